Source: an optimization exercise on an open RTL-to-GDS flow (aim: small area, a short achievable clock period and few clock cycles). Production flows keep margins and buffers that such runs may drop.
RTL that was checked went through simulation tests only; none was proved equivalent to the original.
Runs are listed by start time; runs that overlapped did not see each other's results, and the first one shown may already differ from the original design.
Some runs may be left out. An edit can pass the tests and still lose a function that they never use.
The RTL of runs 2 to 12, 15 to 20, 22, 25, 31 and 32 was laid out without a check of its function.

$ cat design/flow/run.sh
#!/bin/bash
# synth_recipe.tcl (not shown) runs the flow's synth.tcl, then flattens the netlist and writes it again
# the make line also repeats each setting of config.mk as NAME=value (left out here)
make -C /OpenROAD-flow-scripts/flow DESIGN_CONFIG=/design/flow/config.mk WORK_HOME=/design/flow/orfs CLKGATE_MAP_FILE= SYNTH_SCRIPT=/design/flow/synth_recipe.tcl finish
$ cat design/flow/config.mk
export PLATFORM = sky130hd
export DESIGN_NAME = tqvp_CORDIC
export DESIGN_NICKNAME = tqvp_CORDIC
export VERILOG_FILES = /design/flow/design.v
export SDC_FILE = /design/flow/constraint.sdc
export NUM_CORES = 4
export LEC_CHECK = 0
export CAP_MARGIN = 20
export CORE_MARGIN = 2
export CORE_UTILIZATION = 40
export SLEW_MARGIN = 20
$ cat design/flow/constraint.sdc
create_clock -name core_clock -period 12.0 [get_ports {clk}]
set_input_delay 2.4000 -clock core_clock [delete_from_list [all_inputs] [get_ports {clk}]]
set_output_delay 2.4000 -clock core_clock [all_outputs]
set_load 0.01 [all_outputs]
$ cat design/flow/design.v
module CORDIC_angles_ROM_comb #(
    parameter FIXED_WIDTH = 16,
    parameter ITERATIONS  = 9
)(
    input  wire [$clog2(ITERATIONS):0] which_angle,                   
    output wire signed [FIXED_WIDTH-1:0] angle_out
);
    wire [$clog2(ITERATIONS):0] idx = (which_angle > (ITERATIONS-1)) ? (ITERATIONS-1) : which_angle;
    function [FIXED_WIDTH-1:0] atan_lut;
        input [$clog2(ITERATIONS):0] i;
        begin
            case (i)
                'd0:        atan_lut = 16'b0011001001000100;  
                'd1:        atan_lut = 16'b0001110110101100;  
                'd2:        atan_lut = 16'b0000111110101110;  
                'd3:        atan_lut = 16'b0000011111110101;  
                'd4:        atan_lut = 16'b0000001111111111;  
                'd5:        atan_lut = 16'b0000001000000000;  
                'd6:        atan_lut = 16'b0000000100000000;  
                'd7:        atan_lut = 16'b0000000010000000;  
                'd8:        atan_lut = 16'b0000000001000000;  
                'd9:        atan_lut = 16'b0000000000100000;  
                'd10:       atan_lut = 16'b0000000000010000;  
                default:    atan_lut = 16'b0000000000001000;  
            endcase
        end
    endfunction
    assign angle_out = $signed(atan_lut(idx));
endmodule
module CORDIC_atanh_ROM_comb #(parameter FIXED_WIDTH = 16,
                               parameter ITERATIONS = 9)
                               (
                                    input wire [$clog2(ITERATIONS):0] which_angle,
                                    output wire signed [FIXED_WIDTH-1:0] angle_out
                               );
    wire [$clog2(ITERATIONS):0] idx = (which_angle > (ITERATIONS-1)) ? (ITERATIONS-1) : which_angle;
    function [FIXED_WIDTH-1:0] atanh_lut;
        input [$clog2(ITERATIONS):0] i;
        begin 
            case(i)
                'd1: atanh_lut     = 16'b0010001100101000;      
                'd2: atanh_lut     = 16'b0001000001011001;      
                'd3: atanh_lut     = 16'b0000100000001011;      
                'd4: atanh_lut     = 16'b0000010000000001;      
                'd5: atanh_lut     = 16'b0000001000000000;      
                'd6: atanh_lut     = 16'b0000000100000000;      
                'd7: atanh_lut     = 16'b0000000010000000;      
                'd8: atanh_lut     = 16'b0000000001000000;      
                'd9: atanh_lut     = 16'b0000000000100000;      
                'd10: atanh_lut    = 16'b0000000000010000;      
                'd11: atanh_lut    = 16'b0000000000001000;      
                default: atanh_lut = 16'b0000000000000100;      
            endcase 
        end 
    endfunction
    assign angle_out = $signed(atanh_lut(idx));
endmodule
module CORDIC_iteration #(parameter FIXED_WIDTH = 16,
                          parameter ITERATIONS = 9)
                        (input signed  [FIXED_WIDTH-1:0] x,
                         input signed  [FIXED_WIDTH-1:0] y,
                         input signed  [FIXED_WIDTH-1:0] z,
                         input [$clog2(ITERATIONS):0] shift,
                         input signed [FIXED_WIDTH-1:0] delta_z,
                         input is_sigma_positive,
                         input [1:0] mode, 
                         output reg signed [FIXED_WIDTH-1:0] next_x,
                         output reg signed [FIXED_WIDTH-1:0] next_y,
                         output reg signed [FIXED_WIDTH-1:0] next_z);
        wire [4:0] sh = shift;
        wire signed [FIXED_WIDTH-1:0] x_s = x >>> sh;
        wire signed [FIXED_WIDTH-1:0] y_s = y >>> sh;
        always @(*)
        begin
            next_x = {FIXED_WIDTH{1'b0}};
            next_y = {FIXED_WIDTH{1'b0}};
            next_z = {FIXED_WIDTH{1'b0}};
            case (mode)
                2'b00:
                begin
                    if (is_sigma_positive)
                    begin
                        next_x = x - y_s;
                        next_y = y + x_s; 
                        next_z = z - delta_z;
                    end
                    else 
                    begin 
                        next_x = x + y_s;
                        next_y = y - x_s; 
                        next_z = z + delta_z;
                    end
                end
                2'b01:
                begin
                    if (is_sigma_positive)
                    begin
                        next_x = x;
                        next_y = y + x_s;
                        next_z = z - delta_z;
                    end
                    else 
                    begin
                        next_x = x;
                        next_y = y - x_s;
                        next_z = z + delta_z;
                    end
                end
                2'b10:
                begin
                    if (is_sigma_positive)
                    begin
                        next_x = x + y_s;
                        next_y = y + x_s; 
                        next_z = z - delta_z;
                    end
                    else 
                    begin
                        next_x = x - y_s;
                        next_y = y - x_s;
                        next_z = z + delta_z;
                    end
                end
                default:
                begin
                end
            endcase 
        end
endmodule
module CORDIC #(
    parameter ITERATIONS  = 9,
    parameter FIXED_WIDTH = 16
)(
    input                                   clk,
    input                                   rst_n,
    input                                   start,
    input                                   is_rotating,             
    input [1:0]                             mode,                    
    input [$clog2(FIXED_WIDTH):0]         alpha_one_left_shift,
    input [FIXED_WIDTH-1:0]                 A,
    input [FIXED_WIDTH-1:0]                 B,
    output reg [FIXED_WIDTH-1:0]            out1,
    output reg [FIXED_WIDTH-1:0]            out2,
    output reg                              done
);
    function [FIXED_WIDTH-1:0] abs_tc;
        input signed [FIXED_WIDTH-1:0] v;
        begin
            abs_tc = v[FIXED_WIDTH-1] ? (~v + {{(FIXED_WIDTH-1){1'b0}},1'b1}) : v;
        end
    endfunction
    localparam integer IDX_W = (FIXED_WIDTH <= 1) ? 1 : $clog2(FIXED_WIDTH);
    function [IDX_W:0] msb_index;
        input [FIXED_WIDTH-1:0] v;
        integer i;
        reg hit;
        begin
            msb_index = {(IDX_W+1){1'b0}};
            hit = 1'b0;
            for (i = FIXED_WIDTH-1; i >= 0; i = i - 1) begin
                if (!hit && v[i]) begin
                    msb_index = i[IDX_W:0];  
                    hit = 1'b1;                
                end
            end
        end
    endfunction
    localparam integer ITER_W = $clog2(ITERATIONS);
    reg      [ITER_W:0] iteration;
    wire     last_iter = (iteration == (ITERATIONS-1));
    reg running;
    reg [1:0] mode_latched;
    reg       rot_latched;
    reg  signed [FIXED_WIDTH-1:0] x, y, z;
    wire signed  [FIXED_WIDTH-1:0] next_x, next_y, next_z;
    wire [ITER_W:0] sh_u = iteration;
    wire [ITER_W:0] sh   = (sh_u > (FIXED_WIDTH-1)) ? (FIXED_WIDTH-1) : sh_u;
    wire is_sigma_positive = rot_latched ? ~z[FIXED_WIDTH-1] : y[FIXED_WIDTH-1];
    wire       sh_le_alpha = (sh <= alpha_one_left_shift);
    wire [$clog2(FIXED_WIDTH):0] diff = alpha_one_left_shift - sh[$clog2(FIXED_WIDTH):0];
    wire signed [FIXED_WIDTH-1:0] alpha_linear = sh_le_alpha ? ({{(FIXED_WIDTH-1){1'b0}},1'b1} <<< diff) : '0;
    wire signed [FIXED_WIDTH-1:0] delta_theta_atan;
    CORDIC_angles_ROM_comb #(
        .FIXED_WIDTH(FIXED_WIDTH),
        .ITERATIONS (ITERATIONS)
    ) angles_rom (
        .which_angle(sh),
        .angle_out  (delta_theta_atan)
    );
    wire signed [FIXED_WIDTH-1:0] delta_theta_atanh;
    CORDIC_atanh_ROM_comb #(.FIXED_WIDTH(FIXED_WIDTH),
                            .ITERATIONS(ITERATIONS)) atanh_angles_rom(.which_angle(sh),
                                                                      .angle_out(delta_theta_atanh));
    reg signed [FIXED_WIDTH-1:0] delta_z;
    always @* begin
        case (mode_latched)
            2'b00:   delta_z = delta_theta_atan;
            2'b01:     delta_z = alpha_linear;
            2'b10: delta_z = delta_theta_atanh;
            default:          delta_z = {{(FIXED_WIDTH-1){1'b0}},1'b1};  
        endcase
    end
    CORDIC_iteration #(
        .FIXED_WIDTH(FIXED_WIDTH),
        .ITERATIONS (ITERATIONS)
    ) iter_stage (
        .x(x), .y(y), .z(z),
        .shift(sh),
        .delta_z(delta_z),
        .is_sigma_positive(is_sigma_positive),
        .mode(mode_latched),
        .next_x(next_x), .next_y(next_y), .next_z(next_z)
    );
    localparam signed [FIXED_WIDTH-1:0] K_INV_Q = 16'sd9949;
    localparam signed [FIXED_WIDTH-1:0] K_HYP = 16'b0100110101001000;  
    localparam integer K_W = $clog2(FIXED_WIDTH);
    reg  [K_W:0] k_lat;   
    wire [K_W:0] msb_z = msb_index(abs_tc($signed(B)));
    wire [K_W:0] msb_y = msb_index(abs_tc($signed(B)));
    wire [K_W:0] msb_x = msb_index(abs_tc($signed(A)));
    wire [K_W:0] k_mul = (msb_z >= (alpha_one_left_shift + 1)) ? (msb_z - alpha_one_left_shift) : {(K_W+1){1'b0}};
    wire [K_W:0] k_div = (msb_y > msb_x) ? (msb_y - msb_x) : {(K_W+1){1'b0}};
    wire [K_W:0] k_comb =(mode == 2'b01) ? (is_rotating ? k_mul : k_div) : {(K_W+1){1'b0}};
    wire repeat_signal = (mode == 2'b10 && ((iteration == 4) || (iteration == 13)));
    reg skipped_already;
    always @(*)
    begin
        out1 = 0;
        out2 = 0;
        case (mode)
            2'b00:
            begin
                if (rot_latched)
                begin
                    out1 = x;  
                    out2 = y;  
                end 
                else 
                begin
                    out1 = x;  
                    out2 = z;  
                end
            end
            2'b01:
            begin
               if (rot_latched) begin
                    out1 = $signed(y) <<< k_lat;
                    out2 = z;  
                end 
                else 
                begin
                    out1 = $signed(z) <<< k_lat;
                    out2 = y;  
                end                
            end
            2'b10:
            begin
                if (rot_latched)
                begin
                    out1 = x;
                    out2 = y;
                end 
                else 
                begin
                    out1 = x;
                    out2 = z;
                end
            end
            default:
            begin
                out1 = x;
                out2 = z;
            end 
        endcase
    end
    always @(posedge clk) begin
        if (!rst_n) begin
            running          <= 1'b0;
            iteration        <= 'd0;
            mode_latched     <= 2'b00;
            rot_latched      <= 1'b0;
            x                <= '0; 
            y                <= '0; 
            z                <= '0;
            done             <= 1'b0;
            k_lat            <= {(K_W+1){1'b0}};
            skipped_already  <= 0;
        end else begin
            done             <= 1'b0;
            if (start && !running) begin
                mode_latched    <= mode;
                rot_latched     <= is_rotating;
                k_lat           <= k_comb;        
                iteration       <= 'd0;
                running         <= 1'b1;
                skipped_already <= 0;
                case (mode)
                  2'b00: begin
                      if (is_rotating) begin
                          z <= $signed(A);
                          x <= K_INV_Q; 
                          y <= '0;
                      end else begin
                          x <= $signed(A); 
                          y <= $signed(B); 
                          z <= '0;
                      end
                  end
                  2'b01: begin
                      if (is_rotating) begin
                          x <= $signed(A);
                          y <= '0;
                          z <= $signed($signed(B) >>> k_comb);
                      end else begin
                          x <= $signed(A);
                          y <= $signed($signed(B) >>> k_comb);
                          z <= '0;
                      end
                  end
                  2'b10: begin
                    iteration <= 'd1;
                    if (is_rotating)
                    begin
                        z <= $signed(A);
                        x <= K_HYP;
                        y <= 0;                        
                    end
                    else 
                    begin
                        x <= $signed(A);
                        y <= $signed(B);
                        z <= '0;
                    end
                  end
                  default: begin
                      x <= '0; y <= '0; z <= '0;
                  end
                endcase
            end else if (running) begin
                x <= next_x; 
                y <= next_y;
                z <= next_z;
                if (last_iter) 
                begin
                    running <= 1'b0;
                    done <= 1'b1;
                    skipped_already <= 0;
                end 
                else
                begin
                    if (skipped_already)
                    begin
                        skipped_already <= 0;
                        iteration <= iteration + 1'b1;
                    end
                    else if (repeat_signal)
                    begin
                        iteration <= iteration;
                        skipped_already <= 1;
                    end
                    else
                        iteration <= iteration + 1'b1;
                end
            end
        end
    end
endmodule
`default_nettype none
module tqvp_CORDIC
    #(parameter ITERATIONS=12,
      parameter FIXED_WIDTH=16)
     (
    input         clk,           
    input         rst_n,         
    input  [7:0]  ui_in,         
    output [7:0]  uo_out,        
    input [5:0]   address,       
    input [31:0]  data_in,       
    input [1:0]   data_write_n,  
    input [1:0]   data_read_n,   
    output [31:0] data_out,      
    output        data_ready,
    output        user_interrupt   
);
    reg [1:0] mode_reg;
    reg is_rotating_reg, start_reg;
    reg [FIXED_WIDTH-1:0]           A, B;
    reg [$clog2(FIXED_WIDTH):0]   shift;
    wire [FIXED_WIDTH-1:0]          out1, out2;
    wire                            done;     
    reg                             done_reg;                        
    reg [1:0] status_reg;
    generate
    always @(posedge clk) begin
        if (!rst_n) 
        begin
            mode_reg <= 0;
            is_rotating_reg <= 0;
            start_reg <= 0;
            A <= 0;
            B <= 0;
            shift <= 11;
            done_reg <= 0;
            status_reg <= 0;
        end 
        else
         begin
            done_reg <= done_reg | done;
            start_reg <= 0;
            if (done)
            begin
                status_reg <= 2;
            end
            if (address == 6'h0) 
            begin
               if (data_write_n != 2'b11)
               begin
                    mode_reg <= data_in[2:1];
                    is_rotating_reg <= data_in[3];
                    start_reg <= data_in[0];
                    if (data_in[0] && !done)
                    begin
                        status_reg <= 1;
                    end
               end
            end
            else if (address == 6'h1)
            begin
                if (data_write_n != 2'b11)              A[7:0]   <= data_in[7:0];
                if (data_write_n[1] != data_write_n[0]) A[15:8]  <= data_in[15:8];
            end
            else if (address == 6'h2)
            begin
                if (data_write_n != 2'b11)              B[7:0]   <= data_in[7:0];
                if (data_write_n[1] != data_write_n[0]) B[15:8]  <= data_in[15:8];
            end
            else if (address == 6'h3)
            begin
                if (data_write_n != 2'b11) 
                    shift <= data_in[$clog2(FIXED_WIDTH):0];
            end
        end
    end
    endgenerate
    CORDIC #(
    .ITERATIONS(ITERATIONS),
    .FIXED_WIDTH(FIXED_WIDTH)
    )cordic_module (.clk(clk),
                    .rst_n(rst_n),
                    .start(start_reg),
                    .is_rotating(is_rotating_reg), 
                    .mode(mode_reg),                 
                    .alpha_one_left_shift(shift),    
                    .A(A),                           
                    .B(B),                           
                    .out1(out1),                     
                    .out2(out2),                     
                    .done(done)                      
);
    assign data_out = (address == 6'h0) ? 32'hbadcaffe :
                      (address == 6'h4) ?  { {(32-FIXED_WIDTH){1'b0}}, out1} :
                      (address == 6'h5) ?  { {(32-FIXED_WIDTH){1'b0}}, out2} :
                      (address == 6'h6) ? {30'b0, status_reg} :
                      32'h0;
    assign data_ready = 1;
    assign user_interrupt = done;
    wire _unused = &{data_read_n, 1'b0};
    wire _unused2 = &{ui_in, 1'b0};  
    wire _unused3 = &data_in[31:16];
    assign uo_out = {6'b0, status_reg};
endmodule
==> results of run 1 <==
==> routing by layer <==
metal | part of all wire | global-route usage | vias to the layer above
met5 | 0 | 0 | -
met4 | 0.056 | 0.149 | 0
met3 | 0.086 | 0.0406 | 150
met2 | 0.43 | 0.434 | 829
met1 | 0.42 | 0.377 | 7139
li1 | - | - | 7078
==> through the flow <==
step	hold WS [ns]	cell area (sq um)	instances	util
floorplan	0.457	14400	1955	-
global placement	0.476	14900	2327	0.420
detailed placement	0.507	14900	2327	0.420
CTS	0.536	15200	2343	0.429
global route	0.547	15200	2343	0.430
finish	0.532	15200	2343	0.430
==> layout by cell type, fill, tap and decap left out, types with 13 or more instances in the layout <==
cell type	synthesis	routed
sky130_fd_sc_hd__nor2_1	194	194
sky130_fd_sc_hd__nand2_1	162	162
sky130_fd_sc_hd__o21ai_0	148	148
sky130_fd_sc_hd__a21oi_1	144	142
sky130_fd_sc_hd__mux2i_1	125	124
sky130_fd_sc_hd__dfxtp_1	107	106
sky130_fd_sc_hd__ha_1	93	93
sky130_fd_sc_hd__inv_1	69	69
sky130_fd_sc_hd__xnor2_1	55	54
sky130_fd_sc_hd__clkdlybuf4s50_1	0	54
sky130_fd_sc_hd__nor3_1	51	51
sky130_fd_sc_hd__nand3_1	46	46
sky130_fd_sc_hd__a211oi_1	37	37
sky130_fd_sc_hd__a31oi_1	34	34
sky130_fd_sc_hd__xor2_1	33	33
sky130_fd_sc_hd__a221oi_1	28	28
sky130_fd_sc_hd__nand2b_1	25	25
sky130_fd_sc_hd__nor2b_1	23	23
sky130_fd_sc_hd__a22oi_1	23	23
sky130_fd_sc_hd__a21o_1	21	21
sky130_fd_sc_hd__mux4_2	20	20
sky130_fd_sc_hd__o31ai_1	19	19
sky130_fd_sc_hd__buf_4	28	17
sky130_fd_sc_hd__o221ai_1	16	16
sky130_fd_sc_hd__o21a_1	15	15
sky130_fd_sc_hd__or3_1	14	14
sky130_fd_sc_hd__and2_1	14	14
sky130_fd_sc_hd__conb_1	2	14
sky130_fd_sc_hd__nor4_1	13	13
==> cell families (layout without fill, tap and decap cells) <==
kind of cell | count (synthesis) | in the layout | share of synthesized area
multiplexers | 156 | 156 | 0.127
other | 2 | 14 | 0.000523
flip-flops | 107 | 107 | 0.149
adder cells (fa/ha/maj) | 100 | 100 | 0.0908
buffers and inverters | 237 | 164 | 0.0725
AND/OR/NAND/NOR | 615 | 615 | 0.206
XOR/XNOR | 88 | 88 | 0.0537
AO/OA/AOI/OAI | 638 | 638 | 0.300
==> layout make-up <==
type                       instances  area [sq um]  area share
clock inverter                     6          81.3     0.00533
sequential                       107          2140       0.141
tap                              461           577      0.0378
clock buffer                      10           239      0.0157
inverter                          77           292      0.0191
timing repair buffer              71           668      0.0438
multi-input combinational       1611         11200       0.738
==> how the worst max path moves through the flow <==
stage / depth (start not counted) / end / from / slack, ns
floorplan: 34 / cordic_module.z[15] / cordic_module.iteration[2] / 5.21
global placement: 26 / cordic_module.z[14] / cordic_module.iteration[1] / 4.13
detailed placement: 25 / cordic_module.z[14] / cordic_module.iteration[1] / 4.04
CTS: 25 / cordic_module.z[14] / cordic_module.iteration[1] / 3.99
global route: 25 / cordic_module.z[14] / cordic_module.iteration[1] / 3.41
finish: 25 / cordic_module.z[14] / cordic_module.iteration[1] / 3.88
==> worst min-delay path, stage by stage, from the launching register on <==
cell	delay, ns
sky130_fd_sc_hd__dfxtp_1	0.35
sky130_fd_sc_hd__a21oi_1	0.07
sky130_fd_sc_hd__nor2_1	0.08
==> summary.txt, run 1 <==
----------------------------------------------------
[Setup path]
  Critical path's largest stage delay ... 0.83 ns
  Biggest fanout along the worst timing path ... 35
  R2R depth ... 25
  Setup slack, reg-to-reg ... 3.88 ns
  Required time reported for the critical path endpoint ... 12.23 ns
  R2r endpoint ... cordic_module.z[14]
  Endpoint arrival time on the critical path ... 8.35 ns
  Crit path buffers/inverters ... 2
  Worst-path cell with the longest stage delay ... sky130_fd_sc_hd__dfxtp_1
  Crit end category ... flip-flop
  Kind of start point of the critical path ... flip-flop
  Worst setup path category ... flip-flop to flip-flop
  FF-to-FF Start ... cordic_module.iteration[1]
  Delay-heaviest family, CP ... compound AO/OA/AOI/OAI gates
  Worst path most repeated cell ... sky130_fd_sc_hd__ha_1

[Clocking]
  Hold-fix buffer count after cts ... 0
  Number of H-tree levels ... 3
  Latest clock arrival within the worst-skew pair ... approximately 0.38 ns
  Clock sink total ... 107
  TritonCTS clock tree ... done
  Buffers from clock root to sink, at most ... 2
  Total CTS buffers ... 9
  Cts repair resizes ... 0
  CTS Root Cell ... sky130_fd_sc_hd__clkbuf_16
  Post-CTS clock slew at the launch and capture registers of the worst setup and hold paths ... about 0.090 ns
  Post-CTS setup-driven buffer insertion count ... 0

[GRT]
  Largest net degree at the start of global routing ... 70
  Global routing usage summed across all routing layers ... 0.281
  Aggregate global routing overflow ... 0
  First-pass GRT wire length ... ~83000 um
  Via count of the first global-routing pass ... 14000
  Initial antenna violation count ... 0

[Yosys]
  Commonest cells post-synth ... sky130_fd_sc_hd__nor2_1, sky130_fd_sc_hd__nand2_1, sky130_fd_sc_hd__o21ai_0, sky130_fd_sc_hd__a21oi_1, sky130_fd_sc_hd__mux2i_1
  EDFF count, synth ... 0
  Register bit count reported by yosys ... 107
  Post-synthesis cell type with the largest combined area ... sky130_fd_sc_hd__dfxtp_1
  Syn. warnings ... 5
  Ys flop type ... sky130_fd_sc_hd__dfxtp_1
  Synth cell types ... roughly 100
  Part of the Yosys area used for sequential elements ... 0.149
  Most area-consuming cells after synthesis ... sky130_fd_sc_hd__dfxtp_1, sky130_fd_sc_hd__mux2i_1, sky130_fd_sc_hd__ha_1
  Fraction of registers with async set or reset after synthesis ... 0
  Average cell area after synthesis ... 7.39 sq um
  Cell with the most instances after synthesis ... sky130_fd_sc_hd__nor2_1
  Post-Synthesis Cells ... around 1900
  Synth top area share ... 0.149
  Synthesized cell area ... 0.0144 sq mm

[Placed design]
  Detailed placer's ending HPWL ... just over 40000 um
  Final weighted congestion in routability-driven placement ... 0.994
  Number of I/O port buffers ... between 50 and 60
  Pre-CTS setup slack ... a little over 4 ns

[Status]
  Outcome ... timing/DRC/antenna clean

[Floorplanning]
  Die H ... 193 um
  Initial core utilization ... 0.405
  DIE AREA ... 0.0374 sq mm
  Standard-cell rows ... 69
  Die width ... a little under 200 um
  Area of the core region ... 0.0355 sq mm
  Count of boundary I/O pins ... 94

[Finish]
  Synth-to-Final Area Change ... 6.24%
  Count of antenna diodes in the layout ... 0
  Layout cell share with drive strength beyond 1 ... 0.0648
  Net count, final ... 2029
  Total of fill cells in the finished design ... roughly 3600

[Routing]
  Wire length per cell after detailed routing ... around 23 um
  Number of DRC violations after detailed-routing iteration 0 ... ~1900
  Number of optimization iterations in the first detailed-route pass ... 6
  Count of antenna-violating nets left after detailed routing ... 0
  Detailed-route via count ... 15200
  Number of vias per cell after detailed routing ... around 6.5
  Wire length after detailed routing ... 54700 um
  Residual DRC count ... 0

[STA]
  Number of hold-slack violations in the final timing report ... 0
  Final setup viols ... 0
  Worst-case headroom to the max-slew limit ... 0.262
  Period minus WS final ... 8.12 ns
  Count of final max-slew check failures ... 0
  Max Clock Freq ... 123 MHz
  Setup Total Neg Slack ... 0 ns
  Final setup slack of the worst path ... 3.88 ns
  Worst Max-Slew Pin Slew ... ~1.1 ns
  Unrepaired setup endpoints after global routing ... false
  Crit share post-route ... 0.676
  Worst Skew ... 0.0188 ns

[Min path]
  Hold Path End ... status_reg[1]
  Hold_sp ... status_reg[1]
  Worst hold path depth ... 2
  Hold Path Class ... flip-flop to flip-flop

[Job]
  Reported max-cap violation count ... 0

----------------------------------------------------
Testbench counts, summed over its fixed seeds: cycles 30,347.
Power of run 1 is not shown: the default activity estimate is doubtful for this run.
==> run 2, diff against run 1 <==
==> design/flow/design.v (replaced) <==
module CORDIC_angles_ROM_comb (
    input  wire [3:0]  which_angle,
    output reg  [15:0] angle_out
);
    always @* begin
        case (which_angle)
            4'd0:    angle_out = 16'b0011001001000100;  
            4'd1:    angle_out = 16'b0001110110101100;  
            4'd2:    angle_out = 16'b0000111110101110;  
            4'd3:    angle_out = 16'b0000011111110101;  
            4'd4:    angle_out = 16'b0000001111111111;  
            4'd5:    angle_out = 16'b0000001000000000;  
            4'd6:    angle_out = 16'b0000000100000000;  
            4'd7:    angle_out = 16'b0000000010000000;  
            4'd8:    angle_out = 16'b0000000001000000;  
            4'd9:    angle_out = 16'b0000000000100000;  
            4'd10:   angle_out = 16'b0000000000010000;  
            default: angle_out = 16'b0000000000001000;  
        endcase
    end
endmodule
module CORDIC_atanh_ROM_comb (
    input  wire [3:0]  which_angle,
    output reg  [15:0] angle_out
);
    always @* begin
        case (which_angle)
            4'd1:    angle_out = 16'b0010001100101000;  
            4'd2:    angle_out = 16'b0001000001011001;  
            4'd3:    angle_out = 16'b0000100000001011;  
            4'd4:    angle_out = 16'b0000010000000001;  
            4'd5:    angle_out = 16'b0000001000000000;  
            4'd6:    angle_out = 16'b0000000100000000;  
            4'd7:    angle_out = 16'b0000000010000000;  
            4'd8:    angle_out = 16'b0000000001000000;  
            4'd9:    angle_out = 16'b0000000000100000;  
            4'd10:   angle_out = 16'b0000000000010000;  
            4'd11:   angle_out = 16'b0000000000001000;  
            default: angle_out = 16'b0000000000000100;  
        endcase
    end
endmodule
module CORDIC_iteration (
    input  [15:0] x, y, z,
    input  [15:0] x_s, y_s,
    input  [15:0] delta_z,
    input         sigma,      
    input         hold_x,     
    input         hyp,
    output [15:0] next_x, next_y, next_z
);
    wire        sub_x = sigma ^ hyp;
    wire [15:0] bx    = hold_x ? 16'd0 : (y_s ^ {16{sub_x}});
    assign next_x = x + bx + {15'd0, sub_x & ~hold_x};
    assign next_y = y + (x_s ^ {16{~sigma}}) + {15'd0, ~sigma};
    assign next_z = z + (delta_z ^ {16{sigma}}) + {15'd0, sigma};
endmodule
module CORDIC (
    input             clk,
    input             rst_n,
    input             start,
    input      [1:0]  mode_in,
    input             rot_in,
    input      [4:0]  s,
    input      [15:0] A,
    input      [15:0] B,
    output     [15:0] out1,
    output     [15:0] out2,
    output     [1:0]  status,
    output reg        done
);
    localparam signed [15:0] K_INV_Q = 16'sd9949;
    localparam signed [15:0] K_HYP   = 16'b0100110101001000;
    reg  [1:0] mode;
    reg        rot;
    reg        busy, fin;
    reg  [3:0] cnt;
    reg  [3:0] k;
    reg  signed [15:0] x, y, z;
    wire lin  = (mode == 2'b01);
    wire hyp  = (mode == 2'b10);
    wire circ = (mode == 2'b00);
    wire [3:0] sh = cnt + {3'b0, hyp & (cnt < 4'd4)};
    function [3:0] msb_abs;
        input [15:0] v;
        reg [15:0] a;
        integer i;
        begin
            a = v[15] ? (~v + 16'd1) : v;
            msb_abs = 4'd0;
            for (i = 0; i < 16; i = i + 1)
                if (a[i]) msb_abs = i[3:0];
        end
    endfunction
    wire [3:0] msb_b = msb_abs(B);
    wire [3:0] msb_a = msb_abs(A);
    wire [4:0] k_mul = ({1'b0, msb_b} > s) ? ({1'b0, msb_b} - s) : 5'd0;
    wire [3:0] k_div = (msb_b > msb_a) ? (msb_b - msb_a) : 4'd0;
    wire [3:0] k_new = rot_in ? k_mul[3:0] : k_div;
    wire signed [15:0] shx_in  = busy ? x : B;
    wire        [3:0]  shx_amt = busy ? sh : k_new;
    wire signed [15:0] x_s = shx_in >>> shx_amt;
    wire signed [15:0] y_s = y >>> sh;
    wire [15:0] atan_v, atanh_v;
    CORDIC_angles_ROM_comb angles_rom (.which_angle(sh), .angle_out(atan_v));
    CORDIC_atanh_ROM_comb  atanh_rom  (.which_angle(sh), .angle_out(atanh_v));
    wire [4:0]  diff  = s - {1'b0, sh};
    wire [15:0] alpha = ({1'b0, sh} <= s) ? (16'd1 << diff) : 16'd0;
    reg  [15:0] dz;
    always @* begin
        case (mode)
            2'b00:   dz = atan_v;
            2'b01:     dz = alpha;
            2'b10: dz = atanh_v;
            default:          dz = 16'd0;
        endcase
    end
    wire sigma = rot ? ~z[15] : y[15];
    wire [15:0] nx, ny, nz;
    CORDIC_iteration iter_stage (
        .x(x), .y(y), .z(z), .x_s(x_s), .y_s(y_s), .delta_z(dz),
        .sigma(sigma), .hold_x(lin | ~(circ | hyp)), .hyp(hyp),
        .next_x(nx), .next_y(ny), .next_z(nz)
    );
    wire last = (cnt == 4'd11);
    always @(posedge clk) begin
        if (!rst_n) begin
            busy <= 1'b0;
            fin  <= 1'b0;
            done <= 1'b0;
        end else begin
            done <= busy & last;
            if (start) begin
                busy <= 1'b1;
                fin  <= 1'b0;
            end else if (busy & last) begin
                busy <= 1'b0;
                fin  <= 1'b1;
            end
        end
    end
    always @(posedge clk) begin
        if (start) begin
            mode <= mode_in;
            rot  <= rot_in;
            k    <= k_new;
            cnt  <= 4'd0;
            case (mode_in)
                2'b00: begin
                    x <= rot_in ? K_INV_Q : A;
                    y <= rot_in ? 16'd0 : B;
                    z <= rot_in ? A : 16'd0;
                end
                2'b01: begin
                    x <= A;
                    y <= rot_in ? 16'd0 : x_s;
                    z <= rot_in ? x_s : 16'd0;
                end
                2'b10: begin
                    x <= rot_in ? K_HYP : A;
                    y <= rot_in ? 16'd0 : B;
                    z <= rot_in ? A : 16'd0;
                end
                default: begin
                    x <= 16'd0;
                    y <= 16'd0;
                    z <= 16'd0;
                end
            endcase
        end else if (busy) begin
            cnt <= cnt + 4'd1;
            x <= nx;
            y <= ny;
            z <= nz;
        end
    end
    wire [15:0] lin_v = rot ? y : z;
    assign out1   = lin ? (lin_v << k) : x;
    assign out2   = (rot ^ lin) ? y : z;
    assign status = {fin, busy};
endmodule
`default_nettype none
module tqvp_CORDIC (
    input         clk,
    input         rst_n,
    input  [7:0]  ui_in,
    output [7:0]  uo_out,
    input [5:0]   address,
    input [31:0]  data_in,
    input [1:0]   data_write_n,
    input [1:0]   data_read_n,
    output [31:0] data_out,
    output        data_ready,
    output        user_interrupt
);
    reg  [15:0] A, B;
    reg  [4:0]  shift;
    wire [15:0] out1, out2;
    wire [1:0]  status;
    wire        done;
    wire wr    = (data_write_n != 2'b11);
    wire wr_hi = (data_write_n[1] != data_write_n[0]);
    wire start = wr && (address == 6'h0) && data_in[0];
    always @(posedge clk) begin
        if (!rst_n) begin
            A     <= 16'd0;
            B     <= 16'd0;
            shift <= 5'd11;
        end else begin
            if (address == 6'h1 && wr)    A[7:0]  <= data_in[7:0];
            if (address == 6'h1 && wr_hi) A[15:8] <= data_in[15:8];
            if (address == 6'h2 && wr)    B[7:0]  <= data_in[7:0];
            if (address == 6'h2 && wr_hi) B[15:8] <= data_in[15:8];
            if (address == 6'h3 && wr)    shift   <= data_in[4:0];
        end
    end
    CORDIC cordic_module (
        .clk(clk), .rst_n(rst_n),
        .start(start), .mode_in(data_in[2:1]), .rot_in(data_in[3]),
        .s(shift), .A(A), .B(B),
        .out1(out1), .out2(out2), .status(status), .done(done)
    );
    assign data_out = (address == 6'h0) ? 32'hbadcaffe :
                      (address == 6'h4) ? {16'b0, out1} :
                      (address == 6'h5) ? {16'b0, out2} :
                      (address == 6'h6) ? {30'b0, status} :
                      32'h0;
    assign data_ready     = 1'b1;
    assign user_interrupt = done;
    assign uo_out         = {6'b0, status};
    wire _unused = &{data_read_n, ui_in, data_in[31:16], 1'b0};
endmodule
==> run 2 against run 1 <==
Net effect: die area is 14% lower; sequential cell count is 8 lower; synthesized cell count is 21% lower; via count is 22% lower; clock-buffer cell count is 1 lower; first-iteration DRC count is 34% lower; cell count is 19% lower; core utilization is 0.79 points higher; register-to-register slack worse by 1.4 ns; worst setup slack worse by 1.4 ns; sequential share of layout area is 5.0 points higher; critical endpoint is now cordic_module.y[14]; largest cell class unchanged; highest routed layer unchanged.
==> summary.txt, run 2 <==
----------------------------------------------------
[Setup path]
  CP Depth ... 38 (was 25)
  Endpoint arrival time on the critical path ... 9.63 ns (was 8.35 ns)
  Worst-path cell with the longest stage delay ... sky130_fd_sc_hd__o21ai_0 (was sky130_fd_sc_hd__dfxtp_1)
  Crit end category ... flip-flop (unchanged)
  Biggest fanout along the worst timing path ... 9 (was 35)
  Setup slack, reg-to-reg ... 2.46 ns (was 3.88 ns)
  Critical path's largest stage delay ... 0.53 ns (was 0.83 ns)
  Worst setup path category ... flip-flop to flip-flop (unchanged)
  Required time reported for the critical path endpoint ... 12.09 ns (was 12.23 ns)
  Worst path most repeated cell ... sky130_fd_sc_hd__a21oi_1 (was sky130_fd_sc_hd__ha_1)
  Crit path buffers/inverters ... 2 (unchanged)
  Kind of start point of the critical path ... flip-flop (unchanged)
  Critical Path Sink ... cordic_module.y[14] (was cordic_module.z[14])
  Origin of the worst setup path ... A[1] (was cordic_module.iteration[1])
  FF-to-FF Start ... A[1] (was cordic_module.iteration[1])
  Delay-heaviest family, CP ... compound AO/OA/AOI/OAI gates (unchanged)
  R2R depth ... 38 (was 25)
  R2r endpoint ... cordic_module.y[14] (was cordic_module.z[14])

[Floorplanning]
  Initial core utilization ... 0.405 (about the same)
  DIE AREA ... 0.0322 sq mm (was 0.0374 sq mm)
  Area of the core region ... 0.0304 sq mm (was 0.0355 sq mm)
  Standard-cell rows ... 64 (was 69)
  Die H ... 179 um (was 193 um)
  Count of boundary I/O pins ... 94 (unchanged)
  Die width ... 179 um (was 193 um)

[Placed design]
  Total cell area at the placement stage ... 0.0130 sq mm (was 0.0149 sq mm)
  Number of I/O port buffers ... 54 (unchanged)
  Detailed placer's ending HPWL ... 33100 um (was 41600 um)
  Final weighted congestion in routability-driven placement ... 0.947 (was 0.994)

[Routing]
  Residual DRC count ... 0 (unchanged)
  Number of vias per cell after detailed routing ... 6.26 (was 6.49)
  Number of optimization iterations in the first detailed-route pass ... 7 (was 6)
  Wire length per cell after detailed routing ... 22.9 um (was 23.4 um)
  Met3 wire length ... 3220 um (was 4710 um)
  Number of DRC violations after detailed-routing iteration 0 ... 1250 (was 1901)
  Wire length after detailed routing ... 43700 um (was 54700 um)
  Wire length on met1 ... 19100 um (was 23200 um)
  Met2 routed WL ... 19600 um (was 23800 um)
  Count of antenna-violating nets left after detailed routing ... 0 (unchanged)
  Uppermost metal layer occupied by signal nets ... met4 (unchanged)
  Detailed-route via count ... 11900 (was 15200)

[STA]
  Worst Max-Slew Pin Slew ... 1.05 ns (was 1.11 ns)
  Worst Skew ... 0.0202 ns (was 0.0188 ns)
  Final setup viols ... 0 (unchanged)
  Max Clock Freq ... 105 MHz (was 123 MHz)
  Unrepaired setup endpoints after global routing ... false (unchanged)
  Count of final max-slew check failures ... 0 (unchanged)
  Setup Total Neg Slack ... 0 ns (unchanged)
  Number of hold-slack violations in the final timing report ... 0 (unchanged)
  Crit share post-route ... 0.795 (was 0.676)
  Period minus WS final ... 9.54 ns (was 8.12 ns)
  Worst-case headroom to the max-slew limit ... 0.300 (was 0.262)

[Clocking]
  Number of H-tree levels ... 3 (unchanged)
  CTS Root Cell ... sky130_fd_sc_hd__clkbuf_16 (unchanged)
  Clock sink total ... 99 (was 107)
  Post-CTS clock slew at the launch and capture registers of the worst setup and hold paths ... 0.08 ns (was 0.09 ns)
  Cts repair resizes ... 0 (unchanged)
  Buffers from clock root to sink, at most ... 2 (unchanged)
  Total CTS buffers ... 9 (unchanged)
  Hold-fix buffer count after cts ... 0 (unchanged)
  TritonCTS clock tree ... done (unchanged)
  Post-CTS setup-driven buffer insertion count ... 0 (unchanged)
  Latest clock arrival within the worst-skew pair ... 0.38 ns (about the same)

[Yosys]
  Register bit count reported by yosys ... 99 (was 107)
  Cell with the most instances after synthesis ... sky130_fd_sc_hd__nand2_1 (was sky130_fd_sc_hd__nor2_1)
  Part of the Yosys area used for sequential elements ... 0.206 (was 0.149)
  Synth cell types ... 86 (was 102)
  Average cell area after synthesis ... 8.05 sq um (was 7.39 sq um)
  Post-synthesis cell type with the largest combined area ... sky130_fd_sc_hd__edfxtp_1 (was sky130_fd_sc_hd__dfxtp_1)
  Commonest cells post-synth ... sky130_fd_sc_hd__nand2_1, sky130_fd_sc_hd__nor2_1, sky130_fd_sc_hd__a21oi_1, sky130_fd_sc_hd__mux2i_1, sky130_fd_sc_hd__clkbuf_1 (was sky130_fd_sc_hd__nor2_1, sky130_fd_sc_hd__nand2_1, sky130_fd_sc_hd__o21ai_0, sky130_fd_sc_hd__a21oi_1, sky130_fd_sc_hd__mux2i_1)
  Ys flop type ... sky130_fd_sc_hd__edfxtp_1 (was sky130_fd_sc_hd__dfxtp_1)
  Syn. warnings ... 4 (was 5)
  Synthesized cell area ... 0.0123 sq mm (was 0.0144 sq mm)
  Post-Synthesis Cells ... 1531 (was 1943)
  Fraction of registers with async set or reset after synthesis ... 0 (unchanged)
  Most area-consuming cells after synthesis ... sky130_fd_sc_hd__edfxtp_1, sky130_fd_sc_hd__mux2i_1, sky130_fd_sc_hd__dfxtp_1 (was sky130_fd_sc_hd__dfxtp_1, sky130_fd_sc_hd__mux2i_1, sky130_fd_sc_hd__ha_1)
  Synth top area share ... 0.134 (was 0.149)
  EDFF count, synth ... 55 (was 0)

[Finish]
  Leading cell type in the layout, fill and taps excluded ... sky130_fd_sc_hd__nand2_1 (was sky130_fd_sc_hd__nor2_1)
  Total area of multi-input combinational cells ... 0.00910 sq mm (was 0.0112 sq mm)
  Count of antenna diodes in the layout ... 0 (unchanged)
  Net count, final ... 1631 (was 2029)
  Layout cell share with drive strength beyond 1 ... 0.0743 (was 0.0648)
  Synth-to-Final Area Change ... 8.13% (was 6.24%)
  Most used cells in the layout excluding fill and tap cells ... sky130_fd_sc_hd__nand2_1, sky130_fd_sc_hd__nor2_1, sky130_fd_sc_hd__a21oi_1 (was sky130_fd_sc_hd__nor2_1, sky130_fd_sc_hd__nand2_1, sky130_fd_sc_hd__o21ai_0)
  Area used by sequential logic in the layout ... 0.00253 sq mm (was 0.00214 sq mm)
  Total of fill cells in the finished design ... 3070 (was 3635)
  Cell area after layout ... 0.0133 sq mm (was 0.0152 sq mm)

[Status]
  Outcome ... timing/DRC/antenna clean (unchanged)

[GRT]
  Aggregate global routing overflow ... 0 (unchanged)
  Via count of the first global-routing pass ... 11200 (was 14000)
  Initial antenna violation count ... 0 (unchanged)
  Global routing usage summed across all routing layers ... 0.264 (was 0.281)
  Largest net degree at the start of global routing ... 57 (was 70)
  First-pass GRT wire length ... 66800 um (was 82900 um)

[Job]
  Reported max-cap violation count ... 0 (unchanged)

[Min path]
  Hold Path Class ... flip-flop to flip-flop (unchanged)
  Hold_sp ... B[1] (was status_reg[1])

----------------------------------------------------
run 2: cell types whose count changed in the layout (fill, tap and decap cells not counted), sizes merged, moves of 26 or more:
cell    change
nor2       -68
nand2      -33
o22ai      +26
dfxtp      -63
edfxtp     +55
o21ai      -70
a21oi      -36
nor2b      +49
run 2: worst min-delay path, cell delays in order, from the launching register on:
cell and delay (ns):
sky130_fd_sc_hd__dfxtp_1 0.33, sky130_fd_sc_hd__mux2i_1 0.12, sky130_fd_sc_hd__nor2b_1 0.06
run 2: how the worst min path moves through the flow:
stage / end / cells after the start
3_3_place_gp: B[0] / 2
6_report: B[1] / 2
5_1_grt: B[0] / 2
4_1_cts: B[1] / 2
2_1_floorplan: shift[0] / 2
3_5_place_dp: B[1] / 2
run 2: kinds of logic after synthesis:
group / count (synthesis) / share of synthesized area
compound gates: 451 / 0.243
xor+xnor: 99 / 0.0704
fa+ha+maj: 76 / 0.0815
buf+inv: 179 / 0.0629
flops: 99 / 0.206
mux: 147 / 0.148
other cells: 2 / 0.000610
simple gates: 478 / 0.188
run 2: area by class of cell:
class / instances / share of cell area
flip-flops and latches: 99 / 0.190
multi-input cells: 1264 / 0.683
clock buffers: 9 / 0.0169
repair buffers: 76 / 0.0524
inverters: 53 / 0.0151
clock inverters: 7 / 0.00517
well taps: 396 / 0.0372
run 2: layer usage:
layer | global-route usage | vias up
li1 | - | 5596
met1 | 0.370 | 5682
met2 | 0.419 | 558
met3 | 0.0274 | 80
met4 | 0.105 | 0
met5 | 0 | -
run 2: stage by stage:
step / instances / hold WS, ns / util / worst slack, ns
2_1_floorplan: 1542 / 0.498 / - / 3.74
3_3_place_gp: 1887 / 0.541 / 0.428 / 2.84
3_5_place_dp: 1887 / 0.545 / 0.428 / 2.70
4_1_cts: 1903 / 0.558 / 0.438 / 2.63
5_1_grt: 1904 / 0.590 / 0.438 / 1.76
6_report: 1904 / 0.555 / 0.438 / 2.46
Power of run 2 is not shown: the default activity estimate is doubtful for this run.
==> run 3, diff against run 2 <==
--- a/design/flow/design.v
+++ b/design/flow/design.v
@@ -83,13 +83,19 @@
     wire [3:0] sh = cnt + {3'b0, hyp & (cnt < 4'd4)};
     function [3:0] msb_abs;
         input [15:0] v;
-        reg [15:0] a;
+        reg [15:0] u, c;
+        reg t;
         integer i;
         begin
-            a = v[15] ? (~v + 16'd1) : v;
+            u = v ^ {16{v[15]}};
+            t = v[15];
+            for (i = 0; i < 16; i = i + 1) begin
+                c[i] = u[i] | t;
+                t = t & u[i];
+            end
             msb_abs = 4'd0;
             for (i = 0; i < 16; i = i + 1)
-                if (a[i]) msb_abs = i[3:0];
+                if (c[i]) msb_abs = i[3:0];
         end
     endfunction
     wire [3:0] msb_b = msb_abs(B);
@@ -97,15 +103,15 @@
     wire [4:0] k_mul = ({1'b0, msb_b} > s) ? ({1'b0, msb_b} - s) : 5'd0;
     wire [3:0] k_div = (msb_b > msb_a) ? (msb_b - msb_a) : 4'd0;
     wire [3:0] k_new = rot_in ? k_mul[3:0] : k_div;
-    wire signed [15:0] shx_in  = busy ? x : B;
-    wire        [3:0]  shx_amt = busy ? sh : k_new;
-    wire signed [15:0] x_s = shx_in >>> shx_amt;
-    wire signed [15:0] y_s = y >>> sh;
+    wire pre = (cnt == 4'd15);
+    wire signed [15:0] x_s = x >>> sh;
+    wire signed [15:0] y_s = y >>> (pre ? k : sh);
     wire [15:0] atan_v, atanh_v;
     CORDIC_angles_ROM_comb angles_rom (.which_angle(sh), .angle_out(atan_v));
     CORDIC_atanh_ROM_comb  atanh_rom  (.which_angle(sh), .angle_out(atanh_v));
-    wire [4:0]  diff  = s - {1'b0, sh};
-    wire [15:0] alpha = ({1'b0, sh} <= s) ? (16'd1 << diff) : 16'd0;
+    wire [3:0] kk  = rot ? 4'd0 : k;
+    wire [5:0] e   = {1'b0, s} + {2'b0, kk} - {2'b0, sh};
+    wire [15:0] alpha = (({1'b0, sh} <= s) && (e < 6'd16)) ? (16'd1 << e[3:0]) : 16'd0;
     reg  [15:0] dz;
     always @* begin
         case (mode)
@@ -144,7 +150,7 @@
             mode <= mode_in;
             rot  <= rot_in;
             k    <= k_new;
-            cnt  <= 4'd0;
+            cnt  <= (mode_in == 2'b01) ? 4'd15 : 4'd0;
             case (mode_in)
                 2'b00: begin
                     x <= rot_in ? K_INV_Q : A;
@@ -153,8 +159,8 @@
                 end
                 2'b01: begin
                     x <= A;
-                    y <= rot_in ? 16'd0 : x_s;
-                    z <= rot_in ? x_s : 16'd0;
+                    y <= B;
+                    z <= 16'd0;
                 end
                 2'b10: begin
                     x <= rot_in ? K_HYP : A;
@@ -169,13 +175,17 @@
             endcase
         end else if (busy) begin
             cnt <= cnt + 4'd1;
-            x <= nx;
-            y <= ny;
-            z <= nz;
-        end
-    end
-    wire [15:0] lin_v = rot ? y : z;
-    assign out1   = lin ? (lin_v << k) : x;
+            if (pre) begin
+                y <= rot ? 16'd0 : y_s;
+                z <= rot ? y_s : 16'd0;
+            end else begin
+                x <= nx;
+                y <= ny;
+                z <= nz;
+            end
+        end
+    end
+    assign out1   = lin ? (rot ? (y << k) : z) : x;
     assign out2   = (rot ^ lin) ? y : z;
     assign status = {fin, busy};
 endmodule
--- a/design/flow/config.mk
+++ b/design/flow/config.mk
@@ -5,7 +5,10 @@
 export SDC_FILE = /design/flow/constraint.sdc
 export NUM_CORES = 4
 export LEC_CHECK = 0
+export ABC_CLOCK_PERIOD_IN_PS = 6000
 export CAP_MARGIN = 20
 export CORE_MARGIN = 2
 export CORE_UTILIZATION = 40
+export SETUP_SLACK_MARGIN = 5
 export SLEW_MARGIN = 20
+export TNS_END_PERCENT = 100
==> run 3 against run 2 <==
Net effect: cell count rose by 0.32%; sequential share of layout area rose by 0.094 points; clock-buffer cell count did not move; still clean on timing, DRC and antenna; critical path depth fell by 33; core utilization rose by 1.8 points; die area fell by 2.7%; critical path type is now input pin to output port; register-to-register slack improved by 2.9 ns; area after synthesis fell by 2.8%; first-iteration DRC count rose by 4.2%; via count fell by 0.63%; sequential cell count did not move.
==> summary.txt, run 3 <==
----------------------------------------------------
[Status]
  Outcome ... timing/DRC/antenna clean (unchanged)

[Floorplanning]
  Initial core utilization ... 0.405 (about the same)
  DIE AREA ... 0.0313 sq mm (was 0.0322 sq mm)
  Area of the core region ... 0.0296 sq mm (was 0.0304 sq mm)
  Count of boundary I/O pins ... 94 (unchanged)
  Die width ... 177 um (was 179 um)
  Die H ... 177 um (was 179 um)
  Standard-cell rows ... 63 (was 64)

[Min path]
  Hold Path Class ... flip-flop to flip-flop (unchanged)
  Hold Path End ... shift[2] (was B[1])
  Hold_sp ... shift[2] (was B[1])
  Worst hold path depth ... 2 (unchanged)

[Finish]
  Synth-to-Final Area Change ... 12.4% (was 8.13%)
  Layout cell share with drive strength beyond 1 ... 0.0895 (was 0.0743)
  Total area of multi-input combinational cells ... 0.00892 sq mm (was 0.00910 sq mm)
  Count of antenna diodes in the layout ... 0 (unchanged)
  Most used cells in the layout excluding fill and tap cells ... sky130_fd_sc_hd__nand2_1, sky130_fd_sc_hd__nor2_1, sky130_fd_sc_hd__mux2i_1 (was sky130_fd_sc_hd__nand2_1, sky130_fd_sc_hd__nor2_1, sky130_fd_sc_hd__a21oi_1)
  Total of fill cells in the finished design ... 2962 (was 3070)
  Area used by sequential logic in the layout ... 0.00257 sq mm (was 0.00253 sq mm)
  Number of cells in the finished layout apart from fillers ... 1910 (was 1904)
  Leading cell type in the layout, fill and taps excluded ... sky130_fd_sc_hd__nand2_1 (unchanged)
  Net count, final ... 1646 (was 1631)

[Routing]
  Residual DRC count ... 0 (unchanged)
  Detailed-route via count ... 11800 (was 11900)
  Wire length on met1 ... 18500 um (was 19100 um)
  Met2 routed WL ... 18400 um (was 19600 um)
  Met3 wire length ... 3760 um (was 3220 um)
  Count of antenna-violating nets left after detailed routing ... 0 (unchanged)
  Number of vias per cell after detailed routing ... 6.20 (was 6.26)
  Number of DRC violations after detailed-routing iteration 0 ... 1303 (was 1250)
  Number of optimization iterations in the first detailed-route pass ... 7 (unchanged)
  Wire length after detailed routing ... 42500 um (was 43700 um)
  Uppermost metal layer occupied by signal nets ... met4 (unchanged)
  Wire length per cell after detailed routing ... 22.3 um (was 22.9 um)

[Yosys]
  Average cell area after synthesis ... 7.91 sq um (was 8.05 sq um)
  Cell with the most instances after synthesis ... sky130_fd_sc_hd__nand2_1 (unchanged)
  Commonest cells post-synth ... sky130_fd_sc_hd__nand2_1, sky130_fd_sc_hd__nor2_1, sky130_fd_sc_hd__mux2i_1, sky130_fd_sc_hd__a21oi_1, sky130_fd_sc_hd__o21ai_0 (was sky130_fd_sc_hd__nand2_1, sky130_fd_sc_hd__nor2_1, sky130_fd_sc_hd__a21oi_1, sky130_fd_sc_hd__mux2i_1, sky130_fd_sc_hd__clkbuf_1)
  Fraction of registers with async set or reset after synthesis ... 0 (unchanged)
  Synthesized cell area ... 0.0120 sq mm (was 0.0123 sq mm)
  Synth top area share ... 0.148 (was 0.134)
  Post-synthesis cell type with the largest combined area ... sky130_fd_sc_hd__edfxtp_1 (unchanged)
  Synth cell types ... 80 (was 86)
  Syn. warnings ... 4 (unchanged)
  EDFF count, synth ... 59 (was 55)
  Ys flop type ... sky130_fd_sc_hd__edfxtp_1 (unchanged)
  Post-Synthesis Cells ... 1514 (was 1531)
  Part of the Yosys area used for sequential elements ... 0.215 (was 0.206)
  Most area-consuming cells after synthesis ... sky130_fd_sc_hd__edfxtp_1, sky130_fd_sc_hd__mux2i_1, sky130_fd_sc_hd__ha_1 (was sky130_fd_sc_hd__edfxtp_1, sky130_fd_sc_hd__mux2i_1, sky130_fd_sc_hd__dfxtp_1)
  Register bit count reported by yosys ... 99 (unchanged)

[Clocking]
  Clock sink total ... 99 (unchanged)
  Buffers from clock root to sink, at most ... 2 (unchanged)
  Latest clock arrival within the worst-skew pair ... 0.37 ns (was 0.38 ns)
  Hold-fix buffer count after cts ... 0 (unchanged)
  TritonCTS clock tree ... done (unchanged)
  Total CTS buffers ... 9 (unchanged)
  Number of H-tree levels ... 3 (unchanged)
  Post-CTS clock slew at the launch and capture registers of the worst setup and hold paths ... 0.08 ns (about the same)
  CTS Root Cell ... sky130_fd_sc_hd__clkbuf_16 (unchanged)

[STA]
  Worst Skew ... 0.0102 ns (was 0.0202 ns)
  Number of hold-slack violations in the final timing report ... 0 (unchanged)
  Final setup viols ... 0 (unchanged)
  Crit share post-route ... 0.581 (was 0.795)
  Unrepaired setup endpoints after global routing ... true (was false)
  Max Clock Freq ... 144 MHz (was 105 MHz)
  Count of final max-slew check failures ... 0 (unchanged)
  Worst-case headroom to the max-slew limit ... 0.299 (was 0.300)
  Period minus WS final ... 6.97 ns (was 9.54 ns)
  Setup Total Neg Slack ... 0 ns (unchanged)
  Worst Max-Slew Pin Slew ... 1.04 ns (was 1.05 ns)

[Setup path]
  Crit end category ... output port (was flip-flop)
  Worst path most repeated cell ... sky130_fd_sc_hd__clkdlybuf4s50_1 (was sky130_fd_sc_hd__a21oi_1)
  Worst setup path category ... input pin to output port (was flip-flop to flip-flop)
  R2r endpoint ... cordic_module.x[14] (was cordic_module.y[14])
  Critical path's largest stage delay ... 0.61 ns (was 0.53 ns)
  Required time reported for the critical path endpoint ... 9.60 ns (was 12.09 ns)
  Endpoint arrival time on the critical path ... 4.57 ns (was 9.63 ns)
  Ordered list of cells on the worst path ... clkdlybuf4s50_1 > nor3_4 > nand3_4 > o221ai_1 > clkdlybuf4s50_1
  FF-to-FF Start ... cordic_module.mode[0] (was A[1])
  Kind of start point of the critical path ... input pin (was flip-flop)
  Setup slack, reg-to-reg ... 5.32 ns (was 2.46 ns)
  Worst-path cell with the longest stage delay ... sky130_fd_sc_hd__clkdlybuf4s50_1 (was sky130_fd_sc_hd__o21ai_0)
  Biggest fanout along the worst timing path ... 14 (was 9)
  R2R depth ... 28 (was 38)

[Placed design]
  Final weighted congestion in routability-driven placement ... 0.982 (was 0.947)
  Cells after DPL ... 1871 (was 1887)
  Detailed placer's ending HPWL ... 31500 um (was 33100 um)
  Number of I/O port buffers ... 54 (unchanged)

[GRT]
  Largest net degree at the start of global routing ... 41 (was 57)
  Global routing usage summed across all routing layers ... 0.266 (was 0.264)
  Via count of the first global-routing pass ... 10700 (was 11200)
  First-pass GRT wire length ... 63400 um (was 66800 um)
  Initial antenna violation count ... 0 (unchanged)
  Aggregate global routing overflow ... 0 (unchanged)

[Job]
  Reported max-cap violation count ... 0 (unchanged)

----------------------------------------------------
[run 3: cell types whose count changed after synthesis, sizes merged, moves of 10 or more]
cell	before	now
a211oi	31	21
a221o	1	12
mux2i	105	122
mux4	27	12
nand2	131	144
nand3	32	43
nor2b	72	58
o21a	15	4
o21ai	82	100
o22ai	40	22
xnor2	66	56
xor2	33	48
[run 3: metrics by stage]
step / worst slack, ns / area, sq um / hold WS (ns) / util
final: 5.03 / 13500 / 0.575 / 0.455
after global routing: 4.95 / 13500 / 0.597 / 0.455
after CTS: 4.97 / 13200 / 0.572 / 0.447
after detailed placement: 3.99 / 12700 / 0.566 / 0.430
after global placement: 4.05 / 12700 / 0.544 / 0.430
after floorplan: 5.30 / 12000 / 0.500 / -
[run 3: worst max-delay path by stage]
stage | to | slack (ns) | startpoint
3_3_place_gp | cordic_module.z[14] | 4.05 | cordic_module.mode[1]
5_1_grt | cordic_module.x[14] | 4.95 | cordic_module.mode[0]
3_5_place_dp | cordic_module.z[14] | 3.99 | cordic_module.mode[1]
6_report | data_out[7] | 5.03 | address[3]
4_1_cts | cordic_module.z[14] | 4.97 | cordic_module.mode[0]
2_1_floorplan | cordic_module.z[14] | 5.30 | cordic_module.cnt[2]
[run 3: what timing repair did]
item	CTS	global route
setup endpoints to repair	40	27
cloned	1	0
setup buffers	5	17
resized for setup	29	23
pin swaps	2	6
[run 3: layout make-up]
cell class | instances | area share
inverters | 45 | 0.0135
clock buffers | 9 | 0.0167
well taps | 390 | 0.0362
clock inverters | 7 | 0.00520
repair buffers | 107 | 0.0744
flip-flops and latches | 99 | 0.191
multi-input cells | 1253 | 0.663
[run 3: logic make-up (layout without fill, tap and decap cells)]
family / Yosys count / count (layout) / share of synthesized area
simple gates: 497 / 497 / 0.197
compound gates: 419 / 419 / 0.228
buf+inv: 173 / 168 / 0.0633
mux: 141 / 141 / 0.131
xor+xnor: 104 / 104 / 0.0773
flops: 99 / 99 / 0.215
fa+ha+maj: 79 / 79 / 0.0869
other cells: 2 / 13 / 0.000627
[run 3: worst max-delay path: cells and delay by family]
kind,cells,cell delay [ns]
buf+inv,2,1.11
simple gates,2,0.69
compound gates,1,0.35
[run 3: per-layer routing]
layer  vias up  global-route usage
li1       5572                   -
met1      5626               0.363
met2       556               0.408
met3        87              0.0556
met4         0               0.110
met5         -                   0
Power of run 3 is not shown: the default activity estimate is doubtful for this run.
==> run 4, diff against run 3 <==
==> design/flow/config.mk (replaced) <==
export PLATFORM = sky130hd
export DESIGN_NAME = tqvp_CORDIC
export DESIGN_NICKNAME = tqvp_CORDIC
export VERILOG_FILES = /design/flow/design.v
export SDC_FILE = /design/flow/constraint.sdc
export NUM_CORES = 4
export LEC_CHECK = 0
export CAP_MARGIN = 20
export CORE_MARGIN = 2
export CORE_UTILIZATION = 40
export SLEW_MARGIN = 20
==> run 4 against run 3 <==
Net effect: die area unchanged; sequential share of layout area up 0.67 points; core utilization down 1.5 points; global-route usage down 0.35 points; hold slack worse by 0.0040 ns; worst setup slack worse by 1.2 ns; critical path type is now flip-flop to flip-flop; largest cell class unchanged.
==> summary.txt, run 4 <==
----------------------------------------------------
[Clocking]
  Clock sink total ... 99 (unchanged)
  TritonCTS clock tree ... done (unchanged)
  CTS Root Cell ... sky130_fd_sc_hd__clkbuf_16 (unchanged)
  Post-CTS clock slew at the launch and capture registers of the worst setup and hold paths ... 0.08 ns (about the same)
  Hold-fix buffer count after cts ... 0 (unchanged)
  Post-CTS setup-driven buffer insertion count ... 0 (was 5)
  Buffers from clock root to sink, at most ... 2 (unchanged)
  Total CTS buffers ... 9 (unchanged)
  Cts repair resizes ... 0 (was 29)
  Latest clock arrival within the worst-skew pair ... 0.37 ns (about the same)
  Number of H-tree levels ... 3 (unchanged)

[STA]
  Period minus WS final ... 8.14 ns (was 6.97 ns)
  Worst-case headroom to the max-slew limit ... 0.270 (was 0.299)
  Count of final max-slew check failures ... 0 (unchanged)
  Max Clock Freq ... 123 MHz (was 144 MHz)
  Setup Total Neg Slack ... 0 ns (unchanged)
  Worst Max-Slew Pin Slew ... 1.10 ns (was 1.04 ns)
  Unrepaired setup endpoints after global routing ... false (was true)
  Worst Skew ... 0.0137 ns (was 0.0102 ns)
  Final setup viols ... 0 (unchanged)
  Number of hold-slack violations in the final timing report ... 0 (unchanged)
  Crit share post-route ... 0.678 (was 0.581)

[Routing]
  Wire length per cell after detailed routing ... 22.1 um (was 22.3 um)
  Number of optimization iterations in the first detailed-route pass ... 5 (was 7)
  Wire length after detailed routing ... 41600 um (was 42500 um)
  Residual DRC count ... 0 (unchanged)
  Detailed-route via count ... 11700 (was 11800)
  Count of antenna-violating nets left after detailed routing ... 0 (unchanged)
  Number of vias per cell after detailed routing ... 6.18 (was 6.20)
  Number of DRC violations after detailed-routing iteration 0 ... 1304 (was 1303)

[Setup path]
  Crit end category ... flip-flop (was output port)
  Endpoint arrival time on the critical path ... 8.22 ns (was 4.57 ns)
  Worst-path cell with the longest stage delay ... sky130_fd_sc_hd__edfxtp_1 (was sky130_fd_sc_hd__clkdlybuf4s50_1)
  Biggest fanout along the worst timing path ... 26 (was 14)
  Worst path most repeated cell ... sky130_fd_sc_hd__ha_1 (was sky130_fd_sc_hd__clkdlybuf4s50_1)
  Critical path's largest stage delay ... 0.79 ns (was 0.61 ns)
  Worst setup path category ... flip-flop to flip-flop (was input pin to output port)
  Kind of start point of the critical path ... flip-flop (was input pin)
  Required time reported for the critical path endpoint ... 12.08 ns (was 9.60 ns)

[Yosys]
  Fraction of registers with async set or reset after synthesis ... 0 (unchanged)
  Average cell area after synthesis ... 7.91 sq um (unchanged)
  Synthesized cell area ... 0.0120 sq mm (unchanged)
  Post-Synthesis Cells ... 1514 (unchanged)
  Synth cell types ... 80 (unchanged)
  EDFF count, synth ... 59 (unchanged)
  Ys flop type ... sky130_fd_sc_hd__edfxtp_1 (unchanged)
  Commonest cells post-synth ... sky130_fd_sc_hd__nand2_1, sky130_fd_sc_hd__nor2_1, sky130_fd_sc_hd__mux2i_1, sky130_fd_sc_hd__a21oi_1, sky130_fd_sc_hd__o21ai_0 (unchanged)
  Most area-consuming cells after synthesis ... sky130_fd_sc_hd__edfxtp_1, sky130_fd_sc_hd__mux2i_1, sky130_fd_sc_hd__ha_1 (unchanged)
  Syn. warnings ... 4 (unchanged)
  Register bit count reported by yosys ... 99 (unchanged)
  Cell with the most instances after synthesis ... sky130_fd_sc_hd__nand2_1 (unchanged)
  Post-synthesis cell type with the largest combined area ... sky130_fd_sc_hd__edfxtp_1 (unchanged)
  Part of the Yosys area used for sequential elements ... 0.215 (unchanged)
  Synth top area share ... 0.148 (unchanged)

[GRT]
  Initial antenna violation count ... 0 (unchanged)
  Via count of the first global-routing pass ... 10600 (was 10700)
  First-pass GRT wire length ... 62600 um (was 63400 um)
  Global routing usage summed across all routing layers ... 0.263 (was 0.266)
  Largest net degree at the start of global routing ... 41 (unchanged)
  Aggregate global routing overflow ... 0 (unchanged)

[Finish]
  Leading cell type in the layout, fill and taps excluded ... sky130_fd_sc_hd__nand2_1 (unchanged)
  Net count, final ... 1623 (was 1646)
  Count of antenna diodes in the layout ... 0 (unchanged)
  Cell area after layout ... 0.0130 sq mm (was 0.0135 sq mm)
  Layout cell share with drive strength beyond 1 ... 0.0568 (was 0.0895)
  Synth-to-Final Area Change ... 8.64% (was 12.4%)
  Most used cells in the layout excluding fill and tap cells ... sky130_fd_sc_hd__nand2_1, sky130_fd_sc_hd__nor2_1, sky130_fd_sc_hd__mux2i_1 (unchanged)
  Layout Utilization ... 0.440 (was 0.455)

[Placed design]
  Final weighted congestion in routability-driven placement ... 0.982 (unchanged)
  Detailed placer's ending HPWL ... 31500 um (unchanged)
  Total cell area at the placement stage ... 0.0127 sq mm (unchanged)
  Number of I/O port buffers ... 54 (unchanged)

[Job]
  Reported max-cap violation count ... 0 (unchanged)

[Floorplanning]
  Area of the core region ... 0.0296 sq mm (unchanged)
  Die H ... 177 um (unchanged)
  Initial core utilization ... 0.405 (unchanged)
  Standard-cell rows ... 63 (unchanged)
  Count of boundary I/O pins ... 94 (unchanged)
  Die width ... 177 um (unchanged)
  DIE AREA ... 0.0313 sq mm (unchanged)

[Status]
  Outcome ... timing/DRC/antenna clean (unchanged)

[Min path]
  Hold Path Class ... flip-flop to flip-flop (unchanged)

----------------------------------------------------
## run 4: worst paths after layout
| path | from | to | slack [ns] | cells after the start |
|---|---|---|---|---|
| setup / recovery | cordic_module.mode[1] | cordic_module.z[14] | 3.86 | 30 |
| hold / removal | shift[2] | shift[2] | 0.57 | 2 |
| setup reg to reg | cordic_module.mode[1] | cordic_module.z[14] | 3.86 | 30 |
| hold reg to reg | shift[2] | shift[2] | 0.57 | 2 |
## run 4: cells by family (layout without fill, tap and decap cells)
kind of cell               after synthesis  in the layout  share of synthesized area
AOI/OAI and AO/OA                      419            419                      0.228
xor gates and xnor gates               104            104                     0.0773
adders and majority gates               79             79                     0.0869
buffers and inverters                  173            145                     0.0633
DFF                                     99             99                      0.215
muxes                                  141            141                      0.131
other                                    2             13                   0.000627
and+or+nand+nor                        497            497                      0.197
## run 4: final cells by class
type / count / area, sq um
fill: 2980 / 16600
multi-input combinational: 1253 / 8720
sequential: 99 / 2570
timing repair buffer: 84 / 761
tap: 390 / 488
clock buffer: 9 / 225
inverter: 45 / 169
clock inverter: 7 / 70.1
## run 4: through the flow
stage | hold slack, ns | std cells | worst slack [ns]
6_report | 0.571 | 1887 | 3.86
5_1_grt | 0.596 | 1887 | 3.22
4_1_cts | 0.572 | 1887 | 3.91
3_5_place_dp | 0.566 | 1871 | 3.99
3_3_place_gp | 0.544 | 1871 | 4.05
2_1_floorplan | 0.500 | 1525 | 5.30
## run 4: worst max-delay path, delay by kind of cell, from the launching register on
kind | cells | cell delay [ns]
and+or+nand+nor | 10 | 2.21
xor gates and xnor gates | 3 | 0.46
DFF | 1 | 0.79
buffers and inverters | 2 | 0.69
adders and majority gates | 5 | 1.79
AOI/OAI and AO/OA | 10 | 1.92
## run 4: routing by layer
metal	track usage	vias up	wire (um)
met2	0.398	562	18000
li1	-	5507	-
met3	0.0528	76	3640
met5	0	-	0
met1	0.364	5524	18300
met4	0.108	0	1690
Power of run 4 is not shown: the default activity estimate is doubtful for this run.
==> run 5, diff against run 4 <==
--- a/design/flow/design.v
+++ b/design/flow/design.v
@@ -104,8 +104,18 @@
     wire [3:0] k_div = (msb_b > msb_a) ? (msb_b - msb_a) : 4'd0;
     wire [3:0] k_new = rot_in ? k_mul[3:0] : k_div;
     wire pre = (cnt == 4'd15);
+    function [15:0] rev16;
+        input [15:0] v;
+        integer i;
+        begin
+            for (i = 0; i < 16; i = i + 1) rev16[i] = v[15 - i];
+        end
+    endfunction
     wire signed [15:0] x_s = x >>> sh;
-    wire signed [15:0] y_s = y >>> (pre ? k : sh);
+    wire        [15:0] ysh_in = busy ? y : rev16(y);
+    wire        [3:0]  ysh_amt = (pre | ~busy) ? k : sh;
+    wire        [31:0] ysh_ext = {{16{busy & y[15]}}, ysh_in} >> ysh_amt;
+    wire        [15:0] y_s = ysh_ext[15:0];
     wire [15:0] atan_v, atanh_v;
     CORDIC_angles_ROM_comb angles_rom (.which_angle(sh), .angle_out(atan_v));
     CORDIC_atanh_ROM_comb  atanh_rom  (.which_angle(sh), .angle_out(atanh_v));
@@ -185,7 +195,7 @@
             end
         end
     end
-    assign out1   = lin ? (rot ? (y << k) : z) : x;
+    assign out1   = lin ? (rot ? rev16(y_s) : z) : x;
     assign out2   = (rot ^ lin) ? y : z;
     assign status = {fin, busy};
 endmodule
--- a/design/flow/config.mk
+++ b/design/flow/config.mk
@@ -5,7 +5,10 @@
 export SDC_FILE = /design/flow/constraint.sdc
 export NUM_CORES = 4
 export LEC_CHECK = 0
+export ABC_CLOCK_PERIOD_IN_PS = 6000
 export CAP_MARGIN = 20
 export CORE_MARGIN = 2
 export CORE_UTILIZATION = 40
+export SETUP_SLACK_MARGIN = 5
 export SLEW_MARGIN = 20
+export TNS_END_PERCENT = 100
==> run 5 against run 4 <==
Net effect: still clean; register-to-register slack better by 1.2 ns; synthesized cell count is 5.4% lower; core utilization is 2.7 points higher; worst setup slack better by 1.2 ns; cell count is 3.3% lower; clock-buffer cell count is 1 higher; die area is 1.7% lower; maximum frequency is 17% higher; design area is 3.6% higher; critical path type unchanged.
==> summary.txt, run 5 <==
----------------------------------------------------
[STA]
  Worst Skew ... 0.0115 ns (was 0.0137 ns)
  Period minus WS final ... 6.98 ns (was 8.14 ns)
  Unrepaired setup endpoints after global routing ... true (was false)
  Crit share post-route ... 0.582 (was 0.678)
  Number of hold-slack violations in the final timing report ... 0 (unchanged)
  Max Clock Freq ... 143 MHz (was 123 MHz)
  Worst Max-Slew Pin Slew ... 1.03 ns (was 1.10 ns)
  Worst-case headroom to the max-slew limit ... 0.310 (was 0.270)
  Setup Total Neg Slack ... 0 ns (unchanged)
  Count of final max-slew check failures ... 0 (unchanged)
  Final setup viols ... 0 (unchanged)

[Setup path]
  Kind of start point of the critical path ... flip-flop (unchanged)
  Origin of the worst setup path ... cordic_module.mode[0] (was cordic_module.mode[1])
  Crit end category ... flip-flop (unchanged)
  Required time reported for the critical path endpoint ... 12.10 ns (was 12.08 ns)
  FF-to-FF Start ... cordic_module.mode[0] (was cordic_module.mode[1])
  Crit path buffers/inverters ... 3 (was 2)
  Endpoint arrival time on the critical path ... 7.08 ns (was 8.22 ns)
  Biggest fanout along the worst timing path ... 29 (was 26)
  Critical path's largest stage delay ... 0.43 ns (was 0.79 ns)
  Delay-heaviest family, CP ... compound AO/OA/AOI/OAI gates (was simple AND/OR/NAND/NOR gates)
  Worst-path cell with the longest stage delay ... sky130_fd_sc_hd__edfxtp_1 (unchanged)
  Setup slack, reg-to-reg ... 5.02 ns (was 3.86 ns)
  Worst path most repeated cell ... sky130_fd_sc_hd__a21o_1 (was sky130_fd_sc_hd__ha_1)
  Worst setup path category ... flip-flop to flip-flop (unchanged)

[Finish]
  Area used by sequential logic in the layout ... 0.00257 sq mm (unchanged)
  Synth-to-Final Area Change ... 14.6% (was 8.64%)
  Net count, final ... 1567 (was 1623)
  Layout Utilization ... 0.467 (was 0.440)
  Most used cells in the layout excluding fill and tap cells ... sky130_fd_sc_hd__nor2_1, sky130_fd_sc_hd__nand2_1, sky130_fd_sc_hd__o21ai_0 (was sky130_fd_sc_hd__nand2_1, sky130_fd_sc_hd__nor2_1, sky130_fd_sc_hd__mux2i_1)
  Cell area after layout ... 0.0135 sq mm (was 0.0130 sq mm)
  Total area of multi-input combinational cells ... 0.00886 sq mm (was 0.00872 sq mm)
  Number of cells in the finished layout apart from fillers ... 1825 (was 1887)
  Count of antenna diodes in the layout ... 0 (unchanged)
  Total of fill cells in the finished design ... 2873 (was 2980)
  Leading cell type in the layout, fill and taps excluded ... sky130_fd_sc_hd__nor2_1 (was sky130_fd_sc_hd__nand2_1)
  Layout cell share with drive strength beyond 1 ... 0.131 (was 0.0568)

[GRT]
  Via count of the first global-routing pass ... 10500 (was 10600)
  Initial antenna violation count ... 0 (unchanged)
  First-pass GRT wire length ... 64000 um (was 62600 um)
  Global routing usage summed across all routing layers ... 0.275 (was 0.263)
  Largest net degree at the start of global routing ... 46 (was 41)
  Aggregate global routing overflow ... 0 (unchanged)

[Yosys]
  Synth cell types ... 82 (was 80)
  Dominant combinational cell family by area after synthesis ... compound AO/OA/AOI/OAI gates (unchanged)
  EDFF count, synth ... 59 (unchanged)
  Synth top area share ... 0.151 (was 0.148)
  Post-synthesis cell type with the largest combined area ... sky130_fd_sc_hd__edfxtp_1 (unchanged)
  Xor/xnor cell area share of the yosys netlist ... 0.0782 (was 0.0773)
  Synthesized cell area ... 0.0118 sq mm (was 0.0120 sq mm)
  Fraction of registers with async set or reset after synthesis ... 0 (unchanged)
  Portion of netlist area occupied by mux cells ... 0.131 (about the same)
  Most area-consuming cells after synthesis ... sky130_fd_sc_hd__edfxtp_1, sky130_fd_sc_hd__ha_1, sky130_fd_sc_hd__mux2i_1 (was sky130_fd_sc_hd__edfxtp_1, sky130_fd_sc_hd__mux2i_1, sky130_fd_sc_hd__ha_1)
  Fraction of the mapped netlist area in adder cells ... 0.0885 (was 0.0869)
  Register bit count reported by yosys ... 99 (unchanged)
  Ys flop type ... sky130_fd_sc_hd__edfxtp_1 (unchanged)
  Syn. warnings ... 4 (unchanged)
  Average cell area after synthesis ... 8.21 sq um (was 7.91 sq um)
  Synth Area in Compound Gates ... 0.239 (was 0.228)
  Simple-gate portion of the synthesized area ... 0.178 (was 0.197)
  Commonest cells post-synth ... sky130_fd_sc_hd__nor2_1, sky130_fd_sc_hd__nand2_1, sky130_fd_sc_hd__o21ai_0, sky130_fd_sc_hd__a21oi_1, sky130_fd_sc_hd__mux2i_1 (was sky130_fd_sc_hd__nand2_1, sky130_fd_sc_hd__nor2_1, sky130_fd_sc_hd__mux2i_1, sky130_fd_sc_hd__a21oi_1, sky130_fd_sc_hd__o21ai_0)
  Post-Synthesis Cells ... 1432 (was 1514)
  Cell with the most instances after synthesis ... sky130_fd_sc_hd__nor2_1 (was sky130_fd_sc_hd__nand2_1)
  Part of the Yosys area used for sequential elements ... 0.219 (was 0.215)

[Routing]
  Detailed-route via count ... 11500 (was 11700)
  Count of antenna-violating nets left after detailed routing ... 0 (unchanged)
  Residual DRC count ... 0 (unchanged)
  Wire length after detailed routing ... 43100 um (was 41600 um)
  Number of DRC violations after detailed-routing iteration 0 ... 1278 (was 1304)
  Wire length per cell after detailed routing ... 23.6 um (was 22.1 um)
  Number of optimization iterations in the first detailed-route pass ... 8 (was 5)
  Number of vias per cell after detailed routing ... 6.33 (was 6.18)

[Min path]
  Hold_sp ... shift[3] (was shift[2])
  Hold Path Class ... flip-flop to flip-flop (unchanged)

[Clocking]
  Buffers from clock root to sink, at most ... 2 (unchanged)
  Number of H-tree levels ... 3 (unchanged)
  Post-CTS clock slew at the launch and capture registers of the worst setup and hold paths ... 0.08 ns (about the same)
  Latest clock arrival within the worst-skew pair ... 0.37 ns (about the same)
  Total CTS buffers ... 9 (unchanged)
  TritonCTS clock tree ... done (unchanged)
  Clock sink total ... 99 (unchanged)
  CTS Root Cell ... sky130_fd_sc_hd__clkbuf_16 (unchanged)

[Status]
  Outcome ... timing/DRC/antenna clean (unchanged)

[Placed design]
  Number of I/O port buffers ... 54 (unchanged)
  Total cell area at the placement stage ... 0.0125 sq mm (was 0.0127 sq mm)
  Detailed placer's ending HPWL ... 31500 um (about the same)
  Cells after DPL ... 1783 (was 1871)
  Final weighted congestion in routability-driven placement ... 1.07 (was 0.982)

[Floorplanning]
  DIE AREA ... 0.0308 sq mm (was 0.0313 sq mm)
  Die H ... 175 um (was 177 um)
  Count of boundary I/O pins ... 94 (unchanged)
  Initial core utilization ... 0.408 (was 0.405)
  Area of the core region ... 0.0289 sq mm (was 0.0296 sq mm)
  Standard-cell rows ... 62 (was 63)
  Die width ... 175 um (was 177 um)

[Job]
  Reported max-cap violation count ... 0 (unchanged)

----------------------------------------------------
## run 5: routing by layer
metal  share of wire  up-vias  routed length [um]  global-route usage
li1                -     5284                   -                   -
met5               0        -                   0                   0
met1            0.42     5506               18100               0.379
met2            0.43      602               18500               0.413
met4           0.060        0                2570               0.150
met3           0.092      152                3970              0.0426
## run 5: cells by family (layout without fill, tap and decap cells)
logic type	count (synthesis)	count (layout)
flip-flops	99	99
buffers and inverters	172	169
AO/OA/AOI/OAI	429	429
AND/OR/NAND/NOR	427	428
XOR/XNOR	102	102
adder cells (fa/ha/maj)	79	79
other	2	13
multiplexers	122	122
## run 5: through the flow
step | hold slack, ns | worst slack (ns)
global placement | 0.561 | 3.90
global route | 0.626 | 4.80
detailed placement | 0.562 | 3.84
CTS | 0.572 | 4.91
finish | 0.580 | 5.02
floorplan | 0.501 | 5.02
## run 5: worst paths after layout
path / end / cells after the start
min: shift[3] / 2
max reg2reg: cordic_module.z[14] / 29
min reg2reg: shift[3] / 2
max: cordic_module.z[14] / 29
## run 5: repair_timing
item | in CTS | in global routing
cloned | 2 | 1
hold buffers | 0 | 0
gates resized for setup | 58 | 43
setup buffers | 16 | 7
pin swaps | 6 | 10
endpoints found under the setup margin | 38 | 27
## run 5: final cells by class
cell class | count | share of cell area
clock buffers | 10 | 0.0186
clock inverters | 6 | 0.00390
inverters | 39 | 0.0123
multi-input cells | 1173 | 0.658
flip-flops and latches | 99 | 0.191
well taps | 384 | 0.0357
repair buffers | 113 | 0.0801
repair inverters | 1 | 0.000557
## run 5: worst min-delay path, stage by stage (launching register included)
cell and delay, ns:
sky130_fd_sc_hd__dfxtp_1 0.31, sky130_fd_sc_hd__inv_1 0.11, sky130_fd_sc_hd__o211ai_1 0.10
Power of run 5 is not shown: the default activity estimate is doubtful for this run.
==> run 6, diff against run 5 <==
--- a/design/flow/config.mk
+++ b/design/flow/config.mk
@@ -5,7 +5,7 @@
 export SDC_FILE = /design/flow/constraint.sdc
 export NUM_CORES = 4
 export LEC_CHECK = 0
-export ABC_CLOCK_PERIOD_IN_PS = 6000
+export ABC_AREA = 1
 export CAP_MARGIN = 20
 export CORE_MARGIN = 2
 export CORE_UTILIZATION = 40
==> run 6 against run 5 <==
Net effect: cell count is 19% higher; sequential share of layout area rose by 1.1 points; routed wire length is 2.3% lower; sequential cell count is the same; clock-buffer cell count shrank 1; synthesized cell count is 23% higher; first-iteration DRC count rose by 9.2%; design area shrank 5.7%; maximum frequency is 0.29% higher; area after synthesis is 3.8% lower; core utilization fell by 0.94 points; critical endpoint is now data_out[2].
==> summary.txt, run 6 <==
----------------------------------------------------
[Clocking]
  TritonCTS clock tree ... done (unchanged)
  Post-CTS clock slew at the launch and capture registers of the worst setup and hold paths ... 0.07 ns (was 0.08 ns)
  CTS Root Cell ... sky130_fd_sc_hd__clkbuf_16 (unchanged)
  Number of H-tree levels ... 3 (unchanged)
  Total CTS buffers ... 9 (unchanged)
  Buffers from clock root to sink, at most ... 2 (unchanged)
  Latest clock arrival within the worst-skew pair ... 0.36 ns (was 0.37 ns)
  Clock sink total ... 99 (unchanged)

[Setup path]
  Crit end category ... output port (was flip-flop)
  Critical path's largest stage delay ... 0.55 ns (was 0.43 ns)
  R2r endpoint ... cordic_module.z[15] (was cordic_module.z[14])
  Ordered list of cells on the worst path ... clkdlybuf4s50_1 > nor2_1 > inv_1 > nor3_4 > inv_1 > nor2_1 > buf_6 > clkinv_4 > o21ai_0 > inv_1 > nand2_1 > clkdlybuf4s50_1
  FF-to-FF Start ... cordic_module.mode[0] (unchanged)
  R2R depth ... 31 (was 29)
  Kind of start point of the critical path ... input pin (was flip-flop)
  Worst path most repeated cell ... sky130_fd_sc_hd__inv_1 (was sky130_fd_sc_hd__a21o_1)
  Worst setup path category ... input pin to output port (was flip-flop to flip-flop)
  Crit path buffers/inverters ... 7 (was 3)
  Endpoint arrival time on the critical path ... 4.56 ns (was 7.08 ns)
  Required time reported for the critical path endpoint ... 9.60 ns (was 12.10 ns)
  Biggest fanout along the worst timing path ... 9 (was 29)
  Setup slack, reg-to-reg ... 5.64 ns (was 5.02 ns)
  Delay-heaviest family, CP ... buffers and inverters (was compound AO/OA/AOI/OAI gates)
  Worst-path cell with the longest stage delay ... sky130_fd_sc_hd__clkdlybuf4s50_1 (was sky130_fd_sc_hd__edfxtp_1)

[GRT]
  Aggregate global routing overflow ... 0 (unchanged)
  Global routing met2 resource utilization ... 0.456 (was 0.413)
  Largest net degree at the start of global routing ... 37 (was 46)
  Global routing's busiest layer ... met2 (unchanged)
  First-pass GRT wire length ... 63200 um (was 64000 um)
  Routing usage on met3 ... 0.0540 (was 0.0426)
  Via count of the first global-routing pass ... 10900 (was 10500)
  Met1 Usage GRT ... 0.388 (was 0.379)
  Global routing usage summed across all routing layers ... 0.286 (was 0.275)
  Initial antenna violation count ... 0 (unchanged)

[STA]
  Unrepaired setup endpoints after global routing ... true (unchanged)
  Final setup viols ... 0 (unchanged)
  Period minus WS final ... 6.96 ns (was 6.98 ns)
  Setup Total Neg Slack ... 0 ns (unchanged)
  Crit share post-route ... 0.580 (was 0.582)
  Worst-case headroom to the max-slew limit ... 0.404 (was 0.310)
  Worst hold slack ... 0.539 ns (was 0.580 ns)
  Max Clock Freq ... 144 MHz (was 143 MHz)
  Worst Skew ... 0.0117 ns (was 0.0115 ns)
  Count of final max-slew check failures ... 0 (unchanged)
  Worst Max-Slew Pin Slew ... 0.884 ns (was 1.03 ns)
  Number of hold-slack violations in the final timing report ... 0 (unchanged)

[Floorplanning]
  Count of boundary I/O pins ... 94 (unchanged)
  Area of the core region ... 0.0278 sq mm (was 0.0289 sq mm)
  Standard-cell rows ... 61 (was 62)
  Die H ... 172 um (was 175 um)
  DIE AREA ... 0.0296 sq mm (was 0.0308 sq mm)
  Die width ... 172 um (was 175 um)
  Initial core utilization ... 0.407 (was 0.408)

[Finish]
  Number of cells in the finished layout apart from fillers ... 2175 (was 1825)
  Layout cell share with drive strength beyond 1 ... 0.0662 (was 0.131)
  Most used cells in the layout excluding fill and tap cells ... sky130_fd_sc_hd__nand2_1, sky130_fd_sc_hd__o21ai_0, sky130_fd_sc_hd__inv_1 (was sky130_fd_sc_hd__nor2_1, sky130_fd_sc_hd__nand2_1, sky130_fd_sc_hd__o21ai_0)
  Net count, final ... 1923 (was 1567)
  Synth-to-Final Area Change ... 12.3% (was 14.6%)
  Count of antenna diodes in the layout ... 0 (unchanged)
  Leading cell type in the layout, fill and taps excluded ... sky130_fd_sc_hd__nand2_1 (was sky130_fd_sc_hd__nor2_1)
  Cell area after layout ... 0.0127 sq mm (was 0.0135 sq mm)

[Min path]
  Hold_sp ... B[0] (was shift[3])
  Worst hold path depth ... 2 (unchanged)
  Hold Path End ... B[0] (was shift[3])
  Hold Path Class ... flip-flop to flip-flop (unchanged)

[Yosys]
  Synth top area share ... 0.157 (was 0.151)
  Fraction of registers with async set or reset after synthesis ... 0 (unchanged)
  Most area-consuming cells after synthesis ... sky130_fd_sc_hd__edfxtp_1, sky130_fd_sc_hd__nand2_1, sky130_fd_sc_hd__o21ai_0 (was sky130_fd_sc_hd__edfxtp_1, sky130_fd_sc_hd__ha_1, sky130_fd_sc_hd__mux2i_1)
  Commonest cells post-synth ... sky130_fd_sc_hd__nand2_1, sky130_fd_sc_hd__o21ai_0, sky130_fd_sc_hd__inv_1, sky130_fd_sc_hd__nor2_1, sky130_fd_sc_hd__a21oi_1 (was sky130_fd_sc_hd__nor2_1, sky130_fd_sc_hd__nand2_1, sky130_fd_sc_hd__o21ai_0, sky130_fd_sc_hd__a21oi_1, sky130_fd_sc_hd__mux2i_1)
  Post-Synthesis Cells ... 1761 (was 1432)
  Average cell area after synthesis ... 6.42 sq um (was 8.21 sq um)
  Cell with the most instances after synthesis ... sky130_fd_sc_hd__nand2_1 (was sky130_fd_sc_hd__nor2_1)
  Part of the Yosys area used for sequential elements ... 0.227 (was 0.219)
  Synthesized cell area ... 0.0113 sq mm (was 0.0118 sq mm)
  Syn. warnings ... 4 (unchanged)
  EDFF count, synth ... 59 (unchanged)
  Register bit count reported by yosys ... 99 (unchanged)
  Synth cell types ... 61 (was 82)
  Ys flop type ... sky130_fd_sc_hd__edfxtp_1 (unchanged)
  Post-synthesis cell type with the largest combined area ... sky130_fd_sc_hd__edfxtp_1 (unchanged)

[Status]
  Outcome ... timing/DRC/antenna clean (unchanged)

[Routing]
  Number of vias per cell after detailed routing ... 5.53 (was 6.33)
  Wire length per cell after detailed routing ... 19.3 um (was 23.6 um)
  Count of antenna-violating nets left after detailed routing ... 0 (unchanged)
  Number of optimization iterations in the first detailed-route pass ... 8 (unchanged)
  Detailed-route via count ... 12000 (was 11500)
  Wire length after detailed routing ... 42100 um (was 43100 um)
  Residual DRC count ... 0 (unchanged)
  Number of DRC violations after detailed-routing iteration 0 ... 1396 (was 1278)

[Placed design]
  Detailed placer's ending HPWL ... 32600 um (was 31500 um)
  Number of I/O port buffers ... 54 (unchanged)
  Final weighted congestion in routability-driven placement ... 0.990 (was 1.07)
  Total cell area at the placement stage ... 0.0120 sq mm (was 0.0125 sq mm)
  Cells after DPL ... 2130 (was 1783)

[Job]
  Reported max-cap violation count ... 0 (unchanged)

----------------------------------------------------
[run 6: worst max-delay path by stage]
stage / from / endpoint / slack, ns / cells after the start
floorplan: address[5] / data_out[10] / 5.70 / 8
global placement: address[5] / data_out[9] / 4.15 / 9
detailed placement: address[5] / data_out[9] / 4.01 / 9
CTS: address[5] / data_out[2] / 4.95 / 12
global route: address[5] / data_out[2] / 4.91 / 12
finish: address[5] / data_out[2] / 5.04 / 12
[run 6: repair_timing]
action	4_1_cts	5_1_grt
buffers inserted	13	12
pin swaps	7	3
setup endpoints to repair	36	18
hold buffers	0	0
resized for setup	31	22
hold endpoints to repair	0	0
gates cloned	3	1
[run 6: stage by stage]
step / setup slack, ns / util
5_1_grt: 4.91 / 0.457
3_5_place_dp: 4.01 / 0.432
6_report: 5.04 / 0.457
3_3_place_gp: 4.15 / 0.432
4_1_cts: 4.95 / 0.451
2_1_floorplan: 5.70 / -
[run 6: cell type report]
cell class	count	area (sq um)
inverters	201	778
clock inverters	7	68.8
well taps	378	473
clock buffers	9	225
repair buffers	90	837
multi-input cells	1391	7750
flip-flops and latches	99	2570
fillers	2956	15100
[run 6: kinds of logic after synthesis]
kind of cell / share of synthesized area
simple gates: 0.269
compound gates: 0.237
buf+inv: 0.108
flops: 0.227
xor+xnor: 0.0641
fa+ha+maj: 0.0920
other cells: 0.000664
mux: 0.00177
[run 6: worst min-delay path, delay by kind of cell (launching register included)]
kind / cells / cell delay [ns]
DFF: 1 / 0.34
buffers and inverters: 1 / 0.10
AOI/OAI and AO/OA: 1 / 0.06
[run 6: per-layer routing]
| layer | up-vias | part of all wire |
|---|---|---|
| li1 | 5928 | - |
| met1 | 5541 | 0.44 |
| met2 | 486 | 0.44 |
| met3 | 72 | 0.084 |
| met4 | 0 | 0.037 |
| met5 | - | 0 |
Power of run 6 is not shown: the default activity estimate is doubtful for this run.
==> run 7, diff against run 6 <==
--- a/design/flow/design.v
+++ b/design/flow/design.v
@@ -80,7 +80,8 @@
     wire lin  = (mode == 2'b01);
     wire hyp  = (mode == 2'b10);
     wire circ = (mode == 2'b00);
-    wire [3:0] sh = cnt + {3'b0, hyp & (cnt < 4'd4)};
+    reg        rep;
+    wire [3:0] sh = cnt;
     function [3:0] msb_abs;
         input [15:0] v;
         reg [15:0] u, c;
@@ -160,7 +161,9 @@
             mode <= mode_in;
             rot  <= rot_in;
             k    <= k_new;
-            cnt  <= (mode_in == 2'b01) ? 4'd15 : 4'd0;
+            cnt  <= (mode_in == 2'b01) ? 4'd15 :
+                    (mode_in == 2'b10) ? 4'd1 : 4'd0;
+            rep  <= 1'b0;
             case (mode_in)
                 2'b00: begin
                     x <= rot_in ? K_INV_Q : A;
@@ -184,7 +187,10 @@
                 end
             endcase
         end else if (busy) begin
-            cnt <= cnt + 4'd1;
+            if (hyp && cnt == 4'd4 && !rep)
+                rep <= 1'b1;
+            else
+                cnt <= cnt + 4'd1;
             if (pre) begin
                 y <= rot ? 16'd0 : y_s;
                 z <= rot ? y_s : 16'd0;
==> run 7 against run 6 <==
Net effect: still clean; hold slack lost 0.019 ns; maximum frequency grew 0.54%; worst setup slack improved by 0.037 ns; clock skew up 0.0046 ns; clock-buffer cell count rose by 11; area after synthesis is 8.3% higher; design area increased by 7.3%; routed wire length up 8.1%; critical endpoint is now data_out[14].
==> summary.txt, run 7 <==
----------------------------------------------------
[STA]
  Crit share post-route ... 0.577 (was 0.580)
  Worst hold slack ... 0.520 ns (was 0.539 ns)
  Unrepaired setup endpoints after global routing ... false (was true)
  Worst Skew ... 0.0163 ns (was 0.0117 ns)
  Period minus WS final ... 6.93 ns (was 6.96 ns)
  Setup Total Neg Slack ... 0 ns (unchanged)
  Worst Max-Slew Pin Slew ... 1.05 ns (was 0.884 ns)
  Worst-case headroom to the max-slew limit ... 0.294 (was 0.404)
  Number of hold-slack violations in the final timing report ... 0 (unchanged)
  Count of final max-slew check failures ... 0 (unchanged)
  Max Clock Freq ... 144 MHz (about the same)
  Final setup viols ... 0 (unchanged)

[Setup path]
  Kind of start point of the critical path ... input pin (unchanged)
  Crit path buffers/inverters ... 4 (was 7)
  Worst setup path category ... input pin to output port (unchanged)
  Endpoint arrival time on the critical path ... 4.53 ns (was 4.56 ns)
  Worst path most repeated cell ... sky130_fd_sc_hd__clkdlybuf4s50_1 (was sky130_fd_sc_hd__inv_1)
  Crit end category ... output port (unchanged)
  Delay-heaviest family, CP ... buffers and inverters (unchanged)
  Biggest fanout along the worst timing path ... 11 (was 9)
  Ordered list of cells on the worst path ... clkdlybuf4s50_1 > inv_1 > nor2_2 > nand2_4 > inv_2 > o211ai_1 > a21oi_2 > clkdlybuf4s50_1 (was clkdlybuf4s50_1 > nor2_1 > inv_1 > nor3_4 > inv_1 > nor2_1 > buf_6 > clkinv_4 > o21ai_0 > inv_1 > nand2_1 > clkdlybuf4s50_1)
  Critical path's largest stage delay ... 0.60 ns (was 0.55 ns)
  Worst-path cell with the longest stage delay ... sky130_fd_sc_hd__clkdlybuf4s50_1 (unchanged)
  Required time reported for the critical path endpoint ... 9.60 ns (about the same)

[Yosys]
  Commonest cells post-synth ... sky130_fd_sc_hd__nand2_1, sky130_fd_sc_hd__o21ai_0, sky130_fd_sc_hd__inv_1, sky130_fd_sc_hd__nor2_1, sky130_fd_sc_hd__a21oi_1 (unchanged)
  Post-Synthesis Cells ... 1850 (was 1761)
  Most area-consuming cells after synthesis ... sky130_fd_sc_hd__edfxtp_1, sky130_fd_sc_hd__nand2_1, sky130_fd_sc_hd__dfxtp_1 (was sky130_fd_sc_hd__edfxtp_1, sky130_fd_sc_hd__nand2_1, sky130_fd_sc_hd__o21ai_0)
  Cell with the most instances after synthesis ... sky130_fd_sc_hd__nand2_1 (unchanged)
  Syn. warnings ... 4 (unchanged)
  Ys flop type ... sky130_fd_sc_hd__dfxtp_1 (was sky130_fd_sc_hd__edfxtp_1)
  Post-synthesis cell type with the largest combined area ... sky130_fd_sc_hd__edfxtp_1 (unchanged)
  Part of the Yosys area used for sequential elements ... 0.256 (was 0.227)
  Synth top area share ... 0.145 (was 0.157)
  Average cell area after synthesis ... 6.62 sq um (was 6.42 sq um)
  Fraction of registers with async set or reset after synthesis ... 0 (unchanged)
  Synthesized cell area ... 0.0123 sq mm (was 0.0113 sq mm)
  Register bit count reported by yosys ... 127 (was 99)
  EDFF count, synth ... 59 (unchanged)
  Synth cell types ... 63 (was 61)

[Clocking]
  Clock sink total ... 127 (was 99)
  TritonCTS clock tree ... done (unchanged)
  Total CTS buffers ... 17 (was 9)
  Latest clock arrival within the worst-skew pair ... 0.44 ns (was 0.36 ns)
  CTS Root Cell ... sky130_fd_sc_hd__clkbuf_16 (unchanged)
  Buffers from clock root to sink, at most ... 2 (unchanged)
  Post-CTS clock slew at the launch and capture registers of the worst setup and hold paths ... 0.06 ns (was 0.07 ns)
  Number of H-tree levels ... 4 (was 3)
  Hold-fix buffer count after cts ... 0 (unchanged)

[Placed design]
  Number of I/O port buffers ... 54 (unchanged)
  Final weighted congestion in routability-driven placement ... 1.02 (was 0.990)
  Detailed placer's ending HPWL ... 35400 um (was 32600 um)
  Cells after DPL ... 2236 (was 2130)

[Status]
  Outcome ... timing/DRC/antenna clean (unchanged)

[Finish]
  Leading cell type in the layout, fill and taps excluded ... sky130_fd_sc_hd__nand2_1 (unchanged)
  Most used cells in the layout excluding fill and tap cells ... sky130_fd_sc_hd__nand2_1, sky130_fd_sc_hd__o21ai_0, sky130_fd_sc_hd__inv_1 (unchanged)
  Layout Utilization ... 0.449 (was 0.457)
  Number of cells in the finished layout apart from fillers ... 2270 (was 2175)
  Count of antenna diodes in the layout ... 0 (unchanged)
  Net count, final ... 2003 (was 1923)
  Synth-to-Final Area Change ... 11.3% (was 12.3%)
  Total of fill cells in the finished design ... 3150 (was 2956)
  Layout cell share with drive strength beyond 1 ... 0.0550 (was 0.0662)

[GRT]
  Initial antenna violation count ... 0 (unchanged)
  Global routing usage summed across all routing layers ... 0.284 (was 0.286)
  Via count of the first global-routing pass ... 11300 (was 10900)
  Largest net degree at the start of global routing ... 47 (was 37)
  First-pass GRT wire length ... 67200 um (was 63200 um)
  Aggregate global routing overflow ... 0 (unchanged)

[Routing]
  Count of antenna-violating nets left after detailed routing ... 0 (unchanged)
  Number of optimization iterations in the first detailed-route pass ... 5 (was 8)
  Number of vias per cell after detailed routing ... 5.55 (was 5.53)
  Detailed-route via count ... 12600 (was 12000)
  Residual DRC count ... 0 (unchanged)
  Wire length per cell after detailed routing ... 20.0 um (was 19.3 um)
  Wire length after detailed routing ... 45500 um (was 42100 um)
  Number of DRC violations after detailed-routing iteration 0 ... 1265 (was 1396)

[Floorplanning]
  Die width ... 179 um (was 172 um)
  DIE AREA ... 0.0320 sq mm (was 0.0296 sq mm)
  Initial core utilization ... 0.404 (was 0.407)
  Count of boundary I/O pins ... 94 (unchanged)
  Area of the core region ... 0.0303 sq mm (was 0.0278 sq mm)
  Die H ... 179 um (was 172 um)
  Standard-cell rows ... 64 (was 61)

[Min path]
  Hold Path Class ... flip-flop to flip-flop (unchanged)

[Job]
  Reported max-cap violation count ... 0 (unchanged)

----------------------------------------------------
-- run 7: changes by cell type after synthesis, moves of 6 or more --
cell                       change
sky130_fd_sc_hd__dfxtp_1      +28
sky130_fd_sc_hd__o21ai_0      -22
sky130_fd_sc_hd__nand2_1      +21
sky130_fd_sc_hd__nand3_1      +17
sky130_fd_sc_hd__nor2_1       +17
sky130_fd_sc_hd__a21oi_1      +12
sky130_fd_sc_hd__o221ai_1     -10
sky130_fd_sc_hd__ha_1          +8
sky130_fd_sc_hd__o21ai_1       -8
sky130_fd_sc_hd__o21bai_1      -8
sky130_fd_sc_hd__o211ai_1      +6
sky130_fd_sc_hd__o22ai_1       +6
-- run 7: cells by family after synthesis --
kind of cell | after synthesis | share of synthesized area
buffers and inverters | 295 | 0.103
AND/OR/NAND/NOR | 797 | 0.271
adder cells (fa/ha/maj) | 90 | 0.0980
flip-flops | 127 | 0.256
other | 2 | 0.000613
AO/OA/AOI/OAI | 452 | 0.209
XOR/XNOR | 83 | 0.0600
multiplexers | 4 | 0.00327
-- run 7: per-layer routing --
layer	track usage	vias up	routed length, um
li1	-	6162	-
met1	0.386	5817	19900
met2	0.455	511	20600
met3	0.0335	102	3010
met4	0.117	0	1990
met5	0	-	0
-- run 7: layout make-up --
cell class | instances | area [sq um] | share of cell area
inverter | 208 | 786 | 0.0576
clock buffer | 20 | 489 | 0.0359
timing repair buffer | 67 | 642 | 0.0471
clock inverter | 12 | 134 | 0.00982
sequential | 127 | 3130 | 0.230
multi-input combinational | 1440 | 7960 | 0.584
tap | 396 | 495 | 0.0363
-- run 7: worst paths after layout --
kind / startpoint / endpoint / slack, ns / cells after the start
max: address[0] / data_out[14] / 5.07 / 8
max reg2reg: cordic_module.rot / cordic_module.z[15] / 6.14 / 26
min reg2reg: cordic_module.rep / cordic_module.rep / 0.52 / 2
min: cordic_module.rep / cordic_module.rep / 0.52 / 2
-- run 7: stage by stage --
stage / cell area, sq um / setup slack [ns]
final: 13600 / 5.07
after global routing: 13600 / 5.01
after CTS: 13600 / 5.02
after detailed placement: 12900 / 4.55
after global placement: 12900 / 4.56
after floorplan: 12300 / 6.18
-- run 7: what timing repair did --
item	in CTS	in global routing
buffers inserted	1	0
setup endpoints to repair	16	5
pin swaps	2	1
resized for setup	11	5
cloned	0	1
hold endpoints to repair	0	0
-- run 7: worst register-to-register path: cells and delay by family (launching register included) --
kind / cells / cell delay (ns)
buffers and inverters: 5 / 1.06
and+or+nand+nor: 12 / 1.34
xor gates and xnor gates: 1 / 0.25
AOI/OAI and AO/OA: 5 / 1.39
adders and majority gates: 3 / 1.19
DFF: 1 / 0.36
Power of run 7 is not shown: the default activity estimate is doubtful for this run.
==> run 8, diff against run 7 <==
--- a/design/flow/design.v
+++ b/design/flow/design.v
@@ -80,8 +80,7 @@
     wire lin  = (mode == 2'b01);
     wire hyp  = (mode == 2'b10);
     wire circ = (mode == 2'b00);
-    reg        rep;
-    wire [3:0] sh = cnt;
+    wire [3:0] sh = cnt + {3'b0, hyp & (cnt < 4'd4)};
     function [3:0] msb_abs;
         input [15:0] v;
         reg [15:0] u, c;
@@ -161,9 +160,7 @@
             mode <= mode_in;
             rot  <= rot_in;
             k    <= k_new;
-            cnt  <= (mode_in == 2'b01) ? 4'd15 :
-                    (mode_in == 2'b10) ? 4'd1 : 4'd0;
-            rep  <= 1'b0;
+            cnt  <= (mode_in == 2'b01) ? 4'd15 : 4'd0;
             case (mode_in)
                 2'b00: begin
                     x <= rot_in ? K_INV_Q : A;
@@ -187,10 +184,7 @@
                 end
             endcase
         end else if (busy) begin
-            if (hyp && cnt == 4'd4 && !rep)
-                rep <= 1'b1;
-            else
-                cnt <= cnt + 4'd1;
+            cnt <= cnt + 4'd1;
             if (pre) begin
                 y <= rot ? 16'd0 : y_s;
                 z <= rot ? y_s : 16'd0;
==> design/flow/flow/run.sh (new file) <==
#!/bin/bash
set -euo pipefail
bash standard.sh SETUP_SLACK_MARGIN=6 finish > flow_make.log 2>&1
==> design/flow/standard.sh (new file) <==
#!/bin/bash
# synth_recipe.tcl (not shown) runs the flow's synth.tcl, then flattens the netlist and writes it again
# the make line also repeats each setting of config.mk as NAME=value (left out here)
make -C /OpenROAD-flow-scripts/flow DESIGN_CONFIG=/design/flow/config.mk WORK_HOME=/design/flow/orfs CLKGATE_MAP_FILE= SYNTH_SCRIPT=/design/flow/synth_recipe.tcl "${@:-finish}"
removed: design/flow/run.sh
==> run 8 against run 7 <==
Net effect: hold slack improved by 0.020 ns; sequential cell count decreased by 28; global-route usage about the same; worst setup slack improved by 0.66 ns; area after synthesis decreased by 7.6%; clock skew decreased by 0.00056 ns; still clean on timing, DRC and antenna; register-to-register slack improved by 0.14 ns; cell count decreased by 2.7%; critical path depth increased by 4; routed wire length decreased by 6.0%.
==> summary.txt, run 8 <==
----------------------------------------------------
[Yosys]
  Cell with the most instances after synthesis ... sky130_fd_sc_hd__nand2_1 (unchanged)
  Synth cell types ... 61 (was 63)
  Most area-consuming cells after synthesis ... sky130_fd_sc_hd__edfxtp_1, sky130_fd_sc_hd__nand2_1, sky130_fd_sc_hd__o21ai_0 (was sky130_fd_sc_hd__edfxtp_1, sky130_fd_sc_hd__nand2_1, sky130_fd_sc_hd__dfxtp_1)
  Average cell area after synthesis ... 6.42 sq um (was 6.62 sq um)
  Portion of netlist area occupied by mux cells ... 0.00177 (was 0.00327)
  Synth top area share ... 0.157 (was 0.145)
  Post-synthesis cell type with the largest combined area ... sky130_fd_sc_hd__edfxtp_1 (unchanged)
  Commonest cells post-synth ... sky130_fd_sc_hd__nand2_1, sky130_fd_sc_hd__o21ai_0, sky130_fd_sc_hd__inv_1, sky130_fd_sc_hd__nor2_1, sky130_fd_sc_hd__a21oi_1 (unchanged)
  Xor/xnor cell area share of the yosys netlist ... 0.0641 (was 0.0600)
  Dominant combinational cell family by area after synthesis ... simple AND/OR/NAND/NOR gates (unchanged)
  Fraction of the mapped netlist area in adder cells ... 0.0920 (was 0.0980)
  Post-Synthesis Cells ... 1761 (was 1850)
  Register bit count reported by yosys ... 99 (was 127)
  Syn. warnings ... 4 (unchanged)
  Simple-gate portion of the synthesized area ... 0.269 (was 0.271)
  EDFF count, synth ... 59 (unchanged)
  Ys flop type ... sky130_fd_sc_hd__edfxtp_1 (was sky130_fd_sc_hd__dfxtp_1)
  Fraction of registers with async set or reset after synthesis ... 0 (unchanged)
  Synthesized cell area ... 0.0113 sq mm (was 0.0123 sq mm)
  Synth Area in Compound Gates ... 0.237 (was 0.209)
  Part of the Yosys area used for sequential elements ... 0.227 (was 0.256)

[Min path]
  Worst hold path depth ... 2 (unchanged)
  Hold_sp ... B[0] (was cordic_module.rep)
  Hold Path Class ... flip-flop to flip-flop (unchanged)
  Hold Path End ... B[0] (was cordic_module.rep)

[Setup path]
  FF-to-FF Start ... cordic_module.mode[0] (was cordic_module.rot)
  R2r endpoint ... cordic_module.z[15] (unchanged)
  Ordered list of cells on the worst path ... buf_6 > nor2_4 > inv_2 > nor3_2 > inv_1 > nor2_4 > clkinvlp_4 > buf_4 > o21ai_1 > inv_1 > nand2_1 > clkdlybuf4s15_2 (was clkdlybuf4s50_1 > inv_1 > nor2_2 > nand2_4 > inv_2 > o211ai_1 > a21oi_2 > clkdlybuf4s50_1)
  Crit end category ... output port (unchanged)
  Worst setup path category ... input pin to output port (unchanged)
  Setup slack, reg-to-reg ... 6.28 ns (was 6.14 ns)
  Crit path buffers/inverters ... 7 (was 4)
  Kind of start point of the critical path ... input pin (unchanged)
  Endpoint arrival time on the critical path ... 3.86 ns (was 4.53 ns)
  Origin of the worst setup path ... address[4] (was address[0])
  Critical path's largest stage delay ... 0.23 ns (was 0.60 ns)
  Required time reported for the critical path endpoint ... 9.60 ns (about the same)
  Worst-path cell with the longest stage delay ... sky130_fd_sc_hd__clkdlybuf4s15_2 (was sky130_fd_sc_hd__clkdlybuf4s50_1)
  Biggest fanout along the worst timing path ... 13 (was 11)
  R2R depth ... 33 (was 26)
  CP Depth ... 12 (was 8)
  Delay-heaviest family, CP ... buffers and inverters (unchanged)

[Finish]
  Number of cells in the finished layout apart from fillers ... 2209 (was 2270)
  Leading cell type in the layout, fill and taps excluded ... sky130_fd_sc_hd__nand2_1 (unchanged)
  Net count, final ... 1957 (was 2003)
  Total of fill cells in the finished design ... 2920 (was 3150)
  Synth-to-Final Area Change ... 16.0% (was 11.3%)
  Count of antenna diodes in the layout ... 0 (unchanged)
  Layout cell share with drive strength beyond 1 ... 0.117 (was 0.0550)
  Most used cells in the layout excluding fill and tap cells ... sky130_fd_sc_hd__nand2_1, sky130_fd_sc_hd__o21ai_0, sky130_fd_sc_hd__inv_1 (unchanged)

[STA]
  Worst Skew ... 0.0158 ns (was 0.0163 ns)
  Worst Max-Slew Pin Slew ... 0.939 ns (was 1.05 ns)
  Crit share post-route ... 0.522 (was 0.577)
  Period minus WS final ... 6.26 ns (was 6.93 ns)
  Final setup slack of the worst path ... 5.74 ns (was 5.07 ns)
  Final setup viols ... 0 (unchanged)
  Worst-case headroom to the max-slew limit ... 0.368 (was 0.294)
  Number of hold-slack violations in the final timing report ... 0 (unchanged)
  Max Clock Freq ... 160 MHz (was 144 MHz)
  Unrepaired setup endpoints after global routing ... true (was false)
  Setup Total Neg Slack ... 0 ns (unchanged)
  Worst hold slack ... 0.540 ns (was 0.520 ns)
  Count of final max-slew check failures ... 0 (unchanged)

[Routing]
  Number of optimization iterations in the first detailed-route pass ... 6 (was 5)
  Number of DRC violations after detailed-routing iteration 0 ... 1536 (was 1265)
  Wire length per cell after detailed routing ... 19.4 um (was 20.0 um)
  Detailed-route via count ... 12300 (was 12600)
  Residual DRC count ... 0 (unchanged)
  Wire length after detailed routing ... 42800 um (was 45500 um)
  Number of vias per cell after detailed routing ... 5.58 (was 5.55)
  Count of antenna-violating nets left after detailed routing ... 0 (unchanged)

[GRT]
  Largest net degree at the start of global routing ... 37 (was 47)
  Initial antenna violation count ... 1 (was 0)
  Via count of the first global-routing pass ... 11100 (was 11300)
  Aggregate global routing overflow ... 0 (unchanged)
  Global routing usage summed across all routing layers ... 0.283 (was 0.284)
  First-pass GRT wire length ... 63200 um (was 67200 um)

[Floorplanning]
  Die width ... 172 um (was 179 um)
  Die H ... 172 um (was 179 um)
  Area of the core region ... 0.0278 sq mm (was 0.0303 sq mm)
  DIE AREA ... 0.0296 sq mm (was 0.0320 sq mm)
  Initial core utilization ... 0.407 (was 0.404)
  Count of boundary I/O pins ... 94 (unchanged)
  Standard-cell rows ... 61 (was 64)

[Clocking]
  TritonCTS clock tree ... done (unchanged)
  CTS Root Cell ... sky130_fd_sc_hd__clkbuf_16 (unchanged)
  Clock sink total ... 99 (was 127)
  Total CTS buffers ... 9 (was 17)
  Latest clock arrival within the worst-skew pair ... 0.38 ns (was 0.44 ns)
  Post-CTS clock slew at the launch and capture registers of the worst setup and hold paths ... 0.08 ns (was 0.06 ns)
  Number of H-tree levels ... 3 (was 4)
  Hold-fix buffer count after cts ... 0 (unchanged)
  Buffers from clock root to sink, at most ... 2 (unchanged)

[Placed design]
  Pre-CTS setup slack ... 3.94 ns (was 4.55 ns)
  Number of I/O port buffers ... 54 (unchanged)
  Final weighted congestion in routability-driven placement ... 0.997 (was 1.02)
  Cells after DPL ... 2128 (was 2236)
  Detailed placer's ending HPWL ... 31200 um (was 35400 um)

[Status]
  Outcome ... timing/DRC/antenna clean (unchanged)

[Job]
  Reported max-cap violation count ... 0 (unchanged)

----------------------------------------------------
==> run 8: how the worst max path moves through the flow <==
stage,end,slack [ns]
after floorplan,data_out[10],6.02
after global placement,data_out[9],3.93
after detailed placement,data_out[9],3.94
after CTS,data_out[12],5.69
after global routing,data_out[12],5.68
final,data_out[2],5.74
==> run 8: worst register-to-register path: cells and delay by family (launching register included) <==
kind	cells	cell delay, ns
xor gates and xnor gates	1	0.21
buffers and inverters	4	0.36
and+or+nand+nor	18	2.07
adders and majority gates	6	1.35
AOI/OAI and AO/OA	4	1.01
DFF	1	0.48
==> run 8: layer usage <==
layer | GRT usage | part of all wire | vias to the layer above
met2 | 0.448 | 0.43 | 587
met3 | 0.0522 | 0.088 | 137
li1 | - | - | 6000
met4 | 0.125 | 0.059 | 2
met1 | 0.377 | 0.42 | 5609
met5 | 0 | 0.00021 | -
==> run 8: area by class of cell <==
cell class,instances,area (sq um),share of cell area
timing repair inverter,2,13.8,0.00105
inverter,201,790,0.0602
multi-input combinational,1393,8000,0.609
sequential,99,2570,0.196
timing repair buffer,120,973,0.0742
clock buffer,10,229,0.0174
clock inverter,6,78.8,0.00601
tap,378,473,0.0360
==> run 8: cells by family (layout without fill, tap and decap cells) <==
group / Yosys count / after routing
XOR/XNOR: 82 / 83
AND/OR/NAND/NOR: 739 / 742
buffers and inverters: 286 / 339
AO/OA/AOI/OAI: 472 / 474
multiplexers: 2 / 2
flip-flops: 99 / 99
other: 2 / 13
adder cells (fa/ha/maj): 79 / 79
==> run 8: timing repair <==
item                                    4_1_cts  5_1_grt
resized for setup                           142       60
setup buffers                                29       28
hold endpoints to repair                      0        0
pin swaps                                    31       32
endpoints found under the setup margin       50       38
cloned                                        5        3
==> run 8: per-stage QoR <==
stage                util  instance area [sq um]
CTS                 0.458                  12700
floorplan               -                  11400
global placement    0.432                  12000
global route        0.472                  13100
finish              0.472                  13100
detailed placement  0.432                  12000
Power of run 8 is not shown: the default activity estimate is doubtful for this run.
==> run 9, diff against run 8 <==
--- a/design/flow/design.v
+++ b/design/flow/design.v
@@ -1,44 +1,17 @@
 module CORDIC_angles_ROM_comb (
     input  wire [3:0]  which_angle,
-    output reg  [15:0] angle_out
-);
-    always @* begin
-        case (which_angle)
-            4'd0:    angle_out = 16'b0011001001000100;  
-            4'd1:    angle_out = 16'b0001110110101100;  
-            4'd2:    angle_out = 16'b0000111110101110;  
-            4'd3:    angle_out = 16'b0000011111110101;  
-            4'd4:    angle_out = 16'b0000001111111111;  
-            4'd5:    angle_out = 16'b0000001000000000;  
-            4'd6:    angle_out = 16'b0000000100000000;  
-            4'd7:    angle_out = 16'b0000000010000000;  
-            4'd8:    angle_out = 16'b0000000001000000;  
-            4'd9:    angle_out = 16'b0000000000100000;  
-            4'd10:   angle_out = 16'b0000000000010000;  
-            default: angle_out = 16'b0000000000001000;  
-        endcase
-    end
-endmodule
-module CORDIC_atanh_ROM_comb (
-    input  wire [3:0]  which_angle,
-    output reg  [15:0] angle_out
-);
-    always @* begin
-        case (which_angle)
-            4'd1:    angle_out = 16'b0010001100101000;  
-            4'd2:    angle_out = 16'b0001000001011001;  
-            4'd3:    angle_out = 16'b0000100000001011;  
-            4'd4:    angle_out = 16'b0000010000000001;  
-            4'd5:    angle_out = 16'b0000001000000000;  
-            4'd6:    angle_out = 16'b0000000100000000;  
-            4'd7:    angle_out = 16'b0000000010000000;  
-            4'd8:    angle_out = 16'b0000000001000000;  
-            4'd9:    angle_out = 16'b0000000000100000;  
-            4'd10:   angle_out = 16'b0000000000010000;  
-            4'd11:   angle_out = 16'b0000000000001000;  
-            default: angle_out = 16'b0000000000000100;  
-        endcase
-    end
+    input  wire        hyp,
+    output wire [15:0] angle_out
+);
+    wire [3:0]  i = which_angle;
+    wire [15:0] tbl =
+        (i == 4'd0) ? 16'b0011001001000100 :                                    
+        (i == 4'd1) ? (hyp ? 16'b0010001100101000 : 16'b0001110110101100) :     
+        (i == 4'd2) ? (hyp ? 16'b0001000001011001 : 16'b0000111110101110) :     
+        (i == 4'd3) ? (hyp ? 16'b0000100000001011 : 16'b0000011111110101) :     
+                      (hyp ? 16'b0000010000000001 : 16'b0000001111111111);      
+    wire [3:0]  p = 4'd14 - i;
+    assign angle_out = (i < 4'd5) ? tbl : (16'd1 << p);
 endmodule
 module CORDIC_iteration (
     input  [15:0] x, y, z,
@@ -80,7 +53,8 @@
     wire lin  = (mode == 2'b01);
     wire hyp  = (mode == 2'b10);
     wire circ = (mode == 2'b00);
-    wire [3:0] sh = cnt + {3'b0, hyp & (cnt < 4'd4)};
+    reg        rep;
+    wire [3:0] sh = cnt;
     function [3:0] msb_abs;
         input [15:0] v;
         reg [15:0] u, c;
@@ -98,11 +72,11 @@
                 if (c[i]) msb_abs = i[3:0];
         end
     endfunction
-    wire [3:0] msb_b = msb_abs(B);
-    wire [3:0] msb_a = msb_abs(A);
-    wire [4:0] k_mul = ({1'b0, msb_b} > s) ? ({1'b0, msb_b} - s) : 5'd0;
-    wire [3:0] k_div = (msb_b > msb_a) ? (msb_b - msb_a) : 4'd0;
-    wire [3:0] k_new = rot_in ? k_mul[3:0] : k_div;
+    wire [3:0] msb_v = msb_abs(busy ? A : B);
+    wire [4:0] k_mul = ({1'b0, msb_v} > s) ? ({1'b0, msb_v} - s) : 5'd0;
+    wire [3:0] k_new = rot_in ? k_mul[3:0] : msb_v;
+    wire [3:0] k_div = (k > msb_v) ? (k - msb_v) : 4'd0;
+    wire [3:0] k_pre = rot ? k : k_div;
     wire pre = (cnt == 4'd15);
     function [15:0] rev16;
         input [15:0] v;
@@ -113,24 +87,15 @@
     endfunction
     wire signed [15:0] x_s = x >>> sh;
     wire        [15:0] ysh_in = busy ? y : rev16(y);
-    wire        [3:0]  ysh_amt = (pre | ~busy) ? k : sh;
+    wire        [3:0]  ysh_amt = ~busy ? k : pre ? k_pre : sh;
     wire        [31:0] ysh_ext = {{16{busy & y[15]}}, ysh_in} >> ysh_amt;
     wire        [15:0] y_s = ysh_ext[15:0];
-    wire [15:0] atan_v, atanh_v;
-    CORDIC_angles_ROM_comb angles_rom (.which_angle(sh), .angle_out(atan_v));
-    CORDIC_atanh_ROM_comb  atanh_rom  (.which_angle(sh), .angle_out(atanh_v));
+    wire [15:0] ang;
+    CORDIC_angles_ROM_comb angles_rom (.which_angle(sh), .hyp(hyp), .angle_out(ang));
     wire [3:0] kk  = rot ? 4'd0 : k;
     wire [5:0] e   = {1'b0, s} + {2'b0, kk} - {2'b0, sh};
     wire [15:0] alpha = (({1'b0, sh} <= s) && (e < 6'd16)) ? (16'd1 << e[3:0]) : 16'd0;
-    reg  [15:0] dz;
-    always @* begin
-        case (mode)
-            2'b00:   dz = atan_v;
-            2'b01:     dz = alpha;
-            2'b10: dz = atanh_v;
-            default:          dz = 16'd0;
-        endcase
-    end
+    wire [15:0] dz = lin ? alpha : (circ | hyp) ? ang : 16'd0;
     wire sigma = rot ? ~z[15] : y[15];
     wire [15:0] nx, ny, nz;
     CORDIC_iteration iter_stage (
@@ -160,7 +125,9 @@
             mode <= mode_in;
             rot  <= rot_in;
             k    <= k_new;
-            cnt  <= (mode_in == 2'b01) ? 4'd15 : 4'd0;
+            cnt  <= (mode_in == 2'b01) ? 4'd15 :
+                    (mode_in == 2'b10) ? 4'd1 : 4'd0;
+            rep  <= 1'b0;
             case (mode_in)
                 2'b00: begin
                     x <= rot_in ? K_INV_Q : A;
@@ -184,8 +151,12 @@
                 end
             endcase
         end else if (busy) begin
-            cnt <= cnt + 4'd1;
+            if (hyp && cnt == 4'd4 && !rep)
+                rep <= 1'b1;
+            else
+                cnt <= cnt + 4'd1;
             if (pre) begin
+                k <= k_pre;
                 y <= rot ? 16'd0 : y_s;
                 z <= rot ? y_s : 16'd0;
             end else begin
==> design/flow/run.sh (new file) <==
#!/bin/bash
# synth_recipe.tcl (not shown) runs the flow's synth.tcl, then flattens the netlist and writes it again
# the make line also repeats each setting of config.mk as NAME=value (left out here)
make -C /OpenROAD-flow-scripts/flow DESIGN_CONFIG=/design/flow/config.mk WORK_HOME=/design/flow/orfs CLKGATE_MAP_FILE= SYNTH_SCRIPT=/design/flow/synth_recipe.tcl finish
removed: design/flow/flow/run.sh
removed: design/flow/standard.sh
==> run 9 against run 8 <==
Net effect: sequential cell count is 1 higher; clock-buffer cell count is 1 lower; non-clock buffer count is 39 higher; still clean; hold slack worse by 0.070 ns; routed wire length is 15% higher; critical path depth is 22 higher; sequential share of layout area is 1.4 points lower.
==> summary.txt, run 9 <==
----------------------------------------------------
[Yosys]
  Fraction of registers with async set or reset after synthesis ... 0 (unchanged)
  Register bit count reported by yosys ... 100 (was 99)
  Part of the Yosys area used for sequential elements ... 0.220 (was 0.227)
  Synthesized cell area ... 0.0118 sq mm (was 0.0113 sq mm)
  Cell with the most instances after synthesis ... sky130_fd_sc_hd__nand2_1 (unchanged)
  Post-Synthesis Cells ... 1862 (was 1761)
  EDFF count, synth ... 59 (unchanged)
  Ys flop type ... sky130_fd_sc_hd__edfxtp_1 (unchanged)
  Commonest cells post-synth ... sky130_fd_sc_hd__nand2_1, sky130_fd_sc_hd__inv_1, sky130_fd_sc_hd__o21ai_0, sky130_fd_sc_hd__nor2_1, sky130_fd_sc_hd__a21oi_1 (was sky130_fd_sc_hd__nand2_1, sky130_fd_sc_hd__o21ai_0, sky130_fd_sc_hd__inv_1, sky130_fd_sc_hd__nor2_1, sky130_fd_sc_hd__a21oi_1)
  Synth cell types ... 63 (was 61)
  Synth top area share ... 0.154 (was 0.157)
  Average cell area after synthesis ... 6.33 sq um (was 6.42 sq um)
  Most area-consuming cells after synthesis ... sky130_fd_sc_hd__nand2_1, sky130_fd_sc_hd__edfxtp_1, sky130_fd_sc_hd__o21ai_0 (was sky130_fd_sc_hd__edfxtp_1, sky130_fd_sc_hd__nand2_1, sky130_fd_sc_hd__o21ai_0)
  Post-synthesis cell type with the largest combined area ... sky130_fd_sc_hd__nand2_1 (was sky130_fd_sc_hd__edfxtp_1)
  Syn. warnings ... 2 (was 4)

[STA]
  Worst-case headroom to the max-slew limit ... 0.360 (was 0.368)
  Final setup slack of the worst path ... 4.34 ns (was 5.74 ns)
  Count of final max-slew check failures ... 0 (unchanged)
  Number of hold-slack violations in the final timing report ... 0 (unchanged)
  Setup Total Neg Slack ... 0 ns (unchanged)
  Worst Max-Slew Pin Slew ... 0.957 ns (was 0.939 ns)
  Max Clock Freq ... 131 MHz (was 160 MHz)
  Final setup viols ... 0 (unchanged)
  Period minus WS final ... 7.66 ns (was 6.26 ns)
  Worst Skew ... 0.0161 ns (was 0.0158 ns)
  Unrepaired setup endpoints after global routing ... true (unchanged)
  Crit share post-route ... 0.638 (was 0.522)

[Setup path]
  Worst path most repeated cell ... sky130_fd_sc_hd__nand2_2
  Setup slack, reg-to-reg ... 4.68 ns (was 6.28 ns)
  Origin of the worst setup path ... cordic_module.busy (was address[4])
  CP Depth ... 34 (was 12)
  Delay-heaviest family, CP ... simple AND/OR/NAND/NOR gates (was buffers and inverters)
  Endpoint arrival time on the critical path ... 5.26 ns (was 3.86 ns)
  Kind of start point of the critical path ... flip-flop (was input pin)
  Critical path's largest stage delay ... 0.43 ns (was 0.23 ns)
  Crit end category ... output port (unchanged)
  FF-to-FF Start ... cordic_module.busy (was cordic_module.mode[0])
  Worst-path cell with the longest stage delay ... sky130_fd_sc_hd__dfxtp_4 (was sky130_fd_sc_hd__clkdlybuf4s15_2)
  Required time reported for the critical path endpoint ... 9.60 ns (about the same)
  Worst setup path category ... flip-flop to output port (was input pin to output port)
  Critical Path Sink ... data_out[1] (was data_out[2])
  R2R depth ... 49 (was 33)
  R2r endpoint ... cordic_module.x[13] (was cordic_module.z[15])
  Biggest fanout along the worst timing path ... 7 (was 13)
  Crit path buffers/inverters ... 6 (was 7)

[Routing]
  Count of antenna-violating nets left after detailed routing ... 0 (unchanged)
  Wire length after detailed routing ... 49100 um (was 42800 um)
  Number of optimization iterations in the first detailed-route pass ... 9 (was 6)
  Wire length per cell after detailed routing ... 20.9 um (was 19.4 um)
  Detailed-route via count ... 13500 (was 12300)
  Number of vias per cell after detailed routing ... 5.74 (was 5.58)
  Residual DRC count ... 0 (unchanged)
  Number of DRC violations after detailed-routing iteration 0 ... 1691 (was 1536)

[Min path]
  Hold_sp ... cordic_module.rep (was B[0])
  Hold Path Class ... flip-flop to flip-flop (unchanged)

[Finish]
  Net count, final ... 2101 (was 1957)
  Synth-to-Final Area Change ... 21.3% (was 16.0%)
  Most used cells in the layout excluding fill and tap cells ... sky130_fd_sc_hd__nand2_1, sky130_fd_sc_hd__inv_1, sky130_fd_sc_hd__o21ai_0 (was sky130_fd_sc_hd__nand2_1, sky130_fd_sc_hd__o21ai_0, sky130_fd_sc_hd__inv_1)
  Leading cell type in the layout, fill and taps excluded ... sky130_fd_sc_hd__nand2_1 (unchanged)
  Total of fill cells in the finished design ... 2943 (was 2920)
  Layout cell share with drive strength beyond 1 ... 0.157 (was 0.117)
  Cell area after layout ... 0.0143 sq mm (was 0.0131 sq mm)

[GRT]
  Largest net degree at the start of global routing ... 38 (was 37)
  Initial antenna violation count ... 0 (was 1)
  Global routing usage summed across all routing layers ... 0.306 (was 0.283)
  First-pass GRT wire length ... 71700 um (was 63200 um)
  Aggregate global routing overflow ... 0 (unchanged)
  Via count of the first global-routing pass ... 12200 (was 11100)

[Floorplanning]
  Die H ... 176 um (was 172 um)
  DIE AREA ... 0.0308 sq mm (was 0.0296 sq mm)
  Count of boundary I/O pins ... 94 (unchanged)
  Area of the core region ... 0.0289 sq mm (was 0.0278 sq mm)
  Initial core utilization ... 0.408 (was 0.407)
  Standard-cell rows ... 62 (was 61)
  Die width ... 176 um (was 172 um)

[Clocking]
  CTS Root Cell ... sky130_fd_sc_hd__clkbuf_16 (unchanged)
  Post-CTS clock slew at the launch and capture registers of the worst setup and hold paths ... 0.07 ns (was 0.08 ns)
  TritonCTS clock tree ... done (unchanged)
  Total CTS buffers ... 9 (unchanged)
  Number of H-tree levels ... 3 (unchanged)
  Clock sink total ... 100 (was 99)
  Latest clock arrival within the worst-skew pair ... 0.37 ns (was 0.38 ns)
  Buffers from clock root to sink, at most ... 2 (unchanged)
  Hold-fix buffer count after cts ... 0 (unchanged)

[Job]
  Reported max-cap violation count ... 0 (unchanged)

[Placed design]
  Detailed placer's ending HPWL ... 36200 um (was 31200 um)
  Pre-CTS setup slack ... 3.04 ns (was 3.94 ns)
  Number of I/O port buffers ... 54 (unchanged)
  Final weighted congestion in routability-driven placement ... 1.00 (was 0.997)
  Total cell area at the placement stage ... 0.0125 sq mm (was 0.0120 sq mm)

[Status]
  Outcome ... timing/DRC/antenna clean (unchanged)

----------------------------------------------------
run 9: cell count changes in the layout (fill, tap and decap cells not counted), sizes merged, moves of 7 or more:
cell	before	now
nand2	443	492
inv	199	236
buf	84	118
nand3	85	117
a21oi	108	137
xnor2	36	7
nor2	174	149
clkdlybuf4s50	22	38
o21ai	263	253
ha	72	81
or2	7	14
run 9: area by class of cell:
class,count,area (sq um),area share
clock inverter,7,71.3,0.00499
multi-input combinational,1451,8490,0.594
clock buffer,9,225,0.0158
timing repair buffer,159,1520,0.106
sequential,100,2600,0.182
tap,384,480,0.0336
antenna,1,2.50,0.000175
inverter,237,910,0.0637
run 9: worst min-delay path, cell delays in order (launching register included):
cell and delay (ns):
sky130_fd_sc_hd__dfxtp_1 0.33, sky130_fd_sc_hd__a21oi_1 0.04, sky130_fd_sc_hd__nor2_1 0.06
run 9: stage by stage:
stage          hold WS, ns  std cells   util
2_1_floorplan        0.437       1873      -
3_3_place_gp         0.452       2239  0.432
3_5_place_dp         0.456       2239  0.432
4_1_cts              0.478       2314  0.472
5_1_grt              0.553       2347  0.495
6_report             0.470       2348  0.495
run 9: logic make-up after synthesis:
kind of cell | after synthesis | share of synthesized area
XOR/XNOR | 56 | 0.0416
buffers and inverters | 324 | 0.117
adder cells (fa/ha/maj) | 91 | 0.103
flip-flops | 100 | 0.220
other | 2 | 0.000638
AND/OR/NAND/NOR | 801 | 0.283
AO/OA/AOI/OAI | 480 | 0.227
multiplexers | 8 | 0.00680
run 9: worst min path at each step:
stage / end / slack [ns] / cells after the start
2_1_floorplan: cordic_module.rep / 0.44 / 2
3_3_place_gp: cordic_module.rep / 0.45 / 2
3_5_place_dp: cordic_module.rep / 0.46 / 2
4_1_cts: cordic_module.rep / 0.48 / 2
5_1_grt: cordic_module.rep / 0.55 / 2
6_report: cordic_module.rep / 0.47 / 2
run 9: per-layer routing:
layer | vias to the layer above | global-route usage | share of wire
met4 | 0 | 0.123 | 0.050
met1 | 6219 | 0.409 | 0.41
met2 | 735 | 0.488 | 0.44
met3 | 151 | 0.0539 | 0.097
li1 | 6369 | - | -
met5 | - | 0 | 0
run 9: repair_timing:
action	4_1_cts	5_1_grt
endpoints found under the hold margin	0	0
pin swaps	36	57
gates resized for setup	143	119
endpoints found under the setup margin	31	37
gates cloned	5	1
buffers inserted	54	32
Power of run 9 is not shown: the default activity estimate is doubtful for this run.
==> run 10, diff against run 9 <==
--- a/design/flow/design.v
+++ b/design/flow/design.v
@@ -72,11 +72,11 @@
                 if (c[i]) msb_abs = i[3:0];
         end
     endfunction
-    wire [3:0] msb_v = msb_abs(busy ? A : B);
-    wire [4:0] k_mul = ({1'b0, msb_v} > s) ? ({1'b0, msb_v} - s) : 5'd0;
-    wire [3:0] k_new = rot_in ? k_mul[3:0] : msb_v;
-    wire [3:0] k_div = (k > msb_v) ? (k - msb_v) : 4'd0;
-    wire [3:0] k_pre = rot ? k : k_div;
+    wire [3:0] msb_b = msb_abs(B);
+    wire [3:0] msb_a = msb_abs(A);
+    wire [4:0] k_mul = ({1'b0, msb_b} > s) ? ({1'b0, msb_b} - s) : 5'd0;
+    wire [3:0] k_div = (msb_b > msb_a) ? (msb_b - msb_a) : 4'd0;
+    wire [3:0] k_new = rot_in ? k_mul[3:0] : k_div;
     wire pre = (cnt == 4'd15);
     function [15:0] rev16;
         input [15:0] v;
@@ -87,7 +87,7 @@
     endfunction
     wire signed [15:0] x_s = x >>> sh;
     wire        [15:0] ysh_in = busy ? y : rev16(y);
-    wire        [3:0]  ysh_amt = ~busy ? k : pre ? k_pre : sh;
+    wire        [3:0]  ysh_amt = (pre | ~busy) ? k : sh;
     wire        [31:0] ysh_ext = {{16{busy & y[15]}}, ysh_in} >> ysh_amt;
     wire        [15:0] y_s = ysh_ext[15:0];
     wire [15:0] ang;
@@ -156,7 +156,6 @@
             else
                 cnt <= cnt + 4'd1;
             if (pre) begin
-                k <= k_pre;
                 y <= rot ? 16'd0 : y_s;
                 z <= rot ? y_s : 16'd0;
             end else begin
@@ -211,11 +210,14 @@
         .s(shift), .A(A), .B(B),
         .out1(out1), .out2(out2), .status(status), .done(done)
     );
-    assign data_out = (address == 6'h0) ? 32'hbadcaffe :
-                      (address == 6'h4) ? {16'b0, out1} :
-                      (address == 6'h5) ? {16'b0, out2} :
-                      (address == 6'h6) ? {30'b0, status} :
-                      32'h0;
+    wire hi0   = (address[5:3] == 3'b000);
+    wire sel0  = hi0 & (address[2:0] == 3'b000);
+    wire sel45 = hi0 & (address[2:1] == 2'b10);
+    wire sel6  = hi0 & (address[2:0] == 3'b110);
+    wire [15:0] out12 = address[0] ? out2 : out1;
+    assign data_out = ({32{sel0}} & 32'hbadcaffe) |
+                      {16'b0, {16{sel45}} & out12} |
+                      {30'b0, {2{sel6}} & status};
     assign data_ready     = 1'b1;
     assign user_interrupt = done;
     assign uo_out         = {6'b0, status};
==> design/flow/flow/run.sh (new file) <==
#!/bin/bash
set -euo pipefail
bash standard.sh SETUP_SLACK_MARGIN=6 finish > flow_make.log 2>&1
==> design/flow/standard.sh (new file) <==
#!/bin/bash
# synth_recipe.tcl (not shown) runs the flow's synth.tcl, then flattens the netlist and writes it again
# the make line also repeats each setting of config.mk as NAME=value (left out here)
make -C /OpenROAD-flow-scripts/flow DESIGN_CONFIG=/design/flow/config.mk WORK_HOME=/design/flow/orfs CLKGATE_MAP_FILE= SYNTH_SCRIPT=/design/flow/synth_recipe.tcl "${@:-finish}"
removed: design/flow/run.sh
==> run 10 against run 9 <==
Net effect: die area up 1.1%; global-route usage fell by 2.5 points; cell count down 1.4%; non-clock buffer count is 43 lower; critical endpoint is now data_out[15]; largest cell class unchanged.
==> summary.txt, run 10 <==
----------------------------------------------------
[STA]
  Final setup viols ... 0 (unchanged)
  Worst Skew ... 0.0128 ns (was 0.0161 ns)
  Number of hold-slack violations in the final timing report ... 0 (unchanged)
  Worst Max-Slew Pin Slew ... 0.954 ns (was 0.957 ns)
  Setup Total Neg Slack ... 0 ns (unchanged)
  Max Clock Freq ... 163 MHz (was 131 MHz)
  Worst-case headroom to the max-slew limit ... 0.363 (was 0.360)
  Count of final max-slew check failures ... 0 (unchanged)
  Period minus WS final ... 6.15 ns (was 7.66 ns)
  Worst hold slack ... 0.476 ns (was 0.470 ns)
  Crit share post-route ... 0.513 (was 0.638)
  Unrepaired setup endpoints after global routing ... true (unchanged)

[Yosys]
  Most area-consuming cells after synthesis ... sky130_fd_sc_hd__nand2_1, sky130_fd_sc_hd__edfxtp_1, sky130_fd_sc_hd__ha_1 (was sky130_fd_sc_hd__nand2_1, sky130_fd_sc_hd__edfxtp_1, sky130_fd_sc_hd__o21ai_0)
  Synth top area share ... 0.161 (was 0.154)
  Synthesized cell area ... 0.0119 sq mm (was 0.0118 sq mm)
  Synth cell types ... 55 (was 63)
  Post-Synthesis Cells ... 1871 (was 1862)
  Register bit count reported by yosys ... 100 (unchanged)
  Average cell area after synthesis ... 6.36 sq um (was 6.33 sq um)
  Post-synthesis cell type with the largest combined area ... sky130_fd_sc_hd__nand2_1 (unchanged)
  Part of the Yosys area used for sequential elements ... 0.218 (was 0.220)
  Syn. warnings ... 2 (unchanged)
  Fraction of registers with async set or reset after synthesis ... 0 (unchanged)
  Commonest cells post-synth ... sky130_fd_sc_hd__nand2_1, sky130_fd_sc_hd__o21ai_0, sky130_fd_sc_hd__inv_1, sky130_fd_sc_hd__nor2_1, sky130_fd_sc_hd__a21oi_1 (was sky130_fd_sc_hd__nand2_1, sky130_fd_sc_hd__inv_1, sky130_fd_sc_hd__o21ai_0, sky130_fd_sc_hd__nor2_1, sky130_fd_sc_hd__a21oi_1)
  Cell with the most instances after synthesis ... sky130_fd_sc_hd__nand2_1 (unchanged)
  Ys flop type ... sky130_fd_sc_hd__edfxtp_1 (unchanged)
  EDFF count, synth ... 59 (unchanged)

[Routing]
  Wire length after detailed routing ... 44900 um (was 49100 um)
  Detailed-route via count ... 12900 (was 13500)
  Residual DRC count ... 0 (unchanged)
  Wire length per cell after detailed routing ... 19.4 um (was 20.9 um)
  Number of optimization iterations in the first detailed-route pass ... 9 (unchanged)
  Number of DRC violations after detailed-routing iteration 0 ... 1496 (was 1691)
  Count of antenna-violating nets left after detailed routing ... 0 (unchanged)
  Number of vias per cell after detailed routing ... 5.59 (was 5.74)

[Placed design]
  Number of I/O port buffers ... 54 (unchanged)
  Total cell area at the placement stage ... 0.0125 sq mm (about the same)
  Detailed placer's ending HPWL ... 33600 um (was 36200 um)
  Final weighted congestion in routability-driven placement ... 0.966 (was 1.00)

[GRT]
  Largest net degree at the start of global routing ... 44 (was 38)
  Initial antenna violation count ... 0 (unchanged)
  Global routing usage summed across all routing layers ... 0.281 (was 0.306)
  Aggregate global routing overflow ... 0 (unchanged)
  First-pass GRT wire length ... 66400 um (was 71700 um)
  Via count of the first global-routing pass ... 11600 (was 12200)

[Finish]
  Synth-to-Final Area Change ... 14.0% (was 21.3%)
  Most used cells in the layout excluding fill and tap cells ... sky130_fd_sc_hd__nand2_1, sky130_fd_sc_hd__inv_1, sky130_fd_sc_hd__o21ai_0 (unchanged)
  Layout cell share with drive strength beyond 1 ... 0.110 (was 0.157)
  Count of antenna diodes in the layout ... 0 (was 1)
  Leading cell type in the layout, fill and taps excluded ... sky130_fd_sc_hd__nand2_1 (unchanged)
  Layout Utilization ... 0.460 (was 0.495)
  Cell area after layout ... 0.0136 sq mm (was 0.0143 sq mm)
  Net count, final ... 2067 (was 2101)

[Floorplanning]
  Die width ... 177 um (was 176 um)
  Standard-cell rows ... 63 (was 62)
  Count of boundary I/O pins ... 94 (unchanged)
  Initial core utilization ... 0.404 (was 0.408)
  Area of the core region ... 0.0295 sq mm (was 0.0289 sq mm)
  DIE AREA ... 0.0312 sq mm (was 0.0308 sq mm)
  Die H ... 177 um (was 176 um)

[Setup path]
  Critical Path Sink ... data_out[15] (was data_out[1])
  Required time reported for the critical path endpoint ... 9.60 ns (about the same)
  Setup slack, reg-to-reg ... 6.53 ns (was 4.68 ns)
  Kind of start point of the critical path ... input pin (was flip-flop)
  Biggest fanout along the worst timing path ... 3 (was 7)
  FF-to-FF Start ... cordic_module.rot (was cordic_module.busy)
  R2R depth ... 30 (was 49)
  Worst setup path category ... input pin to output port (was flip-flop to output port)
  Endpoint arrival time on the critical path ... 3.75 ns (was 5.26 ns)
  Crit end category ... output port (unchanged)
  Origin of the worst setup path ... address[4] (was cordic_module.busy)
  R2r endpoint ... cordic_module.z[12] (was cordic_module.x[13])

[Status]
  Outcome ... timing/DRC/antenna clean (unchanged)

[Clocking]
  Clock sink total ... 100 (unchanged)
  Number of H-tree levels ... 3 (unchanged)
  CTS Root Cell ... sky130_fd_sc_hd__clkbuf_16 (unchanged)
  Hold-fix buffer count after cts ... 0 (unchanged)
  Latest clock arrival within the worst-skew pair ... 0.37 ns (about the same)
  Buffers from clock root to sink, at most ... 2 (unchanged)
  TritonCTS clock tree ... done (unchanged)
  Total CTS buffers ... 9 (unchanged)
  Post-CTS clock slew at the launch and capture registers of the worst setup and hold paths ... 0.08 ns (was 0.07 ns)

[Min path]
  Hold Path Class ... flip-flop to flip-flop (unchanged)

[Job]
  Reported max-cap violation count ... 0 (unchanged)

----------------------------------------------------
==> run 10: cell types whose count changed in the layout (fill, tap and decap cells not counted), sizes merged, moves of 16 or more <==
cell and change:
o21ai -24, buf -29, a21oi -16, xnor2 +24, inv -24, o22ai +16, clkdlybuf4s50 -17, nand2 +24
==> run 10: worst min-delay path by stage <==
stage / start / endpoint / slack (ns) / cells past startpoint
6_report: cordic_module.rep / cordic_module.rep / 0.48 / 2
5_1_grt: cordic_module.rep / cordic_module.rep / 0.52 / 2
4_1_cts: cordic_module.rep / cordic_module.rep / 0.48 / 2
3_5_place_dp: cordic_module.rep / cordic_module.rep / 0.46 / 2
3_3_place_gp: cordic_module.rep / cordic_module.rep / 0.45 / 2
2_1_floorplan: cordic_module.rep / cordic_module.rep / 0.44 / 2
==> run 10: cell families (layout without fill, tap and decap cells) <==
| logic type | after synthesis | after routing | synth area share |
|---|---|---|---|
| AOI/OAI and AO/OA | 452 | 453 | 0.212 |
| adders and majority gates | 95 | 95 | 0.106 |
| muxes | 5 | 5 | 0.00420 |
| buffers and inverters | 307 | 347 | 0.110 |
| DFF | 100 | 100 | 0.218 |
| xor gates and xnor gates | 77 | 77 | 0.0579 |
| other | 2 | 13 | 0.000631 |
| and+or+nand+nor | 833 | 835 | 0.291 |
==> run 10: metal layers <==
layer | wire length, um | track usage | vias to the layer above
met5 | 0 | 0 | -
met4 | 1570 | 0.102 | 0
met3 | 4020 | 0.0502 | 88
met2 | 20000 | 0.446 | 601
met1 | 19300 | 0.381 | 5963
li1 | - | - | 6293
==> run 10: stage by stage <==
step | instances | worst slack [ns]
floorplan | 1882 | 6.07
global placement | 2241 | 4.18
detailed placement | 2241 | 4.14
CTS | 2307 | 5.89
global route | 2315 | 5.83
finish | 2315 | 5.85
==> run 10: area by class of cell <==
class / count / area, sq um
inverter: 213 / 825
sequential: 100 / 2590
timing repair inverter: 2 / 15.0
tap: 390 / 488
timing repair buffer: 116 / 1050
fill: 3136 / 15900
multi-input combinational: 1478 / 8300
clock buffer: 9 / 225
clock inverter: 7 / 75.1
==> run 10: what timing repair did <==
action,in CTS,in global routing
endpoints found under the hold margin,0,0
setup endpoints to repair,29,50
pin swaps,14,20
setup buffers,46,5
resized for setup,165,92
gates cloned,4,3
==> run 10: worst max-delay path, cell delays in order <==
cell,delay [ns]
sky130_fd_sc_hd__buf_6,0.10
sky130_fd_sc_hd__nor2_4,0.15
sky130_fd_sc_hd__nand2_4,0.08
sky130_fd_sc_hd__nor2_4,0.10
sky130_fd_sc_hd__inv_2,0.07
sky130_fd_sc_hd__nor3_4,0.13
sky130_fd_sc_hd__buf_6,0.16
sky130_fd_sc_hd__clkinvlp_4,0.14
sky130_fd_sc_hd__buf_6,0.14
sky130_fd_sc_hd__buf_6,0.11
sky130_fd_sc_hd__nand2_2,0.07
sky130_fd_sc_hd__buf_6,0.10
Power of run 10 is not shown: the default activity estimate is doubtful for this run.
==> run 11, diff against run 10 <==
==> design/flow/flow/run.sh (replaced) <==
#!/bin/bash
set -euo pipefail
bash standard.sh SETUP_SLACK_MARGIN=7 finish > flow_make.log 2>&1
==> run 11 against run 10 <==
Net effect: die area unchanged; largest cell class unchanged; register-to-register slack gained 0.40 ns; global-route usage decreased by 0.14 points; clock-buffer cell count grew 1; sequential share of layout area shrank 0.72 points; worst setup slack improved by 0.20 ns; still clean.
==> summary.txt, run 11 <==
----------------------------------------------------
[STA]
  Worst Skew ... 0.0129 ns (was 0.0128 ns)
  Period minus WS final ... 5.95 ns (was 6.15 ns)
  Unrepaired setup endpoints after global routing ... true (unchanged)
  Max Clock Freq ... 168 MHz (was 163 MHz)
  Setup Total Neg Slack ... 0 ns (unchanged)
  Final setup viols ... 0 (unchanged)
  Count of final max-slew check failures ... 0 (unchanged)
  Worst-case headroom to the max-slew limit ... 0.355 (was 0.363)
  Number of hold-slack violations in the final timing report ... 0 (unchanged)
  Crit share post-route ... 0.496 (was 0.513)
  Worst Max-Slew Pin Slew ... 0.964 ns (was 0.954 ns)

[Routing]
  Wire length per cell after detailed routing ... 19.3 um (was 19.4 um)
  Number of DRC violations after detailed-routing iteration 0 ... 1480 (was 1496)
  Residual DRC count ... 0 (unchanged)
  Number of optimization iterations in the first detailed-route pass ... 6 (was 9)
  Detailed-route via count ... 12900 (about the same)
  Met2 routed WL ... 19700 um (was 20000 um)
  Uppermost metal layer occupied by signal nets ... met4 (unchanged)
  Count of antenna-violating nets left after detailed routing ... 0 (unchanged)
  Number of vias per cell after detailed routing ... 5.55 (was 5.59)
  Wire length after detailed routing ... 44800 um (was 44900 um)
  Met3 wire length ... 3690 um (was 4020 um)
  Wire length on met1 ... 19500 um (was 19300 um)

[Clocking]
  CTS Root Cell ... sky130_fd_sc_hd__clkbuf_16 (unchanged)
  Latest clock arrival within the worst-skew pair ... 0.37 ns (about the same)
  Clock sink total ... 100 (unchanged)
  Total CTS buffers ... 9 (unchanged)
  Buffers from clock root to sink, at most ... 2 (unchanged)
  Post-CTS clock slew at the launch and capture registers of the worst setup and hold paths ... 0.08 ns (about the same)
  Number of H-tree levels ... 3 (unchanged)
  TritonCTS clock tree ... done (unchanged)

[Yosys]
  Most area-consuming cells after synthesis ... sky130_fd_sc_hd__nand2_1, sky130_fd_sc_hd__edfxtp_1, sky130_fd_sc_hd__ha_1 (unchanged)
  Commonest cells post-synth ... sky130_fd_sc_hd__nand2_1, sky130_fd_sc_hd__o21ai_0, sky130_fd_sc_hd__inv_1, sky130_fd_sc_hd__nor2_1, sky130_fd_sc_hd__a21oi_1 (unchanged)
  Syn. warnings ... 2 (unchanged)
  Average cell area after synthesis ... 6.36 sq um (unchanged)
  EDFF count, synth ... 59 (unchanged)
  Part of the Yosys area used for sequential elements ... 0.218 (unchanged)
  Ys flop type ... sky130_fd_sc_hd__edfxtp_1 (unchanged)
  Fraction of registers with async set or reset after synthesis ... 0 (unchanged)
  Synth top area share ... 0.161 (unchanged)
  Register bit count reported by yosys ... 100 (unchanged)
  Cell with the most instances after synthesis ... sky130_fd_sc_hd__nand2_1 (unchanged)
  Synth cell types ... 55 (unchanged)
  Post-synthesis cell type with the largest combined area ... sky130_fd_sc_hd__nand2_1 (unchanged)
  Post-Synthesis Cells ... 1871 (unchanged)
  Synthesized cell area ... 0.0119 sq mm (unchanged)

[Setup path]
  Required time reported for the critical path endpoint ... 9.60 ns (about the same)
  Crit end category ... output port (unchanged)
  Biggest fanout along the worst timing path ... 9 (was 3)
  Worst setup path category ... input pin to output port (unchanged)
  R2R depth ... 33 (was 30)
  Endpoint arrival time on the critical path ... 3.55 ns (was 3.75 ns)
  Kind of start point of the critical path ... input pin (unchanged)

[GRT]
  Initial antenna violation count ... 0 (unchanged)
  Global routing usage summed across all routing layers ... 0.279 (was 0.281)
  Aggregate global routing overflow ... 0 (unchanged)
  Largest net degree at the start of global routing ... 44 (unchanged)
  First-pass GRT wire length ... 66200 um (was 66400 um)
  Via count of the first global-routing pass ... 11700 (was 11600)

[Floorplanning]
  Area of the core region ... 0.0295 sq mm (unchanged)
  DIE AREA ... 0.0312 sq mm (unchanged)
  Initial core utilization ... 0.404 (unchanged)
  Standard-cell rows ... 63 (unchanged)
  Die width ... 177 um (unchanged)
  Die H ... 177 um (unchanged)
  Count of boundary I/O pins ... 94 (unchanged)

[Status]
  Outcome ... timing/DRC/antenna clean (unchanged)

[Finish]
  Synth-to-Final Area Change ... 18.5% (was 14.0%)
  Layout cell share with drive strength beyond 1 ... 0.139 (was 0.110)
  Net count, final ... 2076 (was 2067)
  Count of antenna diodes in the layout ... 0 (unchanged)
  Most used cells in the layout excluding fill and tap cells ... sky130_fd_sc_hd__nand2_1, sky130_fd_sc_hd__inv_1, sky130_fd_sc_hd__o21ai_0 (unchanged)
  Leading cell type in the layout, fill and taps excluded ... sky130_fd_sc_hd__nand2_1 (unchanged)

[Placed design]
  Final weighted congestion in routability-driven placement ... 0.965 (was 0.966)
  Number of I/O port buffers ... 54 (unchanged)
  Detailed placer's ending HPWL ... 33700 um (was 33600 um)

[Job]
  Reported max-cap violation count ... 0 (unchanged)

[Min path]
  Hold Path Class ... flip-flop to flip-flop (unchanged)
  Worst hold path depth ... 2 (unchanged)

----------------------------------------------------
[run 11: changes by cell type in the layout (fill, tap and decap cells not counted), moves of 6 or more]
cell	before	now
sky130_fd_sc_hd__nand2_2	18	28
sky130_fd_sc_hd__buf_2	15	9
sky130_fd_sc_hd__nand2_1	490	473
sky130_fd_sc_hd__nand3_1	101	92
sky130_fd_sc_hd__buf_4	42	52
[run 11: routing by layer]
metal	vias up	global-route usage
li1	6317	-
met5	-	0
met2	512	0.436
met4	0	0.109
met1	5984	0.382
met3	92	0.0506
[run 11: layout make-up]
type                            instances  area, sq um
Multi-Input combinational cell       1478         8610
Clock buffer                           10          229
Timing Repair Buffer                  126         1250
Sequential cell                       100         2590
Timing Repair inverter                  1         8.76
Inverter                              213          858
Tap cell                              390          488
Clock inverter                          6         62.6
Fill cell                            3109        15400
[run 11: final timing paths]
kind / startpoint / slack (ns) / to
worst max-delay path: address[4] / 6.05 / data_out[15]
worst max register to register: cordic_module.rot / 6.93 / cordic_module.z[12]
worst min-delay path: cordic_module.rep / 0.47 / cordic_module.rep
worst min register to register: cordic_module.rep / 0.47 / cordic_module.rep
[run 11: kinds of logic after synthesis]
kind of cell,share of synthesized area
flip-flops,0.218
AND/OR/NAND/NOR,0.291
adder cells (fa/ha/maj),0.106
XOR/XNOR,0.0579
buffers and inverters,0.110
other,0.000631
multiplexers,0.00420
AO/OA/AOI/OAI,0.212
[run 11: per-stage QoR]
step	setup slack, ns	cells	hold slack, ns	cell area [sq um]	util
4_1_cts	6.06	2292	0.476	13400	0.456
5_1_grt	6.00	2324	0.528	14100	0.478
6_report	6.05	2324	0.474	14100	0.478
2_1_floorplan	6.11	1882	0.437	12000	-
3_3_place_gp	4.51	2243	0.450	12600	0.427
3_5_place_dp	4.64	2243	0.458	12600	0.427
[run 11: timing repair]
item                       in CTS  in global routing
pin swaps                      21                 30
hold buffers                    0                  0
setup buffers                  28                 28
gates cloned                    5                  4
setup endpoints to repair     127                 61
gates resized for setup       212                116
[run 11: critical path, stage by stage]
cell and delay (ns):
sky130_fd_sc_hd__buf_6 0.09, sky130_fd_sc_hd__nor2_4 0.13, sky130_fd_sc_hd__nand2_4 0.09, sky130_fd_sc_hd__nor2_4 0.10, sky130_fd_sc_hd__inv_2 0.05, sky130_fd_sc_hd__nor3_4 0.13
sky130_fd_sc_hd__buf_6 0.16, sky130_fd_sc_hd__inv_8 0.06, sky130_fd_sc_hd__buf_4 0.14, sky130_fd_sc_hd__nand2_1 0.06, sky130_fd_sc_hd__buf_2 0.13
Power of run 11 is not shown: the default activity estimate is doubtful for this run.
==> run 12, diff against run 11 <==
--- a/design/flow/design.v
+++ b/design/flow/design.v
@@ -18,13 +18,11 @@
     input  [15:0] x_s, y_s,
     input  [15:0] delta_z,
     input         sigma,      
-    input         hold_x,     
     input         hyp,
     output [15:0] next_x, next_y, next_z
 );
     wire        sub_x = sigma ^ hyp;
-    wire [15:0] bx    = hold_x ? 16'd0 : (y_s ^ {16{sub_x}});
-    assign next_x = x + bx + {15'd0, sub_x & ~hold_x};
+    assign next_x = x + (y_s ^ {16{sub_x}}) + {15'd0, sub_x};
     assign next_y = y + (x_s ^ {16{~sigma}}) + {15'd0, ~sigma};
     assign next_z = z + (delta_z ^ {16{sigma}}) + {15'd0, sigma};
 endmodule
@@ -95,12 +93,12 @@
     wire [3:0] kk  = rot ? 4'd0 : k;
     wire [5:0] e   = {1'b0, s} + {2'b0, kk} - {2'b0, sh};
     wire [15:0] alpha = (({1'b0, sh} <= s) && (e < 6'd16)) ? (16'd1 << e[3:0]) : 16'd0;
-    wire [15:0] dz = lin ? alpha : (circ | hyp) ? ang : 16'd0;
+    wire [15:0] dz = lin ? alpha : ang;
     wire sigma = rot ? ~z[15] : y[15];
     wire [15:0] nx, ny, nz;
     CORDIC_iteration iter_stage (
         .x(x), .y(y), .z(z), .x_s(x_s), .y_s(y_s), .delta_z(dz),
-        .sigma(sigma), .hold_x(lin | ~(circ | hyp)), .hyp(hyp),
+        .sigma(sigma), .hyp(hyp),
         .next_x(nx), .next_y(ny), .next_z(nz)
     );
     wire last = (cnt == 4'd11);
@@ -158,8 +156,8 @@
             if (pre) begin
                 y <= rot ? 16'd0 : y_s;
                 z <= rot ? y_s : 16'd0;
-            end else begin
-                x <= nx;
+            end else if (mode != 2'b11) begin
+                if (!lin) x <= nx;
                 y <= ny;
                 z <= nz;
             end
==> design/flow/flow/run.sh (replaced) <==
#!/bin/bash
set -euo pipefail
bash standard.sh SETUP_SLACK_MARGIN=6 finish > flow_make.log 2>&1
==> run 12 against run 11 <==
Net effect: still clean on timing, DRC and antenna; core utilization fell by 1.5 points; clock skew is 0.0068 ns higher; worst setup slack worse by 0.10 ns; critical path depth grew 3; non-clock buffer count is 22 lower; first-iteration DRC count did not move; area after synthesis shrank 0.64%; clock-buffer cell count down 1.
==> summary.txt, run 12 <==
----------------------------------------------------
[Yosys]
  Most area-consuming cells after synthesis ... sky130_fd_sc_hd__edfxtp_1, sky130_fd_sc_hd__nand2_1, sky130_fd_sc_hd__ha_1 (was sky130_fd_sc_hd__nand2_1, sky130_fd_sc_hd__edfxtp_1, sky130_fd_sc_hd__ha_1)
  Dominant combinational cell family by area after synthesis ... simple AND/OR/NAND/NOR gates (unchanged)
  Xor/xnor cell area share of the yosys netlist ... 0.0731 (was 0.0579)
  Simple-gate portion of the synthesized area ... 0.285 (was 0.291)
  Synth cell types ... 63 (was 55)
  Syn. warnings ... 2 (unchanged)
  Register bit count reported by yosys ... 100 (unchanged)
  Average cell area after synthesis ... 6.53 sq um (was 6.36 sq um)
  Fraction of registers with async set or reset after synthesis ... 0 (unchanged)
  Part of the Yosys area used for sequential elements ... 0.219 (was 0.218)
  Portion of netlist area occupied by mux cells ... 0.000846 (was 0.00420)
  Synth Area in Compound Gates ... 0.215 (was 0.212)
  Post-Synthesis Cells ... 1812 (was 1871)
  Synthesized cell area ... 0.0118 sq mm (was 0.0119 sq mm)
  Commonest cells post-synth ... sky130_fd_sc_hd__nand2_1, sky130_fd_sc_hd__o21ai_0, sky130_fd_sc_hd__inv_1 (was sky130_fd_sc_hd__nand2_1, sky130_fd_sc_hd__o21ai_0, sky130_fd_sc_hd__inv_1, sky130_fd_sc_hd__nor2_1, sky130_fd_sc_hd__a21oi_1)
  Post-synthesis cell type with the largest combined area ... sky130_fd_sc_hd__edfxtp_1 (was sky130_fd_sc_hd__nand2_1)
  Ys flop type ... sky130_fd_sc_hd__edfxtp_1 (unchanged)
  Fraction of the mapped netlist area in adder cells ... 0.105 (was 0.106)
  Synth top area share ... 0.150 (was 0.161)
  Cell with the most instances after synthesis ... sky130_fd_sc_hd__nand2_1 (unchanged)
  EDFF count, synth ... 59 (unchanged)

[GRT]
  Global routing usage summed across all routing layers ... 0.291 (was 0.279)
  Aggregate global routing overflow ... 0 (unchanged)
  Initial antenna violation count ... 1 (was 0)
  First-pass GRT wire length ... 68400 um (was 66200 um)
  Largest net degree at the start of global routing ... 48 (was 44)
  Via count of the first global-routing pass ... 11500 (was 11700)

[Floorplanning]
  Die H ... 176 um (was 177 um)
  Count of boundary I/O pins ... 94 (unchanged)
  Standard-cell rows ... 62 (was 63)
  Area of the core region ... 0.0289 sq mm (was 0.0295 sq mm)
  Die width ... 176 um (was 177 um)
  DIE AREA ... 0.0310 sq mm (was 0.0312 sq mm)
  Initial core utilization ... 0.409 (was 0.404)

[Finish]
  Synth-to-Final Area Change ... 13.3% (was 18.5%)
  Count of antenna diodes in the layout ... 0 (unchanged)
  Most used cells in the layout excluding fill and tap cells ... sky130_fd_sc_hd__nand2_1, sky130_fd_sc_hd__o21ai_0, sky130_fd_sc_hd__inv_1 (was sky130_fd_sc_hd__nand2_1, sky130_fd_sc_hd__inv_1, sky130_fd_sc_hd__o21ai_0)
  Leading cell type in the layout, fill and taps excluded ... sky130_fd_sc_hd__nand2_1 (unchanged)
  Layout cell share with drive strength beyond 1 ... 0.0948 (was 0.139)
  Net count, final ... 1997 (was 2076)

[STA]
  Period minus WS final ... 6.05 ns (was 5.95 ns)
  Setup Total Neg Slack ... 0 ns (unchanged)
  Count of final max-slew check failures ... 0 (unchanged)
  Worst Skew ... 0.0197 ns (was 0.0129 ns)
  Worst Max-Slew Pin Slew ... 0.981 ns (was 0.964 ns)
  Max Clock Freq ... 165 MHz (was 168 MHz)
  Crit share post-route ... 0.505 (was 0.496)
  Unrepaired setup endpoints after global routing ... true (unchanged)
  Number of hold-slack violations in the final timing report ... 0 (unchanged)
  Worst-case headroom to the max-slew limit ... 0.345 (was 0.355)
  Final setup viols ... 0 (unchanged)

[Routing]
  Wire length on met1 ... 20100 um (was 19500 um)
  Number of vias per cell after detailed routing ... 5.73 (was 5.55)
  Number of DRC violations after detailed-routing iteration 0 ... 1480 (unchanged)
  Wire length per cell after detailed routing ... 20.2 um (was 19.3 um)
  Uppermost metal layer occupied by signal nets ... met4 (unchanged)
  Number of optimization iterations in the first detailed-route pass ... 7 (was 6)
  Met3 wire length ... 3680 um (was 3690 um)
  Wire length after detailed routing ... 45300 um (was 44800 um)
  Count of antenna-violating nets left after detailed routing ... 0 (unchanged)
  Residual DRC count ... 0 (unchanged)
  Met2 routed WL ... 20100 um (was 19700 um)
  Detailed-route via count ... 12800 (was 12900)

[Setup path]
  Endpoint arrival time on the critical path ... 3.65 ns (was 3.55 ns)
  Biggest fanout along the worst timing path ... 11 (was 9)
  Worst setup path category ... flip-flop to output port (was input pin to output port)
  Required time reported for the critical path endpoint ... 9.60 ns (about the same)
  Kind of start point of the critical path ... flip-flop (was input pin)
  Crit end category ... output port (unchanged)
  Ordered list of cells on the worst path ... buf_4 > inv_1 > o21ai_4 > clkinvlp_4 > buf_4 > o21ai_0 > a21oi_1 > nor2_1 > nor2_1 > o22ai_1 > nand2_1 > nand3_1 > nand2_4 > buf_6 (was buf_6 > nor2_4 > nand2_4 > nor2_4 > inv_2 > nor3_4 > buf_6 > inv_8 > buf_4 > nand2_1 > buf_2)
  Worst-path cell with the longest stage delay ... sky130_fd_sc_hd__edfxtp_1 (was sky130_fd_sc_hd__buf_6)
  Critical path's largest stage delay ... 0.54 ns (was 0.16 ns)

[Clocking]
  Buffers from clock root to sink, at most ... 2 (unchanged)
  Clock sink total ... 100 (unchanged)
  Hold-fix buffer count after cts ... 0 (unchanged)
  TritonCTS clock tree ... done (unchanged)
  Number of H-tree levels ... 3 (unchanged)
  Total CTS buffers ... 9 (unchanged)
  Latest clock arrival within the worst-skew pair ... 0.38 ns (was 0.37 ns)
  Post-CTS clock slew at the launch and capture registers of the worst setup and hold paths ... 0.08 ns (about the same)
  CTS Root Cell ... sky130_fd_sc_hd__clkbuf_16 (unchanged)

[Placed design]
  Final weighted congestion in routability-driven placement ... 0.979 (was 0.965)
  Detailed placer's ending HPWL ... 34800 um (was 33700 um)
  Number of I/O port buffers ... 54 (unchanged)

[Min path]
  Hold Path Class ... flip-flop to flip-flop (unchanged)

[Job]
  Reported max-cap violation count ... 0 (unchanged)

[Status]
  Outcome ... timing/DRC/antenna clean (unchanged)

----------------------------------------------------
## run 12: area by class of cell
type,count,area [sq um]
clock buffers,9,225
clock inverters,7,88.8
fillers,3032,15500
inverters,188,722
multi-input cells,1446,8350
flip-flops and latches,100,2590
well taps,384,480
repair buffers,104,931
repair inverters,2,15.0
## run 12: cells by family (layout without fill, tap and decap cells)
| logic type | count (synthesis) | in the layout |
|---|---|---|
| and+or+nand+nor | 791 | 792 |
| buffers and inverters | 278 | 310 |
| xor gates and xnor gates | 97 | 97 |
| DFF | 100 | 100 |
| muxes | 1 | 1 |
| AOI/OAI and AO/OA | 449 | 449 |
| other | 2 | 13 |
| adders and majority gates | 94 | 94 |
## run 12: layer usage
layer  vias up  GRT usage
li1       6149          -
met1      6021      0.405
met2       592      0.463
met3        79     0.0459
met4         0     0.0933
met5         -          0
## run 12: critical path: cells and delay by family (launching register included)
family                 cells  cell delay [ns]
AOI/OAI and AO/OA          4             0.80
DFF                        1             0.54
buffers and inverters      5             1.07
and+or+nand+nor            5             0.87
## run 12: worst paths after layout
check | start | to | slack (ns) | cells past startpoint
max | cordic_module.cnt[3] | data_out[9] | 5.95 | 14
min | B[0] | B[0] | 0.50 | 2
max reg2reg | cordic_module.rot | cordic_module.z[14] | 6.43 | 30
min reg2reg | B[0] | B[0] | 0.50 | 2
## run 12: metrics by stage
step	setup slack [ns]	cell area [sq um]	instances	utilization	hold slack, ns
global placement	4.49	12500	2186	0.433	0.450
global route	5.90	13400	2240	0.463	0.541
detailed placement	4.47	12500	2186	0.433	0.489
floorplan	6.03	11900	1823	-	0.437
CTS	5.90	13200	2227	0.457	0.500
finish	5.95	13400	2240	0.463	0.499
## run 12: repair_timing
action / CTS / global route
cloned: 4 / 0
pin swaps: 15 / 5
gates resized for setup: 154 / 35
buffers inserted: 21 / 12
endpoints found under the setup margin: 26 / 24
Power of run 12 is not shown: the default activity estimate is doubtful for this run.
==> run 13, diff against run 12 <==
--- a/design/flow/design.v
+++ b/design/flow/design.v
@@ -21,10 +21,47 @@
     input         hyp,
     output [15:0] next_x, next_y, next_z
 );
-    wire        sub_x = sigma ^ hyp;
-    assign next_x = x + (y_s ^ {16{sub_x}}) + {15'd0, sub_x};
-    assign next_y = y + (x_s ^ {16{~sigma}}) + {15'd0, ~sigma};
-    assign next_z = z + (delta_z ^ {16{sigma}}) + {15'd0, sigma};
+    wire sub_x = sigma ^ hyp;
+    bk_add16 ax (.a(x), .b(y_s ^ {16{sub_x}}),  .ci(sub_x),  .s(next_x));
+    bk_add16 ay (.a(y), .b(x_s ^ {16{~sigma}}), .ci(~sigma), .s(next_y));
+    bk_add16 az (.a(z), .b(delta_z ^ {16{sigma}}), .ci(sigma), .s(next_z));
+endmodule
+module bk_add16 (
+    input  [15:0] a, b,
+    input         ci,
+    output [15:0] s
+);
+    wire [15:0] p = a ^ b;
+    wire [15:0] g0 = a & b;
+    wire [15:0] g = {g0[15:1], g0[0] | (p[0] & ci)};
+    wire g10 = g[1] | p[1] & g[0],     p10 = p[1] & p[0];
+    wire g32 = g[3] | p[3] & g[2],     p32 = p[3] & p[2];
+    wire g54 = g[5] | p[5] & g[4],     p54 = p[5] & p[4];
+    wire g76 = g[7] | p[7] & g[6],     p76 = p[7] & p[6];
+    wire g98 = g[9] | p[9] & g[8],     p98 = p[9] & p[8];
+    wire gba = g[11] | p[11] & g[10],  pba = p[11] & p[10];
+    wire gdc = g[13] | p[13] & g[12],  pdc = p[13] & p[12];
+    wire g30 = g32 | p32 & g10,        p30 = p32 & p10;
+    wire g74 = g76 | p76 & g54,        p74 = p76 & p54;
+    wire gb8 = gba | pba & g98,        pb8 = pba & p98;
+    wire g70 = g74 | p74 & g30;
+    wire [14:0] c;
+    assign c[0]  = g[0];
+    assign c[1]  = g10;
+    assign c[3]  = g30;
+    assign c[7]  = g70;
+    assign c[11] = gb8 | pb8 & c[7];
+    assign c[5]  = g54 | p54 & c[3];
+    assign c[9]  = g98 | p98 & c[7];
+    assign c[13] = gdc | pdc & c[11];
+    assign c[2]  = g[2] | p[2] & c[1];
+    assign c[4]  = g[4] | p[4] & c[3];
+    assign c[6]  = g[6] | p[6] & c[5];
+    assign c[8]  = g[8] | p[8] & c[7];
+    assign c[10] = g[10] | p[10] & c[9];
+    assign c[12] = g[12] | p[12] & c[11];
+    assign c[14] = g[14] | p[14] & c[13];
+    assign s = p ^ {c, ci};
 endmodule
 module CORDIC (
     input             clk,
==> run 13 against run 12 <==
Net effect: non-clock buffer count down 9; register-to-register slack worse by 0.12 ns; clock skew is 0.011 ns lower; global-route usage is 1.9 points lower; area after synthesis is 0.36% lower; die area down 0.35%; clock-buffer cell count is the same; hold slack gained 0.011 ns; critical path depth decreased by 5; worst setup slack got worse by 0.076 ns.
==> summary.txt, run 13 <==
----------------------------------------------------
[Clocking]
  TritonCTS clock tree ... done (unchanged)
  Buffers from clock root to sink, at most ... 2 (unchanged)
  CTS Root Cell ... sky130_fd_sc_hd__clkbuf_16 (unchanged)
  Number of H-tree levels ... 3 (unchanged)
  Hold-fix buffer count after cts ... 0 (unchanged)
  Latest clock arrival within the worst-skew pair ... 0.38 ns (about the same)
  Total CTS buffers ... 9 (unchanged)
  Post-CTS clock slew at the launch and capture registers of the worst setup and hold paths ... 0.08 ns (about the same)
  Clock sink total ... 100 (unchanged)

[STA]
  Period minus WS final ... 6.13 ns (was 6.05 ns)
  Setup Total Neg Slack ... 0 ns (unchanged)
  Worst Max-Slew Pin Slew ... 0.931 ns (was 0.981 ns)
  Crit share post-route ... 0.511 (was 0.505)
  Unrepaired setup endpoints after global routing ... true (unchanged)
  Max Clock Freq ... 163 MHz (was 165 MHz)
  Count of final max-slew check failures ... 0 (unchanged)
  Final setup viols ... 0 (unchanged)
  Number of hold-slack violations in the final timing report ... 0 (unchanged)
  Final setup slack of the worst path ... 5.87 ns (was 5.95 ns)
  Worst-case headroom to the max-slew limit ... 0.375 (was 0.345)
  Worst Skew ... 0.00869 ns (was 0.0197 ns)

[Floorplanning]
  Die H ... 176 um (about the same)
  Standard-cell rows ... 62 (unchanged)
  Die width ... 176 um (about the same)
  Initial core utilization ... 0.408 (was 0.409)
  Count of boundary I/O pins ... 94 (unchanged)
  Area of the core region ... 0.0289 sq mm (about the same)
  DIE AREA ... 0.0309 sq mm (was 0.0310 sq mm)

[Yosys]
  Register bit count reported by yosys ... 100 (unchanged)
  EDFF count, synth ... 59 (unchanged)
  Most area-consuming cells after synthesis ... sky130_fd_sc_hd__nand2_1, sky130_fd_sc_hd__edfxtp_1, sky130_fd_sc_hd__ha_1 (was sky130_fd_sc_hd__edfxtp_1, sky130_fd_sc_hd__nand2_1, sky130_fd_sc_hd__ha_1)
  Part of the Yosys area used for sequential elements ... 0.220 (was 0.219)
  Average cell area after synthesis ... 6.63 sq um (was 6.53 sq um)
  Fraction of registers with async set or reset after synthesis ... 0 (unchanged)
  Syn. warnings ... 2 (unchanged)
  Synth top area share ... 0.156 (was 0.150)
  Synth cell types ... 63 (unchanged)
  Post-synthesis cell type with the largest combined area ... sky130_fd_sc_hd__nand2_1 (was sky130_fd_sc_hd__edfxtp_1)
  Synthesized cell area ... 0.0118 sq mm (about the same)
  Cell with the most instances after synthesis ... sky130_fd_sc_hd__nand2_1 (unchanged)
  Commonest cells post-synth ... sky130_fd_sc_hd__nand2_1, sky130_fd_sc_hd__inv_1, sky130_fd_sc_hd__nand3_1, sky130_fd_sc_hd__o21ai_0, sky130_fd_sc_hd__nor2_1 (was sky130_fd_sc_hd__nand2_1, sky130_fd_sc_hd__o21ai_0, sky130_fd_sc_hd__inv_1)
  Ys flop type ... sky130_fd_sc_hd__edfxtp_1 (unchanged)
  Post-Synthesis Cells ... 1778 (was 1812)

[Setup path]
  Crit path buffers/inverters ... 4 (was 5)
  Crit end category ... output port (unchanged)
  Worst path most repeated cell ... sky130_fd_sc_hd__buf_6
  Delay-heaviest family, CP ... buffers and inverters (unchanged)
  Worst-path cell with the longest stage delay ... sky130_fd_sc_hd__nor3_4 (was sky130_fd_sc_hd__edfxtp_1)
  Endpoint arrival time on the critical path ... 3.73 ns (was 3.65 ns)
  Critical path's largest stage delay ... 0.24 ns (was 0.54 ns)
  Biggest fanout along the worst timing path ... 4 (was 11)
  Ordered list of cells on the worst path ... buf_6 > nor2_4 > nand2_4 > nor3_4 > buf_6 > buf_6 > o21ai_0 > a21oi_1 > buf_2 (was buf_4 > inv_1 > o21ai_4 > clkinvlp_4 > buf_4 > o21ai_0 > a21oi_1 > nor2_1 > nor2_1 > o22ai_1 > nand2_1 > nand3_1 > nand2_4 > buf_6)
  Required time reported for the critical path endpoint ... 9.60 ns (about the same)
  Worst setup path category ... input pin to output port (was flip-flop to output port)
  Kind of start point of the critical path ... input pin (was flip-flop)

[Job]
  Reported max-cap violation count ... 0 (unchanged)

[Finish]
  Net count, final ... 1960 (was 1997)
  Count of antenna diodes in the layout ... 0 (unchanged)
  Leading cell type in the layout, fill and taps excluded ... sky130_fd_sc_hd__nand2_1 (unchanged)
  Most used cells in the layout excluding fill and tap cells ... sky130_fd_sc_hd__nand2_1, sky130_fd_sc_hd__inv_1, sky130_fd_sc_hd__nand3_1 (was sky130_fd_sc_hd__nand2_1, sky130_fd_sc_hd__o21ai_0, sky130_fd_sc_hd__inv_1)
  Layout cell share with drive strength beyond 1 ... 0.0946 (was 0.0948)
  Synth-to-Final Area Change ... 10.5% (was 13.3%)
  Total of fill cells in the finished design ... 3057 (was 3032)

[GRT]
  Largest net degree at the start of global routing ... 44 (was 48)
  Via count of the first global-routing pass ... 11100 (was 11500)
  Initial antenna violation count ... 0 (was 1)
  First-pass GRT wire length ... 64200 um (was 68400 um)
  Aggregate global routing overflow ... 0 (unchanged)
  Global routing usage summed across all routing layers ... 0.272 (was 0.291)

[Routing]
  Wire length per cell after detailed routing ... 19.5 um (was 20.2 um)
  Wire length after detailed routing ... 42800 um (was 45300 um)
  Count of antenna-violating nets left after detailed routing ... 0 (unchanged)
  Met3 wire length ... 3900 um (was 3680 um)
  Number of optimization iterations in the first detailed-route pass ... 8 (was 7)
  Met2 routed WL ... 18800 um (was 20100 um)
  Wire length on met1 ... 18800 um (was 20100 um)
  Uppermost metal layer occupied by signal nets ... met4 (unchanged)
  Number of DRC violations after detailed-routing iteration 0 ... 1422 (was 1480)
  Number of vias per cell after detailed routing ... 5.55 (was 5.73)
  Residual DRC count ... 0 (unchanged)
  Detailed-route via count ... 12200 (was 12800)

[Placed design]
  Number of I/O port buffers ... 54 (unchanged)
  Detailed placer's ending HPWL ... 33100 um (was 34800 um)
  Pre-CTS setup slack ... 4.93 ns (was 4.47 ns)
  Final weighted congestion in routability-driven placement ... 0.975 (was 0.979)

[Min path]
  Hold Path Class ... flip-flop to flip-flop (unchanged)

[Status]
  Outcome ... timing/DRC/antenna clean (unchanged)

----------------------------------------------------
## run 13: cell count changes after synthesis, moves of 18 or more
cell,before,now
sky130_fd_sc_hd__o21ai_0,199,151
sky130_fd_sc_hd__a21oi_1,132,95
sky130_fd_sc_hd__nand2_1,453,489
sky130_fd_sc_hd__fa_1,9,30
sky130_fd_sc_hd__inv_1,177,196
sky130_fd_sc_hd__nand3_1,132,151
sky130_fd_sc_hd__nor2_1,132,114
## run 13: what timing repair did
item | CTS | global route
resized for setup | 143 | 47
cloned | 2 | 2
setup buffers | 20 | 9
endpoints found under the setup margin | 30 | 28
pin swaps | 11 | 11
## run 13: stage by stage
stage | utilization | std cells | cell area [sq um] | hold WS (ns)
global route | 0.451 | 2192 | 13000 | 0.544
detailed placement | 0.429 | 2143 | 12400 | 0.457
global placement | 0.429 | 2143 | 12400 | 0.449
CTS | 0.445 | 2181 | 12800 | 0.477
floorplan | - | 1789 | 11800 | 0.437
finish | 0.451 | 2192 | 13000 | 0.510
## run 13: final timing paths
check,from,endpoint,slack (ns),cells past startpoint
worst max register to register,cordic_module.cnt[1],cordic_module.x[15],6.31,23
worst min-delay path,cordic_module.rep,cordic_module.rep,0.51,2
worst max-delay path,address[4],data_out[12],5.87,9
worst min register to register,cordic_module.rep,cordic_module.rep,0.51,2
## run 13: metal layers
metal | up-vias | track usage
met1 | 5656 | 0.386
met3 | 78 | 0.0439
li1 | 5873 | -
met4 | 0 | 0.0823
met5 | - | 0
met2 | 551 | 0.424
## run 13: final cells by class
| type | count | area, sq um | share of cell area |
|---|---|---|---|
| Clock buffer | 9 | 225 | 0.0173 |
| Sequential cell | 100 | 2590 | 0.199 |
| Inverter | 219 | 841 | 0.0646 |
| Tap cell | 384 | 480 | 0.0369 |
| Clock inverter | 7 | 70.1 | 0.00538 |
| Timing Repair Buffer | 95 | 818 | 0.0629 |
| Timing Repair inverter | 1 | 5.00 | 0.000384 |
| Multi-Input combinational cell | 1377 | 7990 | 0.613 |
## run 13: cell families after synthesis
logic type | Yosys count | synth area share
compound gates | 355 | 0.171
xor+xnor | 90 | 0.0691
fa+ha+maj | 105 | 0.131
buf+inv | 313 | 0.117
flops | 100 | 0.220
mux | 2 | 0.00170
other cells | 2 | 0.000637
simple gates | 811 | 0.290
## run 13: worst register-to-register path: stages, from the launching register on
cell,delay [ns]
sky130_fd_sc_hd__edfxtp_1,0.39
sky130_fd_sc_hd__ha_1,0.34
sky130_fd_sc_hd__nand3_4,0.31
sky130_fd_sc_hd__nand2_8,0.19
sky130_fd_sc_hd__o21ai_4,0.46
sky130_fd_sc_hd__inv_2,0.27
sky130_fd_sc_hd__nand3_1,0.19
sky130_fd_sc_hd__nand3_1,0.17
sky130_fd_sc_hd__nand2_1,0.23
sky130_fd_sc_hd__xor2_1,0.24
sky130_fd_sc_hd__ha_1,0.30
sky130_fd_sc_hd__nand2_1,0.08
sky130_fd_sc_hd__nand2_1,0.05
sky130_fd_sc_hd__a31oi_1,0.27
sky130_fd_sc_hd__inv_1,0.11
sky130_fd_sc_hd__a221o_1,0.35
sky130_fd_sc_hd__nand2_1,0.07
sky130_fd_sc_hd__nand2_1,0.06
sky130_fd_sc_hd__a21boi_0,0.46
sky130_fd_sc_hd__fa_1,0.29
sky130_fd_sc_hd__xnor2_1,0.13
sky130_fd_sc_hd__xor2_1,0.19
sky130_fd_sc_hd__xor2_1,0.21
sky130_fd_sc_hd__o22ai_1,0.09
Testbench counts for the RTL of run 13, summed over its fixed seeds: cycles 29,352.
Power of run 13 is not shown: the default activity estimate is doubtful for this run.
==> run 14, diff against run 13 <==
--- a/design/flow/config.mk
+++ b/design/flow/config.mk
@@ -8,7 +8,7 @@
 export ABC_AREA = 1
 export CAP_MARGIN = 20
 export CORE_MARGIN = 2
-export CORE_UTILIZATION = 40
+export CORE_UTILIZATION = 60
 export SETUP_SLACK_MARGIN = 5
 export SLEW_MARGIN = 20
 export TNS_END_PERCENT = 100
==> run 14 against run 13 <==
Net effect: first-iteration DRC count is 6.6% lower; global-route usage is 12 points higher; largest cell class unchanged; non-clock buffer count is 3 lower; maximum frequency is 2.1% higher; synthesized cell count stayed put; clock-buffer cell count stayed put; sequential share of layout area is 0.14 points higher; critical endpoint is now data_out[1]; design area is 0.69% lower; hold slack worse by 0.038 ns; cell count is 5.6% lower; register-to-register slack better by 0.17 ns.
==> summary.txt, run 14 <==
----------------------------------------------------
[Finish]
  Most used cells in the layout excluding fill and tap cells ... sky130_fd_sc_hd__nand2_1, sky130_fd_sc_hd__inv_1, sky130_fd_sc_hd__nand3_1 (unchanged)
  Total of fill cells in the finished design ... 1819 (was 3057)
  Synth-to-Final Area Change ... 9.69% (was 10.5%)
  Leading cell type in the layout, fill and taps excluded ... sky130_fd_sc_hd__nand2_1 (unchanged)
  Layout cell share with drive strength beyond 1 ... 0.0970 (was 0.0946)
  Count of antenna diodes in the layout ... 0 (unchanged)
  Net count, final ... 1956 (was 1960)

[Yosys]
  Fraction of the mapped netlist area in adder cells ... 0.131 (unchanged)
  Cell with the most instances after synthesis ... sky130_fd_sc_hd__nand2_1 (unchanged)
  Commonest cells post-synth ... sky130_fd_sc_hd__nand2_1, sky130_fd_sc_hd__inv_1, sky130_fd_sc_hd__nand3_1, sky130_fd_sc_hd__o21ai_0, sky130_fd_sc_hd__nor2_1 (unchanged)
  Post-Synthesis Cells ... 1778 (unchanged)
  Synth cell types ... 63 (unchanged)
  Synth top area share ... 0.156 (unchanged)
  Post-synthesis cell type with the largest combined area ... sky130_fd_sc_hd__nand2_1 (unchanged)
  Syn. warnings ... 2 (unchanged)
  Most area-consuming cells after synthesis ... sky130_fd_sc_hd__nand2_1, sky130_fd_sc_hd__edfxtp_1, sky130_fd_sc_hd__ha_1 (unchanged)
  Xor/xnor cell area share of the yosys netlist ... 0.0691 (unchanged)
  Portion of netlist area occupied by mux cells ... 0.00170 (unchanged)
  Synthesized cell area ... 0.0118 sq mm (unchanged)
  EDFF count, synth ... 59 (unchanged)
  Average cell area after synthesis ... 6.63 sq um (unchanged)
  Register bit count reported by yosys ... 100 (unchanged)
  Synth Area in Compound Gates ... 0.171 (unchanged)
  Fraction of registers with async set or reset after synthesis ... 0 (unchanged)
  Dominant combinational cell family by area after synthesis ... simple AND/OR/NAND/NOR gates (unchanged)
  Ys flop type ... sky130_fd_sc_hd__edfxtp_1 (unchanged)
  Simple-gate portion of the synthesized area ... 0.290 (unchanged)
  Part of the Yosys area used for sequential elements ... 0.220 (unchanged)

[Routing]
  Number of optimization iterations in the first detailed-route pass ... 6 (was 8)
  Number of vias per cell after detailed routing ... 5.92 (was 5.55)
  Number of DRC violations after detailed-routing iteration 0 ... 1328 (was 1422)
  Wire length after detailed routing ... 40300 um (was 42800 um)
  Detailed-route via count ... 12200 (about the same)
  Count of antenna-violating nets left after detailed routing ... 0 (unchanged)
  Wire length per cell after detailed routing ... 19.5 um (about the same)
  Residual DRC count ... 0 (unchanged)

[Floorplanning]
  Count of boundary I/O pins ... 94 (unchanged)
  Standard-cell rows ... 51 (was 62)
  Area of the core region ... 0.0194 sq mm (was 0.0289 sq mm)
  Die width ... 144 um (was 176 um)
  DIE AREA ... 0.0208 sq mm (was 0.0309 sq mm)
  Initial core utilization ... 0.608 (was 0.408)
  Die H ... 144 um (was 176 um)

[GRT]
  First-pass GRT wire length ... 60600 um (was 64200 um)
  Aggregate global routing overflow ... 0 (unchanged)
  Largest net degree at the start of global routing ... 44 (unchanged)
  Initial antenna violation count ... 0 (unchanged)
  Via count of the first global-routing pass ... 11000 (was 11100)
  Global routing usage summed across all routing layers ... 0.390 (was 0.272)

[Clocking]
  Post-CTS clock slew at the launch and capture registers of the worst setup and hold paths ... 0.08 ns (about the same)
  Latest clock arrival within the worst-skew pair ... 0.37 ns (was 0.38 ns)
  Buffers from clock root to sink, at most ... 2 (unchanged)
  Hold-fix buffer count after cts ... 0 (unchanged)
  Clock sink total ... 100 (unchanged)
  TritonCTS clock tree ... done (unchanged)
  Total CTS buffers ... 9 (unchanged)
  CTS Root Cell ... sky130_fd_sc_hd__clkbuf_16 (unchanged)
  Number of H-tree levels ... 3 (unchanged)

[Setup path]
  Crit end category ... output port (unchanged)
  Kind of start point of the critical path ... input pin (unchanged)
  Ordered list of cells on the worst path ... buf_6 > nor2_4 > nand2_4 > nor3_4 > buf_6 > buf_6 > o21ai_2 > inv_1 > nand2_2 > nand2_2 > buf_6 (was buf_6 > nor2_4 > nand2_4 > nor3_4 > buf_6 > buf_6 > o21ai_0 > a21oi_1 > buf_2)
  Endpoint arrival time on the critical path ... 3.60 ns (was 3.73 ns)
  Worst setup path category ... input pin to output port (unchanged)
  Critical path's largest stage delay ... 0.24 ns (about the same)
  Worst-path cell with the longest stage delay ... sky130_fd_sc_hd__nor3_4 (unchanged)
  Worst path most repeated cell ... sky130_fd_sc_hd__buf_6 (unchanged)
  Required time reported for the critical path endpoint ... 9.60 ns (about the same)
  Crit path buffers/inverters ... 5 (was 4)
  Biggest fanout along the worst timing path ... 4 (unchanged)
  Delay-heaviest family, CP ... simple AND/OR/NAND/NOR gates (was buffers and inverters)

[STA]
  Final setup viols ... 0 (unchanged)
  Count of final max-slew check failures ... 0 (unchanged)
  Number of hold-slack violations in the final timing report ... 0 (unchanged)
  Worst Max-Slew Pin Slew ... 0.992 ns (was 0.931 ns)
  Unrepaired setup endpoints after global routing ... true (unchanged)
  Crit share post-route ... 0.500 (was 0.511)
  Setup Total Neg Slack ... 0 ns (unchanged)
  Period minus WS final ... 6.00 ns (was 6.13 ns)
  Worst Skew ... 0.0105 ns (was 0.00869 ns)
  Max Clock Freq ... 167 MHz (was 163 MHz)
  Worst-case headroom to the max-slew limit ... 0.334 (was 0.375)

[Min path]
  Hold Path Class ... flip-flop to flip-flop (unchanged)

[Status]
  Outcome ... timing/DRC/antenna clean (unchanged)

[Job]
  Reported max-cap violation count ... 0 (unchanged)

[Placed design]
  Final weighted congestion in routability-driven placement ... 1.04 (was 0.975)
  Detailed placer's ending HPWL ... 31400 um (was 33100 um)
  Number of I/O port buffers ... 54 (unchanged)

----------------------------------------------------
==> run 14: cell types whose count changed in the layout (fill, tap and decap cells not counted), moves of 2 or more <==
cell / change
sky130_fd_sc_hd__buf_12: +4
sky130_fd_sc_hd__buf_6: -4
sky130_fd_sc_hd__inv_1: -4
sky130_fd_sc_hd__buf_2: -3
sky130_fd_sc_hd__inv_2: +3
sky130_fd_sc_hd__inv_6: +3
sky130_fd_sc_hd__nand2_1: -3
sky130_fd_sc_hd__inv_8: -2
sky130_fd_sc_hd__nand2_2: +2
sky130_fd_sc_hd__o21ai_0: -2
sky130_fd_sc_hd__o21ai_1: +2
==> run 14: area by class of cell <==
type                    instances  area [sq um]  area share
multi-input cells            1376          7990       0.618
flip-flops and latches        100          2590       0.201
repair buffers                 92           855      0.0661
inverters                     219           840      0.0649
well taps                     265           332      0.0256
clock buffers                   9           225      0.0174
clock inverters                 7          92.6     0.00716
repair inverters                1          5.00    0.000387
==> run 14: kinds of logic (layout without fill, tap and decap cells) <==
logic type / Yosys count / count (layout)
compound gates: 355 / 355
xor+xnor: 90 / 90
fa+ha+maj: 105 / 105
buf+inv: 313 / 328
flops: 100 / 100
mux: 2 / 2
other cells: 2 / 13
simple gates: 811 / 811
==> run 14: routing by layer <==
metal  track usage  share of wire  wire length, um
met2         0.583           0.42            16900
met5             0              0                0
met4         0.199          0.058             2350
met1         0.534           0.41            16400
met3        0.0791           0.12             4660
==> run 14: worst register-to-register path: cells and delay by family (launching register included) <==
kind | cells | cell delay [ns]
adder cells (fa/ha/maj) | 4 | 1.58
AND/OR/NAND/NOR | 17 | 1.46
AO/OA/AOI/OAI | 5 | 0.76
buffers and inverters | 5 | 0.50
flip-flops | 1 | 0.49
XOR/XNOR | 3 | 0.47
==> run 14: metrics by stage <==
stage | cells | cell area (sq um) | hold WS, ns | util | setup WS, ns
after CTS | 2061 | 12800 | 0.470 | 0.659 | 6.00
after global placement | 2026 | 12200 | 0.448 | 0.631 | 5.07
after detailed placement | 2026 | 12200 | 0.459 | 0.631 | 5.00
after global routing | 2069 | 12900 | 0.497 | 0.666 | 5.95
after floorplan | 1789 | 11800 | 0.437 | - | 6.02
final | 2069 | 12900 | 0.473 | 0.666 | 6.00
==> run 14: worst paths after layout <==
| check | startpoint | to | slack (ns) | cells past startpoint |
|---|---|---|---|---|
| worst max-delay path | address[4] | data_out[1] | 6.00 | 11 |
| worst min-delay path | cordic_module.busy | cordic_module.busy | 0.47 | 2 |
| worst max register to register | cordic_module.rot | cordic_module.z[15] | 6.48 | 34 |
| worst min register to register | cordic_module.busy | cordic_module.busy | 0.47 | 2 |
==> run 14: repair_timing <==
item                                    CTS  global route
pin swaps                                 7            17
gates resized for setup                 157            45
gates cloned                              2             1
endpoints found under the setup margin   27            31
setup buffers                            17             7
Power of run 14 is not shown: the default activity estimate is doubtful for this run.
==> run 15, diff against run 14 <==
--- a/design/flow/design.v
+++ b/design/flow/design.v
@@ -75,6 +75,7 @@
     output     [15:0] out1,
     output     [15:0] out2,
     output     [1:0]  status,
+    output            zero_out,
     output reg        done
 );
     localparam signed [15:0] K_INV_Q = 16'sd9949;
@@ -112,7 +113,7 @@
     wire [4:0] k_mul = ({1'b0, msb_b} > s) ? ({1'b0, msb_b} - s) : 5'd0;
     wire [3:0] k_div = (msb_b > msb_a) ? (msb_b - msb_a) : 4'd0;
     wire [3:0] k_new = rot_in ? k_mul[3:0] : k_div;
-    wire pre = (cnt == 4'd15);
+    reg pre;
     function [15:0] rev16;
         input [15:0] v;
         integer i;
@@ -122,8 +123,7 @@
     endfunction
     wire signed [15:0] x_s = x >>> sh;
     wire        [15:0] ysh_in = busy ? y : rev16(y);
-    wire        [3:0]  ysh_amt = (pre | ~busy) ? k : sh;
-    wire        [31:0] ysh_ext = {{16{busy & y[15]}}, ysh_in} >> ysh_amt;
+    wire        [31:0] ysh_ext = {{16{busy & y[15]}}, ysh_in} >> cnt;
     wire        [15:0] y_s = ysh_ext[15:0];
     wire [15:0] ang;
     CORDIC_angles_ROM_comb angles_rom (.which_angle(sh), .hyp(hyp), .angle_out(ang));
@@ -138,7 +138,7 @@
         .sigma(sigma), .hyp(hyp),
         .next_x(nx), .next_y(ny), .next_z(nz)
     );
-    wire last = (cnt == 4'd11);
+    wire last = ~pre & (cnt == 4'd11);
     always @(posedge clk) begin
         if (!rst_n) begin
             busy <= 1'b0;
@@ -160,40 +160,27 @@
             mode <= mode_in;
             rot  <= rot_in;
             k    <= k_new;
-            cnt  <= (mode_in == 2'b01) ? 4'd15 :
+            cnt  <= (mode_in == 2'b01) ? k_new :
                     (mode_in == 2'b10) ? 4'd1 : 4'd0;
+            pre  <= (mode_in == 2'b01);
             rep  <= 1'b0;
-            case (mode_in)
-                2'b00: begin
-                    x <= rot_in ? K_INV_Q : A;
-                    y <= rot_in ? 16'd0 : B;
-                    z <= rot_in ? A : 16'd0;
-                end
-                2'b01: begin
-                    x <= A;
-                    y <= B;
-                    z <= 16'd0;
-                end
-                2'b10: begin
-                    x <= rot_in ? K_HYP : A;
-                    y <= rot_in ? 16'd0 : B;
-                    z <= rot_in ? A : 16'd0;
-                end
-                default: begin
-                    x <= 16'd0;
-                    y <= 16'd0;
-                    z <= 16'd0;
-                end
-            endcase
+            x <= (rot_in && mode_in != 2'b01) ?
+                     ((mode_in == 2'b10) ? K_HYP : K_INV_Q) : A;
+            y <= (rot_in && mode_in != 2'b01) ? 16'd0 : B;
+            z <= rot_in ? A : 16'd0;
         end else if (busy) begin
-            if (hyp && cnt == 4'd4 && !rep)
-                rep <= 1'b1;
-            else
-                cnt <= cnt + 4'd1;
             if (pre) begin
+                pre <= 1'b0;
+                cnt <= 4'd0;
                 y <= rot ? 16'd0 : y_s;
-                z <= rot ? y_s : 16'd0;
-            end else if (mode != 2'b11) begin
+                if (rot) z <= y_s;
+            end else begin
+                if (last)
+                    cnt <= k;
+                else if (hyp && cnt == 4'd4 && !rep)
+                    rep <= 1'b1;
+                else
+                    cnt <= cnt + 4'd1;
                 if (!lin) x <= nx;
                 y <= ny;
                 z <= nz;
@@ -203,6 +190,7 @@
     assign out1   = lin ? (rot ? rev16(y_s) : z) : x;
     assign out2   = (rot ^ lin) ? y : z;
     assign status = {fin, busy};
+    assign zero_out = (mode == 2'b11);
 endmodule
 `default_nettype none
 module tqvp_CORDIC (
@@ -223,6 +211,7 @@
     wire [15:0] out1, out2;
     wire [1:0]  status;
     wire        done;
+    wire        zero_out;    
     wire wr    = (data_write_n != 2'b11);
     wire wr_hi = (data_write_n[1] != data_write_n[0]);
     wire start = wr && (address == 6'h0) && data_in[0];
@@ -243,11 +232,11 @@
         .clk(clk), .rst_n(rst_n),
         .start(start), .mode_in(data_in[2:1]), .rot_in(data_in[3]),
         .s(shift), .A(A), .B(B),
-        .out1(out1), .out2(out2), .status(status), .done(done)
+        .out1(out1), .out2(out2), .status(status), .zero_out(zero_out), .done(done)
     );
     wire hi0   = (address[5:3] == 3'b000);
     wire sel0  = hi0 & (address[2:0] == 3'b000);
-    wire sel45 = hi0 & (address[2:1] == 2'b10);
+    wire sel45 = hi0 & (address[2:1] == 2'b10) & ~zero_out;
     wire sel6  = hi0 & (address[2:0] == 3'b110);
     wire [15:0] out12 = address[0] ? out2 : out1;
     assign data_out = ({32{sel0}} & 32'hbadcaffe) |
==> run 15 against run 14 <==
Net effect: highest routed layer unchanged; clock skew about the same; first-iteration DRC count decreased by 14%; non-clock buffer count decreased by 12; largest cell class unchanged; area after synthesis decreased by 6.3%; sequential share of layout area increased by 1.7 points; worst setup slack got worse by 0.036 ns; core utilization increased by 0.23 points; still clean.
==> summary.txt, run 15 <==
----------------------------------------------------
[Setup path]
  Crit path buffers/inverters ... 5 (unchanged)
  Delay-heaviest family, CP ... buffers and inverters (was simple AND/OR/NAND/NOR gates)
  Required time reported for the critical path endpoint ... 9.60 ns (about the same)
  Worst setup path category ... input pin to output port (unchanged)
  Biggest fanout along the worst timing path ... 3 (was 4)
  Worst-path cell with the longest stage delay ... sky130_fd_sc_hd__buf_4 (was sky130_fd_sc_hd__nor3_4)
  Critical path's largest stage delay ... 0.21 ns (was 0.24 ns)
  Worst path most repeated cell ... sky130_fd_sc_hd__buf_6 (unchanged)
  Endpoint arrival time on the critical path ... 3.64 ns (was 3.60 ns)
  Ordered list of cells on the worst path ... buf_8 > nor2_4 > nand2_4 > a2111oi_4 > buf_4 > buf_6 > buf_6 > a32o_2 > buf_6 (was buf_6 > nor2_4 > nand2_4 > nor3_4 > buf_6 > buf_6 > o21ai_2 > inv_1 > nand2_2 > nand2_2 > buf_6)
  Crit end category ... output port (unchanged)
  Kind of start point of the critical path ... input pin (unchanged)

[Finish]
  Number of cells in the finished layout apart from fillers ... 1841 (was 2069)
  Layout cell share with drive strength beyond 1 ... 0.0738 (was 0.0970)
  Total of fill cells in the finished design ... 1677 (was 1819)
  Count of antenna diodes in the layout ... 0 (unchanged)
  Synth-to-Final Area Change ... 9.15% (was 9.69%)
  Area used by sequential logic in the layout ... 0.00262 sq mm (was 0.00259 sq mm)
  Leading cell type in the layout, fill and taps excluded ... sky130_fd_sc_hd__nand2_1 (unchanged)
  Net count, final ... 1760 (was 1956)
  Most used cells in the layout excluding fill and tap cells ... sky130_fd_sc_hd__nand2_1, sky130_fd_sc_hd__inv_1, sky130_fd_sc_hd__o21ai_0 (was sky130_fd_sc_hd__nand2_1, sky130_fd_sc_hd__inv_1, sky130_fd_sc_hd__nand3_1)
  Total area of multi-input combinational cells ... 0.00739 sq mm (was 0.00799 sq mm)

[Yosys]
  Cell with the most instances after synthesis ... sky130_fd_sc_hd__nand2_1 (unchanged)
  Fraction of registers with async set or reset after synthesis ... 0 (unchanged)
  Synth top area share ... 0.163 (was 0.156)
  Simple-gate portion of the synthesized area ... 0.244 (was 0.290)
  Dominant combinational cell family by area after synthesis ... simple AND/OR/NAND/NOR gates (unchanged)
  Fraction of the mapped netlist area in adder cells ... 0.135 (was 0.131)
  Register bit count reported by yosys ... 101 (was 100)
  Portion of netlist area occupied by mux cells ... 0.00181 (was 0.00170)
  Ys flop type ... sky130_fd_sc_hd__edfxtp_1 (unchanged)
  Synth cell types ... 59 (was 63)
  Most area-consuming cells after synthesis ... sky130_fd_sc_hd__edfxtp_1, sky130_fd_sc_hd__nand2_1, sky130_fd_sc_hd__ha_1 (was sky130_fd_sc_hd__nand2_1, sky130_fd_sc_hd__edfxtp_1, sky130_fd_sc_hd__ha_1)
  EDFF count, synth ... 60 (was 59)
  Average cell area after synthesis ... 6.96 sq um (was 6.63 sq um)
  Part of the Yosys area used for sequential elements ... 0.237 (was 0.220)
  Post-Synthesis Cells ... 1586 (was 1778)
  Synthesized cell area ... 0.0110 sq mm (was 0.0118 sq mm)
  Synth Area in Compound Gates ... 0.193 (was 0.171)
  Post-synthesis cell type with the largest combined area ... sky130_fd_sc_hd__edfxtp_1 (was sky130_fd_sc_hd__nand2_1)
  Commonest cells post-synth ... sky130_fd_sc_hd__nand2_1, sky130_fd_sc_hd__inv_1, sky130_fd_sc_hd__o21ai_0, sky130_fd_sc_hd__nor2_1, sky130_fd_sc_hd__nand3_1 (was sky130_fd_sc_hd__nand2_1, sky130_fd_sc_hd__inv_1, sky130_fd_sc_hd__nand3_1, sky130_fd_sc_hd__o21ai_0, sky130_fd_sc_hd__nor2_1)
  Xor/xnor cell area share of the yosys netlist ... 0.0786 (was 0.0691)
  Syn. warnings ... 2 (unchanged)

[STA]
  Worst Skew ... 0.0102 ns (was 0.0105 ns)
  Crit share post-route ... 0.503 (was 0.500)
  Setup Total Neg Slack ... 0 ns (unchanged)
  Worst Max-Slew Pin Slew ... 0.989 ns (was 0.992 ns)
  Worst hold slack ... 0.490 ns (was 0.473 ns)
  Unrepaired setup endpoints after global routing ... true (unchanged)
  Final setup slack of the worst path ... 5.96 ns (was 6.00 ns)
  Final setup viols ... 0 (unchanged)
  Max Clock Freq ... 166 MHz (was 167 MHz)
  Number of hold-slack violations in the final timing report ... 0 (unchanged)
  Worst-case headroom to the max-slew limit ... 0.340 (was 0.334)
  Count of final max-slew check failures ... 0 (unchanged)
  Period minus WS final ... 6.04 ns (was 6.00 ns)

[Routing]
  Number of vias per cell after detailed routing ... 6.15 (was 5.92)
  Detailed-route via count ... 11300 (was 12200)
  Residual DRC count ... 0 (unchanged)
  Number of optimization iterations in the first detailed-route pass ... 5 (was 6)
  Count of antenna-violating nets left after detailed routing ... 0 (unchanged)
  Wire length per cell after detailed routing ... 21.0 um (was 19.5 um)
  Wire length after detailed routing ... 38600 um (was 40300 um)
  Number of DRC violations after detailed-routing iteration 0 ... 1137 (was 1328)

[Clocking]
  Total CTS buffers ... 9 (unchanged)
  CTS Root Cell ... sky130_fd_sc_hd__clkbuf_16 (unchanged)
  Buffers from clock root to sink, at most ... 2 (unchanged)
  Number of H-tree levels ... 3 (unchanged)
  Hold-fix buffer count after cts ... 0 (unchanged)
  Clock sink total ... 101 (was 100)
  TritonCTS clock tree ... done (unchanged)
  Post-CTS clock slew at the launch and capture registers of the worst setup and hold paths ... 0.07 ns (was 0.08 ns)
  Latest clock arrival within the worst-skew pair ... 0.36 ns (was 0.37 ns)

[Status]
  Outcome ... timing/DRC/antenna clean (unchanged)

[GRT]
  Initial antenna violation count ... 0 (unchanged)
  Largest net degree at the start of global routing ... 45 (was 44)
  Aggregate global routing overflow ... 0 (unchanged)
  Via count of the first global-routing pass ... 10500 (was 11000)
  First-pass GRT wire length ... 59100 um (was 60600 um)
  Global routing usage summed across all routing layers ... 0.394 (was 0.390)

[Floorplanning]
  Die width ... 140 um (was 144 um)
  Area of the core region ... 0.0180 sq mm (was 0.0194 sq mm)
  Initial core utilization ... 0.613 (was 0.608)
  Count of boundary I/O pins ... 94 (unchanged)
  DIE AREA ... 0.0195 sq mm (was 0.0208 sq mm)
  Standard-cell rows ... 49 (was 51)
  Die H ... 140 um (was 144 um)

[Min path]
  Hold Path Class ... flip-flop to flip-flop (unchanged)

[Placed design]
  Cells after DPL ... 1812 (was 2026)
  Pre-CTS setup slack ... 4.01 ns (was 5.00 ns)
  Final weighted congestion in routability-driven placement ... 0.988 (was 1.04)
  Detailed placer's ending HPWL ... 30200 um (was 31400 um)
  Number of I/O port buffers ... 54 (unchanged)

[Job]
  Reported max-cap violation count ... 0 (unchanged)

----------------------------------------------------
[run 15: timing repair]
action                     CTS  global route
setup endpoints to repair   91            19
pin swaps                    9             8
buffers inserted            12             1
resized for setup          131            27
[run 15: per-layer routing]
layer / track usage / share of wire
met5: 0 / 0
met4: 0.166 / 0.046
met3: 0.0819 / 0.12
met2: 0.624 / 0.45
met1: 0.526 / 0.39
[run 15: final cells by class]
cell class,instances,share of cell area
clock buffers,9,0.0187
clock inverters,7,0.00519
inverters,199,0.0640
multi-input cells,1216,0.613
flip-flops and latches,101,0.218
well taps,229,0.0238
repair buffers,80,0.0576
[run 15: through the flow]
| step | instance area, sq um | utilization |
|---|---|---|
| global placement | 11600 | 0.642 |
| global route | 12100 | 0.669 |
| floorplan | 11100 | - |
| finish | 12100 | 0.669 |
| CTS | 12000 | 0.667 |
| detailed placement | 11600 | 0.642 |
[run 15: worst paths after layout]
path | from | endpoint | slack, ns | depth (start not counted)
setup / recovery | address[4] | data_out[0] | 5.96 | 9
hold / removal | cordic_module.rep | cordic_module.rep | 0.49 | 2
setup reg to reg | cordic_module.cnt[1] | cordic_module.z[15] | 6.33 | 24
hold reg to reg | cordic_module.rep | cordic_module.rep | 0.49 | 2
[run 15: cells by family after synthesis]
| family | count (synthesis) |
|---|---|
| compound gates | 352 |
| xor+xnor | 97 |
| fa+ha+maj | 101 |
| buf+inv | 280 |
| flops | 101 |
| mux | 2 |
| other cells | 2 |
| simple gates | 651 |
[run 15: tightest hold or removal path, stage by stage (launching register included)]
cell,delay (ns)
sky130_fd_sc_hd__dfxtp_1,0.31
sky130_fd_sc_hd__inv_1,0.07
sky130_fd_sc_hd__a21oi_1,0.06
Power of run 15 is not shown: the default activity estimate is doubtful for this run.
==> run 16, diff against run 15 <==
--- a/design/flow/design.v
+++ b/design/flow/design.v
@@ -72,10 +72,10 @@
     input      [4:0]  s,
     input      [15:0] A,
     input      [15:0] B,
-    output     [15:0] out1,
-    output     [15:0] out2,
+    input             rd4,       
+    input             rd5,       
+    output     [15:0] rdata,     
     output     [1:0]  status,
-    output            zero_out,
     output reg        done
 );
     localparam signed [15:0] K_INV_Q = 16'sd9949;
@@ -108,12 +108,11 @@
                 if (c[i]) msb_abs = i[3:0];
         end
     endfunction
-    wire [3:0] msb_b = msb_abs(B);
-    wire [3:0] msb_a = msb_abs(A);
-    wire [4:0] k_mul = ({1'b0, msb_b} > s) ? ({1'b0, msb_b} - s) : 5'd0;
-    wire [3:0] k_div = (msb_b > msb_a) ? (msb_b - msb_a) : 4'd0;
-    wire [3:0] k_new = rot_in ? k_mul[3:0] : k_div;
-    reg pre;
+    wire [3:0] msb_v = msb_abs(busy ? A : B);
+    wire [4:0] k_mul = ({1'b0, msb_v} > s) ? ({1'b0, msb_v} - s) : 5'd0;
+    wire [3:0] k_new = rot_in ? k_mul[3:0] : msb_v;
+    wire [3:0] k_div = (k > msb_v) ? (k - msb_v) : 4'd0;
+    reg pre, pre1;    
     function [15:0] rev16;
         input [15:0] v;
         integer i;
@@ -163,13 +162,18 @@
             cnt  <= (mode_in == 2'b01) ? k_new :
                     (mode_in == 2'b10) ? 4'd1 : 4'd0;
             pre  <= (mode_in == 2'b01);
+            pre1 <= (mode_in == 2'b01) & ~rot_in;
             rep  <= 1'b0;
             x <= (rot_in && mode_in != 2'b01) ?
                      ((mode_in == 2'b10) ? K_HYP : K_INV_Q) : A;
             y <= (rot_in && mode_in != 2'b01) ? 16'd0 : B;
             z <= rot_in ? A : 16'd0;
         end else if (busy) begin
-            if (pre) begin
+            if (pre1) begin
+                pre1 <= 1'b0;
+                k    <= k_div;
+                cnt  <= k_div;
+            end else if (pre) begin
                 pre <= 1'b0;
                 cnt <= 4'd0;
                 y <= rot ? 16'd0 : y_s;
@@ -187,10 +191,16 @@
             end
         end
     end
-    assign out1   = lin ? (rot ? rev16(y_s) : z) : x;
-    assign out2   = (rot ^ lin) ? y : z;
+    wire m3   = (mode == 2'b11);
+    wire r4   = rd4 & ~m3;
+    wire r5   = rd5 & ~m3;
+    wire s_x  = r4 & ~lin;
+    wire s_yl = r4 & lin & rot;
+    wire s_z  = (r4 & lin & ~rot) | (r5 & ~(rot ^ lin));
+    wire s_y  = r5 & (rot ^ lin);
+    assign rdata = ({16{s_x}} & x) | ({16{s_yl}} & rev16(y_s)) |
+                   ({16{s_z}} & z) | ({16{s_y}} & y);
     assign status = {fin, busy};
-    assign zero_out = (mode == 2'b11);
 endmodule
 `default_nettype none
 module tqvp_CORDIC (
@@ -208,10 +218,9 @@
 );
     reg  [15:0] A, B;
     reg  [4:0]  shift;
-    wire [15:0] out1, out2;
+    wire [15:0] rdata;
     wire [1:0]  status;
     wire        done;
-    wire        zero_out;    
     wire wr    = (data_write_n != 2'b11);
     wire wr_hi = (data_write_n[1] != data_write_n[0]);
     wire start = wr && (address == 6'h0) && data_in[0];
@@ -232,15 +241,15 @@
         .clk(clk), .rst_n(rst_n),
         .start(start), .mode_in(data_in[2:1]), .rot_in(data_in[3]),
         .s(shift), .A(A), .B(B),
-        .out1(out1), .out2(out2), .status(status), .zero_out(zero_out), .done(done)
+        .rd4(sel4), .rd5(sel5), .rdata(rdata), .status(status), .done(done)
     );
-    wire hi0   = (address[5:3] == 3'b000);
-    wire sel0  = hi0 & (address[2:0] == 3'b000);
-    wire sel45 = hi0 & (address[2:1] == 2'b10) & ~zero_out;
-    wire sel6  = hi0 & (address[2:0] == 3'b110);
-    wire [15:0] out12 = address[0] ? out2 : out1;
+    wire hi0  = (address[5:3] == 3'b000);
+    wire sel0 = hi0 & (address[2:0] == 3'b000);
+    wire sel4 = hi0 & (address[2:0] == 3'b100);
+    wire sel5 = hi0 & (address[2:0] == 3'b101);
+    wire sel6 = hi0 & (address[2:0] == 3'b110);
     assign data_out = ({32{sel0}} & 32'hbadcaffe) |
-                      {16'b0, {16{sel45}} & out12} |
+                      {16'b0, rdata} |
                       {30'b0, {2{sel6}} & status};
     assign data_ready     = 1'b1;
     assign user_interrupt = done;
==> run 16 against run 15 <==
Net effect: critical path depth unchanged; register-to-register slack got worse by 0.20 ns; hold slack got worse by 0.017 ns; clock skew increased by 0.0040 ns; die area decreased by 2.2%; synthesized cell count decreased by 3.9%; maximum frequency decreased by 4.6%; area after synthesis decreased by 2.3%; worst setup slack got worse by 0.29 ns; design area increased by 1.7%; routed wire length decreased by 1.6%; first-iteration DRC count increased by 32%.
==> summary.txt, run 16 <==
----------------------------------------------------
[Status]
  Outcome ... timing/DRC/antenna clean (unchanged)

[Yosys]
  Post-Synthesis Cells ... 1524 (was 1586)
  Post-synthesis cell type with the largest combined area ... sky130_fd_sc_hd__edfxtp_1 (unchanged)
  Ys flop type ... sky130_fd_sc_hd__edfxtp_1 (unchanged)
  Synthesized cell area ... 0.0108 sq mm (was 0.0110 sq mm)
  Synth cell types ... 61 (was 59)
  Synth top area share ... 0.170 (was 0.163)
  Part of the Yosys area used for sequential elements ... 0.246 (was 0.237)
  Cell with the most instances after synthesis ... sky130_fd_sc_hd__nand2_1 (unchanged)
  Most area-consuming cells after synthesis ... sky130_fd_sc_hd__edfxtp_1, sky130_fd_sc_hd__nand2_1, sky130_fd_sc_hd__o21ai_0 (was sky130_fd_sc_hd__edfxtp_1, sky130_fd_sc_hd__nand2_1, sky130_fd_sc_hd__ha_1)
  Syn. warnings ... 2 (unchanged)
  Register bit count reported by yosys ... 102 (was 101)
  Commonest cells post-synth ... sky130_fd_sc_hd__nand2_1, sky130_fd_sc_hd__o21ai_0, sky130_fd_sc_hd__inv_1, sky130_fd_sc_hd__a21oi_1, sky130_fd_sc_hd__nor2_1 (was sky130_fd_sc_hd__nand2_1, sky130_fd_sc_hd__inv_1, sky130_fd_sc_hd__o21ai_0, sky130_fd_sc_hd__nor2_1, sky130_fd_sc_hd__nand3_1)
  Average cell area after synthesis ... 7.08 sq um (was 6.96 sq um)
  EDFF count, synth ... 61 (was 60)
  Fraction of registers with async set or reset after synthesis ... 0 (unchanged)

[Finish]
  Count of antenna diodes in the layout ... 0 (unchanged)
  Net count, final ... 1718 (was 1760)
  Layout cell share with drive strength beyond 1 ... 0.129 (was 0.0738)
  Leading cell type in the layout, fill and taps excluded ... sky130_fd_sc_hd__nand2_1 (unchanged)
  Most used cells in the layout excluding fill and tap cells ... sky130_fd_sc_hd__nand2_1, sky130_fd_sc_hd__o21ai_0, sky130_fd_sc_hd__inv_1 (was sky130_fd_sc_hd__nand2_1, sky130_fd_sc_hd__inv_1, sky130_fd_sc_hd__o21ai_0)
  Synth-to-Final Area Change ... 13.7% (was 9.15%)
  Number of cells in the finished layout apart from fillers ... 1799 (was 1841)

[Placed design]
  Final weighted congestion in routability-driven placement ... 1.06 (was 0.988)
  Number of I/O port buffers ... 54 (unchanged)
  Cells after DPL ... 1748 (was 1812)
  Detailed placer's ending HPWL ... 28300 um (was 30200 um)

[GRT]
  Global routing usage summed across all routing layers ... 0.387 (was 0.394)
  Initial antenna violation count ... 0 (unchanged)
  Largest net degree at the start of global routing ... 54 (was 45)
  Via count of the first global-routing pass ... 10300 (was 10500)
  Aggregate global routing overflow ... 0 (unchanged)
  First-pass GRT wire length ... 57500 um (was 59100 um)

[Setup path]
  Required time reported for the critical path endpoint ... 9.60 ns (about the same)
  Biggest fanout along the worst timing path ... 6 (was 3)
  Critical path's largest stage delay ... 0.32 ns (was 0.21 ns)
  Kind of start point of the critical path ... input pin (unchanged)
  Ordered list of cells on the worst path ... buf_6 > nor3_4 > inv_2 > nor3_4 > inv_2 > nor2_4 > inv_4 > o211ai_1 > buf_2 (was buf_8 > nor2_4 > nand2_4 > a2111oi_4 > buf_4 > buf_6 > buf_6 > a32o_2 > buf_6)
  Crit end category ... output port (unchanged)
  Endpoint arrival time on the critical path ... 3.93 ns (was 3.64 ns)
  Worst setup path category ... input pin to output port (unchanged)
  Worst-path cell with the longest stage delay ... sky130_fd_sc_hd__o211ai_1 (was sky130_fd_sc_hd__buf_4)

[Routing]
  Number of optimization iterations in the first detailed-route pass ... 7 (was 5)
  Count of antenna-violating nets left after detailed routing ... 0 (unchanged)
  Residual DRC count ... 0 (unchanged)
  Detailed-route via count ... 11100 (was 11300)
  Number of vias per cell after detailed routing ... 6.18 (was 6.15)
  Wire length after detailed routing ... 38000 um (was 38600 um)
  Number of DRC violations after detailed-routing iteration 0 ... 1501 (was 1137)
  Wire length per cell after detailed routing ... 21.1 um (was 21.0 um)

[STA]
  Worst Skew ... 0.0142 ns (was 0.0102 ns)
  Period minus WS final ... 6.33 ns (was 6.04 ns)
  Final setup viols ... 0 (unchanged)
  Number of hold-slack violations in the final timing report ... 0 (unchanged)
  Count of final max-slew check failures ... 0 (unchanged)
  Worst hold slack ... 0.473 ns (was 0.490 ns)
  Unrepaired setup endpoints after global routing ... true (unchanged)
  Max Clock Freq ... 158 MHz (was 166 MHz)
  Worst-case headroom to the max-slew limit ... 0.228 (was 0.340)
  Crit share post-route ... 0.528 (was 0.503)
  Worst Max-Slew Pin Slew ... 1.15 ns (was 0.989 ns)
  Setup Total Neg Slack ... 0 ns (unchanged)

[Floorplanning]
  Area of the core region ... 0.0178 sq mm (was 0.0180 sq mm)
  Count of boundary I/O pins ... 94 (unchanged)
  Die H ... 138 um (was 140 um)
  Initial core utilization ... 0.607 (was 0.613)
  Standard-cell rows ... 49 (unchanged)
  DIE AREA ... 0.0191 sq mm (was 0.0195 sq mm)
  Die width ... 138 um (was 140 um)

[Min path]
  Hold Path Class ... flip-flop to flip-flop (unchanged)

[Clocking]
  Clock sink total ... 102 (was 101)
  CTS Root Cell ... sky130_fd_sc_hd__clkbuf_16 (unchanged)
  Buffers from clock root to sink, at most ... 2 (unchanged)
  TritonCTS clock tree ... done (unchanged)
  Latest clock arrival within the worst-skew pair ... 0.37 ns (was 0.36 ns)
  Number of H-tree levels ... 3 (unchanged)
  Post-CTS clock slew at the launch and capture registers of the worst setup and hold paths ... 0.07 ns (about the same)
  Total CTS buffers ... 9 (unchanged)
  Hold-fix buffer count after cts ... 0 (unchanged)

[Job]
  Reported max-cap violation count ... 0 (unchanged)

----------------------------------------------------
## run 16: worst paths after layout
kind	from	endpoint	slack (ns)	depth (start not counted)
setup / recovery	address[5]	data_out[14]	5.67	9
hold / removal	B[14]	B[14]	0.47	2
setup reg to reg	cordic_module.rot	cordic_module.z[15]	6.13	32
hold reg to reg	B[14]	B[14]	0.47	2
## run 16: kinds of logic after synthesis
kind of cell,share of synthesized area
AND/OR/NAND/NOR,0.207
flip-flops,0.246
multiplexers,0.00557
AO/OA/AOI/OAI,0.221
other,0.000696
adder cells (fa/ha/maj),0.138
buffers and inverters,0.116
XOR/XNOR,0.0663
## run 16: worst max-delay path: cells and delay by family
family	cells	cell delay (ns)
buffers and inverters	5	0.61
AND/OR/NAND/NOR	3	0.59
AO/OA/AOI/OAI	1	0.32
## run 16: repair_timing
action,CTS,global route
gates resized for setup,192,31
setup buffers,20,12
endpoints found under the setup margin,36,34
hold endpoints to repair,0,0
gates cloned,3,0
pin swaps,25,26
## run 16: cell type report
| type | count | area, sq um |
|---|---|---|
| Inverter | 207 | 813 |
| Timing Repair Buffer | 104 | 913 |
| Multi-Input combinational cell | 1141 | 7310 |
| Clock inverter | 7 | 65.1 |
| Tap cell | 229 | 287 |
| Sequential cell | 102 | 2660 |
| Clock buffer | 9 | 225 |
| Fill cell | 1593 | 5510 |
## run 16: metrics by stage
step                       util  worst slack [ns]  cell area [sq um]
after floorplan               -              5.99              10800
after global placement    0.637              4.13              11300
after detailed placement  0.637              4.09              11300
after CTS                 0.678              5.77              12100
after global routing      0.690              5.65              12300
final                     0.690              5.67              12300
## run 16: per-layer routing
layer / track usage / vias up / part of all wire
li1: - / 5148 / -
met1: 0.524 / 5078 / 0.40
met2: 0.600 / 730 / 0.43
met3: 0.0856 / 162 / 0.12
met4: 0.169 / 0 / 0.049
met5: 0 / - / 0
Power of run 16 is not shown: the default activity estimate is doubtful for this run.
==> run 17, diff against run 16 <==
--- a/design/flow/design.v
+++ b/design/flow/design.v
@@ -72,10 +72,10 @@
     input      [4:0]  s,
     input      [15:0] A,
     input      [15:0] B,
-    input             rd4,       
-    input             rd5,       
-    output     [15:0] rdata,     
+    output     [15:0] out1,
+    output     [15:0] out2,
     output     [1:0]  status,
+    output            zero_out,
     output reg        done
 );
     localparam signed [15:0] K_INV_Q = 16'sd9949;
@@ -191,16 +191,10 @@
             end
         end
     end
-    wire m3   = (mode == 2'b11);
-    wire r4   = rd4 & ~m3;
-    wire r5   = rd5 & ~m3;
-    wire s_x  = r4 & ~lin;
-    wire s_yl = r4 & lin & rot;
-    wire s_z  = (r4 & lin & ~rot) | (r5 & ~(rot ^ lin));
-    wire s_y  = r5 & (rot ^ lin);
-    assign rdata = ({16{s_x}} & x) | ({16{s_yl}} & rev16(y_s)) |
-                   ({16{s_z}} & z) | ({16{s_y}} & y);
+    assign out1   = lin ? (rot ? rev16(y_s) : z) : x;
+    assign out2   = (rot ^ lin) ? y : z;
     assign status = {fin, busy};
+    assign zero_out = (mode == 2'b11);
 endmodule
 `default_nettype none
 module tqvp_CORDIC (
@@ -218,9 +212,10 @@
 );
     reg  [15:0] A, B;
     reg  [4:0]  shift;
-    wire [15:0] rdata;
+    wire [15:0] out1, out2;
     wire [1:0]  status;
     wire        done;
+    wire        zero_out;    
     wire wr    = (data_write_n != 2'b11);
     wire wr_hi = (data_write_n[1] != data_write_n[0]);
     wire start = wr && (address == 6'h0) && data_in[0];
@@ -241,15 +236,15 @@
         .clk(clk), .rst_n(rst_n),
         .start(start), .mode_in(data_in[2:1]), .rot_in(data_in[3]),
         .s(shift), .A(A), .B(B),
-        .rd4(sel4), .rd5(sel5), .rdata(rdata), .status(status), .done(done)
+        .out1(out1), .out2(out2), .status(status), .zero_out(zero_out), .done(done)
     );
-    wire hi0  = (address[5:3] == 3'b000);
-    wire sel0 = hi0 & (address[2:0] == 3'b000);
-    wire sel4 = hi0 & (address[2:0] == 3'b100);
-    wire sel5 = hi0 & (address[2:0] == 3'b101);
-    wire sel6 = hi0 & (address[2:0] == 3'b110);
+    wire hi0   = (address[5:3] == 3'b000);
+    wire sel0  = hi0 & (address[2:0] == 3'b000);
+    wire sel45 = hi0 & (address[2:1] == 2'b10) & ~zero_out;
+    wire sel6  = hi0 & (address[2:0] == 3'b110);
+    wire [15:0] out12 = address[0] ? out2 : out1;
     assign data_out = ({32{sel0}} & 32'hbadcaffe) |
-                      {16'b0, rdata} |
+                      {16'b0, {16{sel45}} & out12} |
                       {30'b0, {2{sel6}} & status};
     assign data_ready     = 1'b1;
     assign user_interrupt = done;
==> run 17 against run 16 <==
Net effect: maximum frequency up 3.2%; design area up 1.3%; via count up 5.7%; sequential cell count unchanged; first-iteration DRC count up 4.2%; cell count up 3.6%; core utilization up 0.21 points; hold slack worse by 0.013 ns; worst setup slack better by 0.19 ns; synthesized cell count up 4.2%; routed wire length up 7.4%; clock skew down 0.0057 ns.
==> summary.txt, run 17 <==
----------------------------------------------------
[Placed design]
  Final weighted congestion in routability-driven placement ... 1.03 (was 1.06)
  Number of I/O port buffers ... 54 (unchanged)
  Detailed placer's ending HPWL ... 29900 um (was 28300 um)

[Min path]
  Hold Path Class ... flip-flop to flip-flop (unchanged)
  Worst hold path depth ... 2 (unchanged)
  Hold_sp ... cordic_module.rep (was B[14])
  Hold Path End ... cordic_module.rep (was B[14])

[Clocking]
  Buffers from clock root to sink, at most ... 2 (unchanged)
  TritonCTS clock tree ... done (unchanged)
  Post-CTS clock slew at the launch and capture registers of the worst setup and hold paths ... 0.08 ns (was 0.07 ns)
  CTS Root Cell ... sky130_fd_sc_hd__clkbuf_16 (unchanged)
  Total CTS buffers ... 9 (unchanged)
  Hold-fix buffer count after cts ... 0 (unchanged)
  Latest clock arrival within the worst-skew pair ... 0.35 ns (was 0.37 ns)
  Clock sink total ... 102 (unchanged)
  Number of H-tree levels ... 3 (unchanged)

[Yosys]
  Average cell area after synthesis ... 6.91 sq um (was 7.08 sq um)
  Post-synthesis cell type with the largest combined area ... sky130_fd_sc_hd__edfxtp_1 (unchanged)
  Part of the Yosys area used for sequential elements ... 0.242 (was 0.246)
  Ys flop type ... sky130_fd_sc_hd__edfxtp_1 (unchanged)
  EDFF count, synth ... 61 (unchanged)
  Syn. warnings ... 2 (unchanged)
  Post-Synthesis Cells ... 1588 (was 1524)
  Most area-consuming cells after synthesis ... sky130_fd_sc_hd__edfxtp_1, sky130_fd_sc_hd__nand2_1, sky130_fd_sc_hd__o21ai_0 (unchanged)
  Register bit count reported by yosys ... 102 (unchanged)
  Synthesized cell area ... 0.0110 sq mm (was 0.0108 sq mm)
  Fraction of registers with async set or reset after synthesis ... 0 (unchanged)
  Commonest cells post-synth ... sky130_fd_sc_hd__nand2_1, sky130_fd_sc_hd__o21ai_0, sky130_fd_sc_hd__inv_1, sky130_fd_sc_hd__nor2_1, sky130_fd_sc_hd__a21oi_1 (was sky130_fd_sc_hd__nand2_1, sky130_fd_sc_hd__o21ai_0, sky130_fd_sc_hd__inv_1, sky130_fd_sc_hd__a21oi_1, sky130_fd_sc_hd__nor2_1)
  Synth cell types ... 58 (was 61)
  Cell with the most instances after synthesis ... sky130_fd_sc_hd__nand2_1 (unchanged)
  Synth top area share ... 0.167 (was 0.170)

[STA]
  Worst Skew ... 0.00851 ns (was 0.0142 ns)
  Count of final max-slew check failures ... 0 (unchanged)
  Crit share post-route ... 0.511 (was 0.528)
  Setup Total Neg Slack ... 0 ns (unchanged)
  Number of hold-slack violations in the final timing report ... 0 (unchanged)
  Max Clock Freq ... 163 MHz (was 158 MHz)
  Final setup viols ... 0 (unchanged)
  Unrepaired setup endpoints after global routing ... true (unchanged)
  Period minus WS final ... 6.14 ns (was 6.33 ns)
  Worst Max-Slew Pin Slew ... 1.13 ns (was 1.15 ns)
  Worst-case headroom to the max-slew limit ... 0.238 (was 0.228)

[Setup path]
  Endpoint arrival time on the critical path ... 3.74 ns (was 3.93 ns)
  Setup slack, reg-to-reg ... 6.12 ns (was 6.13 ns)
  R2r endpoint ... cordic_module.z[15] (unchanged)
  Origin of the worst setup path ... address[2] (was address[5])
  Worst setup path category ... input pin to output port (unchanged)
  Required time reported for the critical path endpoint ... 9.60 ns (about the same)
  Biggest fanout along the worst timing path ... 7 (was 6)
  Crit end category ... output port (unchanged)
  R2R depth ... 31 (was 32)
  Kind of start point of the critical path ... input pin (unchanged)
  FF-to-FF Start ... cordic_module.rot (unchanged)

[GRT]
  Global routing usage summed across all routing layers ... 0.416 (was 0.387)
  Initial antenna violation count ... 0 (unchanged)
  First-pass GRT wire length ... 62400 um (was 57500 um)
  Largest net degree at the start of global routing ... 38 (was 54)
  Aggregate global routing overflow ... 0 (unchanged)
  Via count of the first global-routing pass ... 11000 (was 10300)

[Finish]
  Net count, final ... 1782 (was 1718)
  Most used cells in the layout excluding fill and tap cells ... sky130_fd_sc_hd__nand2_1, sky130_fd_sc_hd__inv_1, sky130_fd_sc_hd__o21ai_0 (was sky130_fd_sc_hd__nand2_1, sky130_fd_sc_hd__o21ai_0, sky130_fd_sc_hd__inv_1)
  Leading cell type in the layout, fill and taps excluded ... sky130_fd_sc_hd__nand2_1 (unchanged)
  Synth-to-Final Area Change ... 13.3% (was 13.7%)
  Layout cell share with drive strength beyond 1 ... 0.0985 (was 0.129)

[Routing]
  Wire length after detailed routing ... 40800 um (was 38000 um)
  Wire length per cell after detailed routing ... 21.9 um (was 21.1 um)
  Residual DRC count ... 0 (unchanged)
  Count of antenna-violating nets left after detailed routing ... 0 (unchanged)
  Detailed-route via count ... 11700 (was 11100)
  Number of vias per cell after detailed routing ... 6.30 (was 6.18)
  Number of DRC violations after detailed-routing iteration 0 ... 1564 (was 1501)
  Number of optimization iterations in the first detailed-route pass ... 7 (unchanged)

[Floorplanning]
  DIE AREA ... 0.0194 sq mm (was 0.0191 sq mm)
  Count of boundary I/O pins ... 94 (unchanged)
  Standard-cell rows ... 49 (unchanged)
  Area of the core region ... 0.0180 sq mm (was 0.0178 sq mm)
  Die width ... 139 um (was 138 um)
  Die H ... 139 um (was 138 um)
  Initial core utilization ... 0.611 (was 0.607)

[Job]
  Reported max-cap violation count ... 0 (unchanged)

[Status]
  Outcome ... timing/DRC/antenna clean (unchanged)

----------------------------------------------------
-- run 17: layout make-up --
type                    count  area [sq um]
inverters                 209           807
well taps                 229           287
clock inverters             7          87.6
clock buffers               9           225
fillers                  1556          5530
diodes                      1          2.50
repair buffers            108          1050
flip-flops and latches    102          2660
multi-input cells        1199          7320
-- run 17: cells by family after synthesis --
family | count (synthesis) | synth area share
other | 2 | 0.000685
AO/OA/AOI/OAI | 419 | 0.218
buffers and inverters | 298 | 0.113
XOR/XNOR | 78 | 0.0623
AND/OR/NAND/NOR | 584 | 0.224
multiplexers | 4 | 0.00365
adder cells (fa/ha/maj) | 101 | 0.136
flip-flops | 102 | 0.242
-- run 17: worst max-delay path by stage --
stage | end | slack [ns] | cells past startpoint
finish | data_out[4] | 5.86 | 9
global route | cordic_module.z[15] | 5.70 | 32
CTS | data_out[4] | 5.84 | 11
detailed placement | data_out[8] | 4.83 | 9
global placement | data_out[4] | 4.96 | 9
floorplan | data_out[10] | 6.02 | 8
-- run 17: timing repair --
| item | in CTS | in global routing |
|---|---|---|
| setup endpoints to repair | 38 | 28 |
| cloned | 4 | 0 |
| buffers inserted | 27 | 5 |
| pin swaps | 22 | 16 |
| gates resized for setup | 148 | 35 |
-- run 17: per-layer routing --
metal / GRT usage / vias up / part of all wire / wire length (um)
li1: - / 5368 / - / -
met4: 0.208 / 0 / 0.065 / 2650
met2: 0.610 / 885 / 0.41 / 16700
met1: 0.575 / 5330 / 0.38 / 15700
met3: 0.102 / 165 / 0.14 / 5800
met5: 0 / - / 0 / 0
-- run 17: worst max-delay path: stages --
cell	delay, ns
sky130_fd_sc_hd__clkdlybuf4s15_1	0.22
sky130_fd_sc_hd__nor2_4	0.14
sky130_fd_sc_hd__inv_2	0.06
sky130_fd_sc_hd__nor3_4	0.20
sky130_fd_sc_hd__buf_6	0.14
sky130_fd_sc_hd__clkinvlp_4	0.17
sky130_fd_sc_hd__buf_8	0.20
sky130_fd_sc_hd__o21ai_1	0.07
sky130_fd_sc_hd__buf_2	0.14
-- run 17: through the flow --
stage | cell area [sq um] | utilization | hold slack, ns | cells | setup slack, ns
final | 12400 | 0.692 | 0.461 | 1864 | 5.86
after global routing | 12400 | 0.692 | 0.486 | 1863 | 5.70
after CTS | 12300 | 0.684 | 0.458 | 1858 | 5.84
after detailed placement | 11500 | 0.642 | 0.446 | 1811 | 4.83
after global placement | 11500 | 0.642 | 0.434 | 1811 | 4.96
after floorplan | 11000 | - | 0.426 | 1599 | 6.02
Power of run 17 is not shown: the default activity estimate is doubtful for this run.
==> run 18, diff against run 17 <==
--- a/design/flow/design.v
+++ b/design/flow/design.v
@@ -72,6 +72,9 @@
     input      [4:0]  s,
     input      [15:0] A,
     input      [15:0] B,
+    input             a_wr,      
+    input             b_wr,      
+    input      [15:0] AB_next,   
     output     [15:0] out1,
     output     [15:0] out2,
     output     [1:0]  status,
@@ -108,11 +111,21 @@
                 if (c[i]) msb_abs = i[3:0];
         end
     endfunction
-    wire [3:0] msb_v = msb_abs(busy ? A : B);
-    wire [4:0] k_mul = ({1'b0, msb_v} > s) ? ({1'b0, msb_v} - s) : 5'd0;
-    wire [3:0] k_new = rot_in ? k_mul[3:0] : msb_v;
-    wire [3:0] k_div = (k > msb_v) ? (k - msb_v) : 4'd0;
-    reg pre, pre1;    
+    reg  [3:0] msb_a, msb_b;
+    wire [3:0] msb_w = msb_abs(AB_next);
+    always @(posedge clk) begin
+        if (!rst_n) begin
+            msb_a <= 4'd0;
+            msb_b <= 4'd0;
+        end else begin
+            if (a_wr) msb_a <= msb_w;
+            if (b_wr) msb_b <= msb_w;
+        end
+    end
+    wire [4:0] k_mul = ({1'b0, msb_b} > s) ? ({1'b0, msb_b} - s) : 5'd0;
+    wire [3:0] k_div = (msb_b > msb_a) ? (msb_b - msb_a) : 4'd0;
+    wire [3:0] k_new = rot_in ? k_mul[3:0] : k_div;
+    reg pre;
     function [15:0] rev16;
         input [15:0] v;
         integer i;
@@ -162,18 +175,13 @@
             cnt  <= (mode_in == 2'b01) ? k_new :
                     (mode_in == 2'b10) ? 4'd1 : 4'd0;
             pre  <= (mode_in == 2'b01);
-            pre1 <= (mode_in == 2'b01) & ~rot_in;
             rep  <= 1'b0;
             x <= (rot_in && mode_in != 2'b01) ?
                      ((mode_in == 2'b10) ? K_HYP : K_INV_Q) : A;
             y <= (rot_in && mode_in != 2'b01) ? 16'd0 : B;
             z <= rot_in ? A : 16'd0;
         end else if (busy) begin
-            if (pre1) begin
-                pre1 <= 1'b0;
-                k    <= k_div;
-                cnt  <= k_div;
-            end else if (pre) begin
+            if (pre) begin
                 pre <= 1'b0;
                 cnt <= 4'd0;
                 y <= rot ? 16'd0 : y_s;
@@ -219,23 +227,25 @@
     wire wr    = (data_write_n != 2'b11);
     wire wr_hi = (data_write_n[1] != data_write_n[0]);
     wire start = wr && (address == 6'h0) && data_in[0];
+    wire a_wr  = wr && (address == 6'h1);
+    wire b_wr  = wr && (address == 6'h2);
+    wire [15:0] AB_next = {wr_hi ? data_in[15:8] : (address[1] ? B[15:8] : A[15:8]),
+                           data_in[7:0]};
     always @(posedge clk) begin
         if (!rst_n) begin
             A     <= 16'd0;
             B     <= 16'd0;
             shift <= 5'd11;
         end else begin
-            if (address == 6'h1 && wr)    A[7:0]  <= data_in[7:0];
-            if (address == 6'h1 && wr_hi) A[15:8] <= data_in[15:8];
-            if (address == 6'h2 && wr)    B[7:0]  <= data_in[7:0];
-            if (address == 6'h2 && wr_hi) B[15:8] <= data_in[15:8];
+            if (a_wr)                     A       <= AB_next;
+            if (b_wr)                     B       <= AB_next;
             if (address == 6'h3 && wr)    shift   <= data_in[4:0];
         end
     end
     CORDIC cordic_module (
         .clk(clk), .rst_n(rst_n),
         .start(start), .mode_in(data_in[2:1]), .rot_in(data_in[3]),
-        .s(shift), .A(A), .B(B),
+        .s(shift), .A(A), .B(B), .a_wr(a_wr), .b_wr(b_wr), .AB_next(AB_next),
         .out1(out1), .out2(out2), .status(status), .zero_out(zero_out), .done(done)
     );
     wire hi0   = (address[5:3] == 3'b000);
==> run 18 against run 17 <==
Net effect: non-clock buffer count is 11 lower; sequential share of layout area is 1.5 points higher; first-iteration DRC count is 0.83% higher; sequential cell count is 7 higher.
==> summary.txt, run 18 <==
----------------------------------------------------
[STA]
  Setup Total Neg Slack ... 0 ns (unchanged)
  Worst-case headroom to the max-slew limit ... 0.288 (was 0.238)
  Worst Max-Slew Pin Slew ... 1.06 ns (was 1.13 ns)
  Unrepaired setup endpoints after global routing ... true (unchanged)
  Count of final max-slew check failures ... 0 (unchanged)
  Final setup viols ... 0 (unchanged)
  Period minus WS final ... 6.11 ns (was 6.14 ns)
  Worst Skew ... 0.0123 ns (was 0.00851 ns)
  Crit share post-route ... 0.509 (was 0.511)
  Max Clock Freq ... 164 MHz (was 163 MHz)
  Number of hold-slack violations in the final timing report ... 0 (unchanged)

[Clocking]
  Clock sink total ... 109 (was 102)
  Buffers from clock root to sink, at most ... 2 (unchanged)
  Latest clock arrival within the worst-skew pair ... 0.37 ns (was 0.35 ns)
  Post-CTS clock slew at the launch and capture registers of the worst setup and hold paths ... 0.08 ns (about the same)
  CTS Root Cell ... sky130_fd_sc_hd__clkbuf_16 (unchanged)
  Number of H-tree levels ... 3 (unchanged)
  Hold-fix buffer count after cts ... 0 (unchanged)
  Total CTS buffers ... 9 (unchanged)
  TritonCTS clock tree ... done (unchanged)

[GRT]
  Global routing usage summed across all routing layers ... 0.394 (was 0.416)
  Initial antenna violation count ... 0 (unchanged)
  Aggregate global routing overflow ... 0 (unchanged)
  Via count of the first global-routing pass ... 10200 (was 11000)
  First-pass GRT wire length ... 58900 um (was 62400 um)
  Largest net degree at the start of global routing ... 46 (was 38)

[Setup path]
  Critical path's largest stage delay ... 0.17 ns (was 0.22 ns)
  Crit end category ... output port (unchanged)
  Crit path buffers/inverters ... 6 (unchanged)
  Delay-heaviest family, CP ... buffers and inverters (unchanged)
  Ordered list of cells on the worst path ... buf_6 > nor2_2 > inv_1 > nor2_2 > nand4_1 > buf_6 > clkinvlp_4 > buf_12 > o211ai_1 > nand2_1 > buf_2 (was clkdlybuf4s15_1 > nor2_4 > inv_2 > nor3_4 > buf_6 > clkinvlp_4 > buf_8 > o21ai_1 > buf_2)
  Worst setup path category ... input pin to output port (unchanged)
  Worst-path cell with the longest stage delay ... sky130_fd_sc_hd__buf_6 (was sky130_fd_sc_hd__clkdlybuf4s15_1)
  Endpoint arrival time on the critical path ... 3.71 ns (was 3.74 ns)
  Biggest fanout along the worst timing path ... 7 (unchanged)
  Required time reported for the critical path endpoint ... 9.60 ns (about the same)
  Kind of start point of the critical path ... input pin (unchanged)

[Yosys]
  Post-synthesis cell type with the largest combined area ... sky130_fd_sc_hd__edfxtp_1 (unchanged)
  Ys flop type ... sky130_fd_sc_hd__edfxtp_1 (unchanged)
  Synth top area share ... 0.164 (was 0.167)
  Synthesized cell area ... 0.0110 sq mm (about the same)
  Synth cell types ... 56 (was 58)
  Post-Synthesis Cells ... 1535 (was 1588)
  Average cell area after synthesis ... 7.15 sq um (was 6.91 sq um)
  Register bit count reported by yosys ... 109 (was 102)
  Syn. warnings ... 2 (unchanged)
  Most area-consuming cells after synthesis ... sky130_fd_sc_hd__edfxtp_1, sky130_fd_sc_hd__nand2_1, sky130_fd_sc_hd__dfxtp_1 (was sky130_fd_sc_hd__edfxtp_1, sky130_fd_sc_hd__nand2_1, sky130_fd_sc_hd__o21ai_0)
  EDFF count, synth ... 60 (was 61)
  Cell with the most instances after synthesis ... sky130_fd_sc_hd__nand2_1 (unchanged)
  Part of the Yosys area used for sequential elements ... 0.254 (was 0.242)
  Fraction of registers with async set or reset after synthesis ... 0 (unchanged)
  Commonest cells post-synth ... sky130_fd_sc_hd__nand2_1, sky130_fd_sc_hd__inv_1, sky130_fd_sc_hd__o21ai_0, sky130_fd_sc_hd__nor2_1, sky130_fd_sc_hd__a21oi_1 (was sky130_fd_sc_hd__nand2_1, sky130_fd_sc_hd__o21ai_0, sky130_fd_sc_hd__inv_1, sky130_fd_sc_hd__nor2_1, sky130_fd_sc_hd__a21oi_1)

[Floorplanning]
  Area of the core region ... 0.0180 sq mm (unchanged)
  Initial core utilization ... 0.611 (about the same)
  DIE AREA ... 0.0194 sq mm (about the same)
  Die H ... 139 um (about the same)
  Die width ... 139 um (about the same)
  Count of boundary I/O pins ... 94 (unchanged)
  Standard-cell rows ... 49 (unchanged)

[Finish]
  Total area of multi-input combinational cells ... 0.00710 sq mm (was 0.00732 sq mm)
  Total of fill cells in the finished design ... 1612 (was 1556)
  Count of antenna diodes in the layout ... 0 (was 1)
  Leading cell type in the layout, fill and taps excluded ... sky130_fd_sc_hd__nand2_1 (unchanged)
  Area used by sequential logic in the layout ... 0.00278 sq mm (was 0.00266 sq mm)
  Most used cells in the layout excluding fill and tap cells ... sky130_fd_sc_hd__nand2_1, sky130_fd_sc_hd__inv_1, sky130_fd_sc_hd__o21ai_0 (unchanged)
  Layout cell share with drive strength beyond 1 ... 0.0989 (was 0.0985)
  Net count, final ... 1715 (was 1782)
  Synth-to-Final Area Change ... 10.6% (was 13.3%)

[Routing]
  Count of antenna-violating nets left after detailed routing ... 0 (unchanged)
  Number of DRC violations after detailed-routing iteration 0 ... 1577 (was 1564)
  Wire length after detailed routing ... 38600 um (was 40800 um)
  Wire length per cell after detailed routing ... 21.5 um (was 21.9 um)
  Number of vias per cell after detailed routing ... 6.25 (was 6.30)
  Detailed-route via count ... 11200 (was 11700)
  Number of optimization iterations in the first detailed-route pass ... 6 (was 7)
  Residual DRC count ... 0 (unchanged)

[Status]
  Outcome ... timing/DRC/antenna clean (unchanged)

[Job]
  Reported max-cap violation count ... 0 (unchanged)

[Placed design]
  Detailed placer's ending HPWL ... 29600 um (was 29900 um)
  Final weighted congestion in routability-driven placement ... 1.07 (was 1.03)
  Number of I/O port buffers ... 54 (unchanged)

[Min path]
  Hold Path Class ... flip-flop to flip-flop (unchanged)

----------------------------------------------------
-- run 18: stage by stage --
step / std cells / util / setup slack, ns / instance area [sq um] / hold WS, ns
floorplan: 1546 / - / 6.02 / 11000 / 0.453
global placement: 1754 / 0.641 / 4.34 / 11500 / 0.467
detailed placement: 1754 / 0.641 / 4.34 / 11500 / 0.475
CTS: 1793 / 0.667 / 5.81 / 12000 / 0.507
global route: 1796 / 0.676 / 5.78 / 12100 / 0.572
finish: 1796 / 0.676 / 5.89 / 12100 / 0.524
-- run 18: routing by layer --
metal  track usage  wire [um]  vias to the layer above
li1              -          -                     5192
met3        0.0705       4160                      141
met4         0.201       2440                        0
met2         0.605      16700                      706
met1         0.535      15300                     5180
met5             0          0                        -
-- run 18: area by class of cell --
class                   count  area share
clock buffers               9      0.0185
clock inverters             7     0.00618
inverters                 203      0.0643
multi-input cells        1142       0.584
flip-flops and latches    109       0.229
well taps                 229      0.0236
repair buffers             97      0.0738
-- run 18: final timing paths --
path / start / endpoint / slack [ns] / depth (start not counted)
min reg2reg: cordic_module.rep / cordic_module.rep / 0.52 / 2
max reg2reg: cordic_module.rot / cordic_module.z[15] / 6.23 / 33
min: cordic_module.rep / cordic_module.rep / 0.52 / 2
max: address[4] / data_out[1] / 5.89 / 11
-- run 18: kinds of logic (layout without fill, tap and decap cells) --
logic type,count (synthesis),in the layout,share of synthesized area
other cells,2,13,0.000684
fa+ha+maj,101,101,0.136
mux,2,2,0.00182
buf+inv,295,316,0.113
compound gates,420,420,0.228
simple gates,523,523,0.202
xor+xnor,83,83,0.0662
flops,109,109,0.254
-- run 18: what timing repair did --
item | in CTS | in global routing
resized for setup | 141 | 44
pin swaps | 6 | 9
setup buffers | 22 | 3
cloned | 1 | 0
setup endpoints to repair | 27 | 31
-- run 18: worst register-to-register path: cells and delay by family, from the launching register on --
family                     cells  cell delay, ns
xor gates and xnor gates       3            0.53
buffers and inverters          3            0.31
AOI/OAI and AO/OA              9            1.07
adders and majority gates      4            1.63
and+or+nand+nor               14            1.49
DFF                            1            0.48
Power of run 18 is not shown: the default activity estimate is doubtful for this run.
==> run 19, diff against run 18 <==
--- a/design/flow/design.v
+++ b/design/flow/design.v
@@ -143,10 +143,14 @@
     wire [5:0] e   = {1'b0, s} + {2'b0, kk} - {2'b0, sh};
     wire [15:0] alpha = (({1'b0, sh} <= s) && (e < 6'd16)) ? (16'd1 << e[3:0]) : 16'd0;
     wire [15:0] dz = lin ? alpha : ang;
+    wire iter  = busy & ~pre;
+    wire [15:0] x_sg = x_s & {16{iter}};
+    wire [15:0] y_sg = y_s & {16{iter & ~lin}};     
+    wire [15:0] dz_g = dz & {16{iter}};
     wire sigma = rot ? ~z[15] : y[15];
     wire [15:0] nx, ny, nz;
     CORDIC_iteration iter_stage (
-        .x(x), .y(y), .z(z), .x_s(x_s), .y_s(y_s), .delta_z(dz),
+        .x(x), .y(y), .z(z), .x_s(x_sg), .y_s(y_sg), .delta_z(dz_g),
         .sigma(sigma), .hyp(hyp),
         .next_x(nx), .next_y(ny), .next_z(nz)
     );
@@ -176,16 +180,10 @@
                     (mode_in == 2'b10) ? 4'd1 : 4'd0;
             pre  <= (mode_in == 2'b01);
             rep  <= 1'b0;
-            x <= (rot_in && mode_in != 2'b01) ?
-                     ((mode_in == 2'b10) ? K_HYP : K_INV_Q) : A;
-            y <= (rot_in && mode_in != 2'b01) ? 16'd0 : B;
-            z <= rot_in ? A : 16'd0;
         end else if (busy) begin
             if (pre) begin
                 pre <= 1'b0;
                 cnt <= 4'd0;
-                y <= rot ? 16'd0 : y_s;
-                if (rot) z <= y_s;
             end else begin
                 if (last)
                     cnt <= k;
@@ -193,10 +191,23 @@
                     rep <= 1'b1;
                 else
                     cnt <= cnt + 4'd1;
-                if (!lin) x <= nx;
-                y <= ny;
-                z <= nz;
             end
+        end
+    end
+    always @(posedge clk) begin
+        if (start) begin
+            x <= (rot_in && mode_in != 2'b01) ?
+                     ((mode_in == 2'b10) ? K_HYP : K_INV_Q) : A;
+            y <= (rot_in && mode_in != 2'b01) ? 16'd0 : B;
+            z <= rot_in ? A : 16'd0;
+        end else if (busy & pre) begin
+            x <= nx;
+            y <= rot ? 16'd0 : y_s;
+            z <= rot ? y_s : nz;
+        end else begin
+            x <= nx;
+            y <= ny;
+            z <= nz;
         end
     end
     assign out1   = lin ? (rot ? rev16(y_s) : z) : x;
==> run 19 against run 18 <==
Net effect: still clean on timing, DRC and antenna; core utilization is 2.1 points higher; hold slack worse by 0.019 ns; area after synthesis is 2.7% lower; worst setup slack worse by 0.19 ns; register-to-register slack better by 0.07 ns; cell count is 3.7% higher; routed wire length is 3.4% lower; sequential share of layout area is 3.9 points lower; critical path type unchanged; highest routed layer unchanged.
==> summary.txt, run 19 <==
----------------------------------------------------
[STA]
  Count of final max-slew check failures ... 0 (unchanged)
  Worst Max-Slew Pin Slew ... 0.984 ns (was 1.06 ns)
  Number of hold-slack violations in the final timing report ... 0 (unchanged)
  Setup Total Neg Slack ... 0 ns (unchanged)
  Max Clock Freq ... 159 MHz (was 164 MHz)
  Worst hold slack ... 0.505 ns (was 0.524 ns)
  Crit share post-route ... 0.524 (was 0.509)
  Final setup slack of the worst path ... 5.71 ns (was 5.89 ns)
  Unrepaired setup endpoints after global routing ... true (unchanged)
  Worst Skew ... 0.0145 ns (was 0.0123 ns)
  Worst-case headroom to the max-slew limit ... 0.337 (was 0.288)
  Period minus WS final ... 6.29 ns (was 6.11 ns)
  Final setup viols ... 0 (unchanged)

[Clocking]
  Number of H-tree levels ... 3 (unchanged)
  Post-CTS clock slew at the launch and capture registers of the worst setup and hold paths ... 0.07 ns (was 0.08 ns)
  Latest clock arrival within the worst-skew pair ... 0.36 ns (was 0.37 ns)
  Total CTS buffers ... 9 (unchanged)
  TritonCTS clock tree ... done (unchanged)
  CTS Root Cell ... sky130_fd_sc_hd__clkbuf_16 (unchanged)
  Buffers from clock root to sink, at most ... 2 (unchanged)
  Clock sink total ... 109 (unchanged)

[Floorplanning]
  Die H ... 137 um (was 139 um)
  Die width ... 137 um (was 139 um)
  DIE AREA ... 0.0189 sq mm (was 0.0194 sq mm)
  Initial core utilization ... 0.615 (was 0.611)
  Area of the core region ... 0.0174 sq mm (was 0.0180 sq mm)
  Standard-cell rows ... 48 (was 49)
  Count of boundary I/O pins ... 94 (unchanged)

[Finish]
  Leading cell type in the layout, fill and taps excluded ... sky130_fd_sc_hd__nand2_1 (unchanged)
  Cell area after layout ... 0.0121 sq mm (about the same)
  Layout cell share with drive strength beyond 1 ... 0.0984 (was 0.0989)
  Net count, final ... 1785 (was 1715)
  Count of antenna diodes in the layout ... 0 (unchanged)
  Synth-to-Final Area Change ... 13.3% (was 10.6%)
  Most used cells in the layout excluding fill and tap cells ... sky130_fd_sc_hd__nand2_1, sky130_fd_sc_hd__o21ai_0, sky130_fd_sc_hd__inv_1 (was sky130_fd_sc_hd__nand2_1, sky130_fd_sc_hd__inv_1, sky130_fd_sc_hd__o21ai_0)

[Routing]
  Wire length per cell after detailed routing ... 20.0 um (was 21.5 um)
  Number of DRC violations after detailed-routing iteration 0 ... 1472 (was 1577)
  Residual DRC count ... 0 (unchanged)
  Number of optimization iterations in the first detailed-route pass ... 5 (was 6)
  Number of vias per cell after detailed routing ... 6.12 (was 6.25)
  Wire length after detailed routing ... 37300 um (was 38600 um)
  Count of antenna-violating nets left after detailed routing ... 0 (unchanged)
  Detailed-route via count ... 11400 (was 11200)

[Yosys]
  Post-synthesis cell type with the largest combined area ... sky130_fd_sc_hd__dfxtp_1 (was sky130_fd_sc_hd__edfxtp_1)
  Synth top area share ... 0.182 (was 0.164)
  EDFF count, synth ... 12 (was 60)
  Synth cell types ... 50 (was 56)
  Cell with the most instances after synthesis ... sky130_fd_sc_hd__nand2_1 (unchanged)
  Register bit count reported by yosys ... 109 (unchanged)
  Synthesized cell area ... 0.0107 sq mm (was 0.0110 sq mm)
  Average cell area after synthesis ... 6.72 sq um (was 7.15 sq um)
  Ys flop type ... sky130_fd_sc_hd__dfxtp_1 (was sky130_fd_sc_hd__edfxtp_1)
  Part of the Yosys area used for sequential elements ... 0.216 (was 0.254)
  Post-Synthesis Cells ... 1588 (was 1535)
  Commonest cells post-synth ... sky130_fd_sc_hd__nand2_1, sky130_fd_sc_hd__o21ai_0, sky130_fd_sc_hd__inv_1, sky130_fd_sc_hd__a21oi_1, sky130_fd_sc_hd__dfxtp_1 (was sky130_fd_sc_hd__nand2_1, sky130_fd_sc_hd__inv_1, sky130_fd_sc_hd__o21ai_0, sky130_fd_sc_hd__nor2_1, sky130_fd_sc_hd__a21oi_1)
  Fraction of registers with async set or reset after synthesis ... 0 (unchanged)
  Most area-consuming cells after synthesis ... sky130_fd_sc_hd__dfxtp_1, sky130_fd_sc_hd__nand2_1, sky130_fd_sc_hd__o21ai_0 (was sky130_fd_sc_hd__edfxtp_1, sky130_fd_sc_hd__nand2_1, sky130_fd_sc_hd__dfxtp_1)
  Syn. warnings ... 2 (unchanged)

[GRT]
  Initial antenna violation count ... 0 (unchanged)
  Via count of the first global-routing pass ... 10100 (was 10200)
  Largest net degree at the start of global routing ... 46 (unchanged)
  Aggregate global routing overflow ... 0 (unchanged)
  First-pass GRT wire length ... 56100 um (was 58900 um)
  Global routing usage summed across all routing layers ... 0.395 (was 0.394)

[Setup path]
  Kind of start point of the critical path ... input pin (unchanged)
  Required time reported for the critical path endpoint ... 9.60 ns (about the same)
  Endpoint arrival time on the critical path ... 3.89 ns (was 3.71 ns)
  Crit end category ... output port (unchanged)
  Biggest fanout along the worst timing path ... 6 (was 7)
  Setup slack, reg-to-reg ... 6.30 ns (was 6.23 ns)
  Worst setup path category ... input pin to output port (unchanged)

[Placed design]
  Number of I/O port buffers ... 54 (unchanged)
  Total cell area at the placement stage ... 0.0113 sq mm (was 0.0115 sq mm)
  Pre-CTS setup slack ... 4.31 ns (was 4.34 ns)
  Detailed placer's ending HPWL ... 28300 um (was 29600 um)
  Final weighted congestion in routability-driven placement ... 1.01 (was 1.07)

[Min path]
  Hold Path Class ... flip-flop to flip-flop (unchanged)

[Job]
  Reported max-cap violation count ... 0 (unchanged)

[Status]
  Outcome ... timing/DRC/antenna clean (unchanged)

----------------------------------------------------
## run 19: area by class of cell
class,instances,area (sq um)
repair buffers,117,1110
multi-input cells,1179,7290
well taps,225,282
inverters,216,828
clock buffers,10,229
flip-flops and latches,109,2300
clock inverters,6,62.6
fillers,1540,5260
## run 19: cells by family after synthesis
logic type | after synthesis | share of synthesized area
compound gates | 459 | 0.247
xor+xnor | 85 | 0.0697
fa+ha+maj | 101 | 0.139
buf+inv | 311 | 0.120
flops | 109 | 0.216
mux | 7 | 0.00656
other cells | 2 | 0.000703
simple gates | 514 | 0.201
## run 19: per-layer routing
metal  part of all wire  track usage  routed length (um)
met5                  0            0                   0
met4              0.043        0.150                1590
met3               0.11       0.0751                3980
met2               0.44        0.618               16300
met1               0.41        0.540               15400
## run 19: worst paths after layout
check | depth (start not counted) | from | endpoint
hold / removal | 2 | cordic_module.rep | cordic_module.rep
setup reg to reg | 30 | cordic_module.rot | cordic_module.z[15]
hold reg to reg | 2 | cordic_module.rep | cordic_module.rep
setup / recovery | 11 | address[3] | data_out[11]
## run 19: worst max-delay path, cell delays in order
cell	delay (ns)
sky130_fd_sc_hd__clkdlybuf4s15_1	0.20
sky130_fd_sc_hd__nor2_4	0.14
sky130_fd_sc_hd__inv_2	0.05
sky130_fd_sc_hd__nor2_2	0.09
sky130_fd_sc_hd__inv_2	0.06
sky130_fd_sc_hd__nor3_4	0.21
sky130_fd_sc_hd__clkinvlp_4	0.25
sky130_fd_sc_hd__buf_6	0.19
sky130_fd_sc_hd__buf_6	0.12
sky130_fd_sc_hd__nand2_1	0.05
sky130_fd_sc_hd__buf_2	0.12
## run 19: metrics by stage
| stage | utilization | instances |
|---|---|---|
| floorplan | - | 1599 |
| global placement | 0.648 | 1803 |
| finish | 0.697 | 1862 |
| global route | 0.697 | 1862 |
| detailed placement | 0.648 | 1803 |
| CTS | 0.683 | 1843 |
## run 19: what timing repair did
| action | in CTS | in global routing |
|---|---|---|
| hold buffers | 0 | 0 |
| resized for setup | 167 | 32 |
| buffers inserted | 23 | 19 |
| endpoints found under the setup margin | 30 | 32 |
| cloned | 1 | 0 |
| pin swaps | 8 | 12 |
Power of run 19 is not shown: the default activity estimate is doubtful for this run.
==> run 20, diff against run 19 <==
==> design/flow/flow/run.sh (replaced) <==
#!/bin/bash
set -euo pipefail
bash standard.sh SETUP_SLACK_MARGIN=5.5 finish > flow_make.log 2>&1
==> run 20 against run 19 <==
Net effect: clock-buffer cell count fell by 1; sequential share of layout area rose by 0.72 points; synthesized cell count did not move; critical path depth fell by 6; clock skew fell by 0.0067 ns; cell count fell by 1.6%.
==> summary.txt, run 20 <==
----------------------------------------------------
[Status]
  Outcome ... timing/DRC/antenna clean (unchanged)

[Floorplanning]
  Standard-cell rows ... 48 (unchanged)
  Die width ... 137 um (unchanged)
  Die H ... 137 um (unchanged)
  Area of the core region ... 0.0174 sq mm (unchanged)
  DIE AREA ... 0.0189 sq mm (unchanged)
  Count of boundary I/O pins ... 94 (unchanged)
  Initial core utilization ... 0.615 (unchanged)

[Finish]
  Most used cells in the layout excluding fill and tap cells ... sky130_fd_sc_hd__nand2_1, sky130_fd_sc_hd__o21ai_0, sky130_fd_sc_hd__inv_1 (unchanged)
  Leading cell type in the layout, fill and taps excluded ... sky130_fd_sc_hd__nand2_1 (unchanged)
  Layout Utilization ... 0.671 (was 0.697)
  Synth-to-Final Area Change ... 9.16% (was 13.3%)
  Net count, final ... 1755 (was 1785)
  Count of antenna diodes in the layout ... 0 (unchanged)
  Layout cell share with drive strength beyond 1 ... 0.0622 (was 0.0984)

[Setup path]
  Worst setup path category ... input pin to output port (unchanged)
  R2R depth ... 23 (was 30)
  R2r endpoint ... cordic_module.x[15] (was cordic_module.z[15])
  Required time reported for the critical path endpoint ... 9.60 ns (about the same)
  Biggest fanout along the worst timing path ... 3 (was 6)
  Kind of start point of the critical path ... input pin (unchanged)
  Setup slack, reg-to-reg ... 5.95 ns (was 6.30 ns)
  FF-to-FF Start ... cordic_module.cnt[3] (was cordic_module.rot)
  Endpoint arrival time on the critical path ... 4.09 ns (was 3.89 ns)
  Crit end category ... output port (unchanged)

[Yosys]
  Average cell area after synthesis ... 6.72 sq um (unchanged)
  EDFF count, synth ... 12 (unchanged)
  Fraction of registers with async set or reset after synthesis ... 0 (unchanged)
  Post-Synthesis Cells ... 1588 (unchanged)
  Register bit count reported by yosys ... 109 (unchanged)
  Synthesized cell area ... 0.0107 sq mm (unchanged)
  Synth cell types ... 50 (unchanged)
  Syn. warnings ... 2 (unchanged)
  Part of the Yosys area used for sequential elements ... 0.216 (unchanged)
  Ys flop type ... sky130_fd_sc_hd__dfxtp_1 (unchanged)
  Synth top area share ... 0.182 (unchanged)
  Commonest cells post-synth ... sky130_fd_sc_hd__nand2_1, sky130_fd_sc_hd__o21ai_0, sky130_fd_sc_hd__inv_1, sky130_fd_sc_hd__a21oi_1, sky130_fd_sc_hd__dfxtp_1 (unchanged)
  Cell with the most instances after synthesis ... sky130_fd_sc_hd__nand2_1 (unchanged)
  Post-synthesis cell type with the largest combined area ... sky130_fd_sc_hd__dfxtp_1 (unchanged)
  Most area-consuming cells after synthesis ... sky130_fd_sc_hd__dfxtp_1, sky130_fd_sc_hd__nand2_1, sky130_fd_sc_hd__o21ai_0 (unchanged)

[STA]
  Number of hold-slack violations in the final timing report ... 0 (unchanged)
  Period minus WS final ... 6.49 ns (was 6.29 ns)
  Unrepaired setup endpoints after global routing ... true (unchanged)
  Worst Skew ... 0.00785 ns (was 0.0145 ns)
  Final setup slack of the worst path ... 5.51 ns (was 5.71 ns)
  Count of final max-slew check failures ... 0 (unchanged)
  Worst-case headroom to the max-slew limit ... 0.263 (was 0.337)
  Crit share post-route ... 0.541 (was 0.524)
  Setup Total Neg Slack ... 0 ns (unchanged)
  Worst Max-Slew Pin Slew ... 1.10 ns (was 0.984 ns)
  Final setup viols ... 0 (unchanged)
  Max Clock Freq ... 154 MHz (was 159 MHz)

[Routing]
  Residual DRC count ... 0 (unchanged)
  Number of optimization iterations in the first detailed-route pass ... 6 (was 5)
  Number of vias per cell after detailed routing ... 6.18 (was 6.12)
  Wire length per cell after detailed routing ... 20.5 um (was 20.0 um)
  Number of DRC violations after detailed-routing iteration 0 ... 1289 (was 1472)
  Count of antenna-violating nets left after detailed routing ... 0 (unchanged)
  Wire length after detailed routing ... 37500 um (was 37300 um)
  Detailed-route via count ... 11300 (was 11400)

[Clocking]
  Clock sink total ... 109 (unchanged)
  Total CTS buffers ... 9 (unchanged)
  Latest clock arrival within the worst-skew pair ... 0.36 ns (about the same)
  Post-CTS clock slew at the launch and capture registers of the worst setup and hold paths ... 0.08 ns (was 0.07 ns)
  Buffers from clock root to sink, at most ... 2 (unchanged)
  TritonCTS clock tree ... done (unchanged)
  Number of H-tree levels ... 3 (unchanged)
  Hold-fix buffer count after cts ... 0 (unchanged)
  CTS Root Cell ... sky130_fd_sc_hd__clkbuf_16 (unchanged)

[Placed design]
  Detailed placer's ending HPWL ... 29200 um (was 28300 um)
  Final weighted congestion in routability-driven placement ... 1.05 (was 1.01)
  Pre-CTS setup slack ... 4.05 ns (was 4.31 ns)
  Number of I/O port buffers ... 54 (unchanged)

[Min path]
  Hold Path End ... cordic_module.y[2] (was cordic_module.rep)
  Worst hold path depth ... 1 (was 2)
  Hold_sp ... B[2] (was cordic_module.rep)
  Hold Path Class ... flip-flop to flip-flop (unchanged)

[Job]
  Reported max-cap violation count ... 0 (unchanged)

[GRT]
  Global routing usage summed across all routing layers ... 0.401 (was 0.395)
  Via count of the first global-routing pass ... 10200 (was 10100)
  Aggregate global routing overflow ... 0 (unchanged)
  Initial antenna violation count ... 0 (unchanged)
  First-pass GRT wire length ... 57100 um (was 56100 um)
  Largest net degree at the start of global routing ... 46 (unchanged)

----------------------------------------------------
-- run 20: cell counts after synthesis --
No cell type changed its count.
-- run 20: area by class of cell --
type	instances	area (sq um)
inverter	216	822
timing repair buffer	86	731
tap	225	282
clock buffer	9	225
timing repair inverter	1	7.51
clock inverter	7	76.3
sequential	109	2300
multi-input combinational	1179	7210
fill	1610	5700
-- run 20: per-layer routing --
metal | track usage | wire (um) | vias to the layer above
li1 | - | - | 5291
met1 | 0.537 | 15000 | 5184
met2 | 0.618 | 16200 | 725
met3 | 0.0986 | 4810 | 116
met4 | 0.163 | 1540 | 0
met5 | 0 | 0 | -
-- run 20: timing repair --
item / in CTS / in global routing
setup buffers: 14 / 4
endpoints found under the hold margin: 0 / 0
pin swaps: 6 / 5
endpoints found under the setup margin: 26 / 19
gates cloned: 1 / 0
gates resized for setup: 72 / 19
-- run 20: cell families after synthesis --
kind of cell / after synthesis / synth area share
compound gates: 459 / 0.247
xor+xnor: 85 / 0.0697
fa+ha+maj: 101 / 0.139
buf+inv: 311 / 0.120
flops: 109 / 0.216
mux: 7 / 0.00656
other cells: 2 / 0.000703
simple gates: 514 / 0.201
-- run 20: worst max path at each step --
stage	from	to
after CTS	address[5]	data_out[10]
after detailed placement	address[0]	data_out[10]
final	address[2]	data_out[0]
after floorplan	address[4]	data_out[11]
after global routing	address[2]	data_out[0]
after global placement	address[0]	data_out[10]
-- run 20: worst max-delay path: stages --
cell                              delay (ns)
sky130_fd_sc_hd__clkdlybuf4s50_1        0.53
sky130_fd_sc_hd__nand4_1                0.26
sky130_fd_sc_hd__inv_4                  0.13
sky130_fd_sc_hd__a32o_1                 0.22
sky130_fd_sc_hd__clkdlybuf4s50_1        0.55
-- run 20: stage by stage --
| step | cells | instance area [sq um] | hold WS (ns) |
|---|---|---|---|
| detailed placement | 1797 | 11200 | 0.456 |
| CTS | 1828 | 11700 | 0.476 |
| finish | 1832 | 11700 | 0.476 |
| floorplan | 1599 | 10700 | 0.429 |
| global route | 1832 | 11700 | 0.489 |
| global placement | 1797 | 11200 | 0.457 |
Power of run 20 is not shown: the default activity estimate is doubtful for this run.
==> run 21, diff against run 20 <==
--- a/design/flow/design.v
+++ b/design/flow/design.v
@@ -1,6 +1,9 @@
 module CORDIC_angles_ROM_comb (
     input  wire [3:0]  which_angle,
     input  wire        hyp,
+    input  wire        lin,
+    input  wire [3:0]  e,
+    input  wire        a_en,
     output wire [15:0] angle_out
 );
     wire [3:0]  i = which_angle;
@@ -10,8 +13,10 @@
         (i == 4'd2) ? (hyp ? 16'b0001000001011001 : 16'b0000111110101110) :     
         (i == 4'd3) ? (hyp ? 16'b0000100000001011 : 16'b0000011111110101) :     
                       (hyp ? 16'b0000010000000001 : 16'b0000001111111111);      
-    wire [3:0]  p = 4'd14 - i;
-    assign angle_out = (i < 4'd5) ? tbl : (16'd1 << p);
+    wire [3:0]  p   = lin ? e : (4'd14 - i);
+    wire        en  = lin ? a_en : 1'b1;
+    wire [15:0] dec = en ? (16'd1 << p) : 16'd0;
+    assign angle_out = (!lin && i < 4'd5) ? tbl : dec;
 endmodule
 module CORDIC_iteration (
     input  [15:0] x, y, z,
@@ -122,9 +127,8 @@
             if (b_wr) msb_b <= msb_w;
         end
     end
-    wire [4:0] k_mul = ({1'b0, msb_b} > s) ? ({1'b0, msb_b} - s) : 5'd0;
-    wire [3:0] k_div = (msb_b > msb_a) ? (msb_b - msb_a) : 4'd0;
-    wire [3:0] k_new = rot_in ? k_mul[3:0] : k_div;
+    wire [5:0] k_d   = {2'b0, msb_b} - (rot_in ? {1'b0, s} : {2'b0, msb_a});
+    wire [3:0] k_new = k_d[5] ? 4'd0 : k_d[3:0];
     reg pre;
     function [15:0] rev16;
         input [15:0] v;
@@ -137,12 +141,14 @@
     wire        [15:0] ysh_in = busy ? y : rev16(y);
     wire        [31:0] ysh_ext = {{16{busy & y[15]}}, ysh_in} >> cnt;
     wire        [15:0] y_s = ysh_ext[15:0];
-    wire [15:0] ang;
-    CORDIC_angles_ROM_comb angles_rom (.which_angle(sh), .hyp(hyp), .angle_out(ang));
+    wire [15:0] dz;
     wire [3:0] kk  = rot ? 4'd0 : k;
     wire [5:0] e   = {1'b0, s} + {2'b0, kk} - {2'b0, sh};
-    wire [15:0] alpha = (({1'b0, sh} <= s) && (e < 6'd16)) ? (16'd1 << e[3:0]) : 16'd0;
-    wire [15:0] dz = lin ? alpha : ang;
+    wire        a_en = ({1'b0, sh} <= s) && (e < 6'd16);
+    CORDIC_angles_ROM_comb angles_rom (
+        .which_angle(sh), .hyp(hyp), .lin(lin), .e(e[3:0]), .a_en(a_en),
+        .angle_out(dz)
+    );
     wire iter  = busy & ~pre;
     wire [15:0] x_sg = x_s & {16{iter}};
     wire [15:0] y_sg = y_s & {16{iter & ~lin}};     
==> design/flow/flow/run.sh (replaced) <==
#!/bin/bash
set -euo pipefail
bash standard.sh SETUP_SLACK_MARGIN=6.5 finish > flow_make.log 2>&1
==> run 21 against run 20 <==
Net effect: still clean on timing, DRC and antenna; area after synthesis down 2.6%; critical path depth up 8; die area down 2.5%; worst setup slack better by 0.31 ns.
==> summary.txt, run 21 <==
----------------------------------------------------
[Routing]
  Wire length after detailed routing ... 38000 um (was 37500 um)
  Number of optimization iterations in the first detailed-route pass ... 6 (unchanged)
  Count of antenna-violating nets left after detailed routing ... 0 (unchanged)
  Residual DRC count ... 0 (unchanged)
  Wire length per cell after detailed routing ... 20.7 um (was 20.5 um)
  Detailed-route via count ... 11300 (about the same)
  Number of vias per cell after detailed routing ... 6.14 (was 6.18)
  Number of DRC violations after detailed-routing iteration 0 ... 1565 (was 1289)

[Yosys]
  Synth top area share ... 0.187 (was 0.182)
  Post-Synthesis Cells ... 1551 (was 1588)
  Synthesized cell area ... 0.0104 sq mm (was 0.0107 sq mm)
  Register bit count reported by yosys ... 109 (unchanged)
  Commonest cells post-synth ... sky130_fd_sc_hd__nand2_1, sky130_fd_sc_hd__o21ai_0, sky130_fd_sc_hd__inv_1, sky130_fd_sc_hd__dfxtp_1, sky130_fd_sc_hd__nor2_1 (was sky130_fd_sc_hd__nand2_1, sky130_fd_sc_hd__o21ai_0, sky130_fd_sc_hd__inv_1, sky130_fd_sc_hd__a21oi_1, sky130_fd_sc_hd__dfxtp_1)
  Portion of netlist area occupied by mux cells ... 0.00674 (was 0.00656)
  Average cell area after synthesis ... 6.71 sq um (was 6.72 sq um)
  Post-synthesis cell type with the largest combined area ... sky130_fd_sc_hd__dfxtp_1 (unchanged)
  Simple-gate portion of the synthesized area ... 0.201 (about the same)
  EDFF count, synth ... 12 (unchanged)
  Ys flop type ... sky130_fd_sc_hd__dfxtp_1 (unchanged)
  Most area-consuming cells after synthesis ... sky130_fd_sc_hd__dfxtp_1, sky130_fd_sc_hd__nand2_1, sky130_fd_sc_hd__o21ai_0 (unchanged)
  Part of the Yosys area used for sequential elements ... 0.221 (was 0.216)
  Xor/xnor cell area share of the yosys netlist ... 0.0706 (was 0.0697)
  Cell with the most instances after synthesis ... sky130_fd_sc_hd__nand2_1 (unchanged)
  Synth cell types ... 54 (was 50)
  Fraction of the mapped netlist area in adder cells ... 0.133 (was 0.139)
  Syn. warnings ... 2 (unchanged)
  Synth Area in Compound Gates ... 0.248 (was 0.247)
  Dominant combinational cell family by area after synthesis ... compound AO/OA/AOI/OAI gates (unchanged)
  Fraction of registers with async set or reset after synthesis ... 0 (unchanged)

[Clocking]
  Buffers from clock root to sink, at most ... 2 (unchanged)
  Hold-fix buffer count after cts ... 0 (unchanged)
  Number of H-tree levels ... 3 (unchanged)
  CTS Root Cell ... sky130_fd_sc_hd__clkbuf_16 (unchanged)
  Total CTS buffers ... 9 (unchanged)
  Clock sink total ... 109 (unchanged)
  TritonCTS clock tree ... done (unchanged)
  Latest clock arrival within the worst-skew pair ... 0.37 ns (was 0.36 ns)
  Post-CTS clock slew at the launch and capture registers of the worst setup and hold paths ... 0.09 ns (was 0.08 ns)

[STA]
  Crit share post-route ... 0.515 (was 0.541)
  Final setup slack of the worst path ... 5.82 ns (was 5.51 ns)
  Number of hold-slack violations in the final timing report ... 0 (unchanged)
  Count of final max-slew check failures ... 0 (unchanged)
  Worst-case headroom to the max-slew limit ... 0.465 (was 0.263)
  Setup Total Neg Slack ... 0 ns (unchanged)
  Final setup viols ... 0 (unchanged)
  Period minus WS final ... 6.18 ns (was 6.49 ns)
  Worst Max-Slew Pin Slew ... 0.796 ns (was 1.10 ns)
  Worst Skew ... 0.0148 ns (was 0.00785 ns)
  Max Clock Freq ... 162 MHz (was 154 MHz)
  Unrepaired setup endpoints after global routing ... true (unchanged)

[Setup path]
  Kind of start point of the critical path ... input pin (unchanged)
  Crit end category ... output port (unchanged)
  Biggest fanout along the worst timing path ... 6 (was 3)
  Required time reported for the critical path endpoint ... 9.60 ns (about the same)
  R2R depth ... 35 (was 23)
  Endpoint arrival time on the critical path ... 3.78 ns (was 4.09 ns)
  Setup slack, reg-to-reg ... 6.53 ns (was 5.95 ns)
  R2r endpoint ... cordic_module.z[15] (was cordic_module.x[15])
  FF-to-FF Start ... cordic_module.rot (was cordic_module.cnt[3])
  Worst setup path category ... input pin to output port (unchanged)

[Min path]
  Hold Path Class ... flip-flop to flip-flop (unchanged)
  Hold Path End ... cordic_module.x[0] (was cordic_module.y[2])
  Hold_sp ... cordic_module.x[0] (was B[2])
  Worst hold path depth ... 2 (was 1)

[Placed design]
  Final weighted congestion in routability-driven placement ... 1.05 (about the same)
  Number of I/O port buffers ... 54 (unchanged)
  Detailed placer's ending HPWL ... 27300 um (was 29200 um)
  Pre-CTS setup slack ... 4.52 ns (was 4.05 ns)
  Total cell area at the placement stage ... 0.0110 sq mm (was 0.0112 sq mm)

[GRT]
  Aggregate global routing overflow ... 0 (unchanged)
  Largest net degree at the start of global routing ... 42 (was 46)
  Via count of the first global-routing pass ... 10200 (about the same)
  Global routing usage summed across all routing layers ... 0.409 (was 0.401)
  Initial antenna violation count ... 0 (unchanged)
  First-pass GRT wire length ... 56800 um (was 57100 um)

[Finish]
  Total of fill cells in the finished design ... 1546 (was 1610)
  Layout cell share with drive strength beyond 1 ... 0.118 (was 0.0622)
  Most used cells in the layout excluding fill and tap cells ... sky130_fd_sc_hd__nand2_1, sky130_fd_sc_hd__o21ai_0, sky130_fd_sc_hd__inv_1 (unchanged)
  Area used by sequential logic in the layout ... 0.00230 sq mm (unchanged)
  Synth-to-Final Area Change ... 15.8% (was 9.16%)
  Net count, final ... 1753 (was 1755)
  Count of antenna diodes in the layout ... 0 (unchanged)
  Layout Utilization ... 0.704 (was 0.671)
  Total area of multi-input combinational cells ... 0.00710 sq mm (was 0.00721 sq mm)
  Cell area after layout ... 0.0120 sq mm (was 0.0117 sq mm)
  Leading cell type in the layout, fill and taps excluded ... sky130_fd_sc_hd__nand2_1 (unchanged)

[Floorplanning]
  Initial core utilization ... 0.608 (was 0.615)
  Count of boundary I/O pins ... 94 (unchanged)
  Die H ... 136 um (was 137 um)
  DIE AREA ... 0.0184 sq mm (was 0.0189 sq mm)
  Standard-cell rows ... 48 (unchanged)
  Die width ... 136 um (was 137 um)
  Area of the core region ... 0.0171 sq mm (was 0.0174 sq mm)

[Status]
  Outcome ... timing/DRC/antenna clean (unchanged)

[Job]
  Reported max-cap violation count ... 0 (unchanged)

----------------------------------------------------
run 21: cell count changes in the layout (fill, tap and decap cells not counted), moves of 9 or more:
| cell | previous run | this run |
|---|---|---|
| sky130_fd_sc_hd__o21ai_1 | 0 | 12 |
| sky130_fd_sc_hd__buf_6 | 7 | 34 |
| sky130_fd_sc_hd__buf_4 | 27 | 51 |
| sky130_fd_sc_hd__nand3_1 | 58 | 49 |
| sky130_fd_sc_hd__inv_1 | 204 | 192 |
| sky130_fd_sc_hd__a21oi_1 | 108 | 87 |
| sky130_fd_sc_hd__xnor2_1 | 20 | 8 |
| sky130_fd_sc_hd__dlygate4sd2_1 | 17 | 1 |
| sky130_fd_sc_hd__xor2_1 | 64 | 74 |
run 21: repair_timing:
action                     CTS  global route
setup endpoints to repair   73            76
cloned                       5             1
pin swaps                   10            12
buffers inserted            42            13
gates resized for setup    198            33
run 21: cells by family after synthesis:
| kind of cell | after synthesis |
|---|---|
| simple gates | 505 |
| compound gates | 452 |
| buf+inv | 300 |
| flops | 109 |
| fa+ha+maj | 93 |
| xor+xnor | 83 |
| mux | 7 |
| other cells | 2 |
run 21: worst max path at each step:
| stage | startpoint | endpoint | slack [ns] | cells after the start |
|---|---|---|---|---|
| final | address[5] | data_out[15] | 5.82 | 13 |
| after global routing | address[5] | data_out[15] | 5.78 | 13 |
| after CTS | address[5] | data_out[15] | 5.94 | 13 |
| after detailed placement | address[0] | data_out[15] | 4.52 | 5 |
| after global placement | address[1] | data_out[1] | 4.53 | 7 |
| after floorplan | address[4] | data_out[13] | 6.02 | 10 |
run 21: final cells by class:
class | instances | area share
repair buffers | 121 | 0.0977
inverters | 209 | 0.0696
clock buffers | 10 | 0.0190
clock inverters | 6 | 0.00685
repair inverters | 5 | 0.00312
multi-input cells | 1153 | 0.589
well taps | 225 | 0.0234
flip-flops and latches | 109 | 0.191
run 21: per-layer routing:
metal | vias to the layer above | global-route usage | routed length (um)
li1 | 5227 | - | -
met1 | 5177 | 0.534 | 14700
met5 | - | 0 | 0
met4 | 0 | 0.178 | 2170
met3 | 169 | 0.118 | 4870
met2 | 720 | 0.632 | 16200
run 21: critical path, cell delays in order:
cell	delay (ns)
sky130_fd_sc_hd__buf_6	0.09
sky130_fd_sc_hd__nor2_4	0.09
sky130_fd_sc_hd__inv_2	0.03
sky130_fd_sc_hd__nor2_2	0.11
sky130_fd_sc_hd__inv_1	0.07
sky130_fd_sc_hd__nor2_1	0.11
sky130_fd_sc_hd__inv_2	0.06
sky130_fd_sc_hd__nor3_4	0.23
sky130_fd_sc_hd__buf_6	0.18
sky130_fd_sc_hd__inv_8	0.06
sky130_fd_sc_hd__buf_6	0.13
sky130_fd_sc_hd__o21ai_2	0.06
sky130_fd_sc_hd__buf_2	0.15
run 21: per-stage QoR:
step	hold WS, ns	std cells
2_1_floorplan	0.423	1562
4_1_cts	0.498	1823
3_3_place_gp	0.464	1760
6_report	0.507	1838
5_1_grt	0.533	1838
3_5_place_dp	0.485	1760
Testbench counts for the RTL of run 21, summed over its fixed seeds: cycles 29,352.
Power of run 21 is not shown: the default activity estimate is doubtful for this run.
==> run 22, diff against run 21 <==
--- a/design/flow/design.v
+++ b/design/flow/design.v
@@ -80,10 +80,10 @@
     input             a_wr,      
     input             b_wr,      
     input      [15:0] AB_next,   
-    output     [15:0] out1,
-    output     [15:0] out2,
+    input             rd4,       
+    input             rd5,       
+    output     [15:0] rdata,     
     output     [1:0]  status,
-    output            zero_out,
     output reg        done
 );
     localparam signed [15:0] K_INV_Q = 16'sd9949;
@@ -216,10 +216,16 @@
             z <= nz;
         end
     end
-    assign out1   = lin ? (rot ? rev16(y_s) : z) : x;
-    assign out2   = (rot ^ lin) ? y : z;
+    wire m3   = (mode == 2'b11);
+    wire r4   = rd4 & ~m3;
+    wire r5   = rd5 & ~m3;
+    wire s_x  = r4 & ~lin;
+    wire s_yl = r4 & lin & rot;
+    wire s_z  = (r4 & lin & ~rot) | (r5 & ~(rot ^ lin));
+    wire s_y  = r5 & (rot ^ lin);
+    assign rdata = ({16{s_x}} & x) | ({16{s_yl}} & rev16(y_s)) |
+                   ({16{s_z}} & z) | ({16{s_y}} & y);
     assign status = {fin, busy};
-    assign zero_out = (mode == 2'b11);
 endmodule
 `default_nettype none
 module tqvp_CORDIC (
@@ -237,10 +243,9 @@
 );
     reg  [15:0] A, B;
     reg  [4:0]  shift;
-    wire [15:0] out1, out2;
+    wire [15:0] rdata;
     wire [1:0]  status;
     wire        done;
-    wire        zero_out;    
     wire wr    = (data_write_n != 2'b11);
     wire wr_hi = (data_write_n[1] != data_write_n[0]);
     wire start = wr && (address == 6'h0) && data_in[0];
@@ -263,15 +268,15 @@
         .clk(clk), .rst_n(rst_n),
         .start(start), .mode_in(data_in[2:1]), .rot_in(data_in[3]),
         .s(shift), .A(A), .B(B), .a_wr(a_wr), .b_wr(b_wr), .AB_next(AB_next),
-        .out1(out1), .out2(out2), .status(status), .zero_out(zero_out), .done(done)
+        .rd4(sel4), .rd5(sel5), .rdata(rdata), .status(status), .done(done)
     );
-    wire hi0   = (address[5:3] == 3'b000);
-    wire sel0  = hi0 & (address[2:0] == 3'b000);
-    wire sel45 = hi0 & (address[2:1] == 2'b10) & ~zero_out;
-    wire sel6  = hi0 & (address[2:0] == 3'b110);
-    wire [15:0] out12 = address[0] ? out2 : out1;
+    wire hi0  = (address[5:3] == 3'b000);
+    wire sel0 = hi0 & (address[2:0] == 3'b000);
+    wire sel4 = hi0 & (address[2:0] == 3'b100);
+    wire sel5 = hi0 & (address[2:0] == 3'b101);
+    wire sel6 = hi0 & (address[2:0] == 3'b110);
     assign data_out = ({32{sel0}} & 32'hbadcaffe) |
-                      {16'b0, {16{sel45}} & out12} |
+                      {16'b0, rdata} |
                       {30'b0, {2{sel6}} & status};
     assign data_ready     = 1'b1;
     assign user_interrupt = done;
==> design/flow/flow/run.sh (replaced) <==
#!/bin/bash
set -euo pipefail
bash standard.sh SETUP_SLACK_MARGIN=6 finish > flow_make.log 2>&1
==> run 22 against run 21 <==
Net effect: still clean; worst setup slack worse by 0.25 ns; critical path depth down 2; area after synthesis down 2.6%; routed wire length down 7.6%; critical path type unchanged; largest cell class unchanged.
==> summary.txt, run 22 <==
----------------------------------------------------
[Yosys]
  Register bit count reported by yosys ... 109 (unchanged)
  Synth cell types ... 49 (was 54)
  Dominant combinational cell family by area after synthesis ... compound AO/OA/AOI/OAI gates (unchanged)
  Ys flop type ... sky130_fd_sc_hd__dfxtp_1 (unchanged)
  Average cell area after synthesis ... 6.82 sq um (was 6.71 sq um)
  EDFF count, synth ... 12 (unchanged)
  Synth top area share ... 0.192 (was 0.187)
  Fraction of the mapped netlist area in adder cells ... 0.136 (was 0.133)
  Most area-consuming cells after synthesis ... sky130_fd_sc_hd__dfxtp_1, sky130_fd_sc_hd__nand2_1, sky130_fd_sc_hd__o21ai_0 (unchanged)
  Fraction of registers with async set or reset after synthesis ... 0 (unchanged)
  Simple-gate portion of the synthesized area ... 0.199 (was 0.201)
  Commonest cells post-synth ... sky130_fd_sc_hd__nand2_1, sky130_fd_sc_hd__inv_1, sky130_fd_sc_hd__o21ai_0, sky130_fd_sc_hd__dfxtp_1, sky130_fd_sc_hd__nor2_1 (was sky130_fd_sc_hd__nand2_1, sky130_fd_sc_hd__o21ai_0, sky130_fd_sc_hd__inv_1, sky130_fd_sc_hd__dfxtp_1, sky130_fd_sc_hd__nor2_1)
  Synthesized cell area ... 0.0101 sq mm (was 0.0104 sq mm)
  Synth Area in Compound Gates ... 0.238 (was 0.248)
  Xor/xnor cell area share of the yosys netlist ... 0.0700 (was 0.0706)
  Portion of netlist area occupied by mux cells ... 0.0119 (was 0.00674)
  Post-synthesis cell type with the largest combined area ... sky130_fd_sc_hd__dfxtp_1 (unchanged)
  Part of the Yosys area used for sequential elements ... 0.227 (was 0.221)
  Cell with the most instances after synthesis ... sky130_fd_sc_hd__nand2_1 (unchanged)
  Syn. warnings ... 2 (unchanged)
  Post-Synthesis Cells ... 1486 (was 1551)

[Clocking]
  CTS Root Cell ... sky130_fd_sc_hd__clkbuf_16 (unchanged)
  Clock sink total ... 109 (unchanged)
  Latest clock arrival within the worst-skew pair ... 0.36 ns (was 0.37 ns)
  Post-CTS clock slew at the launch and capture registers of the worst setup and hold paths ... 0.08 ns (was 0.09 ns)
  Buffers from clock root to sink, at most ... 2 (unchanged)
  Number of H-tree levels ... 3 (unchanged)
  TritonCTS clock tree ... done (unchanged)
  Total CTS buffers ... 9 (unchanged)
  Hold-fix buffer count after cts ... 0 (unchanged)

[STA]
  Worst Max-Slew Pin Slew ... 1.06 ns (was 0.796 ns)
  Setup Total Neg Slack ... 0 ns (unchanged)
  Unrepaired setup endpoints after global routing ... true (unchanged)
  Crit share post-route ... 0.536 (was 0.515)
  Count of final max-slew check failures ... 0 (unchanged)
  Number of hold-slack violations in the final timing report ... 0 (unchanged)
  Worst-case headroom to the max-slew limit ... 0.294 (was 0.465)
  Max Clock Freq ... 155 MHz (was 162 MHz)
  Final setup viols ... 0 (unchanged)
  Period minus WS final ... 6.43 ns (was 6.18 ns)
  Worst Skew ... 0.0130 ns (was 0.0148 ns)

[GRT]
  Via count of the first global-routing pass ... 9469 (was 10200)
  Initial antenna violation count ... 0 (unchanged)
  Aggregate global routing overflow ... 0 (unchanged)
  Largest net degree at the start of global routing ... 44 (was 42)
  Global routing usage summed across all routing layers ... 0.389 (was 0.409)
  First-pass GRT wire length ... 53800 um (was 56800 um)

[Setup path]
  Worst setup path category ... input pin to output port (unchanged)
  Kind of start point of the critical path ... input pin (unchanged)
  Crit end category ... output port (unchanged)
  Biggest fanout along the worst timing path ... 5 (was 6)
  Required time reported for the critical path endpoint ... 9.60 ns (about the same)
  Endpoint arrival time on the critical path ... 4.03 ns (was 3.78 ns)

[Floorplanning]
  Area of the core region ... 0.0165 sq mm (was 0.0171 sq mm)
  Die width ... 134 um (was 136 um)
  DIE AREA ... 0.0179 sq mm (was 0.0184 sq mm)
  Count of boundary I/O pins ... 94 (unchanged)
  Die H ... 134 um (was 136 um)
  Initial core utilization ... 0.613 (was 0.608)
  Standard-cell rows ... 47 (was 48)

[Routing]
  Number of DRC violations after detailed-routing iteration 0 ... 1549 (was 1565)
  Wire length after detailed routing ... 35100 um (was 38000 um)
  Count of antenna-violating nets left after detailed routing ... 0 (unchanged)
  Number of optimization iterations in the first detailed-route pass ... 6 (unchanged)
  Number of vias per cell after detailed routing ... 6.12 (was 6.14)
  Residual DRC count ... 0 (unchanged)
  Detailed-route via count ... 10700 (was 11300)
  Wire length per cell after detailed routing ... 20.1 um (was 20.7 um)

[Job]
  Reported max-cap violation count ... 0 (unchanged)

[Finish]
  Net count, final ... 1664 (was 1753)
  Leading cell type in the layout, fill and taps excluded ... sky130_fd_sc_hd__nand2_1 (unchanged)
  Most used cells in the layout excluding fill and tap cells ... sky130_fd_sc_hd__nand2_1, sky130_fd_sc_hd__inv_1, sky130_fd_sc_hd__o21ai_0 (was sky130_fd_sc_hd__nand2_1, sky130_fd_sc_hd__o21ai_0, sky130_fd_sc_hd__inv_1)
  Synth-to-Final Area Change ... 13.5% (was 15.8%)
  Count of antenna diodes in the layout ... 0 (unchanged)
  Layout cell share with drive strength beyond 1 ... 0.109 (was 0.118)
  Total of fill cells in the finished design ... 1473 (was 1546)

[Status]
  Outcome ... timing/DRC/antenna clean (unchanged)

[Placed design]
  Final weighted congestion in routability-driven placement ... 1.02 (was 1.05)
  Number of I/O port buffers ... 54 (unchanged)
  Detailed placer's ending HPWL ... 26400 um (was 27300 um)

[Min path]
  Hold Path Class ... flip-flop to flip-flop (unchanged)

----------------------------------------------------
-- run 22: changes by cell type in the layout (fill, tap and decap cells not counted), moves of 9 or more --
cell	before	now
sky130_fd_sc_hd__a221oi_2	0	9
sky130_fd_sc_hd__buf_2	4	16
sky130_fd_sc_hd__buf_4	51	30
sky130_fd_sc_hd__buf_6	34	15
sky130_fd_sc_hd__inv_1	192	181
sky130_fd_sc_hd__inv_2	6	17
sky130_fd_sc_hd__nor2_1	87	77
sky130_fd_sc_hd__o21ai_0	221	173
sky130_fd_sc_hd__o21ai_1	12	25
-- run 22: cells by family after synthesis --
| group | after synthesis |
|---|---|
| flops | 109 |
| mux | 12 |
| fa+ha+maj | 93 |
| xor+xnor | 81 |
| compound gates | 412 |
| buf+inv | 291 |
| simple gates | 486 |
| other cells | 2 |
-- run 22: per-stage QoR --
step,cell area (sq um),instances,util,hold slack [ns],setup slack [ns]
2_1_floorplan,10200,1497,-,0.421,6.00
3_3_place_gp,10700,1697,0.646,0.440,4.06
3_5_place_dp,10700,1697,0.646,0.450,4.03
4_1_cts,11300,1732,0.686,0.464,5.72
5_1_grt,11500,1744,0.696,0.496,5.57
6_report,11500,1744,0.696,0.464,5.57
-- run 22: repair_timing --
| item | in CTS | in global routing |
|---|---|---|
| buffers inserted | 16 | 12 |
| gates cloned | 3 | 0 |
| resized for setup | 158 | 38 |
| setup endpoints to repair | 28 | 36 |
| pin swaps | 21 | 10 |
-- run 22: path summary, 6_finish.rpt --
check / end / startpoint / cells past startpoint / slack (ns)
min reg2reg: cordic_module.rep / cordic_module.rep / 2 / 0.46
max: data_out[0] / address[2] / 11 / 5.57
max reg2reg: cordic_module.z[15] / cordic_module.rot / 32 / 6.23
min: cordic_module.rep / cordic_module.rep / 2 / 0.46
-- run 22: final cells by class --
type                       count  area (sq um)  share of cell area
timing repair buffer          99           892              0.0776
inverter                     203           776              0.0675
sequential                   109          2300               0.200
clock buffer                   9           225              0.0196
clock inverter                 7          67.6             0.00588
tap                          220           275              0.0239
multi-input combinational   1097          6960               0.605
-- run 22: metal layers --
metal / vias up / GRT usage / share of wire
li1: 4975 / - / -
met5: - / 0 / 0
met3: 122 / 0.0574 / 0.11
met1: 4905 / 0.546 / 0.41
met4: 0 / 0.155 / 0.047
met2: 665 / 0.604 / 0.43
-- run 22: worst max-delay path, cell delays in order --
cell	delay, ns
sky130_fd_sc_hd__buf_8	0.08
sky130_fd_sc_hd__inv_4	0.03
sky130_fd_sc_hd__a21oi_2	0.11
sky130_fd_sc_hd__inv_2	0.09
sky130_fd_sc_hd__nor3_4	0.24
sky130_fd_sc_hd__inv_2	0.11
sky130_fd_sc_hd__nor2_4	0.18
sky130_fd_sc_hd__clkinvlp_4	0.12
sky130_fd_sc_hd__buf_6	0.14
sky130_fd_sc_hd__o211ai_1	0.31
sky130_fd_sc_hd__buf_2	0.20
Power of run 22 is not shown: the default activity estimate is doubtful for this run.
==> run 23, diff against run 22 <==
==> design/flow/design.v: back to that of run 21 <==
--- a/design/flow/config.mk
+++ b/design/flow/config.mk
@@ -9,6 +9,8 @@
 export CAP_MARGIN = 20
 export CORE_MARGIN = 2
 export CORE_UTILIZATION = 60
+export CTS_BUF_LIST = sky130_fd_sc_hd__clkbuf_8
+export CTS_CLUSTER_SIZE = 30
 export SETUP_SLACK_MARGIN = 5
 export SLEW_MARGIN = 20
 export TNS_END_PERCENT = 100
==> run 23 against run 22 <==
Net effect: first-iteration DRC count shrank 12%; register-to-register slack worse by 0.02 ns; routed wire length up 13%; worst setup slack improved by 0.32 ns; hold slack improved by 0.046 ns; critical path depth is 2 higher; highest routed layer unchanged.
==> summary.txt, run 23 <==
----------------------------------------------------
[Status]
  Outcome ... timing/DRC/antenna clean (unchanged)

[Finish]
  Most used cells in the layout excluding fill and tap cells ... sky130_fd_sc_hd__nand2_1, sky130_fd_sc_hd__o21ai_0, sky130_fd_sc_hd__inv_1 (was sky130_fd_sc_hd__nand2_1, sky130_fd_sc_hd__inv_1, sky130_fd_sc_hd__o21ai_0)
  Net count, final ... 1743 (was 1664)
  Synth-to-Final Area Change ... 14.4% (was 13.5%)
  Count of antenna diodes in the layout ... 0 (unchanged)
  Layout Utilization ... 0.695 (was 0.696)
  Layout cell share with drive strength beyond 1 ... 0.109 (about the same)
  Leading cell type in the layout, fill and taps excluded ... sky130_fd_sc_hd__nand2_1 (unchanged)

[Yosys]
  Ys flop type ... sky130_fd_sc_hd__dfxtp_1 (unchanged)
  Average cell area after synthesis ... 6.71 sq um (was 6.82 sq um)
  Part of the Yosys area used for sequential elements ... 0.221 (was 0.227)
  Register bit count reported by yosys ... 109 (unchanged)
  Synth cell types ... 54 (was 49)
  Synth top area share ... 0.187 (was 0.192)
  Commonest cells post-synth ... sky130_fd_sc_hd__nand2_1, sky130_fd_sc_hd__o21ai_0, sky130_fd_sc_hd__inv_1, sky130_fd_sc_hd__dfxtp_1, sky130_fd_sc_hd__nor2_1 (was sky130_fd_sc_hd__nand2_1, sky130_fd_sc_hd__inv_1, sky130_fd_sc_hd__o21ai_0, sky130_fd_sc_hd__dfxtp_1, sky130_fd_sc_hd__nor2_1)
  Synthesized cell area ... 0.0104 sq mm (was 0.0101 sq mm)
  Syn. warnings ... 2 (unchanged)
  Most area-consuming cells after synthesis ... sky130_fd_sc_hd__dfxtp_1, sky130_fd_sc_hd__nand2_1, sky130_fd_sc_hd__o21ai_0 (unchanged)
  Post-synthesis cell type with the largest combined area ... sky130_fd_sc_hd__dfxtp_1 (unchanged)
  EDFF count, synth ... 12 (unchanged)
  Cell with the most instances after synthesis ... sky130_fd_sc_hd__nand2_1 (unchanged)
  Post-Synthesis Cells ... 1551 (was 1486)
  Fraction of registers with async set or reset after synthesis ... 0 (unchanged)

[Routing]
  Number of DRC violations after detailed-routing iteration 0 ... 1357 (was 1549)
  Number of vias per cell after detailed routing ... 6.17 (was 6.12)
  Detailed-route via count ... 11300 (was 10700)
  Residual DRC count ... 0 (unchanged)
  Wire length on met1 ... 14800 um (was 14500 um)
  Count of antenna-violating nets left after detailed routing ... 0 (unchanged)
  Met2 routed WL ... 17200 um (was 15300 um)
  Wire length after detailed routing ... 39500 um (was 35100 um)
  Met3 wire length ... 4490 um (was 3700 um)
  Uppermost metal layer occupied by signal nets ... met4 (unchanged)
  Wire length per cell after detailed routing ... 21.6 um (was 20.1 um)
  Number of optimization iterations in the first detailed-route pass ... 6 (unchanged)

[STA]
  Worst hold slack ... 0.509 ns (was 0.464 ns)
  Worst-case headroom to the max-slew limit ... 0.305 (was 0.294)
  Number of hold-slack violations in the final timing report ... 0 (unchanged)
  Max Clock Freq ... 164 MHz (was 155 MHz)
  Crit share post-route ... 0.509 (was 0.536)
  Worst Skew ... 0.00946 ns (was 0.0130 ns)
  Worst Max-Slew Pin Slew ... 1.04 ns (was 1.06 ns)
  Count of final max-slew check failures ... 0 (unchanged)
  Setup Total Neg Slack ... 0 ns (unchanged)
  Unrepaired setup endpoints after global routing ... true (unchanged)
  Period minus WS final ... 6.11 ns (was 6.43 ns)
  Final setup viols ... 0 (unchanged)

[Placed design]
  Final weighted congestion in routability-driven placement ... 1.04 (was 1.02)
  Number of I/O port buffers ... 54 (unchanged)
  Detailed placer's ending HPWL ... 28800 um (was 26400 um)

[Floorplanning]
  Initial core utilization ... 0.608 (was 0.613)
  Area of the core region ... 0.0171 sq mm (was 0.0165 sq mm)
  DIE AREA ... 0.0184 sq mm (was 0.0179 sq mm)
  Die H ... 136 um (was 134 um)
  Count of boundary I/O pins ... 94 (unchanged)
  Die width ... 136 um (was 134 um)
  Standard-cell rows ... 48 (was 47)

[Setup path]
  Critical path's largest stage delay ... 0.16 ns (was 0.31 ns)
  Ordered list of cells on the worst path ... buf_6 > nor2_4 > inv_2 > nor2_4 > inv_2 > nor2_4 > inv_2 > nor3_4 > buf_6 > clkinv_8 > buf_8 > o21ai_2 > buf_2 (was buf_8 > inv_4 > a21oi_2 > inv_2 > nor3_4 > inv_2 > nor2_4 > clkinvlp_4 > buf_6 > o211ai_1 > buf_2)
  Biggest fanout along the worst timing path ... 4 (was 5)
  Worst-path cell with the longest stage delay ... sky130_fd_sc_hd__nor3_4 (was sky130_fd_sc_hd__o211ai_1)
  Origin of the worst setup path ... address[4] (was address[2])
  Worst setup path category ... input pin to output port (unchanged)
  Endpoint arrival time on the critical path ... 3.71 ns (was 4.03 ns)
  Required time reported for the critical path endpoint ... 9.60 ns (about the same)
  FF-to-FF Start ... cordic_module.cnt[1] (was cordic_module.rot)
  Kind of start point of the critical path ... input pin (unchanged)
  Crit end category ... output port (unchanged)

[GRT]
  Via count of the first global-routing pass ... 10200 (was 9469)
  Aggregate global routing overflow ... 0 (unchanged)
  Global routing usage summed across all routing layers ... 0.425 (was 0.389)
  First-pass GRT wire length ... 58200 um (was 53800 um)
  Largest net degree at the start of global routing ... 42 (was 44)
  Initial antenna violation count ... 0 (unchanged)

[Clocking]
  Clock sink total ... 109 (unchanged)
  Total CTS buffers ... 9 (unchanged)
  Number of H-tree levels ... 3 (unchanged)
  TritonCTS clock tree ... done (unchanged)
  Latest clock arrival within the worst-skew pair ... 0.42 ns (was 0.36 ns)
  CTS Root Cell ... sky130_fd_sc_hd__clkbuf_8 (was sky130_fd_sc_hd__clkbuf_16)
  Buffers from clock root to sink, at most ... 2 (unchanged)
  Post-CTS clock slew at the launch and capture registers of the worst setup and hold paths ... 0.11 ns (was 0.08 ns)

[Min path]
  Hold Path Class ... flip-flop to flip-flop (unchanged)
  Hold_sp ... A[0] (was cordic_module.rep)

[Job]
  Reported max-cap violation count ... 0 (unchanged)

----------------------------------------------------
==> run 23: cell types whose count changed after synthesis, sizes merged, moves of 4 or more <==
| cell | before | now |
|---|---|---|
| o21ai | 200 | 239 |
| a21oi | 81 | 92 |
| nor2 | 87 | 97 |
| a221oi | 15 | 9 |
| nand3 | 47 | 53 |
| mux2i | 12 | 7 |
| clkbuf | 49 | 53 |
| inv | 202 | 206 |
| o211ai | 34 | 30 |
| or2 | 3 | 7 |
==> run 23: path summary, 6_finish.rpt <==
| path | to | slack, ns | cells past startpoint |
|---|---|---|---|
| worst max-delay path | data_out[7] | 5.89 | 13 |
| worst min register to register | cordic_module.z[0] | 0.51 | 2 |
| worst max register to register | cordic_module.z[15] | 6.21 | 29 |
| worst min-delay path | cordic_module.z[0] | 0.51 | 2 |
==> run 23: cells by family after synthesis <==
logic type | after synthesis | synth area share
AOI/OAI and AO/OA | 452 | 0.248
xor gates and xnor gates | 83 | 0.0706
adders and majority gates | 93 | 0.133
buffers and inverters | 300 | 0.119
DFF | 109 | 0.221
muxes | 7 | 0.00674
other | 2 | 0.000722
and+or+nand+nor | 505 | 0.201
==> run 23: stage by stage <==
step           std cells  instance area [sq um]  setup WS [ns]
2_1_floorplan       1562                  10500           5.99
3_3_place_gp        1768                  11000           4.52
3_5_place_dp        1768                  11000           4.50
4_1_cts             1811                  11500           5.86
5_1_grt             1828                  11900           5.74
6_report            1828                  11900           5.89
==> run 23: per-layer routing <==
metal,GRT usage,vias to the layer above
met4,0.280,0
met5,0,-
li1,-,5200
met1,0.551,5127
met3,0.0748,187
met2,0.648,760
==> run 23: critical path: cells and delay by family <==
| kind | cells | cell delay [ns] |
|---|---|---|
| compound gates | 1 | 0.05 |
| buf+inv | 8 | 0.78 |
| simple gates | 4 | 0.46 |
==> run 23: timing repair <==
item                       CTS  global route
buffers inserted            23            16
gates cloned                 4             1
setup endpoints to repair   33            34
gates resized for setup    170            70
hold buffers                 0             0
pin swaps                   10            12
==> run 23: layout make-up <==
type	count	area, sq um
Timing Repair inverter	2	12.5
Multi-Input combinational cell	1153	7100
Fill cell	1475	5220
Clock inverter	7	120
Sequential cell	109	2300
Tap cell	225	282
Clock buffer	9	124
Inverter	209	825
Timing Repair Buffer	114	1130
Testbench counts for the RTL of run 23, summed over its fixed seeds: cycles 29,352.
Power of run 23 is not shown: the default activity estimate is doubtful for this run.
==> run 24, diff against run 23 <==
--- a/design/flow/config.mk
+++ b/design/flow/config.mk
@@ -9,8 +9,6 @@
 export CAP_MARGIN = 20
 export CORE_MARGIN = 2
 export CORE_UTILIZATION = 60
-export CTS_BUF_LIST = sky130_fd_sc_hd__clkbuf_8
-export CTS_CLUSTER_SIZE = 30
 export SETUP_SLACK_MARGIN = 5
 export SLEW_MARGIN = 20
 export TNS_END_PERCENT = 100
==> run 24 against run 23 <==
Net effect: global-route usage about the same; maximum frequency increased by 1.4%; first-iteration DRC count increased by 15%; largest cell class unchanged; critical endpoint is now data_out[1]; critical path depth decreased by 6; cell count decreased by 0.44%; die area unchanged; routed wire length decreased by 0.84%.
==> summary.txt, run 24 <==
----------------------------------------------------
[Status]
  Outcome ... timing/DRC/antenna clean (unchanged)

[Routing]
  Count of antenna-violating nets left after detailed routing ... 0 (unchanged)
  Number of optimization iterations in the first detailed-route pass ... 5 (was 6)
  Number of vias per cell after detailed routing ... 6.15 (was 6.17)
  Detailed-route via count ... 11200 (was 11300)
  Residual DRC count ... 0 (unchanged)
  Wire length per cell after detailed routing ... 21.5 um (was 21.6 um)
  Number of DRC violations after detailed-routing iteration 0 ... 1554 (was 1357)
  Wire length after detailed routing ... 39200 um (was 39500 um)

[Job]
  Reported max-cap violation count ... 0 (unchanged)

[Placed design]
  Detailed placer's ending HPWL ... 28800 um (unchanged)
  Number of I/O port buffers ... 54 (unchanged)
  Cells after DPL ... 1768 (unchanged)
  Final weighted congestion in routability-driven placement ... 1.04 (unchanged)
  Total cell area at the placement stage ... 0.0110 sq mm (unchanged)

[STA]
  Worst Max-Slew Pin Slew ... 1.04 ns (about the same)
  Max Clock Freq ... 166 MHz (was 164 MHz)
  Worst-case headroom to the max-slew limit ... 0.303 (was 0.305)
  Worst Skew ... 0.00935 ns (was 0.00946 ns)
  Worst hold slack ... 0.489 ns (was 0.509 ns)
  Count of final max-slew check failures ... 0 (unchanged)
  Number of hold-slack violations in the final timing report ... 0 (unchanged)
  Setup Total Neg Slack ... 0 ns (unchanged)
  Crit share post-route ... 0.503 (was 0.509)
  Unrepaired setup endpoints after global routing ... true (unchanged)
  Period minus WS final ... 6.03 ns (was 6.11 ns)
  Final setup viols ... 0 (unchanged)

[Yosys]
  Average cell area after synthesis ... 6.71 sq um (unchanged)
  Post-synthesis cell type with the largest combined area ... sky130_fd_sc_hd__dfxtp_1 (unchanged)
  Fraction of registers with async set or reset after synthesis ... 0 (unchanged)
  Xor/xnor cell area share of the yosys netlist ... 0.0706 (unchanged)
  Synth Area in Compound Gates ... 0.248 (unchanged)
  Syn. warnings ... 2 (unchanged)
  Cell with the most instances after synthesis ... sky130_fd_sc_hd__nand2_1 (unchanged)
  Synth top area share ... 0.187 (unchanged)
  Post-Synthesis Cells ... 1551 (unchanged)
  Part of the Yosys area used for sequential elements ... 0.221 (unchanged)
  Portion of netlist area occupied by mux cells ... 0.00674 (unchanged)
  Ys flop type ... sky130_fd_sc_hd__dfxtp_1 (unchanged)
  Register bit count reported by yosys ... 109 (unchanged)
  Commonest cells post-synth ... sky130_fd_sc_hd__nand2_1, sky130_fd_sc_hd__o21ai_0, sky130_fd_sc_hd__inv_1, sky130_fd_sc_hd__dfxtp_1, sky130_fd_sc_hd__nor2_1 (unchanged)
  Simple-gate portion of the synthesized area ... 0.201 (unchanged)
  Synthesized cell area ... 0.0104 sq mm (unchanged)
  Dominant combinational cell family by area after synthesis ... compound AO/OA/AOI/OAI gates (unchanged)
  Most area-consuming cells after synthesis ... sky130_fd_sc_hd__dfxtp_1, sky130_fd_sc_hd__nand2_1, sky130_fd_sc_hd__o21ai_0 (unchanged)
  Synth cell types ... 54 (unchanged)
  EDFF count, synth ... 12 (unchanged)
  Fraction of the mapped netlist area in adder cells ... 0.133 (unchanged)

[Clocking]
  Clock sink total ... 109 (unchanged)
  TritonCTS clock tree ... done (unchanged)
  Buffers from clock root to sink, at most ... 2 (unchanged)
  Latest clock arrival within the worst-skew pair ... 0.37 ns (was 0.42 ns)
  Total CTS buffers ... 9 (unchanged)
  CTS Root Cell ... sky130_fd_sc_hd__clkbuf_16 (was sky130_fd_sc_hd__clkbuf_8)
  Hold-fix buffer count after cts ... 0 (unchanged)
  Number of H-tree levels ... 3 (unchanged)
  Post-CTS clock slew at the launch and capture registers of the worst setup and hold paths ... 0.08 ns (was 0.11 ns)

[Floorplanning]
  Die width ... 136 um (unchanged)
  Die H ... 136 um (unchanged)
  Area of the core region ... 0.0171 sq mm (unchanged)
  DIE AREA ... 0.0184 sq mm (unchanged)
  Count of boundary I/O pins ... 94 (unchanged)
  Initial core utilization ... 0.608 (unchanged)
  Standard-cell rows ... 48 (unchanged)

[Finish]
  Cell area after layout ... 0.0119 sq mm (about the same)
  Total of fill cells in the finished design ... 1478 (was 1475)
  Most used cells in the layout excluding fill and tap cells ... sky130_fd_sc_hd__nand2_1, sky130_fd_sc_hd__o21ai_0, sky130_fd_sc_hd__inv_1 (unchanged)
  Number of cells in the finished layout apart from fillers ... 1820 (was 1828)
  Count of antenna diodes in the layout ... 0 (unchanged)
  Synth-to-Final Area Change ... 14.3% (was 14.4%)
  Layout cell share with drive strength beyond 1 ... 0.103 (was 0.109)
  Net count, final ... 1735 (was 1743)
  Leading cell type in the layout, fill and taps excluded ... sky130_fd_sc_hd__nand2_1 (unchanged)

[Setup path]
  Origin of the worst setup path ... address[0] (was address[4])
  FF-to-FF Start ... cordic_module.rot (was cordic_module.cnt[1])
  Biggest fanout along the worst timing path ... 13 (was 4)
  Critical Path Sink ... data_out[1] (was data_out[7])
  Kind of start point of the critical path ... input pin (unchanged)
  R2R depth ... 32 (was 29)
  Crit end category ... output port (unchanged)
  Worst setup path category ... input pin to output port (unchanged)
  Required time reported for the critical path endpoint ... 9.60 ns (about the same)
  Setup slack, reg-to-reg ... 6.38 ns (was 6.21 ns)
  Endpoint arrival time on the critical path ... 3.63 ns (was 3.71 ns)
  R2r endpoint ... cordic_module.z[15] (unchanged)

[Min path]
  Hold Path Class ... flip-flop to flip-flop (unchanged)

[GRT]
  First-pass GRT wire length ... 58300 um (was 58200 um)
  Initial antenna violation count ... 0 (unchanged)
  Global routing usage summed across all routing layers ... 0.425 (about the same)
  Via count of the first global-routing pass ... 10200 (about the same)
  Largest net degree at the start of global routing ... 42 (unchanged)
  Aggregate global routing overflow ... 0 (unchanged)

----------------------------------------------------
[run 24: changes by cell type in the layout (fill, tap and decap cells not counted), moves of 2 or more]
cell,previous run,this run
sky130_fd_sc_hd__o21ai_0,218,220
sky130_fd_sc_hd__a221oi_2,3,1
sky130_fd_sc_hd__nand2_2,6,4
sky130_fd_sc_hd__o21ai_1,14,12
sky130_fd_sc_hd__buf_4,44,40
sky130_fd_sc_hd__clkbuf_8,9,0
sky130_fd_sc_hd__a221oi_1,6,8
sky130_fd_sc_hd__nand2_4,9,11
sky130_fd_sc_hd__buf_6,29,27
sky130_fd_sc_hd__clkbuf_16,1,10
[run 24: logic make-up after synthesis]
| logic type | after synthesis |
|---|---|
| AO/OA/AOI/OAI | 452 |
| XOR/XNOR | 83 |
| adder cells (fa/ha/maj) | 93 |
| buffers and inverters | 300 |
| flip-flops | 109 |
| multiplexers | 7 |
| other | 2 |
| AND/OR/NAND/NOR | 505 |
[run 24: final cells by class]
cell class | instances | area (sq um) | area share
Multi-Input combinational cell | 1153 | 7080 | 0.596
Clock buffer | 10 | 229 | 0.0193
Inverter | 209 | 822 | 0.0691
Timing Repair inverter | 2 | 12.5 | 0.00105
Sequential cell | 109 | 2300 | 0.194
Clock inverter | 6 | 116 | 0.00978
Tap cell | 225 | 282 | 0.0237
Timing Repair Buffer | 106 | 1050 | 0.0879
[run 24: worst min-delay path by stage]
stage               from  slack [ns]            endpoint  cells past startpoint
finish              B[0]        0.49  cordic_module.y[0]                      1
global route        B[0]        0.50  cordic_module.y[0]                      1
CTS                 B[0]        0.48  cordic_module.y[0]                      1
detailed placement  B[0]        0.46  cordic_module.y[0]                      1
global placement    B[0]        0.46  cordic_module.y[0]                      1
floorplan           B[1]        0.42  cordic_module.y[1]                      2
[run 24: worst max-delay path, stage by stage]
cell and delay [ns]:
sky130_fd_sc_hd__clkbuf_4 0.15, sky130_fd_sc_hd__bufbuf_16 0.29, sky130_fd_sc_hd__a221oi_1 0.18, sky130_fd_sc_hd__o21ai_0 0.13, sky130_fd_sc_hd__o211ai_1 0.18, sky130_fd_sc_hd__nand2_1 0.13
sky130_fd_sc_hd__buf_2 0.16
[run 24: through the flow]
step	utilization	setup WS (ns)
floorplan	-	5.99
global placement	0.640	4.52
detailed placement	0.640	4.50
CTS	0.677	5.86
global route	0.695	5.84
finish	0.695	5.97
[run 24: layer usage]
metal | GRT usage | up-vias | part of all wire
li1 | - | 5186 | -
met1 | 0.555 | 5117 | 0.38
met2 | 0.641 | 719 | 0.43
met3 | 0.0737 | 175 | 0.11
met4 | 0.286 | 0 | 0.077
met5 | 0 | - | 0
[run 24: timing repair]
item,CTS,global route
setup buffers,20,11
gates cloned,4,1
hold endpoints to repair,0,0
pin swaps,10,10
setup endpoints to repair,33,34
gates resized for setup,170,59
Power of run 24 is not shown: the default activity estimate is doubtful for this run.
==> run 25, diff against run 24 <==
--- a/design/flow/design.v
+++ b/design/flow/design.v
@@ -143,8 +143,9 @@
     wire        [15:0] y_s = ysh_ext[15:0];
     wire [15:0] dz;
     wire [3:0] kk  = rot ? 4'd0 : k;
-    wire [5:0] e   = {1'b0, s} + {2'b0, kk} - {2'b0, sh};
-    wire        a_en = ({1'b0, sh} <= s) && (e < 6'd16);
+    reg  [5:0] e;
+    reg        ev;
+    wire        a_en = ev && (e[5:4] == 2'b00);
     CORDIC_angles_ROM_comb angles_rom (
         .which_angle(sh), .hyp(hyp), .lin(lin), .e(e[3:0]), .a_en(a_en),
         .angle_out(dz)
@@ -189,8 +190,12 @@
         end else if (busy) begin
             if (pre) begin
                 pre <= 1'b0;
+                e   <= {1'b0, s} + {2'b0, kk};
+                ev  <= 1'b1;
                 cnt <= 4'd0;
             end else begin
+                e  <= e - 6'd1;
+                ev <= ev & (e != {2'b0, kk});
                 if (last)
                     cnt <= k;
                 else if (hyp && cnt == 4'd4 && !rep)
==> run 25 against run 24 <==
Net effect: critical endpoint unchanged; hold slack got worse by 0.0053 ns; maximum frequency is 3.8% lower; largest cell class unchanged; via count is 2.1% higher.
==> summary.txt, run 25 <==
----------------------------------------------------
[Setup path]
  Required time reported for the critical path endpoint ... 9.60 ns (about the same)
  Worst path most repeated cell ... sky130_fd_sc_hd__buf_6
  Critical path's largest stage delay ... 0.16 ns (was 0.29 ns)
  Endpoint arrival time on the critical path ... 3.87 ns (was 3.63 ns)
  Worst-path cell with the longest stage delay ... sky130_fd_sc_hd__buf_6 (was sky130_fd_sc_hd__bufbuf_16)
  Worst setup path category ... input pin to output port (unchanged)
  Kind of start point of the critical path ... input pin (unchanged)
  Ordered list of cells on the worst path ... buf_6 > nor2_4 > inv_2 > nor2_4 > buf_6 > buf_6 > nand4_1 > buf_6 > clkinvlp_4 > buf_6 > buf_6 > o211ai_1 > nand2_1 > buf_2 (was clkbuf_4 > bufbuf_16 > a221oi_1 > o21ai_0 > o211ai_1 > nand2_1 > buf_2)
  Biggest fanout along the worst timing path ... 2 (was 13)
  Crit end category ... output port (unchanged)

[Clocking]
  Post-CTS clock slew at the launch and capture registers of the worst setup and hold paths ... 0.06 ns (was 0.08 ns)
  Latest clock arrival within the worst-skew pair ... 0.43 ns (was 0.37 ns)
  Total CTS buffers ... 17 (was 9)
  TritonCTS clock tree ... done (unchanged)
  CTS Root Cell ... sky130_fd_sc_hd__clkbuf_16 (unchanged)
  Hold-fix buffer count after cts ... 0 (unchanged)
  Buffers from clock root to sink, at most ... 2 (unchanged)
  Number of H-tree levels ... 4 (was 3)
  Clock sink total ... 116 (was 109)

[Yosys]
  EDFF count, synth ... 19 (was 12)
  Cell with the most instances after synthesis ... sky130_fd_sc_hd__nand2_1 (unchanged)
  Synth cell types ... 54 (unchanged)
  Syn. warnings ... 2 (unchanged)
  Commonest cells post-synth ... sky130_fd_sc_hd__nand2_1, sky130_fd_sc_hd__o21ai_0, sky130_fd_sc_hd__inv_1, sky130_fd_sc_hd__nor2_1, sky130_fd_sc_hd__dfxtp_1 (was sky130_fd_sc_hd__nand2_1, sky130_fd_sc_hd__o21ai_0, sky130_fd_sc_hd__inv_1, sky130_fd_sc_hd__dfxtp_1, sky130_fd_sc_hd__nor2_1)
  Most area-consuming cells after synthesis ... sky130_fd_sc_hd__dfxtp_1, sky130_fd_sc_hd__nand2_1, sky130_fd_sc_hd__o21ai_0 (unchanged)
  Ys flop type ... sky130_fd_sc_hd__dfxtp_1 (unchanged)
  Part of the Yosys area used for sequential elements ... 0.237 (was 0.221)
  Register bit count reported by yosys ... 116 (was 109)
  Synth top area share ... 0.183 (was 0.187)
  Fraction of registers with async set or reset after synthesis ... 0 (unchanged)
  Post-Synthesis Cells ... 1549 (was 1551)
  Post-synthesis cell type with the largest combined area ... sky130_fd_sc_hd__dfxtp_1 (unchanged)
  Average cell area after synthesis ... 6.83 sq um (was 6.71 sq um)
  Synthesized cell area ... 0.0106 sq mm (was 0.0104 sq mm)

[Routing]
  Detailed-route via count ... 11400 (was 11200)
  Count of antenna-violating nets left after detailed routing ... 0 (unchanged)
  Wire length after detailed routing ... 39300 um (was 39200 um)
  Residual DRC count ... 0 (unchanged)
  Number of vias per cell after detailed routing ... 6.25 (was 6.15)
  Number of DRC violations after detailed-routing iteration 0 ... 1518 (was 1554)
  Number of optimization iterations in the first detailed-route pass ... 10 (was 5)
  Wire length per cell after detailed routing ... 21.5 um (about the same)

[STA]
  Unrepaired setup endpoints after global routing ... true (unchanged)
  Worst Max-Slew Pin Slew ... 1.12 ns (was 1.04 ns)
  Period minus WS final ... 6.27 ns (was 6.03 ns)
  Worst hold slack ... 0.484 ns (was 0.489 ns)
  Worst-case headroom to the max-slew limit ... 0.243 (was 0.303)
  Count of final max-slew check failures ... 0 (unchanged)
  Setup Total Neg Slack ... 0 ns (unchanged)
  Max Clock Freq ... 160 MHz (was 166 MHz)
  Worst Skew ... 0.00799 ns (was 0.00935 ns)
  Crit share post-route ... 0.522 (was 0.503)
  Number of hold-slack violations in the final timing report ... 0 (unchanged)
  Final setup viols ... 0 (unchanged)

[Finish]
  Cell area after layout ... 0.0122 sq mm (was 0.0119 sq mm)
  Number of cells in the finished layout apart from fillers ... 1830 (was 1820)
  Net count, final ... 1726 (was 1735)
  Total of fill cells in the finished design ... 1499 (was 1478)
  Total area of multi-input combinational cells ... 0.00696 sq mm (was 0.00708 sq mm)
  Synth-to-Final Area Change ... 15.5% (was 14.3%)
  Most used cells in the layout excluding fill and tap cells ... sky130_fd_sc_hd__nand2_1, sky130_fd_sc_hd__o21ai_0, sky130_fd_sc_hd__inv_1 (unchanged)
  Area used by sequential logic in the layout ... 0.00251 sq mm (was 0.00230 sq mm)
  Leading cell type in the layout, fill and taps excluded ... sky130_fd_sc_hd__nand2_1 (unchanged)
  Count of antenna diodes in the layout ... 0 (unchanged)
  Layout cell share with drive strength beyond 1 ... 0.112 (was 0.103)

[Floorplanning]
  Count of boundary I/O pins ... 94 (unchanged)
  Area of the core region ... 0.0173 sq mm (was 0.0171 sq mm)
  Die width ... 137 um (was 136 um)
  Die H ... 137 um (was 136 um)
  DIE AREA ... 0.0187 sq mm (was 0.0184 sq mm)
  Standard-cell rows ... 48 (unchanged)
  Initial core utilization ... 0.612 (was 0.608)

[GRT]
  Aggregate global routing overflow ... 0 (unchanged)
  Via count of the first global-routing pass ... 10300 (was 10200)
  Global routing usage summed across all routing layers ... 0.418 (was 0.425)
  Largest net degree at the start of global routing ... 46 (was 42)
  Initial antenna violation count ... 2 (was 0)
  First-pass GRT wire length ... 58100 um (was 58300 um)

[Placed design]
  Detailed placer's ending HPWL ... 28300 um (was 28800 um)
  Final weighted congestion in routability-driven placement ... 1.03 (was 1.04)
  Number of I/O port buffers ... 54 (unchanged)
  Total cell area at the placement stage ... 0.0111 sq mm (was 0.0110 sq mm)
  Cells after DPL ... 1756 (was 1768)

[Min path]
  Hold Path Class ... flip-flop to flip-flop (unchanged)

[Job]
  Reported max-cap violation count ... 0 (unchanged)

[Status]
  Outcome ... timing/DRC/antenna clean (unchanged)

----------------------------------------------------
run 25: changes by cell type after synthesis, sizes merged, moves of 6 or more:
cell	delta
o21ai	-15
nand3	-12
buf	+11
nor2	+10
o22ai	+10
inv	-9
ha	-8
a21oi	-7
edfxtp	+7
nand2	-7
a31oi	+6
run 25: layer usage:
layer  wire [um]  global-route usage
met1       14500               0.513
met2       17200               0.645
met3        4550               0.108
met4        3080               0.284
met5           0                   0
run 25: cell type report:
class / instances / area share
Clock buffer: 18 / 0.0369
Clock inverter: 14 / 0.0122
Inverter: 202 / 0.0639
Multi-Input combinational cell: 1145 / 0.570
Sequential cell: 116 / 0.206
Tap cell: 225 / 0.0230
Timing Repair Buffer: 108 / 0.0877
Timing Repair inverter: 2 / 0.00102
run 25: through the flow:
step | worst slack, ns | util
5_1_grt | 5.64 | 0.707
2_1_floorplan | 6.03 | -
3_5_place_dp | 4.59 | 0.639
4_1_cts | 5.73 | 0.697
3_3_place_gp | 4.64 | 0.639
6_report | 5.73 | 0.707
run 25: logic make-up after synthesis:
group | after synthesis | synth area share
mux | 11 | 0.0104
fa+ha+maj | 82 | 0.115
compound gates | 450 | 0.247
simple gates | 502 | 0.198
flops | 116 | 0.237
buf+inv | 299 | 0.119
other cells | 2 | 0.000710
xor+xnor | 87 | 0.0720
run 25: repair_timing:
item / 4_1_cts / 5_1_grt
cloned: 2 / 2
buffers inserted: 26 / 12
pin swaps: 10 / 10
resized for setup: 184 / 30
hold endpoints to repair: 0 / 0
endpoints found under the setup margin: 26 / 34
run 25: critical path: cells and delay by family:
kind | cells | cell delay, ns
buf+inv | 9 | 0.88
simple gates | 4 | 0.44
compound gates | 1 | 0.15
run 25: worst paths after layout:
check             slack, ns                  end  cells after the start            startpoint
setup / recovery       5.73          data_out[1]                     14            address[4]
hold / removal         0.48   cordic_module.y[0]                      1                  B[0]
setup reg to reg       6.08  cordic_module.y[15]                     22  cordic_module.cnt[2]
hold reg to reg        0.48   cordic_module.y[0]                      1                  B[0]
Power of run 25 is not shown: the default activity estimate is doubtful for this run.
==> run 26, diff against run 25 <==
--- a/design/flow/design.v
+++ b/design/flow/design.v
@@ -143,9 +143,8 @@
     wire        [15:0] y_s = ysh_ext[15:0];
     wire [15:0] dz;
     wire [3:0] kk  = rot ? 4'd0 : k;
-    reg  [5:0] e;
-    reg        ev;
-    wire        a_en = ev && (e[5:4] == 2'b00);
+    wire [5:0] e   = {1'b0, s} + {2'b0, kk} - {2'b0, sh};
+    wire        a_en = ({1'b0, sh} <= s) && (e < 6'd16);
     CORDIC_angles_ROM_comb angles_rom (
         .which_angle(sh), .hyp(hyp), .lin(lin), .e(e[3:0]), .a_en(a_en),
         .angle_out(dz)
@@ -190,12 +189,8 @@
         end else if (busy) begin
             if (pre) begin
                 pre <= 1'b0;
-                e   <= {1'b0, s} + {2'b0, kk};
-                ev  <= 1'b1;
                 cnt <= 4'd0;
             end else begin
-                e  <= e - 6'd1;
-                ev <= ev & (e != {2'b0, kk});
                 if (last)
                     cnt <= k;
                 else if (hyp && cnt == 4'd4 && !rep)
--- a/design/flow/config.mk
+++ b/design/flow/config.mk
@@ -8,7 +8,7 @@
 export ABC_AREA = 1
 export CAP_MARGIN = 20
 export CORE_MARGIN = 2
-export CORE_UTILIZATION = 60
+export CORE_UTILIZATION = 66
 export SETUP_SLACK_MARGIN = 5
 export SLEW_MARGIN = 20
 export TNS_END_PERCENT = 100
==> run 26 against run 25 <==
Net effect: worst setup slack improved by 0.20 ns; maximum frequency rose by 3.4%; clock skew decreased by 0.0028 ns; sequential share of layout area decreased by 0.70 points; area after synthesis fell by 1.7%; cell count fell by 1.9%; clock-buffer cell count is 9 lower; die area decreased by 10%; via count fell by 1.6%; non-clock buffer count is 12 lower.
==> summary.txt, run 26 <==
----------------------------------------------------
[Routing]
  Residual DRC count ... 0 (unchanged)
  Number of DRC violations after detailed-routing iteration 0 ... 1595 (was 1518)
  Count of antenna-violating nets left after detailed routing ... 0 (unchanged)
  Detailed-route via count ... 11200 (was 11400)
  Wire length per cell after detailed routing ... 20.4 um (was 21.5 um)
  Number of optimization iterations in the first detailed-route pass ... 6 (was 10)
  Wire length after detailed routing ... 36700 um (was 39300 um)
  Number of vias per cell after detailed routing ... 6.26 (was 6.25)

[Clocking]
  Latest clock arrival within the worst-skew pair ... 0.37 ns (was 0.43 ns)
  CTS Root Cell ... sky130_fd_sc_hd__clkbuf_16 (unchanged)
  Post-CTS clock slew at the launch and capture registers of the worst setup and hold paths ... 0.08 ns (was 0.06 ns)
  TritonCTS clock tree ... done (unchanged)
  Buffers from clock root to sink, at most ... 2 (unchanged)
  Total CTS buffers ... 9 (was 17)
  Clock sink total ... 109 (was 116)
  Number of H-tree levels ... 3 (was 4)

[Yosys]
  Register bit count reported by yosys ... 109 (was 116)
  Average cell area after synthesis ... 6.71 sq um (was 6.83 sq um)
  Most area-consuming cells after synthesis ... sky130_fd_sc_hd__dfxtp_1, sky130_fd_sc_hd__nand2_1, sky130_fd_sc_hd__o21ai_0 (unchanged)
  Post-Synthesis Cells ... 1551 (was 1549)
  Part of the Yosys area used for sequential elements ... 0.221 (was 0.237)
  Synth cell types ... 54 (unchanged)
  Ys flop type ... sky130_fd_sc_hd__dfxtp_1 (unchanged)
  Commonest cells post-synth ... sky130_fd_sc_hd__nand2_1, sky130_fd_sc_hd__o21ai_0, sky130_fd_sc_hd__inv_1, sky130_fd_sc_hd__dfxtp_1, sky130_fd_sc_hd__nor2_1 (was sky130_fd_sc_hd__nand2_1, sky130_fd_sc_hd__o21ai_0, sky130_fd_sc_hd__inv_1, sky130_fd_sc_hd__nor2_1, sky130_fd_sc_hd__dfxtp_1)
  Synth top area share ... 0.187 (was 0.183)
  Synthesized cell area ... 0.0104 sq mm (was 0.0106 sq mm)
  EDFF count, synth ... 12 (was 19)
  Fraction of registers with async set or reset after synthesis ... 0 (unchanged)
  Post-synthesis cell type with the largest combined area ... sky130_fd_sc_hd__dfxtp_1 (unchanged)
  Cell with the most instances after synthesis ... sky130_fd_sc_hd__nand2_1 (unchanged)
  Syn. warnings ... 2 (unchanged)

[GRT]
  First-pass GRT wire length ... 54800 um (was 58100 um)
  Global routing met2 resource utilization ... 0.650 (was 0.645)
  Global routing usage summed across all routing layers ... 0.435 (was 0.418)
  Aggregate global routing overflow ... 0 (unchanged)
  Routing usage on met3 ... 0.152 (was 0.108)
  Via count of the first global-routing pass ... 10100 (was 10300)
  Met1 Usage GRT ... 0.557 (was 0.513)
  Initial antenna violation count ... 1 (was 2)
  Largest net degree at the start of global routing ... 44 (was 46)
  Global routing's busiest layer ... met2 (unchanged)

[STA]
  Count of final max-slew check failures ... 0 (unchanged)
  Unrepaired setup endpoints after global routing ... true (unchanged)
  Worst Skew ... 0.00522 ns (was 0.00799 ns)
  Crit share post-route ... 0.505 (was 0.522)
  Final setup viols ... 0 (unchanged)
  Worst-case headroom to the max-slew limit ... 0.367 (was 0.243)
  Worst Max-Slew Pin Slew ... 0.940 ns (was 1.12 ns)
  Setup Total Neg Slack ... 0 ns (unchanged)
  Period minus WS final ... 6.06 ns (was 6.27 ns)
  Max Clock Freq ... 165 MHz (was 160 MHz)
  Number of hold-slack violations in the final timing report ... 0 (unchanged)

[Setup path]
  Required time reported for the critical path endpoint ... 9.60 ns (about the same)
  Biggest fanout along the worst timing path ... 12 (was 2)
  Worst-path cell with the longest stage delay ... sky130_fd_sc_hd__clkdlybuf4s15_1 (was sky130_fd_sc_hd__buf_6)
  Ordered list of cells on the worst path ... clkdlybuf4s15_1 > nor2_4 > buf_4 > nand4_1 > buf_6 > clkinv_8 > o211ai_1 > nand2_1 > buf_2 (was buf_6 > nor2_4 > inv_2 > nor2_4 > buf_6 > buf_6 > nand4_1 > buf_6 > clkinvlp_4 > buf_6 > buf_6 > o211ai_1 > nand2_1 > buf_2)
  Worst setup path category ... input pin to output port (unchanged)
  Crit end category ... output port (unchanged)
  Critical path's largest stage delay ... 0.20 ns (was 0.16 ns)
  Kind of start point of the critical path ... input pin (unchanged)
  Endpoint arrival time on the critical path ... 3.66 ns (was 3.87 ns)

[Status]
  Outcome ... timing/DRC/antenna clean (unchanged)

[Floorplanning]
  Count of boundary I/O pins ... 94 (unchanged)
  Standard-cell rows ... 45 (was 48)
  Area of the core region ... 0.0153 sq mm (was 0.0173 sq mm)
  Die H ... 130 um (was 137 um)
  DIE AREA ... 0.0168 sq mm (was 0.0187 sq mm)
  Die width ... 130 um (was 137 um)
  Initial core utilization ... 0.679 (was 0.612)

[Placed design]
  Number of I/O port buffers ... 54 (unchanged)
  Detailed placer's ending HPWL ... 27100 um (was 28300 um)
  Final weighted congestion in routability-driven placement ... 1.09 (was 1.03)

[Finish]
  Net count, final ... 1725 (was 1726)
  Count of antenna diodes in the layout ... 0 (unchanged)
  Area used by sequential logic in the layout ... 0.00230 sq mm (was 0.00251 sq mm)
  Total of fill cells in the finished design ... 1249 (was 1499)
  Synth-to-Final Area Change ... 11.5% (was 15.5%)
  Most used cells in the layout excluding fill and tap cells ... sky130_fd_sc_hd__nand2_1, sky130_fd_sc_hd__o21ai_0, sky130_fd_sc_hd__inv_1 (unchanged)
  Layout cell share with drive strength beyond 1 ... 0.0890 (was 0.112)
  Total area of multi-input combinational cells ... 0.00701 sq mm (was 0.00696 sq mm)
  Leading cell type in the layout, fill and taps excluded ... sky130_fd_sc_hd__nand2_1 (unchanged)

[Job]
  Reported max-cap violation count ... 0 (unchanged)

[Min path]
  Hold Path Class ... flip-flop to flip-flop (unchanged)

----------------------------------------------------
==> run 26: changes by cell type in the layout (fill, tap and decap cells not counted), moves of 8 or more <==
cell / change
sky130_fd_sc_hd__nor2_1: -8
sky130_fd_sc_hd__nand2_1: +16
sky130_fd_sc_hd__clkbuf_16: -8
sky130_fd_sc_hd__buf_2: +10
sky130_fd_sc_hd__buf_6: -19
sky130_fd_sc_hd__nand3_1: +16
sky130_fd_sc_hd__ha_1: +8
sky130_fd_sc_hd__o21ai_0: +16
sky130_fd_sc_hd__o22ai_1: -10
==> run 26: per-layer routing <==
layer  vias up  routed length [um]
met3       164                5180
met4         0                2020
li1       5176                   -
met5         -                   0
met1      5136               13900
met2       770               15700
==> run 26: path summary, 6_finish.rpt <==
kind | startpoint | endpoint | slack, ns | depth (start not counted)
worst min register to register | B[4] | cordic_module.y[4] | 0.49 | 1
worst min-delay path | B[4] | cordic_module.y[4] | 0.49 | 1
worst max-delay path | address[3] | data_out[1] | 5.94 | 9
worst max register to register | cordic_module.cnt[0] | cordic_module.z[15] | 6.42 | 34
==> run 26: per-stage QoR <==
| stage | utilization | cell area (sq um) | hold WS [ns] | cells | setup WS (ns) |
|---|---|---|---|---|---|
| 3_5_place_dp | 0.712 | 10900 | 0.460 | 1749 | 4.33 |
| 2_1_floorplan | - | 10500 | 0.423 | 1562 | 5.99 |
| 3_3_place_gp | 0.712 | 10900 | 0.465 | 1749 | 4.36 |
| 6_report | 0.757 | 11600 | 0.488 | 1796 | 5.94 |
| 4_1_cts | 0.739 | 11300 | 0.491 | 1782 | 5.87 |
| 5_1_grt | 0.757 | 11600 | 0.502 | 1796 | 5.91 |
==> run 26: kinds of logic (layout without fill, tap and decap cells) <==
| group | count (synthesis) | in the layout | share of synthesized area |
|---|---|---|---|
| AND/OR/NAND/NOR | 505 | 505 | 0.201 |
| adder cells (fa/ha/maj) | 93 | 93 | 0.133 |
| buffers and inverters | 300 | 323 | 0.119 |
| XOR/XNOR | 83 | 83 | 0.0706 |
| AO/OA/AOI/OAI | 452 | 452 | 0.248 |
| flip-flops | 109 | 109 | 0.221 |
| multiplexers | 7 | 7 | 0.00674 |
| other | 2 | 13 | 0.000722 |
==> run 26: what timing repair did <==
action	4_1_cts	5_1_grt
cloned	2	1
pin swaps	5	10
hold buffers	0	0
endpoints found under the setup margin	35	34
gates resized for setup	147	45
setup buffers	15	12
==> run 26: layout make-up <==
type                       instances  share of cell area
clock inverter                     7             0.00831
sequential                       109               0.199
clock buffer                       9              0.0194
tap                              211              0.0228
multi-input combinational       1153               0.605
timing repair inverter             2             0.00108
timing repair buffer              96              0.0747
inverter                         209              0.0706
==> run 26: critical path: cells and delay by family <==
family / cells / cell delay [ns]
AOI/OAI and AO/OA: 1 / 0.17
buffers and inverters: 5 / 0.71
and+or+nand+nor: 3 / 0.38
Testbench counts for the RTL of run 26, summed over its fixed seeds: cycles 29,352.
Power of run 26 is not shown: the default activity estimate is doubtful for this run.
==> run 27, diff against run 26 <==
--- a/design/flow/config.mk
+++ b/design/flow/config.mk
@@ -8,7 +8,7 @@
 export ABC_AREA = 1
 export CAP_MARGIN = 20
 export CORE_MARGIN = 2
-export CORE_UTILIZATION = 66
+export CORE_UTILIZATION = 60
 export SETUP_SLACK_MARGIN = 5
 export SLEW_MARGIN = 20
-export TNS_END_PERCENT = 100
+export TNS_END_PERCENT = 0
==> run 27 against run 26 <==
Net effect: non-clock buffer count increased by 5; cell count increased by 1.1%; hold slack improved by 0.011 ns; sequential cell count unchanged; sequential share of layout area about the same; clock-buffer cell count increased by 1; area after synthesis unchanged; register-to-register slack got worse by 0.16 ns; maximum frequency decreased by 1.1%; routed wire length increased by 6.4%; worst setup slack got worse by 0.066 ns; design area about the same; critical path type unchanged; critical endpoint unchanged.
==> summary.txt, run 27 <==
----------------------------------------------------
[Finish]
  Leading cell type in the layout, fill and taps excluded ... sky130_fd_sc_hd__nand2_1 (unchanged)
  Layout cell share with drive strength beyond 1 ... 0.0893 (was 0.0890)
  Synth-to-Final Area Change ... 11.4% (was 11.5%)
  Net count, final ... 1730 (was 1725)
  Most used cells in the layout excluding fill and tap cells ... sky130_fd_sc_hd__nand2_1, sky130_fd_sc_hd__o21ai_0, sky130_fd_sc_hd__inv_1 (unchanged)
  Total of fill cells in the finished design ... 1545 (was 1249)

[STA]
  Period minus WS final ... 6.13 ns (was 6.06 ns)
  Crit share post-route ... 0.511 (was 0.505)
  Setup Total Neg Slack ... 0 ns (unchanged)
  Worst-case headroom to the max-slew limit ... 0.288 (was 0.367)
  Count of final max-slew check failures ... 0 (unchanged)
  Unrepaired setup endpoints after global routing ... true (unchanged)
  Number of hold-slack violations in the final timing report ... 0 (unchanged)
  Worst Max-Slew Pin Slew ... 1.07 ns (was 0.940 ns)
  Final setup viols ... 0 (unchanged)
  Worst Skew ... 0.00923 ns (was 0.00522 ns)
  Max Clock Freq ... 163 MHz (was 165 MHz)

[Setup path]
  Origin of the worst setup path ... address[5] (was address[3])
  R2R depth ... 33 (was 34)
  Kind of start point of the critical path ... input pin (unchanged)
  Endpoint arrival time on the critical path ... 3.73 ns (was 3.66 ns)
  R2r endpoint ... cordic_module.z[15] (unchanged)
  Critical Path Sink ... data_out[1] (unchanged)
  Crit end category ... output port (unchanged)
  Setup slack, reg-to-reg ... 6.26 ns (was 6.42 ns)
  FF-to-FF Start ... cordic_module.cnt[1] (was cordic_module.cnt[0])
  Worst setup path category ... input pin to output port (unchanged)
  Required time reported for the critical path endpoint ... 9.60 ns (about the same)
  Biggest fanout along the worst timing path ... 2 (was 12)

[GRT]
  Initial antenna violation count ... 0 (was 1)
  Global routing usage summed across all routing layers ... 0.423 (was 0.435)
  Aggregate global routing overflow ... 0 (unchanged)
  Largest net degree at the start of global routing ... 42 (was 44)
  First-pass GRT wire length ... 58100 um (was 54800 um)
  Via count of the first global-routing pass ... 10300 (was 10100)

[Yosys]
  Post-Synthesis Cells ... 1551 (unchanged)
  Fraction of registers with async set or reset after synthesis ... 0 (unchanged)
  Register bit count reported by yosys ... 109 (unchanged)
  Syn. warnings ... 2 (unchanged)
  EDFF count, synth ... 12 (unchanged)
  Commonest cells post-synth ... sky130_fd_sc_hd__nand2_1, sky130_fd_sc_hd__o21ai_0, sky130_fd_sc_hd__inv_1, sky130_fd_sc_hd__dfxtp_1, sky130_fd_sc_hd__nor2_1 (unchanged)
  Average cell area after synthesis ... 6.71 sq um (unchanged)
  Synth cell types ... 54 (unchanged)
  Cell with the most instances after synthesis ... sky130_fd_sc_hd__nand2_1 (unchanged)
  Synth top area share ... 0.187 (unchanged)
  Ys flop type ... sky130_fd_sc_hd__dfxtp_1 (unchanged)
  Post-synthesis cell type with the largest combined area ... sky130_fd_sc_hd__dfxtp_1 (unchanged)
  Synthesized cell area ... 0.0104 sq mm (unchanged)
  Part of the Yosys area used for sequential elements ... 0.221 (unchanged)
  Most area-consuming cells after synthesis ... sky130_fd_sc_hd__dfxtp_1, sky130_fd_sc_hd__nand2_1, sky130_fd_sc_hd__o21ai_0 (unchanged)

[Routing]
  Met3 wire length ... 4380 um (was 5180 um)
  Number of vias per cell after detailed routing ... 6.17 (was 6.26)
  Number of DRC violations after detailed-routing iteration 0 ... 1411 (was 1595)
  Wire length per cell after detailed routing ... 21.5 um (was 20.4 um)
  Detailed-route via count ... 11200 (about the same)
  Number of optimization iterations in the first detailed-route pass ... 6 (unchanged)
  Wire length on met1 ... 14800 um (was 13900 um)
  Residual DRC count ... 0 (unchanged)
  Met2 routed WL ... 17000 um (was 15700 um)
  Count of antenna-violating nets left after detailed routing ... 0 (unchanged)
  Uppermost metal layer occupied by signal nets ... met4 (unchanged)
  Wire length after detailed routing ... 39000 um (was 36700 um)

[Clocking]
  Hold-fix buffer count after cts ... 0 (unchanged)
  Clock sink total ... 109 (unchanged)
  Latest clock arrival within the worst-skew pair ... 0.37 ns (about the same)
  Total CTS buffers ... 9 (unchanged)
  Buffers from clock root to sink, at most ... 2 (unchanged)
  CTS Root Cell ... sky130_fd_sc_hd__clkbuf_16 (unchanged)
  Number of H-tree levels ... 3 (unchanged)
  TritonCTS clock tree ... done (unchanged)
  Post-CTS clock slew at the launch and capture registers of the worst setup and hold paths ... 0.08 ns (about the same)

[Floorplanning]
  Die H ... 136 um (was 130 um)
  Standard-cell rows ... 48 (was 45)
  DIE AREA ... 0.0184 sq mm (was 0.0168 sq mm)
  Count of boundary I/O pins ... 94 (unchanged)
  Die width ... 136 um (was 130 um)
  Initial core utilization ... 0.608 (was 0.679)
  Area of the core region ... 0.0171 sq mm (was 0.0153 sq mm)

[Placed design]
  Final weighted congestion in routability-driven placement ... 1.04 (was 1.09)
  Detailed placer's ending HPWL ... 28800 um (was 27100 um)
  Number of I/O port buffers ... 54 (unchanged)

[Min path]
  Hold Path Class ... flip-flop to flip-flop (unchanged)

[Status]
  Outcome ... timing/DRC/antenna clean (unchanged)

[Job]
  Reported max-cap violation count ... 0 (unchanged)

----------------------------------------------------
[run 27: cell counts after synthesis]
No cell type changed its count.
[run 27: stage by stage]
stage / instances / instance area [sq um] / util / setup slack (ns) / hold slack (ns)
6_report: 1816 / 11600 / 0.677 / 5.87 / 0.498
5_1_grt: 1815 / 11600 / 0.677 / 5.82 / 0.506
3_3_place_gp: 1768 / 11000 / 0.640 / 4.52 / 0.460
4_1_cts: 1805 / 11500 / 0.671 / 5.85 / 0.484
3_5_place_dp: 1768 / 11000 / 0.640 / 4.50 / 0.464
2_1_floorplan: 1562 / 10500 / - / 5.99 / 0.423
[run 27: area by class of cell]
cell class / count / area, sq um / area share
clock inverters: 6 / 116 / 0.0100
repair buffers: 101 / 841 / 0.0725
repair inverters: 2 / 12.5 / 0.00108
clock buffers: 10 / 229 / 0.0198
well taps: 225 / 282 / 0.0243
diodes: 1 / 2.50 / 0.000216
inverters: 209 / 812 / 0.0701
flip-flops and latches: 109 / 2300 / 0.199
multi-input cells: 1153 / 6990 / 0.603
[run 27: kinds of logic (layout without fill, tap and decap cells)]
group,count (synthesis),in the layout,share of synthesized area
adder cells (fa/ha/maj),93,93,0.133
buffers and inverters,300,328,0.119
XOR/XNOR,83,83,0.0706
AO/OA/AOI/OAI,452,452,0.248
multiplexers,7,7,0.00674
flip-flops,109,109,0.221
AND/OR/NAND/NOR,505,505,0.201
other,2,14,0.000722
[run 27: worst min-delay path by stage]
stage          slack (ns)  from  depth (start not counted)            endpoint
6_report             0.50  A[0]                          2  cordic_module.z[0]
5_1_grt              0.51  B[0]                          1  cordic_module.y[0]
4_1_cts              0.48  B[0]                          1  cordic_module.y[0]
3_5_place_dp         0.46  B[0]                          1  cordic_module.y[0]
3_3_place_gp         0.46  B[0]                          1  cordic_module.y[0]
2_1_floorplan        0.42  B[1]                          2  cordic_module.y[1]
[run 27: what timing repair did]
item                       CTS  global route
setup endpoints to repair   33            35
setup buffers               18            10
gates cloned                 3             0
resized for setup          126            29
pin swaps                    7             6
[run 27: layer usage]
layer	GRT usage	vias up
met2	0.650	729
met5	0	-
li1	-	5173
met3	0.0643	164
met4	0.266	0
met1	0.557	5130
[run 27: critical path, cell delays in order]
cell and delay (ns):
sky130_fd_sc_hd__buf_6 0.09, sky130_fd_sc_hd__nor2_2 0.08, sky130_fd_sc_hd__inv_1 0.06, sky130_fd_sc_hd__nor2_4 0.11, sky130_fd_sc_hd__inv_2 0.07, sky130_fd_sc_hd__nor2_4 0.09, sky130_fd_sc_hd__inv_2 0.06, sky130_fd_sc_hd__nor3_4 0.22
sky130_fd_sc_hd__buf_4 0.17, sky130_fd_sc_hd__buf_6 0.10, sky130_fd_sc_hd__a21oi_2 0.03, sky130_fd_sc_hd__nand2_1 0.10, sky130_fd_sc_hd__buf_2 0.14
Power of run 27 is not shown: the default activity estimate is doubtful for this run.
==> run 28, diff against run 27 <==
--- a/design/flow/config.mk
+++ b/design/flow/config.mk
@@ -5,10 +5,10 @@
 export SDC_FILE = /design/flow/constraint.sdc
 export NUM_CORES = 4
 export LEC_CHECK = 0
-export ABC_AREA = 1
+export ABC_AREA = 0
 export CAP_MARGIN = 20
 export CORE_MARGIN = 2
-export CORE_UTILIZATION = 60
+export CORE_UTILIZATION = 66
 export SETUP_SLACK_MARGIN = 5
 export SLEW_MARGIN = 20
 export TNS_END_PERCENT = 0
==> run 28 against run 27 <==
Net effect: critical endpoint is now data_out[4]; critical path depth is 5 lower; synthesized cell count shrank 6.5%; still clean; routed wire length rose by 2.9%; area after synthesis up 11%; via count increased by 4.8%.
==> summary.txt, run 28 <==
----------------------------------------------------
[STA]
  Crit share post-route ... 0.521 (was 0.511)
  Worst-case headroom to the max-slew limit ... 0.350 (was 0.288)
  Period minus WS final ... 6.25 ns (was 6.13 ns)
  Count of final max-slew check failures ... 0 (unchanged)
  Setup Total Neg Slack ... 0 ns (unchanged)
  Worst Max-Slew Pin Slew ... 0.971 ns (was 1.07 ns)
  Final setup viols ... 0 (unchanged)
  Unrepaired setup endpoints after global routing ... true (unchanged)
  Max Clock Freq ... 160 MHz (was 163 MHz)
  Worst Skew ... 0.00733 ns (was 0.00923 ns)
  Worst hold slack ... 0.459 ns (was 0.498 ns)
  Number of hold-slack violations in the final timing report ... 0 (unchanged)

[Yosys]
  Fraction of registers with async set or reset after synthesis ... 0 (unchanged)
  Synth cell types ... 96 (was 54)
  Synth top area share ... 0.168 (was 0.187)
  Most area-consuming cells after synthesis ... sky130_fd_sc_hd__dfxtp_1, sky130_fd_sc_hd__ha_1, sky130_fd_sc_hd__a21oi_1 (was sky130_fd_sc_hd__dfxtp_1, sky130_fd_sc_hd__nand2_1, sky130_fd_sc_hd__o21ai_0)
  Synthesized cell area ... 0.0116 sq mm (was 0.0104 sq mm)
  EDFF count, synth ... 12 (unchanged)
  Cell with the most instances after synthesis ... sky130_fd_sc_hd__nand2_1 (unchanged)
  Post-Synthesis Cells ... 1450 (was 1551)
  Average cell area after synthesis ... 7.97 sq um (was 6.71 sq um)
  Register bit count reported by yosys ... 109 (unchanged)
  Syn. warnings ... 2 (unchanged)
  Post-synthesis cell type with the largest combined area ... sky130_fd_sc_hd__dfxtp_1 (unchanged)
  Commonest cells post-synth ... sky130_fd_sc_hd__nand2_1, sky130_fd_sc_hd__a21oi_1, sky130_fd_sc_hd__nor2_1, sky130_fd_sc_hd__o21ai_0, sky130_fd_sc_hd__dfxtp_1 (was sky130_fd_sc_hd__nand2_1, sky130_fd_sc_hd__o21ai_0, sky130_fd_sc_hd__inv_1, sky130_fd_sc_hd__dfxtp_1, sky130_fd_sc_hd__nor2_1)
  Part of the Yosys area used for sequential elements ... 0.199 (was 0.221)
  Ys flop type ... sky130_fd_sc_hd__dfxtp_1 (unchanged)

[Routing]
  Detailed-route via count ... 11700 (was 11200)
  Wire length per cell after detailed routing ... 23.7 um (was 21.5 um)
  Number of optimization iterations in the first detailed-route pass ... 7 (was 6)
  Count of antenna-violating nets left after detailed routing ... 0 (unchanged)
  Residual DRC count ... 0 (unchanged)
  Number of DRC violations after detailed-routing iteration 0 ... 1711 (was 1411)
  Number of vias per cell after detailed routing ... 6.93 (was 6.17)
  Wire length after detailed routing ... 40200 um (was 39000 um)

[GRT]
  First-pass GRT wire length ... 60000 um (was 58100 um)
  Aggregate global routing overflow ... 0 (unchanged)
  Global routing usage summed across all routing layers ... 0.426 (was 0.423)
  Global routing's busiest layer ... met2 (unchanged)
  Met1 Usage GRT ... 0.582 (was 0.557)
  Initial antenna violation count ... 0 (unchanged)
  Largest net degree at the start of global routing ... 60 (was 42)
  Via count of the first global-routing pass ... 10600 (was 10300)
  Routing usage on met3 ... 0.101 (was 0.0643)
  Global routing met2 resource utilization ... 0.641 (was 0.650)

[Clocking]
  Post-CTS clock slew at the launch and capture registers of the worst setup and hold paths ... 0.08 ns (about the same)
  Total CTS buffers ... 9 (unchanged)
  TritonCTS clock tree ... done (unchanged)
  Number of H-tree levels ... 3 (unchanged)
  Latest clock arrival within the worst-skew pair ... 0.37 ns (about the same)
  Clock sink total ... 109 (unchanged)
  Buffers from clock root to sink, at most ... 2 (unchanged)
  CTS Root Cell ... sky130_fd_sc_hd__clkbuf_16 (unchanged)
  Hold-fix buffer count after cts ... 0 (unchanged)

[Status]
  Outcome ... timing/DRC/antenna clean (unchanged)

[Setup path]
  Setup slack, reg-to-reg ... 5.83 ns (was 6.26 ns)
  Biggest fanout along the worst timing path ... 11 (was 2)
  Worst setup path category ... input pin to output port (unchanged)
  R2r endpoint ... cordic_module.z[15] (unchanged)
  FF-to-FF Start ... cordic_module.rot (was cordic_module.cnt[1])
  Crit end category ... output port (unchanged)
  Endpoint arrival time on the critical path ... 3.85 ns (was 3.73 ns)
  Required time reported for the critical path endpoint ... 9.60 ns (about the same)
  R2R depth ... 25 (was 33)
  Kind of start point of the critical path ... input pin (unchanged)

[Floorplanning]
  Standard-cell rows ... 48 (unchanged)
  Die width ... 136 um (about the same)
  Initial core utilization ... 0.673 (was 0.608)
  Die H ... 136 um (about the same)
  Area of the core region ... 0.0172 sq mm (was 0.0171 sq mm)
  Count of boundary I/O pins ... 94 (unchanged)
  DIE AREA ... 0.0186 sq mm (was 0.0184 sq mm)

[Finish]
  Most used cells in the layout excluding fill and tap cells ... sky130_fd_sc_hd__nand2_1, sky130_fd_sc_hd__a21oi_1, sky130_fd_sc_hd__nor2_1 (was sky130_fd_sc_hd__nand2_1, sky130_fd_sc_hd__o21ai_0, sky130_fd_sc_hd__inv_1)
  Total of fill cells in the finished design ... 1352 (was 1545)
  Layout Utilization ... 0.750 (was 0.677)
  Net count, final ... 1607 (was 1730)
  Layout cell share with drive strength beyond 1 ... 0.162 (was 0.0893)
  Cell area after layout ... 0.0129 sq mm (was 0.0116 sq mm)
  Leading cell type in the layout, fill and taps excluded ... sky130_fd_sc_hd__nand2_1 (unchanged)
  Synth-to-Final Area Change ... 11.5% (was 11.4%)

[Placed design]
  Number of I/O port buffers ... 54 (unchanged)
  Final weighted congestion in routability-driven placement ... 0.989 (was 1.04)
  Detailed placer's ending HPWL ... 28500 um (was 28800 um)
  Total cell area at the placement stage ... 0.0119 sq mm (was 0.0110 sq mm)

[Min path]
  Hold Path End ... B[3] (was cordic_module.z[0])
  Hold_sp ... B[3] (was A[0])
  Worst hold path depth ... 2 (unchanged)
  Hold Path Class ... flip-flop to flip-flop (unchanged)

[Job]
  Reported max-cap violation count ... 0 (unchanged)

----------------------------------------------------
## run 28: cell count changes after synthesis, sizes merged, moves of 32 or more
| cell | previous run | this run |
|---|---|---|
| a21oi | 92 | 152 |
| buf | 38 | 70 |
| inv | 206 | 65 |
| mux2i | 7 | 51 |
| mux4 | 0 | 32 |
| nand2 | 331 | 180 |
| o21ai | 239 | 122 |
| xnor2 | 8 | 59 |
| xor2 | 75 | 16 |
## run 28: what timing repair did
action                     4_1_cts  5_1_grt
resized for setup              149       44
setup buffers                   21       15
setup endpoints to repair       34       29
pin swaps                       13       29
hold endpoints to repair         0        0
gates cloned                     3        0
## run 28: stage by stage
step                std cells  setup WS [ns]
floorplan                1461           5.95
global placement         1637           3.97
detailed placement       1637           3.93
CTS                      1677           5.81
global route             1692           5.63
finish                   1693           5.75
## run 28: worst max-delay path by stage
stage	from	end	slack, ns	cells past startpoint
5_1_grt	cordic_module.rot	cordic_module.z[15]	5.63	28
2_1_floorplan	address[1]	data_out[14]	5.95	5
4_1_cts	address[5]	data_out[11]	5.81	9
6_report	address[1]	data_out[4]	5.75	8
3_3_place_gp	address[1]	data_out[7]	3.97	6
3_5_place_dp	address[1]	data_out[7]	3.93	6
## run 28: cell families after synthesis
family	Yosys count	share of synthesized area
mux	96	0.123
compound gates	431	0.240
fa+ha+maj	93	0.120
xor+xnor	75	0.0575
flops	109	0.199
buf+inv	190	0.0805
other cells	2	0.000650
simple gates	454	0.180
## run 28: metal layers
layer	routed length, um	part of all wire	vias to the layer above
met1	15500	0.39	5462
met3	5220	0.13	192
met4	2180	0.054	0
li1	-	-	5218
met5	0	0	-
met2	17300	0.43	861
## run 28: critical path, cell delays in order
cell	delay (ns)
sky130_fd_sc_hd__buf_4	0.22
sky130_fd_sc_hd__nor4_4	0.05
sky130_fd_sc_hd__buf_6	0.13
sky130_fd_sc_hd__buf_4	0.13
sky130_fd_sc_hd__nand2_4	0.08
sky130_fd_sc_hd__clkinvlp_4	0.15
sky130_fd_sc_hd__or3_4	0.44
sky130_fd_sc_hd__clkdlybuf4s15_2	0.23
## run 28: layout make-up
cell class / instances / area (sq um) / area share
multi-input cells: 1163 / 8770 / 0.681
flip-flops and latches: 109 / 2300 / 0.179
repair buffers: 111 / 976 / 0.0758
well taps: 225 / 282 / 0.0219
inverters: 67 / 259 / 0.0201
clock buffers: 11 / 253 / 0.0196
clock inverters: 5 / 32.5 / 0.00253
repair inverters: 1 / 5.00 / 0.000389
diodes: 1 / 2.50 / 0.000194
Power of run 28 is not shown: the default activity estimate is doubtful for this run.
==> run 29, diff against run 28 <==
==> design/flow/flow/run.sh (replaced) <==
#!/bin/bash
set -euo pipefail
bash standard.sh SETUP_SLACK_MARGIN=6 \
  "CTS_ARGS=-sink_clustering_enable -repair_clock_nets -dont_use_dummy_load" \
  finish > flow_make.log 2>&1
--- a/design/flow/config.mk
+++ b/design/flow/config.mk
@@ -5,7 +5,7 @@
 export SDC_FILE = /design/flow/constraint.sdc
 export NUM_CORES = 4
 export LEC_CHECK = 0
-export ABC_AREA = 0
+export ABC_AREA = 1
 export CAP_MARGIN = 20
 export CORE_MARGIN = 2
 export CORE_UTILIZATION = 66
==> run 29 against run 28 <==
Net effect: routed wire length is 9.7% lower; sequential cell count stayed put; still clean; clock-buffer cell count is 2 lower; cell count is 5.4% higher; die area is 9.7% lower; global-route usage is 0.48 points higher; first-iteration DRC count is 10% lower; via count is 4.7% lower; core utilization is 0.85 points lower; worst setup slack better by 0.069 ns.
==> summary.txt, run 29 <==
----------------------------------------------------
[Finish]
  Area used by sequential logic in the layout ... 0.00230 sq mm (unchanged)
  Total of fill cells in the finished design ... 1304 (was 1352)
  Most used cells in the layout excluding fill and tap cells ... sky130_fd_sc_hd__nand2_1, sky130_fd_sc_hd__o21ai_0, sky130_fd_sc_hd__inv_1 (was sky130_fd_sc_hd__nand2_1, sky130_fd_sc_hd__a21oi_1, sky130_fd_sc_hd__nor2_1)
  Layout cell share with drive strength beyond 1 ... 0.0750 (was 0.162)
  Count of antenna diodes in the layout ... 0 (was 1)
  Leading cell type in the layout, fill and taps excluded ... sky130_fd_sc_hd__nand2_1 (unchanged)
  Total area of multi-input combinational cells ... 0.00697 sq mm (was 0.00877 sq mm)
  Net count, final ... 1720 (was 1607)
  Synth-to-Final Area Change ... 9.14% (was 11.5%)

[Routing]
  Count of antenna-violating nets left after detailed routing ... 0 (unchanged)
  Wire length after detailed routing ... 36300 um (was 40200 um)
  Residual DRC count ... 0 (unchanged)
  Number of DRC violations after detailed-routing iteration 0 ... 1540 (was 1711)
  Detailed-route via count ... 11200 (was 11700)
  Number of optimization iterations in the first detailed-route pass ... 6 (was 7)
  Number of vias per cell after detailed routing ... 6.27 (was 6.93)
  Wire length per cell after detailed routing ... 20.3 um (was 23.7 um)

[GRT]
  Initial antenna violation count ... 2 (was 0)
  Global routing usage summed across all routing layers ... 0.431 (was 0.426)
  Aggregate global routing overflow ... 0 (unchanged)
  First-pass GRT wire length ... 54600 um (was 60000 um)
  Via count of the first global-routing pass ... 9997 (was 10600)
  Largest net degree at the start of global routing ... 44 (was 60)

[Yosys]
  Most area-consuming cells after synthesis ... sky130_fd_sc_hd__dfxtp_1, sky130_fd_sc_hd__nand2_1, sky130_fd_sc_hd__o21ai_0 (was sky130_fd_sc_hd__dfxtp_1, sky130_fd_sc_hd__ha_1, sky130_fd_sc_hd__a21oi_1)
  Fraction of registers with async set or reset after synthesis ... 0 (unchanged)
  Synth top area share ... 0.187 (was 0.168)
  Post-synthesis cell type with the largest combined area ... sky130_fd_sc_hd__dfxtp_1 (unchanged)
  Post-Synthesis Cells ... 1551 (was 1450)
  Synth cell types ... 54 (was 96)
  Average cell area after synthesis ... 6.71 sq um (was 7.97 sq um)
  Synthesized cell area ... 0.0104 sq mm (was 0.0116 sq mm)
  Syn. warnings ... 2 (unchanged)
  EDFF count, synth ... 12 (unchanged)
  Commonest cells post-synth ... sky130_fd_sc_hd__nand2_1, sky130_fd_sc_hd__o21ai_0, sky130_fd_sc_hd__inv_1, sky130_fd_sc_hd__dfxtp_1, sky130_fd_sc_hd__nor2_1 (was sky130_fd_sc_hd__nand2_1, sky130_fd_sc_hd__a21oi_1, sky130_fd_sc_hd__nor2_1, sky130_fd_sc_hd__o21ai_0, sky130_fd_sc_hd__dfxtp_1)
  Cell with the most instances after synthesis ... sky130_fd_sc_hd__nand2_1 (unchanged)
  Part of the Yosys area used for sequential elements ... 0.221 (was 0.199)
  Ys flop type ... sky130_fd_sc_hd__dfxtp_1 (unchanged)
  Register bit count reported by yosys ... 109 (unchanged)

[Clocking]
  Number of H-tree levels ... 3 (unchanged)
  Post-CTS clock slew at the launch and capture registers of the worst setup and hold paths ... 0.07 ns (was 0.08 ns)
  Buffers from clock root to sink, at most ... 2 (unchanged)
  Clock sink total ... 109 (unchanged)
  Total CTS buffers ... 9 (unchanged)
  TritonCTS clock tree ... done (unchanged)
  CTS Root Cell ... sky130_fd_sc_hd__clkbuf_16 (unchanged)
  Latest clock arrival within the worst-skew pair ... 0.37 ns (about the same)

[Floorplanning]
  Count of boundary I/O pins ... 94 (unchanged)
  Area of the core region ... 0.0153 sq mm (was 0.0172 sq mm)
  Initial core utilization ... 0.679 (was 0.673)
  DIE AREA ... 0.0168 sq mm (was 0.0186 sq mm)
  Standard-cell rows ... 45 (was 48)
  Die H ... 130 um (was 136 um)
  Die width ... 130 um (was 136 um)

[STA]
  Worst-case headroom to the max-slew limit ... 0.306 (was 0.350)
  Setup Total Neg Slack ... 0 ns (unchanged)
  Period minus WS final ... 6.18 ns (was 6.25 ns)
  Final setup viols ... 0 (unchanged)
  Worst Skew ... 0.0254 ns (was 0.00733 ns)
  Max Clock Freq ... 162 MHz (was 160 MHz)
  Number of hold-slack violations in the final timing report ... 0 (unchanged)
  Worst Max-Slew Pin Slew ... 1.04 ns (was 0.971 ns)
  Count of final max-slew check failures ... 0 (unchanged)
  Crit share post-route ... 0.515 (was 0.521)
  Unrepaired setup endpoints after global routing ... true (unchanged)

[Status]
  Outcome ... timing/DRC/antenna clean (unchanged)

[Placed design]
  Final weighted congestion in routability-driven placement ... 1.09 (was 0.989)
  Number of I/O port buffers ... 54 (unchanged)
  Detailed placer's ending HPWL ... 27100 um (was 28500 um)

[Setup path]
  Required time reported for the critical path endpoint ... 9.60 ns (about the same)
  Worst setup path category ... input pin to output port (unchanged)
  Biggest fanout along the worst timing path ... 12 (was 11)
  Worst-path cell with the longest stage delay ... sky130_fd_sc_hd__dlygate4sd2_1 (was sky130_fd_sc_hd__or3_4)
  Crit end category ... output port (unchanged)
  Critical path's largest stage delay ... 0.24 ns (was 0.44 ns)
  Ordered list of cells on the worst path ... dlygate4sd2_1 > nor2_2 > buf_4 > nand4_1 > buf_4 > inv_8 > o211ai_1 > nand2_1 > buf_2 (was buf_4 > nor4_4 > buf_6 > buf_4 > nand2_4 > clkinvlp_4 > or3_4 > clkdlybuf4s15_2)
  Endpoint arrival time on the critical path ... 3.78 ns (was 3.85 ns)
  Worst path most repeated cell ... sky130_fd_sc_hd__buf_4 (unchanged)
  Kind of start point of the critical path ... input pin (unchanged)

[Job]
  Reported max-cap violation count ... 0 (unchanged)

[Min path]
  Hold Path Class ... flip-flop to flip-flop (unchanged)

----------------------------------------------------
==> run 29: changes by cell type in the layout (fill, tap and decap cells not counted), sizes merged, moves of 51 or more <==
cell   before  now
a21oi     152   92
inv        65  204
xor2       16   75
nand2     180  331
o21ai     122  239
xnor2      59    8
==> run 29: cell families after synthesis <==
| kind of cell | share of synthesized area |
|---|---|
| simple gates | 0.201 |
| compound gates | 0.248 |
| xor+xnor | 0.0706 |
| fa+ha+maj | 0.133 |
| flops | 0.221 |
| mux | 0.00674 |
| other cells | 0.000722 |
| buf+inv | 0.119 |
==> run 29: what timing repair did <==
action,4_1_cts,5_1_grt
cloned,2,0
buffers inserted,13,11
setup endpoints to repair,35,36
pin swaps,5,4
hold buffers,0,0
resized for setup,124,19
==> run 29: per-stage QoR <==
step           instances  hold slack (ns)   util  area (sq um)  setup slack, ns
6_report            1784            0.485  0.741         11400             5.82
5_1_grt             1784            0.502  0.741         11400             5.81
4_1_cts             1773            0.488  0.734         11200             5.86
3_5_place_dp        1749            0.460  0.712         10900             4.33
3_3_place_gp        1749            0.465  0.712         10900             4.36
2_1_floorplan       1562            0.423      -         10500             5.99
==> run 29: metal layers <==
| layer | track usage | wire, um | vias to the layer above |
|---|---|---|---|
| met5 | 0 | 0 | - |
| met4 | 0.213 | 2090 | 0 |
| li1 | - | - | 5162 |
| met2 | 0.644 | 15300 | 767 |
| met3 | 0.137 | 4950 | 164 |
| met1 | 0.565 | 13900 | 5086 |
==> run 29: area by class of cell <==
type,count,share of cell area
clock buffer,9,0.0198
inverter,209,0.0714
multi-input combinational,1153,0.614
sequential,109,0.203
tap,211,0.0233
timing repair buffer,91,0.0676
timing repair inverter,2,0.00110
==> run 29: worst max-delay path, delay by kind of cell <==
| family | cells | cell delay, ns |
|---|---|---|
| compound gates | 1 | 0.18 |
| simple gates | 3 | 0.40 |
| buf+inv | 5 | 0.81 |
==> run 29: worst paths after layout <==
kind                                            from                   to  slack [ns]  cells past startpoint
worst max register to register  cordic_module.cnt[0]  cordic_module.z[15]        6.36                     34
worst max-delay path                      address[3]          data_out[1]        5.82                      9
worst min register to register                  B[4]   cordic_module.y[4]        0.48                      1
worst min-delay path                            B[4]   cordic_module.y[4]        0.48                      1
Power of run 29 is not shown: the default activity estimate is doubtful for this run.
==> run 30, diff against run 29 <==
==> design/flow/flow/run.sh (replaced) <==
#!/bin/bash
set -euo pipefail
bash standard.sh SETUP_SLACK_MARGIN=6 finish > flow_make.log 2>&1
==> run 30 against run 29 <==
Net effect: clock skew is 0.019 ns lower; critical path depth up 2; synthesized cell count unchanged; via count up 0.55%; worst setup slack improved by 0.079 ns; design area is 1.0% higher; non-clock buffer count is 1 higher; critical endpoint unchanged; register-to-register slack improved by 0.05 ns; hold slack improved by 0.0096 ns; die area unchanged.
==> summary.txt, run 30 <==
----------------------------------------------------
[Yosys]
  Synth top area share ... 0.187 (unchanged)
  Synthesized cell area ... 0.0104 sq mm (unchanged)
  Fraction of registers with async set or reset after synthesis ... 0 (unchanged)
  Ys flop type ... sky130_fd_sc_hd__dfxtp_1 (unchanged)
  Syn. warnings ... 2 (unchanged)
  Cell with the most instances after synthesis ... sky130_fd_sc_hd__nand2_1 (unchanged)
  EDFF count, synth ... 12 (unchanged)
  Synth cell types ... 54 (unchanged)
  Post-Synthesis Cells ... 1551 (unchanged)
  Commonest cells post-synth ... sky130_fd_sc_hd__nand2_1, sky130_fd_sc_hd__o21ai_0, sky130_fd_sc_hd__inv_1, sky130_fd_sc_hd__dfxtp_1, sky130_fd_sc_hd__nor2_1 (unchanged)
  Most area-consuming cells after synthesis ... sky130_fd_sc_hd__dfxtp_1, sky130_fd_sc_hd__nand2_1, sky130_fd_sc_hd__o21ai_0 (unchanged)
  Post-synthesis cell type with the largest combined area ... sky130_fd_sc_hd__dfxtp_1 (unchanged)
  Average cell area after synthesis ... 6.71 sq um (unchanged)
  Part of the Yosys area used for sequential elements ... 0.221 (unchanged)
  Register bit count reported by yosys ... 109 (unchanged)

[Finish]
  Most used cells in the layout excluding fill and tap cells ... sky130_fd_sc_hd__nand2_1, sky130_fd_sc_hd__o21ai_0, sky130_fd_sc_hd__inv_1 (unchanged)
  Layout cell share with drive strength beyond 1 ... 0.0803 (was 0.0750)
  Synth-to-Final Area Change ... 10.3% (was 9.14%)
  Layout Utilization ... 0.749 (was 0.741)
  Count of antenna diodes in the layout ... 0 (unchanged)
  Leading cell type in the layout, fill and taps excluded ... sky130_fd_sc_hd__nand2_1 (unchanged)
  Net count, final ... 1721 (was 1720)

[STA]
  Max Clock Freq ... 164 MHz (was 162 MHz)
  Worst Skew ... 0.00691 ns (was 0.0254 ns)
  Final setup viols ... 0 (unchanged)
  Worst-case headroom to the max-slew limit ... 0.410 (was 0.306)
  Unrepaired setup endpoints after global routing ... true (unchanged)
  Crit share post-route ... 0.509 (was 0.515)
  Count of final max-slew check failures ... 0 (unchanged)
  Worst Max-Slew Pin Slew ... 0.875 ns (was 1.04 ns)
  Number of hold-slack violations in the final timing report ... 0 (unchanged)
  Period minus WS final ... 6.11 ns (was 6.18 ns)
  Worst hold slack ... 0.495 ns (was 0.485 ns)
  Setup Total Neg Slack ... 0 ns (unchanged)

[GRT]
  Initial antenna violation count ... 1 (was 2)
  Largest net degree at the start of global routing ... 44 (unchanged)
  Via count of the first global-routing pass ... 10100 (was 9997)
  Aggregate global routing overflow ... 0 (unchanged)
  Global routing usage summed across all routing layers ... 0.433 (was 0.431)
  First-pass GRT wire length ... 54800 um (was 54600 um)

[Setup path]
  Crit path buffers/inverters ... 6 (was 5)
  Worst path most repeated cell ... sky130_fd_sc_hd__buf_2 (was sky130_fd_sc_hd__buf_4)
  Required time reported for the critical path endpoint ... 9.60 ns (about the same)
  Worst-path cell with the longest stage delay ... sky130_fd_sc_hd__buf_6 (was sky130_fd_sc_hd__dlygate4sd2_1)
  Endpoint arrival time on the critical path ... 3.71 ns (was 3.78 ns)
  Kind of start point of the critical path ... input pin (unchanged)
  Critical path's largest stage delay ... 0.17 ns (was 0.24 ns)
  Biggest fanout along the worst timing path ... 12 (unchanged)
  Crit end category ... output port (unchanged)
  Delay-heaviest family, CP ... buffers and inverters (unchanged)
  Ordered list of cells on the worst path ... buf_2 > nor2_4 > inv_1 > nor2_2 > buf_4 > nand4_1 > buf_6 > clkinv_8 > o211ai_1 > nand2_1 > buf_2 (was dlygate4sd2_1 > nor2_2 > buf_4 > nand4_1 > buf_4 > inv_8 > o211ai_1 > nand2_1 > buf_2)
  Worst setup path category ... input pin to output port (unchanged)

[Placed design]
  Final weighted congestion in routability-driven placement ... 1.09 (unchanged)
  Detailed placer's ending HPWL ... 27100 um (unchanged)
  Number of I/O port buffers ... 54 (unchanged)

[Floorplanning]
  Standard-cell rows ... 45 (unchanged)
  Area of the core region ... 0.0153 sq mm (unchanged)
  Initial core utilization ... 0.679 (unchanged)
  Die width ... 130 um (unchanged)
  Count of boundary I/O pins ... 94 (unchanged)
  DIE AREA ... 0.0168 sq mm (unchanged)
  Die H ... 130 um (unchanged)

[Routing]
  Number of vias per cell after detailed routing ... 6.27 (about the same)
  Count of antenna-violating nets left after detailed routing ... 0 (unchanged)
  Wire length after detailed routing ... 36200 um (was 36300 um)
  Number of DRC violations after detailed-routing iteration 0 ... 1686 (was 1540)
  Number of optimization iterations in the first detailed-route pass ... 9 (was 6)
  Wire length per cell after detailed routing ... 20.2 um (was 20.3 um)
  Detailed-route via count ... 11200 (about the same)
  Residual DRC count ... 0 (unchanged)

[Clocking]
  Hold-fix buffer count after cts ... 0 (unchanged)
  TritonCTS clock tree ... done (unchanged)
  Clock sink total ... 109 (unchanged)
  Latest clock arrival within the worst-skew pair ... 0.37 ns (about the same)
  Number of H-tree levels ... 3 (unchanged)
  CTS Root Cell ... sky130_fd_sc_hd__clkbuf_16 (unchanged)
  Buffers from clock root to sink, at most ... 2 (unchanged)
  Post-CTS clock slew at the launch and capture registers of the worst setup and hold paths ... 0.08 ns (was 0.07 ns)
  Total CTS buffers ... 9 (unchanged)

[Status]
  Outcome ... timing/DRC/antenna clean (unchanged)

[Job]
  Reported max-cap violation count ... 0 (unchanged)

[Min path]
  Hold Path Class ... flip-flop to flip-flop (unchanged)

----------------------------------------------------
-- run 30: changes by cell type in the layout (fill, tap and decap cells not counted), sizes merged --
| cell | previous run | this run |
|---|---|---|
| clkinv | 2 | 6 |
| inv | 204 | 207 |
| buf | 55 | 57 |
| clkbuf | 11 | 12 |
| clkdlybuf4s15 | 10 | 9 |
| dlygate4sd2 | 2 | 1 |
-- run 30: area by class of cell --
class                           count  area [sq um]
Sequential cell                   109          2300
Inverter                          209           816
Timing Repair Buffer               92           774
Multi-Input combinational cell   1153          6980
Clock buffer                        9           225
Clock inverter                      7          96.3
Timing Repair inverter              2          12.5
Fill cell                        1281          3840
Tap cell                          211           264
-- run 30: metal layers --
layer | wire (um) | GRT usage | part of all wire
met1 | 14000 | 0.565 | 0.39
met2 | 15600 | 0.650 | 0.43
met5 | 0 | 0 | 0
met3 | 4720 | 0.131 | 0.13
met4 | 1950 | 0.223 | 0.054
-- run 30: timing repair --
item,CTS,global route
setup endpoints to repair,35,36
cloned,2,0
buffers inserted,13,11
pin swaps,5,7
gates resized for setup,123,26
-- run 30: cell families after synthesis --
family | after synthesis | share of synthesized area
simple gates | 505 | 0.201
compound gates | 452 | 0.248
fa+ha+maj | 93 | 0.133
mux | 7 | 0.00674
flops | 109 | 0.221
buf+inv | 300 | 0.119
xor+xnor | 83 | 0.0706
other cells | 2 | 0.000722
-- run 30: metrics by stage --
step / cells / setup WS (ns) / cell area (sq um)
after floorplan: 1562 / 5.99 / 10500
after global placement: 1749 / 4.36 / 10900
after detailed placement: 1749 / 4.33 / 10900
after global routing: 1792 / 5.85 / 11500
final: 1792 / 5.89 / 11500
after CTS: 1780 / 5.87 / 11300
-- run 30: path summary, 6_finish.rpt --
path,from,endpoint,slack (ns),cells after the start
worst max register to register,cordic_module.cnt[0],cordic_module.z[15],6.41,34
worst min register to register,B[4],cordic_module.y[4],0.49,1
worst min-delay path,B[4],cordic_module.y[4],0.49,1
worst max-delay path,address[4],data_out[1],5.89,11
Power of run 30 is not shown: the default activity estimate is doubtful for this run.
==> run 31, diff against run 30 <==
--- a/design/flow/design.v
+++ b/design/flow/design.v
@@ -143,8 +143,9 @@
     wire        [15:0] y_s = ysh_ext[15:0];
     wire [15:0] dz;
     wire [3:0] kk  = rot ? 4'd0 : k;
-    wire [5:0] e   = {1'b0, s} + {2'b0, kk} - {2'b0, sh};
-    wire        a_en = ({1'b0, sh} <= s) && (e < 6'd16);
+    reg  [5:0] e;
+    reg        ev;
+    wire        a_en = ev && (e[5:4] == 2'b00);
     CORDIC_angles_ROM_comb angles_rom (
         .which_angle(sh), .hyp(hyp), .lin(lin), .e(e[3:0]), .a_en(a_en),
         .angle_out(dz)
@@ -189,8 +190,12 @@
         end else if (busy) begin
             if (pre) begin
                 pre <= 1'b0;
+                e   <= {1'b0, s} + {2'b0, kk};
+                ev  <= 1'b1;
                 cnt <= 4'd0;
             end else begin
+                e  <= e - 6'd1;
+                ev <= ev & (e != {2'b0, kk});
                 if (last)
                     cnt <= k;
                 else if (hyp && cnt == 4'd4 && !rep)
==> run 31 against run 30 <==
Net effect: sequential share of layout area rose by 1.2 points; die area rose by 1.7%; design area rose by 2.9%; synthesized cell count fell by 0.13%; core utilization fell by 0.069 points; sequential cell count rose by 7; global-route usage fell by 0.72 points; non-clock buffer count fell by 12; critical endpoint unchanged.
==> summary.txt, run 31 <==
----------------------------------------------------
[Status]
  Outcome ... timing/DRC/antenna clean (unchanged)

[Setup path]
  Critical path's largest stage delay ... 0.23 ns (was 0.17 ns)
  CP Depth ... 11 (unchanged)
  Origin of the worst setup path ... address[4] (unchanged)
  R2R depth ... 21 (was 34)
  Biggest fanout along the worst timing path ... 5 (was 12)
  Kind of start point of the critical path ... input pin (unchanged)
  Required time reported for the critical path endpoint ... 9.60 ns (about the same)
  R2r endpoint ... cordic_module.y[15] (was cordic_module.z[15])
  Crit path buffers/inverters ... 6 (unchanged)
  Crit end category ... output port (unchanged)
  FF-to-FF Start ... cordic_module.cnt[2] (was cordic_module.cnt[0])
  Worst-path cell with the longest stage delay ... sky130_fd_sc_hd__nand4_1 (was sky130_fd_sc_hd__buf_6)
  Delay-heaviest family, CP ... buffers and inverters (unchanged)
  Critical Path Sink ... data_out[1] (unchanged)
  Ordered list of cells on the worst path ... buf_8 > nor2_4 > inv_2 > nor2_4 > buf_6 > nand4_1 > inv_4 > buf_12 > o211ai_1 > nand2_1 > buf_2 (was buf_2 > nor2_4 > inv_1 > nor2_2 > buf_4 > nand4_1 > buf_6 > clkinv_8 > o211ai_1 > nand2_1 > buf_2)
  Worst setup path category ... input pin to output port (unchanged)
  Endpoint arrival time on the critical path ... 3.86 ns (was 3.71 ns)
  Setup slack, reg-to-reg ... 6.03 ns (was 6.41 ns)
  Worst path most repeated cell ... sky130_fd_sc_hd__nor2_4 (was sky130_fd_sc_hd__buf_2)

[Placed design]
  Final weighted congestion in routability-driven placement ... 1.10 (was 1.09)
  Detailed placer's ending HPWL ... 27100 um (about the same)
  Number of I/O port buffers ... 54 (unchanged)

[Floorplanning]
  Die H ... 131 um (was 130 um)
  DIE AREA ... 0.0171 sq mm (was 0.0168 sq mm)
  Initial core utilization ... 0.671 (was 0.679)
  Die width ... 131 um (was 130 um)
  Area of the core region ... 0.0158 sq mm (was 0.0153 sq mm)
  Standard-cell rows ... 46 (was 45)
  Count of boundary I/O pins ... 94 (unchanged)

[Routing]
  Number of DRC violations after detailed-routing iteration 0 ... 1680 (was 1686)
  Number of vias per cell after detailed routing ... 6.32 (was 6.27)
  Wire length after detailed routing ... 36500 um (was 36200 um)
  Wire length per cell after detailed routing ... 20.4 um (was 20.2 um)
  Count of antenna-violating nets left after detailed routing ... 0 (unchanged)
  Number of optimization iterations in the first detailed-route pass ... 6 (was 9)
  Residual DRC count ... 0 (unchanged)
  Detailed-route via count ... 11300 (was 11200)

[Yosys]
  Simple-gate portion of the synthesized area ... 0.198 (was 0.201)
  Ys flop type ... sky130_fd_sc_hd__dfxtp_1 (unchanged)
  Cell with the most instances after synthesis ... sky130_fd_sc_hd__nand2_1 (unchanged)
  Post-synthesis cell type with the largest combined area ... sky130_fd_sc_hd__dfxtp_1 (unchanged)
  Fraction of the mapped netlist area in adder cells ... 0.115 (was 0.133)
  Commonest cells post-synth ... sky130_fd_sc_hd__nand2_1, sky130_fd_sc_hd__o21ai_0, sky130_fd_sc_hd__inv_1, sky130_fd_sc_hd__nor2_1, sky130_fd_sc_hd__dfxtp_1 (was sky130_fd_sc_hd__nand2_1, sky130_fd_sc_hd__o21ai_0, sky130_fd_sc_hd__inv_1, sky130_fd_sc_hd__dfxtp_1, sky130_fd_sc_hd__nor2_1)
  Synth Area in Compound Gates ... 0.247 (was 0.248)
  Register bit count reported by yosys ... 116 (was 109)
  Dominant combinational cell family by area after synthesis ... compound AO/OA/AOI/OAI gates (unchanged)
  Synth cell types ... 54 (unchanged)
  Xor/xnor cell area share of the yosys netlist ... 0.0720 (was 0.0706)
  Post-Synthesis Cells ... 1549 (was 1551)
  Fraction of registers with async set or reset after synthesis ... 0 (unchanged)
  Synthesized cell area ... 0.0106 sq mm (was 0.0104 sq mm)
  Portion of netlist area occupied by mux cells ... 0.0104 (was 0.00674)
  Syn. warnings ... 2 (unchanged)
  Part of the Yosys area used for sequential elements ... 0.237 (was 0.221)
  Synth top area share ... 0.183 (was 0.187)
  Average cell area after synthesis ... 6.83 sq um (was 6.71 sq um)
  Most area-consuming cells after synthesis ... sky130_fd_sc_hd__dfxtp_1, sky130_fd_sc_hd__nand2_1, sky130_fd_sc_hd__o21ai_0 (unchanged)
  EDFF count, synth ... 19 (was 12)

[STA]
  Final setup viols ... 0 (unchanged)
  Period minus WS final ... 6.26 ns (was 6.11 ns)
  Unrepaired setup endpoints after global routing ... true (unchanged)
  Worst-case headroom to the max-slew limit ... 0.353 (was 0.410)
  Worst hold slack ... 0.491 ns (was 0.495 ns)
  Number of hold-slack violations in the final timing report ... 0 (unchanged)
  Setup Total Neg Slack ... 0 ns (unchanged)
  Worst Skew ... 0.00993 ns (was 0.00691 ns)
  Worst Max-Slew Pin Slew ... 0.970 ns (was 0.875 ns)
  Crit share post-route ... 0.522 (was 0.509)
  Count of final max-slew check failures ... 0 (unchanged)
  Max Clock Freq ... 160 MHz (was 164 MHz)

[Finish]
  Net count, final ... 1699 (was 1721)
  Count of antenna diodes in the layout ... 0 (unchanged)
  Leading cell type in the layout, fill and taps excluded ... sky130_fd_sc_hd__nand2_1 (unchanged)
  Synth-to-Final Area Change ... 11.5% (was 10.3%)
  Layout cell share with drive strength beyond 1 ... 0.0830 (was 0.0803)
  Most used cells in the layout excluding fill and tap cells ... sky130_fd_sc_hd__nand2_1, sky130_fd_sc_hd__o21ai_0, sky130_fd_sc_hd__inv_1 (unchanged)

[Clocking]
  Number of H-tree levels ... 4 (was 3)
  Latest clock arrival within the worst-skew pair ... 0.42 ns (was 0.37 ns)
  Clock sink total ... 116 (was 109)
  TritonCTS clock tree ... done (unchanged)
  Total CTS buffers ... 17 (was 9)
  Post-CTS clock slew at the launch and capture registers of the worst setup and hold paths ... 0.05 ns (was 0.08 ns)
  Hold-fix buffer count after cts ... 0 (unchanged)
  CTS Root Cell ... sky130_fd_sc_hd__clkbuf_16 (unchanged)
  Buffers from clock root to sink, at most ... 2 (unchanged)

[GRT]
  Initial antenna violation count ... 0 (was 1)
  Aggregate global routing overflow ... 0 (unchanged)
  Largest net degree at the start of global routing ... 46 (was 44)
  Global routing usage summed across all routing layers ... 0.426 (was 0.433)
  Via count of the first global-routing pass ... 10100 (about the same)
  First-pass GRT wire length ... 54800 um (about the same)

[Min path]
  Hold Path Class ... flip-flop to flip-flop (unchanged)

[Job]
  Reported max-cap violation count ... 0 (unchanged)

----------------------------------------------------
## run 31: worst register-to-register path: cells and delay by family, from the launching register on
kind / cells / cell delay, ns
compound gates: 8 / 1.87
buf+inv: 4 / 0.97
simple gates: 3 / 0.93
xor+xnor: 4 / 0.80
flops: 1 / 0.78
fa+ha+maj: 2 / 0.53
## run 31: final cells by class
class / instances / area [sq um]
Multi-Input combinational cell: 1145 / 6890
Timing Repair Buffer: 80 / 693
Clock inverter: 9 / 149
Clock buffer: 23 / 478
Timing Repair inverter: 3 / 20.0
Sequential cell: 116 / 2510
Fill cell: 1290 / 3970
Tap cell: 216 / 270
Inverter: 202 / 785
## run 31: how the worst min path moves through the flow
stage / endpoint / slack, ns / from / cells after the start
after floorplan: A[7] / 0.44 / A[7] / 2
after global placement: cordic_module.rep / 0.46 / cordic_module.rep / 1
after detailed placement: cordic_module.rep / 0.47 / cordic_module.rep / 1
after CTS: cordic_module.rep / 0.48 / cordic_module.rep / 1
after global routing: cordic_module.rep / 0.50 / cordic_module.rep / 1
final: cordic_module.y[0] / 0.49 / B[0] / 1
## run 31: timing repair
action | in CTS | in global routing
gates resized for setup | 121 | 25
setup buffers | 11 | 3
setup endpoints to repair | 28 | 39
cloned | 1 | 3
pin swaps | 6 | 6
## run 31: cells by family after synthesis
| logic type | count (synthesis) |
|---|---|
| AO/OA/AOI/OAI | 450 |
| XOR/XNOR | 87 |
| adder cells (fa/ha/maj) | 82 |
| buffers and inverters | 299 |
| flip-flops | 116 |
| multiplexers | 11 |
| other | 2 |
| AND/OR/NAND/NOR | 502 |
## run 31: per-layer routing
metal,up-vias,share of wire,GRT usage
li1,5179,-,-
met1,5135,0.38,0.543
met2,815,0.43,0.643
met3,201,0.11,0.0908
met4,0,0.079,0.302
met5,-,0,0
## run 31: stage by stage
stage               setup WS, ns  utilization  cell area [sq um]  cells
global route                5.70        0.748              11800   1794
CTS                         5.80        0.743              11700   1788
global placement            4.28        0.699              11000   1744
detailed placement          4.28        0.699              11000   1744
finish                      5.74        0.748              11800   1794
floorplan                   6.03            -              10600   1560
Power of run 31 is not shown: the default activity estimate is doubtful for this run.
==> run 32, diff against run 31 <==
--- a/design/flow/design.v
+++ b/design/flow/design.v
@@ -83,7 +83,6 @@
     output     [15:0] out1,
     output     [15:0] out2,
     output     [1:0]  status,
-    output            zero_out,
     output reg        done
 );
     localparam signed [15:0] K_INV_Q = 16'sd9949;
@@ -143,9 +142,8 @@
     wire        [15:0] y_s = ysh_ext[15:0];
     wire [15:0] dz;
     wire [3:0] kk  = rot ? 4'd0 : k;
-    reg  [5:0] e;
-    reg        ev;
-    wire        a_en = ev && (e[5:4] == 2'b00);
+    wire [5:0] e   = {1'b0, s} + {2'b0, kk} - {2'b0, sh};
+    wire        a_en = ({1'b0, sh} <= s) && (e < 6'd16);
     CORDIC_angles_ROM_comb angles_rom (
         .which_angle(sh), .hyp(hyp), .lin(lin), .e(e[3:0]), .a_en(a_en),
         .angle_out(dz)
@@ -190,12 +188,8 @@
         end else if (busy) begin
             if (pre) begin
                 pre <= 1'b0;
-                e   <= {1'b0, s} + {2'b0, kk};
-                ev  <= 1'b1;
                 cnt <= 4'd0;
             end else begin
-                e  <= e - 6'd1;
-                ev <= ev & (e != {2'b0, kk});
                 if (last)
                     cnt <= k;
                 else if (hyp && cnt == 4'd4 && !rep)
@@ -221,10 +215,15 @@
             z <= nz;
         end
     end
-    assign out1   = lin ? (rot ? rev16(y_s) : z) : x;
-    assign out2   = (rot ^ lin) ? y : z;
+    wire m3  = (mode == 2'b11);
+    wire c1x = ~lin & ~m3;
+    wire c1y = lin & rot;
+    wire c1z = lin & ~rot;
+    wire c2y = (rot ^ lin) & ~m3;
+    wire c2z = ~(rot ^ lin) & ~m3;
+    assign out1 = ({16{c1x}} & x) | ({16{c1y}} & rev16(y_s)) | ({16{c1z}} & z);
+    assign out2 = ({16{c2y}} & y) | ({16{c2z}} & z);
     assign status = {fin, busy};
-    assign zero_out = (mode == 2'b11);
 endmodule
 `default_nettype none
 module tqvp_CORDIC (
@@ -245,7 +244,6 @@
     wire [15:0] out1, out2;
     wire [1:0]  status;
     wire        done;
-    wire        zero_out;    
     wire wr    = (data_write_n != 2'b11);
     wire wr_hi = (data_write_n[1] != data_write_n[0]);
     wire start = wr && (address == 6'h0) && data_in[0];
@@ -268,15 +266,15 @@
         .clk(clk), .rst_n(rst_n),
         .start(start), .mode_in(data_in[2:1]), .rot_in(data_in[3]),
         .s(shift), .A(A), .B(B), .a_wr(a_wr), .b_wr(b_wr), .AB_next(AB_next),
-        .out1(out1), .out2(out2), .status(status), .zero_out(zero_out), .done(done)
+        .out1(out1), .out2(out2), .status(status), .done(done)
     );
-    wire hi0   = (address[5:3] == 3'b000);
-    wire sel0  = hi0 & (address[2:0] == 3'b000);
-    wire sel45 = hi0 & (address[2:1] == 2'b10) & ~zero_out;
-    wire sel6  = hi0 & (address[2:0] == 3'b110);
-    wire [15:0] out12 = address[0] ? out2 : out1;
+    wire hi0  = (address[5:3] == 3'b000);
+    wire sel0 = hi0 & (address[2:0] == 3'b000);
+    wire sel4 = hi0 & (address[2:0] == 3'b100);
+    wire sel5 = hi0 & (address[2:0] == 3'b101);
+    wire sel6 = hi0 & (address[2:0] == 3'b110);
     assign data_out = ({32{sel0}} & 32'hbadcaffe) |
-                      {16'b0, {16{sel45}} & out12} |
+                      {16'b0, ({16{sel4}} & out1) | ({16{sel5}} & out2)} |
                       {30'b0, {2{sel6}} & status};
     assign data_ready     = 1'b1;
     assign user_interrupt = done;
==> run 32 against run 31 <==
Net effect: still clean; highest routed layer unchanged; register-to-register slack improved by 0.17 ns; via count increased by 0.42%; largest cell class unchanged; sequential share of layout area decreased by 1.5 points.
==> summary.txt, run 32 <==
----------------------------------------------------
[Job]
  Reported max-cap violation count ... 0 (unchanged)

[Finish]
  Area used by sequential logic in the layout ... 0.00230 sq mm (was 0.00251 sq mm)
  Layout Utilization ... 0.759 (was 0.748)
  Synth-to-Final Area Change ... 11.3% (was 11.5%)
  Most used cells in the layout excluding fill and tap cells ... sky130_fd_sc_hd__nand2_1, sky130_fd_sc_hd__o21ai_0, sky130_fd_sc_hd__inv_1 (unchanged)
  Layout cell share with drive strength beyond 1 ... 0.0869 (was 0.0830)
  Leading cell type in the layout, fill and taps excluded ... sky130_fd_sc_hd__nand2_1 (unchanged)
  Count of antenna diodes in the layout ... 0 (unchanged)
  Total area of multi-input combinational cells ... 0.00700 sq mm (was 0.00689 sq mm)
  Net count, final ... 1730 (was 1699)
  Total of fill cells in the finished design ... 1198 (was 1290)

[Setup path]
  Setup slack, reg-to-reg ... 6.20 ns (was 6.03 ns)
  Biggest fanout along the worst timing path ... 6 (was 5)
  Endpoint arrival time on the critical path ... 3.71 ns (was 3.86 ns)
  R2R depth ... 20 (was 21)
  R2r endpoint ... cordic_module.x[15] (was cordic_module.y[15])
  FF-to-FF Start ... cordic_module.mode[0] (was cordic_module.cnt[2])
  Kind of start point of the critical path ... input pin (unchanged)
  Crit end category ... output port (unchanged)
  Worst setup path category ... input pin to output port (unchanged)
  Required time reported for the critical path endpoint ... 9.60 ns (about the same)

[Routing]
  Wire length after detailed routing ... 37800 um (was 36500 um)
  Number of vias per cell after detailed routing ... 6.32 (about the same)
  Number of optimization iterations in the first detailed-route pass ... 10 (was 6)
  Detailed-route via count ... 11400 (was 11300)
  Residual DRC count ... 0 (unchanged)
  Number of DRC violations after detailed-routing iteration 0 ... 1610 (was 1680)
  Wire length per cell after detailed routing ... 21.0 um (was 20.4 um)
  Count of antenna-violating nets left after detailed routing ... 0 (unchanged)

[STA]
  Period minus WS final ... 6.11 ns (was 6.26 ns)
  Count of final max-slew check failures ... 0 (unchanged)
  Crit share post-route ... 0.509 (was 0.522)
  Max Clock Freq ... 164 MHz (was 160 MHz)
  Worst Max-Slew Pin Slew ... 1.04 ns (was 0.970 ns)
  Number of hold-slack violations in the final timing report ... 0 (unchanged)
  Worst Skew ... 0.0105 ns (was 0.00993 ns)
  Setup Total Neg Slack ... 0 ns (unchanged)
  Final setup viols ... 0 (unchanged)
  Worst-case headroom to the max-slew limit ... 0.305 (was 0.353)
  Unrepaired setup endpoints after global routing ... true (unchanged)

[Yosys]
  EDFF count, synth ... 12 (was 19)
  Ys flop type ... sky130_fd_sc_hd__dfxtp_1 (unchanged)
  Syn. warnings ... 2 (unchanged)
  Fraction of registers with async set or reset after synthesis ... 0 (unchanged)
  Post-Synthesis Cells ... 1549 (unchanged)
  Cell with the most instances after synthesis ... sky130_fd_sc_hd__nand2_1 (unchanged)
  Commonest cells post-synth ... sky130_fd_sc_hd__nand2_1, sky130_fd_sc_hd__o21ai_0, sky130_fd_sc_hd__inv_1, sky130_fd_sc_hd__a21oi_1, sky130_fd_sc_hd__dfxtp_1 (was sky130_fd_sc_hd__nand2_1, sky130_fd_sc_hd__o21ai_0, sky130_fd_sc_hd__inv_1, sky130_fd_sc_hd__nor2_1, sky130_fd_sc_hd__dfxtp_1)
  Average cell area after synthesis ... 6.74 sq um (was 6.83 sq um)
  Post-synthesis cell type with the largest combined area ... sky130_fd_sc_hd__dfxtp_1 (unchanged)
  Most area-consuming cells after synthesis ... sky130_fd_sc_hd__dfxtp_1, sky130_fd_sc_hd__nand2_1, sky130_fd_sc_hd__o21ai_0 (unchanged)
  Part of the Yosys area used for sequential elements ... 0.220 (was 0.237)
  Register bit count reported by yosys ... 109 (was 116)
  Synth cell types ... 51 (was 54)
  Synth top area share ... 0.186 (was 0.183)
  Synthesized cell area ... 0.0104 sq mm (was 0.0106 sq mm)

[Placed design]
  Final weighted congestion in routability-driven placement ... 1.07 (was 1.10)
  Detailed placer's ending HPWL ... 28000 um (was 27100 um)
  Number of I/O port buffers ... 54 (unchanged)

[Clocking]
  TritonCTS clock tree ... done (unchanged)
  Post-CTS clock slew at the launch and capture registers of the worst setup and hold paths ... 0.08 ns (was 0.05 ns)
  Buffers from clock root to sink, at most ... 2 (unchanged)
  Hold-fix buffer count after cts ... 0 (unchanged)
  Latest clock arrival within the worst-skew pair ... 0.35 ns (was 0.42 ns)
  CTS Root Cell ... sky130_fd_sc_hd__clkbuf_16 (unchanged)
  Number of H-tree levels ... 3 (was 4)
  Total CTS buffers ... 9 (was 17)
  Clock sink total ... 109 (was 116)

[Floorplanning]
  Count of boundary I/O pins ... 94 (unchanged)
  Die H ... 130 um (was 131 um)
  Die width ... 130 um (was 131 um)
  Standard-cell rows ... 45 (was 46)
  Initial core utilization ... 0.682 (was 0.671)
  DIE AREA ... 0.0168 sq mm (was 0.0171 sq mm)
  Area of the core region ... 0.0153 sq mm (was 0.0158 sq mm)

[GRT]
  First-pass GRT wire length ... 57300 um (was 54800 um)
  Via count of the first global-routing pass ... 10400 (was 10100)
  Initial antenna violation count ... 0 (unchanged)
  Largest net degree at the start of global routing ... 51 (was 46)
  Global routing usage summed across all routing layers ... 0.445 (was 0.426)
  Aggregate global routing overflow ... 0 (unchanged)

[Min path]
  Worst hold path depth ... 1 (unchanged)
  Hold Path End ... cordic_module.y[4] (was cordic_module.y[0])
  Hold_sp ... B[4] (was B[0])
  Hold Path Class ... flip-flop to flip-flop (unchanged)

[Status]
  Outcome ... timing/DRC/antenna clean (unchanged)

----------------------------------------------------
[run 32: cell types whose count changed in the layout (fill, tap and decap cells not counted), sizes merged, moves of 14 or more]
cell	change
a21oi	+14
buf	+14
nand3	+20
nor2	-26
clkbuf	-14
inv	+27
o21ai	+14
[run 32: layout make-up]
cell class              count  share of cell area
multi-input cells        1138               0.602
flip-flops and latches    109               0.198
repair buffers            100              0.0781
inverters                 224              0.0736
well taps                 211              0.0227
clock buffers              10              0.0197
clock inverters             6             0.00485
repair inverters            1            0.000431
[run 32: routing by layer]
metal,share of wire,routed length [um],global-route usage,vias up
met5,0,0,0,-
met4,0.063,2390,0.228,0
met3,0.15,5540,0.119,201
met2,0.43,16100,0.673,930
met1,0.36,13800,0.586,5087
li1,-,-,-,5160
[run 32: worst max-delay path, cell delays in order]
cell and delay, ns:
sky130_fd_sc_hd__buf_6 0.10, sky130_fd_sc_hd__nor3_4 0.17, sky130_fd_sc_hd__inv_2 0.09, sky130_fd_sc_hd__nor2_1 0.11, sky130_fd_sc_hd__inv_1 0.09, sky130_fd_sc_hd__nor2_4 0.19, sky130_fd_sc_hd__buf_6 0.14, sky130_fd_sc_hd__buf_16 0.11
sky130_fd_sc_hd__a21oi_2 0.03, sky130_fd_sc_hd__nand2_1 0.12, sky130_fd_sc_hd__buf_2 0.15
[run 32: cell families after synthesis]
kind of cell,Yosys count,share of synthesized area
AO/OA/AOI/OAI,453,0.243
XOR/XNOR,83,0.0721
adder cells (fa/ha/maj),95,0.135
buffers and inverters,313,0.123
flip-flops,109,0.220
multiplexers,10,0.00959
other,2,0.000719
AND/OR/NAND/NOR,484,0.196
[run 32: what timing repair did]
| action | in CTS | in global routing |
|---|---|---|
| setup endpoints to repair | 27 | 35 |
| pin swaps | 7 | 2 |
| gates cloned | 5 | 1 |
| gates resized for setup | 136 | 9 |
| buffers inserted | 15 | 8 |
[run 32: worst max-delay path by stage]
| stage | start | end | slack [ns] | cells after the start |
|---|---|---|---|---|
| global route | cordic_module.cnt[1] | cordic_module.z[15] | 5.83 | 32 |
| detailed placement | address[1] | data_out[14] | 4.75 | 6 |
| global placement | address[0] | data_out[14] | 4.79 | 7 |
| finish | address[5] | data_out[2] | 5.89 | 11 |
| floorplan | address[3] | data_out[10] | 6.02 | 6 |
| CTS | address[5] | data_out[2] | 5.93 | 11 |
[run 32: metrics by stage]
step           hold WS (ns)  std cells  setup slack, ns  cell area (sq um)
6_report              0.478       1799             5.89              11600
4_1_cts               0.475       1790             5.93              11500
5_1_grt               0.502       1799             5.83              11600
3_5_place_dp          0.457       1754             4.75              11000
3_3_place_gp          0.451       1754             4.79              11000
2_1_floorplan         0.423       1560             6.02              10500
Power of run 32 is not shown: the default activity estimate is doubtful for this run.

re-timing with driven ports:
How much do the figures lean on ideal ports? The routed layouts below were timed once more, with nothing changed but the port constraints. Step 1 (the two cells are an assumption about what drives the block):
set clk [get_ports {clk}]
set_driving_cell -lib_cell sky130_fd_sc_hd__clkbuf_16 $clk
set_driving_cell -lib_cell sky130_fd_sc_hd__buf_2 [delete_from_list [all_inputs] $clk]
Step 2 times the ports against the registers' clock, not the clock port: input delays grow and output delays shrink by t, the midpoint of the rising clock arrivals with the driver on. Slacks: ideal ports / drivers / drivers and shift; pairs: ideal ports / drivers.
run | t (ns) | setup slack, ns | worst setup path after step 2 | worst register clock-pin slew, ns | worst data-port slew with drivers (ns)
run 1 | 0.424 | 3.882 / 3.882 / 3.882 | register to register | 0.09 / 0.09 | 0.04
run 2 | 0.421 | 2.460 / 2.460 / 2.460 | register to register | 0.09 / 0.09 | 0.04
run 3 | 0.413 | 5.033 / 5.012 / 5.012 | input to output | 0.08 / 0.08 | 0.03
run 4 | 0.411 | 3.859 / 3.859 / 3.859 | register to register | 0.08 / 0.08 | 0.04
run 5 | 0.409 | 5.016 / 5.016 / 5.016 | register to register | 0.08 / 0.08 | 0.04
run 6 | 0.403 | 5.036 / 5.014 / 5.014 | input to output | 0.08 / 0.08 | 0.03
run 7 | 0.482 | 5.073 / 5.050 / 4.905 | input to register | 0.07 / 0.07 | 0.04
run 8 | 0.419 | 5.738 / 5.706 / 5.706 | input to output | 0.09 / 0.09 | 0.04
run 9 | 0.414 | 4.343 / 4.293 / 4.676 | register to register | 0.09 / 0.09 | 0.04
run 10 | 0.410 | 5.849 / 5.817 / 5.485 | input to register | 0.09 / 0.09 | 0.04
run 11 | 0.405 | 6.046 / 6.015 / 6.015 | input to output | 0.08 / 0.08 | 0.05
run 12 | 0.423 | 5.945 / 5.894 / 5.948 | input to output | 0.10 / 0.10 | 0.06
run 13 | 0.416 | 5.869 / 5.837 / 5.837 | input to output | 0.08 / 0.08 | 0.04
run 14 | 0.405 | 5.995 / 5.964 / 5.964 | input to output | 0.08 / 0.08 | 0.04
run 15 | 0.398 | 5.959 / 5.921 / 5.921 | input to output | 0.08 / 0.08 | 0.05
run 16 | 0.406 | 5.669 / 5.638 / 5.638 | input to output | 0.08 / 0.08 | 0.04
run 17 | 0.391 | 5.863 / 5.830 / 5.830 | input to output | 0.08 / 0.08 | 0.04
run 18 | 0.412 | 5.893 / 5.862 / 5.862 | input to output | 0.09 / 0.09 | 0.05
run 19 | 0.403 | 5.708 / 5.686 / 5.686 | input to output | 0.09 / 0.09 | 0.04
run 20 | 0.401 | 5.511 / 5.485 / 5.485 | input to output | 0.08 / 0.08 | 0.03
run 21 | 0.403 | 5.818 / 5.788 / 5.788 | input to output | 0.09 / 0.09 | 0.04
run 22 | 0.404 | 5.567 / 5.509 / 5.509 | input to output | 0.08 / 0.08 | 0.06
run 23 | 0.452 | 5.887 / 5.855 / 5.855 | input to output | 0.11 / 0.11 | 0.04
run 24 | 0.411 | 5.969 / 5.943 / 5.943 | input to output | 0.08 / 0.08 | 0.04
run 25 | 0.471 | 5.732 / 5.701 / 5.701 | input to output | 0.06 / 0.06 | 0.04
run 26 | 0.408 | 5.937 / 5.911 / 5.911 | input to output | 0.09 / 0.09 | 0.05
run 27 | 0.416 | 5.871 / 5.838 / 5.838 | input to output | 0.08 / 0.08 | 0.04
run 28 | 0.403 | 5.747 / 5.721 / 5.721 | input to output | 0.08 / 0.08 | 0.05
run 29 | 0.398 | 5.816 / 5.796 / 5.796 | input to output | 0.09 / 0.09 | 0.04
run 30 | 0.406 | 5.894 / 5.865 / 5.865 | input to output | 0.09 / 0.09 | 0.04
run 31 | 0.465 | 5.740 / 5.702 / 5.702 | input to output | 0.06 / 0.06 | 0.05
run 32 | 0.387 | 5.890 / 5.857 / 5.857 | input to output | 0.08 / 0.08 | 0.04
After both steps every run listed still meets setup and hold. For run 10, which loses most, drivers alone change the setup slack by -0.032 ns; drivers and shift together by -0.364 ns.
